This is an optimization exercise on Yosys and OpenROAD, whose aim is small area, not a production implementation.
RTL that was checked went through simulation tests only; none was proved equivalent to the original.
The runs stand in the order in which they began. Some may have run side by side, so a run need not build on the results above it, and the first need not be the original design.
Some runs may be left out. An edit can pass the tests and still lose a function that they never use.
For runs 8, 10, 20, 22, 23, 25, 27, 29 to 31 and 34, only the layout was checked, not whether the RTL still works.
The flow treats the clock pin as an ideal source, which a real chip does not have.
Power and IR drop assume default switching activity.

[flow/run.sh]
#!/bin/bash
# synth_recipe.tcl (not shown) runs the flow's synth.tcl, then flattens the netlist and writes it again
# the make line also repeats each setting of config.mk as NAME=value (left out here)
make -C /OpenROAD-flow-scripts/flow DESIGN_CONFIG=/design/flow/config.mk WORK_HOME=/design/flow/orfs CLKGATE_MAP_FILE= SYNTH_SCRIPT=/design/flow/synth_recipe.tcl finish
[flow/config.mk]
export PLATFORM = sky130hd
export DESIGN_NAME = mul16_top
export DESIGN_NICKNAME = mul16_top
export VERILOG_FILES = /design/flow/design.v
export SDC_FILE = /design/flow/constraint.sdc
export NUM_CORES = 4
export LEC_CHECK = 0
export CAP_MARGIN = 20
export CORE_MARGIN = 2
export CORE_UTILIZATION = 40
export SLEW_MARGIN = 20
[flow/constraint.sdc]
create_clock -name core_clock -period 6.5 [get_ports {clk}]
set_input_delay 1.3000 -clock core_clock [delete_from_list [all_inputs] [get_ports {clk}]]
set_output_delay 1.3000 -clock core_clock [all_outputs]
set_load 0.01 [all_outputs]
[flow/design.v]
module booth_16x16(
    input   wire    a_signed,
    input   wire    b_signed,
    input   wire    [15:0]  mul_a,
    input   wire    [15:0]  mul_b,
    output  wire    [17:0]  pp1,
    output  wire    [17:0]  pp2,
    output  wire    [17:0]  pp3,
    output  wire    [17:0]  pp4,
    output  wire    [17:0]  pp5,
    output  wire    [17:0]  pp6,
    output  wire    [17:0]  pp7,
    output  wire    [17:0]  pp8,
    output  wire    [17:0]  pp9
);
wire    [1:0]   sign_a = a_signed ? {2{mul_a[15]}} : 2'b00;
wire    [1:0]   sign_b = b_signed ? {2{mul_b[15]}} : 2'b00;
wire    [17:0]  todo = {sign_a, mul_a};
wire    [17:0]  negtodo = ~todo + 1;
wire    [17:0]  doubletodo = todo << 1;
wire    [17:0]  negdoubletodo = negtodo << 1;
wire    [18:0]  b = {sign_b, mul_b, 1'b0};
assign pp1 = (b[2:0] == 3'b001 || b[2:0] == 3'b010) ? todo :
             (b[2:0] == 3'b101 || b[2:0] == 3'b110)  ? negtodo :
             (b[2:0] == 3'b011) ? doubletodo :
             (b[2:0] == 3'b100) ? negdoubletodo : 18'b0;
assign pp2 = (b[4:2] == 3'b001 || b[4:2] == 3'b010) ? todo :
             (b[4:2] == 3'b101 || b[4:2] == 3'b110)  ? negtodo :
             (b[4:2] == 3'b011) ? doubletodo :
             (b[4:2] == 3'b100) ? negdoubletodo : 18'b0;
assign pp3 = (b[6:4] == 3'b001 || b[6:4] == 3'b010) ? todo :
             (b[6:4] == 3'b101 || b[6:4] == 3'b110)  ? negtodo :
             (b[6:4] == 3'b011) ? doubletodo :
             (b[6:4] == 3'b100) ? negdoubletodo : 18'b0;
assign pp4 = (b[8:6] == 3'b001 || b[8:6] == 3'b010) ? todo :
             (b[8:6] == 3'b101 || b[8:6] == 3'b110)  ? negtodo :
             (b[8:6] == 3'b011) ? doubletodo :
             (b[8:6] == 3'b100) ? negdoubletodo : 18'b0;
assign pp5 = (b[10:8] == 3'b001 || b[10:8] == 3'b010) ? todo :
             (b[10:8] == 3'b101 || b[10:8] == 3'b110)  ? negtodo :
             (b[10:8] == 3'b011) ? doubletodo :
             (b[10:8] == 3'b100) ? negdoubletodo : 18'b0;
assign pp6 = (b[12:10] == 3'b001 || b[12:10] == 3'b010) ? todo :
             (b[12:10] == 3'b101 || b[12:10] == 3'b110)  ? negtodo :
             (b[12:10] == 3'b011) ? doubletodo :
             (b[12:10] == 3'b100) ? negdoubletodo : 18'b0;
assign pp7 = (b[14:12] == 3'b001 || b[14:12] == 3'b010) ? todo :
             (b[14:12] == 3'b101 || b[14:12] == 3'b110)  ? negtodo :
             (b[14:12] == 3'b011) ? doubletodo :
             (b[14:12] == 3'b100) ? negdoubletodo : 18'b0;
assign pp8 = (b[16:14] == 3'b001 || b[16:14] == 3'b010) ? todo :
             (b[16:14] == 3'b101 || b[16:14] == 3'b110)  ? negtodo :
             (b[16:14] == 3'b011) ? doubletodo :
             (b[16:14] == 3'b100) ? negdoubletodo : 18'b0;                                                                              
assign pp9 = (b[18:16] == 3'b001 || b[18:16] == 3'b010) ? todo :
             (b[18:16] == 3'b101 || b[18:16] == 3'b110)  ? negtodo :
             (b[18:16] == 3'b011) ? doubletodo :
             (b[18:16] == 3'b100) ? negdoubletodo : 18'b0;
endmodule
module half_adder(input   wire a,
                  input   wire b,
		  output  wire s,
		  output  wire co);
  assign s  = a ^ b;
  assign co = a & b;
endmodule
module full_adder(input   wire a,
                  input   wire b,
		  input   wire ci,
		  output  wire s,
		  output  wire co);
  assign s  = a ^ b ^ ci;
  assign co = (a & b) | (a & ci) | (b & ci);
endmodule
module wtree_3to2_16x16(
    input   wire    [17:0]  pp1,
    input   wire    [17:0]  pp2,
    input   wire    [17:0]  pp3,
    input   wire    [17:0]  pp4,
    input   wire    [17:0]  pp5,
    input   wire    [17:0]  pp6,
    input   wire    [17:0]  pp7,
    input   wire    [17:0]  pp8,
    input   wire    [17:0]  pp9,
    output  wire    [31:0]  final_p
);
wire    [21:0]  a11data, a11carry;
assign a11data[1:0] = pp1[1:0];
assign a11carry[1:0] = 2'b0;
half_adder hadd_1_1_1 (.a(pp1[ 2]), .b(pp2[ 0]),               .s(a11data[ 2]), .co(a11carry[ 2])),
           hadd_1_1_2 (.a(pp1[ 3]), .b(pp2[ 1]),               .s(a11data[ 3]), .co(a11carry[ 3]));
full_adder fadd_1_1_1 (.a(pp1[ 4]), .b(pp2[ 2]), .ci(pp3[ 0]), .s(a11data[ 4]), .co(a11carry[ 4])),
           fadd_1_1_2 (.a(pp1[ 5]), .b(pp2[ 3]), .ci(pp3[ 1]), .s(a11data[ 5]), .co(a11carry[ 5])),
           fadd_1_1_3 (.a(pp1[ 6]), .b(pp2[ 4]), .ci(pp3[ 2]), .s(a11data[ 6]), .co(a11carry[ 6])),
           fadd_1_1_4 (.a(pp1[ 7]), .b(pp2[ 5]), .ci(pp3[ 3]), .s(a11data[ 7]), .co(a11carry[ 7])),
           fadd_1_1_5 (.a(pp1[ 8]), .b(pp2[ 6]), .ci(pp3[ 4]), .s(a11data[ 8]), .co(a11carry[ 8])),
           fadd_1_1_6 (.a(pp1[ 9]), .b(pp2[ 7]), .ci(pp3[ 5]), .s(a11data[ 9]), .co(a11carry[ 9])),
           fadd_1_1_7 (.a(pp1[10]), .b(pp2[ 8]), .ci(pp3[ 6]), .s(a11data[10]), .co(a11carry[10])),
           fadd_1_1_8 (.a(pp1[11]), .b(pp2[ 9]), .ci(pp3[ 7]), .s(a11data[11]), .co(a11carry[11])),
           fadd_1_1_9 (.a(pp1[12]), .b(pp2[10]), .ci(pp3[ 8]), .s(a11data[12]), .co(a11carry[12])),
           fadd_1_1_10(.a(pp1[13]), .b(pp2[11]), .ci(pp3[ 9]), .s(a11data[13]), .co(a11carry[13])),
           fadd_1_1_11(.a(pp1[14]), .b(pp2[12]), .ci(pp3[10]), .s(a11data[14]), .co(a11carry[14])),
           fadd_1_1_12(.a(pp1[15]), .b(pp2[13]), .ci(pp3[11]), .s(a11data[15]), .co(a11carry[15])),
           fadd_1_1_13(.a(pp1[16]), .b(pp2[14]), .ci(pp3[12]), .s(a11data[16]), .co(a11carry[16])),
           fadd_1_1_14(.a(pp1[17]), .b(pp2[15]), .ci(pp3[13]), .s(a11data[17]), .co(a11carry[17])),
           fadd_1_1_15(.a(pp1[17]), .b(pp2[16]), .ci(pp3[14]), .s(a11data[18]), .co(a11carry[18])),
           fadd_1_1_16(.a(pp1[17]), .b(pp2[17]), .ci(pp3[15]), .s(a11data[19]), .co(a11carry[19])),
           fadd_1_1_17(.a(pp1[17]), .b(pp2[17]), .ci(pp3[16]), .s(a11data[20]), .co(a11carry[20])),
           fadd_1_1_18(.a(pp1[17]), .b(pp2[17]), .ci(pp3[17]), .s(a11data[21]), .co(a11carry[21]));
wire    [21:0]  a12data, a12carry;
assign a12data[1:0] = pp4[1:0];
assign a12carry[1:0] = 2'b0;
half_adder hadd_1_2_1 (.a(pp4[ 2]), .b(pp5[ 0]),               .s(a12data[ 2]), .co(a12carry[ 2])),
           hadd_1_2_2 (.a(pp4[ 3]), .b(pp5[ 1]),               .s(a12data[ 3]), .co(a12carry[ 3]));
full_adder fadd_1_2_1 (.a(pp4[ 4]), .b(pp5[ 2]), .ci(pp6[ 0]), .s(a12data[ 4]), .co(a12carry[ 4])),
           fadd_1_2_2 (.a(pp4[ 5]), .b(pp5[ 3]), .ci(pp6[ 1]), .s(a12data[ 5]), .co(a12carry[ 5])),
           fadd_1_2_3 (.a(pp4[ 6]), .b(pp5[ 4]), .ci(pp6[ 2]), .s(a12data[ 6]), .co(a12carry[ 6])),
           fadd_1_2_4 (.a(pp4[ 7]), .b(pp5[ 5]), .ci(pp6[ 3]), .s(a12data[ 7]), .co(a12carry[ 7])),
           fadd_1_2_5 (.a(pp4[ 8]), .b(pp5[ 6]), .ci(pp6[ 4]), .s(a12data[ 8]), .co(a12carry[ 8])),
           fadd_1_2_6 (.a(pp4[ 9]), .b(pp5[ 7]), .ci(pp6[ 5]), .s(a12data[ 9]), .co(a12carry[ 9])),
           fadd_1_2_7 (.a(pp4[10]), .b(pp5[ 8]), .ci(pp6[ 6]), .s(a12data[10]), .co(a12carry[10])),
           fadd_1_2_8 (.a(pp4[11]), .b(pp5[ 9]), .ci(pp6[ 7]), .s(a12data[11]), .co(a12carry[11])),
           fadd_1_2_9 (.a(pp4[12]), .b(pp5[10]), .ci(pp6[ 8]), .s(a12data[12]), .co(a12carry[12])),
           fadd_1_2_10(.a(pp4[13]), .b(pp5[11]), .ci(pp6[ 9]), .s(a12data[13]), .co(a12carry[13])),
           fadd_1_2_11(.a(pp4[14]), .b(pp5[12]), .ci(pp6[10]), .s(a12data[14]), .co(a12carry[14])),
           fadd_1_2_12(.a(pp4[15]), .b(pp5[13]), .ci(pp6[11]), .s(a12data[15]), .co(a12carry[15])),
           fadd_1_2_13(.a(pp4[16]), .b(pp5[14]), .ci(pp6[12]), .s(a12data[16]), .co(a12carry[16])),
           fadd_1_2_14(.a(pp4[17]), .b(pp5[15]), .ci(pp6[13]), .s(a12data[17]), .co(a12carry[17])),
           fadd_1_2_15(.a(pp4[17]), .b(pp5[16]), .ci(pp6[14]), .s(a12data[18]), .co(a12carry[18])),
           fadd_1_2_16(.a(pp4[17]), .b(pp5[17]), .ci(pp6[15]), .s(a12data[19]), .co(a12carry[19])),
           fadd_1_2_17(.a(pp4[17]), .b(pp5[17]), .ci(pp6[16]), .s(a12data[20]), .co(a12carry[20])),
           fadd_1_2_18(.a(pp4[17]), .b(pp5[17]), .ci(pp6[17]), .s(a12data[21]), .co(a12carry[21]));
wire    [19:0]  a13data, a13carry;
assign a13data[1:0] = pp7[1:0];
assign a13carry[1:0] = 2'b0;
half_adder hadd_1_3_1 (.a(pp7[ 2]), .b(pp8[ 0]),               .s(a13data[ 2]), .co(a13carry[ 2])),
           hadd_1_3_2 (.a(pp7[ 3]), .b(pp8[ 1]),               .s(a13data[ 3]), .co(a13carry[ 3]));
full_adder fadd_1_3_1 (.a(pp7[ 4]), .b(pp8[ 2]), .ci(pp9[ 0]), .s(a13data[ 4]), .co(a13carry[ 4])),
           fadd_1_3_2 (.a(pp7[ 5]), .b(pp8[ 3]), .ci(pp9[ 1]), .s(a13data[ 5]), .co(a13carry[ 5])),
           fadd_1_3_3 (.a(pp7[ 6]), .b(pp8[ 4]), .ci(pp9[ 2]), .s(a13data[ 6]), .co(a13carry[ 6])),
           fadd_1_3_4 (.a(pp7[ 7]), .b(pp8[ 5]), .ci(pp9[ 3]), .s(a13data[ 7]), .co(a13carry[ 7])),
           fadd_1_3_5 (.a(pp7[ 8]), .b(pp8[ 6]), .ci(pp9[ 4]), .s(a13data[ 8]), .co(a13carry[ 8])),
           fadd_1_3_6 (.a(pp7[ 9]), .b(pp8[ 7]), .ci(pp9[ 5]), .s(a13data[ 9]), .co(a13carry[ 9])),
           fadd_1_3_7 (.a(pp7[10]), .b(pp8[ 8]), .ci(pp9[ 6]), .s(a13data[10]), .co(a13carry[10])),
           fadd_1_3_8 (.a(pp7[11]), .b(pp8[ 9]), .ci(pp9[ 7]), .s(a13data[11]), .co(a13carry[11])),
           fadd_1_3_9 (.a(pp7[12]), .b(pp8[10]), .ci(pp9[ 8]), .s(a13data[12]), .co(a13carry[12])),
           fadd_1_3_10(.a(pp7[13]), .b(pp8[11]), .ci(pp9[ 9]), .s(a13data[13]), .co(a13carry[13])),
           fadd_1_3_11(.a(pp7[14]), .b(pp8[12]), .ci(pp9[10]), .s(a13data[14]), .co(a13carry[14])),
           fadd_1_3_12(.a(pp7[15]), .b(pp8[13]), .ci(pp9[11]), .s(a13data[15]), .co(a13carry[15])),
           fadd_1_3_13(.a(pp7[16]), .b(pp8[14]), .ci(pp9[12]), .s(a13data[16]), .co(a13carry[16])),
           fadd_1_3_14(.a(pp7[17]), .b(pp8[15]), .ci(pp9[13]), .s(a13data[17]), .co(a13carry[17])),
           fadd_1_3_15(.a(pp7[17]), .b(pp8[16]), .ci(pp9[14]), .s(a13data[18]), .co(a13carry[18])),
           fadd_1_3_16(.a(pp7[17]), .b(pp8[17]), .ci(pp9[15]), .s(a13data[19]), .co(a13carry[19]));
wire    [27:0]  a21data, a21carry;
assign a21data[0] = a11data[0];
assign a21carry[0] = 1'b0;
half_adder hadd_2_1_1 (.a(a11data[ 1]), .b(a11carry[ 0]),               .s(a21data[ 1]), .co(a21carry[ 1])),
           hadd_2_1_2 (.a(a11data[ 2]), .b(a11carry[ 1]),               .s(a21data[ 2]), .co(a21carry[ 2])),
           hadd_2_1_3 (.a(a11data[ 3]), .b(a11carry[ 2]),               .s(a21data[ 3]), .co(a21carry[ 3])),
           hadd_2_1_4 (.a(a11data[ 4]), .b(a11carry[ 3]),               .s(a21data[ 4]), .co(a21carry[ 4])),
           hadd_2_1_5 (.a(a11data[ 5]), .b(a11carry[ 4]),               .s(a21data[ 5]), .co(a21carry[ 5]));
full_adder fadd_2_1_1 (.a(a11data[ 6]), .b(a11carry[ 5]), .ci(a12data[ 0]), .s(a21data[ 6]), .co(a21carry[ 6])),
           fadd_2_1_2 (.a(a11data[ 7]), .b(a11carry[ 6]), .ci(a12data[ 1]), .s(a21data[ 7]), .co(a21carry[ 7])),
           fadd_2_1_3 (.a(a11data[ 8]), .b(a11carry[ 7]), .ci(a12data[ 2]), .s(a21data[ 8]), .co(a21carry[ 8])),
           fadd_2_1_4 (.a(a11data[ 9]), .b(a11carry[ 8]), .ci(a12data[ 3]), .s(a21data[ 9]), .co(a21carry[ 9])),
           fadd_2_1_5 (.a(a11data[10]), .b(a11carry[ 9]), .ci(a12data[ 4]), .s(a21data[10]), .co(a21carry[10])),
           fadd_2_1_6 (.a(a11data[11]), .b(a11carry[10]), .ci(a12data[ 5]), .s(a21data[11]), .co(a21carry[11])),
           fadd_2_1_7 (.a(a11data[12]), .b(a11carry[11]), .ci(a12data[ 6]), .s(a21data[12]), .co(a21carry[12])),
           fadd_2_1_8 (.a(a11data[13]), .b(a11carry[12]), .ci(a12data[ 7]), .s(a21data[13]), .co(a21carry[13])),
           fadd_2_1_9 (.a(a11data[14]), .b(a11carry[13]), .ci(a12data[ 8]), .s(a21data[14]), .co(a21carry[14])),
           fadd_2_1_10(.a(a11data[15]), .b(a11carry[14]), .ci(a12data[ 9]), .s(a21data[15]), .co(a21carry[15])),
           fadd_2_1_11(.a(a11data[16]), .b(a11carry[15]), .ci(a12data[10]), .s(a21data[16]), .co(a21carry[16])),
           fadd_2_1_12(.a(a11data[17]), .b(a11carry[16]), .ci(a12data[11]), .s(a21data[17]), .co(a21carry[17])),
           fadd_2_1_13(.a(a11data[18]), .b(a11carry[17]), .ci(a12data[12]), .s(a21data[18]), .co(a21carry[18])),
           fadd_2_1_14(.a(a11data[19]), .b(a11carry[18]), .ci(a12data[13]), .s(a21data[19]), .co(a21carry[19])),
           fadd_2_1_15(.a(a11data[20]), .b(a11carry[19]), .ci(a12data[14]), .s(a21data[20]), .co(a21carry[20])),
           fadd_2_1_16(.a(a11data[21]), .b(a11carry[20]), .ci(a12data[15]), .s(a21data[21]), .co(a21carry[21])),
           fadd_2_1_17(.a(a11data[21]), .b(a11carry[21]), .ci(a12data[16]), .s(a21data[22]), .co(a21carry[22])),
           fadd_2_1_18(.a(a11data[21]), .b(a11carry[21]), .ci(a12data[17]), .s(a21data[23]), .co(a21carry[23])),
           fadd_2_1_19(.a(a11data[21]), .b(a11carry[21]), .ci(a12data[18]), .s(a21data[24]), .co(a21carry[24])),
           fadd_2_1_20(.a(a11data[21]), .b(a11carry[21]), .ci(a12data[19]), .s(a21data[25]), .co(a21carry[25])),
           fadd_2_1_21(.a(a11data[21]), .b(a11carry[21]), .ci(a12data[20]), .s(a21data[26]), .co(a21carry[26])),
           fadd_2_1_22(.a(a11data[21]), .b(a11carry[21]), .ci(a12data[21]), .s(a21data[27]), .co(a21carry[27]));
wire    [24:0]  a22data, a22carry;
assign a22data[4:0] = a12carry[4:0];
assign a22carry[4:0] = 5'b0;
half_adder hadd_2_2_1 (.a(a12carry[ 5]), .b(a13data[ 0]),                    .s(a22data[ 5]), .co(a22carry[ 5]));
full_adder fadd_2_2_1 (.a(a12carry[ 6]), .b(a13data[ 1]), .ci(a13carry[ 0]), .s(a22data[ 6]), .co(a22carry[ 6])),
           fadd_2_2_2 (.a(a12carry[ 7]), .b(a13data[ 2]), .ci(a13carry[ 1]), .s(a22data[ 7]), .co(a22carry[ 7])),
           fadd_2_2_3 (.a(a12carry[ 8]), .b(a13data[ 3]), .ci(a13carry[ 2]), .s(a22data[ 8]), .co(a22carry[ 8])),
           fadd_2_2_4 (.a(a12carry[ 9]), .b(a13data[ 4]), .ci(a13carry[ 3]), .s(a22data[ 9]), .co(a22carry[ 9])),
           fadd_2_2_5 (.a(a12carry[10]), .b(a13data[ 5]), .ci(a13carry[ 4]), .s(a22data[10]), .co(a22carry[10])),
           fadd_2_2_6 (.a(a12carry[11]), .b(a13data[ 6]), .ci(a13carry[ 5]), .s(a22data[11]), .co(a22carry[11])),
           fadd_2_2_7 (.a(a12carry[12]), .b(a13data[ 7]), .ci(a13carry[ 6]), .s(a22data[12]), .co(a22carry[12])),
           fadd_2_2_8 (.a(a12carry[13]), .b(a13data[ 8]), .ci(a13carry[ 7]), .s(a22data[13]), .co(a22carry[13])),
           fadd_2_2_9 (.a(a12carry[14]), .b(a13data[ 9]), .ci(a13carry[ 8]), .s(a22data[14]), .co(a22carry[14])),
           fadd_2_2_10(.a(a12carry[15]), .b(a13data[10]), .ci(a13carry[ 9]), .s(a22data[15]), .co(a22carry[15])),
           fadd_2_2_11(.a(a12carry[16]), .b(a13data[11]), .ci(a13carry[10]), .s(a22data[16]), .co(a22carry[16])),
           fadd_2_2_12(.a(a12carry[17]), .b(a13data[12]), .ci(a13carry[11]), .s(a22data[17]), .co(a22carry[17])),
           fadd_2_2_13(.a(a12carry[18]), .b(a13data[13]), .ci(a13carry[12]), .s(a22data[18]), .co(a22carry[18])),
           fadd_2_2_14(.a(a12carry[19]), .b(a13data[14]), .ci(a13carry[13]), .s(a22data[19]), .co(a22carry[19])),
           fadd_2_2_15(.a(a12carry[20]), .b(a13data[15]), .ci(a13carry[14]), .s(a22data[20]), .co(a22carry[20])),
           fadd_2_2_16(.a(a12carry[21]), .b(a13data[16]), .ci(a13carry[15]), .s(a22data[21]), .co(a22carry[21])),
           fadd_2_2_17(.a(a12carry[21]), .b(a13data[17]), .ci(a13carry[16]), .s(a22data[22]), .co(a22carry[22])),
           fadd_2_2_18(.a(a12carry[21]), .b(a13data[18]), .ci(a13carry[17]), .s(a22data[23]), .co(a22carry[23])),
           fadd_2_2_19(.a(a12carry[21]), .b(a13data[19]), .ci(a13carry[18]), .s(a22data[24]), .co(a22carry[24]));
wire    [31:0]  a31data, a31carry;
assign a31data[0] = a21data[0];
assign a31carry[0] = 1'b0;
half_adder hadd_3_1_1 (.a(a21data[ 1]), .b(a21carry[ 0]),                   .s(a31data[ 1]), .co(a31carry[ 1])),
           hadd_3_1_2 (.a(a21data[ 2]), .b(a21carry[ 1]),                   .s(a31data[ 2]), .co(a31carry[ 2])),
           hadd_3_1_3 (.a(a21data[ 3]), .b(a21carry[ 2]),                   .s(a31data[ 3]), .co(a31carry[ 3])),
           hadd_3_1_4 (.a(a21data[ 4]), .b(a21carry[ 3]),                   .s(a31data[ 4]), .co(a31carry[ 4])),
           hadd_3_1_5 (.a(a21data[ 5]), .b(a21carry[ 4]),                   .s(a31data[ 5]), .co(a31carry[ 5])),
           hadd_3_1_6 (.a(a21data[ 6]), .b(a21carry[ 5]),                   .s(a31data[ 6]), .co(a31carry[ 6]));
full_adder fadd_3_1_1 (.a(a21data[ 7]), .b(a21carry[ 6]), .ci(a22data[ 0]), .s(a31data[ 7]), .co(a31carry[ 7])),
           fadd_3_1_2 (.a(a21data[ 8]), .b(a21carry[ 7]), .ci(a22data[ 1]), .s(a31data[ 8]), .co(a31carry[ 8])),
           fadd_3_1_3 (.a(a21data[ 9]), .b(a21carry[ 8]), .ci(a22data[ 2]), .s(a31data[ 9]), .co(a31carry[ 9])),
           fadd_3_1_4 (.a(a21data[10]), .b(a21carry[ 9]), .ci(a22data[ 3]), .s(a31data[10]), .co(a31carry[10])),
           fadd_3_1_5 (.a(a21data[11]), .b(a21carry[10]), .ci(a22data[ 4]), .s(a31data[11]), .co(a31carry[11])),
           fadd_3_1_6 (.a(a21data[12]), .b(a21carry[11]), .ci(a22data[ 5]), .s(a31data[12]), .co(a31carry[12])),
           fadd_3_1_7 (.a(a21data[13]), .b(a21carry[12]), .ci(a22data[ 6]), .s(a31data[13]), .co(a31carry[13])),
           fadd_3_1_8 (.a(a21data[14]), .b(a21carry[13]), .ci(a22data[ 7]), .s(a31data[14]), .co(a31carry[14])),
           fadd_3_1_9 (.a(a21data[15]), .b(a21carry[14]), .ci(a22data[ 8]), .s(a31data[15]), .co(a31carry[15])),
           fadd_3_1_10(.a(a21data[16]), .b(a21carry[15]), .ci(a22data[ 9]), .s(a31data[16]), .co(a31carry[16])),
           fadd_3_1_11(.a(a21data[17]), .b(a21carry[16]), .ci(a22data[10]), .s(a31data[17]), .co(a31carry[17])),
           fadd_3_1_12(.a(a21data[18]), .b(a21carry[17]), .ci(a22data[11]), .s(a31data[18]), .co(a31carry[18])),
           fadd_3_1_13(.a(a21data[19]), .b(a21carry[18]), .ci(a22data[12]), .s(a31data[19]), .co(a31carry[19])),
           fadd_3_1_14(.a(a21data[20]), .b(a21carry[19]), .ci(a22data[13]), .s(a31data[20]), .co(a31carry[20])),
           fadd_3_1_15(.a(a21data[21]), .b(a21carry[20]), .ci(a22data[14]), .s(a31data[21]), .co(a31carry[21])),
           fadd_3_1_16(.a(a21data[22]), .b(a21carry[21]), .ci(a22data[15]), .s(a31data[22]), .co(a31carry[22])),
           fadd_3_1_17(.a(a21data[23]), .b(a21carry[22]), .ci(a22data[16]), .s(a31data[23]), .co(a31carry[23])),
           fadd_3_1_18(.a(a21data[24]), .b(a21carry[23]), .ci(a22data[17]), .s(a31data[24]), .co(a31carry[24])),
           fadd_3_1_19(.a(a21data[25]), .b(a21carry[24]), .ci(a22data[18]), .s(a31data[25]), .co(a31carry[25])),
           fadd_3_1_20(.a(a21data[26]), .b(a21carry[25]), .ci(a22data[19]), .s(a31data[26]), .co(a31carry[26])),
           fadd_3_1_21(.a(a21data[27]), .b(a21carry[26]), .ci(a22data[20]), .s(a31data[27]), .co(a31carry[27])),
           fadd_3_1_22(.a(a21data[27]), .b(a21carry[27]), .ci(a22data[21]), .s(a31data[28]), .co(a31carry[28])),
           fadd_3_1_23(.a(a21data[27]), .b(a21carry[27]), .ci(a22data[22]), .s(a31data[29]), .co(a31carry[29])),
           fadd_3_1_24(.a(a21data[27]), .b(a21carry[27]), .ci(a22data[23]), .s(a31data[30]), .co(a31carry[30])),
           fadd_3_1_25(.a(a21data[27]), .b(a21carry[27]), .ci(a22data[24]), .s(a31data[31]), .co(a31carry[31]));
wire    [31:0]  a41data, a41carry;
assign a41data[0] = a31data[0];
assign a41carry[0] = 1'b0;
half_adder hadd_4_1_1 (.a(a31data[ 1]), .b(a31carry[ 0]),                    .s(a41data[ 1]), .co(a41carry[ 1])),
           hadd_4_1_2 (.a(a31data[ 2]), .b(a31carry[ 1]),                    .s(a41data[ 2]), .co(a41carry[ 2])),
           hadd_4_1_3 (.a(a31data[ 3]), .b(a31carry[ 2]),                    .s(a41data[ 3]), .co(a41carry[ 3])),
           hadd_4_1_4 (.a(a31data[ 4]), .b(a31carry[ 3]),                    .s(a41data[ 4]), .co(a41carry[ 4])),
           hadd_4_1_5 (.a(a31data[ 5]), .b(a31carry[ 4]),                    .s(a41data[ 5]), .co(a41carry[ 5])),
           hadd_4_1_6 (.a(a31data[ 6]), .b(a31carry[ 5]),                    .s(a41data[ 6]), .co(a41carry[ 6])),
           hadd_4_1_7 (.a(a31data[ 7]), .b(a31carry[ 6]),                    .s(a41data[ 7]), .co(a41carry[ 7]));
full_adder fadd_4_1_1 (.a(a31data[ 8]), .b(a31carry[ 7]), .ci(a22carry[ 0]), .s(a41data[ 8]), .co(a41carry[ 8])),
           fadd_4_1_2 (.a(a31data[ 9]), .b(a31carry[ 8]), .ci(a22carry[ 1]), .s(a41data[ 9]), .co(a41carry[ 9])),
           fadd_4_1_3 (.a(a31data[10]), .b(a31carry[ 9]), .ci(a22carry[ 2]), .s(a41data[10]), .co(a41carry[10])),
           fadd_4_1_4 (.a(a31data[11]), .b(a31carry[10]), .ci(a22carry[ 3]), .s(a41data[11]), .co(a41carry[11])),
           fadd_4_1_5 (.a(a31data[12]), .b(a31carry[11]), .ci(a22carry[ 4]), .s(a41data[12]), .co(a41carry[12])),
           fadd_4_1_6 (.a(a31data[13]), .b(a31carry[12]), .ci(a22carry[ 5]), .s(a41data[13]), .co(a41carry[13])),
           fadd_4_1_7 (.a(a31data[14]), .b(a31carry[13]), .ci(a22carry[ 6]), .s(a41data[14]), .co(a41carry[14])),
           fadd_4_1_8 (.a(a31data[15]), .b(a31carry[14]), .ci(a22carry[ 7]), .s(a41data[15]), .co(a41carry[15])),
           fadd_4_1_9 (.a(a31data[16]), .b(a31carry[15]), .ci(a22carry[ 8]), .s(a41data[16]), .co(a41carry[16])),
           fadd_4_1_10(.a(a31data[17]), .b(a31carry[16]), .ci(a22carry[ 9]), .s(a41data[17]), .co(a41carry[17])),
           fadd_4_1_11(.a(a31data[18]), .b(a31carry[17]), .ci(a22carry[10]), .s(a41data[18]), .co(a41carry[18])),
           fadd_4_1_12(.a(a31data[19]), .b(a31carry[18]), .ci(a22carry[11]), .s(a41data[19]), .co(a41carry[19])),
           fadd_4_1_13(.a(a31data[20]), .b(a31carry[19]), .ci(a22carry[12]), .s(a41data[20]), .co(a41carry[20])),
           fadd_4_1_14(.a(a31data[21]), .b(a31carry[20]), .ci(a22carry[13]), .s(a41data[21]), .co(a41carry[21])),
           fadd_4_1_15(.a(a31data[22]), .b(a31carry[21]), .ci(a22carry[14]), .s(a41data[22]), .co(a41carry[22])),
           fadd_4_1_16(.a(a31data[23]), .b(a31carry[22]), .ci(a22carry[15]), .s(a41data[23]), .co(a41carry[23])),
           fadd_4_1_17(.a(a31data[24]), .b(a31carry[23]), .ci(a22carry[16]), .s(a41data[24]), .co(a41carry[24])),
           fadd_4_1_18(.a(a31data[25]), .b(a31carry[24]), .ci(a22carry[17]), .s(a41data[25]), .co(a41carry[25])),
           fadd_4_1_19(.a(a31data[26]), .b(a31carry[25]), .ci(a22carry[18]), .s(a41data[26]), .co(a41carry[26])),
           fadd_4_1_20(.a(a31data[27]), .b(a31carry[26]), .ci(a22carry[19]), .s(a41data[27]), .co(a41carry[27])),
           fadd_4_1_21(.a(a31data[28]), .b(a31carry[27]), .ci(a22carry[20]), .s(a41data[28]), .co(a41carry[28])),
           fadd_4_1_22(.a(a31data[29]), .b(a31carry[28]), .ci(a22carry[21]), .s(a41data[29]), .co(a41carry[29])),
           fadd_4_1_23(.a(a31data[30]), .b(a31carry[29]), .ci(a22carry[22]), .s(a41data[30]), .co(a41carry[30])),
           fadd_4_1_24(.a(a31data[31]), .b(a31carry[30]), .ci(a22carry[23]), .s(a41data[31]), .co(a41carry[31]));
assign final_p = a41data + {a41carry[30:0], 1'b0};
endmodule
module multi16x16(
    input   wire    a_signed,
    input   wire    b_signed,
    input   wire    [15:0]  mula,
    input   wire    [15:0]  mulb,
    output  wire    [31:0]  out
);
wire [17:0] pp1, pp2, pp3, pp4, pp5, pp6, pp7, pp8, pp9;
booth_16x16 booth1(
    .a_signed(a_signed),
    .b_signed(b_signed),
    .mul_a(mula),
    .mul_b(mulb),
    .pp1(pp1),
    .pp2(pp2),
    .pp3(pp3),
    .pp4(pp4),
    .pp5(pp5),
    .pp6(pp6),
    .pp7(pp7),
    .pp8(pp8),
    .pp9(pp9)
    );
wtree_3to2_16x16 tree(
    .pp1(pp1),
    .pp2(pp2),
    .pp3(pp3),
    .pp4(pp4),
    .pp5(pp5),
    .pp6(pp6),
    .pp7(pp7),
    .pp8(pp8),
    .pp9(pp9),
    .final_p(out)
    );
endmodule
module mul16_top(
    input   wire            clk,
    input   wire            a_signed,
    input   wire            b_signed,
    input   wire    [15:0]  mula,
    input   wire    [15:0]  mulb,
    output  reg     [31:0]  p
);
reg             a_signed_q, b_signed_q;
reg     [15:0]  mula_q, mulb_q;
wire    [31:0]  prod;
always @(posedge clk) begin
    a_signed_q <= a_signed;
    b_signed_q <= b_signed;
    mula_q     <= mula;
    mulb_q     <= mulb;
    p          <= prod;
end
multi16x16 mult(
    .a_signed(a_signed_q),
    .b_signed(b_signed_q),
    .mula(mula_q),
    .mulb(mulb_q),
    .out(prod)
);
endmodule
==> results of run 1 <==
registers in the layout (all words and copies together) (netlist names):
register / flops
a_signed_q: 1
mulb_q: 16
p: 32
mula_q: 16
b_signed_q: 1
cells in the mapped netlist (12+ instances only):
cell type	n
ha_1	52
clkbuf_1	108
buf_1	19
fa_1	125
inv_1	134
nor2_1	139
xor2_1	32
o21ai_0	121
a21o_1	21
a21oi_1	115
and2_1	20
xnor2_1	74
nor3_1	16
dfxtp_1	66
nor2b_1	22
a22oi_1	50
o22ai_1	28
a31oi_1	18
a221oi_1	44
a211oi_1	12
nand2_1	180
mux2i_1	15
cells by family after synthesis:
group / Yosys count / share of synthesized area [%]
and+or+nand+nor: 428 / 15.9
adders and majority gates: 183 / 27.1
muxes: 17 / 1.46
xor gates and xnor gates: 108 / 8.16
DFF: 66 / 11.1
AOI/OAI and AO/OA: 498 / 27.6
buffers and inverters: 269 / 8.71
worst max-delay path, delay by kind of cell, from the launching register on:
family | cells | cell delay (ps)
AO/OA/AOI/OAI | 7 | 1030
AND/OR/NAND/NOR | 6 | 1410
buffers and inverters | 4 | 560
XOR/XNOR | 2 | 390
adder cells (fa/ha/maj) | 5 | 2440
flip-flops | 1 | 350
routing by layer:
layer	up-vias	routed length, um	part of all wire [%]	GRT usage (%)
li1	5752	-	-	-
met1	6241	22700	41	47.4
met2	692	25000	45	58.4
met3	151	4750	8.6	7.17
met4	0	2990	5.4	17.7
met5	-	0	0	0
how the worst min path moves through the flow:
stage          slack (ps)  cells past startpoint              start      endpoint
6_report              530                      1  mula_q[0]$_DFF_P_  p[0]$_DFF_P_
2_1_floorplan         620                      2  mula_q[0]$_DFF_P_  p[0]$_DFF_P_
4_1_cts               560                      1  mula_q[0]$_DFF_P_  p[0]$_DFF_P_
3_5_place_dp          550                      1  mula_q[0]$_DFF_P_  p[0]$_DFF_P_
3_3_place_gp          540                      1  mula_q[0]$_DFF_P_  p[0]$_DFF_P_
5_1_grt               550                      1  mula_q[0]$_DFF_P_  p[0]$_DFF_P_
power by group:
part	internal (mW)	total [mW]	switching [mW]
combinational	3.37	7.03	3.67
clock	0.344	0.589	0.245
sequential	0.613	0.660	0.0466
cell type report:
type / instances / area [um^2] / area share (%)
Multi-Input combinational cell: 1234 / 9740 / 66.1
Timing Repair Buffer: 277 / 2330 / 15.8
Sequential cell: 66 / 1320 / 8.98
Inverter: 139 / 523 / 3.55
Tap cell: 390 / 488 / 3.31
Clock buffer: 9 / 225 / 1.53
Clock inverter: 7 / 108 / 0.730
Antenna cell: 2 / 5.00 / 0.0340
what timing repair did:
| item | CTS | global route |
|---|---|---|
| gates resized for setup | 2 | 30 |
| buffers inserted | 0 | 0 |
| cloned | 0 | 0 |
| pin swaps | 0 | 10 |
| endpoints found under the setup margin | 2 | 13 |
==> results by group, run 1 <==
Floorplanning
  – Initial Util: ~40%
  – Core Box Area: between 20000 and 30000 um^2
  – Rows: 63
  – IO Pins: 67
  – Die height: around 180 um
  – Die width: 176 um
  – Area of the die: 31000 um^2

Clocking
  – Worst skew pair latency: around 380 ps
  – Clock Sinks: 66
  – Max Root-Sink Buffers: 2
  – CTS root buf: clkbuf_16
  – CTS tree: done
  – Clk slew on worst S/H paths: approximately 60 ps
  – CTS Buf Count: 9
  – CTS hold repair buffers: 0
  – H-tree levels: 3

Min path
  – HP Class: register to register

Detailed routing
  – Total Wirelength: 55400 um
  – Post-DR wirelength/cell: roughly 26 um
  – DRC: 0
  – Vias/cell: about 6.0
  – Routed vias: 12800
  – DRT Pass-1 Iters: 6
  – Initial detailed-routing violation count: 1374
  – Routed Antenna Nets: 0

Worst setup path
  – Worst r2r dst: p[31]$_DFF_P_
  – Crit-path slowest cell: fa_1
  – CP cell instances: or3_1, buf_4, xnor2_1, buf_4, nor2_1, a21oi_1, o22ai_1, nand2_1, o21ai_0, fa_1, inv_1, fa_1, fa_1, inv_1, fa_1, ha_4, and4_1, nand2_1, or4b_4, a31oi_4, a21oi_2, a21oi_2, a31oi_1, xnor2_1
  – R2R Setup Slk: approximately 220 ps
  – Worst reg2reg startpoint: mula_q[2]$_DFF_P_
  – Setup crit start: mula_q[2]$_DFF_P_
  – Register-to-Register Path Depth: 24
  – Worst setup path endpoint: p[31]$_DFF_P_
  – Worst Path Max Fanout: 4
  – CP max stage delay: 700 ps
  – WS Path Type: register to register
  – Crit. End Element: register
  – CP startpoint kind: register
  – CP arrival: between 6000 and 7000 ps
  – Req. time, crit path: around 6800 ps
  – Crit path top cell by count: fa_1

Pwr
  – Final Power: slightly above 8 mW
  – Worst VDD drop: 0.000780 V
  – Leak Pwr: ~6.5 nW
  – Pwr Density: roughly 560 nW/um^2

Place
  – Placed Cells: 2106
  – Place WS: -12.2 ps
  – Input/output buffers: 66
  – Hpwl dp: between 40000 and 50000 um
  – RD Place Congestion: ~1.1
  – Post-DP Area: 14200 um^2

Synth
  – Warnings, synthesis: 1
  – Proportion of netlist area held by the largest area contributor: between 20% and 30%
  – Post-Syn Instances: roughly 1600
  – Sequential share of the synthesized area: between 10% and 20%
  – Cell variety after synth: 70
  – Primary FF master, synth: dfxtp_1
  – EDFF count, synth: 0
  – Async SR Flop Fraction: 0%
  – Synthesized flop and latch total: between 60 and 70
  – Post-synth top area cell: fa_1
  – Synth top area cells: fa_1, dfxtp_1, nand2_1, ha_1, xnor2_1
  – Cell Area, Synth: ~12000 um^2
  – Average size of a mapped cell: roughly 7.6 um^2
  – Syn_nets: ~1800

STA
  – Hold Slack: around 530 ps
  – Fin. max-slew vios: 0
  – Fmax achieved: approximately 160 MHz
  – Worst-Margin Slew: approximately 920 ps
  – Relative slew slack: between 30% and 40%
  – Unrepaired setup endpoints after global routing: true
  – Max Clock Skew: 9.44 ps
  – Final Hold Fails: 0
  – Setup WS post-layout: between 200 and 250 ps
  – Total negative slack: 0 ps
  – Crit path time final: approximately 6300 ps
  – Period utilization: between 90% and 100%
  – # setup viols final: 0

Cells and area
  – Final net count: 1939
  – Share of cells above drive strength 1: around 16%
  – Final std cells w/o fill: 2124
  – Syn-to-layout area delta: 24.3%
  – Filler cells: about 2900
  – Most frequent cells in the layout: buf_4, nand2_1, nor2_1
  – Final core utilization: between 50% and 60%
  – Most common cell after layout, fill and taps aside: buf_4
  – Final Cell Area: roughly 15000 um^2

Global routing
  – Largest net degree at the start of global routing: 37
  – Vias in the first global route: ~13000
  – Initial antenna violation count: 1
  – First-pass GRT wire length: between 80000 and 90000 um
  – Overflow after GRT: 0
  – All-Layer GR Usage: between 30 and 40%

Run status
  – Status: finished clean

Job
  – Max cap viols: 0
==> run 2: changes to the inputs <==
==> flow/design.v (replaced) <==
module half_adder(input wire a, input wire b, output wire s, output wire co);
    assign s  = a ^ b;
    assign co = a & b;
endmodule
module full_adder(input wire a, input wire b, input wire ci, output wire s, output wire co);
    assign s  = a ^ b ^ ci;
    assign co = (a & b) | (a & ci) | (b & ci);
endmodule
module booth_sel(input wire one, input wire two, input wire neg, input wire a, input wire am1, output wire x);
    assign x = ((one & a) | (two & am1)) ^ neg;
endmodule
module booth_sel1(input wire one, input wire neg, input wire a, output wire x);
    assign x = (one & a) ^ neg;
endmodule
module booth_selm(input wire one, input wire two, input wire neg, input wire a, output wire xn);
    assign xn = ~(((one | two) & a) ^ neg);
endmodule
module multi16x16(
    input   wire            a_signed,
    input   wire            b_signed,
    input   wire    [15:0]  mula,
    input   wire    [15:0]  mulb,
    output  wire    [31:0]  out
);
    wire a_top = a_signed & mula[15];
    wire b_top = b_signed & mulb[15];
    wire one0 = mulb[0];
    wire two0 = mulb[1] & ~mulb[0];
    wire neg0 = mulb[1];
    wire n1;
    booth_sel1 s0_0 (.one(one0), .neg(neg0), .a(mula[0]), .x(n1));
    wire n2;
    booth_sel s0_1 (.one(one0), .two(two0), .neg(neg0), .a(mula[1]), .am1(mula[0]), .x(n2));
    wire n3;
    booth_sel s0_2 (.one(one0), .two(two0), .neg(neg0), .a(mula[2]), .am1(mula[1]), .x(n3));
    wire n4;
    booth_sel s0_3 (.one(one0), .two(two0), .neg(neg0), .a(mula[3]), .am1(mula[2]), .x(n4));
    wire n5;
    booth_sel s0_4 (.one(one0), .two(two0), .neg(neg0), .a(mula[4]), .am1(mula[3]), .x(n5));
    wire n6;
    booth_sel s0_5 (.one(one0), .two(two0), .neg(neg0), .a(mula[5]), .am1(mula[4]), .x(n6));
    wire n7;
    booth_sel s0_6 (.one(one0), .two(two0), .neg(neg0), .a(mula[6]), .am1(mula[5]), .x(n7));
    wire n8;
    booth_sel s0_7 (.one(one0), .two(two0), .neg(neg0), .a(mula[7]), .am1(mula[6]), .x(n8));
    wire n9;
    booth_sel s0_8 (.one(one0), .two(two0), .neg(neg0), .a(mula[8]), .am1(mula[7]), .x(n9));
    wire n10;
    booth_sel s0_9 (.one(one0), .two(two0), .neg(neg0), .a(mula[9]), .am1(mula[8]), .x(n10));
    wire n11;
    booth_sel s0_10 (.one(one0), .two(two0), .neg(neg0), .a(mula[10]), .am1(mula[9]), .x(n11));
    wire n12;
    booth_sel s0_11 (.one(one0), .two(two0), .neg(neg0), .a(mula[11]), .am1(mula[10]), .x(n12));
    wire n13;
    booth_sel s0_12 (.one(one0), .two(two0), .neg(neg0), .a(mula[12]), .am1(mula[11]), .x(n13));
    wire n14;
    booth_sel s0_13 (.one(one0), .two(two0), .neg(neg0), .a(mula[13]), .am1(mula[12]), .x(n14));
    wire n15;
    booth_sel s0_14 (.one(one0), .two(two0), .neg(neg0), .a(mula[14]), .am1(mula[13]), .x(n15));
    wire n16;
    booth_sel s0_15 (.one(one0), .two(two0), .neg(neg0), .a(mula[15]), .am1(mula[14]), .x(n16));
    wire n17;
    booth_sel s0_16 (.one(one0), .two(two0), .neg(neg0), .a(a_top), .am1(mula[15]), .x(n17));
    wire n18;
    booth_selm s0_17 (.one(one0), .two(two0), .neg(neg0), .a(a_top), .xn(n18));
    wire one1 = mulb[2] ^ mulb[1];
    wire two1 = (mulb[3] & ~mulb[2] & ~mulb[1]) | (~mulb[3] & mulb[2] & mulb[1]);
    wire neg1 = mulb[3];
    wire n19;
    booth_sel1 s1_0 (.one(one1), .neg(neg1), .a(mula[0]), .x(n19));
    wire n20;
    booth_sel s1_1 (.one(one1), .two(two1), .neg(neg1), .a(mula[1]), .am1(mula[0]), .x(n20));
    wire n21;
    booth_sel s1_2 (.one(one1), .two(two1), .neg(neg1), .a(mula[2]), .am1(mula[1]), .x(n21));
    wire n22;
    booth_sel s1_3 (.one(one1), .two(two1), .neg(neg1), .a(mula[3]), .am1(mula[2]), .x(n22));
    wire n23;
    booth_sel s1_4 (.one(one1), .two(two1), .neg(neg1), .a(mula[4]), .am1(mula[3]), .x(n23));
    wire n24;
    booth_sel s1_5 (.one(one1), .two(two1), .neg(neg1), .a(mula[5]), .am1(mula[4]), .x(n24));
    wire n25;
    booth_sel s1_6 (.one(one1), .two(two1), .neg(neg1), .a(mula[6]), .am1(mula[5]), .x(n25));
    wire n26;
    booth_sel s1_7 (.one(one1), .two(two1), .neg(neg1), .a(mula[7]), .am1(mula[6]), .x(n26));
    wire n27;
    booth_sel s1_8 (.one(one1), .two(two1), .neg(neg1), .a(mula[8]), .am1(mula[7]), .x(n27));
    wire n28;
    booth_sel s1_9 (.one(one1), .two(two1), .neg(neg1), .a(mula[9]), .am1(mula[8]), .x(n28));
    wire n29;
    booth_sel s1_10 (.one(one1), .two(two1), .neg(neg1), .a(mula[10]), .am1(mula[9]), .x(n29));
    wire n30;
    booth_sel s1_11 (.one(one1), .two(two1), .neg(neg1), .a(mula[11]), .am1(mula[10]), .x(n30));
    wire n31;
    booth_sel s1_12 (.one(one1), .two(two1), .neg(neg1), .a(mula[12]), .am1(mula[11]), .x(n31));
    wire n32;
    booth_sel s1_13 (.one(one1), .two(two1), .neg(neg1), .a(mula[13]), .am1(mula[12]), .x(n32));
    wire n33;
    booth_sel s1_14 (.one(one1), .two(two1), .neg(neg1), .a(mula[14]), .am1(mula[13]), .x(n33));
    wire n34;
    booth_sel s1_15 (.one(one1), .two(two1), .neg(neg1), .a(mula[15]), .am1(mula[14]), .x(n34));
    wire n35;
    booth_sel s1_16 (.one(one1), .two(two1), .neg(neg1), .a(a_top), .am1(mula[15]), .x(n35));
    wire n36;
    booth_selm s1_17 (.one(one1), .two(two1), .neg(neg1), .a(a_top), .xn(n36));
    wire one2 = mulb[4] ^ mulb[3];
    wire two2 = (mulb[5] & ~mulb[4] & ~mulb[3]) | (~mulb[5] & mulb[4] & mulb[3]);
    wire neg2 = mulb[5];
    wire n37;
    booth_sel1 s2_0 (.one(one2), .neg(neg2), .a(mula[0]), .x(n37));
    wire n38;
    booth_sel s2_1 (.one(one2), .two(two2), .neg(neg2), .a(mula[1]), .am1(mula[0]), .x(n38));
    wire n39;
    booth_sel s2_2 (.one(one2), .two(two2), .neg(neg2), .a(mula[2]), .am1(mula[1]), .x(n39));
    wire n40;
    booth_sel s2_3 (.one(one2), .two(two2), .neg(neg2), .a(mula[3]), .am1(mula[2]), .x(n40));
    wire n41;
    booth_sel s2_4 (.one(one2), .two(two2), .neg(neg2), .a(mula[4]), .am1(mula[3]), .x(n41));
    wire n42;
    booth_sel s2_5 (.one(one2), .two(two2), .neg(neg2), .a(mula[5]), .am1(mula[4]), .x(n42));
    wire n43;
    booth_sel s2_6 (.one(one2), .two(two2), .neg(neg2), .a(mula[6]), .am1(mula[5]), .x(n43));
    wire n44;
    booth_sel s2_7 (.one(one2), .two(two2), .neg(neg2), .a(mula[7]), .am1(mula[6]), .x(n44));
    wire n45;
    booth_sel s2_8 (.one(one2), .two(two2), .neg(neg2), .a(mula[8]), .am1(mula[7]), .x(n45));
    wire n46;
    booth_sel s2_9 (.one(one2), .two(two2), .neg(neg2), .a(mula[9]), .am1(mula[8]), .x(n46));
    wire n47;
    booth_sel s2_10 (.one(one2), .two(two2), .neg(neg2), .a(mula[10]), .am1(mula[9]), .x(n47));
    wire n48;
    booth_sel s2_11 (.one(one2), .two(two2), .neg(neg2), .a(mula[11]), .am1(mula[10]), .x(n48));
    wire n49;
    booth_sel s2_12 (.one(one2), .two(two2), .neg(neg2), .a(mula[12]), .am1(mula[11]), .x(n49));
    wire n50;
    booth_sel s2_13 (.one(one2), .two(two2), .neg(neg2), .a(mula[13]), .am1(mula[12]), .x(n50));
    wire n51;
    booth_sel s2_14 (.one(one2), .two(two2), .neg(neg2), .a(mula[14]), .am1(mula[13]), .x(n51));
    wire n52;
    booth_sel s2_15 (.one(one2), .two(two2), .neg(neg2), .a(mula[15]), .am1(mula[14]), .x(n52));
    wire n53;
    booth_sel s2_16 (.one(one2), .two(two2), .neg(neg2), .a(a_top), .am1(mula[15]), .x(n53));
    wire n54;
    booth_selm s2_17 (.one(one2), .two(two2), .neg(neg2), .a(a_top), .xn(n54));
    wire one3 = mulb[6] ^ mulb[5];
    wire two3 = (mulb[7] & ~mulb[6] & ~mulb[5]) | (~mulb[7] & mulb[6] & mulb[5]);
    wire neg3 = mulb[7];
    wire n55;
    booth_sel1 s3_0 (.one(one3), .neg(neg3), .a(mula[0]), .x(n55));
    wire n56;
    booth_sel s3_1 (.one(one3), .two(two3), .neg(neg3), .a(mula[1]), .am1(mula[0]), .x(n56));
    wire n57;
    booth_sel s3_2 (.one(one3), .two(two3), .neg(neg3), .a(mula[2]), .am1(mula[1]), .x(n57));
    wire n58;
    booth_sel s3_3 (.one(one3), .two(two3), .neg(neg3), .a(mula[3]), .am1(mula[2]), .x(n58));
    wire n59;
    booth_sel s3_4 (.one(one3), .two(two3), .neg(neg3), .a(mula[4]), .am1(mula[3]), .x(n59));
    wire n60;
    booth_sel s3_5 (.one(one3), .two(two3), .neg(neg3), .a(mula[5]), .am1(mula[4]), .x(n60));
    wire n61;
    booth_sel s3_6 (.one(one3), .two(two3), .neg(neg3), .a(mula[6]), .am1(mula[5]), .x(n61));
    wire n62;
    booth_sel s3_7 (.one(one3), .two(two3), .neg(neg3), .a(mula[7]), .am1(mula[6]), .x(n62));
    wire n63;
    booth_sel s3_8 (.one(one3), .two(two3), .neg(neg3), .a(mula[8]), .am1(mula[7]), .x(n63));
    wire n64;
    booth_sel s3_9 (.one(one3), .two(two3), .neg(neg3), .a(mula[9]), .am1(mula[8]), .x(n64));
    wire n65;
    booth_sel s3_10 (.one(one3), .two(two3), .neg(neg3), .a(mula[10]), .am1(mula[9]), .x(n65));
    wire n66;
    booth_sel s3_11 (.one(one3), .two(two3), .neg(neg3), .a(mula[11]), .am1(mula[10]), .x(n66));
    wire n67;
    booth_sel s3_12 (.one(one3), .two(two3), .neg(neg3), .a(mula[12]), .am1(mula[11]), .x(n67));
    wire n68;
    booth_sel s3_13 (.one(one3), .two(two3), .neg(neg3), .a(mula[13]), .am1(mula[12]), .x(n68));
    wire n69;
    booth_sel s3_14 (.one(one3), .two(two3), .neg(neg3), .a(mula[14]), .am1(mula[13]), .x(n69));
    wire n70;
    booth_sel s3_15 (.one(one3), .two(two3), .neg(neg3), .a(mula[15]), .am1(mula[14]), .x(n70));
    wire n71;
    booth_sel s3_16 (.one(one3), .two(two3), .neg(neg3), .a(a_top), .am1(mula[15]), .x(n71));
    wire n72;
    booth_selm s3_17 (.one(one3), .two(two3), .neg(neg3), .a(a_top), .xn(n72));
    wire one4 = mulb[8] ^ mulb[7];
    wire two4 = (mulb[9] & ~mulb[8] & ~mulb[7]) | (~mulb[9] & mulb[8] & mulb[7]);
    wire neg4 = mulb[9];
    wire n73;
    booth_sel1 s4_0 (.one(one4), .neg(neg4), .a(mula[0]), .x(n73));
    wire n74;
    booth_sel s4_1 (.one(one4), .two(two4), .neg(neg4), .a(mula[1]), .am1(mula[0]), .x(n74));
    wire n75;
    booth_sel s4_2 (.one(one4), .two(two4), .neg(neg4), .a(mula[2]), .am1(mula[1]), .x(n75));
    wire n76;
    booth_sel s4_3 (.one(one4), .two(two4), .neg(neg4), .a(mula[3]), .am1(mula[2]), .x(n76));
    wire n77;
    booth_sel s4_4 (.one(one4), .two(two4), .neg(neg4), .a(mula[4]), .am1(mula[3]), .x(n77));
    wire n78;
    booth_sel s4_5 (.one(one4), .two(two4), .neg(neg4), .a(mula[5]), .am1(mula[4]), .x(n78));
    wire n79;
    booth_sel s4_6 (.one(one4), .two(two4), .neg(neg4), .a(mula[6]), .am1(mula[5]), .x(n79));
    wire n80;
    booth_sel s4_7 (.one(one4), .two(two4), .neg(neg4), .a(mula[7]), .am1(mula[6]), .x(n80));
    wire n81;
    booth_sel s4_8 (.one(one4), .two(two4), .neg(neg4), .a(mula[8]), .am1(mula[7]), .x(n81));
    wire n82;
    booth_sel s4_9 (.one(one4), .two(two4), .neg(neg4), .a(mula[9]), .am1(mula[8]), .x(n82));
    wire n83;
    booth_sel s4_10 (.one(one4), .two(two4), .neg(neg4), .a(mula[10]), .am1(mula[9]), .x(n83));
    wire n84;
    booth_sel s4_11 (.one(one4), .two(two4), .neg(neg4), .a(mula[11]), .am1(mula[10]), .x(n84));
    wire n85;
    booth_sel s4_12 (.one(one4), .two(two4), .neg(neg4), .a(mula[12]), .am1(mula[11]), .x(n85));
    wire n86;
    booth_sel s4_13 (.one(one4), .two(two4), .neg(neg4), .a(mula[13]), .am1(mula[12]), .x(n86));
    wire n87;
    booth_sel s4_14 (.one(one4), .two(two4), .neg(neg4), .a(mula[14]), .am1(mula[13]), .x(n87));
    wire n88;
    booth_sel s4_15 (.one(one4), .two(two4), .neg(neg4), .a(mula[15]), .am1(mula[14]), .x(n88));
    wire n89;
    booth_sel s4_16 (.one(one4), .two(two4), .neg(neg4), .a(a_top), .am1(mula[15]), .x(n89));
    wire n90;
    booth_selm s4_17 (.one(one4), .two(two4), .neg(neg4), .a(a_top), .xn(n90));
    wire one5 = mulb[10] ^ mulb[9];
    wire two5 = (mulb[11] & ~mulb[10] & ~mulb[9]) | (~mulb[11] & mulb[10] & mulb[9]);
    wire neg5 = mulb[11];
    wire n91;
    booth_sel1 s5_0 (.one(one5), .neg(neg5), .a(mula[0]), .x(n91));
    wire n92;
    booth_sel s5_1 (.one(one5), .two(two5), .neg(neg5), .a(mula[1]), .am1(mula[0]), .x(n92));
    wire n93;
    booth_sel s5_2 (.one(one5), .two(two5), .neg(neg5), .a(mula[2]), .am1(mula[1]), .x(n93));
    wire n94;
    booth_sel s5_3 (.one(one5), .two(two5), .neg(neg5), .a(mula[3]), .am1(mula[2]), .x(n94));
    wire n95;
    booth_sel s5_4 (.one(one5), .two(two5), .neg(neg5), .a(mula[4]), .am1(mula[3]), .x(n95));
    wire n96;
    booth_sel s5_5 (.one(one5), .two(two5), .neg(neg5), .a(mula[5]), .am1(mula[4]), .x(n96));
    wire n97;
    booth_sel s5_6 (.one(one5), .two(two5), .neg(neg5), .a(mula[6]), .am1(mula[5]), .x(n97));
    wire n98;
    booth_sel s5_7 (.one(one5), .two(two5), .neg(neg5), .a(mula[7]), .am1(mula[6]), .x(n98));
    wire n99;
    booth_sel s5_8 (.one(one5), .two(two5), .neg(neg5), .a(mula[8]), .am1(mula[7]), .x(n99));
    wire n100;
    booth_sel s5_9 (.one(one5), .two(two5), .neg(neg5), .a(mula[9]), .am1(mula[8]), .x(n100));
    wire n101;
    booth_sel s5_10 (.one(one5), .two(two5), .neg(neg5), .a(mula[10]), .am1(mula[9]), .x(n101));
    wire n102;
    booth_sel s5_11 (.one(one5), .two(two5), .neg(neg5), .a(mula[11]), .am1(mula[10]), .x(n102));
    wire n103;
    booth_sel s5_12 (.one(one5), .two(two5), .neg(neg5), .a(mula[12]), .am1(mula[11]), .x(n103));
    wire n104;
    booth_sel s5_13 (.one(one5), .two(two5), .neg(neg5), .a(mula[13]), .am1(mula[12]), .x(n104));
    wire n105;
    booth_sel s5_14 (.one(one5), .two(two5), .neg(neg5), .a(mula[14]), .am1(mula[13]), .x(n105));
    wire n106;
    booth_sel s5_15 (.one(one5), .two(two5), .neg(neg5), .a(mula[15]), .am1(mula[14]), .x(n106));
    wire n107;
    booth_sel s5_16 (.one(one5), .two(two5), .neg(neg5), .a(a_top), .am1(mula[15]), .x(n107));
    wire n108;
    booth_selm s5_17 (.one(one5), .two(two5), .neg(neg5), .a(a_top), .xn(n108));
    wire one6 = mulb[12] ^ mulb[11];
    wire two6 = (mulb[13] & ~mulb[12] & ~mulb[11]) | (~mulb[13] & mulb[12] & mulb[11]);
    wire neg6 = mulb[13];
    wire n109;
    booth_sel1 s6_0 (.one(one6), .neg(neg6), .a(mula[0]), .x(n109));
    wire n110;
    booth_sel s6_1 (.one(one6), .two(two6), .neg(neg6), .a(mula[1]), .am1(mula[0]), .x(n110));
    wire n111;
    booth_sel s6_2 (.one(one6), .two(two6), .neg(neg6), .a(mula[2]), .am1(mula[1]), .x(n111));
    wire n112;
    booth_sel s6_3 (.one(one6), .two(two6), .neg(neg6), .a(mula[3]), .am1(mula[2]), .x(n112));
    wire n113;
    booth_sel s6_4 (.one(one6), .two(two6), .neg(neg6), .a(mula[4]), .am1(mula[3]), .x(n113));
    wire n114;
    booth_sel s6_5 (.one(one6), .two(two6), .neg(neg6), .a(mula[5]), .am1(mula[4]), .x(n114));
    wire n115;
    booth_sel s6_6 (.one(one6), .two(two6), .neg(neg6), .a(mula[6]), .am1(mula[5]), .x(n115));
    wire n116;
    booth_sel s6_7 (.one(one6), .two(two6), .neg(neg6), .a(mula[7]), .am1(mula[6]), .x(n116));
    wire n117;
    booth_sel s6_8 (.one(one6), .two(two6), .neg(neg6), .a(mula[8]), .am1(mula[7]), .x(n117));
    wire n118;
    booth_sel s6_9 (.one(one6), .two(two6), .neg(neg6), .a(mula[9]), .am1(mula[8]), .x(n118));
    wire n119;
    booth_sel s6_10 (.one(one6), .two(two6), .neg(neg6), .a(mula[10]), .am1(mula[9]), .x(n119));
    wire n120;
    booth_sel s6_11 (.one(one6), .two(two6), .neg(neg6), .a(mula[11]), .am1(mula[10]), .x(n120));
    wire n121;
    booth_sel s6_12 (.one(one6), .two(two6), .neg(neg6), .a(mula[12]), .am1(mula[11]), .x(n121));
    wire n122;
    booth_sel s6_13 (.one(one6), .two(two6), .neg(neg6), .a(mula[13]), .am1(mula[12]), .x(n122));
    wire n123;
    booth_sel s6_14 (.one(one6), .two(two6), .neg(neg6), .a(mula[14]), .am1(mula[13]), .x(n123));
    wire n124;
    booth_sel s6_15 (.one(one6), .two(two6), .neg(neg6), .a(mula[15]), .am1(mula[14]), .x(n124));
    wire n125;
    booth_sel s6_16 (.one(one6), .two(two6), .neg(neg6), .a(a_top), .am1(mula[15]), .x(n125));
    wire n126;
    booth_selm s6_17 (.one(one6), .two(two6), .neg(neg6), .a(a_top), .xn(n126));
    wire one7 = mulb[14] ^ mulb[13];
    wire two7 = (mulb[15] & ~mulb[14] & ~mulb[13]) | (~mulb[15] & mulb[14] & mulb[13]);
    wire neg7 = mulb[15];
    wire n127;
    booth_sel1 s7_0 (.one(one7), .neg(neg7), .a(mula[0]), .x(n127));
    wire n128;
    booth_sel s7_1 (.one(one7), .two(two7), .neg(neg7), .a(mula[1]), .am1(mula[0]), .x(n128));
    wire n129;
    booth_sel s7_2 (.one(one7), .two(two7), .neg(neg7), .a(mula[2]), .am1(mula[1]), .x(n129));
    wire n130;
    booth_sel s7_3 (.one(one7), .two(two7), .neg(neg7), .a(mula[3]), .am1(mula[2]), .x(n130));
    wire n131;
    booth_sel s7_4 (.one(one7), .two(two7), .neg(neg7), .a(mula[4]), .am1(mula[3]), .x(n131));
    wire n132;
    booth_sel s7_5 (.one(one7), .two(two7), .neg(neg7), .a(mula[5]), .am1(mula[4]), .x(n132));
    wire n133;
    booth_sel s7_6 (.one(one7), .two(two7), .neg(neg7), .a(mula[6]), .am1(mula[5]), .x(n133));
    wire n134;
    booth_sel s7_7 (.one(one7), .two(two7), .neg(neg7), .a(mula[7]), .am1(mula[6]), .x(n134));
    wire n135;
    booth_sel s7_8 (.one(one7), .two(two7), .neg(neg7), .a(mula[8]), .am1(mula[7]), .x(n135));
    wire n136;
    booth_sel s7_9 (.one(one7), .two(two7), .neg(neg7), .a(mula[9]), .am1(mula[8]), .x(n136));
    wire n137;
    booth_sel s7_10 (.one(one7), .two(two7), .neg(neg7), .a(mula[10]), .am1(mula[9]), .x(n137));
    wire n138;
    booth_sel s7_11 (.one(one7), .two(two7), .neg(neg7), .a(mula[11]), .am1(mula[10]), .x(n138));
    wire n139;
    booth_sel s7_12 (.one(one7), .two(two7), .neg(neg7), .a(mula[12]), .am1(mula[11]), .x(n139));
    wire n140;
    booth_sel s7_13 (.one(one7), .two(two7), .neg(neg7), .a(mula[13]), .am1(mula[12]), .x(n140));
    wire n141;
    booth_sel s7_14 (.one(one7), .two(two7), .neg(neg7), .a(mula[14]), .am1(mula[13]), .x(n141));
    wire n142;
    booth_sel s7_15 (.one(one7), .two(two7), .neg(neg7), .a(mula[15]), .am1(mula[14]), .x(n142));
    wire n143;
    booth_sel s7_16 (.one(one7), .two(two7), .neg(neg7), .a(a_top), .am1(mula[15]), .x(n143));
    wire n144;
    booth_selm s7_17 (.one(one7), .two(two7), .neg(neg7), .a(a_top), .xn(n144));
    wire one8 = b_top ^ mulb[15];
    wire neg8 = b_top;
    wire n145;
    booth_sel1 s8_0 (.one(one8), .neg(neg8), .a(mula[0]), .x(n145));
    wire n146;
    booth_sel1 s8_1 (.one(one8), .neg(neg8), .a(mula[1]), .x(n146));
    wire n147;
    booth_sel1 s8_2 (.one(one8), .neg(neg8), .a(mula[2]), .x(n147));
    wire n148;
    booth_sel1 s8_3 (.one(one8), .neg(neg8), .a(mula[3]), .x(n148));
    wire n149;
    booth_sel1 s8_4 (.one(one8), .neg(neg8), .a(mula[4]), .x(n149));
    wire n150;
    booth_sel1 s8_5 (.one(one8), .neg(neg8), .a(mula[5]), .x(n150));
    wire n151;
    booth_sel1 s8_6 (.one(one8), .neg(neg8), .a(mula[6]), .x(n151));
    wire n152;
    booth_sel1 s8_7 (.one(one8), .neg(neg8), .a(mula[7]), .x(n152));
    wire n153;
    booth_sel1 s8_8 (.one(one8), .neg(neg8), .a(mula[8]), .x(n153));
    wire n154;
    booth_sel1 s8_9 (.one(one8), .neg(neg8), .a(mula[9]), .x(n154));
    wire n155;
    booth_sel1 s8_10 (.one(one8), .neg(neg8), .a(mula[10]), .x(n155));
    wire n156;
    booth_sel1 s8_11 (.one(one8), .neg(neg8), .a(mula[11]), .x(n156));
    wire n157;
    booth_sel1 s8_12 (.one(one8), .neg(neg8), .a(mula[12]), .x(n157));
    wire n158;
    booth_sel1 s8_13 (.one(one8), .neg(neg8), .a(mula[13]), .x(n158));
    wire n159;
    booth_sel1 s8_14 (.one(one8), .neg(neg8), .a(mula[14]), .x(n159));
    wire n160;
    booth_sel1 s8_15 (.one(one8), .neg(neg8), .a(mula[15]), .x(n160));
    wire n161, n162;
    half_adder ha1 (.a(neg0), .b(n1), .s(n161), .co(n162));
    wire n163, n164;
    half_adder ha2 (.a(n2), .b(n162), .s(n163), .co(n164));
    wire n165, n166;
    full_adder fa1 (.a(neg1), .b(n3), .ci(n19), .s(n165), .co(n166));
    wire n167, n168;
    half_adder ha3 (.a(n164), .b(n165), .s(n167), .co(n168));
    wire n169, n170;
    full_adder fa2 (.a(n4), .b(n20), .ci(n166), .s(n169), .co(n170));
    wire n171, n172;
    half_adder ha4 (.a(n168), .b(n169), .s(n171), .co(n172));
    wire n173, n174;
    full_adder fa3 (.a(neg2), .b(n5), .ci(n21), .s(n173), .co(n174));
    wire n175, n176;
    full_adder fa4 (.a(n37), .b(n173), .ci(n170), .s(n175), .co(n176));
    wire n177, n178;
    half_adder ha5 (.a(n172), .b(n175), .s(n177), .co(n178));
    wire n179, n180;
    full_adder fa5 (.a(n6), .b(n22), .ci(n38), .s(n179), .co(n180));
    wire n181, n182;
    full_adder fa6 (.a(n174), .b(n179), .ci(n176), .s(n181), .co(n182));
    wire n183, n184;
    half_adder ha6 (.a(n178), .b(n181), .s(n183), .co(n184));
    wire n185, n186;
    full_adder fa7 (.a(neg3), .b(n7), .ci(n23), .s(n185), .co(n186));
    wire n187, n188;
    full_adder fa8 (.a(n39), .b(n55), .ci(n180), .s(n187), .co(n188));
    wire n189, n190;
    full_adder fa9 (.a(n185), .b(n187), .ci(n182), .s(n189), .co(n190));
    wire n191, n192;
    full_adder fa10 (.a(n8), .b(n24), .ci(n40), .s(n191), .co(n192));
    wire n193, n194;
    full_adder fa11 (.a(n56), .b(n186), .ci(n191), .s(n193), .co(n194));
    wire n195, n196;
    half_adder ha7 (.a(n188), .b(n193), .s(n195), .co(n196));
    wire n197, n198;
    full_adder fa12 (.a(neg4), .b(n9), .ci(n25), .s(n197), .co(n198));
    wire n199, n200;
    full_adder fa13 (.a(n41), .b(n57), .ci(n73), .s(n199), .co(n200));
    wire n201, n202;
    full_adder fa14 (.a(n192), .b(n197), .ci(n199), .s(n201), .co(n202));
    wire n203, n204;
    half_adder ha8 (.a(n194), .b(n201), .s(n203), .co(n204));
    wire n205, n206;
    full_adder fa15 (.a(n10), .b(n26), .ci(n42), .s(n205), .co(n206));
    wire n207, n208;
    full_adder fa16 (.a(n58), .b(n74), .ci(n198), .s(n207), .co(n208));
    wire n209, n210;
    full_adder fa17 (.a(n200), .b(n205), .ci(n207), .s(n209), .co(n210));
    wire n211, n212;
    half_adder ha9 (.a(n202), .b(n209), .s(n211), .co(n212));
    wire n213, n214;
    full_adder fa18 (.a(neg5), .b(n11), .ci(n27), .s(n213), .co(n214));
    wire n215, n216;
    full_adder fa19 (.a(n43), .b(n59), .ci(n75), .s(n215), .co(n216));
    wire n217, n218;
    full_adder fa20 (.a(n91), .b(n206), .ci(n213), .s(n217), .co(n218));
    wire n219, n220;
    full_adder fa21 (.a(n215), .b(n208), .ci(n217), .s(n219), .co(n220));
    wire n221, n222;
    half_adder ha10 (.a(n210), .b(n219), .s(n221), .co(n222));
    wire n223, n224;
    full_adder fa22 (.a(n12), .b(n28), .ci(n44), .s(n223), .co(n224));
    wire n225, n226;
    full_adder fa23 (.a(n60), .b(n76), .ci(n92), .s(n225), .co(n226));
    wire n227, n228;
    full_adder fa24 (.a(n214), .b(n216), .ci(n223), .s(n227), .co(n228));
    wire n229, n230;
    full_adder fa25 (.a(n225), .b(n218), .ci(n227), .s(n229), .co(n230));
    wire n231, n232;
    half_adder ha11 (.a(n220), .b(n229), .s(n231), .co(n232));
    wire n233, n234;
    full_adder fa26 (.a(neg6), .b(n13), .ci(n29), .s(n233), .co(n234));
    wire n235, n236;
    full_adder fa27 (.a(n45), .b(n61), .ci(n77), .s(n235), .co(n236));
    wire n237, n238;
    full_adder fa28 (.a(n93), .b(n109), .ci(n224), .s(n237), .co(n238));
    wire n239, n240;
    full_adder fa29 (.a(n226), .b(n233), .ci(n235), .s(n239), .co(n240));
    wire n241, n242;
    full_adder fa30 (.a(n237), .b(n228), .ci(n239), .s(n241), .co(n242));
    wire n243, n244;
    half_adder ha12 (.a(n230), .b(n241), .s(n243), .co(n244));
    wire n245, n246;
    full_adder fa31 (.a(n14), .b(n30), .ci(n46), .s(n245), .co(n246));
    wire n247, n248;
    full_adder fa32 (.a(n62), .b(n78), .ci(n94), .s(n247), .co(n248));
    wire n249, n250;
    full_adder fa33 (.a(n110), .b(n234), .ci(n236), .s(n249), .co(n250));
    wire n251, n252;
    full_adder fa34 (.a(n245), .b(n247), .ci(n238), .s(n251), .co(n252));
    wire n253, n254;
    full_adder fa35 (.a(n240), .b(n249), .ci(n251), .s(n253), .co(n254));
    wire n255, n256;
    half_adder ha13 (.a(n242), .b(n253), .s(n255), .co(n256));
    wire n257, n258;
    full_adder fa36 (.a(neg7), .b(n15), .ci(n31), .s(n257), .co(n258));
    wire n259, n260;
    full_adder fa37 (.a(n47), .b(n63), .ci(n79), .s(n259), .co(n260));
    wire n261, n262;
    full_adder fa38 (.a(n95), .b(n111), .ci(n127), .s(n261), .co(n262));
    wire n263, n264;
    full_adder fa39 (.a(n246), .b(n248), .ci(n257), .s(n263), .co(n264));
    wire n265, n266;
    full_adder fa40 (.a(n259), .b(n261), .ci(n250), .s(n265), .co(n266));
    wire n267, n268;
    full_adder fa41 (.a(n263), .b(n252), .ci(n265), .s(n267), .co(n268));
    wire n269, n270;
    half_adder ha14 (.a(n254), .b(n267), .s(n269), .co(n270));
    wire n271, n272;
    full_adder fa42 (.a(n16), .b(n32), .ci(n48), .s(n271), .co(n272));
    wire n273, n274;
    full_adder fa43 (.a(n64), .b(n80), .ci(n96), .s(n273), .co(n274));
    wire n275, n276;
    full_adder fa44 (.a(n112), .b(n128), .ci(n258), .s(n275), .co(n276));
    wire n277, n278;
    full_adder fa45 (.a(n260), .b(n262), .ci(n271), .s(n277), .co(n278));
    wire n279, n280;
    full_adder fa46 (.a(n273), .b(n275), .ci(n264), .s(n279), .co(n280));
    wire n281, n282;
    full_adder fa47 (.a(n277), .b(n266), .ci(n279), .s(n281), .co(n282));
    wire n283, n284;
    half_adder ha15 (.a(n268), .b(n281), .s(n283), .co(n284));
    wire n285, n286;
    full_adder fa48 (.a(neg8), .b(n17), .ci(n33), .s(n285), .co(n286));
    wire n287, n288;
    full_adder fa49 (.a(n49), .b(n65), .ci(n81), .s(n287), .co(n288));
    wire n289, n290;
    full_adder fa50 (.a(n97), .b(n113), .ci(n129), .s(n289), .co(n290));
    wire n291, n292;
    full_adder fa51 (.a(n145), .b(n272), .ci(n274), .s(n291), .co(n292));
    wire n293, n294;
    full_adder fa52 (.a(n285), .b(n287), .ci(n289), .s(n293), .co(n294));
    wire n295, n296;
    full_adder fa53 (.a(n276), .b(n278), .ci(n291), .s(n295), .co(n296));
    wire n297, n298;
    full_adder fa54 (.a(n293), .b(n280), .ci(n295), .s(n297), .co(n298));
    wire n299, n300;
    half_adder ha16 (.a(n282), .b(n297), .s(n299), .co(n300));
    wire n301 = ~n18;
    wire n302, n303;
    full_adder fa55 (.a(n34), .b(n50), .ci(n66), .s(n302), .co(n303));
    wire n304, n305;
    full_adder fa56 (.a(n82), .b(n98), .ci(n114), .s(n304), .co(n305));
    wire n306, n307;
    full_adder fa57 (.a(n130), .b(n146), .ci(n301), .s(n306), .co(n307));
    wire n308, n309;
    full_adder fa58 (.a(n286), .b(n288), .ci(n290), .s(n308), .co(n309));
    wire n310, n311;
    full_adder fa59 (.a(n302), .b(n304), .ci(n306), .s(n310), .co(n311));
    wire n312, n313;
    full_adder fa60 (.a(n292), .b(n294), .ci(n308), .s(n312), .co(n313));
    wire n314, n315;
    full_adder fa61 (.a(n310), .b(n296), .ci(n312), .s(n314), .co(n315));
    wire n316, n317;
    half_adder ha17 (.a(n298), .b(n314), .s(n316), .co(n317));
    wire n318 = ~n35;
    wire n319, n320;
    full_adder fa62 (.a(n51), .b(n67), .ci(n83), .s(n319), .co(n320));
    wire n321, n322;
    full_adder fa63 (.a(n99), .b(n115), .ci(n131), .s(n321), .co(n322));
    wire n323, n324;
    full_adder fa64 (.a(n147), .b(n18), .ci(n318), .s(n323), .co(n324));
    wire n325, n326;
    full_adder fa65 (.a(n303), .b(n305), .ci(n307), .s(n325), .co(n326));
    wire n327, n328;
    full_adder fa66 (.a(n319), .b(n321), .ci(n323), .s(n327), .co(n328));
    wire n329, n330;
    full_adder fa67 (.a(n309), .b(n311), .ci(n325), .s(n329), .co(n330));
    wire n331, n332;
    full_adder fa68 (.a(n327), .b(n313), .ci(n329), .s(n331), .co(n332));
    wire n333, n334;
    half_adder ha18 (.a(n315), .b(n331), .s(n333), .co(n334));
    wire n335, n336;
    full_adder fa69 (.a(n36), .b(n52), .ci(n68), .s(n335), .co(n336));
    wire n337, n338;
    full_adder fa70 (.a(n84), .b(n100), .ci(n116), .s(n337), .co(n338));
    wire n339, n340;
    full_adder fa71 (.a(n132), .b(n148), .ci(n35), .s(n339), .co(n340));
    wire n341, n342;
    full_adder fa72 (.a(n320), .b(n322), .ci(n324), .s(n341), .co(n342));
    wire n343, n344;
    full_adder fa73 (.a(n335), .b(n337), .ci(n339), .s(n343), .co(n344));
    wire n345, n346;
    full_adder fa74 (.a(n326), .b(n328), .ci(n341), .s(n345), .co(n346));
    wire n347, n348;
    full_adder fa75 (.a(n343), .b(n330), .ci(n345), .s(n347), .co(n348));
    wire n349, n350;
    half_adder ha19 (.a(n332), .b(n347), .s(n349), .co(n350));
    wire n351 = ~n53;
    wire n352, n353;
    full_adder fa76 (.a(n69), .b(n85), .ci(n101), .s(n352), .co(n353));
    wire n354, n355;
    full_adder fa77 (.a(n117), .b(n133), .ci(n149), .s(n354), .co(n355));
    wire n356, n357;
    full_adder fa78 (.a(n351), .b(n336), .ci(n338), .s(n356), .co(n357));
    wire n358, n359;
    full_adder fa79 (.a(n340), .b(n352), .ci(n354), .s(n358), .co(n359));
    wire n360, n361;
    full_adder fa80 (.a(n342), .b(n344), .ci(n356), .s(n360), .co(n361));
    wire n362, n363;
    full_adder fa81 (.a(n358), .b(n346), .ci(n360), .s(n362), .co(n363));
    wire n364, n365;
    half_adder ha20 (.a(n348), .b(n362), .s(n364), .co(n365));
    wire n366, n367;
    full_adder fa82 (.a(n54), .b(n70), .ci(n86), .s(n366), .co(n367));
    wire n368, n369;
    full_adder fa83 (.a(n102), .b(n118), .ci(n134), .s(n368), .co(n369));
    wire n370, n371;
    full_adder fa84 (.a(n150), .b(n53), .ci(n353), .s(n370), .co(n371));
    wire n372, n373;
    full_adder fa85 (.a(n355), .b(n366), .ci(n368), .s(n372), .co(n373));
    wire n374, n375;
    full_adder fa86 (.a(n357), .b(n370), .ci(n359), .s(n374), .co(n375));
    wire n376, n377;
    full_adder fa87 (.a(n372), .b(n361), .ci(n374), .s(n376), .co(n377));
    wire n378, n379;
    half_adder ha21 (.a(n363), .b(n376), .s(n378), .co(n379));
    wire n380 = ~n71;
    wire n381, n382;
    full_adder fa88 (.a(n87), .b(n103), .ci(n119), .s(n381), .co(n382));
    wire n383, n384;
    full_adder fa89 (.a(n135), .b(n151), .ci(n380), .s(n383), .co(n384));
    wire n385, n386;
    full_adder fa90 (.a(n367), .b(n369), .ci(n381), .s(n385), .co(n386));
    wire n387, n388;
    full_adder fa91 (.a(n383), .b(n371), .ci(n373), .s(n387), .co(n388));
    wire n389, n390;
    full_adder fa92 (.a(n385), .b(n375), .ci(n387), .s(n389), .co(n390));
    wire n391, n392;
    half_adder ha22 (.a(n377), .b(n389), .s(n391), .co(n392));
    wire n393, n394;
    full_adder fa93 (.a(n72), .b(n88), .ci(n104), .s(n393), .co(n394));
    wire n395, n396;
    full_adder fa94 (.a(n120), .b(n136), .ci(n152), .s(n395), .co(n396));
    wire n397, n398;
    full_adder fa95 (.a(n71), .b(n382), .ci(n384), .s(n397), .co(n398));
    wire n399, n400;
    full_adder fa96 (.a(n393), .b(n395), .ci(n386), .s(n399), .co(n400));
    wire n401, n402;
    full_adder fa97 (.a(n397), .b(n388), .ci(n399), .s(n401), .co(n402));
    wire n403, n404;
    half_adder ha23 (.a(n390), .b(n401), .s(n403), .co(n404));
    wire n405 = ~n89;
    wire n406, n407;
    full_adder fa98 (.a(n105), .b(n121), .ci(n137), .s(n406), .co(n407));
    wire n408, n409;
    full_adder fa99 (.a(n153), .b(n405), .ci(n394), .s(n408), .co(n409));
    wire n410, n411;
    full_adder fa100 (.a(n396), .b(n406), .ci(n398), .s(n410), .co(n411));
    wire n412, n413;
    full_adder fa101 (.a(n408), .b(n410), .ci(n400), .s(n412), .co(n413));
    wire n414, n415;
    half_adder ha24 (.a(n402), .b(n412), .s(n414), .co(n415));
    wire n416, n417;
    full_adder fa102 (.a(n90), .b(n106), .ci(n122), .s(n416), .co(n417));
    wire n418, n419;
    full_adder fa103 (.a(n138), .b(n154), .ci(n89), .s(n418), .co(n419));
    wire n420, n421;
    full_adder fa104 (.a(n407), .b(n416), .ci(n418), .s(n420), .co(n421));
    wire n422, n423;
    full_adder fa105 (.a(n409), .b(n420), .ci(n411), .s(n422), .co(n423));
    wire n424, n425;
    half_adder ha25 (.a(n422), .b(n413), .s(n424), .co(n425));
    wire n426 = ~n107;
    wire n427, n428;
    full_adder fa106 (.a(n123), .b(n139), .ci(n155), .s(n427), .co(n428));
    wire n429, n430;
    full_adder fa107 (.a(n426), .b(n417), .ci(n419), .s(n429), .co(n430));
    wire n431, n432;
    full_adder fa108 (.a(n427), .b(n421), .ci(n429), .s(n431), .co(n432));
    wire n433, n434;
    half_adder ha26 (.a(n431), .b(n423), .s(n433), .co(n434));
    wire n435, n436;
    full_adder fa109 (.a(n108), .b(n124), .ci(n140), .s(n435), .co(n436));
    wire n437, n438;
    full_adder fa110 (.a(n156), .b(n107), .ci(n428), .s(n437), .co(n438));
    wire n439, n440;
    full_adder fa111 (.a(n435), .b(n430), .ci(n437), .s(n439), .co(n440));
    wire n441, n442;
    half_adder ha27 (.a(n432), .b(n439), .s(n441), .co(n442));
    wire n443 = ~n125;
    wire n444, n445;
    full_adder fa112 (.a(n141), .b(n157), .ci(n443), .s(n444), .co(n445));
    wire n446, n447;
    full_adder fa113 (.a(n436), .b(n444), .ci(n438), .s(n446), .co(n447));
    wire n448, n449;
    half_adder ha28 (.a(n440), .b(n446), .s(n448), .co(n449));
    wire n450, n451;
    full_adder fa114 (.a(n126), .b(n142), .ci(n158), .s(n450), .co(n451));
    wire n452, n453;
    full_adder fa115 (.a(n125), .b(n445), .ci(n450), .s(n452), .co(n453));
    wire n454, n455;
    half_adder ha29 (.a(n452), .b(n447), .s(n454), .co(n455));
    wire n456 = ~n143;
    wire n457, n458;
    full_adder fa116 (.a(n159), .b(n456), .ci(n451), .s(n457), .co(n458));
    wire n459, n460;
    half_adder ha30 (.a(n457), .b(n453), .s(n459), .co(n460));
    wire n461, n462;
    full_adder fa117 (.a(n144), .b(n160), .ci(n143), .s(n461), .co(n462));
    wire n463, n464;
    half_adder ha31 (.a(n461), .b(n458), .s(n463), .co(n464));
    wire n465, n466;
    half_adder ha32 (.a(n184), .b(n189), .s(n465), .co(n466));
    wire n467, n468;
    half_adder ha33 (.a(n190), .b(n195), .s(n467), .co(n468));
    wire n469, n470;
    half_adder ha34 (.a(n196), .b(n203), .s(n469), .co(n470));
    wire n471, n472;
    half_adder ha35 (.a(n204), .b(n211), .s(n471), .co(n472));
    wire n473, n474;
    half_adder ha36 (.a(n212), .b(n221), .s(n473), .co(n474));
    wire n475, n476;
    half_adder ha37 (.a(n222), .b(n231), .s(n475), .co(n476));
    wire n477, n478;
    half_adder ha38 (.a(n232), .b(n243), .s(n477), .co(n478));
    wire n479, n480;
    half_adder ha39 (.a(n244), .b(n255), .s(n479), .co(n480));
    wire n481, n482;
    half_adder ha40 (.a(n256), .b(n269), .s(n481), .co(n482));
    wire n483, n484;
    half_adder ha41 (.a(n270), .b(n283), .s(n483), .co(n484));
    wire n485, n486;
    half_adder ha42 (.a(n284), .b(n299), .s(n485), .co(n486));
    wire n487, n488;
    half_adder ha43 (.a(n300), .b(n316), .s(n487), .co(n488));
    wire n489, n490;
    half_adder ha44 (.a(n317), .b(n333), .s(n489), .co(n490));
    wire n491, n492;
    half_adder ha45 (.a(n334), .b(n349), .s(n491), .co(n492));
    wire n493, n494;
    half_adder ha46 (.a(n350), .b(n364), .s(n493), .co(n494));
    wire n495, n496;
    half_adder ha47 (.a(n365), .b(n378), .s(n495), .co(n496));
    wire n497, n498;
    half_adder ha48 (.a(n379), .b(n391), .s(n497), .co(n498));
    wire n499, n500;
    half_adder ha49 (.a(n392), .b(n403), .s(n499), .co(n500));
    wire n501, n502;
    half_adder ha50 (.a(n404), .b(n414), .s(n501), .co(n502));
    wire n503, n504;
    half_adder ha51 (.a(n415), .b(n424), .s(n503), .co(n504));
    wire n505, n506;
    half_adder ha52 (.a(n425), .b(n433), .s(n505), .co(n506));
    wire n507, n508;
    half_adder ha53 (.a(n434), .b(n441), .s(n507), .co(n508));
    wire n509, n510;
    half_adder ha54 (.a(n442), .b(n448), .s(n509), .co(n510));
    wire n511, n512;
    half_adder ha55 (.a(n449), .b(n454), .s(n511), .co(n512));
    wire n513, n514;
    half_adder ha56 (.a(n455), .b(n459), .s(n513), .co(n514));
    wire n515, n516;
    half_adder ha57 (.a(n460), .b(n463), .s(n515), .co(n516));
    wire n517 = n468 | (n467 & n466);
    wire n518 = n467 & n465;
    wire n519 = n472 | (n471 & n470);
    wire n520 = n471 & n469;
    wire n521 = n476 | (n475 & n474);
    wire n522 = n475 & n473;
    wire n523 = n480 | (n479 & n478);
    wire n524 = n479 & n477;
    wire n525 = n484 | (n483 & n482);
    wire n526 = n483 & n481;
    wire n527 = n488 | (n487 & n486);
    wire n528 = n487 & n485;
    wire n529 = n492 | (n491 & n490);
    wire n530 = n491 & n489;
    wire n531 = n496 | (n495 & n494);
    wire n532 = n495 & n493;
    wire n533 = n500 | (n499 & n498);
    wire n534 = n499 & n497;
    wire n535 = n504 | (n503 & n502);
    wire n536 = n503 & n501;
    wire n537 = n508 | (n507 & n506);
    wire n538 = n507 & n505;
    wire n539 = n512 | (n511 & n510);
    wire n540 = n511 & n509;
    wire n541 = n516 | (n515 & n514);
    wire n542 = n515 & n513;
    wire n543 = n519 | (n520 & n517);
    wire n544 = n520 & n518;
    wire n545 = n523 | (n524 & n521);
    wire n546 = n524 & n522;
    wire n547 = n527 | (n528 & n525);
    wire n548 = n528 & n526;
    wire n549 = n531 | (n532 & n529);
    wire n550 = n532 & n530;
    wire n551 = n535 | (n536 & n533);
    wire n552 = n536 & n534;
    wire n553 = n539 | (n540 & n537);
    wire n554 = n540 & n538;
    wire n555 = n545 | (n546 & n543);
    wire n556 = n546 & n544;
    wire n557 = n549 | (n550 & n547);
    wire n558 = n550 & n548;
    wire n559 = n553 | (n554 & n551);
    wire n560 = n554 & n552;
    wire n561 = n557 | (n558 & n555);
    wire n562 = n558 & n556;
    wire n563 = n559 | (n560 & n561);
    wire n564 = n560 & n562;
    wire n565 = n547 | (n548 & n555);
    wire n566 = n548 & n556;
    wire n567 = n551 | (n552 & n561);
    wire n568 = n552 & n562;
    wire n569 = n521 | (n522 & n543);
    wire n570 = n522 & n544;
    wire n571 = n525 | (n526 & n555);
    wire n572 = n526 & n556;
    wire n573 = n529 | (n530 & n565);
    wire n574 = n530 & n566;
    wire n575 = n533 | (n534 & n561);
    wire n576 = n534 & n562;
    wire n577 = n537 | (n538 & n567);
    wire n578 = n538 & n568;
    wire n579 = n541 | (n542 & n563);
    wire n580 = n542 & n564;
    wire n581 = n470 | (n469 & n517);
    wire n582 = n469 & n518;
    wire n583 = n474 | (n473 & n543);
    wire n584 = n473 & n544;
    wire n585 = n478 | (n477 & n569);
    wire n586 = n477 & n570;
    wire n587 = n482 | (n481 & n555);
    wire n588 = n481 & n556;
    wire n589 = n486 | (n485 & n571);
    wire n590 = n485 & n572;
    wire n591 = n490 | (n489 & n565);
    wire n592 = n489 & n566;
    wire n593 = n494 | (n493 & n573);
    wire n594 = n493 & n574;
    wire n595 = n498 | (n497 & n561);
    wire n596 = n497 & n562;
    wire n597 = n502 | (n501 & n575);
    wire n598 = n501 & n576;
    wire n599 = n506 | (n505 & n567);
    wire n600 = n505 & n568;
    wire n601 = n510 | (n509 & n577);
    wire n602 = n509 & n578;
    wire n603 = n514 | (n513 & n563);
    wire n604 = n513 & n564;
    wire n605 = n467 ^ n466;
    wire n606 = n469 ^ n517;
    wire n607 = n471 ^ n581;
    wire n608 = n473 ^ n543;
    wire n609 = n475 ^ n583;
    wire n610 = n477 ^ n569;
    wire n611 = n479 ^ n585;
    wire n612 = n481 ^ n555;
    wire n613 = n483 ^ n587;
    wire n614 = n485 ^ n571;
    wire n615 = n487 ^ n589;
    wire n616 = n489 ^ n565;
    wire n617 = n491 ^ n591;
    wire n618 = n493 ^ n573;
    wire n619 = n495 ^ n593;
    wire n620 = n497 ^ n561;
    wire n621 = n499 ^ n595;
    wire n622 = n501 ^ n575;
    wire n623 = n503 ^ n597;
    wire n624 = n505 ^ n567;
    wire n625 = n507 ^ n599;
    wire n626 = n509 ^ n577;
    wire n627 = n511 ^ n601;
    wire n628 = n513 ^ n563;
    wire n629 = n515 ^ n603;
    assign out[0] = n161;  
    assign out[1] = n163;  
    assign out[2] = n167;  
    assign out[3] = n171;  
    assign out[4] = n177;  
    assign out[5] = n183;  
    assign out[6] = n465;  
    assign out[7] = n605;  
    assign out[8] = n606;  
    assign out[9] = n607;  
    assign out[10] = n608;  
    assign out[11] = n609;  
    assign out[12] = n610;  
    assign out[13] = n611;  
    assign out[14] = n612;  
    assign out[15] = n613;  
    assign out[16] = n614;  
    assign out[17] = n615;  
    assign out[18] = n616;  
    assign out[19] = n617;  
    assign out[20] = n618;  
    assign out[21] = n619;  
    assign out[22] = n620;  
    assign out[23] = n621;  
    assign out[24] = n622;  
    assign out[25] = n623;  
    assign out[26] = n624;  
    assign out[27] = n625;  
    assign out[28] = n626;  
    assign out[29] = n627;  
    assign out[30] = n628;  
    assign out[31] = n629;  
endmodule
module mul16_top(
    input   wire            clk,
    input   wire            a_signed,
    input   wire            b_signed,
    input   wire    [15:0]  mula,
    input   wire    [15:0]  mulb,
    output  reg     [31:0]  p
);
reg             a_signed_q, b_signed_q;
reg     [15:0]  mula_q, mulb_q;
wire    [31:0]  prod;
always @(posedge clk) begin
    a_signed_q <= a_signed;
    b_signed_q <= b_signed;
    mula_q     <= mula;
    mulb_q     <= mulb;
    p          <= prod;
end
multi16x16 mult(
    .a_signed(a_signed_q),
    .b_signed(b_signed_q),
    .mula(mula_q),
    .mulb(mulb_q),
    .out(prod)
);
endmodule
--- a/flow/config.mk
+++ b/flow/config.mk
@@ -6,6 +6,8 @@
 export NUM_CORES = 4
 export LEC_CHECK = 0
+export ABC_AREA = 1
 export CAP_MARGIN = 20
 export CORE_MARGIN = 2
-export CORE_UTILIZATION = 40
+export CORE_UTILIZATION = 55
+export GPL_TIMING_DRIVEN = 0
 export SLEW_MARGIN = 20
==> results by group, run 2 <==
Synth
  – Post-synthesis compound-gate area fraction: 16.6% (-11 points)
  – Cell Area, Synth: 8900 um^2 (-25%)
  – Mux cell area share after synthesis: 0% (-1.5 points)
  – Simple-gate share of the synthesized area: 6.66% (-9.2 points)
  – Most frequent cells after synthesis: inv_1, xor2_1, fa_1
  – Average size of a mapped cell: 9.73 um^2 (+29%)
  – Syn_nets: 1131 (-36%)
  – Primary FF master, synth: dfxtp_1
  – EDFF count, synth: 0 (unchanged)
  – Post-Synth Adder-Cell Area: 36.2% (+9.1 points)
  – Cell variety after synth: 34 (-51%)
  – Post-Syn Instances: 915 (-42%)
  – Warnings, synthesis: 1 (unchanged)
  – Sequential share of the synthesized area: 14.8% (+3.7 points)
  – Post-synth top area cell: fa_1
  – Async SR Flop Fraction: 0% (unchanged)
  – Synthesized flop and latch total: 66 (unchanged)
  – Proportion of netlist area held by the largest area contributor: 28.8% (+7.7 points)
  – XOR/XNOR Fraction of Synth Area: 14.5% (+6.3 points)
  – Largest family of logic cells by synthesized area: adder cells
  – Most common cell in the netlist: inv_1
  – Synth top area cells: fa_1, dfxtp_1, xor2_1, o22ai_2, ha_1

Cells and area
  – Most common cell after layout, fill and taps aside: inv_1
  – Most frequent cells in the layout: inv_1, xor2_1, fa_1
  – Largest regs: p: 32 flops, mula_q: 16 flops, mulb_q: 16 flops
  – Storage cell area: 1320 um^2 (-0.19%)
  – Max FFs per register: 32 (unchanged)
  – Final core utilization: 64.1% (+14 points)
  – Final std cells w/o fill: 1213 (-43%)
  – Final net count: 1208 (-38%)
  – Biggest register: p
  – N_diodes: 0 (-2)
  – Multi-input gate area: 6580 um^2 (-32%)
  – Share of cells above drive strength 1: 16.9% (+0.63 points)
  – Syn-to-layout area delta: 13.9%
  – Filler cells: 1297 (-55%)

Worst setup path
  – CP startpoint kind: register
  – Worst setup path endpoint: p[31]$_DFF_P_
  – Crit. End Element: register
  – WS Path Type: register to register
  – Register-to-Register Path Depth: 27 (+13%)
  – Worst reg2reg startpoint: mulb_q[7]$_DFF_P_
  – R2R Setup Slk: 410 ps (+190 ps)
  – Worst Path Max Fanout: 10 (+6)
  – CP arrival: 6380 ps (-160 ps)
  – Worst r2r dst: p[31]$_DFF_P_
  – Req. time, crit path: 6790 ps (+30 ps)
  – Setup crit start: mulb_q[7]$_DFF_P_

STA
  – Fin. max-slew vios: 0 (unchanged)
  – Hold Slack: 582 ps (+50.4 ps)
  – Total negative slack: 0 ps (unchanged)
  – Final Hold Fails: 0 (unchanged)
  – Period utilization: 93.7% (-2.9 points)
  – Unrepaired setup endpoints after global routing: false
  – Fmax achieved: 164 MHz (+3.1%)
  – # setup viols final: 0 (unchanged)
  – Crit path time final: 6090 ps (-191 ps)
  – Relative slew slack: 42.7% (+4.5 points)
  – Max Clock Skew: 14.9 ps (+5.43 ps)
  – Worst-Margin Slew: 850 ps (-69.5 ps)

Global routing
  – Initial antenna violation count: 0 (-1)
  – Overflow after GRT: 0 (unchanged)
  – Largest net degree at the start of global routing: 15 (-59%)
  – All-Layer GR Usage: 32.0% (-4.5 points)
  – First-pass GRT wire length: 41600 um (-49%)
  – Vias in the first global route: 7369 (-42%)

Detailed routing
  – Post-DR wirelength/cell: 21.8 um (-16%)
  – Routed vias: 6889 (-46%)
  – Initial detailed-routing violation count: 586 (-57%)
  – Routed Antenna Nets: 0 (unchanged)
  – Total Wirelength: 26500 um (-52%)
  – DRT Pass-1 Iters: 8 (+2)
  – DRC: 0 (unchanged)
  – Vias/cell: 5.68 (-6.0%)

Floorplanning
  – Rows: 46 (-27%)
  – Core Box Area: 15800 um^2 (-46%)
  – Initial Util: 56.3% (+16 points)
  – Die height: 131 um (-26%)
  – Area of the die: 17200 um^2 (-45%)
  – Die width: 131 um (-26%)
  – IO Pins: 67 (unchanged)

Clocking
  – CTS Buf Count: 9 (unchanged)
  – Clock Sinks: 66 (unchanged)
  – Post-CTS sizing: 0 (-2)
  – Clk slew on worst S/H paths: 60 ps (about the same)
  – Max Root-Sink Buffers: 2 (unchanged)
  – CTS hold repair buffers: 0 (unchanged)
  – Worst skew pair latency: 360 ps (-20 ps)
  – H-tree levels: 3 (unchanged)
  – Post-CTS Setup Repair Bufs: 0 (unchanged)
  – CTS root buf: clkbuf_16
  – CTS tree: done

Place
  – Input/output buffers: 66 (unchanged)
  – RD Place Congestion: 0.968 (-10%)
  – Hpwl dp: 21000 um (-51%)
  – Placed Cells: 1197 (-43%)

Min path
  – HP Class: register to register

Job
  – Max cap viols: 0 (unchanged)

Run status
  – Status: finished clean
-- run 2: cell count changes in the layout (fill, tap and decap cells not counted), sizes merged, moves of 38 or more --
cell    delta
a21oi     -88
a221oi    -44
a22oi     -50
buf      -163
inv       +38
nand2     -93
nor2     -126
o21ai    -110
o22ai     +97
xnor2     -69
xor2     +109
-- run 2: layout make-up --
class	instances	share of cell area, %
Inverter	177	6.55
Timing Repair Buffer	66	6.51
Multi-Input combinational cell	622	64.9
Tap cell	216	2.66
Sequential cell	66	13.0
Clock inverter	7	0.814
Clock buffer	9	2.22
Buffer	50	3.31
-- run 2: worst min path at each step --
| stage | start | endpoint | slack (ps) | depth (start not counted) |
|---|---|---|---|---|
| 2_1_floorplan | mulb_q[1]$_DFF_P_ | p[0]$_DFF_P_ | 540 | 2 |
| 3_3_place_gp | mulb_q[1]$_DFF_P_ | p[0]$_DFF_P_ | 560 | 2 |
| 3_5_place_dp | mulb_q[1]$_DFF_P_ | p[0]$_DFF_P_ | 580 | 2 |
| 4_1_cts | mulb_q[1]$_DFF_P_ | p[0]$_DFF_P_ | 590 | 2 |
| 5_1_grt | mulb_q[1]$_DFF_P_ | p[0]$_DFF_P_ | 620 | 2 |
| 6_report | mulb_q[1]$_DFF_P_ | p[0]$_DFF_P_ | 580 | 2 |
-- run 2: stage by stage --
step | worst slack (ps) | cell area [um^2]
after global routing | 50.8 | 10100
after detailed placement | 457 | 9840
after floorplan | 1400 | 8900
final | 410 | 10100
after global placement | 553 | 9840
after CTS | 458 | 10100
-- run 2: critical path, stage by stage, from the launching register on --
cell and delay [ps]:
dfxtp_1 540, inv_2 270, nand2_1 150, nand2_2 170, o22ai_1 190, xor2_1 360, fa_1 550, fa_1 430
inv_1 80, fa_1 410, inv_1 80, fa_1 410, ha_1 290, ha_1 360, nand2_1 70, nor2_1 120
inv_1 50, nor2_1 90, nand2_1 60, nand2_1 190, nand2_1 90, nand2_1 120, a21oi_1 130, fa_1 400
nand3b_1 190, nand2_1 80, nand3_1 60, nand2_1 80
-- run 2: cells by family (layout without fill, tap and decap cells) --
group | Yosys count | in the layout
AO/OA/AOI/OAI | 172 | 172
XOR/XNOR | 147 | 147
adder cells (fa/ha/maj) | 181 | 181
buffers and inverters | 227 | 309
flip-flops | 66 | 66
AND/OR/NAND/NOR | 122 | 122
-- run 2: per-layer routing --
metal | global-route usage [%] | wire length [um] | up-vias
li1 | - | - | 3071
met1 | 42.1 | 10900 | 3456
met2 | 53.2 | 12900 | 307
met3 | 5.86 | 1900 | 55
met4 | 11.5 | 838 | 0
met5 | 0 | 0 | -
Power of run 2 is not shown: the default activity estimate is doubtful for this run.
==> run 3: changes to the inputs <==
--- a/flow/config.mk
+++ b/flow/config.mk
@@ -10,4 +10,3 @@
 export CORE_MARGIN = 2
 export CORE_UTILIZATION = 55
-export GPL_TIMING_DRIVEN = 0
 export SLEW_MARGIN = 20
==> results by group, run 3 <==
Worst setup path
  – Setup crit start: mulb_q[1]$_DFF_P_
  – CP arrival: 6270 ps (-110 ps)
  – Crit. End Element: register
  – Crit-path slowest cell: dfxtp_1
  – Worst reg2reg startpoint: mulb_q[1]$_DFF_P_
  – Worst path top cell family by delay: adder cells
  – Crit path top cell by count: nand2_1
  – Worst Path Max Fanout: 10 (unchanged)
  – CP startpoint kind: register
  – CP bufs+invs: 3 (-1)
  – WS Path Type: register to register
  – CP max stage delay: 630 ps (+80 ps)
  – Req. time, crit path: 6800 ps (about the same)

Detailed routing
  – Routed Antenna Nets: 0 (unchanged)
  – DRC: 0 (unchanged)
  – Total Wirelength: 22300 um (-16%)
  – Post-DR wirelength/cell: 18.6 um (-15%)
  – Initial detailed-routing violation count: 414 (-29%)
  – DRT Pass-1 Iters: 5 (-3)
  – Routed vias: 6538 (-5.1%)
  – Vias/cell: 5.46 (-3.9%)

Floorplanning
  – Initial Util: 56.3% (unchanged)
  – Rows: 46 (unchanged)
  – Area of the die: 17200 um^2 (unchanged)
  – Die width: 131 um (unchanged)
  – IO Pins: 67 (unchanged)
  – Die height: 131 um (unchanged)
  – Core Box Area: 15800 um^2 (unchanged)

Synth
  – Post-synth top area cell: fa_1
  – Most common cell in the netlist: inv_1
  – Primary FF master, synth: dfxtp_1
  – Cell Area, Synth: 8900 um^2 (unchanged)
  – Syn_nets: 1131 (unchanged)
  – Most frequent cells after synthesis: inv_1, xor2_1, fa_1
  – EDFF count, synth: 0 (unchanged)
  – Async SR Flop Fraction: 0% (unchanged)
  – Warnings, synthesis: 1 (unchanged)
  – Post-synthesis compound-gate area fraction: 16.6% (unchanged)
  – Post-Synth Adder-Cell Area: 36.2% (unchanged)
  – Synth top area cells: fa_1, dfxtp_1, xor2_1, o22ai_2, ha_1
  – Cell variety after synth: 34 (unchanged)
  – Proportion of netlist area held by the largest area contributor: 28.8% (unchanged)
  – Synthesized flop and latch total: 66 (unchanged)
  – Mux cell area share after synthesis: 0% (unchanged)
  – Average size of a mapped cell: 9.73 um^2 (unchanged)
  – XOR/XNOR Fraction of Synth Area: 14.5% (unchanged)
  – Largest family of logic cells by synthesized area: adder cells
  – Post-Syn Instances: 915 (unchanged)
  – Sequential share of the synthesized area: 14.8% (unchanged)
  – Simple-gate share of the synthesized area: 6.66% (unchanged)

Cells and area
  – Final std cells w/o fill: 1198 (-1.2%)
  – Final net count: 1193 (-1.2%)
  – Max FFs per register: 32 (unchanged)
  – Final Cell Area: 10100 um^2 (-0.72%)
  – Syn-to-layout area delta: 13.1%
  – N_diodes: 0 (unchanged)
  – Biggest register: p
  – Share of cells above drive strength 1: 16.2% (-0.66 points)
  – Most common cell after layout, fill and taps aside: inv_1
  – Most frequent cells in the layout: inv_1, xor2_1, fa_1
  – Largest regs: p: 32 flops, mula_q: 16 flops, mulb_q: 16 flops

Global routing
  – Vias in the first global route: 7004 (-5.0%)
  – Initial antenna violation count: 0 (unchanged)
  – All-Layer GR Usage: 27.4% (-4.7 points)
  – Largest net degree at the start of global routing: 22 (+7)
  – Overflow after GRT: 0 (unchanged)
  – First-pass GRT wire length: 36500 um (-12%)

Clocking
  – Max Root-Sink Buffers: 2 (unchanged)
  – Post-CTS Setup Repair Bufs: 0 (unchanged)
  – CTS hold repair buffers: 0 (unchanged)
  – CTS tree: done
  – H-tree levels: 3 (unchanged)
  – CTS Buf Count: 9 (unchanged)
  – Clock Sinks: 66 (unchanged)
  – CTS root buf: clkbuf_16
  – Clk slew on worst S/H paths: 60 ps (about the same)
  – Worst skew pair latency: 360 ps (about the same)
  – Post-CTS sizing: 0 (unchanged)

STA
  – Period utilization: 91.8% (-1.9 points)
  – # setup viols final: 0 (unchanged)
  – Unrepaired setup endpoints after global routing: false
  – Crit path time final: 5970 ps (-121 ps)
  – Final Hold Fails: 0 (unchanged)
  – Total negative slack: 0 ps (unchanged)
  – Fmax achieved: 168 MHz (+2.0%)
  – Fin. max-slew vios: 0 (unchanged)
  – Setup WS post-layout: 531 ps (+121 ps)
  – Max Clock Skew: 7.08 ps (-7.79 ps)
  – Relative slew slack: 50.9% (+8.2 points)
  – Worst-Margin Slew: 729 ps (-121 ps)

Place
  – Input/output buffers: 66 (unchanged)
  – RD Place Congestion: 0.946 (-2.3%)
  – Post-DP Area: 9760 um^2 (-0.74%)
  – Hpwl dp: 17800 um (-15%)
  – Place WS: 519 ps (+62.6 ps)
  – Placed Cells: 1182 (-1.3%)

Min path
  – Hold_sp: mulb_q[0]$_DFF_P_
  – HP Class: register to register

Run status
  – Status: finished clean

Job
  – Max cap viols: 0 (unchanged)
==> run 3: final cells by class <==
class / count / area [um^2]
clock buffers: 9 / 225
inverters: 177 / 664
multi-input cells: 622 / 6580
flip-flops and latches: 66 / 1320
clock inverters: 7 / 82.6
fillers: 1359 / 5760
well taps: 216 / 270
repair buffers: 101 / 923
==> run 3: logic make-up (layout without fill, tap and decap cells) <==
logic type / after synthesis / in the layout
DFF: 66 / 66
and+or+nand+nor: 122 / 122
adders and majority gates: 181 / 181
AOI/OAI and AO/OA: 172 / 172
buffers and inverters: 227 / 294
xor gates and xnor gates: 147 / 147
==> run 3: stage by stage <==
step	util (%)	hold slack [ps]
2_1_floorplan	-	538
4_1_cts	63.6	691
5_1_grt	63.6	745
3_3_place_gp	61.7	678
3_5_place_dp	61.7	679
6_report	63.6	685
==> run 3: worst register-to-register path: stages, from the launching register on <==
cell and delay [ps]:
dfxtp_1 630, nor2_4 100, o21ai_2 460, o22ai_1 170
xor2_1 380, fa_1 510, fa_1 370, inv_1 80
fa_1 410, inv_1 70, fa_1 410, ha_1 290
ha_1 350, nand2_1 70, nor2_1 120, inv_1 50
nor2_1 90, nand2_1 60, nand2_1 180, nand2_1 70
nand2_1 110, a21oi_1 130, fa_1 400, nand3b_1 190
nand2_1 90, nand3_1 70, nand2_1 60
==> run 3: path summary, 6_finish.rpt <==
path | endpoint | cells past startpoint | slack [ps]
max | p[31]$_DFF_P_ | 26 | 530
min | p[0]$_DFF_P_ | 3 | 680
max reg2reg | p[31]$_DFF_P_ | 26 | 530
min reg2reg | p[0]$_DFF_P_ | 3 | 680
==> run 3: layer usage <==
layer	global-route usage, %	vias up	routed length (um)
met5	0	-	0
met4	10.5	0	695
met3	4.21	43	902
met2	48.7	168	11600
met1	33.5	3290	9150
li1	-	3037	-
Power of run 3 is not shown: the default activity estimate is doubtful for this run.
--- run 4: outline of the changes from run 3 ---
flow/design.v: 900 -> 900 lines; modules unchanged: 6
  multi16x16: edited, 857 -> 857 lines, shown in part
==> module multi16x16, changes in run 4, first 33 of 507 lines <==
@@ -12,346 +12,346 @@
     wire neg0 = mulb[1];
     wire n1;
-    booth_sel1 s0_0 (.one(one0), .neg(neg0), .a(mula[0]), .x(n1));
+    assign n1 = (one0 & mula[0]) ^ neg0;
     wire n2;
-    booth_sel s0_1 (.one(one0), .two(two0), .neg(neg0), .a(mula[1]), .am1(mula[0]), .x(n2));
+    assign n2 = ((one0 & mula[1]) | (two0 & mula[0])) ^ neg0;
     wire n3;
-    booth_sel s0_2 (.one(one0), .two(two0), .neg(neg0), .a(mula[2]), .am1(mula[1]), .x(n3));
+    assign n3 = ((one0 & mula[2]) | (two0 & mula[1])) ^ neg0;
     wire n4;
-    booth_sel s0_3 (.one(one0), .two(two0), .neg(neg0), .a(mula[3]), .am1(mula[2]), .x(n4));
+    assign n4 = ((one0 & mula[3]) | (two0 & mula[2])) ^ neg0;
     wire n5;
-    booth_sel s0_4 (.one(one0), .two(two0), .neg(neg0), .a(mula[4]), .am1(mula[3]), .x(n5));
+    assign n5 = ((one0 & mula[4]) | (two0 & mula[3])) ^ neg0;
     wire n6;
-    booth_sel s0_5 (.one(one0), .two(two0), .neg(neg0), .a(mula[5]), .am1(mula[4]), .x(n6));
+    assign n6 = ((one0 & mula[5]) | (two0 & mula[4])) ^ neg0;
     wire n7;
-    booth_sel s0_6 (.one(one0), .two(two0), .neg(neg0), .a(mula[6]), .am1(mula[5]), .x(n7));
+    assign n7 = ((one0 & mula[6]) | (two0 & mula[5])) ^ neg0;
     wire n8;
-    booth_sel s0_7 (.one(one0), .two(two0), .neg(neg0), .a(mula[7]), .am1(mula[6]), .x(n8));
+    assign n8 = ((one0 & mula[7]) | (two0 & mula[6])) ^ neg0;
     wire n9;
-    booth_sel s0_8 (.one(one0), .two(two0), .neg(neg0), .a(mula[8]), .am1(mula[7]), .x(n9));
+    assign n9 = ((one0 & mula[8]) | (two0 & mula[7])) ^ neg0;
     wire n10;
-    booth_sel s0_9 (.one(one0), .two(two0), .neg(neg0), .a(mula[9]), .am1(mula[8]), .x(n10));
+    assign n10 = ((one0 & mula[9]) | (two0 & mula[8])) ^ neg0;
     wire n11;
--- a/flow/config.mk
+++ b/flow/config.mk
@@ -11,2 +11,3 @@
 export CORE_UTILIZATION = 55
 export SLEW_MARGIN = 20
+export SYNTH_HIERARCHICAL = 1
==> results by group, run 4 <==
Cells and area
  – Syn-to-layout area delta: 8.58%
  – Max FFs per register: 32 (unchanged)
  – N_diodes: 0 (unchanged)
  – Share of cells above drive strength 1: 6.32% (-9.9 points)
  – Most frequent cells in the layout: xor2_1, fa_1, o22ai_1
  – Biggest register: p
  – Most common cell after layout, fill and taps aside: xor2_1
  – Final net count: 1056 (-11%)
  – Largest regs: p: 32 flops, mula_q: 16 flops, mulb_q: 16 flops
  – Filler cells: 1243 (-8.5%)

Clocking
  – CTS tree: done
  – CTS root buf: clkbuf_16
  – Post-CTS Setup Repair Bufs: 0 (unchanged)
  – Clk slew on worst S/H paths: 60 ps (about the same)
  – Post-CTS sizing: 0 (unchanged)
  – Max Root-Sink Buffers: 2 (unchanged)
  – CTS hold repair buffers: 0 (unchanged)
  – H-tree levels: 3 (unchanged)
  – Worst skew pair latency: 350 ps (about the same)
  – CTS Buf Count: 9 (unchanged)
  – Clock Sinks: 66 (unchanged)

Floorplanning
  – Die width: 126 um (-4.2%)
  – Die height: 126 um (-4.2%)
  – Initial Util: 56.3% (about the same)
  – IO Pins: 67 (unchanged)
  – Core Box Area: 14500 um^2 (-8.5%)
  – Rows: 44 (-4.3%)
  – Area of the die: 15800 um^2 (-8.2%)

Worst setup path
  – Worst reg2reg startpoint: mulb_q[11]$_DFF_P_
  – Setup crit start: mulb_q[11]$_DFF_P_
  – Worst Path Max Fanout: 21 (+11)
  – CP startpoint kind: register
  – Register-to-Register Path Depth: 24 (-7.7%)
  – Crit. End Element: register
  – R2R Setup Slk: 590 ps (+60 ps)
  – Req. time, crit path: 6770 ps (-30 ps)
  – WS Path Type: register to register
  – Worst r2r dst: p[29]$_DFF_P_
  – CP arrival: 6180 ps (-90 ps)

Synth
  – Syn_nets: 1053 (-6.9%)
  – Mux cell area share after synthesis: 0% (unchanged)
  – Warnings, synthesis: 7 (+6)
  – Cell Area, Synth: 8150 um^2 (-8.5%)
  – Post-Synth Adder-Cell Area: 39.5% (+3.3 points)
  – Primary FF master, synth: dfxtp_1
  – XOR/XNOR Fraction of Synth Area: 14.1% (-0.38 points)
  – Average size of a mapped cell: 9.81 um^2 (+0.76%)
  – Synth top area cells: fa_1, dfxtp_1, xor2_1, ha_1, o22ai_1
  – Proportion of netlist area held by the largest area contributor: 28.7% (-0.034 points)
  – Cell variety after synth: 30 (-12%)
  – Simple-gate share of the synthesized area: 7.08% (+0.42 points)
  – Sequential share of the synthesized area: 16.2% (+1.4 points)
  – EDFF count, synth: 0 (unchanged)
  – Post-synth top area cell: fa_1
  – Largest family of logic cells by synthesized area: adder cells
  – Post-Syn Instances: 831 (-9.2%)
  – Most common cell in the netlist: xor2_1
  – Async SR Flop Fraction: 0% (unchanged)
  – Post-synthesis compound-gate area fraction: 14.2% (-2.4 points)
  – Most frequent cells after synthesis: xor2_1, fa_1, o22ai_1
  – Synthesized flop and latch total: 66 (unchanged)

Global routing
  – First-pass GRT wire length: 32700 um (-10%)
  – Overflow after GRT: 0 (unchanged)
  – Initial antenna violation count: 0 (unchanged)
  – Largest net degree at the start of global routing: 22 (unchanged)
  – Vias in the first global route: 6052 (-14%)
  – All-Layer GR Usage: 26.3% (-1.0 points)

STA
  – Unrepaired setup endpoints after global routing: false
  – Period utilization: 90.9% (-0.91 points)
  – Max Clock Skew: 8.40 ps (+1.32 ps)
  – # setup viols final: 0 (unchanged)
  – Total negative slack: 0 ps (unchanged)
  – Fin. max-slew vios: 0 (unchanged)
  – Crit path time final: 5910 ps (-59.2 ps)
  – Final Hold Fails: 0 (unchanged)
  – Relative slew slack: 50.6% (-0.27 points)
  – Worst-Margin Slew: 739 ps (+9.93 ps)
  – Fmax achieved: 169 MHz (+1.0%)

Run status
  – Status: finished clean

Min path
  – Hold_sp: mula_q[0]$_DFF_P_
  – HP Class: register to register
  – WHS Path Cells: 2 (-1)
  – WHS Endpoint: p[1]$_DFF_P_

Detailed routing
  – Post-DR wirelength/cell: 19.7 um (+5.5%)
  – DRC: 0 (unchanged)
  – Total Wirelength: 20100 um (-10%)
  – Vias/cell: 5.88 (+7.7%)
  – Routed vias: 6007 (-8.1%)
  – DRT Pass-1 Iters: 5 (unchanged)
  – Initial detailed-routing violation count: 462 (+12%)
  – Routed Antenna Nets: 0 (unchanged)

Job
  – Max cap viols: 0 (unchanged)

Place
  – Input/output buffers: 66 (unchanged)
  – RD Place Congestion: 0.881 (-6.8%)
  – Hpwl dp: 15300 um (-14%)
## run 4: per-stage QoR
step | area [um^2] | hold slack (ps) | worst slack, ps | std cells | utilization [%]
after global routing | 8850 | 738 | 268 | 1022 | 61.1
final | 8850 | 666 | 590 | 1022 | 61.1
after floorplan | 8150 | 568 | 1590 | 831 | -
after detailed placement | 8580 | 654 | 631 | 1007 | 59.3
after CTS | 8850 | 671 | 621 | 1022 | 61.1
after global placement | 8580 | 651 | 849 | 1007 | 59.3
## run 4: critical path, cell delays in order (launching register included)
cell	delay [ps]
dfxtp_1	350
buf_4	390
nand2_1	160
nand2_1	590
o22ai_1	180
xor2_1	260
fa_1	470
fa_1	400
fa_1	560
fa_1	420
ha_1	280
ha_1	320
nand2_1	100
inv_1	60
nand2_1	60
nand2_1	70
a21oi_1	150
nand2_1	140
nand2_1	90
nand2_1	160
nand2_1	120
nand2_1	60
ha_1	180
nor2_1	120
xor2_1	150
## run 4: area by class of cell
| type | count | area, um^2 | share of cell area (%) |
|---|---|---|---|
| Timing Repair Buffer | 75 | 728 | 8.23 |
| Clock inverter | 5 | 40.0 | 0.452 |
| Tap cell | 184 | 230 | 2.60 |
| Multi-Input combinational cell | 628 | 6100 | 68.9 |
| Clock buffer | 10 | 229 | 2.59 |
| Inverter | 54 | 203 | 2.29 |
| Sequential cell | 66 | 1320 | 14.9 |
## run 4: kinds of logic after synthesis
group | count (synthesis)
buf+inv | 137
compound gates | 171
flops | 66
xor+xnor | 131
simple gates | 139
fa+ha+maj | 187
## run 4: worst max-delay path by stage
stage                                to  depth (start not counted)
after global placement    p[29]$_DFF_P_                         24
final                     p[29]$_DFF_P_                         24
after global routing      p[29]$_DFF_P_                         24
after floorplan           p[29]$_DFF_P_                         26
after CTS                 p[29]$_DFF_P_                         24
after detailed placement  p[29]$_DFF_P_                         24
## run 4: metal layers
| metal | global-route usage [%] | up-vias | routed length (um) |
|---|---|---|---|
| met5 | 0 | - | 0 |
| met3 | 5.18 | 24 | 1500 |
| li1 | - | 2775 | - |
| met4 | 6.60 | 0 | 319 |
| met2 | 40.7 | 255 | 9050 |
| met1 | 38.4 | 2953 | 9240 |
## run 4: modules after synthesis, one instance, submodules excluded
module      cells inside  area, um^2
full_adder             1        20.0
half_adder             1        12.5
mul16_top             66        1320
multi16x16           591        3770
Power of run 4 is not shown: the default activity estimate is doubtful for this run.
==> run 5: changes to the inputs <==
--- a/flow/config.mk
+++ b/flow/config.mk
@@ -10,4 +10,6 @@
 export CORE_MARGIN = 2
 export CORE_UTILIZATION = 55
+export CTS_BUF_LIST = sky130_fd_sc_hd__clkbuf_4
+export CTS_CLUSTER_SIZE = 30
 export SLEW_MARGIN = 20
 export SYNTH_HIERARCHICAL = 1
==> results by group, run 5 <==
Run status
  – Status: finished clean

Cells and area
  – Biggest register: p
  – N_diodes: 0 (unchanged)
  – Storage cell area: 1320 um^2 (unchanged)
  – Syn-to-layout area delta: 6.69%
  – Most common cell after layout, fill and taps aside: xor2_1
  – Most frequent cells in the layout: xor2_1, fa_1, o22ai_1
  – Final net count: 1056 (unchanged)
  – Multi-input gate area: 6100 um^2 (unchanged)
  – Max FFs per register: 32 (unchanged)
  – Largest regs: p: 32 flops, mula_q: 16 flops, mulb_q: 16 flops
  – Filler cells: 1268 (+2.0%)
  – Share of cells above drive strength 1: 6.44% (+0.12 points)

STA
  – Unrepaired setup endpoints after global routing: false
  – Worst-Margin Slew: 735 ps (-4.02 ps)
  – Relative slew slack: 50.9% (+0.27 points)
  – Fmax achieved: 168 MHz (-0.79%)
  – # setup viols final: 0 (unchanged)
  – Final Hold Fails: 0 (unchanged)
  – Crit path time final: 5960 ps (+47.2 ps)
  – Period utilization: 91.7% (+0.73 points)
  – Total negative slack: 0 ps (unchanged)
  – Max Clock Skew: 15.5 ps (+7.13 ps)
  – Setup WS post-layout: 543 ps (-47.2 ps)
  – Fin. max-slew vios: 0 (unchanged)

Floorplanning
  – Die width: 126 um (unchanged)
  – Core Box Area: 14500 um^2 (unchanged)
  – Rows: 44 (unchanged)
  – Die height: 126 um (unchanged)
  – Area of the die: 15800 um^2 (unchanged)
  – IO Pins: 67 (unchanged)
  – Initial Util: 56.3% (unchanged)

Clocking
  – Worst skew pair latency: 450 ps (+100 ps)
  – CTS Buf Count: 9 (unchanged)
  – H-tree levels: 3 (unchanged)
  – CTS tree: done
  – CTS hold repair buffers: 0 (unchanged)
  – Clk slew on worst S/H paths: 120 ps (+60 ps)
  – Post-CTS Setup Repair Bufs: 0 (unchanged)
  – Clock Sinks: 66 (unchanged)
  – Max Root-Sink Buffers: 2 (unchanged)
  – Post-CTS sizing: 0 (unchanged)
  – CTS root buf: clkbuf_4

Worst setup path
  – CP bufs+invs: 2 (unchanged)
  – Worst path top cell family by delay: adder cells
  – WS Path Type: register to register
  – Worst r2r dst: p[29]$_DFF_P_
  – CP arrival: 6340 ps (+160 ps)
  – Req. time, crit path: 6880 ps (+110 ps)
  – Crit. End Element: register
  – Worst reg2reg startpoint: mulb_q[11]$_DFF_P_
  – Crit-path slowest cell: nand2_1
  – R2R Setup Slk: 540 ps (-50 ps)
  – CP cell instances: buf_4, nand2_1, nand2_1, o22ai_1, xor2_1, fa_1, fa_1, fa_1, fa_1, ha_1, ha_1, nand2_1, inv_1, nand2_1, nand2_1, a21oi_1, nand2_1, nand2_1, nand2_1, nand2_1, nand2_1, ha_1, nor2_1, xor2_1
  – Worst Path Max Fanout: 21 (unchanged)
  – CP startpoint kind: register
  – Register-to-Register Path Depth: 24 (unchanged)
  – CP max stage delay: 580 ps (about the same)
  – Crit path top cell by count: nand2_1

Job
  – Max cap viols: 0 (unchanged)

Global routing
  – All-Layer GR Usage: 26.2% (-0.15 points)
  – Vias in the first global route: 5983 (-1.1%)
  – Global routing's busiest layer: met2
  – Largest net degree at the start of global routing: 22 (unchanged)
  – First-pass GRT wire length: 32500 um (-0.57%)
  – Met2 usage: 40.8% (+0.095 points)
  – Met1 GRT Util: 38.9% (+0.47 points)
  – Initial antenna violation count: 0 (unchanged)
  – Met3 Usage GRT: 4.08% (-1.1 points)
  – Overflow after GRT: 0 (unchanged)

Synth
  – Post-Syn Instances: 831 (unchanged)
  – Synth top area cells: fa_1, dfxtp_1, xor2_1, ha_1, o22ai_1
  – Warnings, synthesis: 7 (unchanged)
  – Most frequent cells after synthesis: xor2_1, fa_1, o22ai_1
  – Cell Area, Synth: 8150 um^2 (unchanged)
  – Post-Synth Adder-Cell Area: 39.5% (unchanged)
  – Async SR Flop Fraction: 0% (unchanged)
  – Post-synthesis compound-gate area fraction: 14.2% (unchanged)
  – XOR/XNOR Fraction of Synth Area: 14.1% (unchanged)
  – Mux cell area share after synthesis: 0% (unchanged)
  – Largest family of logic cells by synthesized area: adder cells
  – Most common cell in the netlist: xor2_1
  – Simple-gate share of the synthesized area: 7.08% (unchanged)
  – Syn_nets: 1053 (unchanged)
  – Sequential share of the synthesized area: 16.2% (unchanged)
  – Post-synth top area cell: fa_1
  – Cell variety after synth: 30 (unchanged)
  – EDFF count, synth: 0 (unchanged)
  – Average size of a mapped cell: 9.81 um^2 (unchanged)
  – Synthesized flop and latch total: 66 (unchanged)
  – Primary FF master, synth: dfxtp_1
  – Proportion of netlist area held by the largest area contributor: 28.7% (unchanged)

Detailed routing
  – Vias/cell: 5.87 (-0.13%)
  – Initial detailed-routing violation count: 393 (-15%)
  – DRT Pass-1 Iters: 5 (unchanged)
  – Total Wirelength: 20100 um (+0.13%)
  – DRC: 0 (unchanged)
  – Post-DR wirelength/cell: 19.7 um (+0.13%)
  – Routed vias: 5999 (-0.13%)
  – Routed Antenna Nets: 0 (unchanged)

Place
  – Place WS: 631 ps (unchanged)
  – Input/output buffers: 66 (unchanged)
  – Hpwl dp: 15300 um (unchanged)
  – RD Place Congestion: 0.881 (unchanged)

Min path
  – Hold_sp: mula_q[0]$_DFF_P_
  – WHS Path Cells: 2 (unchanged)
  – HP Class: register to register
  – WHS Endpoint: p[1]$_DFF_P_
run 5: routing by layer:
layer / wire [um] / up-vias / share of wire [%]
li1: - / 2778 / -
met1: 9470 / 2956 / 47
met2: 9070 / 241 / 45
met3: 1270 / 24 / 6.3
met4: 322 / 0 / 1.6
met5: 0 / - / 0
run 5: tightest hold or removal path, cell delays in order, from the launching register on:
cell and delay, ps:
dfxtp_1 340, o221ai_1 190, ha_1 130
run 5: final cells by class:
type	count	area share [%]
multi-input cells	628	70.1
flip-flops and latches	66	15.2
repair buffers	75	8.38
well taps	184	2.65
inverters	54	2.33
clock buffers	10	0.863
clock inverters	5	0.460
run 5: kinds of logic (layout without fill, tap and decap cells):
kind of cell    Yosys count  in the layout
buf+inv                 137            144
flops                    66             66
fa+ha+maj               187            187
xor+xnor                131            131
simple gates            139            139
compound gates          171            171
run 5: how the worst max path moves through the flow:
| stage | end | cells after the start | startpoint | slack [ps] |
|---|---|---|---|---|
| 6_report | p[29]$_DFF_P_ | 24 | mulb_q[11]$_DFF_P_ | 540 |
| 2_1_floorplan | p[29]$_DFF_P_ | 26 | mulb_q[1]$_DFF_P_ | 1590 |
| 5_1_grt | p[29]$_DFF_P_ | 24 | mulb_q[11]$_DFF_P_ | 260 |
| 3_5_place_dp | p[29]$_DFF_P_ | 24 | mulb_q[11]$_DFF_P_ | 630 |
| 3_3_place_gp | p[29]$_DFF_P_ | 24 | mulb_q[11]$_DFF_P_ | 850 |
| 4_1_cts | p[29]$_DFF_P_ | 24 | mulb_q[11]$_DFF_P_ | 620 |
run 5: through the flow:
stage,cell area (um^2),util (%),hold WS (ps),std cells
after floorplan,8150,-,568,831
after global placement,8580,59.3,651,1007
after detailed placement,8580,59.3,654,1007
after CTS,8690,60.1,686,1022
after global routing,8690,60.1,755,1022
final,8690,60.1,677,1022
run 5: per-module statistics from Yosys (local to each module, per instance):
module | cell area [um^2] | flip-flops and latches | times used | cells inside
multi16x16 | 3770 | 0 | 1 | 591
mul16_top | 1320 | 66 | 1 | 66
full_adder | 20.0 | 0 | 117 | 1
half_adder | 12.5 | 0 | 57 | 1
Power of run 5 is not shown: the default activity estimate is doubtful for this run.
==> run 6: changes to the inputs <==
--- a/flow/config.mk
+++ b/flow/config.mk
@@ -10,6 +10,5 @@
 export CORE_MARGIN = 2
 export CORE_UTILIZATION = 55
-export CTS_BUF_LIST = sky130_fd_sc_hd__clkbuf_4
-export CTS_CLUSTER_SIZE = 30
+export CTS_BUF_LIST = sky130_fd_sc_hd__clkbuf_2 sky130_fd_sc_hd__clkbuf_4 sky130_fd_sc_hd__clkbuf_8
 export SLEW_MARGIN = 20
 export SYNTH_HIERARCHICAL = 1
==> results by group, run 6 <==
Synth
  – Primary FF master, synth: dfxtp_1
  – Post-Syn Instances: 831 (unchanged)
  – Async SR Flop Fraction: 0% (unchanged)
  – Sequential share of the synthesized area: 16.2% (unchanged)
  – Warnings, synthesis: 7 (unchanged)
  – Synth top area cells: fa_1, dfxtp_1, xor2_1, ha_1, o22ai_1
  – EDFF count, synth: 0 (unchanged)
  – Average size of a mapped cell: 9.81 um^2 (unchanged)
  – Most common cell in the netlist: xor2_1
  – Syn_nets: 1053 (unchanged)
  – Most frequent cells after synthesis: xor2_1, fa_1, o22ai_1
  – Cell variety after synth: 30 (unchanged)
  – Proportion of netlist area held by the largest area contributor: 28.7% (unchanged)
  – Synthesized flop and latch total: 66 (unchanged)
  – Cell Area, Synth: 8150 um^2 (unchanged)
  – Post-synth top area cell: fa_1

Floorplanning
  – IO Pins: 67 (unchanged)
  – Core Box Area: 14500 um^2 (unchanged)
  – Rows: 44 (unchanged)
  – Initial Util: 56.3% (unchanged)
  – Area of the die: 15800 um^2 (unchanged)
  – Die height: 126 um (unchanged)
  – Die width: 126 um (unchanged)

Cells and area
  – Share of cells above drive strength 1: 6.44% (unchanged)
  – Largest regs: p: 32 flops, mula_q: 16 flops, mulb_q: 16 flops
  – Storage cell area: 1320 um^2 (unchanged)
  – Biggest register: p
  – Syn-to-layout area delta: 7.39%
  – Max FFs per register: 32 (unchanged)
  – Final net count: 1056 (unchanged)
  – Most frequent cells in the layout: xor2_1, fa_1, o22ai_1
  – Filler cells: 1254 (-1.1%)
  – Most common cell after layout, fill and taps aside: xor2_1
  – Multi-input gate area: 6100 um^2 (unchanged)
  – N_diodes: 0 (unchanged)

Clocking
  – Clock Sinks: 66 (unchanged)
  – H-tree levels: 3 (unchanged)
  – CTS Buf Count: 9 (unchanged)
  – CTS tree: done
  – Clk slew on worst S/H paths: 80 ps (-40 ps)
  – Post-CTS Setup Repair Bufs: 0 (unchanged)
  – CTS root buf: clkbuf_8
  – Worst skew pair latency: 380 ps (-70 ps)
  – Post-CTS sizing: 0 (unchanged)
  – Max Root-Sink Buffers: 2 (unchanged)
  – CTS hold repair buffers: 0 (unchanged)

Global routing
  – Initial antenna violation count: 0 (unchanged)
  – Largest net degree at the start of global routing: 22 (unchanged)
  – Vias in the first global route: 6005 (+0.37%)
  – First-pass GRT wire length: 32600 um (+0.26%)
  – Overflow after GRT: 0 (unchanged)
  – All-Layer GR Usage: 26.4% (+0.18 points)

STA
  – Max Clock Skew: 12.1 ps (-3.39 ps)
  – Crit path time final: 5910 ps (-52.2 ps)
  – Unrepaired setup endpoints after global routing: false
  – Period utilization: 90.8% (-0.80 points)
  – Fin. max-slew vios: 0 (unchanged)
  – Total negative slack: 0 ps (unchanged)
  – Relative slew slack: 51.0% (+0.15 points)
  – Final Hold Fails: 0 (unchanged)
  – # setup viols final: 0 (unchanged)
  – Worst-Margin Slew: 733 ps (-2.29 ps)
  – Fmax achieved: 169 MHz (+0.88%)

Detailed routing
  – Routed vias: 6025 (+0.43%)
  – Post-DR wirelength/cell: 19.7 um (about the same)
  – Routed Antenna Nets: 0 (unchanged)
  – Initial detailed-routing violation count: 456 (+16%)
  – Total Wirelength: 20200 um (about the same)
  – DRC: 0 (unchanged)
  – DRT Pass-1 Iters: 5 (unchanged)
  – Vias/cell: 5.90 (+0.43%)

Place
  – Hpwl dp: 15300 um (unchanged)
  – RD Place Congestion: 0.881 (unchanged)
  – Input/output buffers: 66 (unchanged)

Worst setup path
  – WS Path Type: register to register
  – Worst Path Max Fanout: 21 (unchanged)
  – Req. time, crit path: 6810 ps (-70 ps)
  – CP startpoint kind: register
  – CP arrival: 6210 ps (-130 ps)
  – Crit. End Element: register

Run status
  – Status: finished clean

Min path
  – HP Class: register to register

Job
  – Max cap viols: 0 (unchanged)
==> run 6: worst paths after layout <==
| kind | startpoint | to | slack (ps) | cells after the start |
|---|---|---|---|---|
| setup / recovery | mulb_q[11]$_DFF_P_ | p[29]$_DFF_P_ | 590 | 24 |
| hold / removal | mula_q[0]$_DFF_P_ | p[1]$_DFF_P_ | 670 | 2 |
| setup reg to reg | mulb_q[11]$_DFF_P_ | p[29]$_DFF_P_ | 590 | 24 |
| hold reg to reg | mula_q[0]$_DFF_P_ | p[1]$_DFF_P_ | 670 | 2 |
==> run 6: per-layer routing <==
| layer | routed length, um | share of wire (%) | GRT usage (%) | vias to the layer above |
|---|---|---|---|---|
| li1 | - | - | - | 2772 |
| met1 | 9260 | 46 | 39.2 | 2974 |
| met2 | 9140 | 45 | 40.7 | 251 |
| met3 | 1340 | 6.7 | 3.27 | 28 |
| met4 | 405 | 2.0 | 7.84 | 0 |
| met5 | 0 | 0 | 0 | - |
==> run 6: final cells by class <==
type	count	area share, %
Clock inverter	5	0.458
Multi-Input combinational cell	628	69.7
Timing Repair Buffer	75	8.32
Tap cell	184	2.63
Sequential cell	66	15.1
Clock buffer	10	1.50
Inverter	54	2.32
==> run 6: cell families after synthesis <==
| family | share of synthesized area, % |
|---|---|
| buf+inv | 8.97 |
| fa+ha+maj | 39.5 |
| flops | 16.2 |
| xor+xnor | 14.1 |
| compound gates | 14.2 |
| simple gates | 7.08 |
==> run 6: critical path: stages, from the launching register on <==
cell and delay, ps:
dfxtp_1 360, buf_4 390, nand2_1 160, nand2_1 570, o22ai_1 170, xor2_1 250
fa_1 470, fa_1 400, fa_1 560, fa_1 420, ha_1 280, ha_1 320
nand2_1 100, inv_1 60, nand2_1 60, nand2_1 70, a21oi_1 150, nand2_1 140
nand2_1 90, nand2_1 160, nand2_1 120, nand2_1 60, ha_1 180, nor2_1 120
xor2_1 150
==> run 6: metrics by stage <==
stage | instances | hold slack, ps | setup slack [ps] | area [um^2] | util (%)
after global routing | 1022 | 744 | 265 | 8750 | 60.4
after CTS | 1022 | 676 | 621 | 8750 | 60.4
final | 1022 | 667 | 595 | 8750 | 60.4
after floorplan | 831 | 568 | 1590 | 8150 | -
after global placement | 1007 | 651 | 849 | 8580 | 59.3
after detailed placement | 1007 | 654 | 631 | 8580 | 59.3
==> run 6: per-module statistics from Yosys (local to each module, per instance) <==
module	area (um^2)	cells
half_adder	12.5	1
full_adder	20.0	1
multi16x16	3770	591
mul16_top	1320	66
Power of run 6 is not shown: the default activity estimate is doubtful for this run.
==> run 7: changes to the inputs <==
==> flow/flow/run.sh (new file) <==
#!/bin/bash
# Standard ORFS layout (standard.sh, unchanged synthesis), except that the
# port buffers inserted before global placement are the smallest buffer cell
# instead of the resizer's default choice. Full make/tool output goes to
# standard.log; ORFS keeps each step's own log under orfs/logs/.
set -euo pipefail
export BUFFER_PORTS_ARGS="-buffer_cell sky130_fd_sc_hd__buf_1"
bash standard.sh > standard.log 2>&1
==> flow/standard.sh (new file) <==
#!/bin/bash
# synth_recipe.tcl (not shown) runs the flow's synth.tcl, then flattens the netlist and writes it again
# the make line also repeats each setting of config.mk as NAME=value (left out here)
make -C /OpenROAD-flow-scripts/flow DESIGN_CONFIG=/design/flow/config.mk WORK_HOME=/design/flow/orfs CLKGATE_MAP_FILE= SYNTH_SCRIPT=/design/flow/synth_recipe.tcl "${@:-finish}"
--- a/flow/config.mk
+++ b/flow/config.mk
@@ -10,5 +10,4 @@
 export CORE_MARGIN = 2
 export CORE_UTILIZATION = 55
-export CTS_BUF_LIST = sky130_fd_sc_hd__clkbuf_2 sky130_fd_sc_hd__clkbuf_4 sky130_fd_sc_hd__clkbuf_8
 export SLEW_MARGIN = 20
 export SYNTH_HIERARCHICAL = 1
removed: flow/run.sh
==> results by group, run 7 <==
Cells and area
  – Final Cell Area: 8490 um^2 (-2.9%)
  – Most frequent cells in the layout: xor2_1, fa_1, o22ai_1
  – Storage cell area: 1320 um^2 (unchanged)
  – Syn-to-layout area delta: 4.24%
  – Max FFs per register: 32 (unchanged)
  – Final net count: 1057 (+0.095%)
  – Largest regs: p: 32 flops, mula_q: 16 flops, mulb_q: 16 flops
  – Share of cells above drive strength 1: 6.67% (+0.22 points)
  – N_diodes: 0 (unchanged)
  – Biggest register: p
  – Multi-input gate area: 6100 um^2 (unchanged)
  – Filler cells: 1276 (+1.8%)
  – Most common cell after layout, fill and taps aside: xor2_1

Global routing
  – Largest net degree at the start of global routing: 23 (+4.5%)
  – Initial antenna violation count: 0 (unchanged)
  – First-pass GRT wire length: 31800 um (-2.7%)
  – Overflow after GRT: 0 (unchanged)
  – Vias in the first global route: 6108 (+1.7%)
  – All-Layer GR Usage: 25.2% (-1.2 points)

Synth
  – Most frequent cells after synthesis: xor2_1, fa_1, o22ai_1
  – Async SR Flop Fraction: 0% (unchanged)
  – Synth top area cells: fa_1, dfxtp_1, xor2_1, ha_1, o22ai_1
  – Syn_nets: 1053 (unchanged)
  – Post-synth top area cell: fa_1
  – Cell Area, Synth: 8150 um^2 (unchanged)
  – Primary FF master, synth: dfxtp_1
  – Proportion of netlist area held by the largest area contributor: 28.7% (unchanged)
  – Post-Syn Instances: 831 (unchanged)
  – Warnings, synthesis: 7 (unchanged)
  – Most common cell in the netlist: xor2_1
  – Cell variety after synth: 30 (unchanged)
  – EDFF count, synth: 0 (unchanged)
  – Average size of a mapped cell: 9.81 um^2 (unchanged)
  – Sequential share of the synthesized area: 16.2% (unchanged)
  – Synthesized flop and latch total: 66 (unchanged)

Worst setup path
  – WS Path Type: register to register
  – Worst reg2reg startpoint: mulb_q[11]$_DFF_P_
  – Setup crit start: mulb_q[11]$_DFF_P_
  – Req. time, crit path: 6730 ps (-80 ps)
  – CP startpoint kind: register
  – Crit. End Element: register
  – R2R Setup Slk: 780 ps (+190 ps)
  – Worst Path Max Fanout: 22 (+4.8%)
  – Worst r2r dst: p[29]$_DFF_P_
  – Register-to-Register Path Depth: 24 (unchanged)
  – CP arrival: 5950 ps (-260 ps)

STA
  – Fin. max-slew vios: 0 (unchanged)
  – Crit path time final: 5720 ps (-189 ps)
  – Fmax achieved: 175 MHz (+3.3%)
  – Unrepaired setup endpoints after global routing: false
  – Final Hold Fails: 0 (unchanged)
  – Period utilization: 87.9% (-2.9 points)
  – Max Clock Skew: 5.95 ps (-6.19 ps)
  – # setup viols final: 0 (unchanged)
  – Relative slew slack: 34.2% (-17 points)
  – Worst-Margin Slew: 983 ps (+250 ps)
  – Total negative slack: 0 ps (unchanged)

Clocking
  – CTS tree: done
  – Max Root-Sink Buffers: 2 (unchanged)
  – Clock Sinks: 66 (unchanged)
  – CTS hold repair buffers: 0 (unchanged)
  – CTS root buf: clkbuf_16
  – H-tree levels: 3 (unchanged)
  – Post-CTS sizing: 0 (unchanged)
  – Post-CTS Setup Repair Bufs: 0 (unchanged)
  – Clk slew on worst S/H paths: 60 ps (-20 ps)
  – Worst skew pair latency: 340 ps (-40 ps)
  – CTS Buf Count: 9 (unchanged)

Detailed routing
  – DRC: 0 (unchanged)
  – Initial detailed-routing violation count: 416 (-8.8%)
  – DRT Pass-1 Iters: 5 (unchanged)
  – Met3 Wirelength: 1340 um (-0.37%)
  – Routed Antenna Nets: 0 (unchanged)
  – Routed wl met2: 8690 um (-4.9%)
  – Post-DR wirelength/cell: 18.7 um (-5.0%)
  – Total Wirelength: 19200 um (-4.8%)
  – Vias/cell: 5.86 (-0.56%)
  – Max Used Layer: met4
  – Routed vias: 6003 (-0.37%)
  – Routed length on met1: 8710 um (-5.9%)

Floorplanning
  – Core Box Area: 14500 um^2 (unchanged)
  – Die width: 126 um (unchanged)
  – Rows: 44 (unchanged)
  – Initial Util: 56.3% (unchanged)
  – Area of the die: 15800 um^2 (unchanged)
  – Die height: 126 um (unchanged)
  – IO Pins: 67 (unchanged)

Place
  – Post-DP Area: 8170 um^2 (-4.7%)
  – Input/output buffers: 66 (unchanged)
  – RD Place Congestion: 0.883 (+0.25%)
  – Hpwl dp: 14700 um (-3.7%)

Min path
  – WHS Endpoint: p[1]$_DFF_P_
  – Hold_sp: mula_q[0]$_DFF_P_
  – WHS Path Cells: 2 (unchanged)
  – HP Class: register to register

Job
  – Max cap viols: 0 (unchanged)

Run status
  – Status: finished clean
-- run 7: cell counts after synthesis --
No cell type changed its count.
-- run 7: final cells by class --
cell class	count	share of cell area, %
Clock inverter	5	0.795
Sequential cell	66	15.6
Timing Repair Buffer	76	3.80
Tap cell	184	2.71
Clock buffer	11	2.98
Inverter	54	2.39
Multi-Input combinational cell	628	71.8
-- run 7: how the worst max path moves through the flow --
stage | depth (start not counted) | slack (ps) | end
after floorplan | 26 | 1590 | p[29]$_DFF_P_
after global placement | 24 | 950 | p[31]$_DFF_P_
after detailed placement | 24 | 850 | p[29]$_DFF_P_
after CTS | 24 | 830 | p[29]$_DFF_P_
after global routing | 22 | 320 | p[29]$_DFF_P_
final | 24 | 780 | p[29]$_DFF_P_
-- run 7: per-layer routing --
metal  vias to the layer above  track usage [%]
met2                       265             39.4
met5                         -                0
met3                        37             3.95
li1                       2783                -
met1                      2918             35.9
met4                         0             8.50
-- run 7: through the flow --
step	instances	hold WS, ps	util, %	setup WS (ps)
2_1_floorplan	831	568	-	1590
3_3_place_gp	1008	644	56.5	947
3_5_place_dp	1008	633	56.5	845
4_1_cts	1024	654	58.7	827
5_1_grt	1024	704	58.7	318
6_report	1024	654	58.7	784
-- run 7: critical path: stages, from the launching register on --
cell	delay, ps
dfxtp_1	300
buf_4	370
or2_1	210
nand2_1	400
o22ai_1	360
xor2_1	230
fa_1	470
fa_1	400
fa_1	540
fa_1	410
ha_1	290
ha_1	340
nand2_1	60
inv_1	70
nand3_1	120
nor2_1	130
nand2_1	70
nand2_1	120
nand2_1	70
nand2_1	170
nand2_1	70
nand2_1	60
ha_1	140
nor2_1	50
xor2_1	130
-- run 7: cells by family after synthesis --
family / share of synthesized area, %
buffers and inverters: 8.97
xor gates and xnor gates: 14.1
AOI/OAI and AO/OA: 14.2
DFF: 16.2
and+or+nand+nor: 7.08
adders and majority gates: 39.5
-- run 7: per-module statistics from Yosys, one instance, submodules excluded --
module | cell area (um^2) | cells | flip-flops and latches | copies in the design
mul16_top | 1320 | 66 | 66 | 1
half_adder | 12.5 | 1 | 0 | 57
multi16x16 | 3770 | 591 | 0 | 1
full_adder | 20.0 | 1 | 0 | 117
Power of run 7 is not shown: the default activity estimate is doubtful for this run.
==> run 8: too many edits to list; what changed since run 7 <==
flow/design.v: 900 -> 880 lines; modules unchanged: 6
  multi16x16: edited, 857 -> 837 lines, shown in part
==> module multi16x16, changes in run 8, first 30 of 739 lines <==
@@ -397,430 +397,410 @@
     full_adder fa14 (.a(n192), .b(n197), .ci(n199), .s(n201), .co(n202));
     wire n203, n204;
-    half_adder ha8 (.a(n194), .b(n201), .s(n203), .co(n204));
+    full_adder fa15 (.a(n194), .b(n201), .ci(n196), .s(n203), .co(n204));
     wire n205, n206;
-    full_adder fa15 (.a(n10), .b(n26), .ci(n42), .s(n205), .co(n206));
+    full_adder fa16 (.a(n10), .b(n26), .ci(n42), .s(n205), .co(n206));
     wire n207, n208;
-    full_adder fa16 (.a(n58), .b(n74), .ci(n198), .s(n207), .co(n208));
+    full_adder fa17 (.a(n58), .b(n74), .ci(n198), .s(n207), .co(n208));
     wire n209, n210;
-    full_adder fa17 (.a(n200), .b(n205), .ci(n207), .s(n209), .co(n210));
+    full_adder fa18 (.a(n200), .b(n205), .ci(n207), .s(n209), .co(n210));
     wire n211, n212;
-    half_adder ha9 (.a(n202), .b(n209), .s(n211), .co(n212));
+    full_adder fa19 (.a(n202), .b(n209), .ci(n204), .s(n211), .co(n212));
     wire n213, n214;
-    full_adder fa18 (.a(neg5), .b(n11), .ci(n27), .s(n213), .co(n214));
+    full_adder fa20 (.a(neg5), .b(n11), .ci(n27), .s(n213), .co(n214));
     wire n215, n216;
-    full_adder fa19 (.a(n43), .b(n59), .ci(n75), .s(n215), .co(n216));
+    full_adder fa21 (.a(n43), .b(n59), .ci(n75), .s(n215), .co(n216));
     wire n217, n218;
-    full_adder fa20 (.a(n91), .b(n206), .ci(n213), .s(n217), .co(n218));
+    full_adder fa22 (.a(n91), .b(n206), .ci(n213), .s(n217), .co(n218));
     wire n219, n220;
-    full_adder fa21 (.a(n215), .b(n208), .ci(n217), .s(n219), .co(n220));
+    full_adder fa23 (.a(n215), .b(n208), .ci(n217), .s(n219), .co(n220));
     wire n221, n222;
--- a/flow/config.mk
+++ b/flow/config.mk
@@ -10,4 +10,5 @@
 export CORE_MARGIN = 2
 export CORE_UTILIZATION = 55
+export CTS_BUF_LIST = sky130_fd_sc_hd__clkbuf_2 sky130_fd_sc_hd__clkbuf_4 sky130_fd_sc_hd__clkbuf_8
 export SLEW_MARGIN = 20
 export SYNTH_HIERARCHICAL = 1
==> results by group, run 8 <==
Worst setup path
  – Req. time, crit path: 6760 ps (+30 ps)
  – R2R Setup Slk: 490 ps (-290 ps)
  – Worst Path Max Fanout: 24 (+9.1%)
  – CP bufs+invs: 0 (-2)
  – WS Path Type: register to register
  – CP arrival: 6270 ps (+320 ps)
  – Crit path top cell by count: nand2_1
  – CP cell instances: nand2_1, o22ai_1, xor2_1, fa_1, fa_1, fa_1, fa_1, fa_1, ha_1, ha_1, nor2_1, nor2_1, nand2_1, nand2_2, nand2_1, nand3_1, nand2_1, nand2_2, nand2_1, nand2_1, ha_1, xor2_1
  – Worst reg2reg startpoint: mulb_q[1]$_DFF_P_
  – Register-to-Register Path Depth: 22 (-8.3%)
  – Crit. End Element: register
  – Crit-path slowest cell: dfxtp_1
  – Worst r2r dst: p[29]$_DFF_P_
  – Worst path top cell family by delay: adder cells
  – CP max stage delay: 960 ps (+420 ps)
  – CP startpoint kind: register

Detailed routing
  – DRC: 0 (unchanged)
  – DRT Pass-1 Iters: 4 (-1)
  – Routed Antenna Nets: 0 (unchanged)
  – Post-DR wirelength/cell: 19.1 um (+2.1%)
  – Initial detailed-routing violation count: 347 (-17%)
  – Vias/cell: 5.84 (-0.33%)
  – Total Wirelength: 19100 um (-0.26%)
  – Routed vias: 5843 (-2.7%)

Floorplanning
  – Rows: 45 (+2.3%)
  – Die width: 127 um (+1.2%)
  – Die height: 127 um (+1.2%)
  – Initial Util: 55.6% (-0.72 points)
  – Core Box Area: 15000 um^2 (+3.8%)
  – IO Pins: 67 (unchanged)
  – Area of the die: 16200 um^2 (+2.4%)

Cells and area
  – N_diodes: 0 (unchanged)
  – Syn-to-layout area delta: 1.96%
  – Final net count: 1021 (-3.4%)
  – Most common cell after layout, fill and taps aside: xor2_1
  – Largest regs: p: 32 flops, mula_q: 16 flops, mulb_q: 16 flops
  – Max FFs per register: 32 (unchanged)
  – Most frequent cells in the layout: xor2_1, fa_1, o22ai_1
  – Biggest register: p
  – Share of cells above drive strength 1: 10.6% (+3.9 points)

Synth
  – Post-synth top area cell: fa_1
  – XOR/XNOR Fraction of Synth Area: 14.7% (+0.60 points)
  – Most frequent cells after synthesis: xor2_1, fa_1, o22ai_1
  – Simple-gate share of the synthesized area: 5.05% (-2.0 points)
  – Post-Synth Adder-Cell Area: 38.0% (-1.4 points)
  – Primary FF master, synth: dfxtp_1
  – Largest family of logic cells by synthesized area: adder cells
  – Cell variety after synth: 36 (+20%)
  – Most common cell in the netlist: xor2_1
  – Sequential share of the synthesized area: 15.8% (-0.40 points)
  – Cell Area, Synth: 8350 um^2 (+2.5%)
  – Mux cell area share after synthesis: 0% (unchanged)
  – Syn_nets: 1017 (-3.4%)
  – Warnings, synthesis: 7 (unchanged)
  – Synth top area cells: fa_1, dfxtp_1, xor2_1, ha_1, o22ai_1
  – Async SR Flop Fraction: 0% (unchanged)
  – Post-Syn Instances: 803 (-3.4%)
  – Average size of a mapped cell: 10.4 um^2 (+6.1%)
  – Proportion of netlist area held by the largest area contributor: 30.0% (+1.2 points)
  – Post-synthesis compound-gate area fraction: 16.5% (+2.3 points)
  – Synthesized flop and latch total: 66 (unchanged)
  – EDFF count, synth: 0 (unchanged)

Job
  – Max cap viols: 0 (unchanged)

Clocking
  – Clock Sinks: 66 (unchanged)
  – CTS tree: done
  – CTS hold repair buffers: 0 (unchanged)
  – Post-CTS sizing: 0 (unchanged)
  – Worst skew pair latency: 380 ps (+40 ps)
  – Post-CTS Setup Repair Bufs: 0 (unchanged)
  – Max Root-Sink Buffers: 2 (unchanged)
  – H-tree levels: 3 (unchanged)
  – Clk slew on worst S/H paths: 90 ps (+30 ps)
  – CTS root buf: clkbuf_8
  – CTS Buf Count: 9 (unchanged)

STA
  – Relative slew slack: 35.8% (+1.6 points)
  – Total negative slack: 0 ps (unchanged)
  – Fin. max-slew vios: 0 (unchanged)
  – Worst-Margin Slew: 961 ps (-21.3 ps)
  – Crit path time final: 6010 ps (+293 ps)
  – Max Clock Skew: 14.1 ps (+8.16 ps)
  – Period utilization: 92.4% (+4.5 points)
  – # setup viols final: 0 (unchanged)
  – Fmax achieved: 166 MHz (-4.9%)
  – Final Hold Fails: 0 (unchanged)
  – Unrepaired setup endpoints after global routing: false

Global routing
  – First-pass GRT wire length: 31700 um (-0.26%)
  – Vias in the first global route: 6038 (-1.1%)
  – Initial antenna violation count: 0 (unchanged)
  – Met2 usage: 40.2% (+0.83 points)
  – All-Layer GR Usage: 25.1% (-0.099 points)
  – Met1 GRT Util: 35.3% (-0.62 points)
  – Met3 Usage GRT: 3.48% (-0.48 points)
  – Largest net degree at the start of global routing: 25 (+8.7%)
  – Overflow after GRT: 0 (unchanged)
  – Global routing's busiest layer: met2

Min path
  – Hold_sp: mulb[1]
  – HP Class: primary input to register
  – WHS Endpoint: mulb_q[1]$_DFF_P_
  – WHS Path Cells: 1 (-1)

Place
  – Hpwl dp: 14600 um (-0.55%)
  – Input/output buffers: 66 (unchanged)
  – RD Place Congestion: 0.895 (+1.3%)

Run status
  – Status: finished clean
==> run 8: cell types whose count changed after synthesis, moves of 12 or more <==
| cell | before | now |
|---|---|---|
| buf_1 | 15 | 3 |
| ha_1 | 70 | 54 |
| nand2_1 | 85 | 38 |
| o221ai_1 | 13 | 0 |
| o22ai_2 | 13 | 28 |
| xor2_1 | 121 | 133 |
==> run 8: layer usage <==
layer | part of all wire, % | wire length, um
met1 | 45 | 8640
met5 | 0 | 0
met3 | 6.0 | 1160
met2 | 47 | 8960
met4 | 2.0 | 382
==> run 8: worst max-delay path by stage <==
stage                                 start       endpoint  slack (ps)  cells after the start
final                     mulb_q[1]$_DFF_P_  p[29]$_DFF_P_         490                     22
after global routing      mulb_q[1]$_DFF_P_  p[31]$_DFF_P_          90                     22
after CTS                 mulb_q[1]$_DFF_P_  p[29]$_DFF_P_         540                     22
after detailed placement  mulb_q[1]$_DFF_P_  p[29]$_DFF_P_         560                     22
after global placement    mulb_q[1]$_DFF_P_  p[31]$_DFF_P_         820                     23
after floorplan           mulb_q[3]$_DFF_P_  p[29]$_DFF_P_        1680                     23
==> run 8: worst reg2reg max path: stages, from the launching register on <==
cell     delay [ps]
dfxtp_1         960
nand2_1         520
o22ai_1         280
xor2_1          120
fa_1            450
fa_1            410
fa_1            390
fa_1            420
fa_1            410
ha_1            320
ha_1            180
nor2_1          240
nor2_1          110
nand2_1          90
nand2_2         100
nand2_1          80
nand3_1         140
nand2_1         110
nand2_2          90
nand2_1          70
nand2_1          50
ha_1            180
xor2_1          160
==> run 8: area by class of cell <==
| class | instances | area (um^2) |
|---|---|---|
| tap | 188 | 235 |
| timing repair buffer | 77 | 330 |
| clock inverter | 7 | 83.8 |
| sequential | 66 | 1320 |
| multi-input combinational | 599 | 6200 |
| clock buffer | 9 | 124 |
| fill | 1341 | 6520 |
| inverter | 54 | 218 |
==> run 8: kinds of logic after synthesis <==
logic type / after synthesis
flops: 66
fa+ha+maj: 179
simple gates: 92
buf+inv: 138
compound gates: 188
xor+xnor: 140
==> run 8: per-stage QoR <==
| step | std cells | setup WS (ps) | cell area, um^2 | util [%] | hold slack [ps] |
|---|---|---|---|---|---|
| after floorplan | 803 | 1680 | 8350 | - | 647 |
| after global placement | 984 | 820 | 8310 | 55.3 | 1030 |
| after detailed placement | 984 | 558 | 8310 | 55.3 | 1010 |
| after CTS | 1000 | 539 | 8520 | 56.7 | 994 |
| after global routing | 1000 | 85.9 | 8520 | 56.7 | 998 |
| final | 1000 | 491 | 8520 | 56.7 | 1000 |
==> run 8: Yosys stat by module (local to each module, per instance) <==
| module | cell area [um^2] | flip-flops and latches |
|---|---|---|
| full_adder | 20.0 | 0 |
| half_adder | 12.5 | 0 |
| mul16_top | 1320 | 66 |
| multi16x16 | 4020 | 0 |
Power of run 8 is not shown: the default activity estimate is doubtful for this run.
## Run 9: large edit since run 8, in outline
flow/design.v: 880 -> 860 lines; modules unchanged: 6
  multi16x16: edited, 837 -> 817 lines, shown in part
==> module multi16x16, changes in run 9, first 28 of 698 lines <==
@@ -389,13 +389,13 @@
     full_adder fa11 (.a(n56), .b(n186), .ci(n191), .s(n193), .co(n194));
     wire n195, n196;
-    half_adder ha7 (.a(n188), .b(n193), .s(n195), .co(n196));
+    full_adder fa12 (.a(n188), .b(n193), .ci(n190), .s(n195), .co(n196));
     wire n197, n198;
-    full_adder fa12 (.a(neg4), .b(n9), .ci(n25), .s(n197), .co(n198));
+    full_adder fa13 (.a(neg4), .b(n9), .ci(n25), .s(n197), .co(n198));
     wire n199, n200;
-    full_adder fa13 (.a(n41), .b(n57), .ci(n73), .s(n199), .co(n200));
+    full_adder fa14 (.a(n41), .b(n57), .ci(n73), .s(n199), .co(n200));
     wire n201, n202;
-    full_adder fa14 (.a(n192), .b(n197), .ci(n199), .s(n201), .co(n202));
+    full_adder fa15 (.a(n192), .b(n197), .ci(n199), .s(n201), .co(n202));
     wire n203, n204;
-    full_adder fa15 (.a(n194), .b(n201), .ci(n196), .s(n203), .co(n204));
+    half_adder ha7 (.a(n194), .b(n201), .s(n203), .co(n204));
     wire n205, n206;
     full_adder fa16 (.a(n10), .b(n26), .ci(n42), .s(n205), .co(n206));
@@ -415,392 +415,372 @@
     full_adder fa23 (.a(n215), .b(n208), .ci(n217), .s(n219), .co(n220));
     wire n221, n222;
-    half_adder ha8 (.a(n210), .b(n219), .s(n221), .co(n222));
+    full_adder fa24 (.a(n210), .b(n219), .ci(n212), .s(n221), .co(n222));
     wire n223, n224;
-    full_adder fa24 (.a(n12), .b(n28), .ci(n44), .s(n223), .co(n224));
+    full_adder fa25 (.a(n12), .b(n28), .ci(n44), .s(n223), .co(n224));
     wire n225, n226;
--- a/flow/config.mk
+++ b/flow/config.mk
@@ -10,5 +10,6 @@
 export CORE_MARGIN = 2
 export CORE_UTILIZATION = 55
-export CTS_BUF_LIST = sky130_fd_sc_hd__clkbuf_2 sky130_fd_sc_hd__clkbuf_4 sky130_fd_sc_hd__clkbuf_8
+export CTS_BUF_LIST = sky130_fd_sc_hd__clkbuf_4 sky130_fd_sc_hd__clkbuf_8
+export CTS_CLUSTER_SIZE = 16
 export SLEW_MARGIN = 20
 export SYNTH_HIERARCHICAL = 1
==> results by group, run 9 <==
Run status
  – Status: finished clean

Clocking
  – Worst skew pair latency: 380 ps (about the same)
  – CTS hold repair buffers: 0 (unchanged)
  – Clk slew on worst S/H paths: 80 ps (about the same)
  – Post-CTS sizing: 0 (unchanged)
  – Post-CTS Setup Repair Bufs: 0 (unchanged)
  – Clock Sinks: 66 (unchanged)
  – CTS tree: done
  – H-tree levels: 3 (unchanged)
  – Max Root-Sink Buffers: 2 (unchanged)
  – CTS Buf Count: 9 (unchanged)
  – CTS root buf: clkbuf_8

STA
  – Max Clock Skew: 9.34 ps (-4.77 ps)
  – Crit path time final: 5870 ps (-141 ps)
  – Fmax achieved: 170 MHz (+2.4%)
  – Unrepaired setup endpoints after global routing: false
  – Relative slew slack: 37.0% (+1.2 points)
  – Total negative slack: 0 ps (unchanged)
  – Hold Slack: 660 ps (-343 ps)
  – Final Hold Fails: 0 (unchanged)
  – Period utilization: 90.3% (-2.2 points)
  – # setup viols final: 0 (unchanged)
  – Fin. max-slew vios: 0 (unchanged)
  – Worst-Margin Slew: 941 ps (-20.4 ps)

Floorplanning
  – Area of the die: 15500 um^2 (-4.0%)
  – Core Box Area: 14400 um^2 (-4.4%)
  – Die width: 125 um (-2.0%)
  – IO Pins: 67 (unchanged)
  – Rows: 44 (-2.2%)
  – Initial Util: 55.7% (+0.17 points)
  – Die height: 125 um (-2.0%)

Global routing
  – Largest net degree at the start of global routing: 22 (-12%)
  – All-Layer GR Usage: 25.6% (+0.56 points)
  – Overflow after GRT: 0 (unchanged)
  – Initial antenna violation count: 0 (unchanged)
  – First-pass GRT wire length: 31300 um (-1.1%)
  – Vias in the first global route: 5953 (-1.4%)

Detailed routing
  – Total Wirelength: 19100 um (-0.43%)
  – Routed vias: 5665 (-3.0%)
  – Routed Antenna Nets: 0 (unchanged)
  – Vias/cell: 5.81 (-0.56%)
  – Post-DR wirelength/cell: 19.5 um (+2.1%)
  – Initial detailed-routing violation count: 369 (+6.3%)
  – DRT Pass-1 Iters: 6 (+2)
  – DRC: 0 (unchanged)

Synth
  – Most frequent cells after synthesis: xor2_1, fa_1, o22ai_1
  – Most common cell in the netlist: xor2_1
  – Cell Area, Synth: 8010 um^2 (-4.1%)
  – Synthesized flop and latch total: 66 (unchanged)
  – Cell variety after synth: 30 (-17%)
  – Syn_nets: 991 (-2.6%)
  – Async SR Flop Fraction: 0% (unchanged)
  – XOR/XNOR Fraction of Synth Area: 15.1% (+0.41 points)
  – Mux cell area share after synthesis: 0% (unchanged)
  – Average size of a mapped cell: 10.2 um^2 (-1.8%)
  – Sequential share of the synthesized area: 16.5% (+0.68 points)
  – Largest family of logic cells by synthesized area: adder cells
  – Post-Syn Instances: 784 (-2.4%)
  – Primary FF master, synth: dfxtp_1
  – Simple-gate share of the synthesized area: 6.42% (+1.4 points)
  – EDFF count, synth: 0 (unchanged)
  – Synth top area cells: fa_1, dfxtp_1, xor2_1, o22ai_1, ha_1
  – Warnings, synthesis: 7 (unchanged)
  – Post-synth top area cell: fa_1
  – Post-Synth Adder-Cell Area: 39.3% (+1.2 points)
  – Post-synthesis compound-gate area fraction: 14.0% (-2.5 points)
  – Proportion of netlist area held by the largest area contributor: 33.0% (+3.0 points)

Cells and area
  – Biggest register: p
  – Share of cells above drive strength 1: 6.19% (-4.4 points)
  – Most common cell after layout, fill and taps aside: xor2_1
  – Most frequent cells in the layout: xor2_1, fa_1, o22ai_1
  – Max FFs per register: 32 (unchanged)
  – Final core utilization: 57.0% (+0.34 points)
  – N_diodes: 0 (unchanged)
  – Syn-to-layout area delta: 2.27%
  – Largest regs: p: 32 flops, mula_q: 16 flops, mulb_q: 16 flops
  – Final net count: 994 (-2.6%)
  – Filler cells: 1293 (-3.6%)

Place
  – Hpwl dp: 14400 um (-1.7%)
  – Input/output buffers: 66 (unchanged)
  – RD Place Congestion: 0.894 (about the same)

Job
  – Max cap viols: 0 (unchanged)

Min path
  – HP Class: register to register

Worst setup path
  – CP arrival: 6130 ps (-140 ps)
  – WS Path Type: register to register
  – Req. time, crit path: 6760 ps (about the same)
  – Worst Path Max Fanout: 15 (-38%)
  – R2R Setup Slk: 630 ps (+140 ps)
  – Crit. End Element: register
  – CP startpoint kind: register
run 9: cell count changes in the layout (fill, tap and decap cells not counted), moves of 7 or more:
| cell | before | now |
|---|---|---|
| a211oi_1 | 7 | 0 |
| a21oi_1 | 33 | 23 |
| clkinv_1 | 9 | 1 |
| fa_1 | 125 | 132 |
| ha_1 | 54 | 40 |
| nand2_1 | 38 | 73 |
| o221ai_1 | 0 | 13 |
| o22ai_2 | 28 | 13 |
run 9: final cells by class:
type / count / area (um^2) / area share (%)
clock buffer: 9 / 124 / 1.51
timing repair buffer: 75 / 315 / 3.85
inverter: 39 / 146 / 1.79
sequential: 66 / 1320 / 16.1
clock inverter: 6 / 67.6 / 0.825
multi-input combinational: 596 / 5980 / 73.1
tap: 184 / 230 / 2.81
run 9: layer usage:
metal  global-route usage [%]  wire length [um]  vias up
met1                     35.1              8430     2834
li1                         -                 -     2616
met5                        0                 0        -
met2                     42.0              9140      190
met4                     5.49               269        0
met3                     5.88              1220       25
run 9: worst paths after layout:
| check | from | to | depth (start not counted) |
|---|---|---|---|
| max | mulb_q[0]$_DFF_P_ | p[31]$_DFF_P_ | 21 |
| max reg2reg | mulb_q[0]$_DFF_P_ | p[31]$_DFF_P_ | 21 |
| min reg2reg | mula_q[0]$_DFF_P_ | p[1]$_DFF_P_ | 2 |
| min | mula_q[0]$_DFF_P_ | p[1]$_DFF_P_ | 2 |
run 9: through the flow:
stage          setup WS (ps)  std cells  area (um^2)
2_1_floorplan           1400        784         8010
3_3_place_gp             826        960         8000
3_5_place_dp             671        960         8000
4_1_cts                  653        975         8190
5_1_grt                  220        975         8190
6_report                 632        975         8190
run 9: per-module statistics from Yosys, one instance, submodules excluded:
module,times used,area (um^2)
mul16_top,1,1320
half_adder,27,12.5
multi16x16,1,3710
full_adder,132,20.0
run 9: cells by family (layout without fill, tap and decap cells):
| kind of cell | after synthesis | count (layout) |
|---|---|---|
| adders and majority gates | 172 | 172 |
| AOI/OAI and AO/OA | 165 | 165 |
| xor gates and xnor gates | 138 | 138 |
| buffers and inverters | 122 | 129 |
| and+or+nand+nor | 121 | 121 |
| DFF | 66 | 66 |
run 9: worst max-delay path: stages (launching register included):
cell	delay, ps
dfxtp_1	450
inv_1	80
nor2_1	720
o21ai_0	490
fa_1	600
fa_1	410
fa_1	530
fa_1	420
ha_1	200
fa_1	370
ha_1	320
nand2_1	70
nor2_1	110
inv_1	50
nor2_1	80
nand2_1	60
nand2_1	190
nand3_1	100
o21ai_0	130
ha_1	210
nor2_1	50
xnor2_1	110
Power of run 9 is not shown: the default activity estimate is doubtful for this run.
==> run 10: too many edits to list; what changed since run 9 <==
flow/design.v: 860 -> 856 lines; modules unchanged: 6
  multi16x16: edited, 817 -> 813 lines, shown in part
==> module multi16x16, changes in run 10, first 33 of 725 lines <==
@@ -385,402 +385,398 @@
     full_adder fa9 (.a(n185), .b(n187), .ci(n182), .s(n189), .co(n190));
     wire n191, n192;
-    full_adder fa10 (.a(n8), .b(n24), .ci(n40), .s(n191), .co(n192));
+    half_adder ha7 (.a(n184), .b(n189), .s(n191), .co(n192));
     wire n193, n194;
-    full_adder fa11 (.a(n56), .b(n186), .ci(n191), .s(n193), .co(n194));
+    full_adder fa10 (.a(n8), .b(n24), .ci(n40), .s(n193), .co(n194));
     wire n195, n196;
-    full_adder fa12 (.a(n188), .b(n193), .ci(n190), .s(n195), .co(n196));
+    full_adder fa11 (.a(n56), .b(n186), .ci(n193), .s(n195), .co(n196));
     wire n197, n198;
-    full_adder fa13 (.a(neg4), .b(n9), .ci(n25), .s(n197), .co(n198));
+    full_adder fa12 (.a(n188), .b(n195), .ci(n190), .s(n197), .co(n198));
     wire n199, n200;
-    full_adder fa14 (.a(n41), .b(n57), .ci(n73), .s(n199), .co(n200));
+    half_adder ha8 (.a(n192), .b(n197), .s(n199), .co(n200));
     wire n201, n202;
-    full_adder fa15 (.a(n192), .b(n197), .ci(n199), .s(n201), .co(n202));
+    full_adder fa13 (.a(neg4), .b(n9), .ci(n25), .s(n201), .co(n202));
     wire n203, n204;
-    half_adder ha7 (.a(n194), .b(n201), .s(n203), .co(n204));
+    full_adder fa14 (.a(n41), .b(n57), .ci(n73), .s(n203), .co(n204));
     wire n205, n206;
-    full_adder fa16 (.a(n10), .b(n26), .ci(n42), .s(n205), .co(n206));
+    full_adder fa15 (.a(n194), .b(n201), .ci(n203), .s(n205), .co(n206));
     wire n207, n208;
-    full_adder fa17 (.a(n58), .b(n74), .ci(n198), .s(n207), .co(n208));
+    full_adder fa16 (.a(n196), .b(n205), .ci(n198), .s(n207), .co(n208));
     wire n209, n210;
-    full_adder fa18 (.a(n200), .b(n205), .ci(n207), .s(n209), .co(n210));
+    full_adder fa17 (.a(n10), .b(n26), .ci(n42), .s(n209), .co(n210));
     wire n211, n212;
==> results by group, run 10 <==
Run status
  – Status: finished clean

Synth
  – Post-synthesis compound-gate area fraction: 13.9% (-0.092 points)
  – Mux cell area share after synthesis: 0% (unchanged)
  – Synthesized flop and latch total: 66 (unchanged)
  – EDFF count, synth: 0 (unchanged)
  – Post-Synth Adder-Cell Area: 39.5% (+0.21 points)
  – Cell variety after synth: 31 (+3.3%)
  – Syn_nets: 989 (-0.20%)
  – Post-Syn Instances: 781 (-0.38%)
  – Proportion of netlist area held by the largest area contributor: 33.0% (+0.041 points)
  – Post-synth top area cell: fa_1
  – Async SR Flop Fraction: 0% (unchanged)
  – Most common cell in the netlist: xor2_1
  – Primary FF master, synth: dfxtp_1
  – XOR/XNOR Fraction of Synth Area: 16.0% (+0.89 points)
  – Sequential share of the synthesized area: 16.5% (+0.021 points)
  – Warnings, synthesis: 7 (unchanged)
  – Cell Area, Synth: 8000 um^2 (-0.13%)
  – Largest family of logic cells by synthesized area: adder cells
  – Synth top area cells: fa_1, dfxtp_1, xor2_1, o22ai_1, ha_1
  – Most frequent cells after synthesis: xor2_1, fa_1, o22ai_1
  – Average size of a mapped cell: 10.2 um^2 (+0.26%)
  – Simple-gate share of the synthesized area: 5.68% (-0.74 points)

STA
  – Max Clock Skew: 11.1 ps (+1.72 ps)
  – # setup viols final: 0 (unchanged)
  – Final Hold Fails: 0 (unchanged)
  – Total negative slack: 0 ps (unchanged)
  – Relative slew slack: 52.2% (+15 points)
  – Crit path time final: 5930 ps (+58.8 ps)
  – Period utilization: 91.2% (+0.90 points)
  – Unrepaired setup endpoints after global routing: false
  – Fin. max-slew vios: 0 (unchanged)
  – Fmax achieved: 169 MHz (-0.99%)
  – Worst-Margin Slew: 709 ps (-232 ps)

Clocking
  – CTS hold repair buffers: 0 (unchanged)
  – Worst skew pair latency: 380 ps (about the same)
  – CTS tree: done
  – CTS root buf: clkbuf_8
  – Clk slew on worst S/H paths: 80 ps (about the same)
  – Clock Sinks: 66 (unchanged)
  – Max Root-Sink Buffers: 2 (unchanged)
  – Post-CTS sizing: 0 (unchanged)
  – CTS Buf Count: 9 (unchanged)
  – H-tree levels: 3 (unchanged)
  – Post-CTS Setup Repair Bufs: 0 (unchanged)

Detailed routing
  – Total Wirelength: 18900 um (-1.1%)
  – Initial detailed-routing violation count: 437 (+18%)
  – DRT Pass-1 Iters: 5 (-1)
  – Routed Antenna Nets: 0 (unchanged)
  – Routed vias: 5656 (-0.16%)
  – DRC: 0 (unchanged)
  – Post-DR wirelength/cell: 19.2 um (-1.9%)
  – Vias/cell: 5.75 (-0.97%)

Worst setup path
  – Crit path top cell by count: fa_1
  – CP max stage delay: 590 ps (-130 ps)
  – CP arrival: 6230 ps (+100 ps)
  – Crit-path slowest cell: dfxtp_1
  – CP bufs+invs: 1 (-1)
  – Req. time, crit path: 6800 ps (+40 ps)
  – Crit. End Element: register
  – CP cell instances: or2_4, nand2_2, buf_4, o22ai_2, xor2_1, fa_1, fa_1, fa_1, fa_1, fa_1, fa_1, ha_1, ha_1, nor2_1, nor2_1, nand2_1, nand2_1, nand2_1, nand2_1, nand2_1, a21oi_1, ha_1, nor2_1, xnor2_1
  – Worst path top cell family by delay: adder cells
  – WS Path Type: register to register
  – CP startpoint kind: register
  – Worst Path Max Fanout: 15 (unchanged)

Place
  – Placed Cells: 967 (+0.73%)
  – Hpwl dp: 14500 um (+0.91%)
  – RD Place Congestion: 0.870 (-2.7%)
  – Input/output buffers: 66 (unchanged)
  – Post-DP Area: 8090 um^2 (+1.2%)

Global routing
  – Initial antenna violation count: 0 (unchanged)
  – First-pass GRT wire length: 30700 um (-2.1%)
  – All-Layer GR Usage: 25.2% (-0.47 points)
  – Largest net degree at the start of global routing: 22 (unchanged)
  – Vias in the first global route: 5795 (-2.7%)
  – Overflow after GRT: 0 (unchanged)

Cells and area
  – Biggest register: p
  – Most common cell after layout, fill and taps aside: xor2_1
  – Syn-to-layout area delta: 3.65%
  – Share of cells above drive strength 1: 8.26% (+2.1 points)
  – Largest regs: p: 32 flops, mula_q: 16 flops, mulb_q: 16 flops
  – Most frequent cells in the layout: xor2_1, fa_1, o22ai_1
  – Final Cell Area: 8290 um^2 (+1.2%)
  – Final net count: 1002 (+0.80%)
  – Max FFs per register: 32 (unchanged)
  – N_diodes: 0 (unchanged)
  – Final std cells w/o fill: 983 (+0.82%)

Min path
  – HP Class: register to register

Floorplanning
  – Die height: 125 um (about the same)
  – Rows: 44 (unchanged)
  – Initial Util: 55.7% (-0.070 points)
  – Core Box Area: 14400 um^2 (unchanged)
  – Area of the die: 15500 um^2 (-0.12%)
  – Die width: 125 um (about the same)
  – IO Pins: 67 (unchanged)

Job
  – Max cap viols: 0 (unchanged)
==> run 10: cell types whose count changed after synthesis, moves of 6 or more <==
cell	previous run	this run
o21ai_0	4	10
inv_1	37	28
xor2_1	135	144
o221ai_1	13	0
o22ai_1	101	111
clkinv_1	1	9
nand2_1	73	53
clkbuf_1	5	14
==> run 10: per-layer routing <==
metal	up-vias	GRT usage [%]	routed length [um]
li1	2611	-	-
met1	2786	36.0	8570
met2	229	38.6	8640
met3	30	5.84	1360
met4	0	7.01	282
met5	-	0	0
==> run 10: worst register-to-register path: stages, from the launching register on <==
cell and delay [ps]:
dfxtp_1 590, or2_4 220, nand2_2 60, buf_4 210, o22ai_2 160, xor2_1 200
fa_1 460, fa_1 420, fa_1 410, fa_1 420, fa_1 430, fa_1 400
ha_1 310, ha_1 170, nor2_1 200, nor2_1 100, nand2_1 70, nand2_1 130
nand2_1 100, nand2_1 130, nand2_1 140, a21oi_1 70, ha_1 180, nor2_1 130
xnor2_1 130
==> run 10: cell type report <==
class,instances,area [um^2]
Clock inverter,7,75.1
Clock buffer,9,124
Sequential cell,66,1320
Inverter,38,143
Timing Repair Buffer,86,398
Multi-Input combinational cell,593,6000
Tap cell,184,230
Fill cell,1256,6080
==> run 10: modules after synthesis, one instance, submodules excluded <==
module      area (um^2)  cells inside  copies in the design
mul16_top          1320            66                     1
multi16x16         3670           554                     1
full_adder         20.0             1                   132
half_adder         12.5             1                    29
==> run 10: logic make-up (layout without fill, tap and decap cells) <==
family,after synthesis,in the layout
adder cells (fa/ha/maj),173,173
AO/OA/AOI/OAI,171,171
XOR/XNOR,146,146
buffers and inverters,122,140
AND/OR/NAND/NOR,103,103
flip-flops,66,66
==> run 10: final timing paths <==
kind / slack [ps] / end / cells after the start / from
worst max-delay path: 570 / p[31]$_DFF_P_ / 24 / mulb_q[1]$_DFF_P_
worst max register to register: 570 / p[31]$_DFF_P_ / 24 / mulb_q[1]$_DFF_P_
worst min register to register: 810 / p[0]$_DFF_P_ / 1 / mulb_q[1]$_DFF_P_
worst min-delay path: 810 / p[0]$_DFF_P_ / 1 / mulb_q[1]$_DFF_P_
==> run 10: stage by stage <==
step	utilization [%]	worst slack, ps	hold slack [ps]
after floorplan	-	1040	544
after global placement	56.3	708	786
after global routing	57.7	153	844
after detailed placement	56.3	640	781
final	57.7	574	813
after CTS	57.7	562	815
Power of run 10 is not shown: the default activity estimate is doubtful for this run.
==> run 11: changes to the inputs <==
==> flow/design.v: back to that of run 9 <==
==> flow/flow/run.sh (replaced) <==
#!/bin/bash
# Standard ORFS layout (standard.sh, unchanged synthesis), except:
#  - the port buffers inserted before global placement are the smallest buffer
#    cell instead of the resizer's default choice;
#  - clock tree synthesis does not add dummy loads to balance the tree.
# Full make/tool output goes to standard.log; ORFS keeps each step's own log
# under orfs/logs/.
set -euo pipefail
export BUFFER_PORTS_ARGS="-buffer_cell sky130_fd_sc_hd__buf_1"
export CTS_ARGS="-sink_clustering_enable -repair_clock_nets -dont_use_dummy_load -sink_clustering_size 16 -buf_list {sky130_fd_sc_hd__clkbuf_4 sky130_fd_sc_hd__clkbuf_8}"
bash standard.sh > standard.log 2>&1
==> results by group, run 11 <==
Run status
  – Status: finished clean

Worst setup path
  – R2R Setup Slk: 620 ps (+40 ps)
  – Crit. End Element: register
  – WS Path Type: register to register
  – CP cell instances: inv_1, nor2_1, o21ai_0, fa_1, fa_1, fa_1, fa_1, ha_1, fa_1, ha_1, nand2_1, nor2_1, inv_1, nor2_1, nand2_1, nand2_1, nand3_1, o21ai_0, ha_1, nor2_1, xnor2_1
  – Crit path top cell by count: fa_1
  – Worst Path Max Fanout: 15 (unchanged)
  – Crit-path slowest cell: nor2_1
  – CP bufs+invs: 2 (+1)
  – Worst path top cell family by delay: adder cells
  – CP startpoint kind: register
  – Req. time, crit path: 6750 ps (-50 ps)
  – CP arrival: 6130 ps (-100 ps)
  – CP max stage delay: 710 ps (+120 ps)

Detailed routing
  – Routed length on met1: 8380 um (-2.2%)
  – Routed wl met2: 9130 um (+5.7%)
  – Initial detailed-routing violation count: 376 (-14%)
  – Post-DR wirelength/cell: 19.7 um (+2.5%)
  – Routed vias: 5676 (+0.35%)
  – Routed Antenna Nets: 0 (unchanged)
  – Total Wirelength: 19000 um (+1.0%)
  – Vias/cell: 5.86 (+1.8%)
  – Met3 Wirelength: 1320 um (-3.5%)
  – DRT Pass-1 Iters: 5 (unchanged)
  – DRC: 0 (unchanged)
  – Max Used Layer: met4

Clocking
  – Clock Sinks: 66 (unchanged)
  – CTS Buf Count: 9 (unchanged)
  – CTS tree: done
  – Max Root-Sink Buffers: 2 (unchanged)
  – CTS root buf: clkbuf_8
  – Post-CTS sizing: 0 (unchanged)
  – H-tree levels: 3 (unchanged)
  – CTS hold repair buffers: 0 (unchanged)
  – Clk slew on worst S/H paths: 80 ps (about the same)
  – Post-CTS Setup Repair Bufs: 0 (unchanged)
  – Worst skew pair latency: 380 ps (about the same)

Floorplanning
  – Die width: 125 um (about the same)
  – Initial Util: 55.7% (+0.070 points)
  – Rows: 44 (unchanged)
  – Die height: 125 um (about the same)
  – Area of the die: 15500 um^2 (+0.12%)
  – Core Box Area: 14400 um^2 (unchanged)
  – IO Pins: 67 (unchanged)

Synth
  – Cell Area, Synth: 8010 um^2 (+0.13%)
  – Synthesized flop and latch total: 66 (unchanged)
  – Cell variety after synth: 30 (-3.2%)
  – Proportion of netlist area held by the largest area contributor: 33.0% (-0.041 points)
  – Average size of a mapped cell: 10.2 um^2 (-0.26%)
  – EDFF count, synth: 0 (unchanged)
  – Syn_nets: 991 (+0.20%)
  – Async SR Flop Fraction: 0% (unchanged)
  – Primary FF master, synth: dfxtp_1
  – Most common cell in the netlist: xor2_1
  – Most frequent cells after synthesis: xor2_1, fa_1, o22ai_1
  – Sequential share of the synthesized area: 16.5% (-0.021 points)
  – Warnings, synthesis: 7 (unchanged)
  – Synth top area cells: fa_1, dfxtp_1, xor2_1, o22ai_1, ha_1
  – Post-Syn Instances: 784 (+0.38%)
  – Post-synth top area cell: fa_1

Cells and area
  – Most frequent cells in the layout: xor2_1, fa_1, o22ai_1
  – Filler cells: 1297 (+3.3%)
  – Biggest register: p
  – Storage cell area: 1320 um^2 (unchanged)
  – Share of cells above drive strength 1: 5.48% (-2.8 points)
  – Final core utilization: 56.5% (-1.2 points)
  – Max FFs per register: 32 (unchanged)
  – Syn-to-layout area delta: 1.42%
  – Multi-input gate area: 5980 um^2 (-0.23%)
  – Most common cell after layout, fill and taps aside: xor2_1
  – Final net count: 994 (-0.80%)
  – N_diodes: 0 (unchanged)
  – Largest regs: p: 32 flops, mula_q: 16 flops, mulb_q: 16 flops

STA
  – Crit path time final: 5880 ps (-42.1 ps)
  – Fmax achieved: 170 MHz (+0.72%)
  – # setup viols final: 0 (unchanged)
  – Total negative slack: 0 ps (unchanged)
  – Final Hold Fails: 0 (unchanged)
  – Period utilization: 90.5% (-0.65 points)
  – Worst-Margin Slew: 936 ps (+227 ps)
  – Max Clock Skew: 22.2 ps (+11.1 ps)
  – Hold Slack: 665 ps (-148 ps)
  – Fin. max-slew vios: 0 (unchanged)
  – Relative slew slack: 37.4% (-15 points)
  – Unrepaired setup endpoints after global routing: false

Global routing
  – Initial antenna violation count: 0 (unchanged)
  – Overflow after GRT: 0 (unchanged)
  – First-pass GRT wire length: 31300 um (+2.1%)
  – Largest net degree at the start of global routing: 22 (unchanged)
  – All-Layer GR Usage: 25.6% (+0.46 points)
  – Vias in the first global route: 5940 (+2.5%)

Place
  – Hpwl dp: 14400 um (-0.90%)
  – Input/output buffers: 66 (unchanged)
  – RD Place Congestion: 0.894 (+2.8%)

Job
  – Max cap viols: 0 (unchanged)

Min path
  – HP Class: register to register
## run 11: cell type report
class                           instances  share of cell area, %
Multi-Input combinational cell        596                   73.7
Inverter                               39                   1.80
Sequential cell                        66                   16.3
Timing Repair Buffer                   75                   3.88
Clock buffer                            9                   1.53
Tap cell                              184                   2.83
## run 11: per-layer routing
metal	track usage, %	vias to the layer above
li1	-	2603
met1	35.2	2855
met2	41.9	198
met3	5.88	20
met4	5.49	0
met5	0	-
## run 11: per-module statistics from Yosys (local to each module, per instance)
module      flops+latches  copies in the design  cells
mul16_top              66                     1     66
half_adder              0                    27      1
full_adder              0                   132      1
multi16x16              0                     1    559
## run 11: final timing paths
path	from	end	cells after the start
max	mulb_q[0]$_DFF_P_	p[31]$_DFF_P_	21
max reg2reg	mulb_q[0]$_DFF_P_	p[31]$_DFF_P_	21
min	mula_q[0]$_DFF_P_	p[1]$_DFF_P_	2
min reg2reg	mula_q[0]$_DFF_P_	p[1]$_DFF_P_	2
## run 11: worst reg2reg max path: stages, from the launching register on
cell	delay (ps)
dfxtp_1	450
inv_1	80
nor2_1	710
o21ai_0	500
fa_1	600
fa_1	410
fa_1	530
fa_1	420
ha_1	200
fa_1	370
ha_1	320
nand2_1	70
nor2_1	110
inv_1	50
nor2_1	80
nand2_1	60
nand2_1	190
nand3_1	110
o21ai_0	130
ha_1	210
nor2_1	50
xnor2_1	110
## run 11: cells by family after synthesis
| logic type | count (synthesis) | share of synthesized area (%) |
|---|---|---|
| AND/OR/NAND/NOR | 121 | 6.42 |
| XOR/XNOR | 138 | 15.1 |
| buffers and inverters | 122 | 8.77 |
| flip-flops | 66 | 16.5 |
| AO/OA/AOI/OAI | 165 | 14.0 |
| adder cells (fa/ha/maj) | 172 | 39.2 |
## run 11: metrics by stage
step	worst slack (ps)	instances	area, um^2
2_1_floorplan	1400	784	8010
3_3_place_gp	826	960	8000
3_5_place_dp	671	960	8000
4_1_cts	635	969	8120
5_1_grt	201	969	8120
6_report	616	969	8120
Power of run 11 is not shown: the default activity estimate is doubtful for this run.
==> run 12: changes to the inputs <==
--- a/flow/flow/run.sh
+++ b/flow/flow/run.sh
@@ -8,4 +8,4 @@
 set -euo pipefail
 export BUFFER_PORTS_ARGS="-buffer_cell sky130_fd_sc_hd__buf_1"
-export CTS_ARGS="-sink_clustering_enable -repair_clock_nets -dont_use_dummy_load -sink_clustering_size 16 -buf_list {sky130_fd_sc_hd__clkbuf_4 sky130_fd_sc_hd__clkbuf_8}"
+export CTS_ARGS="-sink_clustering_enable -repair_clock_nets -dont_use_dummy_load -sink_clustering_size 12 -root_buf sky130_fd_sc_hd__clkbuf_4 -buf_list {sky130_fd_sc_hd__clkbuf_4}"
 bash standard.sh > standard.log 2>&1
==> results by group, run 12 <==
Run status
  – Status: finished clean

Cells and area
  – Max FFs per register: 32 (unchanged)
  – Most common cell after layout, fill and taps aside: xor2_1
  – Most frequent cells in the layout: xor2_1, fa_1, o22ai_1
  – Final net count: 994 (unchanged)
  – Largest regs: p: 32 flops, mula_q: 16 flops, mulb_q: 16 flops
  – Share of cells above drive strength 1: 5.48% (unchanged)
  – Syn-to-layout area delta: 0.781%
  – Biggest register: p
  – Final Cell Area: 8070 um^2 (-0.63%)
  – Final std cells w/o fill: 971 (+0.21%)

STA
  – Worst-Margin Slew: 905 ps (-31.0 ps)
  – Unrepaired setup endpoints after global routing: false
  – Fmax achieved: 170 MHz (about the same)
  – Final Hold Fails: 0 (unchanged)
  – Max Clock Skew: 32.4 ps (+10.2 ps)
  – Period utilization: 90.4% (about the same)
  – Fin. max-slew vios: 0 (unchanged)
  – Crit path time final: 5880 ps (-5.66 ps)
  – Setup WS post-layout: 621 ps (+5.66 ps)
  – Total negative slack: 0 ps (unchanged)
  – Relative slew slack: 39.5% (+2.1 points)
  – # setup viols final: 0 (unchanged)

Min path
  – WHS Path Cells: 2 (unchanged)
  – WHS Endpoint: p[1]$_DFF_P_
  – Hold_sp: mula_q[0]$_DFF_P_
  – HP Class: register to register

Worst setup path
  – Register-to-Register Path Depth: 21 (unchanged)
  – CP arrival: 6210 ps (+80 ps)
  – CP startpoint kind: register
  – Req. time, crit path: 6830 ps (+80 ps)
  – Worst reg2reg startpoint: mulb_q[0]$_DFF_P_
  – Setup crit start: mulb_q[0]$_DFF_P_
  – WS Path Type: register to register
  – Worst r2r dst: p[31]$_DFF_P_
  – R2R Setup Slk: 620 ps (about the same)
  – Crit. End Element: register
  – Worst Path Max Fanout: 15 (unchanged)

Global routing
  – Initial antenna violation count: 2 (+2)
  – Largest net degree at the start of global routing: 22 (unchanged)
  – Vias in the first global route: 5930 (-0.17%)
  – All-Layer GR Usage: 25.7% (+0.046 points)
  – Overflow after GRT: 0 (unchanged)
  – First-pass GRT wire length: 31300 um (unchanged)

Floorplanning
  – IO Pins: 67 (unchanged)
  – Core Box Area: 14400 um^2 (unchanged)
  – Initial Util: 55.7% (unchanged)
  – Area of the die: 15500 um^2 (unchanged)
  – Die height: 125 um (unchanged)
  – Rows: 44 (unchanged)
  – Die width: 125 um (unchanged)

Synth
  – Cell Area, Synth: 8010 um^2 (unchanged)
  – Primary FF master, synth: dfxtp_1
  – Synth top area cells: fa_1, dfxtp_1, xor2_1, o22ai_1, ha_1
  – Synthesized flop and latch total: 66 (unchanged)
  – Syn_nets: 991 (unchanged)
  – Cell variety after synth: 30 (unchanged)
  – Post-synth top area cell: fa_1
  – Average size of a mapped cell: 10.2 um^2 (unchanged)
  – Async SR Flop Fraction: 0% (unchanged)
  – Proportion of netlist area held by the largest area contributor: 33.0% (unchanged)
  – Post-Syn Instances: 784 (unchanged)
  – Most common cell in the netlist: xor2_1
  – EDFF count, synth: 0 (unchanged)
  – Sequential share of the synthesized area: 16.5% (unchanged)
  – Warnings, synthesis: 7 (unchanged)
  – Most frequent cells after synthesis: xor2_1, fa_1, o22ai_1

Clocking
  – H-tree levels: 3 (unchanged)
  – Post-CTS sizing: 0 (unchanged)
  – CTS tree: done
  – Max Root-Sink Buffers: 2 (unchanged)
  – Worst skew pair latency: 450 ps (+70 ps)
  – CTS root buf: clkbuf_4
  – Clk slew on worst S/H paths: 120 ps (+40 ps)
  – Post-CTS Setup Repair Bufs: 0 (unchanged)
  – CTS Buf Count: 9 (unchanged)
  – CTS hold repair buffers: 0 (unchanged)
  – Clock Sinks: 66 (unchanged)

Detailed routing
  – Post-DR wirelength/cell: 19.6 um (-0.23%)
  – Initial detailed-routing violation count: 352 (-6.4%)
  – Vias/cell: 5.80 (-0.98%)
  – Routed Antenna Nets: 0 (unchanged)
  – DRT Pass-1 Iters: 5 (unchanged)
  – DRC: 0 (unchanged)
  – Routed vias: 5632 (-0.78%)
  – Total Wirelength: 19000 um (about the same)

Place
  – RD Place Congestion: 0.894 (unchanged)
  – Placed Cells: 960 (unchanged)
  – Post-DP Area: 8000 um^2 (unchanged)
  – Input/output buffers: 66 (unchanged)
  – Place WS: 671 ps (unchanged)
  – Hpwl dp: 14400 um (unchanged)

Job
  – Max cap viols: 0 (unchanged)
==> run 12: cell count changes in the layout (fill, tap and decap cells not counted), sizes merged <==
| cell | delta |
|---|---|
| diode | +2 |
==> run 12: cells by family after synthesis <==
group / synth area share (%)
adder cells (fa/ha/maj): 39.2
AO/OA/AOI/OAI: 14.0
XOR/XNOR: 15.1
buffers and inverters: 8.77
AND/OR/NAND/NOR: 6.42
flip-flops: 16.5
==> run 12: worst max-delay path: stages, from the launching register on <==
cell and delay, ps:
dfxtp_1 460, inv_1 80, nor2_1 690, o21ai_0 480, fa_1 600, fa_1 420
fa_1 530, fa_1 420, ha_1 200, fa_1 370, ha_1 320, nand2_1 70
nor2_1 110, inv_1 50, nor2_1 80, nand2_1 60, nand2_1 190, nand3_1 100
o21ai_0 130, ha_1 210, nor2_1 50, xnor2_1 110
==> run 12: worst max path at each step <==
stage	endpoint	slack (ps)	cells past startpoint
6_report	p[31]$_DFF_P_	620	21
5_1_grt	p[31]$_DFF_P_	180	21
4_1_cts	p[31]$_DFF_P_	620	21
3_5_place_dp	p[31]$_DFF_P_	670	21
3_3_place_gp	p[31]$_DFF_P_	830	21
2_1_floorplan	p[31]$_DFF_P_	1400	25
==> run 12: final cells by class <==
class / instances / area, um^2
repair buffers: 75 / 315
inverters: 39 / 146
flip-flops and latches: 66 / 1320
clock buffers: 9 / 67.6
well taps: 184 / 230
fillers: 1307 / 6300
multi-input cells: 596 / 5980
diodes: 2 / 5.00
==> run 12: through the flow <==
| stage | hold WS, ps | util, % |
|---|---|---|
| after floorplan | 568 | - |
| after global placement | 640 | 55.7 |
| after detailed placement | 633 | 55.7 |
| after CTS | 669 | 56.1 |
| after global routing | 702 | 56.2 |
| final | 667 | 56.2 |
==> run 12: metal layers <==
layer | GRT usage [%] | vias up | wire, um
li1 | - | 2613 | -
met3 | 6.53 | 20 | 1200
met1 | 35.0 | 2812 | 8500
met5 | 0 | - | 0
met4 | 5.29 | 0 | 252
met2 | 41.8 | 187 | 9080
==> run 12: modules after synthesis, one instance, submodules excluded <==
module	cells	copies in the design	flops+latches	area, um^2
multi16x16	559	1	0	3710
mul16_top	66	1	66	1320
full_adder	1	132	0	20.0
half_adder	1	27	0	12.5
Power of run 12 is not shown: the default activity estimate is doubtful for this run.
==> run 13: changes to the inputs <==
--- a/flow/flow/run.sh
+++ b/flow/flow/run.sh
@@ -8,4 +8,4 @@
 set -euo pipefail
 export BUFFER_PORTS_ARGS="-buffer_cell sky130_fd_sc_hd__buf_1"
-export CTS_ARGS="-sink_clustering_enable -repair_clock_nets -dont_use_dummy_load -sink_clustering_size 12 -root_buf sky130_fd_sc_hd__clkbuf_4 -buf_list {sky130_fd_sc_hd__clkbuf_4}"
+export CTS_ARGS="-sink_clustering_enable -repair_clock_nets -dont_use_dummy_load -sink_clustering_size 12 -buf_list {sky130_fd_sc_hd__clkbuf_2 sky130_fd_sc_hd__clkbuf_4}"
 bash standard.sh > standard.log 2>&1
==> results by group, run 13 <==
Run status
  – Status: finished clean

Synth
  – Sequential share of the synthesized area: 16.5% (unchanged)
  – Mux cell area share after synthesis: 0% (unchanged)
  – Post-Synth Adder-Cell Area: 39.3% (unchanged)
  – Post-synthesis compound-gate area fraction: 14.0% (unchanged)
  – Cell variety after synth: 30 (unchanged)
  – XOR/XNOR Fraction of Synth Area: 15.1% (unchanged)
  – Simple-gate share of the synthesized area: 6.42% (unchanged)
  – Post-Syn Instances: 784 (unchanged)
  – Most common cell in the netlist: xor2_1
  – EDFF count, synth: 0 (unchanged)
  – Post-synth top area cell: fa_1
  – Cell Area, Synth: 8010 um^2 (unchanged)
  – Warnings, synthesis: 7 (unchanged)
  – Average size of a mapped cell: 10.2 um^2 (unchanged)
  – Async SR Flop Fraction: 0% (unchanged)
  – Most frequent cells after synthesis: xor2_1, fa_1, o22ai_1
  – Synthesized flop and latch total: 66 (unchanged)
  – Syn_nets: 991 (unchanged)
  – Synth top area cells: fa_1, dfxtp_1, xor2_1, o22ai_1, ha_1
  – Largest family of logic cells by synthesized area: adder cells
  – Proportion of netlist area held by the largest area contributor: 33.0% (unchanged)
  – Primary FF master, synth: dfxtp_1

STA
  – # setup viols final: 0 (unchanged)
  – Fin. max-slew vios: 0 (unchanged)
  – Max Clock Skew: 32.4 ps (unchanged)
  – Worst-Margin Slew: 905 ps (unchanged)
  – Fmax achieved: 170 MHz (unchanged)
  – Relative slew slack: 39.5% (unchanged)
  – Unrepaired setup endpoints after global routing: false
  – Crit path time final: 5880 ps (unchanged)
  – Final Hold Fails: 0 (unchanged)
  – Total negative slack: 0 ps (unchanged)
  – Period utilization: 90.4% (unchanged)

Cells and area
  – Most frequent cells in the layout: xor2_1, fa_1, o22ai_1
  – Largest regs: p: 32 flops, mula_q: 16 flops, mulb_q: 16 flops
  – Most common cell after layout, fill and taps aside: xor2_1
  – Final net count: 994 (unchanged)
  – Max FFs per register: 32 (unchanged)
  – Syn-to-layout area delta: 0.781% (unchanged)
  – Filler cells: 1307 (unchanged)
  – Biggest register: p
  – Share of cells above drive strength 1: 5.48% (unchanged)

Floorplanning
  – Core Box Area: 14400 um^2 (unchanged)
  – IO Pins: 67 (unchanged)
  – Die height: 125 um (unchanged)
  – Die width: 125 um (unchanged)
  – Area of the die: 15500 um^2 (unchanged)
  – Rows: 44 (unchanged)
  – Initial Util: 55.7% (unchanged)

Worst setup path
  – CP cell instances: inv_1, nor2_1, o21ai_0, fa_1, fa_1, fa_1, fa_1, ha_1, fa_1, ha_1, nand2_1, nor2_1, inv_1, nor2_1, nand2_1, nand2_1, nand3_1, o21ai_0, ha_1, nor2_1, xnor2_1
  – CP max stage delay: 690 ps (about the same)
  – Req. time, crit path: 6830 ps (about the same)
  – Crit. End Element: register
  – CP Depth: 21 (unchanged)
  – Register-to-Register Path Depth: 21 (unchanged)
  – CP bufs+invs: 2 (unchanged)
  – CP arrival: 6210 ps (about the same)
  – CP startpoint kind: register
  – Worst reg2reg startpoint: mulb_q[0]$_DFF_P_
  – Setup crit start: mulb_q[0]$_DFF_P_
  – Worst Path Max Fanout: 15 (unchanged)
  – Crit path top cell by count: fa_1
  – Worst path top cell family by delay: adder cells
  – Crit-path slowest cell: nor2_1
  – WS Path Type: register to register

Global routing
  – All-Layer GR Usage: 25.7% (unchanged)
  – Overflow after GRT: 0 (unchanged)
  – Largest net degree at the start of global routing: 22 (unchanged)
  – First-pass GRT wire length: 31300 um (unchanged)
  – Initial antenna violation count: 2 (unchanged)
  – Vias in the first global route: 5930 (unchanged)

Clocking
  – CTS root buf: clkbuf_4
  – Clk slew on worst S/H paths: 120 ps (about the same)
  – CTS Buf Count: 9 (unchanged)
  – Max Root-Sink Buffers: 2 (unchanged)
  – Post-CTS Setup Repair Bufs: 0 (unchanged)
  – CTS hold repair buffers: 0 (unchanged)
  – Worst skew pair latency: 450 ps (about the same)
  – Post-CTS sizing: 0 (unchanged)
  – Clock Sinks: 66 (unchanged)
  – H-tree levels: 3 (unchanged)
  – CTS tree: done

Min path
  – WHS Path Cells: 2 (unchanged)
  – Hold_sp: mula_q[0]$_DFF_P_
  – HP Class: register to register

Detailed routing
  – Routed vias: 5632 (unchanged)
  – Initial detailed-routing violation count: 352 (unchanged)
  – Total Wirelength: 19000 um (unchanged)
  – DRT Pass-1 Iters: 5 (unchanged)
  – DRC: 0 (unchanged)
  – Routed Antenna Nets: 0 (unchanged)
  – Vias/cell: 5.80 (unchanged)
  – Post-DR wirelength/cell: 19.6 um (unchanged)

Place
  – RD Place Congestion: 0.894 (unchanged)
  – Input/output buffers: 66 (unchanged)
  – Hpwl dp: 14400 um (unchanged)

Job
  – Max cap viols: 0 (unchanged)
==> run 13: kinds of logic after synthesis <==
family	after synthesis
AOI/OAI and AO/OA	165
buffers and inverters	122
adders and majority gates	172
xor gates and xnor gates	138
and+or+nand+nor	121
DFF	66
==> run 13: final cells by class <==
class	instances	area, um^2	share of cell area (%)
Clock buffer	9	67.6	0.837
Multi-Input combinational cell	596	5980	74.2
Antenna cell	2	5.00	0.0620
Tap cell	184	230	2.85
Sequential cell	66	1320	16.4
Inverter	39	146	1.81
Timing Repair Buffer	75	315	3.91
==> run 13: layer usage <==
layer	wire length, um	vias to the layer above	track usage, %	share of wire (%)
met5	0	-	0	0
met4	252	0	5.29	1.3
met3	1200	20	6.53	6.3
met2	9080	187	41.8	48
met1	8500	2812	35.0	45
li1	-	2613	-	-
==> run 13: worst paths after layout <==
check	endpoint	slack [ps]
worst max-delay path	p[31]$_DFF_P_	620
worst max register to register	p[31]$_DFF_P_	620
worst min register to register	p[1]$_DFF_P_	670
worst min-delay path	p[1]$_DFF_P_	670
==> run 13: worst reg2reg max path: cells and delay by family (launching register included) <==
kind | cells | cell delay [ps]
simple gates | 8 | 1360
flops | 1 | 460
fa+ha+maj | 8 | 3070
compound gates | 2 | 620
xor+xnor | 1 | 110
buf+inv | 2 | 130
==> run 13: Yosys stat by module (local to each module, per instance) <==
| module | cells | area [um^2] |
|---|---|---|
| full_adder | 1 | 20.0 |
| half_adder | 1 | 12.5 |
| mul16_top | 66 | 1320 |
| multi16x16 | 559 | 3710 |
==> run 13: per-stage QoR <==
step	instance area [um^2]	utilization, %	instances	setup WS [ps]	hold WS (ps)
detailed placement	8000	55.7	960	671	633
global placement	8000	55.7	960	826	640
finish	8070	56.2	971	621	667
floorplan	8010	-	784	1400	568
CTS	8070	56.1	969	621	669
global route	8070	56.2	971	181	702
Power of run 13 is not shown: the default activity estimate is doubtful for this run.
==> run 14: changes to the inputs <==
==> flow/flow/run.sh (replaced) <==
#!/bin/bash
# Standard ORFS layout (standard.sh, unchanged synthesis), except:
#  - the port buffers inserted before global placement are the smallest buffer
#    cell instead of the resizer's default choice;
#  - clock tree synthesis does not add dummy loads to balance the tree;
#  - after global routing, gates off the critical paths are downsized
#    (ORFS RECOVER_POWER step).
# Full make/tool output goes to standard.log; ORFS keeps each step's own log
# under orfs/logs/.
set -euo pipefail
export BUFFER_PORTS_ARGS="-buffer_cell sky130_fd_sc_hd__buf_1"
export CTS_ARGS="-sink_clustering_enable -repair_clock_nets -dont_use_dummy_load -sink_clustering_size 16 -buf_list {sky130_fd_sc_hd__clkbuf_4 sky130_fd_sc_hd__clkbuf_8}"
export RECOVER_POWER=100
bash standard.sh > standard.log 2>&1
==> results by group, run 14 <==
Detailed routing
  – DRT Pass-1 Iters: 5 (unchanged)
  – Post-DR wirelength/cell: 19.6 um (+0.19%)
  – Initial detailed-routing violation count: 377 (+7.1%)
  – DRC: 0 (unchanged)
  – Routed Antenna Nets: 0 (unchanged)
  – Routed vias: 5662 (+0.53%)
  – Vias/cell: 5.84 (+0.74%)
  – Total Wirelength: 19000 um (about the same)

Clocking
  – H-tree levels: 3 (unchanged)
  – Post-CTS Setup Repair Bufs: 0 (unchanged)
  – Post-CTS sizing: 0 (unchanged)
  – CTS root buf: clkbuf_8
  – Clk slew on worst S/H paths: 80 ps (-40 ps)
  – Worst skew pair latency: 370 ps (-80 ps)
  – CTS tree: done
  – CTS hold repair buffers: 0 (unchanged)
  – CTS Buf Count: 9 (unchanged)
  – Clock Sinks: 66 (unchanged)
  – Max Root-Sink Buffers: 2 (unchanged)

STA
  – Max Clock Skew: 22.2 ps (-10.3 ps)
  – Fin. max-slew vios: 0 (unchanged)
  – Unrepaired setup endpoints after global routing: false
  – Crit path time final: 5920 ps (+41.3 ps)
  – Relative slew slack: 38.8% (-0.66 points)
  – Worst-Margin Slew: 915 ps (+9.82 ps)
  – Total negative slack: 0 ps (unchanged)
  – Final Hold Fails: 0 (unchanged)
  – Period utilization: 91.1% (+0.64 points)
  – Fmax achieved: 169 MHz (-0.70%)
  – # setup viols final: 0 (unchanged)

Worst setup path
  – WS Path Type: register to register
  – Req. time, crit path: 6750 ps (-80 ps)
  – CP max stage delay: 540 ps (-150 ps)
  – Worst Path Max Fanout: 17 (+2)
  – Crit-path slowest cell: fa_1
  – Crit. End Element: register
  – CP arrival: 6170 ps (-40 ps)
  – CP cell instances: or2_4, nand2_1, o22ai_1, xor2_1, fa_1, fa_1, fa_1, fa_1, ha_1, fa_1, ha_1, nand2_1, nor2_1, inv_1, nor2_1, nand2_1, nand2_1, nand3_1, o21ai_0, ha_1, nor2_1, xnor2_1
  – Crit path top cell by count: fa_1
  – CP startpoint kind: register

Floorplanning
  – Initial Util: 55.7% (unchanged)
  – IO Pins: 67 (unchanged)
  – Area of the die: 15500 um^2 (unchanged)
  – Core Box Area: 14400 um^2 (unchanged)
  – Rows: 44 (unchanged)
  – Die height: 125 um (unchanged)
  – Die width: 125 um (unchanged)

Synth
  – Sequential share of the synthesized area: 16.5% (unchanged)
  – Average size of a mapped cell: 10.2 um^2 (unchanged)
  – Cell Area, Synth: 8010 um^2 (unchanged)
  – Synthesized flop and latch total: 66 (unchanged)
  – Async SR Flop Fraction: 0% (unchanged)
  – Warnings, synthesis: 7 (unchanged)
  – EDFF count, synth: 0 (unchanged)
  – Syn_nets: 991 (unchanged)
  – Synth top area cells: fa_1, dfxtp_1, xor2_1, o22ai_1, ha_1
  – Most frequent cells after synthesis: xor2_1, fa_1, o22ai_1
  – Cell variety after synth: 30 (unchanged)
  – Most common cell in the netlist: xor2_1
  – Post-synth top area cell: fa_1
  – Post-Syn Instances: 784 (unchanged)
  – Proportion of netlist area held by the largest area contributor: 33.0% (unchanged)
  – Primary FF master, synth: dfxtp_1

Cells and area
  – Final net count: 994 (unchanged)
  – Storage cell area: 1320 um^2 (unchanged)
  – Largest regs: p: 32 flops, mula_q: 16 flops, mulb_q: 16 flops
  – Final Cell Area: 8110 um^2 (+0.53%)
  – Biggest register: p
  – Max FFs per register: 32 (unchanged)
  – Share of cells above drive strength 1: 5.22% (-0.25 points)
  – N_diodes: 0 (-2)
  – Multi-input gate area: 5980 um^2 (-0.15%)
  – Most frequent cells in the layout: xor2_1, fa_1, o22ai_1
  – Syn-to-layout area delta: 1.31%
  – Most common cell after layout, fill and taps aside: xor2_1
  – Filler cells: 1300 (-0.54%)

Global routing
  – Initial antenna violation count: 0 (-2)
  – Largest net degree at the start of global routing: 22 (unchanged)
  – Met1 GRT Util: 35.2% (+0.14 points)
  – Overflow after GRT: 0 (unchanged)
  – All-Layer GR Usage: 25.6% (-0.046 points)
  – First-pass GRT wire length: 31300 um (unchanged)
  – Met3 Usage GRT: 5.88% (-0.64 points)
  – Vias in the first global route: 5940 (+0.17%)
  – Met2 usage: 41.9% (+0.064 points)
  – Global routing's busiest layer: met2

Place
  – Post-DP Area: 8000 um^2 (unchanged)
  – Input/output buffers: 66 (unchanged)
  – RD Place Congestion: 0.894 (unchanged)
  – Hpwl dp: 14400 um (unchanged)

Job
  – Max cap viols: 0 (unchanged)

Min path
  – HP Class: register to register

Run status
  – Status: finished clean
-- run 14: worst max-delay path, delay by kind of cell, from the launching register on --
family | cells | cell delay [ps]
adders and majority gates | 8 | 3050
and+or+nand+nor | 9 | 1310
buffers and inverters | 1 | 50
DFF | 1 | 490
xor gates and xnor gates | 2 | 380
AOI/OAI and AO/OA | 2 | 490
-- run 14: cell families (layout without fill, tap and decap cells) --
kind of cell    after synthesis  count (layout)  share of synthesized area [%]
fa+ha+maj                   172             172                           39.2
buf+inv                     122             123                           8.77
flops                        66              66                           16.5
simple gates                121             121                           6.42
compound gates              165             165                           14.0
xor+xnor                    138             138                           15.1
-- run 14: cell type report --
class,instances,share of cell area (%)
repair buffers,75,3.89
well taps,184,2.84
multi-input cells,596,73.7
inverters,39,1.80
clock buffers,9,1.53
flip-flops and latches,66,16.3
-- run 14: Yosys stat by module (local to each module, per instance) --
module | cells | copies in the design
half_adder | 1 | 27
full_adder | 1 | 132
multi16x16 | 559 | 1
mul16_top | 66 | 1
-- run 14: final timing paths --
check	start	endpoint	slack (ps)	cells after the start
worst min-delay path	mula_q[0]$_DFF_P_	p[1]$_DFF_P_	660	2
worst max register to register	mulb_q[1]$_DFF_P_	p[31]$_DFF_P_	580	22
worst max-delay path	mulb_q[1]$_DFF_P_	p[31]$_DFF_P_	580	22
worst min register to register	mula_q[0]$_DFF_P_	p[1]$_DFF_P_	660	2
-- run 14: layer usage --
| metal | wire, um | share of wire [%] |
|---|---|---|
| met2 | 9060 | 48 |
| met4 | 250 | 1.3 |
| met3 | 1240 | 6.5 |
| met5 | 0 | 0 |
| met1 | 8480 | 45 |
-- run 14: stage by stage --
step,hold WS [ps],setup slack [ps],cells,util (%)
after floorplan,568,1400,784,-
after global placement,640,826,960,55.7
after detailed placement,633,671,960,55.7
after CTS,659,635,969,56.5
after global routing,691,201,969,56.5
final,660,580,969,56.5
Power of run 14 is not shown: the default activity estimate is doubtful for this run.
==> run 15: changes to the inputs <==
==> flow/flow/run.sh (replaced) <==
#!/bin/bash
# Standard ORFS layout (standard.sh, unchanged synthesis), except:
#  - the port buffers inserted before global placement are the smallest buffer
#    cell instead of the resizer's default choice;
#  - clock tree synthesis does not add dummy loads to balance the tree.
# Full make/tool output goes to standard.log; ORFS keeps each step's own log
# under orfs/logs/.
set -euo pipefail
export BUFFER_PORTS_ARGS="-buffer_cell sky130_fd_sc_hd__buf_1"
export CTS_ARGS="-sink_clustering_enable -repair_clock_nets -dont_use_dummy_load -sink_clustering_size 8 -root_buf sky130_fd_sc_hd__clkbuf_4 -buf_list {sky130_fd_sc_hd__clkbuf_4}"
bash standard.sh > standard.log 2>&1
==> results by group, run 15 <==
Worst setup path
  – Setup crit start: mulb_q[0]$_DFF_P_
  – Worst Path Max Fanout: 15 (-2)
  – Worst reg2reg startpoint: mulb_q[0]$_DFF_P_
  – CP arrival: 6210 ps (+40 ps)
  – CP startpoint kind: register
  – Crit. End Element: register
  – WS Path Type: register to register
  – Req. time, crit path: 6830 ps (+80 ps)

Clocking
  – Post-CTS sizing: 0 (unchanged)
  – Worst skew pair latency: 450 ps (+80 ps)
  – H-tree levels: 3 (unchanged)
  – CTS Buf Count: 9 (unchanged)
  – Max Root-Sink Buffers: 2 (unchanged)
  – Post-CTS Setup Repair Bufs: 0 (unchanged)
  – CTS hold repair buffers: 0 (unchanged)
  – Clk slew on worst S/H paths: 120 ps (+40 ps)
  – CTS root buf: clkbuf_4
  – CTS tree: done
  – Clock Sinks: 66 (unchanged)

Detailed routing
  – Vias/cell: 5.80 (-0.73%)
  – Routed vias: 5632 (-0.53%)
  – DRC: 0 (unchanged)
  – Routed Antenna Nets: 0 (unchanged)
  – Total Wirelength: 19000 um (about the same)
  – Initial detailed-routing violation count: 352 (-6.6%)
  – Post-DR wirelength/cell: 19.6 um (-0.19%)
  – DRT Pass-1 Iters: 5 (unchanged)

Floorplanning
  – IO Pins: 67 (unchanged)
  – Initial Util: 55.7% (unchanged)
  – Rows: 44 (unchanged)
  – Die height: 125 um (unchanged)
  – Core Box Area: 14400 um^2 (unchanged)
  – Area of the die: 15500 um^2 (unchanged)
  – Die width: 125 um (unchanged)

Global routing
  – First-pass GRT wire length: 31300 um (unchanged)
  – Vias in the first global route: 5930 (-0.17%)
  – Largest net degree at the start of global routing: 22 (unchanged)
  – Overflow after GRT: 0 (unchanged)
  – Initial antenna violation count: 2 (+2)
  – All-Layer GR Usage: 25.7% (+0.046 points)

STA
  – Fmax achieved: 170 MHz (+0.70%)
  – Crit path time final: 5880 ps (-41.3 ps)
  – Max Clock Skew: 32.4 ps (+10.3 ps)
  – Period utilization: 90.4% (-0.64 points)
  – Unrepaired setup endpoints after global routing: false
  – Total negative slack: 0 ps (unchanged)
  – Worst-Margin Slew: 905 ps (-9.82 ps)
  – Fin. max-slew vios: 0 (unchanged)
  – # setup viols final: 0 (unchanged)
  – Final Hold Fails: 0 (unchanged)
  – Relative slew slack: 39.5% (+0.66 points)

Synth
  – Most common cell in the netlist: xor2_1
  – Post-synth top area cell: fa_1
  – Warnings, synthesis: 7 (unchanged)
  – Cell variety after synth: 30 (unchanged)
  – XOR/XNOR Fraction of Synth Area: 15.1% (unchanged)
  – Primary FF master, synth: dfxtp_1
  – Cell Area, Synth: 8010 um^2 (unchanged)
  – Most frequent cells after synthesis: xor2_1, fa_1, o22ai_1
  – Syn_nets: 991 (unchanged)
  – Synth top area cells: fa_1, dfxtp_1, xor2_1, o22ai_1, ha_1
  – Synthesized flop and latch total: 66 (unchanged)
  – Largest family of logic cells by synthesized area: adder cells
  – EDFF count, synth: 0 (unchanged)
  – Simple-gate share of the synthesized area: 6.42% (unchanged)
  – Post-Syn Instances: 784 (unchanged)
  – Proportion of netlist area held by the largest area contributor: 33.0% (unchanged)
  – Async SR Flop Fraction: 0% (unchanged)
  – Average size of a mapped cell: 10.2 um^2 (unchanged)
  – Post-synthesis compound-gate area fraction: 14.0% (unchanged)
  – Sequential share of the synthesized area: 16.5% (unchanged)
  – Mux cell area share after synthesis: 0% (unchanged)
  – Post-Synth Adder-Cell Area: 39.3% (unchanged)

Cells and area
  – Final net count: 994 (unchanged)
  – Max FFs per register: 32 (unchanged)
  – Share of cells above drive strength 1: 5.48% (+0.25 points)
  – Multi-input gate area: 5980 um^2 (+0.15%)
  – Most common cell after layout, fill and taps aside: xor2_1
  – Filler cells: 1307 (+0.54%)
  – Storage cell area: 1320 um^2 (unchanged)
  – Most frequent cells in the layout: xor2_1, fa_1, o22ai_1
  – Syn-to-layout area delta: 0.781%
  – Final Cell Area: 8070 um^2 (-0.52%)
  – Largest regs: p: 32 flops, mula_q: 16 flops, mulb_q: 16 flops
  – Biggest register: p

Place
  – Input/output buffers: 66 (unchanged)
  – RD Place Congestion: 0.894 (unchanged)
  – Post-DP Area: 8000 um^2 (unchanged)
  – Hpwl dp: 14400 um (unchanged)

Run status
  – Status: finished clean

Min path
  – HP Class: register to register
  – Hold_sp: mula_q[0]$_DFF_P_

Job
  – Max cap viols: 0 (unchanged)
## run 15: cell counts after synthesis
No cell type changed its count.
## run 15: metrics by stage
step | hold slack [ps] | std cells | utilization [%] | worst slack (ps)
2_1_floorplan | 568 | 784 | - | 1400
3_3_place_gp | 640 | 960 | 55.7 | 826
3_5_place_dp | 633 | 960 | 55.7 | 671
4_1_cts | 669 | 969 | 56.1 | 621
5_1_grt | 702 | 971 | 56.2 | 181
6_report | 667 | 971 | 56.2 | 621
## run 15: worst max-delay path, cell delays in order (launching register included)
cell     delay [ps]
dfxtp_1         460
inv_1            80
nor2_1          690
o21ai_0         480
fa_1            600
fa_1            420
fa_1            530
fa_1            420
ha_1            200
fa_1            370
ha_1            320
nand2_1          70
nor2_1          110
inv_1            50
nor2_1           80
nand2_1          60
nand2_1         190
nand3_1         100
o21ai_0         130
ha_1            210
nor2_1           50
xnor2_1         110
## run 15: final timing paths
kind / endpoint / cells after the start / slack (ps)
max: p[31]$_DFF_P_ / 21 / 620
min: p[1]$_DFF_P_ / 2 / 670
max reg2reg: p[31]$_DFF_P_ / 21 / 620
min reg2reg: p[1]$_DFF_P_ / 2 / 670
## run 15: per-layer routing
layer / wire length (um) / up-vias / share of wire, % / GRT usage (%)
li1: - / 2613 / - / -
met1: 8500 / 2812 / 45 / 35.0
met2: 9080 / 187 / 48 / 41.8
met3: 1200 / 20 / 6.3 / 6.53
met4: 252 / 0 / 1.3 / 5.29
met5: 0 / - / 0 / 0
## run 15: per-module statistics from Yosys (local to each module, per instance)
module      area (um^2)  cells inside
full_adder         20.0             1
half_adder         12.5             1
multi16x16         3710           559
mul16_top          1320            66
## run 15: cell type report
type / count / area share, %
antenna: 2 / 0.0620
multi-input combinational: 596 / 74.2
timing repair buffer: 75 / 3.91
sequential: 66 / 16.4
tap: 184 / 2.85
inverter: 39 / 1.81
clock buffer: 9 / 0.837
## run 15: cell families after synthesis
kind of cell	count (synthesis)
flip-flops	66
AO/OA/AOI/OAI	165
adder cells (fa/ha/maj)	172
buffers and inverters	122
AND/OR/NAND/NOR	121
XOR/XNOR	138
Power of run 15 is not shown: the default activity estimate is doubtful for this run.
==> run 16: changes to the inputs <==
--- a/flow/flow/run.sh
+++ b/flow/flow/run.sh
@@ -8,4 +8,4 @@
 set -euo pipefail
 export BUFFER_PORTS_ARGS="-buffer_cell sky130_fd_sc_hd__buf_1"
-export CTS_ARGS="-sink_clustering_enable -repair_clock_nets -dont_use_dummy_load -sink_clustering_size 8 -root_buf sky130_fd_sc_hd__clkbuf_4 -buf_list {sky130_fd_sc_hd__clkbuf_4}"
+export CTS_ARGS="-sink_clustering_enable -repair_clock_nets -dont_use_dummy_load -sink_clustering_size 8 -sink_clustering_max_diameter 40 -root_buf sky130_fd_sc_hd__clkbuf_4 -buf_list {sky130_fd_sc_hd__clkbuf_4}"
 bash standard.sh > standard.log 2>&1
==> results by group, run 16 <==
Detailed routing
  – Routed vias: 5632 (unchanged)
  – DRC: 0 (unchanged)
  – Vias/cell: 5.80 (unchanged)
  – Total Wirelength: 19000 um (unchanged)
  – Initial detailed-routing violation count: 352 (unchanged)
  – Routed Antenna Nets: 0 (unchanged)
  – Post-DR wirelength/cell: 19.6 um (unchanged)
  – DRT Pass-1 Iters: 5 (unchanged)

Min path
  – HP Class: register to register
  – WHS Path Cells: 2 (unchanged)

Worst setup path
  – CP arrival: 6210 ps (about the same)
  – Crit. End Element: register
  – Worst Path Max Fanout: 15 (unchanged)
  – WS Path Type: register to register
  – CP startpoint kind: register
  – Req. time, crit path: 6830 ps (about the same)
  – Register-to-Register Path Depth: 21 (unchanged)
  – CP bufs+invs: 2 (unchanged)
  – Crit path top cell by count: fa_1
  – CP Depth: 21 (unchanged)
  – Worst path top cell family by delay: adder cells
  – CP cell instances: inv_1, nor2_1, o21ai_0, fa_1, fa_1, fa_1, fa_1, ha_1, fa_1, ha_1, nand2_1, nor2_1, inv_1, nor2_1, nand2_1, nand2_1, nand3_1, o21ai_0, ha_1, nor2_1, xnor2_1
  – CP max stage delay: 690 ps (about the same)
  – Crit-path slowest cell: nor2_1
  – R2R Setup Slk: 620 ps (about the same)

Global routing
  – All-Layer GR Usage: 25.7% (unchanged)
  – Largest net degree at the start of global routing: 22 (unchanged)
  – Vias in the first global route: 5930 (unchanged)
  – Initial antenna violation count: 2 (unchanged)
  – Overflow after GRT: 0 (unchanged)
  – First-pass GRT wire length: 31300 um (unchanged)

Synth
  – Primary FF master, synth: dfxtp_1
  – Sequential share of the synthesized area: 16.5% (unchanged)
  – Post-synth top area cell: fa_1
  – Average size of a mapped cell: 10.2 um^2 (unchanged)
  – Synthesized flop and latch total: 66 (unchanged)
  – Most frequent cells after synthesis: xor2_1, fa_1, o22ai_1
  – Most common cell in the netlist: xor2_1
  – Warnings, synthesis: 7 (unchanged)
  – Cell Area, Synth: 8010 um^2 (unchanged)
  – Cell variety after synth: 30 (unchanged)
  – Proportion of netlist area held by the largest area contributor: 33.0% (unchanged)
  – Synth top area cells: fa_1, dfxtp_1, xor2_1, o22ai_1, ha_1
  – Post-Syn Instances: 784 (unchanged)
  – EDFF count, synth: 0 (unchanged)
  – Syn_nets: 991 (unchanged)
  – Async SR Flop Fraction: 0% (unchanged)

STA
  – Crit path time final: 5880 ps (unchanged)
  – Fin. max-slew vios: 0 (unchanged)
  – Max Clock Skew: 32.4 ps (unchanged)
  – # setup viols final: 0 (unchanged)
  – Final Hold Fails: 0 (unchanged)
  – Unrepaired setup endpoints after global routing: false
  – Period utilization: 90.4% (unchanged)
  – Worst-Margin Slew: 905 ps (unchanged)
  – Relative slew slack: 39.5% (unchanged)
  – Fmax achieved: 170 MHz (unchanged)
  – Setup WS post-layout: 621 ps (unchanged)
  – Total negative slack: 0 ps (unchanged)

Clocking
  – Post-CTS sizing: 0 (unchanged)
  – CTS root buf: clkbuf_4
  – CTS Buf Count: 9 (unchanged)
  – Clk slew on worst S/H paths: 120 ps (about the same)
  – CTS tree: done
  – Worst skew pair latency: 450 ps (about the same)
  – CTS hold repair buffers: 0 (unchanged)
  – Max Root-Sink Buffers: 2 (unchanged)
  – Clock Sinks: 66 (unchanged)
  – H-tree levels: 3 (unchanged)
  – Post-CTS Setup Repair Bufs: 0 (unchanged)

Run status
  – Status: finished clean

Job
  – Max cap viols: 0 (unchanged)

Cells and area
  – Largest regs: p: 32 flops, mula_q: 16 flops, mulb_q: 16 flops
  – Max FFs per register: 32 (unchanged)
  – Final Cell Area: 8070 um^2 (unchanged)
  – Share of cells above drive strength 1: 5.48% (unchanged)
  – Syn-to-layout area delta: 0.781% (unchanged)
  – Final net count: 994 (unchanged)
  – Most frequent cells in the layout: xor2_1, fa_1, o22ai_1
  – Biggest register: p
  – Most common cell after layout, fill and taps aside: xor2_1

Place
  – Hpwl dp: 14400 um (unchanged)
  – RD Place Congestion: 0.894 (unchanged)
  – Post-DP Area: 8000 um^2 (unchanged)
  – Place WS: 671 ps (unchanged)
  – Input/output buffers: 66 (unchanged)

Floorplanning
  – Core Box Area: 14400 um^2 (unchanged)
  – IO Pins: 67 (unchanged)
  – Rows: 44 (unchanged)
  – Die height: 125 um (unchanged)
  – Area of the die: 15500 um^2 (unchanged)
  – Die width: 125 um (unchanged)
  – Initial Util: 55.7% (unchanged)
==> run 16: cell counts after synthesis <==
Identical to the previous run, type by type.
==> run 16: Yosys stat by module, one instance, submodules excluded <==
module,flops+latches,cells inside,area (um^2)
mul16_top,66,66,1320
full_adder,0,1,20.0
half_adder,0,1,12.5
multi16x16,0,559,3710
==> run 16: through the flow <==
step	utilization [%]	hold slack, ps	std cells
4_1_cts	56.1	669	969
6_report	56.2	667	971
3_5_place_dp	55.7	633	960
2_1_floorplan	-	568	784
3_3_place_gp	55.7	640	960
5_1_grt	56.2	702	971
==> run 16: kinds of logic after synthesis <==
logic type,Yosys count,synth area share [%]
DFF,66,16.5
AOI/OAI and AO/OA,165,14.0
buffers and inverters,122,8.77
xor gates and xnor gates,138,15.1
adders and majority gates,172,39.2
and+or+nand+nor,121,6.42
==> run 16: cell type report <==
cell class	instances	area [um^2]
Fill cell	1307	6300
Multi-Input combinational cell	596	5980
Sequential cell	66	1320
Timing Repair Buffer	75	315
Tap cell	184	230
Inverter	39	146
Clock buffer	9	67.6
Antenna cell	2	5.00
==> run 16: metal layers <==
| metal | vias to the layer above | GRT usage (%) | part of all wire, % |
|---|---|---|---|
| met5 | - | 0 | 0 |
| met4 | 0 | 5.29 | 1.3 |
| met3 | 20 | 6.53 | 6.3 |
| met2 | 187 | 41.8 | 48 |
| met1 | 2812 | 35.0 | 45 |
| li1 | 2613 | - | - |
==> run 16: final timing paths <==
check / start / end
hold reg to reg: mula_q[0]$_DFF_P_ / p[1]$_DFF_P_
hold / removal: mula_q[0]$_DFF_P_ / p[1]$_DFF_P_
setup / recovery: mulb_q[0]$_DFF_P_ / p[31]$_DFF_P_
setup reg to reg: mulb_q[0]$_DFF_P_ / p[31]$_DFF_P_
==> run 16: tightest hold or removal path, stage by stage, from the launching register on <==
cell and delay (ps):
dfxtp_1 340, o221ai_1 180, ha_1 130
Power of run 16 is not shown: the default activity estimate is doubtful for this run.
==> run 17: changes to the inputs <==
--- a/flow/flow/run.sh
+++ b/flow/flow/run.sh
@@ -8,4 +8,4 @@
 set -euo pipefail
 export BUFFER_PORTS_ARGS="-buffer_cell sky130_fd_sc_hd__buf_1"
-export CTS_ARGS="-sink_clustering_enable -repair_clock_nets -dont_use_dummy_load -sink_clustering_size 8 -sink_clustering_max_diameter 40 -root_buf sky130_fd_sc_hd__clkbuf_4 -buf_list {sky130_fd_sc_hd__clkbuf_4}"
+export CTS_ARGS="-sink_clustering_enable -repair_clock_nets -dont_use_dummy_load -sink_clustering_size 12 -root_buf sky130_fd_sc_hd__clkbuf_4 -buf_list {sky130_fd_sc_hd__clkbuf_4}"
 bash standard.sh > standard.log 2>&1
--- a/flow/config.mk
+++ b/flow/config.mk
@@ -9,5 +9,5 @@
 export CAP_MARGIN = 20
 export CORE_MARGIN = 2
-export CORE_UTILIZATION = 55
+export CORE_UTILIZATION = 70
 export CTS_BUF_LIST = sky130_fd_sc_hd__clkbuf_4 sky130_fd_sc_hd__clkbuf_8
 export CTS_CLUSTER_SIZE = 16
==> results by group, run 17 <==
Run status
  – Status: finished clean

Cells and area
  – Most frequent cells in the layout: xor2_1, fa_1, o22ai_1
  – Most common cell after layout, fill and taps aside: xor2_1
  – Final net count: 995 (+0.10%)
  – Share of cells above drive strength 1: 5.60% (+0.12 points)
  – Max FFs per register: 32 (unchanged)
  – Largest regs: p: 32 flops, mula_q: 16 flops, mulb_q: 16 flops
  – Syn-to-layout area delta: 0.172%
  – Final core utilization: 71.2% (+15 points)
  – Filler cells: 874 (-33%)
  – Biggest register: p
  – N_diodes: 0 (-2)

Clocking
  – Max Root-Sink Buffers: 2 (unchanged)
  – Worst skew pair latency: 460 ps (about the same)
  – CTS root buf: clkbuf_4
  – Clock Sinks: 66 (unchanged)
  – Clk slew on worst S/H paths: 120 ps (about the same)
  – CTS Buf Count: 9 (unchanged)
  – Post-CTS sizing: 0 (unchanged)
  – CTS tree: done
  – H-tree levels: 3 (unchanged)
  – CTS hold repair buffers: 0 (unchanged)
  – Post-CTS Setup Repair Bufs: 0 (unchanged)

Synth
  – Cell Area, Synth: 8010 um^2 (unchanged)
  – Synthesized flop and latch total: 66 (unchanged)
  – Primary FF master, synth: dfxtp_1
  – Syn_nets: 991 (unchanged)
  – Proportion of netlist area held by the largest area contributor: 33.0% (unchanged)
  – Sequential share of the synthesized area: 16.5% (unchanged)
  – Post-synth top area cell: fa_1
  – Most common cell in the netlist: xor2_1
  – Average size of a mapped cell: 10.2 um^2 (unchanged)
  – EDFF count, synth: 0 (unchanged)
  – Async SR Flop Fraction: 0% (unchanged)
  – Most frequent cells after synthesis: xor2_1, fa_1, o22ai_1
  – Cell variety after synth: 30 (unchanged)
  – Warnings, synthesis: 7 (unchanged)
  – Post-Syn Instances: 784 (unchanged)
  – Synth top area cells: fa_1, dfxtp_1, xor2_1, o22ai_1, ha_1

Place
  – Hpwl dp: 14000 um (-2.6%)
  – RD Place Congestion: 0.943 (+5.5%)
  – Input/output buffers: 66 (unchanged)

STA
  – Unrepaired setup endpoints after global routing: false
  – Relative slew slack: 37.3% (-2.1 points)
  – Period utilization: 91.7% (+1.3 points)
  – # setup viols final: 0 (unchanged)
  – Fmax achieved: 168 MHz (-1.4%)
  – Fin. max-slew vios: 0 (unchanged)
  – Total negative slack: 0 ps (unchanged)
  – Max Clock Skew: 39.1 ps (+6.70 ps)
  – Worst-Margin Slew: 936 ps (+31.5 ps)
  – Final Hold Fails: 0 (unchanged)
  – Crit path time final: 5960 ps (+83.9 ps)

Worst setup path
  – CP cell instances: buf_4, or2_1, nand2_1, o22ai_1, xor2_1, fa_1, fa_1, fa_1, fa_1, ha_1, fa_1, ha_1, nand2_1, nor2_1, inv_1, nor2_1, nand2_1, nand2_1, nand3_1, o21ai_0, ha_1, nor2_1, xnor2_1
  – Setup crit start: mulb_q[5]$_DFF_P_
  – WS Path Type: register to register
  – Worst path top cell family by delay: adder cells
  – Crit-path slowest cell: fa_1
  – CP startpoint kind: register
  – CP bufs+invs: 2 (unchanged)
  – Req. time, crit path: 6810 ps (-20 ps)
  – CP max stage delay: 540 ps (-150 ps)
  – Crit. End Element: register
  – CP arrival: 6280 ps (+70 ps)
  – Worst Path Max Fanout: 17 (+2)
  – Worst reg2reg startpoint: mulb_q[5]$_DFF_P_
  – Crit path top cell by count: fa_1
  – R2R Setup Slk: 540 ps (-80 ps)

Floorplanning
  – Die width: 111 um (-11%)
  – IO Pins: 67 (unchanged)
  – Die height: 111 um (-11%)
  – Core Box Area: 11300 um^2 (-22%)
  – Rows: 39 (-11%)
  – Area of the die: 12300 um^2 (-21%)
  – Initial Util: 71.0% (+15 points)

Detailed routing
  – Routed Antenna Nets: 0 (unchanged)
  – DRC: 0 (unchanged)
  – DRT Pass-1 Iters: 5 (unchanged)
  – Initial detailed-routing violation count: 408 (+16%)
  – Vias/cell: 6.23 (+7.5%)
  – Routed vias: 5790 (+2.8%)
  – Post-DR wirelength/cell: 19.7 um (+0.53%)
  – Total Wirelength: 18300 um (-3.8%)

Global routing
  – Initial antenna violation count: 0 (-2)
  – Overflow after GRT: 0 (unchanged)
  – Largest net degree at the start of global routing: 23 (+4.5%)
  – First-pass GRT wire length: 30200 um (-3.5%)
  – Vias in the first global route: 5928 (-0.034%)
  – Met3 Usage GRT: 5.41% (-1.1 points)
  – All-Layer GR Usage: 31.5% (+5.8 points)
  – Met2 usage: 49.2% (+7.4 points)
  – Met1 GRT Util: 44.3% (+9.2 points)
  – Global routing's busiest layer: met2

Min path
  – Hold_sp: mula_q[0]$_DFF_P_
  – HP Class: register to register

Job
  – Max cap viols: 0 (unchanged)
## run 17: kinds of logic (layout without fill, tap and decap cells)
| kind of cell | after synthesis | count (layout) | synth area share, % |
|---|---|---|---|
| buf+inv | 122 | 124 | 8.77 |
| flops | 66 | 66 | 16.5 |
| compound gates | 165 | 165 | 14.0 |
| simple gates | 121 | 121 | 6.42 |
| fa+ha+maj | 172 | 172 | 39.2 |
| xor+xnor | 138 | 138 | 15.1 |
## run 17: metal layers
metal	wire length, um	share of wire [%]	vias to the layer above
li1	-	-	2613
met1	7870	43	2853
met2	8520	47	283
met3	1420	7.7	41
met4	508	2.8	0
met5	0	0	-
## run 17: layout make-up
type	count	area [um^2]	share of cell area, %
multi-input cells	596	5980	74.6
flip-flops and latches	66	1320	16.5
repair buffers	76	323	4.02
well taps	143	179	2.23
inverters	39	146	1.82
clock buffers	9	67.6	0.842
## run 17: per-module statistics from Yosys (local to each module, per instance)
module      copies in the design  cells inside  flip-flops and latches  area, um^2
multi16x16                     1           559                       0        3710
mul16_top                      1            66                      66        1320
full_adder                   132             1                       0        20.0
half_adder                    27             1                       0        12.5
## run 17: path summary, 6_finish.rpt
path | end | cells after the start
setup / recovery | p[31]$_DFF_P_ | 23
hold / removal | p[1]$_DFF_P_ | 2
setup reg to reg | p[31]$_DFF_P_ | 23
hold reg to reg | p[1]$_DFF_P_ | 2
## run 17: tightest hold or removal path, cell delays in order (launching register included)
cell	delay [ps]
dfxtp_1	340
o221ai_1	170
ha_1	130
## run 17: stage by stage
step           hold slack, ps  instances  worst slack, ps  cell area (um^2)
4_1_cts                   663        929              584              8020
3_3_place_gp              631        920              711              7950
6_report                  653        929              537              8020
5_1_grt                   689        929              180              8020
3_5_place_dp              636        920              610              7950
2_1_floorplan             568        784             1400              8010
Power of run 17 is not shown: the default activity estimate is doubtful for this run.
==> run 18: changes to the inputs <==
--- a/flow/flow/run.sh
+++ b/flow/flow/run.sh
@@ -3,5 +3,6 @@
 #  - the port buffers inserted before global placement are the smallest buffer
 #    cell instead of the resizer's default choice;
-#  - clock tree synthesis does not add dummy loads to balance the tree.
+#  - clock tree synthesis uses clkbuf_4 for the root and the leaves and does
+#    not add dummy loads to balance the tree.
 # Full make/tool output goes to standard.log; ORFS keeps each step's own log
 # under orfs/logs/.
--- a/flow/config.mk
+++ b/flow/config.mk
@@ -9,5 +9,5 @@
 export CAP_MARGIN = 20
 export CORE_MARGIN = 2
-export CORE_UTILIZATION = 70
+export CORE_UTILIZATION = 55
 export CTS_BUF_LIST = sky130_fd_sc_hd__clkbuf_4 sky130_fd_sc_hd__clkbuf_8
 export CTS_CLUSTER_SIZE = 16
==> results by group, run 18 <==
Clocking
  – Clock Sinks: 66 (unchanged)
  – H-tree levels: 3 (unchanged)
  – CTS tree: done
  – CTS root buf: clkbuf_4
  – Worst skew pair latency: 450 ps (about the same)
  – CTS Buf Count: 9 (unchanged)
  – Clk slew on worst S/H paths: 120 ps (about the same)
  – Post-CTS sizing: 0 (unchanged)
  – CTS hold repair buffers: 0 (unchanged)
  – Post-CTS Setup Repair Bufs: 0 (unchanged)
  – Max Root-Sink Buffers: 2 (unchanged)

Synth
  – Synthesized flop and latch total: 66 (unchanged)
  – Average size of a mapped cell: 10.2 um^2 (unchanged)
  – Proportion of netlist area held by the largest area contributor: 33.0% (unchanged)
  – Post-synth top area cell: fa_1
  – EDFF count, synth: 0 (unchanged)
  – Sequential share of the synthesized area: 16.5% (unchanged)
  – Syn_nets: 991 (unchanged)
  – Primary FF master, synth: dfxtp_1
  – Most common cell in the netlist: xor2_1
  – Post-Syn Instances: 784 (unchanged)
  – Cell variety after synth: 30 (unchanged)
  – Cell Area, Synth: 8010 um^2 (unchanged)
  – Synth top area cells: fa_1, dfxtp_1, xor2_1, o22ai_1, ha_1
  – Async SR Flop Fraction: 0% (unchanged)
  – Warnings, synthesis: 7 (unchanged)
  – Most frequent cells after synthesis: xor2_1, fa_1, o22ai_1

Cells and area
  – Biggest register: p
  – Filler cells: 1307 (+50%)
  – Multi-input gate area: 5980 um^2 (unchanged)
  – Most common cell after layout, fill and taps aside: xor2_1
  – Final core utilization: 56.2% (-15 points)
  – Share of cells above drive strength 1: 5.48% (-0.12 points)
  – Most frequent cells in the layout: xor2_1, fa_1, o22ai_1
  – Final net count: 994 (-0.10%)
  – Largest regs: p: 32 flops, mula_q: 16 flops, mulb_q: 16 flops
  – Syn-to-layout area delta: 0.781%
  – Storage cell area: 1320 um^2 (unchanged)
  – Final std cells w/o fill: 971 (+4.5%)
  – Max FFs per register: 32 (unchanged)

Min path
  – HP Class: register to register
  – Hold_sp: mula_q[0]$_DFF_P_

Floorplanning
  – IO Pins: 67 (unchanged)
  – Core Box Area: 14400 um^2 (+27%)
  – Rows: 44 (+13%)
  – Die width: 125 um (+12%)
  – Initial Util: 55.7% (-15 points)
  – Area of the die: 15500 um^2 (+26%)
  – Die height: 125 um (+12%)

Worst setup path
  – Worst reg2reg startpoint: mulb_q[0]$_DFF_P_
  – Setup crit start: mulb_q[0]$_DFF_P_
  – Worst setup path endpoint: p[31]$_DFF_P_
  – Register-to-Register Path Depth: 21 (-8.7%)
  – CP startpoint kind: register
  – Worst r2r dst: p[31]$_DFF_P_
  – R2R Setup Slk: 620 ps (+80 ps)
  – CP arrival: 6210 ps (-70 ps)
  – Crit. End Element: register
  – WS Path Type: register to register
  – Req. time, crit path: 6830 ps (+20 ps)
  – Worst Path Max Fanout: 15 (-2)

STA
  – Final Hold Fails: 0 (unchanged)
  – # setup viols final: 0 (unchanged)
  – Relative slew slack: 39.5% (+2.1 points)
  – Period utilization: 90.4% (-1.3 points)
  – Crit path time final: 5880 ps (-83.9 ps)
  – Unrepaired setup endpoints after global routing: false
  – Total negative slack: 0 ps (unchanged)
  – Worst-Margin Slew: 905 ps (-31.5 ps)
  – Fin. max-slew vios: 0 (unchanged)
  – Hold Slack: 667 ps (+14.1 ps)
  – Fmax achieved: 170 MHz (+1.4%)
  – Max Clock Skew: 32.4 ps (-6.70 ps)

Place
  – Input/output buffers: 66 (unchanged)
  – Hpwl dp: 14400 um (+2.7%)
  – Placed Cells: 960 (+4.3%)
  – RD Place Congestion: 0.894 (-5.2%)

Detailed routing
  – DRT Pass-1 Iters: 5 (unchanged)
  – Post-DR wirelength/cell: 19.6 um (-0.53%)
  – Total Wirelength: 19000 um (+4.0%)
  – Initial detailed-routing violation count: 352 (-14%)
  – Routed Antenna Nets: 0 (unchanged)
  – Routed vias: 5632 (-2.7%)
  – Vias/cell: 5.80 (-6.9%)
  – DRC: 0 (unchanged)

Global routing
  – First-pass GRT wire length: 31300 um (+3.6%)
  – Largest net degree at the start of global routing: 22 (-4.3%)
  – All-Layer GR Usage: 25.7% (-5.8 points)
  – Initial antenna violation count: 2 (+2)
  – Vias in the first global route: 5930 (+0.034%)
  – Overflow after GRT: 0 (unchanged)

Job
  – Max cap viols: 0 (unchanged)

Run status
  – Status: finished clean
## run 18: cell count changes in the layout (fill, tap and decap cells not counted)
cell | before | now
diode_2 | 0 | 2
buf_4 | 10 | 9
## run 18: how the worst min path moves through the flow
stage | endpoint | slack [ps] | cells past startpoint
5_1_grt | p[1]$_DFF_P_ | 700 | 2
6_report | p[1]$_DFF_P_ | 670 | 2
4_1_cts | p[1]$_DFF_P_ | 670 | 2
2_1_floorplan | p[0]$_DFF_P_ | 570 | 2
3_5_place_dp | p[1]$_DFF_P_ | 630 | 2
3_3_place_gp | p[1]$_DFF_P_ | 640 | 2
## run 18: worst max-delay path, stage by stage, from the launching register on
cell	delay [ps]
dfxtp_1	460
inv_1	80
nor2_1	690
o21ai_0	480
fa_1	600
fa_1	420
fa_1	530
fa_1	420
ha_1	200
fa_1	370
ha_1	320
nand2_1	70
nor2_1	110
inv_1	50
nor2_1	80
nand2_1	60
nand2_1	190
nand3_1	100
o21ai_0	130
ha_1	210
nor2_1	50
xnor2_1	110
## run 18: metal layers
layer  track usage [%]  vias to the layer above  wire (um)
li1                  -                     2613          -
met1              35.0                     2812       8500
met2              41.8                      187       9080
met3              6.53                       20       1200
met4              5.29                        0        252
met5                 0                        -          0
## run 18: per-stage QoR
step / cell area [um^2] / worst slack, ps
after detailed placement: 8000 / 671
after floorplan: 8010 / 1400
after CTS: 8070 / 621
after global routing: 8070 / 181
after global placement: 8000 / 826
final: 8070 / 621
## run 18: modules after synthesis (local to each module, per instance)
module / area, um^2 / cells
half_adder: 12.5 / 1
multi16x16: 3710 / 559
mul16_top: 1320 / 66
full_adder: 20.0 / 1
## run 18: area by class of cell
| cell class | count | area share [%] |
|---|---|---|
| well taps | 184 | 2.85 |
| multi-input cells | 596 | 74.2 |
| diodes | 2 | 0.0620 |
| flip-flops and latches | 66 | 16.4 |
| repair buffers | 75 | 3.91 |
| inverters | 39 | 1.81 |
| clock buffers | 9 | 0.837 |
## run 18: cells by family after synthesis
family,synth area share [%]
DFF,16.5
adders and majority gates,39.2
xor gates and xnor gates,15.1
buffers and inverters,8.77
and+or+nand+nor,6.42
AOI/OAI and AO/OA,14.0
Power of run 18 is not shown: the default activity estimate is doubtful for this run.
--- run 19: outline of the changes from run 18 ---
flow/design.v: 860 -> 849 lines; modules unchanged: 6
  multi16x16: edited, 817 -> 806 lines, shown in part
==> module multi16x16, changes in run 19, first 44 of 796 lines <==
@@ -320,38 +320,37 @@
     wire n144;
     assign n144 = ~(((one7 | two7) & a_top) ^ neg7);
-    wire one8 = b_top ^ mulb[15];
-    wire neg8 = b_top;
+    wire one8 = mulb[15] & ~b_top;
     wire n145;
-    assign n145 = (one8 & mula[0]) ^ neg8;
+    assign n145 = one8 & mula[0];
     wire n146;
-    assign n146 = (one8 & mula[1]) ^ neg8;
+    assign n146 = one8 & mula[1];
     wire n147;
-    assign n147 = (one8 & mula[2]) ^ neg8;
+    assign n147 = one8 & mula[2];
     wire n148;
-    assign n148 = (one8 & mula[3]) ^ neg8;
+    assign n148 = one8 & mula[3];
     wire n149;
-    assign n149 = (one8 & mula[4]) ^ neg8;
+    assign n149 = one8 & mula[4];
     wire n150;
-    assign n150 = (one8 & mula[5]) ^ neg8;
+    assign n150 = one8 & mula[5];
     wire n151;
-    assign n151 = (one8 & mula[6]) ^ neg8;
+    assign n151 = one8 & mula[6];
     wire n152;
-    assign n152 = (one8 & mula[7]) ^ neg8;
+    assign n152 = one8 & mula[7];
     wire n153;
-    assign n153 = (one8 & mula[8]) ^ neg8;
+    assign n153 = one8 & mula[8];
     wire n154;
-    assign n154 = (one8 & mula[9]) ^ neg8;
+    assign n154 = one8 & mula[9];
     wire n155;
-    assign n155 = (one8 & mula[10]) ^ neg8;
+    assign n155 = one8 & mula[10];
     wire n156;
-    assign n156 = (one8 & mula[11]) ^ neg8;
+    assign n156 = one8 & mula[11];
     wire n157;
-    assign n157 = (one8 & mula[12]) ^ neg8;
==> flow/flow/run.sh (replaced) <==
#!/bin/bash
# Standard ORFS layout (standard.sh, unchanged synthesis), except:
#  - the port buffers inserted before global placement are the smallest buffer
#    cell instead of the resizer's default choice;
#  - clock tree synthesis does not add dummy loads to balance the tree.
# Full make/tool output goes to standard.log; ORFS keeps each step's own log
# under orfs/logs/.
set -euo pipefail
export BUFFER_PORTS_ARGS="-buffer_cell sky130_fd_sc_hd__buf_1"
export CTS_ARGS="-sink_clustering_enable -repair_clock_nets -dont_use_dummy_load -sink_clustering_size 16 -buf_list {sky130_fd_sc_hd__clkbuf_4 sky130_fd_sc_hd__clkbuf_8}"
bash standard.sh > standard.log 2>&1
==> results by group, run 19 <==
Synth
  – Synth top area cells: fa_1, dfxtp_1, xor2_1, o22ai_1, ha_1
  – Cell Area, Synth: 8080 um^2 (+0.84%)
  – Post-synth top area cell: fa_1
  – EDFF count, synth: 0 (unchanged)
  – Average size of a mapped cell: 10.3 um^2 (+0.84%)
  – Primary FF master, synth: dfxtp_1
  – Syn_nets: 984 (-0.71%)
  – Most frequent cells after synthesis: xor2_1, fa_1, o22ai_1
  – Most common cell in the netlist: xor2_1
  – Proportion of netlist area held by the largest area contributor: 30.5% (-2.5 points)
  – Cell variety after synth: 35 (+17%)
  – Warnings, synthesis: 7 (unchanged)
  – Synthesized flop and latch total: 66 (unchanged)
  – Post-Syn Instances: 784 (unchanged)
  – Async SR Flop Fraction: 0% (unchanged)
  – Sequential share of the synthesized area: 16.4% (-0.14 points)

Place
  – Input/output buffers: 66 (unchanged)
  – RD Place Congestion: 0.910 (+1.8%)
  – Place WS: 613 ps (-57.5 ps)
  – Hpwl dp: 14300 um (-0.64%)

Worst setup path
  – CP max stage delay: 440 ps (-250 ps)
  – Crit. End Element: register
  – CP arrival: 6210 ps (about the same)
  – Worst path top cell family by delay: adder cells
  – Crit-path slowest cell: fa_1
  – CP bufs+invs: 1 (-1)
  – WS Path Type: register to register
  – Worst Path Max Fanout: 17 (+2)
  – CP startpoint kind: register
  – Req. time, crit path: 6790 ps (-40 ps)

Clocking
  – CTS Buf Count: 9 (unchanged)
  – Clock Sinks: 66 (unchanged)
  – Worst skew pair latency: 370 ps (-80 ps)
  – Clk slew on worst S/H paths: 80 ps (-40 ps)
  – Post-CTS Setup Repair Bufs: 0 (unchanged)
  – CTS hold repair buffers: 0 (unchanged)
  – H-tree levels: 3 (unchanged)
  – CTS tree: done
  – Post-CTS sizing: 0 (unchanged)
  – CTS root buf: clkbuf_8
  – Max Root-Sink Buffers: 2 (unchanged)

Cells and area
  – Max FFs per register: 32 (unchanged)
  – Biggest register: p
  – Largest regs: p: 32 flops, mula_q: 16 flops, mulb_q: 16 flops
  – Most frequent cells in the layout: xor2_1, fa_1, o22ai_1
  – Syn-to-layout area delta: 2.12%
  – Final net count: 1000 (+0.60%)
  – N_diodes: 0 (-2)
  – Most common cell after layout, fill and taps aside: xor2_1
  – Share of cells above drive strength 1: 10.8% (+5.3 points)

Floorplanning
  – Rows: 44 (unchanged)
  – Initial Util: 56.0% (+0.26 points)
  – IO Pins: 67 (unchanged)
  – Area of the die: 15700 um^2 (+0.82%)
  – Die width: 125 um (+0.41%)
  – Core Box Area: 14400 um^2 (+0.38%)
  – Die height: 125 um (+0.41%)

STA
  – # setup viols final: 0 (unchanged)
  – Setup WS post-layout: 579 ps (-42.0 ps)
  – Fmax achieved: 169 MHz (-0.71%)
  – Fin. max-slew vios: 0 (unchanged)
  – Max Clock Skew: 30.7 ps (-1.77 ps)
  – Unrepaired setup endpoints after global routing: false
  – Period utilization: 91.1% (+0.65 points)
  – Crit path time final: 5920 ps (+42.0 ps)
  – Worst-Margin Slew: 832 ps (-72.4 ps)
  – Final Hold Fails: 0 (unchanged)
  – Relative slew slack: 43.9% (+4.5 points)
  – Total negative slack: 0 ps (unchanged)

Detailed routing
  – Initial detailed-routing violation count: 382 (+8.5%)
  – Routed Antenna Nets: 0 (unchanged)
  – Vias/cell: 5.76 (-0.72%)
  – Routed vias: 5655 (+0.41%)
  – Total Wirelength: 18500 um (-2.6%)
  – DRC: 0 (unchanged)
  – DRT Pass-1 Iters: 5 (unchanged)
  – Post-DR wirelength/cell: 18.9 um (-3.7%)

Global routing
  – Vias in the first global route: 6013 (+1.4%)
  – All-Layer GR Usage: 25.1% (-0.52 points)
  – Largest net degree at the start of global routing: 24 (+9.1%)
  – First-pass GRT wire length: 31500 um (+0.62%)
  – Initial antenna violation count: 0 (-2)
  – Overflow after GRT: 0 (unchanged)

Run status
  – Status: finished clean

Job
  – Max cap viols: 0 (unchanged)

Min path
  – HP Class: register to register
[run 19: cell types whose count changed after synthesis, moves of 7 or more]
cell,previous run,this run
nand2_2,7,14
a211oi_1,0,7
o221ai_1,13,0
clkinv_1,1,17
nor2_1,27,44
nand2_1,73,36
a21oi_1,23,13
o22ai_2,13,21
inv_1,37,28
fa_1,132,123
[run 19: logic make-up after synthesis]
group                      share of synthesized area, %
buffers and inverters                              10.1
and+or+nand+nor                                    5.69
xor gates and xnor gates                           15.7
AOI/OAI and AO/OA                                  15.2
DFF                                                16.4
adders and majority gates                          37.0
[run 19: cell type report]
type	count	area, um^2
fillers	1313	6180
multi-input cells	582	5940
flip-flops and latches	66	1320
repair buffers	89	420
well taps	184	230
inverters	52	210
clock buffers	9	124
[run 19: per-stage QoR]
step | hold slack [ps] | cells | utilization, % | instance area, um^2
detailed placement | 668 | 973 | 56.3 | 8120
CTS | 694 | 982 | 57.2 | 8250
global route | 738 | 982 | 57.2 | 8250
floorplan | 612 | 784 | - | 8080
finish | 680 | 982 | 57.2 | 8250
global placement | 634 | 973 | 56.3 | 8120
[run 19: per-layer routing]
layer  routed length (um)  global-route usage [%]  vias up
li1                     -                       -     2610
met1                 8170                    34.7     2829
met2                 8900                    40.4      178
met3                  962                    3.94       38
met4                  513                    9.22        0
met5                    0                       0        -
[run 19: modules after synthesis, one instance, submodules excluded]
module / times used / flip-flops and latches / cell area (um^2) / cells inside
full_adder: 123 / 0 / 20.0 / 1
mul16_top: 1 / 66 / 1320 / 66
multi16x16: 1 / 0 / 3920 / 565
half_adder: 30 / 0 / 12.5 / 1
[run 19: worst paths after layout]
path / start / to / slack (ps) / cells after the start
setup reg to reg: mulb_q[0]$_DFF_P_ / p[30]$_DFF_P_ / 580 / 25
hold reg to reg: mulb_q[1]$_DFF_P_ / p[0]$_DFF_P_ / 680 / 1
hold / removal: mulb_q[1]$_DFF_P_ / p[0]$_DFF_P_ / 680 / 1
setup / recovery: mulb_q[0]$_DFF_P_ / p[30]$_DFF_P_ / 580 / 25
Power of run 19 is not shown: the default activity estimate is doubtful for this run.
==> run 20: changes to the inputs <==
--- a/flow/design.v
+++ b/flow/design.v
@@ -409,303 +409,303 @@
     full_adder fa12 (.a(n188), .b(n195), .ci(n190), .s(n197), .co(n198));
     wire n199, n200;
-    full_adder fa13 (.a(neg4), .b(n9), .ci(n25), .s(n199), .co(n200));
+    half_adder ha8 (.a(n192), .b(n197), .s(n199), .co(n200));
     wire n201, n202;
-    full_adder fa14 (.a(n41), .b(n57), .ci(n73), .s(n201), .co(n202));
+    full_adder fa13 (.a(neg4), .b(n9), .ci(n25), .s(n201), .co(n202));
     wire n203, n204;
-    full_adder fa15 (.a(n194), .b(n199), .ci(n201), .s(n203), .co(n204));
+    full_adder fa14 (.a(n41), .b(n57), .ci(n73), .s(n203), .co(n204));
     wire n205, n206;
-    half_adder ha8 (.a(n196), .b(n203), .s(n205), .co(n206));
+    full_adder fa15 (.a(n194), .b(n201), .ci(n203), .s(n205), .co(n206));
     wire n207, n208;
-    full_adder fa16 (.a(n10), .b(n26), .ci(n42), .s(n207), .co(n208));
+    full_adder fa16 (.a(n196), .b(n205), .ci(n198), .s(n207), .co(n208));
     wire n209, n210;
-    full_adder fa17 (.a(n58), .b(n74), .ci(n200), .s(n209), .co(n210));
+    full_adder fa17 (.a(n10), .b(n26), .ci(n42), .s(n209), .co(n210));
     wire n211, n212;
-    full_adder fa18 (.a(n202), .b(n207), .ci(n209), .s(n211), .co(n212));
+    full_adder fa18 (.a(n58), .b(n74), .ci(n202), .s(n211), .co(n212));
     wire n213, n214;
-    full_adder fa19 (.a(n204), .b(n211), .ci(n206), .s(n213), .co(n214));
+    full_adder fa19 (.a(n204), .b(n209), .ci(n211), .s(n213), .co(n214));
     wire n215, n216;
-    full_adder fa20 (.a(neg5), .b(n11), .ci(n27), .s(n215), .co(n216));
+    half_adder ha9 (.a(n206), .b(n213), .s(n215), .co(n216));
     wire n217, n218;
-    full_adder fa21 (.a(n43), .b(n59), .ci(n75), .s(n217), .co(n218));
+    full_adder fa20 (.a(neg5), .b(n11), .ci(n27), .s(n217), .co(n218));
     wire n219, n220;
-    full_adder fa22 (.a(n91), .b(n208), .ci(n215), .s(n219), .co(n220));
+    full_adder fa21 (.a(n43), .b(n59), .ci(n75), .s(n219), .co(n220));
     wire n221, n222;
-    full_adder fa23 (.a(n217), .b(n210), .ci(n219), .s(n221), .co(n222));
+    full_adder fa22 (.a(n91), .b(n210), .ci(n217), .s(n221), .co(n222));
     wire n223, n224;
-    full_adder fa24 (.a(n212), .b(n221), .ci(n214), .s(n223), .co(n224));
+    full_adder fa23 (.a(n219), .b(n212), .ci(n221), .s(n223), .co(n224));
     wire n225, n226;
-    full_adder fa25 (.a(n12), .b(n28), .ci(n44), .s(n225), .co(n226));
+    full_adder fa24 (.a(n214), .b(n223), .ci(n216), .s(n225), .co(n226));
     wire n227, n228;
-    full_adder fa26 (.a(n60), .b(n76), .ci(n92), .s(n227), .co(n228));
+    full_adder fa25 (.a(n12), .b(n28), .ci(n44), .s(n227), .co(n228));
     wire n229, n230;
-    full_adder fa27 (.a(n216), .b(n218), .ci(n225), .s(n229), .co(n230));
+    full_adder fa26 (.a(n60), .b(n76), .ci(n92), .s(n229), .co(n230));
     wire n231, n232;
-    full_adder fa28 (.a(n227), .b(n220), .ci(n229), .s(n231), .co(n232));
+    full_adder fa27 (.a(n218), .b(n220), .ci(n227), .s(n231), .co(n232));
     wire n233, n234;
-    full_adder fa29 (.a(n222), .b(n231), .ci(n224), .s(n233), .co(n234));
+    full_adder fa28 (.a(n229), .b(n222), .ci(n231), .s(n233), .co(n234));
     wire n235, n236;
-    full_adder fa30 (.a(neg6), .b(n13), .ci(n29), .s(n235), .co(n236));
+    full_adder fa29 (.a(n224), .b(n233), .ci(n226), .s(n235), .co(n236));
     wire n237, n238;
-    full_adder fa31 (.a(n45), .b(n61), .ci(n77), .s(n237), .co(n238));
+    full_adder fa30 (.a(neg6), .b(n13), .ci(n29), .s(n237), .co(n238));
     wire n239, n240;
-    full_adder fa32 (.a(n93), .b(n109), .ci(n226), .s(n239), .co(n240));
+    full_adder fa31 (.a(n45), .b(n61), .ci(n77), .s(n239), .co(n240));
     wire n241, n242;
-    full_adder fa33 (.a(n228), .b(n235), .ci(n237), .s(n241), .co(n242));
+    full_adder fa32 (.a(n93), .b(n109), .ci(n228), .s(n241), .co(n242));
     wire n243, n244;
-    full_adder fa34 (.a(n239), .b(n230), .ci(n241), .s(n243), .co(n244));
+    full_adder fa33 (.a(n230), .b(n237), .ci(n239), .s(n243), .co(n244));
     wire n245, n246;
-    half_adder ha9 (.a(n232), .b(n243), .s(n245), .co(n246));
+    full_adder fa34 (.a(n241), .b(n232), .ci(n243), .s(n245), .co(n246));
     wire n247, n248;
-    full_adder fa35 (.a(n14), .b(n30), .ci(n46), .s(n247), .co(n248));
+    full_adder fa35 (.a(n234), .b(n245), .ci(n236), .s(n247), .co(n248));
     wire n249, n250;
-    full_adder fa36 (.a(n62), .b(n78), .ci(n94), .s(n249), .co(n250));
+    full_adder fa36 (.a(n14), .b(n30), .ci(n46), .s(n249), .co(n250));
     wire n251, n252;
-    full_adder fa37 (.a(n110), .b(n236), .ci(n238), .s(n251), .co(n252));
+    full_adder fa37 (.a(n62), .b(n78), .ci(n94), .s(n251), .co(n252));
     wire n253, n254;
-    full_adder fa38 (.a(n247), .b(n249), .ci(n240), .s(n253), .co(n254));
+    full_adder fa38 (.a(n110), .b(n238), .ci(n240), .s(n253), .co(n254));
     wire n255, n256;
-    full_adder fa39 (.a(n242), .b(n251), .ci(n253), .s(n255), .co(n256));
+    full_adder fa39 (.a(n249), .b(n251), .ci(n242), .s(n255), .co(n256));
     wire n257, n258;
-    full_adder fa40 (.a(n244), .b(n255), .ci(n246), .s(n257), .co(n258));
+    full_adder fa40 (.a(n244), .b(n253), .ci(n255), .s(n257), .co(n258));
     wire n259, n260;
-    full_adder fa41 (.a(neg7), .b(n15), .ci(n31), .s(n259), .co(n260));
+    half_adder ha10 (.a(n246), .b(n257), .s(n259), .co(n260));
     wire n261, n262;
-    full_adder fa42 (.a(n47), .b(n63), .ci(n79), .s(n261), .co(n262));
+    full_adder fa41 (.a(neg7), .b(n15), .ci(n31), .s(n261), .co(n262));
     wire n263, n264;
-    full_adder fa43 (.a(n95), .b(n111), .ci(n127), .s(n263), .co(n264));
+    full_adder fa42 (.a(n47), .b(n63), .ci(n79), .s(n263), .co(n264));
     wire n265, n266;
-    full_adder fa44 (.a(n248), .b(n250), .ci(n259), .s(n265), .co(n266));
+    full_adder fa43 (.a(n95), .b(n111), .ci(n127), .s(n265), .co(n266));
     wire n267, n268;
-    full_adder fa45 (.a(n261), .b(n263), .ci(n252), .s(n267), .co(n268));
+    full_adder fa44 (.a(n250), .b(n252), .ci(n261), .s(n267), .co(n268));
     wire n269, n270;
-    full_adder fa46 (.a(n265), .b(n254), .ci(n267), .s(n269), .co(n270));
+    full_adder fa45 (.a(n263), .b(n265), .ci(n254), .s(n269), .co(n270));
     wire n271, n272;
-    full_adder fa47 (.a(n256), .b(n269), .ci(n258), .s(n271), .co(n272));
+    full_adder fa46 (.a(n267), .b(n256), .ci(n269), .s(n271), .co(n272));
     wire n273, n274;
-    full_adder fa48 (.a(n16), .b(n32), .ci(n48), .s(n273), .co(n274));
+    full_adder fa47 (.a(n258), .b(n271), .ci(n260), .s(n273), .co(n274));
     wire n275, n276;
-    full_adder fa49 (.a(n64), .b(n80), .ci(n96), .s(n275), .co(n276));
+    full_adder fa48 (.a(n16), .b(n32), .ci(n48), .s(n275), .co(n276));
     wire n277, n278;
-    full_adder fa50 (.a(n112), .b(n128), .ci(n260), .s(n277), .co(n278));
+    full_adder fa49 (.a(n64), .b(n80), .ci(n96), .s(n277), .co(n278));
     wire n279, n280;
-    full_adder fa51 (.a(n262), .b(n264), .ci(n273), .s(n279), .co(n280));
+    full_adder fa50 (.a(n112), .b(n128), .ci(n262), .s(n279), .co(n280));
     wire n281, n282;
-    full_adder fa52 (.a(n275), .b(n277), .ci(n266), .s(n281), .co(n282));
+    full_adder fa51 (.a(n264), .b(n266), .ci(n275), .s(n281), .co(n282));
     wire n283, n284;
-    full_adder fa53 (.a(n279), .b(n268), .ci(n281), .s(n283), .co(n284));
+    full_adder fa52 (.a(n277), .b(n279), .ci(n268), .s(n283), .co(n284));
     wire n285, n286;
-    half_adder ha10 (.a(n270), .b(n283), .s(n285), .co(n286));
+    full_adder fa53 (.a(n281), .b(n270), .ci(n283), .s(n285), .co(n286));
     wire n287, n288;
-    full_adder fa54 (.a(n17), .b(n33), .ci(n49), .s(n287), .co(n288));
+    full_adder fa54 (.a(n272), .b(n285), .ci(n274), .s(n287), .co(n288));
     wire n289, n290;
-    full_adder fa55 (.a(n65), .b(n81), .ci(n97), .s(n289), .co(n290));
+    full_adder fa55 (.a(n17), .b(n33), .ci(n49), .s(n289), .co(n290));
     wire n291, n292;
-    full_adder fa56 (.a(n113), .b(n129), .ci(n145), .s(n291), .co(n292));
+    full_adder fa56 (.a(n65), .b(n81), .ci(n97), .s(n291), .co(n292));
     wire n293, n294;
-    full_adder fa57 (.a(n274), .b(n276), .ci(n287), .s(n293), .co(n294));
+    full_adder fa57 (.a(n113), .b(n129), .ci(n145), .s(n293), .co(n294));
     wire n295, n296;
-    full_adder fa58 (.a(n289), .b(n291), .ci(n278), .s(n295), .co(n296));
+    full_adder fa58 (.a(n276), .b(n278), .ci(n289), .s(n295), .co(n296));
     wire n297, n298;
-    full_adder fa59 (.a(n280), .b(n293), .ci(n295), .s(n297), .co(n298));
+    full_adder fa59 (.a(n291), .b(n293), .ci(n280), .s(n297), .co(n298));
     wire n299, n300;
-    full_adder fa60 (.a(n282), .b(n297), .ci(n284), .s(n299), .co(n300));
-    wire n301 = ~n18;
-    wire n302, n303;
-    full_adder fa61 (.a(n34), .b(n50), .ci(n66), .s(n302), .co(n303));
+    full_adder fa60 (.a(n282), .b(n295), .ci(n297), .s(n299), .co(n300));
+    wire n301, n302;
+    full_adder fa61 (.a(n284), .b(n299), .ci(n286), .s(n301), .co(n302));
+    wire n303 = ~n18;
     wire n304, n305;
-    full_adder fa62 (.a(n82), .b(n98), .ci(n114), .s(n304), .co(n305));
+    full_adder fa62 (.a(n34), .b(n50), .ci(n66), .s(n304), .co(n305));
     wire n306, n307;
-    full_adder fa63 (.a(n130), .b(n146), .ci(n301), .s(n306), .co(n307));
+    full_adder fa63 (.a(n82), .b(n98), .ci(n114), .s(n306), .co(n307));
     wire n308, n309;
-    full_adder fa64 (.a(n288), .b(n290), .ci(n292), .s(n308), .co(n309));
+    full_adder fa64 (.a(n130), .b(n146), .ci(n303), .s(n308), .co(n309));
     wire n310, n311;
-    full_adder fa65 (.a(n302), .b(n304), .ci(n306), .s(n310), .co(n311));
+    full_adder fa65 (.a(n290), .b(n292), .ci(n294), .s(n310), .co(n311));
     wire n312, n313;
-    full_adder fa66 (.a(n294), .b(n308), .ci(n310), .s(n312), .co(n313));
+    full_adder fa66 (.a(n304), .b(n306), .ci(n308), .s(n312), .co(n313));
     wire n314, n315;
-    full_adder fa67 (.a(n296), .b(n312), .ci(n298), .s(n314), .co(n315));
-    wire n316 = ~n35;
-    wire n317, n318;
-    full_adder fa68 (.a(n51), .b(n67), .ci(n83), .s(n317), .co(n318));
+    full_adder fa67 (.a(n296), .b(n310), .ci(n312), .s(n314), .co(n315));
+    wire n316, n317;
+    full_adder fa68 (.a(n298), .b(n314), .ci(n300), .s(n316), .co(n317));
+    wire n318 = ~n35;
     wire n319, n320;
-    full_adder fa69 (.a(n99), .b(n115), .ci(n131), .s(n319), .co(n320));
+    full_adder fa69 (.a(n51), .b(n67), .ci(n83), .s(n319), .co(n320));
     wire n321, n322;
-    full_adder fa70 (.a(n147), .b(n18), .ci(n316), .s(n321), .co(n322));
+    full_adder fa70 (.a(n99), .b(n115), .ci(n131), .s(n321), .co(n322));
     wire n323, n324;
-    full_adder fa71 (.a(n303), .b(n305), .ci(n307), .s(n323), .co(n324));
+    full_adder fa71 (.a(n147), .b(n18), .ci(n318), .s(n323), .co(n324));
     wire n325, n326;
-    full_adder fa72 (.a(n317), .b(n319), .ci(n321), .s(n325), .co(n326));
+    full_adder fa72 (.a(n305), .b(n307), .ci(n309), .s(n325), .co(n326));
     wire n327, n328;
-    full_adder fa73 (.a(n309), .b(n311), .ci(n323), .s(n327), .co(n328));
+    full_adder fa73 (.a(n319), .b(n321), .ci(n323), .s(n327), .co(n328));
     wire n329, n330;
-    full_adder fa74 (.a(n325), .b(n313), .ci(n327), .s(n329), .co(n330));
+    full_adder fa74 (.a(n311), .b(n313), .ci(n325), .s(n329), .co(n330));
     wire n331, n332;
-    full_adder fa75 (.a(n36), .b(n52), .ci(n68), .s(n331), .co(n332));
+    full_adder fa75 (.a(n327), .b(n315), .ci(n329), .s(n331), .co(n332));
     wire n333, n334;
-    full_adder fa76 (.a(n84), .b(n100), .ci(n116), .s(n333), .co(n334));
+    full_adder fa76 (.a(n36), .b(n52), .ci(n68), .s(n333), .co(n334));
     wire n335, n336;
-    full_adder fa77 (.a(n132), .b(n148), .ci(n35), .s(n335), .co(n336));
+    full_adder fa77 (.a(n84), .b(n100), .ci(n116), .s(n335), .co(n336));
     wire n337, n338;
-    full_adder fa78 (.a(n318), .b(n320), .ci(n322), .s(n337), .co(n338));
+    full_adder fa78 (.a(n132), .b(n148), .ci(n35), .s(n337), .co(n338));
     wire n339, n340;
-    full_adder fa79 (.a(n331), .b(n333), .ci(n335), .s(n339), .co(n340));
+    full_adder fa79 (.a(n320), .b(n322), .ci(n324), .s(n339), .co(n340));
     wire n341, n342;
-    full_adder fa80 (.a(n324), .b(n326), .ci(n337), .s(n341), .co(n342));
+    full_adder fa80 (.a(n333), .b(n335), .ci(n337), .s(n341), .co(n342));
     wire n343, n344;
-    full_adder fa81 (.a(n339), .b(n328), .ci(n341), .s(n343), .co(n344));
-    wire n345 = ~n53;
-    wire n346, n347;
-    full_adder fa82 (.a(n69), .b(n85), .ci(n101), .s(n346), .co(n347));
+    full_adder fa81 (.a(n326), .b(n328), .ci(n339), .s(n343), .co(n344));
+    wire n345, n346;
+    full_adder fa82 (.a(n341), .b(n330), .ci(n343), .s(n345), .co(n346));
+    wire n347 = ~n53;
     wire n348, n349;
-    full_adder fa83 (.a(n117), .b(n133), .ci(n149), .s(n348), .co(n349));
+    full_adder fa83 (.a(n69), .b(n85), .ci(n101), .s(n348), .co(n349));
     wire n350, n351;
-    full_adder fa84 (.a(n345), .b(n332), .ci(n334), .s(n350), .co(n351));
+    full_adder fa84 (.a(n117), .b(n133), .ci(n149), .s(n350), .co(n351));
     wire n352, n353;
-    full_adder fa85 (.a(n336), .b(n346), .ci(n348), .s(n352), .co(n353));
+    full_adder fa85 (.a(n347), .b(n334), .ci(n336), .s(n352), .co(n353));
     wire n354, n355;
-    full_adder fa86 (.a(n338), .b(n340), .ci(n350), .s(n354), .co(n355));
+    full_adder fa86 (.a(n338), .b(n348), .ci(n350), .s(n354), .co(n355));
     wire n356, n357;
-    full_adder fa87 (.a(n352), .b(n342), .ci(n354), .s(n356), .co(n357));
+    full_adder fa87 (.a(n340), .b(n342), .ci(n352), .s(n356), .co(n357));
     wire n358, n359;
-    full_adder fa88 (.a(n54), .b(n70), .ci(n86), .s(n358), .co(n359));
+    full_adder fa88 (.a(n354), .b(n344), .ci(n356), .s(n358), .co(n359));
     wire n360, n361;
-    full_adder fa89 (.a(n102), .b(n118), .ci(n134), .s(n360), .co(n361));
+    full_adder fa89 (.a(n54), .b(n70), .ci(n86), .s(n360), .co(n361));
     wire n362, n363;
-    full_adder fa90 (.a(n150), .b(n53), .ci(n347), .s(n362), .co(n363));
+    full_adder fa90 (.a(n102), .b(n118), .ci(n134), .s(n362), .co(n363));
     wire n364, n365;
-    full_adder fa91 (.a(n349), .b(n358), .ci(n360), .s(n364), .co(n365));
+    full_adder fa91 (.a(n150), .b(n53), .ci(n349), .s(n364), .co(n365));
     wire n366, n367;
-    full_adder fa92 (.a(n351), .b(n362), .ci(n353), .s(n366), .co(n367));
+    full_adder fa92 (.a(n351), .b(n360), .ci(n362), .s(n366), .co(n367));
     wire n368, n369;
-    full_adder fa93 (.a(n364), .b(n355), .ci(n366), .s(n368), .co(n369));
-    wire n370 = ~n71;
-    wire n371, n372;
-    full_adder fa94 (.a(n87), .b(n103), .ci(n119), .s(n371), .co(n372));
+    full_adder fa93 (.a(n353), .b(n364), .ci(n355), .s(n368), .co(n369));
+    wire n370, n371;
+    full_adder fa94 (.a(n366), .b(n357), .ci(n368), .s(n370), .co(n371));
+    wire n372 = ~n71;
     wire n373, n374;
-    full_adder fa95 (.a(n135), .b(n151), .ci(n370), .s(n373), .co(n374));
+    full_adder fa95 (.a(n87), .b(n103), .ci(n119), .s(n373), .co(n374));
     wire n375, n376;
-    full_adder fa96 (.a(n359), .b(n361), .ci(n371), .s(n375), .co(n376));
+    full_adder fa96 (.a(n135), .b(n151), .ci(n372), .s(n375), .co(n376));
     wire n377, n378;
-    full_adder fa97 (.a(n373), .b(n363), .ci(n365), .s(n377), .co(n378));
+    full_adder fa97 (.a(n361), .b(n363), .ci(n373), .s(n377), .co(n378));
     wire n379, n380;
-    full_adder fa98 (.a(n375), .b(n367), .ci(n377), .s(n379), .co(n380));
+    full_adder fa98 (.a(n375), .b(n365), .ci(n367), .s(n379), .co(n380));
     wire n381, n382;
-    full_adder fa99 (.a(n72), .b(n88), .ci(n104), .s(n381), .co(n382));
+    full_adder fa99 (.a(n377), .b(n369), .ci(n379), .s(n381), .co(n382));
     wire n383, n384;
-    full_adder fa100 (.a(n120), .b(n136), .ci(n152), .s(n383), .co(n384));
+    full_adder fa100 (.a(n72), .b(n88), .ci(n104), .s(n383), .co(n384));
     wire n385, n386;
-    full_adder fa101 (.a(n71), .b(n372), .ci(n374), .s(n385), .co(n386));
+    full_adder fa101 (.a(n120), .b(n136), .ci(n152), .s(n385), .co(n386));
     wire n387, n388;
-    full_adder fa102 (.a(n381), .b(n383), .ci(n376), .s(n387), .co(n388));
+    full_adder fa102 (.a(n71), .b(n374), .ci(n376), .s(n387), .co(n388));
     wire n389, n390;
-    full_adder fa103 (.a(n385), .b(n378), .ci(n387), .s(n389), .co(n390));
-    wire n391 = ~n89;
-    wire n392, n393;
-    full_adder fa104 (.a(n105), .b(n121), .ci(n137), .s(n392), .co(n393));
+    full_adder fa103 (.a(n383), .b(n385), .ci(n378), .s(n389), .co(n390));
+    wire n391, n392;
+    full_adder fa104 (.a(n387), .b(n380), .ci(n389), .s(n391), .co(n392));
+    wire n393 = ~n89;
     wire n394, n395;
-    full_adder fa105 (.a(n153), .b(n391), .ci(n382), .s(n394), .co(n395));
+    full_adder fa105 (.a(n105), .b(n121), .ci(n137), .s(n394), .co(n395));
     wire n396, n397;
-    full_adder fa106 (.a(n384), .b(n392), .ci(n386), .s(n396), .co(n397));
+    full_adder fa106 (.a(n153), .b(n393), .ci(n384), .s(n396), .co(n397));
     wire n398, n399;
-    full_adder fa107 (.a(n394), .b(n396), .ci(n388), .s(n398), .co(n399));
+    full_adder fa107 (.a(n386), .b(n394), .ci(n388), .s(n398), .co(n399));
     wire n400, n401;
-    full_adder fa108 (.a(n90), .b(n106), .ci(n122), .s(n400), .co(n401));
+    full_adder fa108 (.a(n396), .b(n398), .ci(n390), .s(n400), .co(n401));
     wire n402, n403;
-    full_adder fa109 (.a(n138), .b(n154), .ci(n89), .s(n402), .co(n403));
+    full_adder fa109 (.a(n90), .b(n106), .ci(n122), .s(n402), .co(n403));
     wire n404, n405;
-    full_adder fa110 (.a(n393), .b(n400), .ci(n402), .s(n404), .co(n405));
+    full_adder fa110 (.a(n138), .b(n154), .ci(n89), .s(n404), .co(n405));
     wire n406, n407;
-    full_adder fa111 (.a(n395), .b(n404), .ci(n397), .s(n406), .co(n407));
-    wire n408 = ~n107;
-    wire n409, n410;
-    full_adder fa112 (.a(n123), .b(n139), .ci(n155), .s(n409), .co(n410));
+    full_adder fa111 (.a(n395), .b(n402), .ci(n404), .s(n406), .co(n407));
+    wire n408, n409;
+    full_adder fa112 (.a(n397), .b(n406), .ci(n399), .s(n408), .co(n409));
+    wire n410 = ~n107;
     wire n411, n412;
-    full_adder fa113 (.a(n408), .b(n401), .ci(n403), .s(n411), .co(n412));
+    full_adder fa113 (.a(n123), .b(n139), .ci(n155), .s(n411), .co(n412));
     wire n413, n414;
-    full_adder fa114 (.a(n409), .b(n405), .ci(n411), .s(n413), .co(n414));
+    full_adder fa114 (.a(n410), .b(n403), .ci(n405), .s(n413), .co(n414));
     wire n415, n416;
-    full_adder fa115 (.a(n108), .b(n124), .ci(n140), .s(n415), .co(n416));
+    full_adder fa115 (.a(n411), .b(n407), .ci(n413), .s(n415), .co(n416));
     wire n417, n418;
-    full_adder fa116 (.a(n156), .b(n107), .ci(n410), .s(n417), .co(n418));
+    full_adder fa116 (.a(n108), .b(n124), .ci(n140), .s(n417), .co(n418));
     wire n419, n420;
-    full_adder fa117 (.a(n415), .b(n412), .ci(n417), .s(n419), .co(n420));
-    wire n421 = ~n125;
-    wire n422, n423;
-    full_adder fa118 (.a(n141), .b(n157), .ci(n421), .s(n422), .co(n423));
+    full_adder fa117 (.a(n156), .b(n107), .ci(n412), .s(n419), .co(n420));
+    wire n421, n422;
+    full_adder fa118 (.a(n417), .b(n414), .ci(n419), .s(n421), .co(n422));
+    wire n423 = ~n125;
     wire n424, n425;
-    full_adder fa119 (.a(n416), .b(n422), .ci(n418), .s(n424), .co(n425));
+    full_adder fa119 (.a(n141), .b(n157), .ci(n423), .s(n424), .co(n425));
     wire n426, n427;
-    full_adder fa120 (.a(n126), .b(n142), .ci(n158), .s(n426), .co(n427));
+    full_adder fa120 (.a(n418), .b(n424), .ci(n420), .s(n426), .co(n427));
     wire n428, n429;
-    full_adder fa121 (.a(n125), .b(n423), .ci(n426), .s(n428), .co(n429));
-    wire n430 = ~n143;
-    wire n431, n432;
-    full_adder fa122 (.a(n159), .b(n430), .ci(n427), .s(n431), .co(n432));
+    full_adder fa121 (.a(n126), .b(n142), .ci(n158), .s(n428), .co(n429));
+    wire n430, n431;
+    full_adder fa122 (.a(n125), .b(n425), .ci(n428), .s(n430), .co(n431));
+    wire n432 = ~n143;
     wire n433, n434;
-    full_adder fa123 (.a(n144), .b(n160), .ci(n143), .s(n433), .co(n434));
+    full_adder fa123 (.a(n159), .b(n432), .ci(n429), .s(n433), .co(n434));
     wire n435, n436;
-    half_adder ha11 (.a(n192), .b(n197), .s(n435), .co(n436));
+    full_adder fa124 (.a(n144), .b(n160), .ci(n143), .s(n435), .co(n436));
     wire n437, n438;
-    half_adder ha12 (.a(n198), .b(n205), .s(n437), .co(n438));
+    half_adder ha11 (.a(n200), .b(n207), .s(n437), .co(n438));
     wire n439, n440;
-    half_adder ha13 (.a(n234), .b(n245), .s(n439), .co(n440));
+    half_adder ha12 (.a(n208), .b(n215), .s(n439), .co(n440));
     wire n441, n442;
-    half_adder ha14 (.a(n272), .b(n285), .s(n441), .co(n442));
+    half_adder ha13 (.a(n248), .b(n259), .s(n441), .co(n442));
     wire n443, n444;
-    half_adder ha15 (.a(n286), .b(n299), .s(n443), .co(n444));
+    half_adder ha14 (.a(n288), .b(n301), .s(n443), .co(n444));
     wire n445, n446;
-    half_adder ha16 (.a(n300), .b(n314), .s(n445), .co(n446));
+    half_adder ha15 (.a(n302), .b(n316), .s(n445), .co(n446));
     wire n447, n448;
-    half_adder ha17 (.a(n315), .b(n329), .s(n447), .co(n448));
+    half_adder ha16 (.a(n317), .b(n331), .s(n447), .co(n448));
     wire n449, n450;
-    half_adder ha18 (.a(n330), .b(n343), .s(n449), .co(n450));
+    half_adder ha17 (.a(n332), .b(n345), .s(n449), .co(n450));
     wire n451, n452;
-    half_adder ha19 (.a(n344), .b(n356), .s(n451), .co(n452));
+    half_adder ha18 (.a(n346), .b(n358), .s(n451), .co(n452));
     wire n453, n454;
-    half_adder ha20 (.a(n357), .b(n368), .s(n453), .co(n454));
+    half_adder ha19 (.a(n359), .b(n370), .s(n453), .co(n454));
     wire n455, n456;
-    half_adder ha21 (.a(n369), .b(n379), .s(n455), .co(n456));
+    half_adder ha20 (.a(n371), .b(n381), .s(n455), .co(n456));
     wire n457, n458;
-    half_adder ha22 (.a(n380), .b(n389), .s(n457), .co(n458));
+    half_adder ha21 (.a(n382), .b(n391), .s(n457), .co(n458));
     wire n459, n460;
-    half_adder ha23 (.a(n390), .b(n398), .s(n459), .co(n460));
+    half_adder ha22 (.a(n392), .b(n400), .s(n459), .co(n460));
     wire n461, n462;
-    half_adder ha24 (.a(n399), .b(n406), .s(n461), .co(n462));
+    half_adder ha23 (.a(n401), .b(n408), .s(n461), .co(n462));
     wire n463, n464;
-    half_adder ha25 (.a(n407), .b(n413), .s(n463), .co(n464));
+    half_adder ha24 (.a(n409), .b(n415), .s(n463), .co(n464));
     wire n465, n466;
-    half_adder ha26 (.a(n414), .b(n419), .s(n465), .co(n466));
+    half_adder ha25 (.a(n416), .b(n421), .s(n465), .co(n466));
     wire n467, n468;
-    half_adder ha27 (.a(n420), .b(n424), .s(n467), .co(n468));
+    half_adder ha26 (.a(n422), .b(n426), .s(n467), .co(n468));
     wire n469, n470;
-    half_adder ha28 (.a(n425), .b(n428), .s(n469), .co(n470));
+    half_adder ha27 (.a(n427), .b(n430), .s(n469), .co(n470));
     wire n471, n472;
-    half_adder ha29 (.a(n429), .b(n431), .s(n471), .co(n472));
+    half_adder ha28 (.a(n431), .b(n433), .s(n471), .co(n472));
     wire n473, n474;
-    half_adder ha30 (.a(n432), .b(n433), .s(n473), .co(n474));
-    wire n475 = n438 | (n437 & n436);
-    wire n476 = n437 & n435;
-    wire n477 = n223 & n213;
-    wire n478 = n439 & n233;
-    wire n479 = n271 & n257;
-    wire n480 = n444 | (n443 & n442);
-    wire n481 = n443 & n441;
-    wire n482 = n448 | (n447 & n446);
-    wire n483 = n447 & n445;
-    wire n484 = n452 | (n451 & n450);
-    wire n485 = n451 & n449;
-    wire n486 = n456 | (n455 & n454);
-    wire n487 = n455 & n453;
-    wire n488 = n460 | (n459 & n458);
-    wire n489 = n459 & n457;
-    wire n490 = n464 | (n463 & n462);
-    wire n491 = n463 & n461;
-    wire n492 = n468 | (n467 & n466);
-    wire n493 = n467 & n465;
-    wire n494 = n472 | (n471 & n470);
-    wire n495 = n471 & n469;
+    half_adder ha29 (.a(n434), .b(n435), .s(n473), .co(n474));
+    wire n475 = n440 | (n439 & n438);
+    wire n476 = n439 & n437;
+    wire n477 = n235 & n225;
+    wire n478 = n441 & n247;
+    wire n479 = n287 & n273;
+    wire n480 = n446 | (n445 & n444);
+    wire n481 = n445 & n443;
+    wire n482 = n450 | (n449 & n448);
+    wire n483 = n449 & n447;
+    wire n484 = n454 | (n453 & n452);
+    wire n485 = n453 & n451;
+    wire n486 = n458 | (n457 & n456);
+    wire n487 = n457 & n455;
+    wire n488 = n462 | (n461 & n460);
+    wire n489 = n461 & n459;
+    wire n490 = n466 | (n465 & n464);
+    wire n491 = n465 & n463;
+    wire n492 = n470 | (n469 & n468);
+    wire n493 = n469 & n467;
+    wire n494 = n474 | (n473 & n472);
+    wire n495 = n473 & n471;
     wire n496 = n477 & n475;
     wire n497 = n477 & n476;
-    wire n498 = n479 & n440;
+    wire n498 = n479 & n442;
     wire n499 = n479 & n478;
     wire n500 = n482 | (n483 & n480);
@@ -731,5 +731,5 @@
     wire n520 = n504 | (n505 & n514);
     wire n521 = n505 & n515;
-    wire n522 = n440 | (n478 & n496);
+    wire n522 = n442 | (n478 & n496);
     wire n523 = n478 & n497;
     wire n524 = n480 | (n481 & n508);
@@ -741,52 +741,49 @@
     wire n530 = n492 | (n493 & n520);
     wire n531 = n493 & n521;
-    wire n532 = n213 & n475;
-    wire n533 = n213 & n476;
-    wire n534 = n233 & n496;
-    wire n535 = n233 & n497;
-    wire n536 = n257 & n522;
-    wire n537 = n257 & n523;
-    wire n538 = n442 | (n441 & n508);
-    wire n539 = n441 & n509;
-    wire n540 = n446 | (n445 & n524);
-    wire n541 = n445 & n525;
-    wire n542 = n450 | (n449 & n518);
-    wire n543 = n449 & n519;
-    wire n544 = n454 | (n453 & n526);
-    wire n545 = n453 & n527;
-    wire n546 = n458 | (n457 & n514);
-    wire n547 = n457 & n515;
-    wire n548 = n462 | (n461 & n528);
-    wire n549 = n461 & n529;
-    wire n550 = n466 | (n465 & n520);
-    wire n551 = n465 & n521;
-    wire n552 = n470 | (n469 & n530);
-    wire n553 = n469 & n531;
-    wire n554 = n474 | (n473 & n516);
-    wire n555 = n473 & n517;
-    wire n556 = n437 ^ n436;
-    wire n557 = n213 ^ n475;
-    wire n558 = n223 ^ n532;
-    wire n559 = n233 ^ n496;
-    wire n560 = n439 ^ n534;
-    wire n561 = n257 ^ n522;
-    wire n562 = n271 ^ n536;
-    wire n563 = n441 ^ n508;
-    wire n564 = n443 ^ n538;
-    wire n565 = n445 ^ n524;
-    wire n566 = n447 ^ n540;
-    wire n567 = n449 ^ n518;
-    wire n568 = n451 ^ n542;
-    wire n569 = n453 ^ n526;
-    wire n570 = n455 ^ n544;
-    wire n571 = n457 ^ n514;
-    wire n572 = n459 ^ n546;
-    wire n573 = n461 ^ n528;
-    wire n574 = n463 ^ n548;
-    wire n575 = n465 ^ n520;
-    wire n576 = n467 ^ n550;
-    wire n577 = n469 ^ n530;
-    wire n578 = n471 ^ n552;
-    wire n579 = n473 ^ n516;
+    wire n532 = n225 & n475;
+    wire n533 = n225 & n476;
+    wire n534 = n247 & n496;
+    wire n535 = n247 & n497;
+    wire n536 = n273 & n522;
+    wire n537 = n273 & n523;
+    wire n538 = n444 | (n443 & n508);
+    wire n539 = n443 & n509;
+    wire n540 = n448 | (n447 & n524);
+    wire n541 = n447 & n525;
+    wire n542 = n452 | (n451 & n518);
+    wire n543 = n451 & n519;
+    wire n544 = n456 | (n455 & n526);
+    wire n545 = n455 & n527;
+    wire n546 = n460 | (n459 & n514);
+    wire n547 = n459 & n515;
+    wire n548 = n464 | (n463 & n528);
+    wire n549 = n463 & n529;
+    wire n550 = n468 | (n467 & n520);
+    wire n551 = n467 & n521;
+    wire n552 = n472 | (n471 & n530);
+    wire n553 = n471 & n531;
+    wire n554 = n439 ^ n438;
+    wire n555 = n225 ^ n475;
+    wire n556 = n235 ^ n532;
+    wire n557 = n247 ^ n496;
+    wire n558 = n441 ^ n534;
+    wire n559 = n273 ^ n522;
+    wire n560 = n287 ^ n536;
+    wire n561 = n443 ^ n508;
+    wire n562 = n445 ^ n538;
+    wire n563 = n447 ^ n524;
+    wire n564 = n449 ^ n540;
+    wire n565 = n451 ^ n518;
+    wire n566 = n453 ^ n542;
+    wire n567 = n455 ^ n526;
+    wire n568 = n457 ^ n544;
+    wire n569 = n459 ^ n514;
+    wire n570 = n461 ^ n546;
+    wire n571 = n463 ^ n528;
+    wire n572 = n465 ^ n548;
+    wire n573 = n467 ^ n520;
+    wire n574 = n469 ^ n550;
+    wire n575 = n471 ^ n530;
+    wire n576 = n473 ^ n552;
     assign out[0] = n161;  
     assign out[1] = n163;  
@@ -796,29 +793,29 @@
     assign out[5] = n183;  
     assign out[6] = n191;  
-    assign out[7] = n435;  
-    assign out[8] = n556;  
-    assign out[9] = n557;  
-    assign out[10] = n558;  
-    assign out[11] = n559;  
-    assign out[12] = n560;  
-    assign out[13] = n561;  
-    assign out[14] = n562;  
-    assign out[15] = n563;  
-    assign out[16] = n564;  
-    assign out[17] = n565;  
-    assign out[18] = n566;  
-    assign out[19] = n567;  
-    assign out[20] = n568;  
-    assign out[21] = n569;  
-    assign out[22] = n570;  
-    assign out[23] = n571;  
-    assign out[24] = n572;  
-    assign out[25] = n573;  
-    assign out[26] = n574;  
-    assign out[27] = n575;  
-    assign out[28] = n576;  
-    assign out[29] = n577;  
-    assign out[30] = n578;  
-    assign out[31] = n579;  
+    assign out[7] = n199;  
+    assign out[8] = n437;  
+    assign out[9] = n554;  
+    assign out[10] = n555;  
+    assign out[11] = n556;  
+    assign out[12] = n557;  
+    assign out[13] = n558;  
+    assign out[14] = n559;  
+    assign out[15] = n560;  
+    assign out[16] = n561;  
+    assign out[17] = n562;  
+    assign out[18] = n563;  
+    assign out[19] = n564;  
+    assign out[20] = n565;  
+    assign out[21] = n566;  
+    assign out[22] = n567;  
+    assign out[23] = n568;  
+    assign out[24] = n569;  
+    assign out[25] = n570;  
+    assign out[26] = n571;  
+    assign out[27] = n572;  
+    assign out[28] = n573;  
+    assign out[29] = n574;  
+    assign out[30] = n575;  
+    assign out[31] = n576;  
 endmodule
 module mul16_top(
==> results by group, run 20 <==
Global routing
  – All-Layer GR Usage: 24.6% (-0.56 points)
  – Largest net degree at the start of global routing: 24 (unchanged)
  – Overflow after GRT: 0 (unchanged)
  – Vias in the first global route: 5720 (-4.9%)
  – First-pass GRT wire length: 30400 um (-3.4%)
  – Initial antenna violation count: 0 (unchanged)

Worst setup path
  – Worst path top cell family by delay: adder cells
  – CP bufs+invs: 1 (unchanged)
  – R2R Setup Slk: 420 ps (-160 ps)
  – CP startpoint kind: register
  – Worst r2r dst: p[31]$_DFF_P_
  – Register-to-Register Path Depth: 25 (unchanged)
  – WS Path Type: register to register
  – Worst reg2reg startpoint: mulb_q[3]$_DFF_P_
  – CP max stage delay: 600 ps (+160 ps)
  – Crit path top cell by count: nand2_1
  – Worst Path Max Fanout: 16 (-1)
  – CP arrival: 6350 ps (+140 ps)
  – Req. time, crit path: 6770 ps (-20 ps)
  – Crit. End Element: register
  – Crit-path slowest cell: dfxtp_1

Cells and area
  – Final net count: 1001 (+0.10%)
  – N_diodes: 0 (unchanged)
  – Share of cells above drive strength 1: 12.8% (+2.0 points)
  – Most common cell after layout, fill and taps aside: xor2_1
  – Largest regs: p: 32 flops, mula_q: 16 flops, mulb_q: 16 flops
  – Max FFs per register: 32 (unchanged)
  – Most frequent cells in the layout: xor2_1, fa_1, o22ai_1
  – Syn-to-layout area delta: 3.58%
  – Biggest register: p

Floorplanning
  – Initial Util: 55.7% (-0.26 points)
  – IO Pins: 67 (unchanged)
  – Core Box Area: 14400 um^2 (unchanged)
  – Die width: 125 um (-0.22%)
  – Rows: 44 (unchanged)
  – Area of the die: 15600 um^2 (-0.45%)
  – Die height: 125 um (-0.22%)

Synth
  – Synthesized flop and latch total: 66 (unchanged)
  – Mux cell area share after synthesis: 0% (unchanged)
  – Synth top area cells: fa_1, dfxtp_1, xor2_1, o22ai_1, ha_1
  – EDFF count, synth: 0 (unchanged)
  – XOR/XNOR Fraction of Synth Area: 15.8% (+0.073 points)
  – Most frequent cells after synthesis: xor2_1, fa_1, o22ai_1
  – Post-Syn Instances: 770 (-1.8%)
  – Cell variety after synth: 33 (-5.7%)
  – Most common cell in the netlist: xor2_1
  – Cell Area, Synth: 8040 um^2 (-0.46%)
  – Post-synthesis compound-gate area fraction: 15.3% (+0.20 points)
  – Warnings, synthesis: 7 (unchanged)
  – Simple-gate share of the synthesized area: 5.21% (-0.47 points)
  – Syn_nets: 970 (-1.4%)
  – Average size of a mapped cell: 10.4 um^2 (+1.3%)
  – Largest family of logic cells by synthesized area: adder cells
  – Post-Synth Adder-Cell Area: 37.3% (+0.27 points)
  – Primary FF master, synth: dfxtp_1
  – Post-synth top area cell: fa_1
  – Sequential share of the synthesized area: 16.4% (+0.076 points)
  – Proportion of netlist area held by the largest area contributor: 30.9% (+0.39 points)
  – Async SR Flop Fraction: 0% (unchanged)

STA
  – Fin. max-slew vios: 0 (unchanged)
  – Period utilization: 93.5% (+2.5 points)
  – Fmax achieved: 164 MHz (-2.6%)
  – # setup viols final: 0 (unchanged)
  – Total negative slack: 0 ps (unchanged)
  – Crit path time final: 6080 ps (+159 ps)
  – Unrepaired setup endpoints after global routing: false
  – Relative slew slack: 44.5% (+0.62 points)
  – Worst-Margin Slew: 823 ps (-9.17 ps)
  – Max Clock Skew: 34.5 ps (+3.87 ps)
  – Final Hold Fails: 0 (unchanged)

Run status
  – Status: finished clean

Detailed routing
  – Initial detailed-routing violation count: 436 (+14%)
  – DRC: 0 (unchanged)
  – Routed vias: 5664 (+0.16%)
  – Vias/cell: 5.76 (about the same)
  – Post-DR wirelength/cell: 18.8 um (-0.63%)
  – Total Wirelength: 18500 um (-0.53%)
  – DRT Pass-1 Iters: 5 (unchanged)
  – Routed Antenna Nets: 0 (unchanged)

Min path
  – WHS Endpoint: p[0]$_DFF_P_
  – Hold_sp: mulb_q[1]$_DFF_P_
  – HP Class: register to register
  – WHS Path Cells: 1 (unchanged)

Clocking
  – Post-CTS sizing: 0 (unchanged)
  – CTS tree: done
  – Clk slew on worst S/H paths: 90 ps (about the same)
  – CTS Buf Count: 9 (unchanged)
  – Clock Sinks: 66 (unchanged)
  – H-tree levels: 3 (unchanged)
  – Post-CTS Setup Repair Bufs: 0 (unchanged)
  – Worst skew pair latency: 370 ps (about the same)
  – CTS root buf: clkbuf_8
  – Max Root-Sink Buffers: 2 (unchanged)
  – CTS hold repair buffers: 0 (unchanged)

Job
  – Max cap viols: 0 (unchanged)

Place
  – RD Place Congestion: 0.913 (+0.31%)
  – Input/output buffers: 66 (unchanged)
  – Hpwl dp: 14300 um (-0.39%)
-- run 20: cell count changes after synthesis, sizes merged, moves of 2 or more --
cell	delta
inv	-3
nand2	-5
nand3	-2
o21ai	-2
-- run 20: worst max-delay path by stage --
stage / from / slack (ps) / depth (start not counted) / to
finish: mulb_q[3]$_DFF_P_ / 420 / 25 / p[31]$_DFF_P_
global route: mulb_q[3]$_DFF_P_ / 70 / 25 / p[31]$_DFF_P_
CTS: mulb_q[3]$_DFF_P_ / 430 / 25 / p[31]$_DFF_P_
detailed placement: mulb_q[3]$_DFF_P_ / 500 / 25 / p[31]$_DFF_P_
global placement: mulb_q[3]$_DFF_P_ / 630 / 25 / p[31]$_DFF_P_
floorplan: mulb_q[1]$_DFF_P_ / 970 / 29 / p[31]$_DFF_P_
-- run 20: cell families (layout without fill, tap and decap cells) --
family | count (synthesis) | count (layout)
flops | 66 | 66
compound gates | 162 | 162
xor+xnor | 145 | 145
buf+inv | 133 | 162
simple gates | 99 | 99
fa+ha+maj | 165 | 165
-- run 20: area by class of cell --
cell class	count	area, um^2
clock buffer	9	124
fill	1275	6100
inverter	49	199
multi-input combinational	571	5920
sequential	66	1320
tap	184	230
timing repair buffer	104	533
-- run 20: modules after synthesis (local to each module, per instance) --
| module | cells | flops+latches |
|---|---|---|
| multi16x16 | 551 | 0 |
| half_adder | 1 | 0 |
| full_adder | 1 | 0 |
| mul16_top | 66 | 66 |
-- run 20: layer usage --
metal  wire (um)  up-vias  track usage (%)  part of all wire (%)
li1            -     2608                -                     -
met1        8460     2810             35.6                    46
met2        8490      224             37.9                    46
met3        1270       22             4.47                   6.9
met4         228        0             7.25                   1.2
met5           0        -                0                     0
-- run 20: worst reg2reg max path, cell delays in order (launching register included) --
cell and delay (ps):
dfxtp_1 600, inv_4 90, o21ai_4 470, o22ai_2 130, xor2_1 190, fa_1 470, fa_1 450, fa_1 460
fa_1 410, fa_1 420, fa_1 400, ha_1 310, ha_1 170, nor2_1 130, nor2_1 90, nand2_1 70
nand2_1 130, nand2_1 110, nand3_1 180, nand2_1 130, nand2_1 80, nand2_1 60, nand2_1 50, ha_1 170
nor2_1 130, xnor2_1 130
-- run 20: through the flow --
stage | hold WS, ps | instance area (um^2) | setup slack, ps | std cells | utilization [%]
floorplan | 592 | 8040 | 966 | 770 | -
global placement | 635 | 8200 | 632 | 974 | 56.9
detailed placement | 648 | 8200 | 500 | 974 | 56.9
CTS | 641 | 8330 | 431 | 983 | 57.7
global route | 672 | 8330 | 68.6 | 983 | 57.7
finish | 625 | 8330 | 420 | 983 | 57.7
Power of run 20 is not shown: the default activity estimate is doubtful for this run.
==> run 21: changes to the inputs <==
==> flow/design.v: back to that of run 9 <==
==> flow/flow/run.sh (replaced) <==
#!/bin/bash
# Standard ORFS layout (standard.sh, unchanged synthesis), except:
#  - the port buffers inserted before global placement are the smallest buffer
#    cell instead of the resizer's default choice;
#  - clock tree synthesis uses clkbuf_4 for the root and the leaves and does
#    not add dummy loads to balance the tree.
# Full make/tool output goes to standard.log; ORFS keeps each step's own log
# under orfs/logs/.
set -euo pipefail
export BUFFER_PORTS_ARGS="-buffer_cell sky130_fd_sc_hd__buf_1"
export CTS_ARGS="-sink_clustering_enable -repair_clock_nets -dont_use_dummy_load -sink_clustering_size 12 -sink_buffer_max_cap_derate 0.5 -root_buf sky130_fd_sc_hd__clkbuf_4 -buf_list {sky130_fd_sc_hd__clkbuf_4}"
bash standard.sh > standard.log 2>&1
==> results by group, run 21 <==
Cells and area
  – Syn-to-layout area delta: 0.781%
  – Storage cell area: 1320 um^2 (unchanged)
  – Biggest register: p
  – Share of cells above drive strength 1: 5.48% (-7.3 points)
  – Most frequent cells in the layout: xor2_1, fa_1, o22ai_1
  – Largest regs: p: 32 flops, mula_q: 16 flops, mulb_q: 16 flops
  – Max FFs per register: 32 (unchanged)
  – Most common cell after layout, fill and taps aside: xor2_1
  – Multi-input gate area: 5980 um^2 (+1.1%)
  – Final net count: 994 (-0.70%)
  – Final std cells w/o fill: 971 (-1.2%)
  – Filler cells: 1307 (+2.5%)

Clocking
  – CTS Buf Count: 9 (unchanged)
  – Worst skew pair latency: 450 ps (+80 ps)
  – Clock Sinks: 66 (unchanged)
  – Clk slew on worst S/H paths: 120 ps (+30 ps)
  – CTS tree: done
  – CTS root buf: clkbuf_4
  – H-tree levels: 3 (unchanged)
  – Max Root-Sink Buffers: 2 (unchanged)
  – Post-CTS Setup Repair Bufs: 0 (unchanged)
  – Post-CTS sizing: 0 (unchanged)
  – CTS hold repair buffers: 0 (unchanged)

STA
  – Period utilization: 90.4% (-3.1 points)
  – Unrepaired setup endpoints after global routing: false
  – Total negative slack: 0 ps (unchanged)
  – Crit path time final: 5880 ps (-201 ps)
  – # setup viols final: 0 (unchanged)
  – Max Clock Skew: 32.4 ps (-2.10 ps)
  – Fin. max-slew vios: 0 (unchanged)
  – Worst-Margin Slew: 905 ps (+81.6 ps)
  – Relative slew slack: 39.5% (-5.1 points)
  – Fmax achieved: 170 MHz (+3.4%)
  – Final Hold Fails: 0 (unchanged)

Detailed routing
  – Initial detailed-routing violation count: 352 (-19%)
  – DRT Pass-1 Iters: 5 (unchanged)
  – Vias/cell: 5.80 (+0.66%)
  – Routed Antenna Nets: 0 (unchanged)
  – Post-DR wirelength/cell: 19.6 um (+4.5%)
  – DRC: 0 (unchanged)
  – Total Wirelength: 19000 um (+3.2%)
  – Routed vias: 5632 (-0.56%)

Synth
  – EDFF count, synth: 0 (unchanged)
  – Cell variety after synth: 30 (-9.1%)
  – Post-Synth Adder-Cell Area: 39.3% (+2.0 points)
  – Cell Area, Synth: 8010 um^2 (-0.37%)
  – Async SR Flop Fraction: 0% (unchanged)
  – Mux cell area share after synthesis: 0% (unchanged)
  – Most common cell in the netlist: xor2_1
  – Most frequent cells after synthesis: xor2_1, fa_1, o22ai_1
  – Synthesized flop and latch total: 66 (unchanged)
  – Proportion of netlist area held by the largest area contributor: 33.0% (+2.1 points)
  – Primary FF master, synth: dfxtp_1
  – Synth top area cells: fa_1, dfxtp_1, xor2_1, o22ai_1, ha_1
  – Sequential share of the synthesized area: 16.5% (+0.062 points)
  – Largest family of logic cells by synthesized area: adder cells
  – Post-Syn Instances: 784 (+1.8%)
  – Warnings, synthesis: 7 (unchanged)
  – Post-synthesis compound-gate area fraction: 14.0% (-1.4 points)
  – Post-synth top area cell: fa_1
  – Simple-gate share of the synthesized area: 6.42% (+1.2 points)
  – Average size of a mapped cell: 10.2 um^2 (-2.2%)
  – XOR/XNOR Fraction of Synth Area: 15.1% (-0.71 points)
  – Syn_nets: 991 (+2.2%)

Min path
  – HP Class: register to register
  – WHS Endpoint: p[1]$_DFF_P_
  – WHS Path Cells: 2 (+1)
  – Hold_sp: mula_q[0]$_DFF_P_

Floorplanning
  – IO Pins: 67 (unchanged)
  – Die width: 125 um (-0.18%)
  – Die height: 125 um (-0.18%)
  – Initial Util: 55.7% (about the same)
  – Rows: 44 (unchanged)
  – Area of the die: 15500 um^2 (-0.37%)
  – Core Box Area: 14400 um^2 (-0.38%)

Global routing
  – Largest net degree at the start of global routing: 22 (-8.3%)
  – Initial antenna violation count: 2 (+2)
  – Vias in the first global route: 5930 (+3.7%)
  – Overflow after GRT: 0 (unchanged)
  – First-pass GRT wire length: 31300 um (+2.9%)
  – All-Layer GR Usage: 25.7% (+1.1 points)

Place
  – Hpwl dp: 14400 um (+1.0%)
  – Placed Cells: 960 (-1.4%)
  – Input/output buffers: 66 (unchanged)
  – RD Place Congestion: 0.894 (-2.1%)

Worst setup path
  – Worst reg2reg startpoint: mulb_q[0]$_DFF_P_
  – CP startpoint kind: register
  – Req. time, crit path: 6830 ps (+60 ps)
  – Setup crit start: mulb_q[0]$_DFF_P_
  – Worst r2r dst: p[31]$_DFF_P_
  – Crit. End Element: register
  – CP arrival: 6210 ps (-140 ps)
  – Worst Path Max Fanout: 15 (-1)
  – WS Path Type: register to register
  – Register-to-Register Path Depth: 21 (-16%)
  – R2R Setup Slk: 620 ps (+200 ps)

Job
  – Max cap viols: 0 (unchanged)

Run status
  – Status: finished clean
-- run 21: cell type report --
type                    instances  share of cell area (%)
multi-input cells             596                    74.2
flip-flops and latches         66                    16.4
repair buffers                 75                    3.91
well taps                     184                    2.85
inverters                      39                    1.81
clock buffers                   9                   0.837
diodes                          2                  0.0620
-- run 21: worst max-delay path by stage --
stage,endpoint,slack [ps]
floorplan,p[31]$_DFF_P_,1400
global placement,p[31]$_DFF_P_,830
detailed placement,p[31]$_DFF_P_,670
CTS,p[31]$_DFF_P_,620
global route,p[31]$_DFF_P_,180
finish,p[31]$_DFF_P_,620
-- run 21: per-module statistics from Yosys (local to each module, per instance) --
module	area, um^2	flops+latches
full_adder	20.0	0
multi16x16	3710	0
half_adder	12.5	0
mul16_top	1320	66
-- run 21: critical path, stage by stage, from the launching register on --
cell and delay (ps):
dfxtp_1 460, inv_1 80, nor2_1 690, o21ai_0 480, fa_1 600, fa_1 420
fa_1 530, fa_1 420, ha_1 200, fa_1 370, ha_1 320, nand2_1 70
nor2_1 110, inv_1 50, nor2_1 80, nand2_1 60, nand2_1 190, nand3_1 100
o21ai_0 130, ha_1 210, nor2_1 50, xnor2_1 110
-- run 21: per-layer routing --
| layer | vias to the layer above | global-route usage, % | share of wire [%] |
|---|---|---|---|
| met5 | - | 0 | 0 |
| met3 | 20 | 6.53 | 6.3 |
| li1 | 2613 | - | - |
| met1 | 2812 | 35.0 | 45 |
| met4 | 0 | 5.29 | 1.3 |
| met2 | 187 | 41.8 | 48 |
-- run 21: kinds of logic (layout without fill, tap and decap cells) --
logic type,count (synthesis),count (layout)
fa+ha+maj,172,172
compound gates,165,165
xor+xnor,138,138
buf+inv,122,123
simple gates,121,121
flops,66,66
other cells,0,2
-- run 21: metrics by stage --
step           util (%)  cell area, um^2  hold WS (ps)  setup slack [ps]
6_report           56.2             8070           667               621
5_1_grt            56.2             8070           702               181
4_1_cts            56.1             8070           669               621
3_5_place_dp       55.7             8000           633               671
3_3_place_gp       55.7             8000           640               826
2_1_floorplan         -             8010           568              1400
Power of run 21 is not shown: the default activity estimate is doubtful for this run.
--- run 22: outline of the changes from run 21 ---
flow/design.v: 860 -> 850 lines; modules unchanged: 5
  multi16x16: edited, 817 -> 807 lines, shown in part
  mul16_top: edited, 26 -> 26 lines
==> module multi16x16, changes in run 22, first 27 of 804 lines <==
@@ -2,8 +2,9 @@
     input   wire            a_signed,
     input   wire            b_signed,
-    input   wire    [15:0]  mula,
+    input   wire    [15:0]  mula_n,
     input   wire    [15:0]  mulb,
     output  wire    [31:0]  out
 );
+    wire [15:0] mula = ~mula_n;
     wire a_top = a_signed & mula[15];
     wire b_top = b_signed & mulb[15];
@@ -320,38 +321,37 @@
     wire n144;
     assign n144 = ~(((one7 | two7) & a_top) ^ neg7);
-    wire one8 = b_top ^ mulb[15];
-    wire neg8 = b_top;
+    wire one8 = mulb[15] & ~b_top;
     wire n145;
-    assign n145 = (one8 & mula[0]) ^ neg8;
+    assign n145 = one8 & mula[0];
     wire n146;
-    assign n146 = (one8 & mula[1]) ^ neg8;
+    assign n146 = one8 & mula[1];
     wire n147;
-    assign n147 = (one8 & mula[2]) ^ neg8;
+    assign n147 = one8 & mula[2];
     wire n148;
==> module mul16_top as of run 22 <==
module mul16_top(
    input   wire            clk,
    input   wire            a_signed,
    input   wire            b_signed,
    input   wire    [15:0]  mula,
    input   wire    [15:0]  mulb,
    output  reg     [31:0]  p
);
reg             a_signed_q, b_signed_q;
reg     [15:0]  mula_nq, mulb_q;
wire    [31:0]  prod;
always @(posedge clk) begin
    a_signed_q <= a_signed;
    b_signed_q <= b_signed;
    mula_nq    <= ~mula;
    mulb_q     <= mulb;
    p          <= prod;
end
multi16x16 mult(
    .a_signed(a_signed_q),
    .b_signed(b_signed_q),
    .mula_n(mula_nq),
    .mulb(mulb_q),
    .out(prod)
);
endmodule
--- a/flow/flow/run.sh
+++ b/flow/flow/run.sh
@@ -9,4 +9,4 @@
 set -euo pipefail
 export BUFFER_PORTS_ARGS="-buffer_cell sky130_fd_sc_hd__buf_1"
-export CTS_ARGS="-sink_clustering_enable -repair_clock_nets -dont_use_dummy_load -sink_clustering_size 12 -sink_buffer_max_cap_derate 0.5 -root_buf sky130_fd_sc_hd__clkbuf_4 -buf_list {sky130_fd_sc_hd__clkbuf_4}"
+export CTS_ARGS="-sink_clustering_enable -repair_clock_nets -dont_use_dummy_load -sink_clustering_size 12 -root_buf sky130_fd_sc_hd__clkbuf_4 -buf_list {sky130_fd_sc_hd__clkbuf_4}"
 bash standard.sh > standard.log 2>&1
==> results by group, run 22 <==
Clocking
  – CTS Buf Count: 9 (unchanged)
  – Worst skew pair latency: 460 ps (about the same)
  – Post-CTS Setup Repair Bufs: 0 (unchanged)
  – Post-CTS sizing: 0 (unchanged)
  – Clock Sinks: 66 (unchanged)
  – H-tree levels: 3 (unchanged)
  – CTS root buf: clkbuf_4
  – Max Root-Sink Buffers: 2 (unchanged)
  – Clk slew on worst S/H paths: 120 ps (about the same)
  – CTS hold repair buffers: 0 (unchanged)
  – CTS tree: done

Synth
  – Proportion of netlist area held by the largest area contributor: 30.4% (-2.6 points)
  – Post-synth top area cell: fa_1
  – Cell variety after synth: 35 (+17%)
  – Post-Syn Instances: 791 (+0.89%)
  – Average size of a mapped cell: 10.2 um^2 (+0.17%)
  – Syn_nets: 992 (+0.10%)
  – Synthesized flop and latch total: 66 (unchanged)
  – Synth top area cells: fa_1, dfxtp_1, xor2_1, o22ai_1, ha_1
  – Most frequent cells after synthesis: xor2_1, fa_1, o22ai_1
  – Sequential share of the synthesized area: 16.3% (-0.17 points)
  – Most common cell in the netlist: xor2_1
  – Async SR Flop Fraction: 0% (unchanged)
  – Cell Area, Synth: 8090 um^2 (+1.1%)
  – Primary FF master, synth: dfxtp_1
  – Warnings, synthesis: 7 (unchanged)
  – EDFF count, synth: 0 (unchanged)

Floorplanning
  – Initial Util: 55.9% (+0.16 points)
  – Core Box Area: 14500 um^2 (+0.77%)
  – Rows: 44 (unchanged)
  – Die height: 125 um (+0.51%)
  – Die width: 125 um (+0.51%)
  – Area of the die: 15700 um^2 (+1.0%)
  – IO Pins: 67 (unchanged)

STA
  – Unrepaired setup endpoints after global routing: false
  – Fmax achieved: 166 MHz (-2.5%)
  – Crit path time final: 6030 ps (+153 ps)
  – # setup viols final: 0 (unchanged)
  – Worst-Margin Slew: 838 ps (-66.9 ps)
  – Max Clock Skew: 44.3 ps (+11.8 ps)
  – Fin. max-slew vios: 0 (unchanged)
  – Final Hold Fails: 0 (unchanged)
  – Period utilization: 92.8% (+2.3 points)
  – Relative slew slack: 43.5% (+4.1 points)
  – Total negative slack: 0 ps (unchanged)
  – Setup WS post-layout: 469 ps (-153 ps)

Detailed routing
  – Routed vias: 5598 (-0.60%)
  – Vias/cell: 5.69 (-1.9%)
  – DRC: 0 (unchanged)
  – Initial detailed-routing violation count: 404 (+15%)
  – Post-DR wirelength/cell: 18.3 um (-6.6%)
  – DRT Pass-1 Iters: 5 (unchanged)
  – Total Wirelength: 18000 um (-5.4%)
  – Routed Antenna Nets: 0 (unchanged)

Cells and area
  – Multi-input gate area: 5930 um^2 (-0.98%)
  – Storage cell area: 1320 um^2 (unchanged)
  – Max FFs per register: 32 (unchanged)
  – Largest regs: p: 32 flops, mula_nq: 16 flops, mulb_q: 16 flops
  – Share of cells above drive strength 1: 12.1% (+6.6 points)
  – Most common cell after layout, fill and taps aside: xor2_1
  – Filler cells: 1276 (-2.4%)
  – Syn-to-layout area delta: 1.76%
  – Most frequent cells in the layout: xor2_1, fa_1, o22ai_1
  – Biggest register: p
  – Final net count: 1003 (+0.91%)
  – N_diodes: 0 (-2)

Worst setup path
  – Crit-path slowest cell: dfxtp_1
  – Crit. End Element: register
  – Worst Path Max Fanout: 17 (+2)
  – CP arrival: 6400 ps (+190 ps)
  – CP startpoint kind: register
  – WS Path Type: register to register
  – Crit path top cell by count: nand2_1
  – CP max stage delay: 440 ps (-250 ps)
  – Req. time, crit path: 6870 ps (+40 ps)

Job
  – Max cap viols: 0 (unchanged)

Place
  – RD Place Congestion: 0.884 (-1.1%)
  – Hpwl dp: 13900 um (-3.4%)
  – Place WS: 478 ps (-193 ps)
  – Input/output buffers: 66 (unchanged)

Global routing
  – Initial antenna violation count: 0 (-2)
  – Largest net degree at the start of global routing: 24 (+9.1%)
  – Vias in the first global route: 5947 (+0.29%)
  – First-pass GRT wire length: 30700 um (-1.9%)
  – All-Layer GR Usage: 24.4% (-1.2 points)
  – Overflow after GRT: 0 (unchanged)

Min path
  – HP Class: register to register

Run status
  – Status: finished clean
## run 22: worst max-delay path: cells and delay by family, from the launching register on
kind,cells,cell delay (ps)
xor+xnor,2,240
fa+ha+maj,10,3520
buf+inv,1,310
compound gates,1,150
flops,1,440
simple gates,12,1290
## run 22: area by class of cell
cell class                      instances  share of cell area [%]
Clock buffer                            9                   0.820
Inverter                               50                    2.28
Multi-Input combinational cell        575                    72.0
Sequential cell                        66                    16.0
Tap cell                              184                    2.80
Timing Repair Buffer                  100                    6.11
## run 22: stage by stage
stage | util, % | hold slack, ps | cell area, um^2 | std cells
floorplan | - | 592 | 8090 | 791
global placement | 56.4 | 616 | 8170 | 975
detailed placement | 56.4 | 636 | 8170 | 975
CTS | 56.9 | 638 | 8240 | 984
global route | 56.9 | 665 | 8240 | 984
finish | 56.9 | 623 | 8240 | 984
## run 22: kinds of logic (layout without fill, tap and decap cells)
family	Yosys count	after routing	share of synthesized area [%]
AND/OR/NAND/NOR	102	102	5.30
buffers and inverters	150	159	10.5
flip-flops	66	66	16.3
AO/OA/AOI/OAI	162	162	15.2
adder cells (fa/ha/maj)	166	166	37.1
XOR/XNOR	145	145	15.7
## run 22: final timing paths
| kind | slack (ps) | startpoint | depth (start not counted) | to |
|---|---|---|---|---|
| max | 470 | mulb_q[1]$_DFF_P_ | 26 | p[31]$_DFF_P_ |
| min | 620 | mulb_q[1]$_DFF_P_ | 1 | p[0]$_DFF_P_ |
| max reg2reg | 470 | mulb_q[1]$_DFF_P_ | 26 | p[31]$_DFF_P_ |
| min reg2reg | 620 | mulb_q[1]$_DFF_P_ | 1 | p[0]$_DFF_P_ |
## run 22: routing by layer
metal | GRT usage [%] | vias to the layer above | routed length [um]
li1 | - | 2607 | -
met4 | 5.42 | 0 | 155
met3 | 4.79 | 14 | 1120
met5 | 0 | - | 0
met1 | 34.3 | 2790 | 8100
met2 | 39.6 | 187 | 8640
## run 22: modules after synthesis, one instance, submodules excluded
module / copies in the design / flops+latches
full_adder: 123 / 0
half_adder: 31 / 0
mul16_top: 1 / 66
multi16x16: 1 / 0
Power of run 22 is not shown: the default activity estimate is doubtful for this run.
==> run 23: changes to the inputs <==
--- a/flow/design.v
+++ b/flow/design.v
@@ -458,17 +458,17 @@
     full_adder fa34 (.a(n241), .b(n232), .ci(n243), .s(n245), .co(n246));
     wire n247, n248;
-    half_adder ha10 (.a(n234), .b(n245), .s(n247), .co(n248));
+    full_adder fa35 (.a(n234), .b(n245), .ci(n236), .s(n247), .co(n248));
     wire n249, n250;
-    full_adder fa35 (.a(n14), .b(n30), .ci(n46), .s(n249), .co(n250));
+    full_adder fa36 (.a(n14), .b(n30), .ci(n46), .s(n249), .co(n250));
     wire n251, n252;
-    full_adder fa36 (.a(n62), .b(n78), .ci(n94), .s(n251), .co(n252));
+    full_adder fa37 (.a(n62), .b(n78), .ci(n94), .s(n251), .co(n252));
     wire n253, n254;
-    full_adder fa37 (.a(n110), .b(n238), .ci(n240), .s(n253), .co(n254));
+    full_adder fa38 (.a(n110), .b(n238), .ci(n240), .s(n253), .co(n254));
     wire n255, n256;
-    full_adder fa38 (.a(n249), .b(n251), .ci(n242), .s(n255), .co(n256));
+    full_adder fa39 (.a(n249), .b(n251), .ci(n242), .s(n255), .co(n256));
     wire n257, n258;
-    full_adder fa39 (.a(n244), .b(n253), .ci(n255), .s(n257), .co(n258));
+    full_adder fa40 (.a(n244), .b(n253), .ci(n255), .s(n257), .co(n258));
     wire n259, n260;
-    full_adder fa40 (.a(n246), .b(n257), .ci(n248), .s(n259), .co(n260));
+    half_adder ha10 (.a(n246), .b(n257), .s(n259), .co(n260));
     wire n261, n262;
     full_adder fa41 (.a(neg7), .b(n15), .ci(n31), .s(n261), .co(n262));
@@ -498,296 +498,293 @@
     full_adder fa53 (.a(n281), .b(n270), .ci(n283), .s(n285), .co(n286));
     wire n287, n288;
-    half_adder ha11 (.a(n272), .b(n285), .s(n287), .co(n288));
+    full_adder fa54 (.a(n272), .b(n285), .ci(n274), .s(n287), .co(n288));
     wire n289, n290;
-    full_adder fa54 (.a(n17), .b(n33), .ci(n49), .s(n289), .co(n290));
+    full_adder fa55 (.a(n17), .b(n33), .ci(n49), .s(n289), .co(n290));
     wire n291, n292;
-    full_adder fa55 (.a(n65), .b(n81), .ci(n97), .s(n291), .co(n292));
+    full_adder fa56 (.a(n65), .b(n81), .ci(n97), .s(n291), .co(n292));
     wire n293, n294;
-    full_adder fa56 (.a(n113), .b(n129), .ci(n145), .s(n293), .co(n294));
+    full_adder fa57 (.a(n113), .b(n129), .ci(n145), .s(n293), .co(n294));
     wire n295, n296;
-    full_adder fa57 (.a(n276), .b(n278), .ci(n289), .s(n295), .co(n296));
+    full_adder fa58 (.a(n276), .b(n278), .ci(n289), .s(n295), .co(n296));
     wire n297, n298;
-    full_adder fa58 (.a(n291), .b(n293), .ci(n280), .s(n297), .co(n298));
+    full_adder fa59 (.a(n291), .b(n293), .ci(n280), .s(n297), .co(n298));
     wire n299, n300;
-    full_adder fa59 (.a(n282), .b(n295), .ci(n297), .s(n299), .co(n300));
+    full_adder fa60 (.a(n282), .b(n295), .ci(n297), .s(n299), .co(n300));
     wire n301, n302;
-    full_adder fa60 (.a(n284), .b(n299), .ci(n286), .s(n301), .co(n302));
+    full_adder fa61 (.a(n284), .b(n299), .ci(n286), .s(n301), .co(n302));
     wire n303 = ~n18;
     wire n304, n305;
-    full_adder fa61 (.a(n34), .b(n50), .ci(n66), .s(n304), .co(n305));
+    full_adder fa62 (.a(n34), .b(n50), .ci(n66), .s(n304), .co(n305));
     wire n306, n307;
-    full_adder fa62 (.a(n82), .b(n98), .ci(n114), .s(n306), .co(n307));
+    full_adder fa63 (.a(n82), .b(n98), .ci(n114), .s(n306), .co(n307));
     wire n308, n309;
-    full_adder fa63 (.a(n130), .b(n146), .ci(n303), .s(n308), .co(n309));
+    full_adder fa64 (.a(n130), .b(n146), .ci(n303), .s(n308), .co(n309));
     wire n310, n311;
-    full_adder fa64 (.a(n290), .b(n292), .ci(n294), .s(n310), .co(n311));
+    full_adder fa65 (.a(n290), .b(n292), .ci(n294), .s(n310), .co(n311));
     wire n312, n313;
-    full_adder fa65 (.a(n304), .b(n306), .ci(n308), .s(n312), .co(n313));
+    full_adder fa66 (.a(n304), .b(n306), .ci(n308), .s(n312), .co(n313));
     wire n314, n315;
-    full_adder fa66 (.a(n296), .b(n310), .ci(n312), .s(n314), .co(n315));
+    full_adder fa67 (.a(n296), .b(n310), .ci(n312), .s(n314), .co(n315));
     wire n316, n317;
-    full_adder fa67 (.a(n298), .b(n314), .ci(n300), .s(n316), .co(n317));
+    full_adder fa68 (.a(n298), .b(n314), .ci(n300), .s(n316), .co(n317));
     wire n318 = ~n35;
     wire n319, n320;
-    full_adder fa68 (.a(n51), .b(n67), .ci(n83), .s(n319), .co(n320));
+    full_adder fa69 (.a(n51), .b(n67), .ci(n83), .s(n319), .co(n320));
     wire n321, n322;
-    full_adder fa69 (.a(n99), .b(n115), .ci(n131), .s(n321), .co(n322));
+    full_adder fa70 (.a(n99), .b(n115), .ci(n131), .s(n321), .co(n322));
     wire n323, n324;
-    full_adder fa70 (.a(n147), .b(n18), .ci(n318), .s(n323), .co(n324));
+    full_adder fa71 (.a(n147), .b(n18), .ci(n318), .s(n323), .co(n324));
     wire n325, n326;
-    full_adder fa71 (.a(n305), .b(n307), .ci(n309), .s(n325), .co(n326));
+    full_adder fa72 (.a(n305), .b(n307), .ci(n309), .s(n325), .co(n326));
     wire n327, n328;
-    full_adder fa72 (.a(n319), .b(n321), .ci(n323), .s(n327), .co(n328));
+    full_adder fa73 (.a(n319), .b(n321), .ci(n323), .s(n327), .co(n328));
     wire n329, n330;
-    full_adder fa73 (.a(n311), .b(n313), .ci(n325), .s(n329), .co(n330));
+    full_adder fa74 (.a(n311), .b(n313), .ci(n325), .s(n329), .co(n330));
     wire n331, n332;
-    full_adder fa74 (.a(n327), .b(n315), .ci(n329), .s(n331), .co(n332));
+    full_adder fa75 (.a(n327), .b(n315), .ci(n329), .s(n331), .co(n332));
     wire n333, n334;
-    full_adder fa75 (.a(n36), .b(n52), .ci(n68), .s(n333), .co(n334));
+    full_adder fa76 (.a(n36), .b(n52), .ci(n68), .s(n333), .co(n334));
     wire n335, n336;
-    full_adder fa76 (.a(n84), .b(n100), .ci(n116), .s(n335), .co(n336));
+    full_adder fa77 (.a(n84), .b(n100), .ci(n116), .s(n335), .co(n336));
     wire n337, n338;
-    full_adder fa77 (.a(n132), .b(n148), .ci(n35), .s(n337), .co(n338));
+    full_adder fa78 (.a(n132), .b(n148), .ci(n35), .s(n337), .co(n338));
     wire n339, n340;
-    full_adder fa78 (.a(n320), .b(n322), .ci(n324), .s(n339), .co(n340));
+    full_adder fa79 (.a(n320), .b(n322), .ci(n324), .s(n339), .co(n340));
     wire n341, n342;
-    full_adder fa79 (.a(n333), .b(n335), .ci(n337), .s(n341), .co(n342));
+    full_adder fa80 (.a(n333), .b(n335), .ci(n337), .s(n341), .co(n342));
     wire n343, n344;
-    full_adder fa80 (.a(n326), .b(n328), .ci(n339), .s(n343), .co(n344));
+    full_adder fa81 (.a(n326), .b(n328), .ci(n339), .s(n343), .co(n344));
     wire n345, n346;
-    full_adder fa81 (.a(n341), .b(n330), .ci(n343), .s(n345), .co(n346));
+    full_adder fa82 (.a(n341), .b(n330), .ci(n343), .s(n345), .co(n346));
     wire n347 = ~n53;
     wire n348, n349;
-    full_adder fa82 (.a(n69), .b(n85), .ci(n101), .s(n348), .co(n349));
+    full_adder fa83 (.a(n69), .b(n85), .ci(n101), .s(n348), .co(n349));
     wire n350, n351;
-    full_adder fa83 (.a(n117), .b(n133), .ci(n149), .s(n350), .co(n351));
+    full_adder fa84 (.a(n117), .b(n133), .ci(n149), .s(n350), .co(n351));
     wire n352, n353;
-    full_adder fa84 (.a(n347), .b(n334), .ci(n336), .s(n352), .co(n353));
+    full_adder fa85 (.a(n347), .b(n334), .ci(n336), .s(n352), .co(n353));
     wire n354, n355;
-    full_adder fa85 (.a(n338), .b(n348), .ci(n350), .s(n354), .co(n355));
+    full_adder fa86 (.a(n338), .b(n348), .ci(n350), .s(n354), .co(n355));
     wire n356, n357;
-    full_adder fa86 (.a(n340), .b(n342), .ci(n352), .s(n356), .co(n357));
+    full_adder fa87 (.a(n340), .b(n342), .ci(n352), .s(n356), .co(n357));
     wire n358, n359;
-    full_adder fa87 (.a(n354), .b(n344), .ci(n356), .s(n358), .co(n359));
+    full_adder fa88 (.a(n354), .b(n344), .ci(n356), .s(n358), .co(n359));
     wire n360, n361;
-    full_adder fa88 (.a(n54), .b(n70), .ci(n86), .s(n360), .co(n361));
+    full_adder fa89 (.a(n54), .b(n70), .ci(n86), .s(n360), .co(n361));
     wire n362, n363;
-    full_adder fa89 (.a(n102), .b(n118), .ci(n134), .s(n362), .co(n363));
+    full_adder fa90 (.a(n102), .b(n118), .ci(n134), .s(n362), .co(n363));
     wire n364, n365;
-    full_adder fa90 (.a(n150), .b(n53), .ci(n349), .s(n364), .co(n365));
+    full_adder fa91 (.a(n150), .b(n53), .ci(n349), .s(n364), .co(n365));
     wire n366, n367;
-    full_adder fa91 (.a(n351), .b(n360), .ci(n362), .s(n366), .co(n367));
+    full_adder fa92 (.a(n351), .b(n360), .ci(n362), .s(n366), .co(n367));
     wire n368, n369;
-    full_adder fa92 (.a(n353), .b(n364), .ci(n355), .s(n368), .co(n369));
+    full_adder fa93 (.a(n353), .b(n364), .ci(n355), .s(n368), .co(n369));
     wire n370, n371;
-    full_adder fa93 (.a(n366), .b(n357), .ci(n368), .s(n370), .co(n371));
+    full_adder fa94 (.a(n366), .b(n357), .ci(n368), .s(n370), .co(n371));
     wire n372 = ~n71;
     wire n373, n374;
-    full_adder fa94 (.a(n87), .b(n103), .ci(n119), .s(n373), .co(n374));
+    full_adder fa95 (.a(n87), .b(n103), .ci(n119), .s(n373), .co(n374));
     wire n375, n376;
-    full_adder fa95 (.a(n135), .b(n151), .ci(n372), .s(n375), .co(n376));
+    full_adder fa96 (.a(n135), .b(n151), .ci(n372), .s(n375), .co(n376));
     wire n377, n378;
-    full_adder fa96 (.a(n361), .b(n363), .ci(n373), .s(n377), .co(n378));
+    full_adder fa97 (.a(n361), .b(n363), .ci(n373), .s(n377), .co(n378));
     wire n379, n380;
-    full_adder fa97 (.a(n375), .b(n365), .ci(n367), .s(n379), .co(n380));
+    full_adder fa98 (.a(n375), .b(n365), .ci(n367), .s(n379), .co(n380));
     wire n381, n382;
-    full_adder fa98 (.a(n377), .b(n369), .ci(n379), .s(n381), .co(n382));
+    full_adder fa99 (.a(n377), .b(n369), .ci(n379), .s(n381), .co(n382));
     wire n383, n384;
-    full_adder fa99 (.a(n72), .b(n88), .ci(n104), .s(n383), .co(n384));
+    full_adder fa100 (.a(n72), .b(n88), .ci(n104), .s(n383), .co(n384));
     wire n385, n386;
-    full_adder fa100 (.a(n120), .b(n136), .ci(n152), .s(n385), .co(n386));
+    full_adder fa101 (.a(n120), .b(n136), .ci(n152), .s(n385), .co(n386));
     wire n387, n388;
-    full_adder fa101 (.a(n71), .b(n374), .ci(n376), .s(n387), .co(n388));
+    full_adder fa102 (.a(n71), .b(n374), .ci(n376), .s(n387), .co(n388));
     wire n389, n390;
-    full_adder fa102 (.a(n383), .b(n385), .ci(n378), .s(n389), .co(n390));
+    full_adder fa103 (.a(n383), .b(n385), .ci(n378), .s(n389), .co(n390));
     wire n391, n392;
-    full_adder fa103 (.a(n387), .b(n380), .ci(n389), .s(n391), .co(n392));
+    full_adder fa104 (.a(n387), .b(n380), .ci(n389), .s(n391), .co(n392));
     wire n393 = ~n89;
     wire n394, n395;
-    full_adder fa104 (.a(n105), .b(n121), .ci(n137), .s(n394), .co(n395));
+    full_adder fa105 (.a(n105), .b(n121), .ci(n137), .s(n394), .co(n395));
     wire n396, n397;
-    full_adder fa105 (.a(n153), .b(n393), .ci(n384), .s(n396), .co(n397));
+    full_adder fa106 (.a(n153), .b(n393), .ci(n384), .s(n396), .co(n397));
     wire n398, n399;
-    full_adder fa106 (.a(n386), .b(n394), .ci(n388), .s(n398), .co(n399));
+    full_adder fa107 (.a(n386), .b(n394), .ci(n388), .s(n398), .co(n399));
     wire n400, n401;
-    full_adder fa107 (.a(n396), .b(n398), .ci(n390), .s(n400), .co(n401));
+    full_adder fa108 (.a(n396), .b(n398), .ci(n390), .s(n400), .co(n401));
     wire n402, n403;
-    full_adder fa108 (.a(n90), .b(n106), .ci(n122), .s(n402), .co(n403));
+    full_adder fa109 (.a(n90), .b(n106), .ci(n122), .s(n402), .co(n403));
     wire n404, n405;
-    full_adder fa109 (.a(n138), .b(n154), .ci(n89), .s(n404), .co(n405));
+    full_adder fa110 (.a(n138), .b(n154), .ci(n89), .s(n404), .co(n405));
     wire n406, n407;
-    full_adder fa110 (.a(n395), .b(n402), .ci(n404), .s(n406), .co(n407));
+    full_adder fa111 (.a(n395), .b(n402), .ci(n404), .s(n406), .co(n407));
     wire n408, n409;
-    full_adder fa111 (.a(n397), .b(n406), .ci(n399), .s(n408), .co(n409));
+    full_adder fa112 (.a(n397), .b(n406), .ci(n399), .s(n408), .co(n409));
     wire n410 = ~n107;
     wire n411, n412;
-    full_adder fa112 (.a(n123), .b(n139), .ci(n155), .s(n411), .co(n412));
+    full_adder fa113 (.a(n123), .b(n139), .ci(n155), .s(n411), .co(n412));
     wire n413, n414;
-    full_adder fa113 (.a(n410), .b(n403), .ci(n405), .s(n413), .co(n414));
+    full_adder fa114 (.a(n410), .b(n403), .ci(n405), .s(n413), .co(n414));
     wire n415, n416;
-    full_adder fa114 (.a(n411), .b(n407), .ci(n413), .s(n415), .co(n416));
+    full_adder fa115 (.a(n411), .b(n407), .ci(n413), .s(n415), .co(n416));
     wire n417, n418;
-    full_adder fa115 (.a(n108), .b(n124), .ci(n140), .s(n417), .co(n418));
+    full_adder fa116 (.a(n108), .b(n124), .ci(n140), .s(n417), .co(n418));
     wire n419, n420;
-    full_adder fa116 (.a(n156), .b(n107), .ci(n412), .s(n419), .co(n420));
+    full_adder fa117 (.a(n156), .b(n107), .ci(n412), .s(n419), .co(n420));
     wire n421, n422;
-    full_adder fa117 (.a(n417), .b(n414), .ci(n419), .s(n421), .co(n422));
+    full_adder fa118 (.a(n417), .b(n414), .ci(n419), .s(n421), .co(n422));
     wire n423 = ~n125;
     wire n424, n425;
-    full_adder fa118 (.a(n141), .b(n157), .ci(n423), .s(n424), .co(n425));
+    full_adder fa119 (.a(n141), .b(n157), .ci(n423), .s(n424), .co(n425));
     wire n426, n427;
-    full_adder fa119 (.a(n418), .b(n424), .ci(n420), .s(n426), .co(n427));
+    full_adder fa120 (.a(n418), .b(n424), .ci(n420), .s(n426), .co(n427));
     wire n428, n429;
-    full_adder fa120 (.a(n126), .b(n142), .ci(n158), .s(n428), .co(n429));
+    full_adder fa121 (.a(n126), .b(n142), .ci(n158), .s(n428), .co(n429));
     wire n430, n431;
-    full_adder fa121 (.a(n125), .b(n425), .ci(n428), .s(n430), .co(n431));
+    full_adder fa122 (.a(n125), .b(n425), .ci(n428), .s(n430), .co(n431));
     wire n432 = ~n143;
     wire n433, n434;
-    full_adder fa122 (.a(n159), .b(n432), .ci(n429), .s(n433), .co(n434));
+    full_adder fa123 (.a(n159), .b(n432), .ci(n429), .s(n433), .co(n434));
     wire n435, n436;
-    full_adder fa123 (.a(n144), .b(n160), .ci(n143), .s(n435), .co(n436));
+    full_adder fa124 (.a(n144), .b(n160), .ci(n143), .s(n435), .co(n436));
     wire n437, n438;
-    half_adder ha12 (.a(n200), .b(n207), .s(n437), .co(n438));
+    half_adder ha11 (.a(n200), .b(n207), .s(n437), .co(n438));
     wire n439, n440;
-    half_adder ha13 (.a(n208), .b(n215), .s(n439), .co(n440));
+    half_adder ha12 (.a(n208), .b(n215), .s(n439), .co(n440));
     wire n441, n442;
-    half_adder ha14 (.a(n236), .b(n247), .s(n441), .co(n442));
+    half_adder ha13 (.a(n248), .b(n259), .s(n441), .co(n442));
     wire n443, n444;
-    half_adder ha15 (.a(n274), .b(n287), .s(n443), .co(n444));
+    half_adder ha14 (.a(n288), .b(n301), .s(n443), .co(n444));
     wire n445, n446;
-    half_adder ha16 (.a(n288), .b(n301), .s(n445), .co(n446));
+    half_adder ha15 (.a(n302), .b(n316), .s(n445), .co(n446));
     wire n447, n448;
-    half_adder ha17 (.a(n302), .b(n316), .s(n447), .co(n448));
+    half_adder ha16 (.a(n317), .b(n331), .s(n447), .co(n448));
     wire n449, n450;
-    half_adder ha18 (.a(n317), .b(n331), .s(n449), .co(n450));
+    half_adder ha17 (.a(n332), .b(n345), .s(n449), .co(n450));
     wire n451, n452;
-    half_adder ha19 (.a(n332), .b(n345), .s(n451), .co(n452));
+    half_adder ha18 (.a(n346), .b(n358), .s(n451), .co(n452));
     wire n453, n454;
-    half_adder ha20 (.a(n346), .b(n358), .s(n453), .co(n454));
+    half_adder ha19 (.a(n359), .b(n370), .s(n453), .co(n454));
     wire n455, n456;
-    half_adder ha21 (.a(n359), .b(n370), .s(n455), .co(n456));
+    half_adder ha20 (.a(n371), .b(n381), .s(n455), .co(n456));
     wire n457, n458;
-    half_adder ha22 (.a(n371), .b(n381), .s(n457), .co(n458));
+    half_adder ha21 (.a(n382), .b(n391), .s(n457), .co(n458));
     wire n459, n460;
-    half_adder ha23 (.a(n382), .b(n391), .s(n459), .co(n460));
+    half_adder ha22 (.a(n392), .b(n400), .s(n459), .co(n460));
     wire n461, n462;
-    half_adder ha24 (.a(n392), .b(n400), .s(n461), .co(n462));
+    half_adder ha23 (.a(n401), .b(n408), .s(n461), .co(n462));
     wire n463, n464;
-    half_adder ha25 (.a(n401), .b(n408), .s(n463), .co(n464));
+    half_adder ha24 (.a(n409), .b(n415), .s(n463), .co(n464));
     wire n465, n466;
-    half_adder ha26 (.a(n409), .b(n415), .s(n465), .co(n466));
+    half_adder ha25 (.a(n416), .b(n421), .s(n465), .co(n466));
     wire n467, n468;
-    half_adder ha27 (.a(n416), .b(n421), .s(n467), .co(n468));
+    half_adder ha26 (.a(n422), .b(n426), .s(n467), .co(n468));
     wire n469, n470;
-    half_adder ha28 (.a(n422), .b(n426), .s(n469), .co(n470));
+    half_adder ha27 (.a(n427), .b(n430), .s(n469), .co(n470));
     wire n471, n472;
-    half_adder ha29 (.a(n427), .b(n430), .s(n471), .co(n472));
+    half_adder ha28 (.a(n431), .b(n433), .s(n471), .co(n472));
     wire n473, n474;
-    half_adder ha30 (.a(n431), .b(n433), .s(n473), .co(n474));
-    wire n475, n476;
-    half_adder ha31 (.a(n434), .b(n435), .s(n475), .co(n476));
-    wire n477 = n440 | (n439 & n438);
-    wire n478 = n439 & n437;
-    wire n479 = n235 & n225;
-    wire n480 = n259 & n442;
-    wire n481 = n259 & n441;
-    wire n482 = n443 & n273;
-    wire n483 = n448 | (n447 & n446);
-    wire n484 = n447 & n445;
-    wire n485 = n452 | (n451 & n450);
-    wire n486 = n451 & n449;
-    wire n487 = n456 | (n455 & n454);
-    wire n488 = n455 & n453;
-    wire n489 = n460 | (n459 & n458);
-    wire n490 = n459 & n457;
-    wire n491 = n464 | (n463 & n462);
-    wire n492 = n463 & n461;
-    wire n493 = n468 | (n467 & n466);
-    wire n494 = n467 & n465;
-    wire n495 = n472 | (n471 & n470);
-    wire n496 = n471 & n469;
-    wire n497 = n476 | (n475 & n474);
-    wire n498 = n475 & n473;
-    wire n499 = n479 & n477;
-    wire n500 = n479 & n478;
-    wire n501 = n444 | (n482 & n480);
-    wire n502 = n482 & n481;
-    wire n503 = n485 | (n486 & n483);
-    wire n504 = n486 & n484;
-    wire n505 = n489 | (n490 & n487);
-    wire n506 = n490 & n488;
-    wire n507 = n493 | (n494 & n491);
-    wire n508 = n494 & n492;
-    wire n509 = n497 | (n498 & n495);
-    wire n510 = n498 & n496;
-    wire n511 = n501 | (n502 & n499);
-    wire n512 = n502 & n500;
-    wire n513 = n505 | (n506 & n503);
-    wire n514 = n506 & n504;
-    wire n515 = n509 | (n510 & n507);
-    wire n516 = n510 & n508;
-    wire n517 = n513 | (n514 & n511);
-    wire n518 = n514 & n512;
-    wire n519 = n515 | (n516 & n517);
-    wire n520 = n516 & n518;
-    wire n521 = n503 | (n504 & n511);
-    wire n522 = n504 & n512;
-    wire n523 = n507 | (n508 & n517);
-    wire n524 = n508 & n518;
-    wire n525 = n480 | (n481 & n499);
-    wire n526 = n481 & n500;
-    wire n527 = n483 | (n484 & n511);
-    wire n528 = n484 & n512;
-    wire n529 = n487 | (n488 & n521);
-    wire n530 = n488 & n522;
-    wire n531 = n491 | (n492 & n517);
-    wire n532 = n492 & n518;
-    wire n533 = n495 | (n496 & n523);
-    wire n534 = n496 & n524;
-    wire n535 = n225 & n477;
-    wire n536 = n225 & n478;
-    wire n537 = n442 | (n441 & n499);
-    wire n538 = n441 & n500;
-    wire n539 = n273 & n525;
-    wire n540 = n273 & n526;
-    wire n541 = n446 | (n445 & n511);
-    wire n542 = n445 & n512;
-    wire n543 = n450 | (n449 & n527);
-    wire n544 = n449 & n528;
-    wire n545 = n454 | (n453 & n521);
-    wire n546 = n453 & n522;
-    wire n547 = n458 | (n457 & n529);
-    wire n548 = n457 & n530;
-    wire n549 = n462 | (n461 & n517);
-    wire n550 = n461 & n518;
-    wire n551 = n466 | (n465 & n531);
-    wire n552 = n465 & n532;
-    wire n553 = n470 | (n469 & n523);
-    wire n554 = n469 & n524;
-    wire n555 = n474 | (n473 & n533);
-    wire n556 = n473 & n534;
-    wire n557 = n439 ^ n438;
-    wire n558 = n225 ^ n477;
-    wire n559 = n235 ^ n535;
-    wire n560 = n441 ^ n499;
-    wire n561 = n259 ^ n537;
-    wire n562 = n273 ^ n525;
-    wire n563 = n443 ^ n539;
-    wire n564 = n445 ^ n511;
-    wire n565 = n447 ^ n541;
-    wire n566 = n449 ^ n527;
-    wire n567 = n451 ^ n543;
-    wire n568 = n453 ^ n521;
-    wire n569 = n455 ^ n545;
-    wire n570 = n457 ^ n529;
-    wire n571 = n459 ^ n547;
-    wire n572 = n461 ^ n517;
-    wire n573 = n463 ^ n549;
-    wire n574 = n465 ^ n531;
-    wire n575 = n467 ^ n551;
-    wire n576 = n469 ^ n523;
-    wire n577 = n471 ^ n553;
-    wire n578 = n473 ^ n533;
-    wire n579 = n475 ^ n555;
+    half_adder ha29 (.a(n434), .b(n435), .s(n473), .co(n474));
+    wire n475 = n440 | (n439 & n438);
+    wire n476 = n439 & n437;
+    wire n477 = n235 & n225;
+    wire n478 = n441 & n247;
+    wire n479 = n287 & n273;
+    wire n480 = n446 | (n445 & n444);
+    wire n481 = n445 & n443;
+    wire n482 = n450 | (n449 & n448);
+    wire n483 = n449 & n447;
+    wire n484 = n454 | (n453 & n452);
+    wire n485 = n453 & n451;
+    wire n486 = n458 | (n457 & n456);
+    wire n487 = n457 & n455;
+    wire n488 = n462 | (n461 & n460);
+    wire n489 = n461 & n459;
+    wire n490 = n466 | (n465 & n464);
+    wire n491 = n465 & n463;
+    wire n492 = n470 | (n469 & n468);
+    wire n493 = n469 & n467;
+    wire n494 = n474 | (n473 & n472);
+    wire n495 = n473 & n471;
+    wire n496 = n477 & n475;
+    wire n497 = n477 & n476;
+    wire n498 = n479 & n442;
+    wire n499 = n479 & n478;
+    wire n500 = n482 | (n483 & n480);
+    wire n501 = n483 & n481;
+    wire n502 = n486 | (n487 & n484);
+    wire n503 = n487 & n485;
+    wire n504 = n490 | (n491 & n488);
+    wire n505 = n491 & n489;
+    wire n506 = n494 | (n495 & n492);
+    wire n507 = n495 & n493;
+    wire n508 = n498 | (n499 & n496);
+    wire n509 = n499 & n497;
+    wire n510 = n502 | (n503 & n500);
+    wire n511 = n503 & n501;
+    wire n512 = n506 | (n507 & n504);
+    wire n513 = n507 & n505;
+    wire n514 = n510 | (n511 & n508);
+    wire n515 = n511 & n509;
+    wire n516 = n512 | (n513 & n514);
+    wire n517 = n513 & n515;
+    wire n518 = n500 | (n501 & n508);
+    wire n519 = n501 & n509;
+    wire n520 = n504 | (n505 & n514);
+    wire n521 = n505 & n515;
+    wire n522 = n442 | (n478 & n496);
+    wire n523 = n478 & n497;
+    wire n524 = n480 | (n481 & n508);
+    wire n525 = n481 & n509;
+    wire n526 = n484 | (n485 & n518);
+    wire n527 = n485 & n519;
+    wire n528 = n488 | (n489 & n514);
+    wire n529 = n489 & n515;
+    wire n530 = n492 | (n493 & n520);
+    wire n531 = n493 & n521;
+    wire n532 = n225 & n475;
+    wire n533 = n225 & n476;
+    wire n534 = n247 & n496;
+    wire n535 = n247 & n497;
+    wire n536 = n273 & n522;
+    wire n537 = n273 & n523;
+    wire n538 = n444 | (n443 & n508);
+    wire n539 = n443 & n509;
+    wire n540 = n448 | (n447 & n524);
+    wire n541 = n447 & n525;
+    wire n542 = n452 | (n451 & n518);
+    wire n543 = n451 & n519;
+    wire n544 = n456 | (n455 & n526);
+    wire n545 = n455 & n527;
+    wire n546 = n460 | (n459 & n514);
+    wire n547 = n459 & n515;
+    wire n548 = n464 | (n463 & n528);
+    wire n549 = n463 & n529;
+    wire n550 = n468 | (n467 & n520);
+    wire n551 = n467 & n521;
+    wire n552 = n472 | (n471 & n530);
+    wire n553 = n471 & n531;
+    wire n554 = n439 ^ n438;
+    wire n555 = n225 ^ n475;
+    wire n556 = n235 ^ n532;
+    wire n557 = n247 ^ n496;
+    wire n558 = n441 ^ n534;
+    wire n559 = n273 ^ n522;
+    wire n560 = n287 ^ n536;
+    wire n561 = n443 ^ n508;
+    wire n562 = n445 ^ n538;
+    wire n563 = n447 ^ n524;
+    wire n564 = n449 ^ n540;
+    wire n565 = n451 ^ n518;
+    wire n566 = n453 ^ n542;
+    wire n567 = n455 ^ n526;
+    wire n568 = n457 ^ n544;
+    wire n569 = n459 ^ n514;
+    wire n570 = n461 ^ n546;
+    wire n571 = n463 ^ n528;
+    wire n572 = n465 ^ n548;
+    wire n573 = n467 ^ n520;
+    wire n574 = n469 ^ n550;
+    wire n575 = n471 ^ n530;
+    wire n576 = n473 ^ n552;
     assign out[0] = n161;  
     assign out[1] = n163;  
@@ -799,27 +796,27 @@
     assign out[7] = n199;  
     assign out[8] = n437;  
-    assign out[9] = n557;  
-    assign out[10] = n558;  
-    assign out[11] = n559;  
-    assign out[12] = n560;  
-    assign out[13] = n561;  
-    assign out[14] = n562;  
-    assign out[15] = n563;  
-    assign out[16] = n564;  
-    assign out[17] = n565;  
-    assign out[18] = n566;  
-    assign out[19] = n567;  
-    assign out[20] = n568;  
-    assign out[21] = n569;  
-    assign out[22] = n570;  
-    assign out[23] = n571;  
-    assign out[24] = n572;  
-    assign out[25] = n573;  
-    assign out[26] = n574;  
-    assign out[27] = n575;  
-    assign out[28] = n576;  
-    assign out[29] = n577;  
-    assign out[30] = n578;  
-    assign out[31] = n579;  
+    assign out[9] = n554;  
+    assign out[10] = n555;  
+    assign out[11] = n556;  
+    assign out[12] = n557;  
+    assign out[13] = n558;  
+    assign out[14] = n559;  
+    assign out[15] = n560;  
+    assign out[16] = n561;  
+    assign out[17] = n562;  
+    assign out[18] = n563;  
+    assign out[19] = n564;  
+    assign out[20] = n565;  
+    assign out[21] = n566;  
+    assign out[22] = n567;  
+    assign out[23] = n568;  
+    assign out[24] = n569;  
+    assign out[25] = n570;  
+    assign out[26] = n571;  
+    assign out[27] = n572;  
+    assign out[28] = n573;  
+    assign out[29] = n574;  
+    assign out[30] = n575;  
+    assign out[31] = n576;  
 endmodule
 module mul16_top(
==> flow/flow/run.sh (replaced) <==
#!/bin/bash
# The standard layout (standard.sh, synthesis unchanged) with these changes:
#  - before floorplan, combinational cells that synthesis upsized are swapped
#    back to their smallest drive strength (flow/downsize.tcl); the standard
#    repair steps add drive back where slew, capacitance or timing need it;
#  - the port buffers inserted before global placement are buf_1 instead of
#    the resizer's default choice;
#  - clock tree synthesis uses clkbuf_4 buffers and adds no dummy loads; after
#    it, a clock buffer driving 10 or more pins becomes a clkbuf_8
#    (flow/cts_fix.tcl) to keep clock-pin slews low.
# The full output of the make run goes to standard.log here; ORFS keeps each
# step's own log under orfs/logs/.
set -euo pipefail
here=$(pwd)
export BUFFER_PORTS_ARGS="-buffer_cell sky130_fd_sc_hd__buf_1"
export CTS_ARGS="-sink_clustering_enable -repair_clock_nets -dont_use_dummy_load -sink_clustering_size 12 -root_buf sky130_fd_sc_hd__clkbuf_4 -buf_list {sky130_fd_sc_hd__clkbuf_4}"
export PRE_FLOORPLAN_TCL="$here/flow/downsize.tcl"
export POST_CTS_TCL="$here/flow/cts_fix.tcl"
export CTS_FIX_MIN_SINKS=10
bash standard.sh > standard.log 2>&1
==> flow/flow/cts_fix.tcl (new file) <==
# POST_CTS hook: a clkbuf_4 clock buffer that drives many flip-flops is
# swapped for a clkbuf_8 so that every clock pin's slew stays well inside the
# limit; the placement is then legalized again.
set db [ord::get_db]
set block [[$db getChip] getBlock]
set big [$db findMaster sky130_fd_sc_hd__clkbuf_8]
set n 0
foreach inst [$block getInsts] {
  if {[[$inst getMaster] getName] != "sky130_fd_sc_hd__clkbuf_4"} { continue }
  set out [$inst findITerm X]
  set net [$out getNet]
  if {$net == "NULL"} { continue }
  set sinks [expr {[llength [$net getITerms]] - 1}]
  if {$sinks >= $::env(CTS_FIX_MIN_SINKS)} {
    puts "clock buffer [$inst getName] drives $sinks pins: clkbuf_8"
    $inst swapMaster $big
    incr n
  }
}
puts "upsized $n clock buffers"
if {$n > 0} {
  detailed_placement
  check_placement -verbose
  estimate_parasitics -placement
}
==> flow/flow/downsize.tcl (new file) <==
# PRE_FLOORPLAN hook: swap every combinational cell that synthesis upsized
# (drive strength 2 or more) back to its smallest variant of the same
# function; buffers, clock cells, flip-flops and adder cells are left alone.
# The standard flow's later repair steps add drive back where slew,
# capacitance or timing need it.
set db [ord::get_db]
set block [[$db getChip] getBlock]
set n 0
foreach inst [$block getInsts] {
  set m [[$inst getMaster] getName]
  if {![regexp {^sky130_fd_sc_hd__([a-z0-9]+)_([0-9]+)$} $m -> base drive]} { continue }
  if {$drive < 2} { continue }
  if {[regexp {^(buf|clkbuf|clkinv|dfxtp|fa|ha|conb|dly|clkdly)} $base]} { continue }
  foreach d {1 0} {
    set new [$db findMaster sky130_fd_sc_hd__${base}_$d]
    if {$new != "NULL"} {
      puts "downsize [$inst getName] $m -> sky130_fd_sc_hd__${base}_$d"
      $inst swapMaster $new
      incr n
      break
    }
  }
}
puts "downsized $n instances"
==> results by group, run 23 <==
Floorplanning
  – Core Box Area: 13900 um^2 (-4.1%)
  – Initial Util: 56.4% (+0.48 points)
  – IO Pins: 67 (unchanged)
  – Die height: 123 um (-1.6%)
  – Area of the die: 15200 um^2 (-3.2%)
  – Rows: 43 (-2.3%)
  – Die width: 123 um (-1.6%)

Cells and area
  – Final Cell Area: 8040 um^2 (-2.4%)
  – Filler cells: 1268 (-0.63%)
  – Largest regs: p: 32 flops, mula_nq: 16 flops, mulb_q: 16 flops
  – Final net count: 1005 (+0.20%)
  – N_diodes: 0 (unchanged)
  – Biggest register: p
  – Most common cell after layout, fill and taps aside: xor2_1
  – Most frequent cells in the layout: xor2_1, o22ai_1, fa_1
  – Share of cells above drive strength 1: 6.23% (-5.9 points)
  – Max FFs per register: 32 (unchanged)

Global routing
  – All-Layer GR Usage: 25.8% (+1.3 points)
  – Largest net degree at the start of global routing: 20 (-17%)
  – First-pass GRT wire length: 29800 um (-3.0%)
  – Initial antenna violation count: 0 (unchanged)
  – Overflow after GRT: 0 (unchanged)
  – Vias in the first global route: 5794 (-2.6%)

Place
  – Hpwl dp: 14100 um (+1.1%)
  – RD Place Congestion: 0.952 (+7.6%)
  – Input/output buffers: 66 (unchanged)
  – Post-DP Area: 7950 um^2 (-2.7%)

Worst setup path
  – CP startpoint kind: register
  – WS Path Type: register to register
  – Worst reg2reg startpoint: mulb_q[1]$_DFF_P_
  – CP max stage delay: 450 ps (about the same)
  – Req. time, crit path: 6890 ps (+20 ps)
  – Crit. End Element: register
  – Crit path top cell by count: nand2_1
  – CP arrival: 6420 ps (+20 ps)
  – Setup crit start: mulb_q[1]$_DFF_P_
  – Worst Path Max Fanout: 10 (-7)
  – Crit-path slowest cell: fa_1

Synth
  – Warnings, synthesis: 7 (unchanged)
  – Syn_nets: 987 (-0.50%)
  – Post-Syn Instances: 787 (-0.51%)

Clocking
  – Clk slew on worst S/H paths: 90 ps (-30 ps)
  – CTS tree: done
  – Clock Sinks: 66 (unchanged)
  – Worst skew pair latency: 470 ps (about the same)

STA
  – Crit path time final: 6030 ps (-0.172 ps)
  – Period utilization: 92.8% (about the same)
  – Fmax achieved: 166 MHz (about the same)
  – Max Clock Skew: 44.5 ps (+0.223 ps)
  – Total negative slack: 0 ps (unchanged)
  – # setup viols final: 0 (unchanged)
  – Relative slew slack: 48.6% (+5.1 points)
  – Final Hold Fails: 0 (unchanged)
  – Fin. max-slew vios: 0 (unchanged)
  – Worst-Margin Slew: 762 ps (-75.7 ps)
  – Unrepaired setup endpoints after global routing: false

Run status
  – Status: finished clean

Detailed routing
  – DRC: 0 (unchanged)
  – DRT Pass-1 Iters: 5 (unchanged)
  – Post-DR wirelength/cell: 18.6 um (+1.6%)
  – Vias/cell: 5.77 (+1.4%)
  – Total Wirelength: 18300 um (+1.5%)
  – Routed Antenna Nets: 0 (unchanged)
  – Initial detailed-routing violation count: 505 (+25%)
  – Routed vias: 5668 (+1.3%)

Job
  – Max cap viols: 0 (unchanged)

Min path
  – Hold_sp: mulb_q[1]$_DFF_P_
  – HP Class: register to register
==> run 23: area by class of cell <==
type / count / area, um^2 / share of cell area [%]
Multi-Input combinational cell: 571 / 5660 / 70.4
Sequential cell: 66 / 1320 / 16.4
Timing Repair Buffer: 107 / 556 / 6.91
Tap cell: 180 / 225 / 2.80
Inverter: 50 / 188 / 2.33
Clock buffer: 9 / 92.6 / 1.15
==> run 23: path summary, 6_finish.rpt <==
path                        end  slack [ps]  cells past startpoint
setup / recovery  p[31]$_DFF_P_         470                     27
hold / removal     p[0]$_DFF_P_         640                      1
setup reg to reg  p[31]$_DFF_P_         470                     27
hold reg to reg    p[0]$_DFF_P_         640                      1
==> run 23: critical path, delay by kind of cell (launching register included) <==
kind / cells / cell delay, ps
adders and majority gates: 10 / 3520
buffers and inverters: 1 / 60
DFF: 1 / 360
and+or+nand+nor: 14 / 1720
xor gates and xnor gates: 2 / 300
==> run 23: through the flow <==
step                      utilization (%)  hold slack [ps]  std cells  worst slack [ps]
after global routing                 57.9              651        983               108
after global placement               57.3              583        974               682
final                                57.9              640        983               469
after floorplan                         -              592        787              1010
after detailed placement             57.3              609        974               451
==> run 23: routing by layer <==
layer  track usage (%)  routed length [um]
met1              35.0                8110
met2              40.3                8340
met3              5.77                1400
met4              9.87                 422
met5                 0                   0
Power of run 23 is not shown: the default activity estimate is doubtful for this run.
==> run 24: changes to the inputs <==
==> flow/design.v: back to that of run 9 <==
--- a/flow/flow/run.sh
+++ b/flow/flow/run.sh
@@ -4,4 +4,6 @@
 #    back to their smallest drive strength (flow/downsize.tcl); the standard
 #    repair steps add drive back where slew, capacitance or timing need it;
+#  - global placement is not timing-driven (no rebuffering there); the
+#    synthesis buffers are still removed before it (flow/unbuffer.tcl);
 #  - the port buffers inserted before global placement are buf_1 instead of
 #    the resizer's default choice;
@@ -17,4 +19,5 @@
 export PRE_FLOORPLAN_TCL="$here/flow/downsize.tcl"
 export POST_CTS_TCL="$here/flow/cts_fix.tcl"
+export PRE_GLOBAL_PLACE_TCL="$here/flow/unbuffer.tcl"
 export CTS_FIX_MIN_SINKS=10
 bash standard.sh > standard.log 2>&1
==> flow/flow/unbuffer.tcl (new file) <==
# PRE_GLOBAL_PLACE hook: remove the buffers synthesis inserted, as the
# standard flow does when global placement is timing-driven; the standard
# repair_design step after placement adds back the buffers that slew,
# capacitance or fanout limits need.
remove_buffers
--- a/flow/config.mk
+++ b/flow/config.mk
@@ -12,4 +12,5 @@
 export CTS_BUF_LIST = sky130_fd_sc_hd__clkbuf_4 sky130_fd_sc_hd__clkbuf_8
 export CTS_CLUSTER_SIZE = 16
+export GPL_TIMING_DRIVEN = 0
 export SLEW_MARGIN = 20
 export SYNTH_HIERARCHICAL = 1
==> results by group, run 24 <==
Cells and area
  – Largest regs: p: 32 flops, mula_q: 16 flops, mulb_q: 16 flops
  – Most common cell after layout, fill and taps aside: xor2_1
  – Final std cells w/o fill: 958 (-2.5%)
  – Final net count: 986 (-1.9%)
  – Share of cells above drive strength 1: 2.32% (-3.9 points)
  – Storage cell area: 1340 um^2 (+1.4%)
  – Most frequent cells in the layout: xor2_1, fa_1, o22ai_1
  – Multi-input gate area: 5870 um^2 (+3.7%)
  – Biggest register: p
  – Max FFs per register: 32 (unchanged)
  – Filler cells: 1253 (-1.2%)
  – Final Cell Area: 7920 um^2 (-1.5%)

Worst setup path
  – Crit. End Element: register
  – Worst Path Max Fanout: 23 (+13)
  – CP startpoint kind: register
  – CP arrival: 6430 ps (about the same)
  – Register-to-Register Path Depth: 21 (-22%)
  – WS Path Type: register to register
  – Worst r2r dst: p[31]$_DFF_P_
  – Req. time, crit path: 6860 ps (-30 ps)
  – R2R Setup Slk: 430 ps (-30 ps)
  – Worst reg2reg startpoint: mulb_q[5]$_DFF_P_

Min path
  – WHS Endpoint: p[1]$_DFF_P_
  – WHS Path Cells: 2 (+1)
  – Hold_sp: mula_q[0]$_DFF_P_
  – HP Class: register to register

Global routing
  – Largest net degree at the start of global routing: 24 (+20%)
  – Global routing's busiest layer: met2
  – Vias in the first global route: 5727 (-1.2%)
  – Overflow after GRT: 0 (unchanged)
  – Met3 Usage GRT: 5.45% (-0.32 points)
  – Initial antenna violation count: 1 (+1)
  – Met1 GRT Util: 38.1% (+3.1 points)
  – Met2 usage: 41.7% (+1.4 points)
  – First-pass GRT wire length: 30500 um (+2.4%)
  – All-Layer GR Usage: 26.7% (+0.89 points)

STA
  – Max Clock Skew: 35.3 ps (-9.21 ps)
  – Crit path time final: 6070 ps (+34.4 ps)
  – Fmax achieved: 165 MHz (-0.57%)
  – Period utilization: 93.3% (+0.53 points)
  – Relative slew slack: 34.5% (-14 points)
  – Total negative slack: 0 ps (unchanged)
  – Final Hold Fails: 0 (unchanged)
  – Worst-Margin Slew: 978 ps (+216 ps)
  – Fin. max-slew vios: 0 (unchanged)
  – Unrepaired setup endpoints after global routing: false
  – # setup viols final: 0 (unchanged)

Clocking
  – Clk slew on worst S/H paths: 90 ps (about the same)
  – CTS tree: done
  – Clock Sinks: 66 (unchanged)
  – Worst skew pair latency: 470 ps (about the same)

Detailed routing
  – Routed Antenna Nets: 0 (unchanged)
  – DRC: 0 (unchanged)
  – Vias/cell: 6.00 (+4.0%)
  – Routed vias: 5744 (+1.3%)
  – Total Wirelength: 18600 um (+2.0%)
  – DRT Pass-1 Iters: 5 (unchanged)
  – Initial detailed-routing violation count: 495 (-2.0%)
  – Post-DR wirelength/cell: 19.5 um (+4.7%)

Place
  – Input/output buffers: 66 (unchanged)
  – Post-DP Area: 7820 um^2 (-1.7%)
  – Hpwl dp: 13800 um (-1.8%)
  – Placed Cells: 947 (-2.8%)
  – RD Place Congestion: 0.903 (-5.1%)

Synth
  – Warnings, synthesis: 7 (unchanged)
  – Post-Syn Instances: 784 (-0.38%)
  – Syn_nets: 991 (+0.41%)

Floorplanning
  – Rows: 43 (unchanged)
  – IO Pins: 67 (unchanged)
  – Initial Util: 56.6% (+0.26 points)
  – Core Box Area: 13900 um^2 (+0.39%)
  – Die width: 124 um (+0.41%)
  – Die height: 124 um (+0.41%)
  – Area of the die: 15300 um^2 (+0.81%)

Job
  – Max cap viols: 0 (unchanged)

Run status
  – Status: finished clean
==> run 24: worst max-delay path by stage <==
stage / start / end / slack, ps / depth (start not counted)
detailed placement: mulb_q[3]$_DFF_P_ / p[31]$_DFF_P_ / -50 / 23
global route: mulb_q[7]$_DFF_P_ / p[31]$_DFF_P_ / 30 / 23
finish: mulb_q[5]$_DFF_P_ / p[31]$_DFF_P_ / 430 / 21
floorplan: mulb_q[1]$_DFF_P_ / p[31]$_DFF_P_ / 1390 / 25
global placement: mulb_q[15]$_DFF_P_ / p[31]$_DFF_P_ / -480 / 23
==> run 24: metrics by stage <==
stage / hold slack (ps) / util [%] / setup slack, ps
final: 658 / 56.8 / 434
after global routing: 685 / 56.8 / 32.8
after detailed placement: 634 / 56.1 / -50.3
after global placement: 644 / 56.0 / -477
after floorplan: 568 / - / 1390
==> run 24: final cells by class <==
type / instances / area share (%)
diodes: 1 / 0.0316
clock buffers: 9 / 1.01
inverters: 39 / 1.90
multi-input cells: 596 / 74.1
flip-flops and latches: 66 / 16.9
well taps: 180 / 2.84
repair buffers: 67 / 3.22
==> run 24: per-layer routing <==
metal  vias to the layer above  share of wire [%]  routed length (um)
met2                       249                 46                8600
met1                      2880                 45                8350
li1                       2596                  -                   -
met5                         -                  0                   0
met4                         0                1.4                 267
met3                        19                7.7                1430
==> run 24: critical path: stages (launching register included) <==
cell and delay (ps):
dfxtp_2 770, inv_1 200, nand2_1 120, nand2_1 350
o22ai_1 280, xor2_1 120, fa_1 450, fa_1 410
fa_1 510, fa_1 440, fa_1 430, fa_1 410
ha_1 370, nand4_1 150, nor2_1 130, nand2_1 60
nand2_1 190, nand3_1 90, o21ai_0 120, ha_1 190
nor2_1 50, xnor2_1 110
Power of run 24 is not shown: the default activity estimate is doubtful for this run.
==> run 25: changes to the inputs <==
==> flow/design.v: back to that of run 23 <==
==> results by group, run 25 <==
Worst setup path
  – Worst path top cell family by delay: adder cells
  – CP cell instances: inv_1, o21ai_4, o22ai_1, xor2_1, fa_1, fa_1, fa_1, fa_1, fa_1, fa_1, ha_1, nand4_1, nor2_1, nand2_1, nand3_1, nand2_1, nand2_1, nand2_1, nand2_1, ha_1, nor2_1, xnor2_1
  – Worst r2r dst: p[31]$_DFF_P_
  – CP arrival: 6490 ps (+60 ps)
  – Crit-path slowest cell: dfxtp_2
  – R2R Setup Slk: 380 ps (-50 ps)
  – Req. time, crit path: 6870 ps (about the same)
  – Crit path top cell by count: fa_1
  – Register-to-Register Path Depth: 22 (+4.8%)
  – CP max stage delay: 790 ps (+20 ps)
  – Worst reg2reg startpoint: mulb_q[9]$_DFF_P_
  – WS Path Type: register to register
  – CP bufs+invs: 1 (unchanged)
  – Worst Path Max Fanout: 22 (-4.3%)
  – Crit. End Element: register
  – CP startpoint kind: register

Clocking
  – Worst skew pair latency: 450 ps (-20 ps)
  – CTS tree: done
  – Clk slew on worst S/H paths: 80 ps (about the same)
  – Clock Sinks: 66 (unchanged)

STA
  – # setup viols final: 0 (unchanged)
  – Final Hold Fails: 0 (unchanged)
  – Setup WS post-layout: 379 ps (-55.0 ps)
  – Crit path time final: 6120 ps (+55.0 ps)
  – Fmax achieved: 163 MHz (-0.90%)
  – Fin. max-slew vios: 0 (unchanged)
  – Max Clock Skew: 31.1 ps (-4.19 ps)
  – Worst-Margin Slew: 786 ps (-193 ps)
  – Unrepaired setup endpoints after global routing: false
  – Period utilization: 94.2% (+0.85 points)
  – Relative slew slack: 47.6% (+13 points)

Detailed routing
  – Vias/cell: 5.89 (-1.8%)
  – DRC: 0 (unchanged)
  – Routed vias: 5602 (-2.5%)
  – Post-DR wirelength/cell: 18.7 um (-4.1%)
  – DRT Pass-1 Iters: 5 (unchanged)
  – Routed Antenna Nets: 0 (unchanged)
  – Initial detailed-routing violation count: 534 (+7.9%)
  – Total Wirelength: 17800 um (-4.8%)

Floorplanning
  – Rows: 43 (unchanged)
  – Die height: 123 um (-0.40%)
  – IO Pins: 67 (unchanged)
  – Die width: 123 um (-0.40%)
  – Core Box Area: 13900 um^2 (-0.39%)
  – Initial Util: 56.4% (-0.26 points)
  – Area of the die: 15200 um^2 (-0.81%)

Place
  – Input/output buffers: 66 (unchanged)
  – RD Place Congestion: 0.852 (-5.7%)
  – Place WS: -829 ps (-779 ps)
  – Hpwl dp: 12700 um (-8.0%)
  – Post-DP Area: 7660 um^2 (-2.0%)

Run status
  – Status: finished clean

Min path
  – HP Class: register to register
  – WHS Endpoint: p[0]$_DFF_P_
  – Hold_sp: mulb_q[1]$_DFF_P_
  – WHS Path Cells: 2 (unchanged)

Cells and area
  – Biggest register: p
  – Multi-input gate area: 5750 um^2 (-2.1%)
  – Filler cells: 1265 (+0.96%)
  – Max FFs per register: 32 (unchanged)
  – Most common cell after layout, fill and taps aside: xor2_1
  – Final Cell Area: 7920 um^2 (about the same)
  – Share of cells above drive strength 1: 4.81% (+2.5 points)
  – Storage cell area: 1340 um^2 (about the same)
  – Final net count: 972 (-1.4%)
  – Largest regs: p: 32 flops, mula_nq: 16 flops, mulb_q: 16 flops
  – Most frequent cells in the layout: xor2_1, o22ai_1, fa_1

Global routing
  – Vias in the first global route: 5738 (+0.19%)
  – All-Layer GR Usage: 25.3% (-1.3 points)
  – Overflow after GRT: 0 (unchanged)
  – Largest net degree at the start of global routing: 24 (unchanged)
  – First-pass GRT wire length: 29500 um (-3.2%)
  – Initial antenna violation count: 1 (unchanged)

Job
  – Max cap viols: 0 (unchanged)

Synth
  – Warnings, synthesis: 7 (unchanged)
  – Syn_nets: 987 (-0.40%)
  – Post-Syn Instances: 787 (+0.38%)
run 25: how the worst max path moves through the flow:
stage | from | to | slack [ps] | depth (start not counted)
after floorplan | mulb_q[1]$_DFF_P_ | p[31]$_DFF_P_ | 1010 | 28
after global placement | mulb_q[3]$_DFF_P_ | p[31]$_DFF_P_ | -760 | 25
after detailed placement | mulb_q[3]$_DFF_P_ | p[31]$_DFF_P_ | -830 | 25
after global routing | mulb_q[9]$_DFF_P_ | p[31]$_DFF_P_ | 3 | 23
final | mulb_q[9]$_DFF_P_ | p[31]$_DFF_P_ | 380 | 22
run 25: area by class of cell:
cell class | instances | share of cell area, %
multi-input cells | 571 | 72.5
diodes | 1 | 0.0316
well taps | 180 | 2.84
inverters | 50 | 2.42
flip-flops and latches | 66 | 16.9
repair buffers | 74 | 4.09
clock buffers | 9 | 1.17
run 25: layer usage:
layer | share of wire, % | GRT usage (%) | vias up
met2 | 46 | 39.4 | 237
met1 | 45 | 36.0 | 2793
li1 | - | - | 2550
met4 | 1.4 | 8.24 | 0
met3 | 7.4 | 4.57 | 22
met5 | 0 | 0 | -
run 25: worst register-to-register path, stage by stage, from the launching register on:
cell and delay (ps):
dfxtp_2 790, inv_1 250, o21ai_4 480, o22ai_1 160
xor2_1 200, fa_1 420, fa_1 430, fa_1 510
fa_1 430, fa_1 430, fa_1 400, ha_1 350
nand4_1 130, nor2_1 60, nand2_1 70, nand3_1 190
nand2_1 120, nand2_1 80, nand2_1 70, nand2_1 50
ha_1 170, nor2_1 150, xnor2_1 130
run 25: through the flow:
| stage | instances | setup TNS [ps] | utilization, % | hold WS (ps) |
|---|---|---|---|---|
| detailed placement | 933 | -7460 | 55.2 | 1040 |
| floorplan | 787 | 0 | - | 592 |
| global route | 951 | 0 | 57.1 | 929 |
| finish | 951 | 0 | 57.1 | 901 |
| global placement | 933 | -6070 | 55.0 | 1040 |
Power of run 25 is not shown: the default activity estimate is doubtful for this run.
==> run 26: changes to the inputs <==
==> flow/design.v: back to that of run 9 <==
--- a/flow/flow/run.sh
+++ b/flow/flow/run.sh
@@ -4,6 +4,4 @@
 #    back to their smallest drive strength (flow/downsize.tcl); the standard
 #    repair steps add drive back where slew, capacitance or timing need it;
-#  - global placement is not timing-driven (no rebuffering there); the
-#    synthesis buffers are still removed before it (flow/unbuffer.tcl);
 #  - the port buffers inserted before global placement are buf_1 instead of
 #    the resizer's default choice;
@@ -19,5 +17,4 @@
 export PRE_FLOORPLAN_TCL="$here/flow/downsize.tcl"
 export POST_CTS_TCL="$here/flow/cts_fix.tcl"
-export PRE_GLOBAL_PLACE_TCL="$here/flow/unbuffer.tcl"
 export CTS_FIX_MIN_SINKS=10
 bash standard.sh > standard.log 2>&1
--- a/flow/config.mk
+++ b/flow/config.mk
@@ -12,5 +12,4 @@
 export CTS_BUF_LIST = sky130_fd_sc_hd__clkbuf_4 sky130_fd_sc_hd__clkbuf_8
 export CTS_CLUSTER_SIZE = 16
-export GPL_TIMING_DRIVEN = 0
 export SLEW_MARGIN = 20
 export SYNTH_HIERARCHICAL = 1
removed: flow/flow/unbuffer.tcl
==> results by group, run 26 <==
Detailed routing
  – DRT Pass-1 Iters: 5 (unchanged)
  – DRC: 0 (unchanged)
  – Routed Antenna Nets: 0 (unchanged)
  – Total Wirelength: 20000 um (+13%)
  – Routed vias: 5721 (+2.1%)
  – Vias/cell: 5.90 (+0.12%)
  – Initial detailed-routing violation count: 500 (-6.4%)
  – Post-DR wirelength/cell: 20.7 um (+11%)

Floorplanning
  – IO Pins: 67 (unchanged)
  – Die height: 124 um (+0.41%)
  – Rows: 43 (unchanged)
  – Die width: 124 um (+0.41%)
  – Area of the die: 15300 um^2 (+0.81%)
  – Core Box Area: 13900 um^2 (+0.39%)
  – Initial Util: 56.6% (+0.26 points)

STA
  – Fin. max-slew vios: 0 (unchanged)
  – Final Hold Fails: 0 (unchanged)
  – Fmax achieved: 170 MHz (+3.9%)
  – Relative slew slack: 32.8% (-15 points)
  – Unrepaired setup endpoints after global routing: false
  – Max Clock Skew: 36.2 ps (+5.05 ps)
  – Total negative slack: 0 ps (unchanged)
  – Worst-Margin Slew: 1000 ps (+219 ps)
  – # setup viols final: 0 (unchanged)
  – Period utilization: 90.6% (-3.5 points)
  – Crit path time final: 5890 ps (-229 ps)

Global routing
  – All-Layer GR Usage: 28.1% (+2.8 points)
  – Initial antenna violation count: 2 (+1)
  – Overflow after GRT: 0 (unchanged)
  – First-pass GRT wire length: 31900 um (+8.0%)
  – Vias in the first global route: 5947 (+3.6%)
  – Largest net degree at the start of global routing: 20 (-17%)

Synth
  – Warnings, synthesis: 7 (unchanged)
  – Syn_nets: 991 (+0.41%)
  – Post-Syn Instances: 784 (-0.38%)

Clocking
  – Clk slew on worst S/H paths: 100 ps (+20 ps)
  – Worst skew pair latency: 470 ps (+20 ps)
  – Clock Sinks: 66 (unchanged)
  – CTS tree: done

Worst setup path
  – CP startpoint kind: register
  – WS Path Type: register to register
  – Req. time, crit path: 6840 ps (-30 ps)
  – Crit path top cell by count: fa_1
  – CP max stage delay: 630 ps (-160 ps)
  – Crit. End Element: register
  – CP bufs+invs: 1 (unchanged)
  – Worst Path Max Fanout: 17 (-23%)
  – CP arrival: 6230 ps (-260 ps)
  – CP cell instances: or2_1, nand2_1, o22ai_1, xor2_1, fa_1, fa_1, fa_1, fa_1, ha_1, fa_1, ha_1, nand2_1, nor2_1, inv_1, nor2_1, nand2_1, nand2_1, nand3_1, o21ai_0, ha_1, nor2_1, xnor2_1
  – Worst path top cell family by delay: adder cells
  – Crit-path slowest cell: dfxtp_1

Cells and area
  – Max FFs per register: 32 (unchanged)
  – Share of cells above drive strength 1: 2.66% (-2.1 points)
  – Filler cells: 1252 (-1.0%)
  – Most common cell after layout, fill and taps aside: xor2_1
  – Most frequent cells in the layout: xor2_1, fa_1, o22ai_1
  – Largest regs: p: 32 flops, mula_q: 16 flops, mulb_q: 16 flops
  – Biggest register: p
  – Final std cells w/o fill: 970 (+2.0%)
  – Final Cell Area: 7980 um^2 (+0.76%)
  – Final net count: 997 (+2.6%)

Job
  – Max cap viols: 0 (unchanged)

Run status
  – Status: finished clean

Place
  – Post-DP Area: 7900 um^2 (+3.1%)
  – Input/output buffers: 66 (unchanged)
  – Hpwl dp: 14800 um (+17%)
  – RD Place Congestion: 0.931 (+9.2%)
  – Placed Cells: 959 (+2.8%)

Min path
  – HP Class: register to register
[run 26: cell type report]
| cell class | count | area [um^2] | share of cell area, % |
|---|---|---|---|
| Multi-Input combinational cell | 596 | 5870 | 73.5 |
| Sequential cell | 66 | 1320 | 16.5 |
| Timing Repair Buffer | 78 | 338 | 4.23 |
| Tap cell | 180 | 225 | 2.82 |
| Inverter | 39 | 146 | 1.83 |
| Clock buffer | 9 | 80.1 | 1.00 |
| Antenna cell | 2 | 5.00 | 0.0627 |
[run 26: worst min-delay path: stages, from the launching register on]
cell and delay [ps]:
dfxtp_1 320, o221ai_1 180, ha_1 130
[run 26: metrics by stage]
| stage | hold slack, ps | worst slack, ps | utilization [%] |
|---|---|---|---|
| 6_report | 649 | 608 | 57.3 |
| 5_1_grt | 714 | 214 | 57.3 |
| 3_5_place_dp | 644 | 704 | 56.7 |
| 3_3_place_gp | 644 | 743 | 56.7 |
| 2_1_floorplan | 568 | 1390 | - |
[run 26: routing by layer]
layer | vias up | global-route usage, % | share of wire [%]
li1 | 2613 | - | -
met1 | 2821 | 37.7 | 43
met2 | 248 | 44.7 | 46
met3 | 39 | 6.50 | 7.5
met4 | 0 | 9.73 | 2.7
met5 | - | 0 | 0
[run 26: worst paths after layout]
kind / startpoint / to / slack (ps) / cells past startpoint
setup / recovery: mulb_q[5]$_DFF_P_ / p[31]$_DFF_P_ / 610 / 22
hold / removal: mula_q[0]$_DFF_P_ / p[1]$_DFF_P_ / 650 / 2
setup reg to reg: mulb_q[5]$_DFF_P_ / p[31]$_DFF_P_ / 610 / 22
hold reg to reg: mula_q[0]$_DFF_P_ / p[1]$_DFF_P_ / 650 / 2
Power of run 26 is not shown: the default activity estimate is doubtful for this run.
==> run 27: too many edits to list; what changed since run 26 <==
flow/design.v: 860 -> 850 lines; modules unchanged: 5
  multi16x16: edited, 817 -> 807 lines, shown in part
  mul16_top: edited, 26 -> 26 lines, not shown
==> module multi16x16, changes in run 27, first 28 of 807 lines <==
@@ -2,8 +2,9 @@
     input   wire            a_signed,
     input   wire            b_signed,
-    input   wire    [15:0]  mula,
+    input   wire    [15:0]  mula_n,
     input   wire    [15:0]  mulb,
     output  wire    [31:0]  out
 );
+    wire [15:0] mula = ~mula_n;
     wire a_top = a_signed & mula[15];
     wire b_top = b_signed & mulb[15];
@@ -320,38 +321,37 @@
     wire n144;
     assign n144 = ~(((one7 | two7) & a_top) ^ neg7);
-    wire one8 = b_top ^ mulb[15];
-    wire neg8 = b_top;
+    wire one8 = mulb[15] & ~b_top;
     wire n145;
-    assign n145 = (one8 & mula[0]) ^ neg8;
+    assign n145 = one8 & mula[0];
     wire n146;
-    assign n146 = (one8 & mula[1]) ^ neg8;
+    assign n146 = one8 & mula[1];
     wire n147;
-    assign n147 = (one8 & mula[2]) ^ neg8;
+    assign n147 = one8 & mula[2];
     wire n148;
-    assign n148 = (one8 & mula[3]) ^ neg8;
--- a/flow/flow/run.sh
+++ b/flow/flow/run.sh
@@ -4,4 +4,6 @@
 #    back to their smallest drive strength (flow/downsize.tcl); the standard
 #    repair steps add drive back where slew, capacitance or timing need it;
+#  - global placement is not timing-driven (no rebuffering there); the
+#    synthesis buffers are still removed before it (flow/unbuffer.tcl);
 #  - the port buffers inserted before global placement are buf_1 instead of
 #    the resizer's default choice;
@@ -17,4 +19,5 @@
 export PRE_FLOORPLAN_TCL="$here/flow/downsize.tcl"
 export POST_CTS_TCL="$here/flow/cts_fix.tcl"
+export PRE_GLOBAL_PLACE_TCL="$here/flow/unbuffer.tcl"
 export CTS_FIX_MIN_SINKS=10
 bash standard.sh > standard.log 2>&1
==> flow/flow/unbuffer.tcl (new file) <==
# PRE_GLOBAL_PLACE hook: remove the buffers synthesis inserted, as the
# standard flow does when global placement is timing-driven; the standard
# repair_design step after placement adds back the buffers that slew,
# capacitance or fanout limits need.
remove_buffers
--- a/flow/config.mk
+++ b/flow/config.mk
@@ -12,4 +12,5 @@
 export CTS_BUF_LIST = sky130_fd_sc_hd__clkbuf_4 sky130_fd_sc_hd__clkbuf_8
 export CTS_CLUSTER_SIZE = 16
+export GPL_TIMING_DRIVEN = 0
 export SLEW_MARGIN = 20
 export SYNTH_HIERARCHICAL = 1
==> results by group, run 27 <==
Detailed routing
  – DRC: 0 (unchanged)
  – Routed vias: 5584 (-2.4%)
  – Initial detailed-routing violation count: 395 (-21%)
  – DRT Pass-1 Iters: 7 (+2)
  – Post-DR wirelength/cell: 18.5 um (-10%)
  – Routed Antenna Nets: 0 (unchanged)
  – Vias/cell: 5.82 (-1.3%)
  – Total Wirelength: 17800 um (-11%)

Cells and area
  – N_diodes: 0 (-2)
  – Largest regs: p: 32 flops, mula_nq: 16 flops, mulb_q: 16 flops
  – Final net count: 981 (-1.6%)
  – Share of cells above drive strength 1: 3.21% (+0.54 points)
  – Filler cells: 1290 (+3.0%)
  – Max FFs per register: 32 (unchanged)
  – Biggest register: p
  – Most common cell after layout, fill and taps aside: xor2_1
  – Most frequent cells in the layout: xor2_1, o22ai_1, fa_1
  – Final Cell Area: 7860 um^2 (-1.6%)
  – Final core utilization: 56.2% (-1.1 points)

Synth
  – Warnings, synthesis: 7 (unchanged)
  – Post-Syn Instances: 801 (+2.2%)
  – Syn_nets: 1001 (+1.0%)

Global routing
  – Largest net degree at the start of global routing: 24 (+20%)
  – First-pass GRT wire length: 29100 um (-8.9%)
  – Vias in the first global route: 5696 (-4.2%)
  – Initial antenna violation count: 0 (-2)
  – Overflow after GRT: 0 (unchanged)
  – All-Layer GR Usage: 25.1% (-3.0 points)

Worst setup path
  – Req. time, crit path: 6860 ps (+20 ps)
  – CP arrival: 6460 ps (+230 ps)
  – CP startpoint kind: register
  – WS Path Type: register to register
  – Worst Path Max Fanout: 22 (+5)
  – Crit. End Element: register

STA
  – Crit path time final: 6090 ps (+201 ps)
  – Final Hold Fails: 0 (unchanged)
  – Unrepaired setup endpoints after global routing: false
  – Period utilization: 93.7% (+3.1 points)
  – Worst-Margin Slew: 1060 ps (+58.5 ps)
  – Fin. max-slew vios: 0 (unchanged)
  – # setup viols final: 0 (unchanged)
  – Setup WS post-layout: 408 ps (-201 ps)
  – Max Clock Skew: 41.0 ps (+4.88 ps)
  – Relative slew slack: 29.0% (-3.7 points)
  – Fmax achieved: 164 MHz (-3.3%)
  – Total negative slack: 0 ps (unchanged)

Min path
  – HP Class: register to register

Floorplanning
  – Die height: 124 um (+0.15%)
  – Die width: 124 um (+0.15%)
  – Area of the die: 15400 um^2 (+0.29%)
  – Initial Util: 56.6% (about the same)
  – Core Box Area: 14000 um^2 (+0.39%)
  – Rows: 43 (unchanged)
  – IO Pins: 67 (unchanged)

Place
  – Hpwl dp: 13200 um (-11%)
  – Post-DP Area: 7720 um^2 (-2.2%)
  – RD Place Congestion: 0.889 (-4.4%)
  – Input/output buffers: 66 (unchanged)
  – Place WS: -579 ps (-1280 ps)

Clocking
  – Worst skew pair latency: 450 ps (-20 ps)
  – Clock Sinks: 66 (unchanged)
  – CTS tree: done
  – Clk slew on worst S/H paths: 90 ps (about the same)

Run status
  – Status: finished clean

Job
  – Max cap viols: 0 (unchanged)
==> run 27: final cells by class <==
cell class              count  area [um^2]  share of cell area, %
repair buffers             69          270                   3.44
clock buffers               9         80.1                   1.02
inverters                  53          199                   2.53
well taps                 180          225                   2.87
multi-input cells         582         5750                   73.1
flip-flops and latches     66         1340                   17.0
==> run 27: worst max-delay path, stage by stage (launching register included) <==
cell and delay (ps):
dfxtp_2 780, inv_1 180, o21ai_1 430, buf_4 280
o22ai_1 100, xor2_1 200, fa_1 460, fa_1 580
fa_1 410, ha_1 210, fa_1 390, fa_1 410
ha_1 360, nand4_1 140, nor2_1 60, nand2_1 60
nand3_1 220, nand2_1 120, nand2_1 70, nand2_1 60
nand2_1 50, ha_1 170, nor2_1 140, xnor2_1 130
==> run 27: final timing paths <==
check	to	cells past startpoint	slack (ps)	startpoint
max	p[30]$_DFF_P_	23	410	mulb_q[9]$_DFF_P_
min	p[0]$_DFF_P_	1	800	mulb_q[1]$_DFF_P_
max reg2reg	p[30]$_DFF_P_	23	410	mulb_q[9]$_DFF_P_
min reg2reg	p[0]$_DFF_P_	1	800	mulb_q[1]$_DFF_P_
==> run 27: layer usage <==
layer	vias up	GRT usage, %	part of all wire (%)
li1	2585	-	-
met1	2748	34.0	44
met2	220	40.0	47
met3	31	5.54	6.7
met4	0	8.57	2.4
met5	-	0	0
==> run 27: stage by stage <==
step                      hold slack (ps)  instances
after global placement               1050        947
after detailed placement             1030        950
final                                 801        959
after global routing                  835        959
after floorplan                       592        801
Power of run 27 is not shown: the default activity estimate is doubtful for this run.
==> run 28: changes to the inputs <==
--- a/flow/design.v
+++ b/flow/design.v
@@ -19,9 +19,8 @@
     input   wire            a_signed,
     input   wire            b_signed,
-    input   wire    [15:0]  mula_n,
+    input   wire    [15:0]  mula,
     input   wire    [15:0]  mulb,
     output  wire    [31:0]  out
 );
-    wire [15:0] mula = ~mula_n;
     wire a_top = a_signed & mula[15];
     wire b_top = b_signed & mulb[15];
@@ -832,10 +831,10 @@
 );
 reg             a_signed_q, b_signed_q;
-reg     [15:0]  mula_nq, mulb_q;
+reg     [15:0]  mula_q, mulb_q;
 wire    [31:0]  prod;
 always @(posedge clk) begin
     a_signed_q <= a_signed;
     b_signed_q <= b_signed;
-    mula_nq    <= ~mula;
+    mula_q     <= mula;
     mulb_q     <= mulb;
     p          <= prod;
@@ -844,5 +843,5 @@
     .a_signed(a_signed_q),
     .b_signed(b_signed_q),
-    .mula_n(mula_nq),
+    .mula(mula_q),
     .mulb(mulb_q),
     .out(prod)
==> results by group, run 28 <==
Cells and area
  – Biggest register: p
  – Storage cell area: 1340 um^2 (-0.28%)
  – Multi-input gate area: 5740 um^2 (-0.11%)
  – Final net count: 979 (-0.20%)
  – Final Cell Area: 7850 um^2 (about the same)
  – Share of cells above drive strength 1: 3.22% (+0.0083 points)
  – Most common cell after layout, fill and taps aside: xor2_1
  – Max FFs per register: 32 (unchanged)
  – Most frequent cells in the layout: xor2_1, o22ai_1, fa_1
  – Largest regs: p: 32 flops, mula_q: 16 flops, mulb_q: 16 flops
  – Filler cells: 1298 (+0.62%)

Run status
  – Status: finished clean

Worst setup path
  – Req. time, crit path: 6870 ps (about the same)
  – CP arrival: 6510 ps (+50 ps)
  – Worst Path Max Fanout: 22 (unchanged)
  – WS Path Type: register to register
  – Crit. End Element: register
  – CP startpoint kind: register

Clocking
  – CTS tree: done
  – Worst skew pair latency: 440 ps (about the same)
  – Clock Sinks: 66 (unchanged)
  – Clk slew on worst S/H paths: 80 ps (about the same)

Floorplanning
  – Die height: 123 um (-0.60%)
  – Initial Util: 56.3% (-0.26 points)
  – IO Pins: 67 (unchanged)
  – Area of the die: 15200 um^2 (-1.2%)
  – Core Box Area: 13900 um^2 (-0.77%)
  – Rows: 43 (unchanged)
  – Die width: 123 um (-0.60%)

STA
  – # setup viols final: 0 (unchanged)
  – Fin. max-slew vios: 0 (unchanged)
  – Relative slew slack: 47.0% (+18 points)
  – Max Clock Skew: 19.5 ps (-21.5 ps)
  – Worst-Margin Slew: 787 ps (-276 ps)
  – Period utilization: 94.5% (+0.77 points)
  – Final Hold Fails: 0 (unchanged)
  – Crit path time final: 6140 ps (+50.0 ps)
  – Unrepaired setup endpoints after global routing: false
  – Fmax achieved: 163 MHz (-0.81%)

Synth
  – Syn_nets: 984 (-1.7%)
  – Post-Syn Instances: 784 (-2.1%)
  – Warnings, synthesis: 7 (unchanged)

Detailed routing
  – Routed Antenna Nets: 0 (unchanged)
  – DRC: 0 (unchanged)
  – Routed vias: 5570 (-0.25%)
  – Post-DR wirelength/cell: 18.4 um (-0.77%)
  – Initial detailed-routing violation count: 324 (-18%)
  – DRT Pass-1 Iters: 5 (-2)
  – Vias/cell: 5.81 (-0.15%)
  – Total Wirelength: 17600 um (-0.87%)

Place
  – Input/output buffers: 66 (unchanged)
  – Hpwl dp: 13000 um (-1.2%)
  – RD Place Congestion: 0.888 (-0.18%)
  – Post-DP Area: 7710 um^2 (-0.15%)

Global routing
  – First-pass GRT wire length: 29400 um (+1.3%)
  – Initial antenna violation count: 1 (+1)
  – Overflow after GRT: 0 (unchanged)
  – All-Layer GR Usage: 25.4% (+0.33 points)
  – Vias in the first global route: 5691 (-0.088%)
  – Largest net degree at the start of global routing: 24 (unchanged)

Job
  – Max cap viols: 0 (unchanged)

Min path
  – HP Class: register to register
==> run 28: per-stage QoR <==
step / setup TNS, ps / std cells / hold WS, ps / utilization (%) / worst slack [ps]
finish: 0 / 958 / 797 / 56.6 / 358
global placement: -3320 / 946 / 1070 / 55.4 / -496
global route: 0 / 958 / 836 / 56.6 / 1.97
detailed placement: -2960 / 948 / 1070 / 55.6 / -464
floorplan: 0 / 784 / 592 / - / 1120
==> run 28: area by class of cell <==
cell class | count | share of cell area, %
antenna | 1 | 0.0319
inverter | 52 | 2.49
timing repair buffer | 68 | 3.35
sequential | 66 | 17.0
multi-input combinational | 582 | 73.1
clock buffer | 9 | 1.18
tap | 180 | 2.87
==> run 28: path summary, 6_finish.rpt <==
kind / startpoint / endpoint / slack, ps / cells past startpoint
setup / recovery: mulb_q[7]$_DFF_P_ / p[30]$_DFF_P_ / 360 / 24
setup reg to reg: mulb_q[7]$_DFF_P_ / p[30]$_DFF_P_ / 360 / 24
hold / removal: mulb_q[1]$_DFF_P_ / p[0]$_DFF_P_ / 800 / 1
hold reg to reg: mulb_q[1]$_DFF_P_ / p[0]$_DFF_P_ / 800 / 1
==> run 28: worst max-delay path, cell delays in order (launching register included) <==
cell and delay [ps]:
dfxtp_2 760, inv_1 210, o21ai_2 640, o22ai_1 170, xor2_1 200, fa_1 560
fa_1 410, ha_1 200, fa_1 380, fa_1 390, fa_1 390, ha_1 360
nand2_1 80, nor2_1 40, nand2_1 60, nand2_1 130, nand2_1 100, nand3_1 220
nand2_1 140, nand2_1 70, nand2_1 60, nand2_1 50, ha_1 170, nor2_1 120
xnor2_1 130
==> run 28: per-layer routing <==
layer  vias to the layer above  global-route usage (%)  part of all wire [%]  routed length, um
met1                      2776                    35.4                    45               7890
li1                       2577                       -                     -                  -
met2                       187                    39.1                    46               8040
met3                        30                    4.61                   6.9               1220
met5                         -                       0                     0                  0
met4                         0                    10.8                   2.6                466
Power of run 28 is not shown: the default activity estimate is doubtful for this run.
--- run 29: outline of the changes from run 28 ---
flow/design.v: 849 -> 850 lines; modules unchanged: 6
  multi16x16: edited, 806 -> 807 lines, shown in part
==> module multi16x16, changes in run 29, first 33 of 733 lines <==
@@ -376,400 +376,401 @@
     full_adder fa6 (.a(n174), .b(n179), .ci(n176), .s(n181), .co(n182));
     wire n183, n184;
-    half_adder ha6 (.a(n178), .b(n181), .s(n183), .co(n184));
+    full_adder fa7 (.a(neg3), .b(n7), .ci(n23), .s(n183), .co(n184));
     wire n185, n186;
-    full_adder fa7 (.a(neg3), .b(n7), .ci(n23), .s(n185), .co(n186));
+    full_adder fa8 (.a(n39), .b(n55), .ci(n180), .s(n185), .co(n186));
     wire n187, n188;
-    full_adder fa8 (.a(n39), .b(n55), .ci(n180), .s(n187), .co(n188));
+    full_adder fa9 (.a(n183), .b(n185), .ci(n182), .s(n187), .co(n188));
     wire n189, n190;
-    full_adder fa9 (.a(n185), .b(n187), .ci(n182), .s(n189), .co(n190));
+    full_adder fa10 (.a(n8), .b(n24), .ci(n40), .s(n189), .co(n190));
     wire n191, n192;
-    half_adder ha7 (.a(n184), .b(n189), .s(n191), .co(n192));
+    full_adder fa11 (.a(n56), .b(n184), .ci(n189), .s(n191), .co(n192));
     wire n193, n194;
-    full_adder fa10 (.a(n8), .b(n24), .ci(n40), .s(n193), .co(n194));
+    full_adder fa12 (.a(n186), .b(n191), .ci(n188), .s(n193), .co(n194));
     wire n195, n196;
-    full_adder fa11 (.a(n56), .b(n186), .ci(n193), .s(n195), .co(n196));
+    full_adder fa13 (.a(neg4), .b(n9), .ci(n25), .s(n195), .co(n196));
     wire n197, n198;
-    full_adder fa12 (.a(n188), .b(n195), .ci(n190), .s(n197), .co(n198));
+    full_adder fa14 (.a(n41), .b(n57), .ci(n73), .s(n197), .co(n198));
     wire n199, n200;
-    full_adder fa13 (.a(neg4), .b(n9), .ci(n25), .s(n199), .co(n200));
+    full_adder fa15 (.a(n190), .b(n195), .ci(n197), .s(n199), .co(n200));
     wire n201, n202;
-    full_adder fa14 (.a(n41), .b(n57), .ci(n73), .s(n201), .co(n202));
+    half_adder ha6 (.a(n192), .b(n199), .s(n201), .co(n202));
     wire n203, n204;
==> results by group, run 29 <==
Clocking
  – Worst skew pair latency: 460 ps (+20 ps)
  – Clk slew on worst S/H paths: 110 ps (+30 ps)
  – CTS tree: done
  – Clock Sinks: 66 (unchanged)

Floorplanning
  – Core Box Area: 13900 um^2 (unchanged)
  – Die width: 123 um (+0.13%)
  – IO Pins: 67 (unchanged)
  – Initial Util: 56.5% (+0.15 points)
  – Area of the die: 15200 um^2 (+0.27%)
  – Die height: 123 um (+0.13%)
  – Rows: 43 (unchanged)

Global routing
  – First-pass GRT wire length: 30800 um (+4.6%)
  – Overflow after GRT: 0 (unchanged)
  – Initial antenna violation count: 1 (unchanged)
  – Vias in the first global route: 5906 (+3.8%)
  – All-Layer GR Usage: 26.5% (+1.1 points)
  – Largest net degree at the start of global routing: 24 (unchanged)

Place
  – Input/output buffers: 66 (unchanged)
  – RD Place Congestion: 0.885 (-0.35%)
  – Hpwl dp: 13600 um (+4.2%)

Cells and area
  – Max FFs per register: 32 (unchanged)
  – Biggest register: p
  – Multi-input gate area: 5730 um^2 (about the same)
  – Filler cells: 1258 (-3.1%)
  – Share of cells above drive strength 1: 3.06% (-0.16 points)
  – Largest regs: p: 32 flops, mula_q: 16 flops, mulb_q: 16 flops
  – Final net count: 986 (+0.72%)
  – Final core utilization: 56.6% (about the same)
  – Most frequent cells in the layout: xor2_1, o22ai_1, fa_1
  – Most common cell after layout, fill and taps aside: xor2_1
  – Storage cell area: 1330 um^2 (-0.19%)

STA
  – Unrepaired setup endpoints after global routing: false
  – Fin. max-slew vios: 0 (unchanged)
  – Crit path time final: 6090 ps (-51.8 ps)
  – Total negative slack: 0 ps (unchanged)
  – Final Hold Fails: 0 (unchanged)
  – # setup viols final: 0 (unchanged)
  – Period utilization: 93.7% (-0.80 points)
  – Fmax achieved: 164 MHz (+0.85%)
  – Relative slew slack: 49.0% (+2.1 points)
  – Worst-Margin Slew: 765 ps (-22.8 ps)
  – Max Clock Skew: 36.8 ps (+17.3 ps)

Min path
  – HP Class: primary input to register
  – WHS Path Cells: 1 (unchanged)

Detailed routing
  – DRT Pass-1 Iters: 5 (unchanged)
  – Routed Antenna Nets: 0 (unchanged)
  – DRC: 0 (unchanged)
  – Total Wirelength: 18400 um (+4.3%)
  – Vias/cell: 5.86 (+0.79%)
  – Initial detailed-routing violation count: 397 (+23%)
  – Post-DR wirelength/cell: 19.0 um (+3.4%)
  – Routed vias: 5661 (+1.6%)

Worst setup path
  – WS Path Type: register to register
  – Register-to-Register Path Depth: 26 (+8.3%)
  – Worst Path Max Fanout: 22 (unchanged)
  – CP arrival: 6470 ps (-40 ps)
  – CP startpoint kind: register
  – Crit. End Element: register
  – Req. time, crit path: 6880 ps (about the same)

Synth
  – Warnings, synthesis: 7 (unchanged)
  – Post-Syn Instances: 794 (+1.3%)
  – Syn_nets: 993 (+0.91%)

Run status
  – Status: finished clean

Job
  – Max cap viols: 0 (unchanged)
==> run 29: worst paths after layout <==
check                    startpoint            endpoint  slack [ps]
setup / recovery  mulb_q[1]$_DFF_P_       p[28]$_DFF_P_         410
setup reg to reg  mulb_q[1]$_DFF_P_       p[28]$_DFF_P_         410
hold / removal             mulb[14]  mulb_q[14]$_DFF_P_         920
hold reg to reg   mulb_q[1]$_DFF_P_        p[0]$_DFF_P_         920
==> run 29: area by class of cell <==
class / count / area share [%]
Multi-Input combinational cell: 584 / 73.0
Sequential cell: 66 / 17.0
Timing Repair Buffer: 67 / 3.25
Tap cell: 180 / 2.87
Inverter: 59 / 2.82
Clock buffer: 9 / 1.02
Antenna cell: 1 / 0.0319
==> run 29: worst max-delay path, stage by stage, from the launching register on <==
cell     delay [ps]
dfxtp_2         720
nand2_1         190
inv_1            90
nor2_1           60
inv_1           430
o22ai_1         170
xor2_1          190
fa_1            420
fa_1            510
fa_1            440
fa_1            420
fa_1            400
fa_1            380
ha_1            330
nand2_1          70
nor2_1           40
nand2_1          60
nand2_1         110
nand2_1          80
nand2_1         150
nand2_1         100
nand3_1          90
nand3_1         100
nand2_1          60
ha_1            170
nor2_1          120
xnor2_1         120
==> run 29: routing by layer <==
| metal | track usage (%) | share of wire (%) |
|---|---|---|
| met5 | 0 | 0 |
| met4 | 10.2 | 2.5 |
| met3 | 3.60 | 5.3 |
| met2 | 42.4 | 48 |
| met1 | 36.6 | 44 |
==> run 29: stage by stage <==
stage | cells | instance area, um^2 | hold slack [ps] | setup slack, ps
floorplan | 794 | 7840 | 592 | 1250
global placement | 955 | 7700 | 1090 | -435
detailed placement | 956 | 7730 | 1080 | -511
global route | 966 | 7850 | 892 | 2.39
finish | 966 | 7850 | 916 | 410
Power of run 29 is not shown: the default activity estimate is doubtful for this run.
--- run 30: outline of the changes from run 29 ---
flow/design.v: 850 -> 853 lines; modules unchanged: 6
  multi16x16: edited, 807 -> 810 lines, shown in part
==> module multi16x16, changes in run 30, first 33 of 737 lines <==
@@ -376,401 +376,404 @@
     full_adder fa6 (.a(n174), .b(n179), .ci(n176), .s(n181), .co(n182));
     wire n183, n184;
-    full_adder fa7 (.a(neg3), .b(n7), .ci(n23), .s(n183), .co(n184));
+    half_adder ha6 (.a(n178), .b(n181), .s(n183), .co(n184));
     wire n185, n186;
-    full_adder fa8 (.a(n39), .b(n55), .ci(n180), .s(n185), .co(n186));
+    full_adder fa7 (.a(neg3), .b(n7), .ci(n23), .s(n185), .co(n186));
     wire n187, n188;
-    full_adder fa9 (.a(n183), .b(n185), .ci(n182), .s(n187), .co(n188));
+    full_adder fa8 (.a(n39), .b(n55), .ci(n180), .s(n187), .co(n188));
     wire n189, n190;
-    full_adder fa10 (.a(n8), .b(n24), .ci(n40), .s(n189), .co(n190));
+    full_adder fa9 (.a(n185), .b(n187), .ci(n182), .s(n189), .co(n190));
     wire n191, n192;
-    full_adder fa11 (.a(n56), .b(n184), .ci(n189), .s(n191), .co(n192));
+    half_adder ha7 (.a(n184), .b(n189), .s(n191), .co(n192));
     wire n193, n194;
-    full_adder fa12 (.a(n186), .b(n191), .ci(n188), .s(n193), .co(n194));
+    full_adder fa10 (.a(n8), .b(n24), .ci(n40), .s(n193), .co(n194));
     wire n195, n196;
-    full_adder fa13 (.a(neg4), .b(n9), .ci(n25), .s(n195), .co(n196));
+    full_adder fa11 (.a(n56), .b(n186), .ci(n193), .s(n195), .co(n196));
     wire n197, n198;
-    full_adder fa14 (.a(n41), .b(n57), .ci(n73), .s(n197), .co(n198));
+    full_adder fa12 (.a(n188), .b(n195), .ci(n190), .s(n197), .co(n198));
     wire n199, n200;
-    full_adder fa15 (.a(n190), .b(n195), .ci(n197), .s(n199), .co(n200));
+    full_adder fa13 (.a(neg4), .b(n9), .ci(n25), .s(n199), .co(n200));
     wire n201, n202;
-    half_adder ha6 (.a(n192), .b(n199), .s(n201), .co(n202));
+    full_adder fa14 (.a(n41), .b(n57), .ci(n73), .s(n201), .co(n202));
     wire n203, n204;
==> results by group, run 30 <==
Worst setup path
  – CP arrival: 6410 ps (-60 ps)
  – Worst r2r dst: p[30]$_DFF_P_
  – Req. time, crit path: 6890 ps (about the same)
  – Worst Path Max Fanout: 17 (-23%)
  – R2R Setup Slk: 470 ps (+60 ps)
  – WS Path Type: register to register
  – Crit. End Element: register
  – Worst reg2reg startpoint: mulb_q[0]$_DFF_P_
  – CP startpoint kind: register
  – Register-to-Register Path Depth: 25 (-3.8%)

Global routing
  – Largest net degree at the start of global routing: 24 (unchanged)
  – Initial antenna violation count: 1 (unchanged)
  – Global routing's busiest layer: met2
  – Met3 Usage GRT: 4.61% (+1.0 points)
  – First-pass GRT wire length: 29500 um (-4.3%)
  – Overflow after GRT: 0 (unchanged)
  – Met2 usage: 40.3% (-2.2 points)
  – Vias in the first global route: 5646 (-4.4%)
  – Met1 GRT Util: 35.9% (-0.68 points)
  – All-Layer GR Usage: 25.5% (-1.0 points)

Place
  – Hpwl dp: 13100 um (-3.6%)
  – Place WS: -403 ps (+107 ps)
  – Input/output buffers: 66 (unchanged)
  – RD Place Congestion: 0.868 (-1.9%)

Floorplanning
  – Die height: 123 um (about the same)
  – Core Box Area: 13900 um^2 (unchanged)
  – Rows: 43 (unchanged)
  – Die width: 123 um (about the same)
  – Area of the die: 15200 um^2 (about the same)
  – Initial Util: 56.5% (about the same)
  – IO Pins: 67 (unchanged)

Cells and area
  – Largest regs: p: 32 flops, mula_q: 16 flops, mulb_q: 16 flops
  – Most frequent cells in the layout: xor2_1, o22ai_1, fa_1
  – Max FFs per register: 32 (unchanged)
  – Final core utilization: 56.6% (about the same)
  – Final net count: 986 (unchanged)
  – Biggest register: p
  – Most common cell after layout, fill and taps aside: xor2_1
  – Share of cells above drive strength 1: 3.32% (+0.26 points)

STA
  – Relative slew slack: 42.5% (-6.5 points)
  – # setup viols final: 0 (unchanged)
  – Fmax achieved: 166 MHz (+1.0%)
  – Worst-Margin Slew: 853 ps (+88.6 ps)
  – Unrepaired setup endpoints after global routing: false
  – Max Clock Skew: 38.6 ps (+1.79 ps)
  – Setup WS post-layout: 473 ps (+63.2 ps)
  – Total negative slack: 0 ps (unchanged)
  – Fin. max-slew vios: 0 (unchanged)
  – Hold Slack: 799 ps (-117 ps)
  – Period utilization: 92.7% (-0.97 points)
  – Final Hold Fails: 0 (unchanged)
  – Crit path time final: 6030 ps (-63.2 ps)

Detailed routing
  – Routed vias: 5646 (-0.26%)
  – Total Wirelength: 17900 um (-2.5%)
  – Initial detailed-routing violation count: 474 (+19%)
  – Vias/cell: 5.86 (about the same)
  – Routed Antenna Nets: 0 (unchanged)
  – DRC: 0 (unchanged)
  – DRT Pass-1 Iters: 5 (unchanged)
  – Post-DR wirelength/cell: 18.6 um (-2.2%)

Clocking
  – Worst skew pair latency: 450 ps (about the same)
  – CTS tree: done
  – Clock Sinks: 66 (unchanged)
  – Clk slew on worst S/H paths: 100 ps (about the same)

Synth
  – Post-Syn Instances: 791 (-0.38%)
  – Warnings, synthesis: 7 (unchanged)
  – Syn_nets: 992 (-0.10%)

Min path
  – WHS Endpoint: p[0]$_DFF_P_
  – WHS Path Cells: 1 (unchanged)
  – HP Class: register to register
  – Hold_sp: mulb_q[1]$_DFF_P_

Job
  – Max cap viols: 0 (unchanged)

Run status
  – Status: finished clean
run 30: how the worst max path moves through the flow:
stage / startpoint / to
final: mulb_q[0]$_DFF_P_ / p[30]$_DFF_P_
after global routing: mulb_q[0]$_DFF_P_ / p[30]$_DFF_P_
after detailed placement: mulb_q[3]$_DFF_P_ / p[30]$_DFF_P_
after global placement: mulb_q[3]$_DFF_P_ / p[30]$_DFF_P_
after floorplan: mulb_q[1]$_DFF_P_ / p[30]$_DFF_P_
run 30: area by class of cell:
cell class / instances / area, um^2
well taps: 180 / 225
multi-input cells: 588 / 5760
inverters: 53 / 199
flip-flops and latches: 66 / 1330
diodes: 1 / 2.50
clock buffers: 9 / 80.1
fillers: 1268 / 6030
repair buffers: 67 / 255
run 30: layer usage:
layer  up-vias  part of all wire, %
met1      2828                   45
met4         0                  1.4
li1       2597                    -
met5         -                    0
met2       207                   47
met3        14                  6.9
run 30: metrics by stage:
stage | cell area (um^2) | std cells
2_1_floorplan | 7840 | 791
3_3_place_gp | 7710 | 953
3_5_place_dp | 7740 | 954
5_1_grt | 7860 | 964
6_report | 7860 | 964
run 30: critical path, cell delays in order (launching register included):
cell      delay [ps]
dfxtp_1          330
clkinv_1         440
nand2_4          380
o22ai_1          130
xor2_1           180
fa_1             420
fa_1             400
fa_1             390
fa_1             440
fa_1             410
fa_1             420
ha_1             310
ha_1             170
nor2_1           190
nor2_1            90
nand2_1           70
nand2_1          140
nand2_1          110
nand3_1          220
nand2_1          120
nand2_1           70
nand2_1           60
nand2_1           50
ha_1             170
nor2_1           130
xnor2_1          120
Power of run 30 is not shown: the default activity estimate is doubtful for this run.
==> run 31: changes to the inputs <==
--- a/flow/design.v
+++ b/flow/design.v
@@ -510,287 +510,289 @@
     wire n299, n300;
     full_adder fa59 (.a(n282), .b(n297), .ci(n284), .s(n299), .co(n300));
-    wire n301 = ~n18;
-    wire n302, n303;
-    full_adder fa60 (.a(n34), .b(n50), .ci(n66), .s(n302), .co(n303));
-    wire n304, n305;
-    full_adder fa61 (.a(n82), .b(n98), .ci(n114), .s(n304), .co(n305));
-    wire n306, n307;
-    full_adder fa62 (.a(n130), .b(n146), .ci(n301), .s(n306), .co(n307));
-    wire n308, n309;
-    full_adder fa63 (.a(n288), .b(n290), .ci(n292), .s(n308), .co(n309));
-    wire n310, n311;
-    full_adder fa64 (.a(n302), .b(n304), .ci(n306), .s(n310), .co(n311));
-    wire n312, n313;
-    full_adder fa65 (.a(n294), .b(n308), .ci(n310), .s(n312), .co(n313));
-    wire n314, n315;
-    full_adder fa66 (.a(n296), .b(n312), .ci(n298), .s(n314), .co(n315));
-    wire n316 = ~n35;
-    wire n317, n318;
-    full_adder fa67 (.a(n51), .b(n67), .ci(n83), .s(n317), .co(n318));
+    wire n301 = ~(n18 ^ n34);
+    wire n302 = n18 | n34;
+    wire n303, n304;
+    full_adder fa60 (.a(n50), .b(n66), .ci(n82), .s(n303), .co(n304));
+    wire n305, n306;
+    full_adder fa61 (.a(n98), .b(n114), .ci(n130), .s(n305), .co(n306));
+    wire n307, n308;
+    full_adder fa62 (.a(n146), .b(n301), .ci(n288), .s(n307), .co(n308));
+    wire n309, n310;
+    full_adder fa63 (.a(n290), .b(n292), .ci(n303), .s(n309), .co(n310));
+    wire n311, n312;
+    full_adder fa64 (.a(n305), .b(n307), .ci(n294), .s(n311), .co(n312));
+    wire n313, n314;
+    full_adder fa65 (.a(n309), .b(n296), .ci(n311), .s(n313), .co(n314));
+    wire n315, n316;
+    half_adder ha12 (.a(n298), .b(n313), .s(n315), .co(n316));
+    wire n317 = ~(n35 ^ n51);
+    wire n318 = n35 | n51;
     wire n319, n320;
-    full_adder fa68 (.a(n99), .b(n115), .ci(n131), .s(n319), .co(n320));
+    full_adder fa66 (.a(n67), .b(n83), .ci(n99), .s(n319), .co(n320));
     wire n321, n322;
-    full_adder fa69 (.a(n147), .b(n18), .ci(n316), .s(n321), .co(n322));
+    full_adder fa67 (.a(n115), .b(n131), .ci(n147), .s(n321), .co(n322));
     wire n323, n324;
-    full_adder fa70 (.a(n303), .b(n305), .ci(n307), .s(n323), .co(n324));
+    full_adder fa68 (.a(n302), .b(n317), .ci(n304), .s(n323), .co(n324));
     wire n325, n326;
-    full_adder fa71 (.a(n317), .b(n319), .ci(n321), .s(n325), .co(n326));
+    full_adder fa69 (.a(n306), .b(n319), .ci(n321), .s(n325), .co(n326));
     wire n327, n328;
-    full_adder fa72 (.a(n309), .b(n311), .ci(n323), .s(n327), .co(n328));
+    full_adder fa70 (.a(n308), .b(n323), .ci(n310), .s(n327), .co(n328));
     wire n329, n330;
-    full_adder fa73 (.a(n325), .b(n313), .ci(n327), .s(n329), .co(n330));
+    full_adder fa71 (.a(n325), .b(n312), .ci(n327), .s(n329), .co(n330));
     wire n331, n332;
-    full_adder fa74 (.a(n36), .b(n52), .ci(n68), .s(n331), .co(n332));
+    half_adder ha13 (.a(n314), .b(n329), .s(n331), .co(n332));
     wire n333, n334;
-    full_adder fa75 (.a(n84), .b(n100), .ci(n116), .s(n333), .co(n334));
+    full_adder fa72 (.a(n36), .b(n52), .ci(n68), .s(n333), .co(n334));
     wire n335, n336;
-    full_adder fa76 (.a(n132), .b(n148), .ci(n35), .s(n335), .co(n336));
+    full_adder fa73 (.a(n84), .b(n100), .ci(n116), .s(n335), .co(n336));
     wire n337, n338;
-    full_adder fa77 (.a(n318), .b(n320), .ci(n322), .s(n337), .co(n338));
+    full_adder fa74 (.a(n132), .b(n148), .ci(n318), .s(n337), .co(n338));
     wire n339, n340;
-    full_adder fa78 (.a(n331), .b(n333), .ci(n335), .s(n339), .co(n340));
+    full_adder fa75 (.a(n320), .b(n322), .ci(n333), .s(n339), .co(n340));
     wire n341, n342;
-    full_adder fa79 (.a(n324), .b(n326), .ci(n337), .s(n341), .co(n342));
+    full_adder fa76 (.a(n335), .b(n337), .ci(n324), .s(n341), .co(n342));
     wire n343, n344;
-    full_adder fa80 (.a(n339), .b(n328), .ci(n341), .s(n343), .co(n344));
-    wire n345 = ~n53;
-    wire n346, n347;
-    full_adder fa81 (.a(n69), .b(n85), .ci(n101), .s(n346), .co(n347));
-    wire n348, n349;
-    full_adder fa82 (.a(n117), .b(n133), .ci(n149), .s(n348), .co(n349));
-    wire n350, n351;
-    full_adder fa83 (.a(n345), .b(n332), .ci(n334), .s(n350), .co(n351));
-    wire n352, n353;
-    full_adder fa84 (.a(n336), .b(n346), .ci(n348), .s(n352), .co(n353));
-    wire n354, n355;
-    full_adder fa85 (.a(n338), .b(n340), .ci(n350), .s(n354), .co(n355));
-    wire n356, n357;
-    full_adder fa86 (.a(n352), .b(n342), .ci(n354), .s(n356), .co(n357));
-    wire n358, n359;
-    full_adder fa87 (.a(n54), .b(n70), .ci(n86), .s(n358), .co(n359));
-    wire n360, n361;
-    full_adder fa88 (.a(n102), .b(n118), .ci(n134), .s(n360), .co(n361));
-    wire n362, n363;
-    full_adder fa89 (.a(n150), .b(n53), .ci(n347), .s(n362), .co(n363));
-    wire n364, n365;
-    full_adder fa90 (.a(n349), .b(n358), .ci(n360), .s(n364), .co(n365));
-    wire n366, n367;
-    full_adder fa91 (.a(n351), .b(n362), .ci(n353), .s(n366), .co(n367));
-    wire n368, n369;
-    full_adder fa92 (.a(n364), .b(n355), .ci(n366), .s(n368), .co(n369));
-    wire n370 = ~n71;
+    full_adder fa77 (.a(n326), .b(n339), .ci(n341), .s(n343), .co(n344));
+    wire n345, n346;
+    full_adder fa78 (.a(n328), .b(n343), .ci(n330), .s(n345), .co(n346));
+    wire n347 = ~(n53 ^ n69);
+    wire n348 = n53 | n69;
+    wire n349, n350;
+    full_adder fa79 (.a(n85), .b(n101), .ci(n117), .s(n349), .co(n350));
+    wire n351, n352;
+    full_adder fa80 (.a(n133), .b(n149), .ci(n347), .s(n351), .co(n352));
+    wire n353, n354;
+    full_adder fa81 (.a(n334), .b(n336), .ci(n349), .s(n353), .co(n354));
+    wire n355, n356;
+    full_adder fa82 (.a(n338), .b(n351), .ci(n340), .s(n355), .co(n356));
+    wire n357, n358;
+    full_adder fa83 (.a(n353), .b(n342), .ci(n355), .s(n357), .co(n358));
+    wire n359, n360;
+    half_adder ha14 (.a(n344), .b(n357), .s(n359), .co(n360));
+    wire n361, n362;
+    full_adder fa84 (.a(n54), .b(n70), .ci(n86), .s(n361), .co(n362));
+    wire n363, n364;
+    full_adder fa85 (.a(n102), .b(n118), .ci(n134), .s(n363), .co(n364));
+    wire n365, n366;
+    full_adder fa86 (.a(n150), .b(n348), .ci(n350), .s(n365), .co(n366));
+    wire n367, n368;
+    full_adder fa87 (.a(n361), .b(n363), .ci(n352), .s(n367), .co(n368));
+    wire n369, n370;
+    full_adder fa88 (.a(n365), .b(n354), .ci(n367), .s(n369), .co(n370));
     wire n371, n372;
-    full_adder fa93 (.a(n87), .b(n103), .ci(n119), .s(n371), .co(n372));
-    wire n373, n374;
-    full_adder fa94 (.a(n135), .b(n151), .ci(n370), .s(n373), .co(n374));
+    full_adder fa89 (.a(n356), .b(n369), .ci(n358), .s(n371), .co(n372));
+    wire n373 = ~(n71 ^ n87);
+    wire n374 = n71 | n87;
     wire n375, n376;
-    full_adder fa95 (.a(n359), .b(n361), .ci(n371), .s(n375), .co(n376));
+    full_adder fa90 (.a(n103), .b(n119), .ci(n135), .s(n375), .co(n376));
     wire n377, n378;
-    full_adder fa96 (.a(n373), .b(n363), .ci(n365), .s(n377), .co(n378));
+    full_adder fa91 (.a(n151), .b(n373), .ci(n362), .s(n377), .co(n378));
     wire n379, n380;
-    full_adder fa97 (.a(n375), .b(n367), .ci(n377), .s(n379), .co(n380));
+    full_adder fa92 (.a(n364), .b(n375), .ci(n366), .s(n379), .co(n380));
     wire n381, n382;
-    full_adder fa98 (.a(n72), .b(n88), .ci(n104), .s(n381), .co(n382));
+    full_adder fa93 (.a(n377), .b(n368), .ci(n379), .s(n381), .co(n382));
     wire n383, n384;
-    full_adder fa99 (.a(n120), .b(n136), .ci(n152), .s(n383), .co(n384));
+    half_adder ha15 (.a(n370), .b(n381), .s(n383), .co(n384));
     wire n385, n386;
-    full_adder fa100 (.a(n71), .b(n372), .ci(n374), .s(n385), .co(n386));
+    full_adder fa94 (.a(n72), .b(n88), .ci(n104), .s(n385), .co(n386));
     wire n387, n388;
-    full_adder fa101 (.a(n381), .b(n383), .ci(n376), .s(n387), .co(n388));
+    full_adder fa95 (.a(n120), .b(n136), .ci(n152), .s(n387), .co(n388));
     wire n389, n390;
-    full_adder fa102 (.a(n385), .b(n378), .ci(n387), .s(n389), .co(n390));
-    wire n391 = ~n89;
-    wire n392, n393;
-    full_adder fa103 (.a(n105), .b(n121), .ci(n137), .s(n392), .co(n393));
-    wire n394, n395;
-    full_adder fa104 (.a(n153), .b(n391), .ci(n382), .s(n394), .co(n395));
-    wire n396, n397;
-    full_adder fa105 (.a(n384), .b(n392), .ci(n386), .s(n396), .co(n397));
-    wire n398, n399;
-    full_adder fa106 (.a(n394), .b(n396), .ci(n388), .s(n398), .co(n399));
-    wire n400, n401;
-    full_adder fa107 (.a(n90), .b(n106), .ci(n122), .s(n400), .co(n401));
-    wire n402, n403;
-    full_adder fa108 (.a(n138), .b(n154), .ci(n89), .s(n402), .co(n403));
-    wire n404, n405;
-    full_adder fa109 (.a(n393), .b(n400), .ci(n402), .s(n404), .co(n405));
-    wire n406, n407;
-    full_adder fa110 (.a(n395), .b(n404), .ci(n397), .s(n406), .co(n407));
-    wire n408 = ~n107;
+    full_adder fa96 (.a(n374), .b(n376), .ci(n385), .s(n389), .co(n390));
+    wire n391, n392;
+    full_adder fa97 (.a(n387), .b(n378), .ci(n389), .s(n391), .co(n392));
+    wire n393, n394;
+    full_adder fa98 (.a(n380), .b(n391), .ci(n382), .s(n393), .co(n394));
+    wire n395 = ~(n89 ^ n105);
+    wire n396 = n89 | n105;
+    wire n397, n398;
+    full_adder fa99 (.a(n121), .b(n137), .ci(n153), .s(n397), .co(n398));
+    wire n399, n400;
+    full_adder fa100 (.a(n395), .b(n386), .ci(n388), .s(n399), .co(n400));
+    wire n401, n402;
+    full_adder fa101 (.a(n397), .b(n390), .ci(n399), .s(n401), .co(n402));
+    wire n403, n404;
+    half_adder ha16 (.a(n392), .b(n401), .s(n403), .co(n404));
+    wire n405, n406;
+    full_adder fa102 (.a(n90), .b(n106), .ci(n122), .s(n405), .co(n406));
+    wire n407, n408;
+    full_adder fa103 (.a(n138), .b(n154), .ci(n396), .s(n407), .co(n408));
     wire n409, n410;
-    full_adder fa111 (.a(n123), .b(n139), .ci(n155), .s(n409), .co(n410));
+    full_adder fa104 (.a(n398), .b(n405), .ci(n407), .s(n409), .co(n410));
     wire n411, n412;
-    full_adder fa112 (.a(n408), .b(n401), .ci(n403), .s(n411), .co(n412));
-    wire n413, n414;
-    full_adder fa113 (.a(n409), .b(n405), .ci(n411), .s(n413), .co(n414));
+    full_adder fa105 (.a(n400), .b(n409), .ci(n402), .s(n411), .co(n412));
+    wire n413 = ~(n107 ^ n123);
+    wire n414 = n107 | n123;
     wire n415, n416;
-    full_adder fa114 (.a(n108), .b(n124), .ci(n140), .s(n415), .co(n416));
+    full_adder fa106 (.a(n139), .b(n155), .ci(n413), .s(n415), .co(n416));
     wire n417, n418;
-    full_adder fa115 (.a(n156), .b(n107), .ci(n410), .s(n417), .co(n418));
+    full_adder fa107 (.a(n406), .b(n408), .ci(n415), .s(n417), .co(n418));
     wire n419, n420;
-    full_adder fa116 (.a(n415), .b(n412), .ci(n417), .s(n419), .co(n420));
-    wire n421 = ~n125;
-    wire n422, n423;
-    full_adder fa117 (.a(n141), .b(n157), .ci(n421), .s(n422), .co(n423));
-    wire n424, n425;
-    full_adder fa118 (.a(n416), .b(n422), .ci(n418), .s(n424), .co(n425));
-    wire n426, n427;
-    full_adder fa119 (.a(n126), .b(n142), .ci(n158), .s(n426), .co(n427));
-    wire n428, n429;
-    full_adder fa120 (.a(n125), .b(n423), .ci(n426), .s(n428), .co(n429));
-    wire n430 = ~n143;
+    full_adder fa108 (.a(n410), .b(n417), .ci(n412), .s(n419), .co(n420));
+    wire n421, n422;
+    full_adder fa109 (.a(n108), .b(n124), .ci(n140), .s(n421), .co(n422));
+    wire n423, n424;
+    full_adder fa110 (.a(n156), .b(n414), .ci(n421), .s(n423), .co(n424));
+    wire n425, n426;
+    full_adder fa111 (.a(n416), .b(n423), .ci(n418), .s(n425), .co(n426));
+    wire n427 = ~(n125 ^ n141);
+    wire n428 = n125 | n141;
+    wire n429, n430;
+    full_adder fa112 (.a(n157), .b(n427), .ci(n422), .s(n429), .co(n430));
     wire n431, n432;
-    full_adder fa121 (.a(n159), .b(n430), .ci(n427), .s(n431), .co(n432));
+    full_adder fa113 (.a(n429), .b(n424), .ci(n426), .s(n431), .co(n432));
     wire n433, n434;
-    full_adder fa122 (.a(n144), .b(n160), .ci(n143), .s(n433), .co(n434));
+    full_adder fa114 (.a(n126), .b(n142), .ci(n158), .s(n433), .co(n434));
     wire n435, n436;
-    half_adder ha12 (.a(n192), .b(n197), .s(n435), .co(n436));
-    wire n437, n438;
-    half_adder ha13 (.a(n198), .b(n205), .s(n437), .co(n438));
+    full_adder fa115 (.a(n428), .b(n433), .ci(n430), .s(n435), .co(n436));
+    wire n437 = ~(n143 ^ n159);
+    wire n438 = n143 | n159;
     wire n439, n440;
-    half_adder ha14 (.a(n224), .b(n233), .s(n439), .co(n440));
+    full_adder fa116 (.a(n437), .b(n434), .ci(n436), .s(n439), .co(n440));
     wire n441, n442;
-    half_adder ha15 (.a(n246), .b(n257), .s(n441), .co(n442));
+    full_adder fa117 (.a(n144), .b(n160), .ci(n438), .s(n441), .co(n442));
     wire n443, n444;
-    half_adder ha16 (.a(n272), .b(n285), .s(n443), .co(n444));
+    half_adder ha17 (.a(n192), .b(n197), .s(n443), .co(n444));
     wire n445, n446;
-    half_adder ha17 (.a(n286), .b(n299), .s(n445), .co(n446));
+    half_adder ha18 (.a(n198), .b(n205), .s(n445), .co(n446));
     wire n447, n448;
-    half_adder ha18 (.a(n300), .b(n314), .s(n447), .co(n448));
+    half_adder ha19 (.a(n224), .b(n233), .s(n447), .co(n448));
     wire n449, n450;
-    half_adder ha19 (.a(n315), .b(n329), .s(n449), .co(n450));
+    half_adder ha20 (.a(n246), .b(n257), .s(n449), .co(n450));
     wire n451, n452;
-    half_adder ha20 (.a(n330), .b(n343), .s(n451), .co(n452));
+    half_adder ha21 (.a(n272), .b(n285), .s(n451), .co(n452));
     wire n453, n454;
-    half_adder ha21 (.a(n344), .b(n356), .s(n453), .co(n454));
+    half_adder ha22 (.a(n286), .b(n299), .s(n453), .co(n454));
     wire n455, n456;
-    half_adder ha22 (.a(n357), .b(n368), .s(n455), .co(n456));
+    half_adder ha23 (.a(n300), .b(n315), .s(n455), .co(n456));
     wire n457, n458;
-    half_adder ha23 (.a(n369), .b(n379), .s(n457), .co(n458));
+    half_adder ha24 (.a(n316), .b(n331), .s(n457), .co(n458));
     wire n459, n460;
-    half_adder ha24 (.a(n380), .b(n389), .s(n459), .co(n460));
+    half_adder ha25 (.a(n332), .b(n345), .s(n459), .co(n460));
     wire n461, n462;
-    half_adder ha25 (.a(n390), .b(n398), .s(n461), .co(n462));
+    half_adder ha26 (.a(n346), .b(n359), .s(n461), .co(n462));
     wire n463, n464;
-    half_adder ha26 (.a(n399), .b(n406), .s(n463), .co(n464));
+    half_adder ha27 (.a(n360), .b(n371), .s(n463), .co(n464));
     wire n465, n466;
-    half_adder ha27 (.a(n407), .b(n413), .s(n465), .co(n466));
+    half_adder ha28 (.a(n372), .b(n383), .s(n465), .co(n466));
     wire n467, n468;
-    half_adder ha28 (.a(n414), .b(n419), .s(n467), .co(n468));
+    half_adder ha29 (.a(n384), .b(n393), .s(n467), .co(n468));
     wire n469, n470;
-    half_adder ha29 (.a(n420), .b(n424), .s(n469), .co(n470));
+    half_adder ha30 (.a(n394), .b(n403), .s(n469), .co(n470));
     wire n471, n472;
-    half_adder ha30 (.a(n425), .b(n428), .s(n471), .co(n472));
+    half_adder ha31 (.a(n404), .b(n411), .s(n471), .co(n472));
     wire n473, n474;
-    half_adder ha31 (.a(n429), .b(n431), .s(n473), .co(n474));
+    half_adder ha32 (.a(n420), .b(n425), .s(n473), .co(n474));
     wire n475, n476;
-    half_adder ha32 (.a(n432), .b(n433), .s(n475), .co(n476));
-    wire n477 = n438 | (n437 & n436);
-    wire n478 = n437 & n435;
-    wire n479 = n223 & n213;
-    wire n480 = n245 & n440;
-    wire n481 = n245 & n439;
-    wire n482 = n271 & n442;
-    wire n483 = n271 & n441;
-    wire n484 = n446 | (n445 & n444);
-    wire n485 = n445 & n443;
-    wire n486 = n450 | (n449 & n448);
-    wire n487 = n449 & n447;
-    wire n488 = n454 | (n453 & n452);
-    wire n489 = n453 & n451;
-    wire n490 = n458 | (n457 & n456);
-    wire n491 = n457 & n455;
-    wire n492 = n462 | (n461 & n460);
-    wire n493 = n461 & n459;
-    wire n494 = n466 | (n465 & n464);
-    wire n495 = n465 & n463;
-    wire n496 = n470 | (n469 & n468);
-    wire n497 = n469 & n467;
-    wire n498 = n474 | (n473 & n472);
-    wire n499 = n473 & n471;
-    wire n500 = n479 & n477;
-    wire n501 = n479 & n478;
-    wire n502 = n482 | (n483 & n480);
-    wire n503 = n483 & n481;
-    wire n504 = n486 | (n487 & n484);
-    wire n505 = n487 & n485;
-    wire n506 = n490 | (n491 & n488);
-    wire n507 = n491 & n489;
-    wire n508 = n494 | (n495 & n492);
-    wire n509 = n495 & n493;
-    wire n510 = n498 | (n499 & n496);
-    wire n511 = n499 & n497;
-    wire n512 = n502 | (n503 & n500);
-    wire n513 = n503 & n501;
-    wire n514 = n506 | (n507 & n504);
-    wire n515 = n507 & n505;
-    wire n516 = n510 | (n511 & n508);
-    wire n517 = n511 & n509;
-    wire n518 = n514 | (n515 & n512);
-    wire n519 = n515 & n513;
-    wire n520 = n516 | (n517 & n518);
-    wire n521 = n517 & n519;
-    wire n522 = n504 | (n505 & n512);
-    wire n523 = n505 & n513;
-    wire n524 = n508 | (n509 & n518);
-    wire n525 = n509 & n519;
-    wire n526 = n480 | (n481 & n500);
-    wire n527 = n481 & n501;
-    wire n528 = n484 | (n485 & n512);
-    wire n529 = n485 & n513;
-    wire n530 = n488 | (n489 & n522);
-    wire n531 = n489 & n523;
-    wire n532 = n492 | (n493 & n518);
-    wire n533 = n493 & n519;
-    wire n534 = n496 | (n497 & n524);
-    wire n535 = n497 & n525;
-    wire n536 = n213 & n477;
-    wire n537 = n213 & n478;
-    wire n538 = n440 | (n439 & n500);
-    wire n539 = n439 & n501;
-    wire n540 = n442 | (n441 & n526);
-    wire n541 = n441 & n527;
-    wire n542 = n444 | (n443 & n512);
-    wire n543 = n443 & n513;
-    wire n544 = n448 | (n447 & n528);
-    wire n545 = n447 & n529;
-    wire n546 = n452 | (n451 & n522);
-    wire n547 = n451 & n523;
-    wire n548 = n456 | (n455 & n530);
-    wire n549 = n455 & n531;
-    wire n550 = n460 | (n459 & n518);
-    wire n551 = n459 & n519;
-    wire n552 = n464 | (n463 & n532);
-    wire n553 = n463 & n533;
-    wire n554 = n468 | (n467 & n524);
-    wire n555 = n467 & n525;
-    wire n556 = n472 | (n471 & n534);
-    wire n557 = n471 & n535;
-    wire n558 = n476 | (n475 & n520);
-    wire n559 = n475 & n521;
-    wire n560 = n437 ^ n436;
-    wire n561 = n213 ^ n477;
-    wire n562 = n223 ^ n536;
-    wire n563 = n439 ^ n500;
-    wire n564 = n245 ^ n538;
-    wire n565 = n441 ^ n526;
-    wire n566 = n271 ^ n540;
-    wire n567 = n443 ^ n512;
-    wire n568 = n445 ^ n542;
-    wire n569 = n447 ^ n528;
-    wire n570 = n449 ^ n544;
-    wire n571 = n451 ^ n522;
-    wire n572 = n453 ^ n546;
-    wire n573 = n455 ^ n530;
-    wire n574 = n457 ^ n548;
-    wire n575 = n459 ^ n518;
-    wire n576 = n461 ^ n550;
-    wire n577 = n463 ^ n532;
-    wire n578 = n465 ^ n552;
-    wire n579 = n467 ^ n524;
-    wire n580 = n469 ^ n554;
-    wire n581 = n471 ^ n534;
-    wire n582 = n473 ^ n556;
-    wire n583 = n475 ^ n520;
+    half_adder ha33 (.a(n432), .b(n435), .s(n475), .co(n476));
+    wire n477, n478;
+    half_adder ha34 (.a(n440), .b(n441), .s(n477), .co(n478));
+    wire n479 = n446 | (n445 & n444);
+    wire n480 = n445 & n443;
+    wire n481 = n223 & n213;
+    wire n482 = n245 & n448;
+    wire n483 = n245 & n447;
+    wire n484 = n271 & n450;
+    wire n485 = n271 & n449;
+    wire n486 = n454 | (n453 & n452);
+    wire n487 = n453 & n451;
+    wire n488 = n458 | (n457 & n456);
+    wire n489 = n457 & n455;
+    wire n490 = n462 | (n461 & n460);
+    wire n491 = n461 & n459;
+    wire n492 = n466 | (n465 & n464);
+    wire n493 = n465 & n463;
+    wire n494 = n470 | (n469 & n468);
+    wire n495 = n469 & n467;
+    wire n496 = n419 & n472;
+    wire n497 = n419 & n471;
+    wire n498 = n431 & n474;
+    wire n499 = n431 & n473;
+    wire n500 = n439 & n476;
+    wire n501 = n439 & n475;
+    wire n502 = n481 & n479;
+    wire n503 = n481 & n480;
+    wire n504 = n484 | (n485 & n482);
+    wire n505 = n485 & n483;
+    wire n506 = n488 | (n489 & n486);
+    wire n507 = n489 & n487;
+    wire n508 = n492 | (n493 & n490);
+    wire n509 = n493 & n491;
+    wire n510 = n496 | (n497 & n494);
+    wire n511 = n497 & n495;
+    wire n512 = n500 | (n501 & n498);
+    wire n513 = n501 & n499;
+    wire n514 = n504 | (n505 & n502);
+    wire n515 = n505 & n503;
+    wire n516 = n508 | (n509 & n506);
+    wire n517 = n509 & n507;
+    wire n518 = n512 | (n513 & n510);
+    wire n519 = n513 & n511;
+    wire n520 = n516 | (n517 & n514);
+    wire n521 = n517 & n515;
+    wire n522 = n518 | (n519 & n520);
+    wire n523 = n519 & n521;
+    wire n524 = n506 | (n507 & n514);
+    wire n525 = n507 & n515;
+    wire n526 = n510 | (n511 & n520);
+    wire n527 = n511 & n521;
+    wire n528 = n482 | (n483 & n502);
+    wire n529 = n483 & n503;
+    wire n530 = n486 | (n487 & n514);
+    wire n531 = n487 & n515;
+    wire n532 = n490 | (n491 & n524);
+    wire n533 = n491 & n525;
+    wire n534 = n494 | (n495 & n520);
+    wire n535 = n495 & n521;
+    wire n536 = n498 | (n499 & n526);
+    wire n537 = n499 & n527;
+    wire n538 = n213 & n479;
+    wire n539 = n213 & n480;
+    wire n540 = n448 | (n447 & n502);
+    wire n541 = n447 & n503;
+    wire n542 = n450 | (n449 & n528);
+    wire n543 = n449 & n529;
+    wire n544 = n452 | (n451 & n514);
+    wire n545 = n451 & n515;
+    wire n546 = n456 | (n455 & n530);
+    wire n547 = n455 & n531;
+    wire n548 = n460 | (n459 & n524);
+    wire n549 = n459 & n525;
+    wire n550 = n464 | (n463 & n532);
+    wire n551 = n463 & n533;
+    wire n552 = n468 | (n467 & n520);
+    wire n553 = n467 & n521;
+    wire n554 = n472 | (n471 & n534);
+    wire n555 = n471 & n535;
+    wire n556 = n474 | (n473 & n526);
+    wire n557 = n473 & n527;
+    wire n558 = n476 | (n475 & n536);
+    wire n559 = n475 & n537;
+    wire n560 = n478 | (n477 & n522);
+    wire n561 = n477 & n523;
+    wire n562 = n445 ^ n444;
+    wire n563 = n213 ^ n479;
+    wire n564 = n223 ^ n538;
+    wire n565 = n447 ^ n502;
+    wire n566 = n245 ^ n540;
+    wire n567 = n449 ^ n528;
+    wire n568 = n271 ^ n542;
+    wire n569 = n451 ^ n514;
+    wire n570 = n453 ^ n544;
+    wire n571 = n455 ^ n530;
+    wire n572 = n457 ^ n546;
+    wire n573 = n459 ^ n524;
+    wire n574 = n461 ^ n548;
+    wire n575 = n463 ^ n532;
+    wire n576 = n465 ^ n550;
+    wire n577 = n467 ^ n520;
+    wire n578 = n469 ^ n552;
+    wire n579 = n471 ^ n534;
+    wire n580 = n419 ^ n554;
+    wire n581 = n473 ^ n526;
+    wire n582 = n431 ^ n556;
+    wire n583 = n475 ^ n536;
+    wire n584 = n439 ^ n558;
+    wire n585 = n477 ^ n522;
     assign out[0] = n161;  
     assign out[1] = n163;  
@@ -800,29 +802,29 @@
     assign out[5] = n183;  
     assign out[6] = n191;  
-    assign out[7] = n435;  
-    assign out[8] = n560;  
-    assign out[9] = n561;  
-    assign out[10] = n562;  
-    assign out[11] = n563;  
-    assign out[12] = n564;  
-    assign out[13] = n565;  
-    assign out[14] = n566;  
-    assign out[15] = n567;  
-    assign out[16] = n568;  
-    assign out[17] = n569;  
-    assign out[18] = n570;  
-    assign out[19] = n571;  
-    assign out[20] = n572;  
-    assign out[21] = n573;  
-    assign out[22] = n574;  
-    assign out[23] = n575;  
-    assign out[24] = n576;  
-    assign out[25] = n577;  
-    assign out[26] = n578;  
-    assign out[27] = n579;  
-    assign out[28] = n580;  
-    assign out[29] = n581;  
-    assign out[30] = n582;  
-    assign out[31] = n583;  
+    assign out[7] = n443;  
+    assign out[8] = n562;  
+    assign out[9] = n563;  
+    assign out[10] = n564;  
+    assign out[11] = n565;  
+    assign out[12] = n566;  
+    assign out[13] = n567;  
+    assign out[14] = n568;  
+    assign out[15] = n569;  
+    assign out[16] = n570;  
+    assign out[17] = n571;  
+    assign out[18] = n572;  
+    assign out[19] = n573;  
+    assign out[20] = n574;  
+    assign out[21] = n575;  
+    assign out[22] = n576;  
+    assign out[23] = n577;  
+    assign out[24] = n578;  
+    assign out[25] = n579;  
+    assign out[26] = n580;  
+    assign out[27] = n581;  
+    assign out[28] = n582;  
+    assign out[29] = n583;  
+    assign out[30] = n584;  
+    assign out[31] = n585;  
 endmodule
 module mul16_top(
==> results by group, run 31 <==
Run status
  – Status: finished clean

Cells and area
  – Max FFs per register: 32 (unchanged)
  – Final std cells w/o fill: 975 (+1.1%)
  – Share of cells above drive strength 1: 3.65% (+0.33 points)
  – Largest regs: p: 32 flops, mula_q: 16 flops, mulb_q: 16 flops
  – Storage cell area: 1340 um^2 (+0.19%)
  – Final Cell Area: 7940 um^2 (+1.1%)
  – Filler cells: 1281 (+1.0%)
  – Final net count: 1002 (+1.6%)
  – Multi-input gate area: 5810 um^2 (+0.91%)
  – Most frequent cells in the layout: xor2_1, o22ai_1, fa_1
  – Biggest register: p
  – Final core utilization: 57.0% (+0.42 points)
  – Most common cell after layout, fill and taps aside: xor2_1

Detailed routing
  – DRC: 0 (unchanged)
  – Routed Antenna Nets: 0 (unchanged)
  – DRT Pass-1 Iters: 7 (+2)
  – Initial detailed-routing violation count: 446 (-5.9%)
  – Total Wirelength: 18200 um (+1.4%)
  – Vias/cell: 5.84 (-0.36%)
  – Routed vias: 5690 (+0.78%)
  – Post-DR wirelength/cell: 18.6 um (+0.21%)

Worst setup path
  – CP max stage delay: 740 ps (+300 ps)
  – CP startpoint kind: register
  – WS Path Type: register to register
  – Crit-path slowest cell: dfxtp_2
  – Worst Path Max Fanout: 21 (+4)
  – Req. time, crit path: 6880 ps (about the same)
  – CP arrival: 6500 ps (+90 ps)
  – Crit. End Element: register
  – Register-to-Register Path Depth: 22 (-12%)
  – CP cell instances: inv_1, o21ai_2, o22ai_1, xor2_1, fa_1, fa_1, fa_1, fa_1, ha_1, fa_1, ha_1, nand4_1, nor2_1, nand2_1, nand3_1, nand2_1, nand2_1, nand2_1, nand2_1, ha_1, nor2_1, xnor2_1

Global routing
  – Overflow after GRT: 0 (unchanged)
  – Vias in the first global route: 5907 (+4.6%)
  – Largest net degree at the start of global routing: 26 (+8.3%)
  – First-pass GRT wire length: 29600 um (+0.35%)
  – All-Layer GR Usage: 25.5% (+0.048 points)
  – Initial antenna violation count: 1 (unchanged)

STA
  – # setup viols final: 0 (unchanged)
  – Crit path time final: 6120 ps (+95.7 ps)
  – Unrepaired setup endpoints after global routing: false
  – Final Hold Fails: 0 (unchanged)
  – Max Clock Skew: 42.0 ps (+3.36 ps)
  – Fmax achieved: 163 MHz (-1.6%)
  – Period utilization: 94.2% (+1.5 points)
  – Hold Slack: 616 ps (-183 ps)
  – Worst-Margin Slew: 836 ps (-17.3 ps)
  – Relative slew slack: 44.3% (+1.7 points)
  – Fin. max-slew vios: 0 (unchanged)

Place
  – Hpwl dp: 13400 um (+2.5%)
  – Placed Cells: 965 (+1.2%)
  – Post-DP Area: 7800 um^2 (+0.81%)
  – RD Place Congestion: 0.847 (-2.4%)
  – Input/output buffers: 66 (unchanged)

Clocking
  – Clock Sinks: 66 (unchanged)
  – Worst skew pair latency: 470 ps (+20 ps)
  – CTS tree: done
  – Clk slew on worst S/H paths: 90 ps (about the same)

Floorplanning
  – Rows: 43 (unchanged)
  – Area of the die: 15300 um^2 (+0.37%)
  – Die width: 124 um (+0.19%)
  – Initial Util: 56.5% (about the same)
  – Core Box Area: 13900 um^2 (+0.39%)
  – IO Pins: 67 (unchanged)
  – Die height: 124 um (+0.19%)

Synth
  – Warnings, synthesis: 7 (unchanged)
  – Syn_nets: 1008 (+1.6%)
  – Post-Syn Instances: 802 (+1.4%)

Min path
  – HP Class: register to register
  – WHS Path Cells: 3 (+2)

Job
  – Max cap viols: 0 (unchanged)
[run 31: stage by stage]
stage	TNS, ps	worst slack, ps
after floorplan	0	1160
after global placement	-3020	-492
after detailed placement	-4820	-629
after global routing	0	1.83
final	0	377
[run 31: worst max-delay path, delay by kind of cell, from the launching register on]
family,cells,cell delay [ps]
flops,1,740
simple gates,9,1020
fa+ha+maj,8,2860
buf+inv,1,250
compound gates,2,860
xor+xnor,2,310
[run 31: worst paths after layout]
check / slack (ps) / endpoint / startpoint
worst min-delay path: 620 / p[0]$_DFF_P_ / mula_q[0]$_DFF_P_
worst min register to register: 620 / p[0]$_DFF_P_ / mula_q[0]$_DFF_P_
worst max register to register: 380 / p[30]$_DFF_P_ / mulb_q[5]$_DFF_P_
worst max-delay path: 380 / p[30]$_DFF_P_ / mulb_q[5]$_DFF_P_
[run 31: final cells by class]
cell class,instances,area share (%)
multi-input combinational,592,73.2
sequential,66,16.8
timing repair buffer,67,3.26
inverter,60,2.88
tap,180,2.84
clock buffer,9,1.01
antenna,1,0.0315
[run 31: per-layer routing]
layer / up-vias / track usage [%] / part of all wire [%]
met5: - / 0 / 0
met1: 2839 / 31.7 / 41
met2: 172 / 43.6 / 52
li1: 2632 / - / -
met3: 47 / 5.04 / 4.2
met4: 0 / 10.4 / 3.6
Power of run 31 is not shown: the default activity estimate is doubtful for this run.
## Run 32: large edit since run 31, in outline
flow/design.v: 855 -> 840 lines; modules unchanged: 6
  multi16x16: edited, 812 -> 797 lines, shown in part
==> module multi16x16, changes in run 32, first 33 of 713 lines <==
@@ -384,398 +384,383 @@
     full_adder fa9 (.a(n185), .b(n187), .ci(n182), .s(n189), .co(n190));
     wire n191, n192;
-    half_adder ha7 (.a(n184), .b(n189), .s(n191), .co(n192));
+    full_adder fa10 (.a(n8), .b(n24), .ci(n40), .s(n191), .co(n192));
     wire n193, n194;
-    full_adder fa10 (.a(n8), .b(n24), .ci(n40), .s(n193), .co(n194));
+    full_adder fa11 (.a(n56), .b(n186), .ci(n191), .s(n193), .co(n194));
     wire n195, n196;
-    full_adder fa11 (.a(n56), .b(n186), .ci(n193), .s(n195), .co(n196));
+    full_adder fa12 (.a(n188), .b(n193), .ci(n190), .s(n195), .co(n196));
     wire n197, n198;
-    full_adder fa12 (.a(n188), .b(n195), .ci(n190), .s(n197), .co(n198));
+    full_adder fa13 (.a(neg4), .b(n9), .ci(n25), .s(n197), .co(n198));
     wire n199, n200;
-    full_adder fa13 (.a(neg4), .b(n9), .ci(n25), .s(n199), .co(n200));
+    full_adder fa14 (.a(n41), .b(n57), .ci(n73), .s(n199), .co(n200));
     wire n201, n202;
-    full_adder fa14 (.a(n41), .b(n57), .ci(n73), .s(n201), .co(n202));
+    full_adder fa15 (.a(n192), .b(n197), .ci(n199), .s(n201), .co(n202));
     wire n203, n204;
-    full_adder fa15 (.a(n194), .b(n199), .ci(n201), .s(n203), .co(n204));
+    half_adder ha7 (.a(n194), .b(n201), .s(n203), .co(n204));
     wire n205, n206;
-    half_adder ha8 (.a(n196), .b(n203), .s(n205), .co(n206));
+    full_adder fa16 (.a(n10), .b(n26), .ci(n42), .s(n205), .co(n206));
     wire n207, n208;
-    full_adder fa16 (.a(n10), .b(n26), .ci(n42), .s(n207), .co(n208));
+    full_adder fa17 (.a(n58), .b(n74), .ci(n198), .s(n207), .co(n208));
     wire n209, n210;
-    full_adder fa17 (.a(n58), .b(n74), .ci(n200), .s(n209), .co(n210));
+    full_adder fa18 (.a(n200), .b(n205), .ci(n207), .s(n209), .co(n210));
     wire n211, n212;
==> results by group, run 32 <==
Clocking
  – Worst skew pair latency: 460 ps (about the same)
  – Clk slew on worst S/H paths: 90 ps (about the same)
  – CTS tree: done
  – Clock Sinks: 66 (unchanged)

Worst setup path
  – R2R Setup Slk: 320 ps (-60 ps)
  – CP arrival: 6520 ps (+20 ps)
  – Crit. End Element: register
  – WS Path Type: register to register
  – CP startpoint kind: register
  – Worst Path Max Fanout: 21 (unchanged)
  – Req. time, crit path: 6840 ps (-40 ps)

STA
  – Relative slew slack: 40.2% (-4.0 points)
  – Max Clock Skew: 48.6 ps (+6.66 ps)
  – Final Hold Fails: 0 (unchanged)
  – Period utilization: 95.0% (+0.85 points)
  – Unrepaired setup endpoints after global routing: false
  – Fmax achieved: 162 MHz (-0.89%)
  – # setup viols final: 0 (unchanged)
  – Fin. max-slew vios: 0 (unchanged)
  – Crit path time final: 6180 ps (+55.1 ps)
  – Worst-Margin Slew: 892 ps (+56.4 ps)

Detailed routing
  – DRT Pass-1 Iters: 5 (-2)
  – DRC: 0 (unchanged)
  – Routed vias: 5549 (-2.5%)
  – Total Wirelength: 17400 um (-4.2%)
  – Routed Antenna Nets: 0 (unchanged)
  – Vias/cell: 5.83 (about the same)
  – Initial detailed-routing violation count: 477 (+7.0%)
  – Post-DR wirelength/cell: 18.3 um (-1.8%)

Cells and area
  – Final net count: 974 (-2.8%)
  – Filler cells: 1224 (-4.4%)
  – N_diodes: 0 (-1)
  – Most common cell after layout, fill and taps aside: xor2_1
  – Biggest register: p
  – Most frequent cells in the layout: xor2_1, o22ai_1, fa_1
  – Largest regs: p: 32 flops, mula_q: 16 flops, mulb_q: 16 flops
  – Max FFs per register: 32 (unchanged)
  – Final std cells w/o fill: 951 (-2.5%)
  – Final core utilization: 56.7% (-0.31 points)
  – Share of cells above drive strength 1: 3.37% (-0.28 points)

Floorplanning
  – Core Box Area: 13800 um^2 (-0.77%)
  – Area of the die: 15100 um^2 (-1.4%)
  – Die width: 123 um (-0.69%)
  – Rows: 43 (unchanged)
  – IO Pins: 67 (unchanged)
  – Initial Util: 56.1% (-0.37 points)
  – Die height: 123 um (-0.69%)

Global routing
  – Largest net degree at the start of global routing: 26 (unchanged)
  – First-pass GRT wire length: 28500 um (-3.5%)
  – All-Layer GR Usage: 24.7% (-0.81 points)
  – Overflow after GRT: 0 (unchanged)
  – Initial antenna violation count: 0 (-1)
  – Vias in the first global route: 5680 (-3.8%)

Run status
  – Status: finished clean

Min path
  – HP Class: register to register

Place
  – Placed Cells: 942 (-2.4%)
  – Input/output buffers: 66 (unchanged)
  – RD Place Congestion: 0.889 (+4.9%)
  – Hpwl dp: 12700 um (-5.2%)

Synth
  – Post-Syn Instances: 779 (-2.9%)
  – Syn_nets: 980 (-2.8%)
  – Warnings, synthesis: 7 (unchanged)

Job
  – Max cap viols: 0 (unchanged)
-- run 32: layout make-up --
type | count | area, um^2 | area share [%]
clock buffer | 9 | 80.1 | 1.02
inverter | 59 | 221 | 2.82
multi-input combinational | 570 | 5730 | 73.0
sequential | 66 | 1330 | 17.0
tap | 180 | 225 | 2.87
timing repair buffer | 67 | 255 | 3.26
-- run 32: final timing paths --
path	start	to	cells after the start
worst max register to register	mulb_q[5]$_DFF_P_	p[31]$_DFF_P_	24
worst max-delay path	mulb_q[5]$_DFF_P_	p[31]$_DFF_P_	24
worst min-delay path	mula_q[0]$_DFF_P_	p[0]$_DFF_P_	3
worst min register to register	mula_q[0]$_DFF_P_	p[0]$_DFF_P_	3
-- run 32: per-stage QoR --
step	hold slack, ps	instance area, um^2	setup slack (ps)	setup TNS, ps
6_report	646	7840	322	0
5_1_grt	701	7840	0.394	0
3_5_place_dp	621	7690	-525	-5200
3_3_place_gp	629	7660	-501	-4190
2_1_floorplan	540	7760	1230	0
-- run 32: layer usage --
metal  global-route usage, %  part of all wire [%]  up-vias
met5                       0                     0        -
met4                    9.77                   2.0        0
met3                    4.23                   6.6       28
met2                    38.9                    47      214
met1                    34.0                    44     2766
li1                        -                     -     2541
-- run 32: worst max-delay path: stages (launching register included) --
cell,delay [ps]
dfxtp_2,730
nor2_1,220
inv_1,90
nand2_1,390
o22ai_1,380
xor2_1,130
fa_1,430
fa_1,460
fa_1,530
fa_1,430
fa_1,420
fa_1,380
ha_1,330
nand2_1,80
inv_1,50
nand2_1,80
nor2_1,50
nor2_1,80
nand2_1,140
nand2_1,90
nand2_1,110
nand2_1,80
nand2_1,60
ha_1,190
xor2_1,160
Power of run 32 is not shown: the default activity estimate is doubtful for this run.
==> run 33: changes to the inputs <==
--- a/flow/config.mk
+++ b/flow/config.mk
@@ -9,8 +9,9 @@
 export CAP_MARGIN = 20
 export CORE_MARGIN = 2
-export CORE_UTILIZATION = 55
+export CORE_UTILIZATION = 65
 export CTS_BUF_LIST = sky130_fd_sc_hd__clkbuf_4 sky130_fd_sc_hd__clkbuf_8
 export CTS_CLUSTER_SIZE = 16
 export GPL_TIMING_DRIVEN = 0
+export PLACE_DENSITY = 0.75
 export SLEW_MARGIN = 20
 export SYNTH_HIERARCHICAL = 1
==> results by group, run 33 <==
Clocking
  – CTS tree: done
  – Clk slew on worst S/H paths: 100 ps (about the same)
  – Worst skew pair latency: 470 ps (about the same)
  – Clock Sinks: 66 (unchanged)

Synth
  – Syn_nets: 980 (unchanged)
  – Post-Syn Instances: 779 (unchanged)
  – Warnings, synthesis: 7 (unchanged)

Job
  – Max cap viols: 0 (unchanged)

Worst setup path
  – CP cell instances: inv_1, o21ai_4, o22ai_1, xor2_1, fa_1, fa_1, fa_1, fa_1, fa_1, fa_1, ha_1, nand2_1, inv_1, nand2_1, nor2_1, nor2_1, nand2_1, nand2_1, nand2_1, nand2_1, nand2_1, ha_1, xor2_1
  – Register-to-Register Path Depth: 23 (-4.2%)
  – Crit-path slowest cell: dfxtp_2
  – R2R Setup Slk: 320 ps (about the same)
  – Crit path top cell by count: nand2_1
  – Worst r2r dst: p[31]$_DFF_P_
  – Worst reg2reg startpoint: mulb_q[5]$_DFF_P_
  – Req. time, crit path: 6850 ps (about the same)
  – CP max stage delay: 750 ps (+20 ps)
  – Worst path top cell family by delay: adder cells
  – Crit. End Element: register
  – CP bufs+invs: 2 (unchanged)
  – Worst Path Max Fanout: 21 (unchanged)
  – CP startpoint kind: register
  – WS Path Type: register to register
  – CP arrival: 6530 ps (about the same)

Min path
  – WHS Endpoint: p[0]$_DFF_P_
  – WHS Path Cells: 3 (unchanged)
  – HP Class: register to register
  – Hold_sp: mula_q[0]$_DFF_P_

Global routing
  – First-pass GRT wire length: 29400 um (+3.1%)
  – All-Layer GR Usage: 29.3% (+4.6 points)
  – Vias in the first global route: 6112 (+7.6%)
  – Initial antenna violation count: 1 (+1)
  – Largest net degree at the start of global routing: 26 (unchanged)
  – Overflow after GRT: 0 (unchanged)

Detailed routing
  – DRT Pass-1 Iters: 16 (+11)
  – Post-DR wirelength/cell: 19.2 um (+5.1%)
  – DRC: 0 (unchanged)
  – Total Wirelength: 17600 um (+1.1%)
  – Routed vias: 5795 (+4.4%)
  – Initial detailed-routing violation count: 581 (+22%)
  – Routed Antenna Nets: 0 (unchanged)
  – Vias/cell: 6.34 (+8.7%)

Floorplanning
  – Die height: 113 um (-7.8%)
  – IO Pins: 67 (unchanged)
  – Initial Util: 67.4% (+11 points)
  – Core Box Area: 11500 um^2 (-17%)
  – Area of the die: 12800 um^2 (-15%)
  – Die width: 113 um (-7.8%)
  – Rows: 39 (-9.3%)

STA
  – Worst-Margin Slew: 934 ps (+41.5 ps)
  – Fin. max-slew vios: 0 (unchanged)
  – # setup viols final: 0 (unchanged)
  – Fmax achieved: 162 MHz (about the same)
  – Max Clock Skew: 44.2 ps (-4.41 ps)
  – Relative slew slack: 37.4% (-2.8 points)
  – Final Hold Fails: 0 (unchanged)
  – Period utilization: 95.1% (about the same)
  – Unrepaired setup endpoints after global routing: false
  – Total negative slack: 0 ps (unchanged)
  – Crit path time final: 6180 ps (+1.84 ps)

Cells and area
  – Max FFs per register: 32 (unchanged)
  – Biggest register: p
  – Share of cells above drive strength 1: 3.38% (+0.0044 points)
  – Most common cell after layout, fill and taps aside: xor2_1
  – Largest regs: p: 32 flops, mula_q: 16 flops, mulb_q: 16 flops
  – Final net count: 973 (-0.10%)
  – Most frequent cells in the layout: xor2_1, o22ai_1, fa_1

Place
  – Hpwl dp: 12900 um (+1.1%)
  – Input/output buffers: 66 (unchanged)
  – RD Place Congestion: 0.920 (+3.6%)

Run status
  – Status: finished clean
run 33: tightest hold or removal path, cell delays in order, from the launching register on:
cell     delay [ps]
dfxtp_1         310
nand2_1          80
xnor2_1         120
ha_1            120
run 33: worst max path at each step:
stage / from / endpoint / slack, ps / cells after the start
after floorplan: mulb_q[7]$_DFF_P_ / p[29]$_DFF_P_ / 1230 / 26
after global placement: mulb_q[13]$_DFF_P_ / p[31]$_DFF_P_ / -510 / 23
after detailed placement: mulb_q[7]$_DFF_P_ / p[31]$_DFF_P_ / -510 / 23
after global routing: mulb_q[5]$_DFF_P_ / p[31]$_DFF_P_ / 0.7 / 24
final: mulb_q[5]$_DFF_P_ / p[31]$_DFF_P_ / 320 / 23
run 33: layout make-up:
class / count / area, um^2
diodes: 1 / 2.50
clock buffers: 9 / 80.1
fillers: 939 / 3710
inverters: 59 / 221
multi-input cells: 570 / 5740
flip-flops and latches: 66 / 1330
well taps: 143 / 179
repair buffers: 66 / 248
run 33: per-layer routing:
| layer | GRT usage, % | wire [um] | vias to the layer above |
|---|---|---|---|
| met3 | 5.89 | 1600 | 45 |
| met5 | 0 | 0 | - |
| li1 | - | - | 2545 |
| met2 | 48.9 | 8710 | 317 |
| met4 | 11.9 | 420 | 0 |
| met1 | 37.6 | 6840 | 2888 |
run 33: per-stage QoR:
step	cells	setup slack [ps]	instance area (um^2)	hold slack, ps	util [%]
3_3_place_gp	904	-507	7610	643	66.1
5_1_grt	914	0.719	7800	687	67.8
3_5_place_dp	904	-512	7640	631	66.4
6_report	914	320	7800	664	67.8
2_1_floorplan	779	1230	7760	540	-
Power of run 33 is not shown: the default activity estimate is doubtful for this run.
==> run 34: changes to the inputs <==
--- a/flow/design.v
+++ b/flow/design.v
@@ -19,8 +19,9 @@
     input   wire            a_signed,
     input   wire            b_signed,
-    input   wire    [15:0]  mula,
+    input   wire    [15:0]  mula_n,
     input   wire    [15:0]  mulb,
     output  wire    [31:0]  out
 );
+    wire [15:0] mula = ~mula_n;
     wire a_top = a_signed & mula[15];
     wire b_top = b_signed & mulb[15];
@@ -822,10 +823,10 @@
 );
 reg             a_signed_q, b_signed_q;
-reg     [15:0]  mula_q, mulb_q;
+reg     [15:0]  mula_nq, mulb_q;
 wire    [31:0]  prod;
 always @(posedge clk) begin
     a_signed_q <= a_signed;
     b_signed_q <= b_signed;
-    mula_q     <= mula;
+    mula_nq    <= ~mula;
     mulb_q     <= mulb;
     p          <= prod;
@@ -834,5 +835,5 @@
     .a_signed(a_signed_q),
     .b_signed(b_signed_q),
-    .mula(mula_q),
+    .mula_n(mula_nq),
     .mulb(mulb_q),
     .out(prod)
--- a/flow/config.mk
+++ b/flow/config.mk
@@ -9,9 +9,8 @@
 export CAP_MARGIN = 20
 export CORE_MARGIN = 2
-export CORE_UTILIZATION = 65
+export CORE_UTILIZATION = 55
 export CTS_BUF_LIST = sky130_fd_sc_hd__clkbuf_4 sky130_fd_sc_hd__clkbuf_8
 export CTS_CLUSTER_SIZE = 16
 export GPL_TIMING_DRIVEN = 0
-export PLACE_DENSITY = 0.75
 export SLEW_MARGIN = 20
 export SYNTH_HIERARCHICAL = 1
==> results by group, run 34 <==
Synth
  – Warnings, synthesis: 7 (unchanged)
  – Post-Syn Instances: 796 (+2.2%)
  – Syn_nets: 997 (+1.7%)

Job
  – Max cap viols: 0 (unchanged)

Global routing
  – Vias in the first global route: 5800 (-5.1%)
  – Overflow after GRT: 0 (unchanged)
  – Initial antenna violation count: 1 (unchanged)
  – First-pass GRT wire length: 30100 um (+2.2%)
  – All-Layer GR Usage: 26.1% (-3.2 points)
  – Largest net degree at the start of global routing: 26 (unchanged)

Cells and area
  – Share of cells above drive strength 1: 3.62% (+0.25 points)
  – Max FFs per register: 32 (unchanged)
  – Most common cell after layout, fill and taps aside: xor2_1
  – Final net count: 976 (+0.31%)
  – Largest regs: p: 32 flops, mula_nq: 16 flops, mulb_q: 16 flops
  – Final std cells w/o fill: 954 (+4.4%)
  – Final Cell Area: 7850 um^2 (+0.63%)
  – Biggest register: p
  – Most frequent cells in the layout: xor2_1, o22ai_1, fa_1

Detailed routing
  – Routed length on met1: 7790 um (+14%)
  – Vias/cell: 5.89 (-7.1%)
  – Max Used Layer: met4
  – Routed wl met2: 8750 um (+0.48%)
  – DRT Pass-1 Iters: 6 (-10)
  – Initial detailed-routing violation count: 324 (-44%)
  – Total Wirelength: 18100 um (+2.8%)
  – Met3 Wirelength: 1140 um (-29%)
  – Routed Antenna Nets: 0 (unchanged)
  – DRC: 0 (unchanged)
  – Routed vias: 5617 (-3.1%)
  – Post-DR wirelength/cell: 18.9 um (-1.5%)

STA
  – Worst-Margin Slew: 861 ps (-73.0 ps)
  – # setup viols final: 0 (unchanged)
  – Max Clock Skew: 45.5 ps (+1.25 ps)
  – Period utilization: 94.8% (-0.23 points)
  – Fin. max-slew vios: 0 (unchanged)
  – Unrepaired setup endpoints after global routing: false
  – Total negative slack: 0 ps (unchanged)
  – Final Hold Fails: 0 (unchanged)
  – Fmax achieved: 162 MHz (+0.24%)
  – Relative slew slack: 42.3% (+4.9 points)
  – Crit path time final: 6160 ps (-15.1 ps)

Floorplanning
  – Die width: 123 um (+8.9%)
  – IO Pins: 67 (unchanged)
  – Area of the die: 15200 um^2 (+18%)
  – Rows: 43 (+10%)
  – Core Box Area: 13900 um^2 (+21%)
  – Die height: 123 um (+8.9%)
  – Initial Util: 56.4% (-11 points)

Worst setup path
  – Worst Path Max Fanout: 21 (unchanged)
  – Crit path top cell by count: nand2_1
  – CP startpoint kind: register
  – Req. time, crit path: 6860 ps (about the same)
  – CP arrival: 6530 ps (about the same)
  – Crit-path slowest cell: dfxtp_2
  – Crit. End Element: register
  – CP max stage delay: 770 ps (+20 ps)
  – CP cell instances: nor2_1, inv_1, nand2_1, o22ai_1, xor2_1, fa_1, fa_1, fa_1, fa_1, fa_1, fa_1, ha_1, nand2_1, inv_1, nand2_1, nor2_1, nor2_1, nand2_1, nand2_1, nand2_1, nand2_1, nand2_1, ha_1, xor2_1
  – WS Path Type: register to register

Clocking
  – Clk slew on worst S/H paths: 110 ps (about the same)
  – Clock Sinks: 66 (unchanged)
  – CTS tree: done
  – Worst skew pair latency: 480 ps (about the same)

Place
  – Input/output buffers: 66 (unchanged)
  – Placed Cells: 944 (+4.4%)
  – Hpwl dp: 13000 um (+0.81%)
  – Post-DP Area: 7710 um^2 (+0.95%)
  – RD Place Congestion: 0.866 (-5.9%)

Min path
  – HP Class: primary input to register

Run status
  – Status: finished clean
-- run 34: layout make-up --
cell class,count,area [um^2]
multi-input cells,570,5710
inverters,60,225
repair buffers,68,267
well taps,180,225
clock buffers,9,80.1
flip-flops and latches,66,1340
fillers,1241,6030
diodes,1,2.50
-- run 34: final timing paths --
path	slack (ps)	depth (start not counted)	end	startpoint
hold reg to reg	930	1	p[0]$_DFF_P_	mulb_q[1]$_DFF_P_
setup reg to reg	340	24	p[29]$_DFF_P_	mulb_q[11]$_DFF_P_
hold / removal	910	1	mulb_q[15]$_DFF_P_	mulb[15]
setup / recovery	340	24	p[29]$_DFF_P_	mulb_q[11]$_DFF_P_
-- run 34: per-layer routing --
layer | global-route usage [%] | up-vias
li1 | - | 2545
met1 | 35.0 | 2836
met2 | 42.6 | 206
met3 | 5.86 | 30
met4 | 7.67 | 0
met5 | 0 | -
-- run 34: critical path, delay by kind of cell (launching register included) --
| family | cells | cell delay (ps) |
|---|---|---|
| DFF | 1 | 770 |
| buffers and inverters | 2 | 140 |
| and+or+nand+nor | 11 | 1430 |
| adders and majority gates | 8 | 3090 |
| xor gates and xnor gates | 2 | 290 |
| AOI/OAI and AO/OA | 1 | 380 |
-- run 34: stage by stage --
step	setup WS (ps)	hold WS (ps)	utilization [%]
final	335	914	56.6
after global routing	38.1	890	56.6
after detailed placement	-523	985	55.6
after global placement	-571	999	55.2
after floorplan	1200	540	-
Power of run 34 is not shown: the default activity estimate is doubtful for this run.

## port drivers added, routing unchanged
The results above use ideal ports. As a check the final layouts listed here were re-extracted and re-timed, cells and wires unchanged. Step 1 (the two cells are an assumption about what drives the block):
set clk [get_ports {clk}]
set_driving_cell -lib_cell sky130_fd_sc_hd__clkbuf_16 $clk
set_driving_cell -lib_cell sky130_fd_sc_hd__buf_2 [delete_from_list [all_inputs] $clk]
Step 2 adds t to the input delays and takes it off the output delays; t is the mean of the earliest and latest rising clock arrival at the registers after step 1. Input paths then give back, and output paths get back, about the clock's delay inside the block. Three values: ideal, step 1, step 2; two values: the first two.
run	t, ns	slack for setup (ns)	worst hold slack (ns)	worst setup path after step 2	latest minus earliest clock arrival (ns)
run 1	0.425	0.219 / 0.219 / 0.219	0.532 / 0.532 / 0.532	register to register	0.009 / 0.010
run 2	0.397	0.410 / 0.410 / 0.410	0.582 / 0.582 / 0.582	register to register	0.016 / 0.016
run 3	0.394	0.531 / 0.531 / 0.531	0.685 / 0.685 / 0.685	register to register	0.007 / 0.007
run 4	0.380	0.590 / 0.590 / 0.590	0.666 / 0.666 / 0.666	register to register	0.011 / 0.011
run 5	0.481	0.543 / 0.543 / 0.543	0.677 / 0.677 / 0.677	register to register	0.019 / 0.019
run 6	0.409	0.595 / 0.595 / 0.595	0.667 / 0.667 / 0.667	register to register	0.016 / 0.016
run 7	0.384	0.784 / 0.784 / 0.784	0.654 / 0.654 / 0.654	register to register	0.006 / 0.006
run 8	0.412	0.491 / 0.491 / 0.491	1.003 / 0.986 / 1.034	register to register	0.015 / 0.014
run 9	0.407	0.632 / 0.632 / 0.632	0.660 / 0.660 / 0.660	register to register	0.013 / 0.013
run 10	0.407	0.574 / 0.573 / 0.573	0.813 / 0.813 / 0.813	register to register	0.011 / 0.012
run 11	0.402	0.616 / 0.616 / 0.616	0.665 / 0.665 / 0.665	register to register	0.022 / 0.023
run 12	0.476	0.621 / 0.621 / 0.621	0.667 / 0.667 / 0.667	register to register	0.032 / 0.033
run 13	0.476	0.621 / 0.621 / 0.621	0.667 / 0.667 / 0.667	register to register	0.032 / 0.033
run 14	0.401	0.580 / 0.580 / 0.580	0.660 / 0.660 / 0.660	register to register	0.022 / 0.022
run 15	0.476	0.621 / 0.621 / 0.621	0.667 / 0.667 / 0.667	register to register	0.032 / 0.033
run 16	0.476	0.621 / 0.621 / 0.621	0.667 / 0.667 / 0.667	register to register	0.032 / 0.033
run 17	0.470	0.537 / 0.537 / 0.537	0.653 / 0.653 / 0.653	register to register	0.040 / 0.040
run 18	0.476	0.621 / 0.621 / 0.621	0.667 / 0.667 / 0.667	register to register	0.032 / 0.033
run 19	0.395	0.579 / 0.579 / 0.579	0.680 / 0.680 / 0.680	register to register	0.030 / 0.031
run 20	0.391	0.420 / 0.420 / 0.420	0.625 / 0.625 / 0.625	register to register	0.035 / 0.035
run 21	0.476	0.621 / 0.621 / 0.621	0.667 / 0.667 / 0.667	register to register	0.032 / 0.033
run 22	0.476	0.469 / 0.469 / 0.469	0.623 / 0.623 / 0.623	register to register	0.044 / 0.045
run 23	0.480	0.469 / 0.469 / 0.469	0.640 / 0.640 / 0.640	register to register	0.045 / 0.045
run 24	0.493	0.434 / 0.434 / 0.434	0.658 / 0.658 / 0.658	register to register	0.035 / 0.036
run 25	0.473	0.379 / 0.379 / 0.379	0.901 / 0.901 / 0.901	register to register	0.031 / 0.031
run 26	0.484	0.608 / 0.608 / 0.608	0.649 / 0.649 / 0.649	register to register	0.036 / 0.036
run 27	0.467	0.408 / 0.408 / 0.408	0.801 / 0.801 / 0.801	register to register	0.053 / 0.053
run 28	0.469	0.358 / 0.358 / 0.358	0.797 / 0.797 / 0.797	register to register	0.020 / 0.020
run 29	0.480	0.410 / 0.410 / 0.410	0.916 / 0.902 / 0.917	register to register	0.038 / 0.038
run 30	0.467	0.473 / 0.473 / 0.473	0.799 / 0.799 / 0.799	register to register	0.039 / 0.039
run 31	0.490	0.377 / 0.377 / 0.377	0.616 / 0.616 / 0.616	register to register	0.042 / 0.042
run 32	0.469	0.322 / 0.322 / 0.322	0.646 / 0.646 / 0.646	register to register	0.049 / 0.049
run 33	0.485	0.320 / 0.320 / 0.320	0.664 / 0.664 / 0.664	register to register	0.047 / 0.047
run 34	0.489	0.335 / 0.335 / 0.335	0.914 / 0.902 / 0.928	register to register	0.046 / 0.046
After both steps every run listed still meets setup and hold. For run 10, which loses most, drivers alone change the setup slack by -0.001 ns; drivers and shift together by -0.001 ns.
